This is an optimization exercise on Yosys and OpenROAD, whose aim is small area, a short achievable clock period and few clock cycles per item, not a production implementation.
Where RTL was checked, it was by simulation tests only, not by an equivalence proof against the original.
The runs stand in the order in which they began. Some may have run side by side, so a run need not build on the results above it, and the first need not be the original design.
Not every run is shown, and edits may drop behaviour that the tests do not exercise.
Only the layout flow was run in runs 2 to 7 and 10 to 14; the RTL was not checked for function there.

===== flow/design.v =====
module FFT(
    clk,
    rst_n,
    in_valid,
    din_r,
    din_i,
    out_valid,
    dout_r,
    dout_i
);
parameter n_points = 32;
parameter n_levels = $clog2(n_points);
parameter S_IDLE = 0;
parameter S_START = 1;
parameter S_BUFFER = 2;
parameter S_DONE = 3;
input clk;
input rst_n;
input in_valid;
input signed [11:0] din_r;
input signed [11:0] din_i;
output out_valid;
output signed [15:0] dout_r;
output signed [15:0] dout_i;
reg [n_levels:0] counter_r, counter_w;
reg signed [11:0] din_r_r;
reg signed [11:0] din_i_r;
reg [1:0] state_r, state_w;
wire signed [15:0] commut_in_top_r [0:n_levels-1];
wire signed [15:0] commut_in_top_i [0:n_levels-1];
wire signed [15:0] commut_out_top_r [0:n_levels-1];
wire signed [15:0] commut_out_top_i [0:n_levels-1];
wire signed [15:0] commut_in_bottom_r [0:n_levels-1];
wire signed [15:0] commut_in_bottom_i [0:n_levels-1];
wire signed [15:0] commut_out_bottom_r [0:n_levels-1];
wire signed [15:0] commut_out_bottom_i [0:n_levels-1];
wire signed [15:0] butterfly_in_top_r [0:n_levels-1];
wire signed [15:0] butterfly_in_top_i [0:n_levels-1];
wire signed [15:0] butterfly_out_bottom_r [0:n_levels-1];
wire signed [15:0] butterfly_out_bottom_i [0:n_levels-1];
wire signed [15:0] twiddle_mult_out_r [0:n_levels-2];
wire signed [15:0] twiddle_mult_out_i [0:n_levels-2];
wire signed [15:0] buff_out1_r, buff_out1_i, buff_out2_r, buff_out2_i;
wire swap [0:n_levels-1];
wire buffer_valid;
assign out_valid = (state_r == S_DONE) ? 1 : 0;
assign buffer_valid = (state_r == S_BUFFER) ? 1 : 0;
commutator commutator_level4({{4{din_r_r[11]}},din_r_r}, {{4{din_i_r[11]}},din_i_r}, 16'b0, 16'b0, 
    commut_out_top_r[4], commut_out_top_i[4], commut_out_bottom_r[4], commut_out_bottom_i[4], swap[4]);
commutator commutator_level3(commut_in_top_r[3], commut_in_top_i[3], commut_in_bottom_r[3], commut_in_bottom_i[3], 
    commut_out_top_r[3], commut_out_top_i[3], commut_out_bottom_r[3], commut_out_bottom_i[3], swap[3]);
commutator commutator_level2(commut_in_top_r[2], commut_in_top_i[2], commut_in_bottom_r[2], commut_in_bottom_i[2], 
    commut_out_top_r[2], commut_out_top_i[2], commut_out_bottom_r[2], commut_out_bottom_i[2], swap[2]);
commutator commutator_level1(commut_in_top_r[1], commut_in_top_i[1], commut_in_bottom_r[1], commut_in_bottom_i[1], 
    commut_out_top_r[1], commut_out_top_i[1], commut_out_bottom_r[1], commut_out_bottom_i[1], swap[1]);
commutator commutator_level0(commut_in_top_r[0], commut_in_top_i[0], commut_in_bottom_r[0], commut_in_bottom_i[0], 
    commut_out_top_r[0], commut_out_top_i[0], commut_out_bottom_r[0], commut_out_bottom_i[0], swap[0]);
delay_line #(.delay_nums(16)) delay_top_level4(clk, rst_n, commut_out_top_r[4], commut_out_top_i[4], butterfly_in_top_r[4], butterfly_in_top_i[4]);
delay_line #(.delay_nums(8)) delay_top_level3(clk, rst_n, commut_out_top_r[3], commut_out_top_i[3], butterfly_in_top_r[3], butterfly_in_top_i[3]);
delay_line #(.delay_nums(4)) delay_top_level2(clk, rst_n, commut_out_top_r[2], commut_out_top_i[2], butterfly_in_top_r[2], butterfly_in_top_i[2]);
delay_line #(.delay_nums(2)) delay_top_level1(clk, rst_n, commut_out_top_r[1], commut_out_top_i[1], butterfly_in_top_r[1], butterfly_in_top_i[1]);
delay_line #(.delay_nums(1)) delay_top_level0(clk, rst_n, commut_out_top_r[0], commut_out_top_i[0], butterfly_in_top_r[0], butterfly_in_top_i[0]);
delay_line #(.delay_nums(8)) delay_bottom_level3(clk, rst_n, twiddle_mult_out_r[3], twiddle_mult_out_i[3], commut_in_bottom_r[3], commut_in_bottom_i[3]);
delay_line #(.delay_nums(4)) delay_bottom_level2(clk, rst_n, twiddle_mult_out_r[2], twiddle_mult_out_i[2], commut_in_bottom_r[2], commut_in_bottom_i[2]);
delay_line #(.delay_nums(2)) delay_bottom_level1(clk, rst_n, twiddle_mult_out_r[1], twiddle_mult_out_i[1], commut_in_bottom_r[1], commut_in_bottom_i[1]);
delay_line #(.delay_nums(1)) delay_bottom_level0(clk, rst_n, twiddle_mult_out_r[0], twiddle_mult_out_i[0], commut_in_bottom_r[0], commut_in_bottom_i[0]);
butterfly butterfly_level4(butterfly_in_top_r[4], butterfly_in_top_i[4], commut_out_bottom_r[4], commut_out_bottom_i[4],
    commut_in_top_r[3], commut_in_top_i[3], butterfly_out_bottom_r[4], butterfly_out_bottom_i[4]);
butterfly butterfly_level3(butterfly_in_top_r[3], butterfly_in_top_i[3], commut_out_bottom_r[3], commut_out_bottom_i[3],
    commut_in_top_r[2], commut_in_top_i[2], butterfly_out_bottom_r[3], butterfly_out_bottom_i[3]);
butterfly butterfly_level2(butterfly_in_top_r[2], butterfly_in_top_i[2], commut_out_bottom_r[2], commut_out_bottom_i[2],
    commut_in_top_r[1], commut_in_top_i[1], butterfly_out_bottom_r[2], butterfly_out_bottom_i[2]);
butterfly butterfly_level1(butterfly_in_top_r[1], butterfly_in_top_i[1], commut_out_bottom_r[1], commut_out_bottom_i[1],
    commut_in_top_r[0], commut_in_top_i[0], butterfly_out_bottom_r[1], butterfly_out_bottom_i[1]);
butterfly butterfly_level0(butterfly_in_top_r[0], butterfly_in_top_i[0], commut_out_bottom_r[0], commut_out_bottom_i[0],
    buff_out1_r, buff_out1_i, buff_out2_r,buff_out2_i);
output_buffer output_buffer_0(clk, rst_n, buff_out1_r, buff_out1_i, buff_out2_r, buff_out2_i, buffer_valid, dout_r, dout_i);
twidle_mult3 twidle_mult3_0(counter_r[3:0], butterfly_out_bottom_r[4], butterfly_out_bottom_i[4], twiddle_mult_out_r[3], twiddle_mult_out_i[3]);
twidle_mult2 twidle_mult2_0(counter_r[2:0], butterfly_out_bottom_r[3], butterfly_out_bottom_i[3], twiddle_mult_out_r[2], twiddle_mult_out_i[2]);
twidle_mult1 twidle_mult1_0(counter_r[1:0], butterfly_out_bottom_r[2], butterfly_out_bottom_i[2], twiddle_mult_out_r[1], twiddle_mult_out_i[1]);
twidle_mult0 twidle_mult0_0(counter_r[0], butterfly_out_bottom_r[1], butterfly_out_bottom_i[1], twiddle_mult_out_r[0], twiddle_mult_out_i[0]);
assign swap[4] = counter_r[4]; 
assign swap[3] = counter_r[3]; 
assign swap[2] = counter_r[2]; 
assign swap[1] = counter_r[1]; 
assign swap[0] = counter_r[0]; 
always@(*) begin
    state_w = state_r;
    counter_w = counter_r;
    if(state_r != S_IDLE)
        counter_w = counter_r + 1;
    if(in_valid == 1)
        state_w = S_START;
    if(counter_r == 29)
        state_w = S_BUFFER;
    if(counter_r == 40)
        state_w = S_DONE;
end
always@(posedge clk or negedge rst_n) begin
    if(!rst_n) begin
        counter_r <= 0;
        state_r <= S_IDLE;
    end
    else begin
        counter_r <= counter_w;
        din_r_r <= din_r;
        din_i_r <= din_i;
        state_r <= state_w;
    end
end
endmodule
module delay_line(
    clk,
    rst_n,
    in_r,
    in_i,
    out_r,
    out_i
);
parameter data_bits = 16;
parameter delay_nums = 4;
input clk, rst_n;
input signed [data_bits-1:0] in_r, in_i;
output signed [data_bits-1:0] out_r, out_i;
reg signed [data_bits-1:0] buffers_r [0:delay_nums-1], buffers_i [0:delay_nums-1];
integer i;
assign out_r = buffers_r[delay_nums-1];
assign out_i = buffers_i[delay_nums-1];
always@(posedge clk or negedge rst_n) begin
    if(!rst_n) begin
        for(i=0;i<delay_nums;i=i+1)
            buffers_r[i] <= 0;
        for(i=0;i<delay_nums;i=i+1)
            buffers_i[i] <= 0;
    end
    else begin
        buffers_r[0] <= in_r;
        buffers_i[0] <= in_i;
        for(i=1;i<delay_nums;i=i+1)
            buffers_r[i] <= buffers_r[i-1];
        for(i=1;i<delay_nums;i=i+1)
            buffers_i[i] <= buffers_i[i-1];
    end
end
endmodule
module commutator(
    in1_r,
    in1_i,
    in2_r,
    in2_i,
    out1_r,
    out1_i,
    out2_r,
    out2_i,
    swap
);
parameter data_bits = 16;
input swap;
input signed [data_bits-1:0] in1_r, in1_i, in2_r, in2_i;
output signed [data_bits-1:0] out1_r, out1_i, out2_r, out2_i;
assign out1_r = (swap == 1) ? in2_r : in1_r;
assign out1_i = (swap == 1) ? in2_i : in1_i;
assign out2_r = (swap == 1) ? in1_r : in2_r;
assign out2_i = (swap == 1) ? in1_i : in2_i;
endmodule
module butterfly(
    in1_r,
    in1_i,
    in2_r,
    in2_i,
    out1_r,
    out1_i,
    out2_r,
    out2_i
);
parameter data_bits = 16;
input signed [data_bits-1:0] in1_r, in1_i, in2_r, in2_i;
output signed [data_bits-1:0] out1_r, out1_i, out2_r, out2_i;
assign out1_r = in1_r + in2_r;
assign out1_i = in1_i + in2_i;
assign out2_r = in1_r - in2_r;
assign out2_i = in1_i - in2_i;
endmodule
module twidle_mult0(
    in_point,
    in_r,
    in_i,
    out_r,
    out_i
);
parameter data_bits = 16;
input in_point;
input signed [data_bits-1:0] in_r, in_i;
output reg signed [data_bits-1:0] out_r, out_i;
always@(*) begin
    case(in_point)
        0:  
        begin
            out_r = in_r;
            out_i = in_i;
        end
        1:  
        begin
            out_r = in_i;
            out_i = -in_r;
        end
    endcase
end
endmodule
module twidle_mult1(
    in_point,
    in_r,
    in_i,
    out_r,
    out_i
);
parameter data_bits = 16;
input [1:0] in_point;
input signed [data_bits-1:0] in_r, in_i;
output reg signed [data_bits-1:0] out_r, out_i;
always@(*) begin
    case(in_point)
        0:  
        begin   
            out_r = in_r;
            out_i = in_i;
        end
        1:  
        begin
            out_r =  in_r - (in_r >>> 2) - (in_r >>> 4) + (in_r >>> 6) + (in_r >>> 8)
                + in_i - (in_i >>> 2) - (in_i >>> 4) + (in_i >>> 6) + (in_i >>> 8) ;
            out_i = - in_r + (in_r >>> 2) + (in_r >>> 4) - (in_r >>> 6) - (in_r >>> 8) 
                + in_i - (in_i >>> 2) - (in_i >>> 4) + (in_i >>> 6) + (in_i >>> 8);
        end
        2:  
        begin
            out_r = in_i;
            out_i = -in_r;
        end
        3:  
        begin
            out_r = - in_r + (in_r >>> 2) + (in_r >>> 4) - (in_r >>> 6) - (in_r >>> 8) 
                + in_i - (in_i >>> 2) - (in_i >>> 4) + (in_i >>> 6) + (in_i >>> 8);
            out_i = - (in_r >>> 1) - (in_r >>> 2) + (in_r >>> 4) - (in_r >>> 6) - (in_r >>> 8)
                - in_i + (in_i >>> 2) + (in_i >>> 4) - (in_i >>> 6) - (in_i >>> 8);
        end
    endcase
end
endmodule
module twidle_mult2(
    in_point,
    in_r,
    in_i,
    out_r,
    out_i
);
parameter data_bits = 16;
input [2:0] in_point;
input signed [data_bits-1:0] in_r, in_i;
output reg signed [data_bits-1:0] out_r, out_i;
always@(*) begin
    case(in_point)
        0:  
        begin
            out_r = in_r;
            out_i = in_i;
        end
        1:  
        begin
            out_r = in_r - (in_r >>> 4) - (in_r >>> 6) + (in_i >>> 1) - (in_i >>> 3);
            out_i = - (in_r >>> 1) + (in_r >>> 3) + in_i - (in_i >>> 4) - (in_i >>> 6);
        end
        2:  
        begin
            out_r =  in_r - (in_r >>> 2) - (in_r >>> 4) + (in_r >>> 6) 
                + in_i - (in_i >>> 2) - (in_i >>> 4) + (in_i >>> 6) ;
            out_i = - in_r + (in_r >>> 2) + (in_r >>> 4) - (in_r >>> 6) 
                + in_i - (in_i >>> 2) - (in_i >>> 4) + (in_i >>> 6) ;
        end
        3:  
        begin
            out_r = (in_r >>> 1) - (in_r >>> 3) + in_i - (in_i >>> 4) - (in_i >>> 6);
            out_i = -in_r + (in_r >>> 4) + (in_r >>> 6) + (in_i >>> 1) - (in_i >>> 3);
        end
        4:  
        begin
            out_r = in_i;
            out_i = -in_r;
        end
        5:  
        begin
            out_r = -(in_r >>> 1) + (in_r >>> 3) + in_i - (in_i >>> 4) - (in_i >>> 6);
            out_i = -in_r + (in_r >>> 4) + (in_r >>> 6) - (in_i >>> 1) + (in_i >>> 3);
        end
        6:  
        begin
            out_r = - in_r + (in_r >>> 2) + (in_r >>> 4) - (in_r >>> 6) 
                + in_i - (in_i >>> 2) - (in_i >>> 4) + (in_i >>> 6) ;
            out_i = - (in_r >>> 1) - (in_r >>> 2) + (in_r >>> 4) - (in_r >>> 6) 
                - in_i + (in_i >>> 2) + (in_i >>> 4) - (in_i >>> 6) ;
        end
        7:  
        begin
            out_r = -in_r + (in_r >>> 4) + (in_r >>> 6) + (in_i >>> 1) - (in_i >>> 3);
            out_i = - (in_r >>> 1) + (in_r >>> 3) - in_i +  (in_i >>> 4) + (in_i >>> 6);
        end
    endcase
end
endmodule
module twidle_mult3(
    in_point,
    in_r,
    in_i,
    out_r,
    out_i
);
parameter data_bits = 16;
input [3:0] in_point;
input signed [data_bits-1:0] in_r, in_i;
output reg signed [data_bits-1:0] out_r, out_i;
always@(*) begin
    case(in_point)
        0:  
        begin
            out_r = in_r;
            out_i = in_i;
        end
        1:  
        begin
            out_r = in_r - (in_r >>> 6) + (in_i >>> 2) - (in_i >>> 4);
            out_i = - (in_r >>> 2) + (in_r >>> 4) + in_i - (in_i >>> 6);
        end
        2:  
        begin
            out_r = in_r - (in_r >>> 4) - (in_r >>> 6) + (in_i >>> 1) - (in_i >>> 3);
            out_i = - (in_r >>> 1) + (in_r >>> 3) + in_i - (in_i >>> 4) - (in_i >>> 6);
        end
        3:  
        begin
            out_r = in_r - (in_r >>> 2) + (in_r >>> 4) + (in_r >>> 6) + (in_i >>> 1) + (in_i >>> 4) - (in_i >>> 6);
            out_i = - (in_r >>> 1) - (in_r >>> 4) + (in_r >>> 6) + in_i - (in_i >>> 2) + (in_i >>> 4) + (in_i >>> 6);
        end
        4:  
        begin
            out_r =  in_r - (in_r >>> 2) - (in_r >>> 4) + (in_r >>> 6) 
                + in_i - (in_i >>> 2) - (in_i >>> 4) + (in_i >>> 6) ;
            out_i = - in_r + (in_r >>> 2) + (in_r >>> 4) - (in_r >>> 6) 
                + in_i - (in_i >>> 2) - (in_i >>> 4) + (in_i >>> 6) ;
        end
        5:  
        begin
            out_r = (in_r >>> 1) + (in_r >>> 4) - (in_r >>> 6) + in_i - (in_i >>> 2) + (in_i >>> 4) ;
            out_i = - in_r + (in_r >>> 2) - (in_r >>> 4) - (in_r >>> 6) + (in_i >>> 1) + (in_i >>> 4) ;
        end
        6:  
        begin
            out_r = (in_r >>> 1) - (in_r >>> 3) + in_i - (in_i >>> 4) - (in_i >>> 6);
            out_i = -in_r + (in_r >>> 4) + (in_r >>> 6) + (in_i >>> 1) - (in_i >>> 3);
        end
        7:  
        begin
            out_r =   (in_r >>> 2) - (in_r >>> 4) + in_i - (in_i >>> 5);
            out_i = - in_r + (in_r >>> 5) + (in_i >>> 2) - (in_i >>> 4);
        end
        8:  
        begin
            out_r = in_i;
            out_i = -in_r;
        end
        9:  
        begin
            out_r = - (in_r >>> 2) + (in_r >>> 4) + in_i - (in_i >>> 5);
            out_i = - in_r + (in_r >>> 5) - (in_i >>> 2) + (in_i >>> 4);
        end
        10:  
        begin
            out_r = -(in_r >>> 1) + (in_r >>> 3) + in_i - (in_i >>> 4) - (in_i >>> 6);
            out_i = -in_r + (in_r >>> 4) + (in_r >>> 6) - (in_i >>> 1) + (in_i >>> 3);
        end
        11:  
        begin
            out_r = - (in_r >>> 1) - (in_r >>> 4) + (in_r >>> 6) + in_i - (in_i >>> 2) + (in_i >>> 4) + (in_i >>> 6);
            out_i = - in_r + (in_r >>> 2) - (in_r >>> 4) - (in_r >>> 6) - (in_i >>> 1) - (in_i >>> 4) + (in_i >>> 6);
        end
        12:  
        begin
            out_r = - in_r + (in_r >>> 2) + (in_r >>> 4) - (in_r >>> 6) 
                + in_i - (in_i >>> 2) - (in_i >>> 4) + (in_i >>> 6) ;
            out_i = - (in_r >>> 1) - (in_r >>> 2) + (in_r >>> 4) - (in_r >>> 6) 
                - in_i + (in_i >>> 2) + (in_i >>> 4) - (in_i >>> 6) ;
        end
        13:  
        begin
            out_r = - in_r + (in_r >>> 2) - (in_r >>> 4) - (in_r >>> 6) + (in_i >>> 1) + (in_i >>> 4) - (in_i >>> 6);
            out_i = - (in_r >>> 1) - (in_r >>> 4) + (in_r >>> 6) - in_i + (in_i >>> 2) - (in_i >>> 4) - (in_i >>> 6);
        end
        14:  
        begin
            out_r = -in_r + (in_r >>> 4) + (in_r >>> 6) + (in_i >>> 1) - (in_i >>> 3);
            out_i = - (in_r >>> 1) + (in_r >>> 3) - in_i +  (in_i >>> 4) + (in_i >>> 6);
        end
        15:  
        begin
            out_r = - in_r + (in_r >>> 5) + (in_i >>> 2) - (in_i >>> 4);
            out_i = - (in_r >>> 2) + (in_r >>> 4) - in_i + (in_i >>> 5);
        end
    endcase
end
endmodule
module output_buffer(
    clk,
    rst_n,
    in1_r,
    in1_i, 
    in2_r, 
    in2_i, 
    i_valid, 
    out_r, 
    out_i
);
parameter data_bits = 16;
parameter n_points = 32;
input clk, rst_n, i_valid;
input signed [data_bits-1:0] in1_r, in1_i, in2_r, in2_i;
output signed [data_bits-1:0] out_r, out_i;
parameter S_IDLE = 0;
parameter S_START = 1;
parameter S_DONE = 2;
integer i;
reg [data_bits-1:0] buffer_r_r [0:n_points-1], buffer_r_w [0:n_points-1];
reg [data_bits-1:0] buffer_i_r [0:n_points-1], buffer_i_w [0:n_points-1];
reg [$clog2(n_points)-1:0] counter_r, counter_w;
reg [$clog2(n_points)-1:0] counter2_r, counter2_w;
reg [$clog2(n_points)-1:0] counter3_r, counter3_w;
reg [$clog2(n_points)-1:0] reverse_w, reverse2_w;
reg [1:0] state_r, state_w;
assign out_r = buffer_r_r[counter3_r];
assign out_i = buffer_i_r[counter3_r];
always@(*) begin
    state_w = state_r;
    counter_w = counter_r;
    counter2_w = counter2_r;
    counter3_w = counter3_r;
    reverse_w = {counter_r[0],counter_r[1],counter_r[2],counter_r[3],counter_r[4]};
    reverse2_w = {counter2_r[0],counter2_r[1],counter2_r[2],counter2_r[3],counter2_r[4]};
    for(i=0;i<n_points;i=i+1) begin
        buffer_r_w[i] = buffer_r_r[i];
        buffer_i_w[i] = buffer_i_r[i];
    end
    if(i_valid == 1)
        state_w = S_START;
    if(state_r == S_START) begin
        counter_w = counter_r + 2;
        counter2_w = counter2_r + 2;
    end
    if(counter2_r == 31)
        state_w = S_DONE;
    if(state_r ==  S_START) begin
        buffer_r_w[reverse_w] = in1_r;
        buffer_i_w[reverse_w] = in1_i;
        buffer_r_w[reverse2_w] = in2_r;
        buffer_i_w[reverse2_w] = in2_i;
    end
    if(state_r != S_IDLE)
        counter3_w = counter3_r + 1;
end
always@(posedge clk or negedge rst_n) begin
    if(!rst_n) begin
        state_r <= S_IDLE;
        counter_r <= 0;
        counter2_r <= 1;
        counter3_r <= 0-10;
    end
    else begin
        state_r <= state_w;
        counter_r <= counter_w;
        counter2_r <= counter2_w;
        counter3_r <= counter3_w;
        for(i=0;i<n_points;i=i+1) begin
            buffer_r_r[i] <= buffer_r_w[i];
            buffer_i_r[i] <= buffer_i_w[i];
        end
    end
end
endmodule

===== flow/constraint.sdc =====
create_clock -name core_clock -period 12.0 [get_ports {clk}]
set_input_delay 2.4000 -clock core_clock [delete_from_list [all_inputs] [get_ports {clk}]]
set_output_delay 2.4000 -clock core_clock [all_outputs]
set_load 0.01 [all_outputs]

===== flow/run.sh =====
#!/bin/bash
# synth_recipe.tcl (not shown) runs the flow's synth.tcl, then flattens the netlist and writes it again
# the make line also repeats each setting of config.mk as NAME=value (left out here)
make -C /OpenROAD-flow-scripts/flow DESIGN_CONFIG=/design/flow/config.mk WORK_HOME=/design/flow/orfs CLKGATE_MAP_FILE= SYNTH_SCRIPT=/design/flow/synth_recipe.tcl finish

===== flow/config.mk =====
export PLATFORM = sky130hd
export DESIGN_NAME = FFT
export DESIGN_NICKNAME = FFT
export VERILOG_FILES = /design/flow/design.v
export SDC_FILE = /design/flow/constraint.sdc
export NUM_CORES = 4
export LEC_CHECK = 0
export CAP_MARGIN = 20
export CORE_MARGIN = 2
export CORE_UTILIZATION = 40
export PLACE_DENSITY = 0.6
export SLEW_MARGIN = 20

==> results of run 1 <==
## area by class of cell
cell class,instances,share of cell area (%)
multi-input cells,9556,48.6
flip-flops and latches,2415,36.1
inverters,2101,4.34
clock buffers,341,4.02
well taps,5405,3.72
repair buffers,538,2.37
clock inverters,116,0.740
diodes,15,0.0206
## synthesized netlist by cell type (105+ instances only)
| library cell | count |
|---|---|
| nor2b_1 | 105 |
| o21ai_0 | 670 |
| o21bai_1 | 241 |
| mux2i_1 | 127 |
| dfrtp_1 | 1364 |
| nor2_1 | 713 |
| a21oi_1 | 878 |
| a22o_1 | 125 |
| nand2_1 | 969 |
| fa_1 | 1389 |
| a22oi_1 | 268 |
| nand3_1 | 183 |
| clkbuf_1 | 433 |
| mux2_2 | 142 |
| nor3_1 | 149 |
| xor2_1 | 267 |
| a221oi_1 | 221 |
| xnor2_1 | 738 |
| ha_1 | 1176 |
| a21o_1 | 191 |
| inv_1 | 2095 |
| edfxtp_1 | 1048 |
## routing by layer
metal | vias up | GRT usage, % | wire (um)
li1 | 50060 | - | -
met4 | 8 | 16.4 | 41200
met5 | - | 0 | 53
met2 | 6103 | 47.1 | 277000
met1 | 58641 | 35.4 | 219000
met3 | 1738 | 4.97 | 52100
## cell families after synthesis
| logic type | Yosys count | synth area share (%) |
|---|---|---|
| buf+inv | 2601 | 6.03 |
| xor+xnor | 1022 | 5.64 |
| fa+ha+maj | 2565 | 26.2 |
| simple gates | 2472 | 6.75 |
| mux | 273 | 1.82 |
| flops | 2415 | 40.4 |
| compound gates | 3224 | 13.1 |
## worst register-to-register path: cells and delay by family, from the launching register on
family | cells | cell delay [ns]
compound gates | 18 | 3.28
xor+xnor | 4 | 0.78
fa+ha+maj | 11 | 4.55
buf+inv | 6 | 0.60
flops | 1 | 0.44
mux | 1 | 0.30
simple gates | 9 | 0.99
## stage by stage
stage          cells  hold WS [ns]  area (um2)  worst slack (ns)  util (%)
2_1_floorplan  14572         0.331      162000            0.0910         -
3_3_place_gp   20009         0.331      173000             0.411      42.8
3_5_place_dp   20011         0.335      173000             0.366      42.9
4_1_cts        20468         0.298      182000             0.210      45.0
5_1_grt        20480         0.316      182000           -0.0523      45.1
6_report       20487         0.304      182000             0.830      45.1
## cell usage in the layout, fill, tap and decap left out, drive strengths merged, types with 343 or more instances in the layout
| cell | Yosys | routed |
|---|---|---|
| a21oi | 881 | 881 |
| buf | 66 | 478 |
| o21ai | 679 | 679 |
| edfxtp | 1048 | 1048 |
| nor2 | 713 | 713 |
| fa | 1389 | 1389 |
| ha | 1176 | 1176 |
| clkbuf | 434 | 343 |
| dfrtp | 1364 | 1364 |
| nand2 | 969 | 969 |
| inv | 2097 | 2120 |
| xnor2 | 745 | 745 |
## registers in the layout (all words and copies together), names as in the netlist, 128 cells and up
signal                         cells
delay_bottom_level3.buffers_i    128
delay_bottom_level3.buffers_r    128
delay_top_level3.buffers_i       128
delay_top_level3.buffers_r       128
delay_top_level4.buffers_i       192
delay_top_level4.buffers_r       192
output_buffer_0.buffer_i_r       512
output_buffer_0.buffer_r_r       512
## worst min-delay path by stage
stage	cells past startpoint	startpoint	endpoint	slack [ns]
after global placement	0	delay_top_level3.buffers_i[5][6]	delay_top_level3.buffers_i[6][6]	0.33
after global routing	0	delay_top_level3.buffers_i[2][3]	delay_top_level3.buffers_i[3][3]	0.32
after CTS	0	delay_bottom_level3.buffers_i[5][5]	delay_bottom_level3.buffers_i[6][5]	0.30
after detailed placement	0	delay_bottom_level1.buffers_i[0][5]	delay_bottom_level1.buffers_i[1][5]	0.33
final	0	delay_bottom_level3.buffers_i[5][5]	delay_bottom_level3.buffers_i[6][5]	0.30
after floorplan	0	delay_bottom_level1.buffers_i[0][0]	delay_bottom_level1.buffers_i[1][0]	0.33
## what timing repair did
| item | in CTS | in global routing |
|---|---|---|
| setup buffers | 0 | 1 |
| hold buffers | 0 | 0 |
| endpoints found under the setup margin | 0 | 9 |
| gates resized for setup | 0 | 34 |
==> results by group, run 1 <==
Clock tree
  – CTS Buffer Depth: 4
  – Num CTS Buffers: 266
  – Clock latency on the worst-skew pair: 0.90 ns
  – CTS tree: built
  – CTS sink count: 2415
  – Clk pin slew, worst setup/hold paths: around 0.06 ns
  – Clock root buffer: clkbuf_16
  – H-tree Lvls: 5

GRT
  – First-pass GRT wire length: 844000 um
  – Largest net degree at the start of global routing: 174
  – Grt ovf: 0
  – Vias in the first global route: roughly 120k
  – Tot GR Track Use: 28.6%
  – Initial antenna violation count: 18

Setup path
  – FF-to-FF setup slack: roughly 0.83 ns
  – Crit end category: flip-flop
  – Termination of the worst setup path: delay_bottom_level1.buffers_i[0][15]
  – CP Launch Type: flip-flop
  – Req. time, crit path: 12.67 ns
  – Worst path top cell family by delay: adder cells
  – CP max FO: 9
  – Crit path DAT: 11.84 ns
  – Reg2reg path depth: 49
  – Reg2reg start: counter_r[4]
  – R2r endpoint: delay_bottom_level1.buffers_i[0][15]
  – WP buf/inv: 6
  – Kind of critical path: reg2reg
  – Critical path's slowest cell: fa_1
  – Crit. Startpoint: counter_r[4]
  – WP depth: 49
  – CP max stage delay: between 0.5 and 0.6 ns

Detailed routing
  – Wire per inst: approximately 29 um
  – First-pass detailed-route iteration total: 9
  – DRT antenna net count: 0
  – Post-DR vias/cell: 5.69
  – WL final: 590000 um
  – Via count: 116550
  – DRC viols: 0
  – 1st-iter DRT viols: approximately 13000

Logic synthesis
  – Post-Syn Area per Cell: 11.1 um2
  – Synth Flop Type: dfrtp_1
  – Synth top area share: 21.0%
  – Post-synth EDFFs: 1048
  – Distinct cells, synth: 116
  – Ys async rst share: 56.6%
  – Yosys reg bits: 2415
  – Cells after Synth: 14572
  – Syn. warnings: 25
  – Largest cells by area after synthesis: dfrtp_1 21%, edfxtp_1 19%, fa_1 17%, ha_1 9.1%, inv_1 4.8%
  – Syn Nets: 17164
  – Mapped cell area: about 160000 um2
  – Dominant cell type by area after synthesis: dfrtp_1
  – Post-synthesis sequential area ratio: 40.4%

STA
  – Setup_tns: 0 ns
  – Hold Vio Cnt, Final: 0
  – RSZ-0062 raised after global routing: yes
  – Final setup violation count: 0
  – Slew Viols, Final: 0
  – Post-route minimum period: 11.17 ns
  – Relative slew slack: 19.7%
  – Tcrit/Tclk final: 93.1%
  – Max Freq: 89.5 MHz
  – Worst-Margin Slew: 1.20 ns
  – Max Clock Skew: 0.104 ns

Final layout
  – Share of cells above drive strength 1: between 8 and 9%
  – FILL cells: ~38000
  – # nets final: 17470
  – Reg area: ~66000 um2
  – Area of the multi-input gates: a little under 90000 um2
  – Layout area overhead: 11.9%

Floorplanning
  – Die area: 411000 um2
  – # IOs: 60
  – Core area: 403000 um2
  – Initial Util: 40.2%
  – Die Height: around 640 um
  – FP Rows: 233
  – Die X: 641 um

Status
  – Outcome: finished clean

Placement
  – IO Port Bufs: 59
  – Dpl hpwl: roughly 420000 um
  – RePlAce Congestion: between 1 and 1.5

Worst hold path
  – Hold WC Path Type: reg2reg

Job
  – Max-cap violations: 0
Testbench counts, summed over its fixed seeds: cycles 28,416, frames 384.
Power of run 1 is not shown: default switching activity piles up to over one toggle a cycle in this logic, so the estimate is an artifact.
==> run 2, diff against run 1 <==
==> flow/design.v (replaced) <==
module FFT(clk, rst_n, in_valid, din_r, din_i, out_valid, dout_r, dout_i);
input clk;
input rst_n;
input in_valid;
input signed [11:0] din_r;
input signed [11:0] din_i;
output out_valid;
output signed [15:0] dout_r;
output signed [15:0] dout_i;
integer k;
reg run;
reg [6:0] P;
reg ov;
assign out_valid = ov;
always @(posedge clk or negedge rst_n) begin
  if (!rst_n) begin
    run <= 1'b0; P <= 7'd0; ov <= 1'b0;
  end else begin
    if (in_valid) run <= 1'b1;
    if ((run || in_valid) && P != 7'd127) P <= P + 7'd1;
    if (P == 7'd37) ov <= 1'b1;
  end
end
function inr; input [6:0] p; input integer lo, hi; inr = (p >= lo) && (p <= hi); endfunction
wire [6:0] Pn = P + 7'd1;
reg f0_dl, f0_ld, f1_ld, f1_pre, f2_dl, f2_ld, f3_ld, f3_pre;
always @(posedge clk) begin
  f0_dl <= inr(Pn, 18, 25);
  f0_ld <= inr(Pn, 26, 33);
  f1_ld <= inr(Pn, 27, 34);
  f1_pre <= (Pn < 27);
  f2_dl <= inr(Pn, 19, 26);
  f2_ld <= inr(Pn, 27, 34);
  f3_ld <= inr(Pn, 28, 35);
  f3_pre <= (Pn < 28);
end
reg [3:0] idx4; reg [2:0] idx3t, idx3b;
always @(posedge clk) begin
  idx4 <= Pn - 7'd18;
  idx3t <= Pn - 7'd27;
  idx3b <= Pn - 7'd28;
end
reg signed [11:0] xr, xi;
always @(posedge clk) begin xr <= din_r; xi <= din_i; end
reg signed [13:0] r0r [0:7], r0i [0:7];
reg signed [15:0] r1r [0:7], r1i [0:7];
reg signed [15:0] r2r [0:7], r2i [0:7];
reg signed [15:0] r3r [0:7], r3i [0:7];
wire signed [11:0] a4r = r3r[7][11:0], a4i = r3i[7][11:0];
reg signed [12:0] S4r, S4i, D4r, D4i;
always @(posedge clk) begin
  S4r <= a4r + xr; S4i <= a4i + xi;
  D4r <= a4r - xr; D4i <= a4i - xi;
end
wire signed [14:0] t4r, t4i;
fft_tw4 u_tw4(.idx(idx4), .dr(D4r), .di(D4i), .yr(t4r), .yi(t4i));
reg signed [14:0] T4r, T4i;
always @(posedge clk) begin T4r <= t4r; T4i <= t4i; end
wire signed [13:0] s3t_r = r0r[7] + S4r, s3t_i = r0i[7] + S4i;
reg signed [13:0] D3tr, D3ti;
always @(posedge clk) begin D3tr <= r0r[7] - S4r; D3ti <= r0i[7] - S4i; end
wire signed [15:0] t3t_r, t3t_i;
fft_tw3 u_tw3t(.idx(idx3t), .dr({{2{D3tr[13]}},D3tr}), .di({{2{D3ti[13]}},D3ti}), .yr(t3t_r), .yi(t3t_i));
wire signed [15:0] b2r = r2r[7], b2i = r2i[7];
wire signed [15:0] s3b_r = b2r + T4r, s3b_i = b2i + T4i;
reg signed [15:0] D3br, D3bi;
always @(posedge clk) begin D3br <= b2r - T4r; D3bi <= b2i - T4i; end
wire signed [15:0] t3b_r, t3b_i;
fft_tw3 u_tw3b(.idx(idx3b), .dr(D3br), .di(D3bi), .yr(t3b_r), .yi(t3b_i));
always @(posedge clk) begin
  for (k = 1; k < 8; k = k + 1) begin
    r0r[k] <= r0r[k-1]; r0i[k] <= r0i[k-1];
    r1r[k] <= r1r[k-1]; r1i[k] <= r1i[k-1];
    r2r[k] <= r2r[k-1]; r2i[k] <= r2i[k-1];
    r3r[k] <= r3r[k-1]; r3i[k] <= r3i[k-1];
  end
  r0r[0] <= f0_ld ? s3t_r : f0_dl ? {S4r[12],S4r} : r0r[7];
  r0i[0] <= f0_ld ? s3t_i : f0_dl ? {S4i[12],S4i} : r0i[7];
  r1r[0] <= f1_ld ? t3t_r : f1_pre ? {{4{xr[11]}},xr} : r1r[7];
  r1i[0] <= f1_ld ? t3t_i : f1_pre ? {{4{xi[11]}},xi} : r1i[7];
  r2r[0] <= f2_ld ? s3b_r : f2_dl ? {T4r[14],T4r} : r2r[7];
  r2i[0] <= f2_ld ? s3b_i : f2_dl ? {T4i[14],T4i} : r2i[7];
  r3r[0] <= f3_ld ? t3b_r : f3_pre ? r1r[7] : r3r[7];
  r3i[0] <= f3_ld ? t3b_i : f3_pre ? r1i[7] : r3i[7];
end
reg [3:0] qsel; reg c2, c3, c4;   
wire [6:0] kn = Pn - 7'd34;
always @(posedge clk) begin
  case (kn[1:0]) 2'd0: qsel <= 4'b0001; 2'd1: qsel <= 4'b0100; 2'd2: qsel <= 4'b0010; default: qsel <= 4'b1000; endcase
  c2 <= kn[2]; c3 <= kn[3]; c4 <= kn[4];
end
wire signed [15:0] w0r = ({16{qsel[0]}} & {{2{r0r[3][13]}},r0r[3]}) | ({16{qsel[1]}} & r1r[4]) | ({16{qsel[2]}} & r2r[3]) | ({16{qsel[3]}} & r3r[4]);
wire signed [15:0] w0i = ({16{qsel[0]}} & {{2{r0i[3][13]}},r0i[3]}) | ({16{qsel[1]}} & r1i[4]) | ({16{qsel[2]}} & r2i[3]) | ({16{qsel[3]}} & r3i[4]);
wire signed [15:0] w1r = ({16{qsel[0]}} & {{2{r0r[2][13]}},r0r[2]}) | ({16{qsel[1]}} & r1r[3]) | ({16{qsel[2]}} & r2r[2]) | ({16{qsel[3]}} & r3r[3]);
wire signed [15:0] w1i = ({16{qsel[0]}} & {{2{r0i[2][13]}},r0i[2]}) | ({16{qsel[1]}} & r1i[3]) | ({16{qsel[2]}} & r2i[2]) | ({16{qsel[3]}} & r3i[3]);
wire signed [15:0] w2r = ({16{qsel[0]}} & {{2{r0r[1][13]}},r0r[1]}) | ({16{qsel[1]}} & r1r[2]) | ({16{qsel[2]}} & r2r[1]) | ({16{qsel[3]}} & r3r[2]);
wire signed [15:0] w2i = ({16{qsel[0]}} & {{2{r0i[1][13]}},r0i[1]}) | ({16{qsel[1]}} & r1i[2]) | ({16{qsel[2]}} & r2i[1]) | ({16{qsel[3]}} & r3i[2]);
wire signed [15:0] w3r = ({16{qsel[0]}} & {{2{r0r[0][13]}},r0r[0]}) | ({16{qsel[1]}} & r1r[1]) | ({16{qsel[2]}} & r2r[0]) | ({16{qsel[3]}} & r3r[1]);
wire signed [15:0] w3i = ({16{qsel[0]}} & {{2{r0i[0][13]}},r0i[0]}) | ({16{qsel[1]}} & r1i[1]) | ({16{qsel[2]}} & r2i[0]) | ({16{qsel[3]}} & r3i[1]);
wire signed [15:0] w4r = ({16{qsel[0]}} & {{2{r0r[7][13]}},r0r[7]}) | ({16{qsel[1]}} & r1r[0]) | ({16{qsel[2]}} & r2r[7]) | ({16{qsel[3]}} & r3r[0]);
wire signed [15:0] w4i = ({16{qsel[0]}} & {{2{r0i[7][13]}},r0i[7]}) | ({16{qsel[1]}} & r1i[0]) | ({16{qsel[2]}} & r2i[7]) | ({16{qsel[3]}} & r3i[0]);
wire signed [15:0] w5r = ({16{qsel[0]}} & {{2{r0r[6][13]}},r0r[6]}) | ({16{qsel[1]}} & r1r[7]) | ({16{qsel[2]}} & r2r[6]) | ({16{qsel[3]}} & r3r[7]);
wire signed [15:0] w5i = ({16{qsel[0]}} & {{2{r0i[6][13]}},r0i[6]}) | ({16{qsel[1]}} & r1i[7]) | ({16{qsel[2]}} & r2i[6]) | ({16{qsel[3]}} & r3i[7]);
wire signed [15:0] w6r = ({16{qsel[0]}} & {{2{r0r[5][13]}},r0r[5]}) | ({16{qsel[1]}} & r1r[6]) | ({16{qsel[2]}} & r2r[5]) | ({16{qsel[3]}} & r3r[6]);
wire signed [15:0] w6i = ({16{qsel[0]}} & {{2{r0i[5][13]}},r0i[5]}) | ({16{qsel[1]}} & r1i[6]) | ({16{qsel[2]}} & r2i[5]) | ({16{qsel[3]}} & r3i[6]);
wire signed [15:0] w7r = ({16{qsel[0]}} & {{2{r0r[4][13]}},r0r[4]}) | ({16{qsel[1]}} & r1r[5]) | ({16{qsel[2]}} & r2r[4]) | ({16{qsel[3]}} & r3r[5]);
wire signed [15:0] w7i = ({16{qsel[0]}} & {{2{r0i[4][13]}},r0i[4]}) | ({16{qsel[1]}} & r1i[5]) | ({16{qsel[2]}} & r2i[4]) | ({16{qsel[3]}} & r3i[5]);
function signed [15:0] addsub; input signed [15:0] a, b; input sub;
  addsub = a + (sub ? ~b : b) + {15'd0, sub};
endfunction
reg signed [15:0] U0r, U0i, U2r, U2i, E1r, E1i, E3r, E3i;
reg d2, d3, d4;
always @(posedge clk) begin
  U0r <= addsub(w0r, w4r, c2); U0i <= addsub(w0i, w4i, c2);
  U2r <= c2 ? w2i - w6i : w2r + w6r;
  U2i <= c2 ? w6r - w2r : w2i + w6i;
  E1r <= addsub(w1r, w5r, c2); E1i <= addsub(w1i, w5i, c2);
  E3r <= addsub(w3r, w7r, c2); E3i <= addsub(w3i, w7i, c2);
  d2 <= c2; d3 <= c3; d4 <= c4;
end
function signed [15:0] f2; input signed [15:0] x;
  f2 = x - (x >>> 2) - (x >>> 4) + (x >>> 6) + (x >>> 8);
endfunction
function signed [15:0] g2; input signed [15:0] x;
  g2 = - (x >>> 1) - (x >>> 2) + (x >>> 4) - (x >>> 6) - (x >>> 8);
endfunction
wire signed [15:0] f1r = f2(E1r), f1i = f2(E1i), f3r = f2(E3r), f3i = f2(E3i), g3r = g2(E3r);
reg signed [15:0] V0r, V0i, V2r, V2i, U1r, U1i, U3r, U3i;
reg e3, e4;
always @(posedge clk) begin
  V0r <= U0r; V0i <= U0i; V2r <= U2r; V2i <= U2i;
  U1r <= d2 ? f1r + f1i : E1r;
  U1i <= d2 ? f1i - f1r : E1i;
  U3r <= d2 ? f3i - f3r : E3r;
  U3i <= d2 ? g3r - f3i : E3i;
  e3 <= d3; e4 <= d4;
end
reg signed [15:0] Y0r, Y0i, Y1r, Y1i;
reg g4;
always @(posedge clk) begin
  Y0r <= addsub(V0r, V2r, e3); Y0i <= addsub(V0i, V2i, e3);
  Y1r <= e3 ? U1i - U3i : U1r + U3r;
  Y1i <= e3 ? U3r - U1r : U1i + U3i;
  g4 <= e4;
end
reg signed [15:0] Xr, Xi;
always @(posedge clk) begin
  Xr <= addsub(Y0r, Y1r, g4); Xi <= addsub(Y0i, Y1i, g4);
end
assign dout_r = Xr;
assign dout_i = Xi;
endmodule
module fft_tw4(input [3:0] idx, input signed [12:0] dr, input signed [12:0] di, output signed [14:0] yr, output signed [14:0] yi);
  wire signed [14:0] xr = dr; wire signed [14:0] xi = di;
  wire en_yr_i0 = (idx==4||idx==5||idx==6||idx==7||idx==8||idx==9||idx==10||idx==11||idx==12); wire ng_yr_i0 = 1'b0;
  wire signed [14:0] sh_yr_i0 = xi >>> 0;
  wire [14:0] t_yr_i0 = (sh_yr_i0 & {15{en_yr_i0}}) ^ {15{ng_yr_i0}};
  wire en_yr_i1 = (idx==2||idx==3||idx==13||idx==14); wire ng_yr_i1 = 1'b0;
  wire signed [14:0] sh_yr_i1 = xi >>> 1;
  wire [14:0] t_yr_i1 = (sh_yr_i1 & {15{en_yr_i1}}) ^ {15{ng_yr_i1}};
  wire en_yr_i2 = (idx==1||idx==4||idx==5||idx==11||idx==12||idx==15); wire ng_yr_i2 = (idx==4||idx==5||idx==11||idx==12);
  wire signed [14:0] sh_yr_i2 = xi >>> 2;
  wire [14:0] t_yr_i2 = (sh_yr_i2 & {15{en_yr_i2}}) ^ {15{ng_yr_i2}};
  wire en_yr_i3 = (idx==2||idx==14); wire ng_yr_i3 = (idx==2||idx==14);
  wire signed [14:0] sh_yr_i3 = xi >>> 3;
  wire [14:0] t_yr_i3 = (sh_yr_i3 & {15{en_yr_i3}}) ^ {15{ng_yr_i3}};
  wire en_yr_i4 = (idx==1||idx==3||idx==4||idx==5||idx==6||idx==10||idx==11||idx==12||idx==13||idx==15); wire ng_yr_i4 = (idx==1||idx==4||idx==6||idx==10||idx==12||idx==15);
  wire signed [14:0] sh_yr_i4 = xi >>> 4;
  wire [14:0] t_yr_i4 = (sh_yr_i4 & {15{en_yr_i4}}) ^ {15{ng_yr_i4}};
  wire en_yr_i5 = (idx==7||idx==9); wire ng_yr_i5 = (idx==7||idx==9);
  wire signed [14:0] sh_yr_i5 = xi >>> 5;
  wire [14:0] t_yr_i5 = (sh_yr_i5 & {15{en_yr_i5}}) ^ {15{ng_yr_i5}};
  wire en_yr_i6 = (idx==3||idx==4||idx==6||idx==10||idx==11||idx==12||idx==13); wire ng_yr_i6 = (idx==3||idx==6||idx==10||idx==13);
  wire signed [14:0] sh_yr_i6 = xi >>> 6;
  wire [14:0] t_yr_i6 = (sh_yr_i6 & {15{en_yr_i6}}) ^ {15{ng_yr_i6}};
  wire en_yr_r0 = (idx==0||idx==1||idx==2||idx==3||idx==4||idx==12||idx==13||idx==14||idx==15); wire ng_yr_r0 = (idx==12||idx==13||idx==14||idx==15);
  wire signed [14:0] sh_yr_r0 = xr >>> 0;
  wire [14:0] t_yr_r0 = (sh_yr_r0 & {15{en_yr_r0}}) ^ {15{ng_yr_r0}};
  wire en_yr_r1 = (idx==5||idx==6||idx==10||idx==11); wire ng_yr_r1 = (idx==10||idx==11);
  wire signed [14:0] sh_yr_r1 = xr >>> 1;
  wire [14:0] t_yr_r1 = (sh_yr_r1 & {15{en_yr_r1}}) ^ {15{ng_yr_r1}};
  wire en_yr_r2 = (idx==3||idx==4||idx==7||idx==9||idx==12||idx==13); wire ng_yr_r2 = (idx==3||idx==4||idx==9);
  wire signed [14:0] sh_yr_r2 = xr >>> 2;
  wire [14:0] t_yr_r2 = (sh_yr_r2 & {15{en_yr_r2}}) ^ {15{ng_yr_r2}};
  wire en_yr_r3 = (idx==6||idx==10); wire ng_yr_r3 = (idx==6);
  wire signed [14:0] sh_yr_r3 = xr >>> 3;
  wire [14:0] t_yr_r3 = (sh_yr_r3 & {15{en_yr_r3}}) ^ {15{ng_yr_r3}};
  wire en_yr_r4 = (idx==2||idx==3||idx==4||idx==5||idx==7||idx==9||idx==11||idx==12||idx==13||idx==14); wire ng_yr_r4 = (idx==2||idx==4||idx==7||idx==11||idx==13);
  wire signed [14:0] sh_yr_r4 = xr >>> 4;
  wire [14:0] t_yr_r4 = (sh_yr_r4 & {15{en_yr_r4}}) ^ {15{ng_yr_r4}};
  wire en_yr_r5 = (idx==15); wire ng_yr_r5 = 1'b0;
  wire signed [14:0] sh_yr_r5 = xr >>> 5;
  wire [14:0] t_yr_r5 = (sh_yr_r5 & {15{en_yr_r5}}) ^ {15{ng_yr_r5}};
  wire en_yr_r6 = (idx==1||idx==2||idx==3||idx==4||idx==5||idx==11||idx==12||idx==13||idx==14); wire ng_yr_r6 = (idx==1||idx==2||idx==5||idx==12||idx==13);
  wire signed [14:0] sh_yr_r6 = xr >>> 6;
  wire [14:0] t_yr_r6 = (sh_yr_r6 & {15{en_yr_r6}}) ^ {15{ng_yr_r6}};
  reg [2:0] k_yr;
  always @(*) case(idx)
    0: k_yr = 0;
    1: k_yr = 2;
    2: k_yr = 3;
    3: k_yr = 2;
    4: k_yr = 4;
    5: k_yr = 2;
    6: k_yr = 3;
    7: k_yr = 2;
    8: k_yr = 0;
    9: k_yr = 2;
    10: k_yr = 3;
    11: k_yr = 3;
    12: k_yr = 4;
    13: k_yr = 4;
    14: k_yr = 2;
    15: k_yr = 2;
    default: k_yr = 0;
  endcase
  assign yr = t_yr_i0 + t_yr_i1 + t_yr_i2 + t_yr_i3 + t_yr_i4 + t_yr_i5 + t_yr_i6 + t_yr_r0 + t_yr_r1 + t_yr_r2 + t_yr_r3 + t_yr_r4 + t_yr_r5 + t_yr_r6 + k_yr;
  wire en_yi_i0 = (idx==0||idx==1||idx==2||idx==3||idx==4||idx==12||idx==13||idx==14||idx==15); wire ng_yi_i0 = (idx==12||idx==13||idx==14||idx==15);
  wire signed [14:0] sh_yi_i0 = xi >>> 0;
  wire [14:0] t_yi_i0 = (sh_yi_i0 & {15{en_yi_i0}}) ^ {15{ng_yi_i0}};
  wire en_yi_i1 = (idx==5||idx==6||idx==10||idx==11); wire ng_yi_i1 = (idx==10||idx==11);
  wire signed [14:0] sh_yi_i1 = xi >>> 1;
  wire [14:0] t_yi_i1 = (sh_yi_i1 & {15{en_yi_i1}}) ^ {15{ng_yi_i1}};
  wire en_yi_i2 = (idx==3||idx==4||idx==7||idx==9||idx==12||idx==13); wire ng_yi_i2 = (idx==3||idx==4||idx==9);
  wire signed [14:0] sh_yi_i2 = xi >>> 2;
  wire [14:0] t_yi_i2 = (sh_yi_i2 & {15{en_yi_i2}}) ^ {15{ng_yi_i2}};
  wire en_yi_i3 = (idx==6||idx==10); wire ng_yi_i3 = (idx==6);
  wire signed [14:0] sh_yi_i3 = xi >>> 3;
  wire [14:0] t_yi_i3 = (sh_yi_i3 & {15{en_yi_i3}}) ^ {15{ng_yi_i3}};
  wire en_yi_i4 = (idx==2||idx==3||idx==4||idx==5||idx==7||idx==9||idx==11||idx==12||idx==13||idx==14); wire ng_yi_i4 = (idx==2||idx==4||idx==7||idx==11||idx==13);
  wire signed [14:0] sh_yi_i4 = xi >>> 4;
  wire [14:0] t_yi_i4 = (sh_yi_i4 & {15{en_yi_i4}}) ^ {15{ng_yi_i4}};
  wire en_yi_i5 = (idx==15); wire ng_yi_i5 = 1'b0;
  wire signed [14:0] sh_yi_i5 = xi >>> 5;
  wire [14:0] t_yi_i5 = (sh_yi_i5 & {15{en_yi_i5}}) ^ {15{ng_yi_i5}};
  wire en_yi_i6 = (idx==1||idx==2||idx==3||idx==4||idx==11||idx==12||idx==13||idx==14); wire ng_yi_i6 = (idx==1||idx==2||idx==12||idx==13);
  wire signed [14:0] sh_yi_i6 = xi >>> 6;
  wire [14:0] t_yi_i6 = (sh_yi_i6 & {15{en_yi_i6}}) ^ {15{ng_yi_i6}};
  wire en_yi_r0 = (idx==4||idx==5||idx==6||idx==7||idx==8||idx==9||idx==10||idx==11); wire ng_yi_r0 = (idx==4||idx==5||idx==6||idx==7||idx==8||idx==9||idx==10||idx==11);
  wire signed [14:0] sh_yi_r0 = xr >>> 0;
  wire [14:0] t_yi_r0 = (sh_yi_r0 & {15{en_yi_r0}}) ^ {15{ng_yi_r0}};
  wire en_yi_r1 = (idx==2||idx==3||idx==12||idx==13||idx==14); wire ng_yi_r1 = (idx==2||idx==3||idx==12||idx==13||idx==14);
  wire signed [14:0] sh_yi_r1 = xr >>> 1;
  wire [14:0] t_yi_r1 = (sh_yi_r1 & {15{en_yi_r1}}) ^ {15{ng_yi_r1}};
  wire en_yi_r2 = (idx==1||idx==4||idx==5||idx==11||idx==12||idx==15); wire ng_yi_r2 = (idx==1||idx==12||idx==15);
  wire signed [14:0] sh_yi_r2 = xr >>> 2;
  wire [14:0] t_yi_r2 = (sh_yi_r2 & {15{en_yi_r2}}) ^ {15{ng_yi_r2}};
  wire en_yi_r3 = (idx==2||idx==14); wire ng_yi_r3 = 1'b0;
  wire signed [14:0] sh_yi_r3 = xr >>> 3;
  wire [14:0] t_yi_r3 = (sh_yi_r3 & {15{en_yi_r3}}) ^ {15{ng_yi_r3}};
  wire en_yi_r4 = (idx==1||idx==3||idx==4||idx==5||idx==6||idx==10||idx==11||idx==12||idx==13||idx==15); wire ng_yi_r4 = (idx==3||idx==5||idx==11||idx==13);
  wire signed [14:0] sh_yi_r4 = xr >>> 4;
  wire [14:0] t_yi_r4 = (sh_yi_r4 & {15{en_yi_r4}}) ^ {15{ng_yi_r4}};
  wire en_yi_r5 = (idx==7||idx==9); wire ng_yi_r5 = 1'b0;
  wire signed [14:0] sh_yi_r5 = xr >>> 5;
  wire [14:0] t_yi_r5 = (sh_yi_r5 & {15{en_yi_r5}}) ^ {15{ng_yi_r5}};
  wire en_yi_r6 = (idx==3||idx==4||idx==5||idx==6||idx==10||idx==11||idx==12||idx==13); wire ng_yi_r6 = (idx==4||idx==5||idx==11||idx==12);
  wire signed [14:0] sh_yi_r6 = xr >>> 6;
  wire [14:0] t_yi_r6 = (sh_yi_r6 & {15{en_yi_r6}}) ^ {15{ng_yi_r6}};
  reg [2:0] k_yi;
  always @(*) case(idx)
    0: k_yi = 0;
    1: k_yi = 2;
    2: k_yi = 3;
    3: k_yi = 3;
    4: k_yi = 4;
    5: k_yi = 3;
    6: k_yi = 2;
    7: k_yi = 2;
    8: k_yi = 1;
    9: k_yi = 2;
    10: k_yi = 2;
    11: k_yi = 5;
    12: k_yi = 5;
    13: k_yi = 5;
    14: k_yi = 2;
    15: k_yi = 2;
    default: k_yi = 0;
  endcase
  assign yi = t_yi_i0 + t_yi_i1 + t_yi_i2 + t_yi_i3 + t_yi_i4 + t_yi_i5 + t_yi_i6 + t_yi_r0 + t_yi_r1 + t_yi_r2 + t_yi_r3 + t_yi_r4 + t_yi_r5 + t_yi_r6 + k_yi;
endmodule
module fft_tw3(input [2:0] idx, input signed [15:0] dr, input signed [15:0] di, output signed [15:0] yr, output signed [15:0] yi);
  wire signed [15:0] xr = dr; wire signed [15:0] xi = di;
  wire en_yr_i0 = (idx==2||idx==3||idx==4||idx==5||idx==6); wire ng_yr_i0 = 1'b0;
  wire signed [15:0] sh_yr_i0 = xi >>> 0;
  wire [15:0] t_yr_i0 = (sh_yr_i0 & {16{en_yr_i0}}) ^ {16{ng_yr_i0}};
  wire en_yr_i1 = (idx==1||idx==7); wire ng_yr_i1 = 1'b0;
  wire signed [15:0] sh_yr_i1 = xi >>> 1;
  wire [15:0] t_yr_i1 = (sh_yr_i1 & {16{en_yr_i1}}) ^ {16{ng_yr_i1}};
  wire en_yr_i2 = (idx==2||idx==6); wire ng_yr_i2 = (idx==2||idx==6);
  wire signed [15:0] sh_yr_i2 = xi >>> 2;
  wire [15:0] t_yr_i2 = (sh_yr_i2 & {16{en_yr_i2}}) ^ {16{ng_yr_i2}};
  wire en_yr_i3 = (idx==1||idx==7); wire ng_yr_i3 = (idx==1||idx==7);
  wire signed [15:0] sh_yr_i3 = xi >>> 3;
  wire [15:0] t_yr_i3 = (sh_yr_i3 & {16{en_yr_i3}}) ^ {16{ng_yr_i3}};
  wire en_yr_i4 = (idx==2||idx==3||idx==5||idx==6); wire ng_yr_i4 = (idx==2||idx==3||idx==5||idx==6);
  wire signed [15:0] sh_yr_i4 = xi >>> 4;
  wire [15:0] t_yr_i4 = (sh_yr_i4 & {16{en_yr_i4}}) ^ {16{ng_yr_i4}};
  wire en_yr_i6 = (idx==2||idx==3||idx==5||idx==6); wire ng_yr_i6 = (idx==3||idx==5);
  wire signed [15:0] sh_yr_i6 = xi >>> 6;
  wire [15:0] t_yr_i6 = (sh_yr_i6 & {16{en_yr_i6}}) ^ {16{ng_yr_i6}};
  wire en_yr_r0 = (idx==0||idx==1||idx==2||idx==6||idx==7); wire ng_yr_r0 = (idx==6||idx==7);
  wire signed [15:0] sh_yr_r0 = xr >>> 0;
  wire [15:0] t_yr_r0 = (sh_yr_r0 & {16{en_yr_r0}}) ^ {16{ng_yr_r0}};
  wire en_yr_r1 = (idx==3||idx==5); wire ng_yr_r1 = (idx==5);
  wire signed [15:0] sh_yr_r1 = xr >>> 1;
  wire [15:0] t_yr_r1 = (sh_yr_r1 & {16{en_yr_r1}}) ^ {16{ng_yr_r1}};
  wire en_yr_r2 = (idx==2||idx==6); wire ng_yr_r2 = (idx==2);
  wire signed [15:0] sh_yr_r2 = xr >>> 2;
  wire [15:0] t_yr_r2 = (sh_yr_r2 & {16{en_yr_r2}}) ^ {16{ng_yr_r2}};
  wire en_yr_r3 = (idx==3||idx==5); wire ng_yr_r3 = (idx==3);
  wire signed [15:0] sh_yr_r3 = xr >>> 3;
  wire [15:0] t_yr_r3 = (sh_yr_r3 & {16{en_yr_r3}}) ^ {16{ng_yr_r3}};
  wire en_yr_r4 = (idx==1||idx==2||idx==6||idx==7); wire ng_yr_r4 = (idx==1||idx==2);
  wire signed [15:0] sh_yr_r4 = xr >>> 4;
  wire [15:0] t_yr_r4 = (sh_yr_r4 & {16{en_yr_r4}}) ^ {16{ng_yr_r4}};
  wire en_yr_r6 = (idx==1||idx==2||idx==6||idx==7); wire ng_yr_r6 = (idx==1||idx==6);
  wire signed [15:0] sh_yr_r6 = xr >>> 6;
  wire [15:0] t_yr_r6 = (sh_yr_r6 & {16{en_yr_r6}}) ^ {16{ng_yr_r6}};
  reg [2:0] k_yr;
  always @(*) case(idx)
    0: k_yr = 0;
    1: k_yr = 3;
    2: k_yr = 4;
    3: k_yr = 3;
    4: k_yr = 0;
    5: k_yr = 3;
    6: k_yr = 4;
    7: k_yr = 2;
    default: k_yr = 0;
  endcase
  assign yr = t_yr_i0 + t_yr_i1 + t_yr_i2 + t_yr_i3 + t_yr_i4 + t_yr_i6 + t_yr_r0 + t_yr_r1 + t_yr_r2 + t_yr_r3 + t_yr_r4 + t_yr_r6 + k_yr;
  wire en_yi_i0 = (idx==0||idx==1||idx==2||idx==6||idx==7); wire ng_yi_i0 = (idx==6||idx==7);
  wire signed [15:0] sh_yi_i0 = xi >>> 0;
  wire [15:0] t_yi_i0 = (sh_yi_i0 & {16{en_yi_i0}}) ^ {16{ng_yi_i0}};
  wire en_yi_i1 = (idx==3||idx==5); wire ng_yi_i1 = (idx==5);
  wire signed [15:0] sh_yi_i1 = xi >>> 1;
  wire [15:0] t_yi_i1 = (sh_yi_i1 & {16{en_yi_i1}}) ^ {16{ng_yi_i1}};
  wire en_yi_i2 = (idx==2||idx==6); wire ng_yi_i2 = (idx==2);
  wire signed [15:0] sh_yi_i2 = xi >>> 2;
  wire [15:0] t_yi_i2 = (sh_yi_i2 & {16{en_yi_i2}}) ^ {16{ng_yi_i2}};
  wire en_yi_i3 = (idx==3||idx==5); wire ng_yi_i3 = (idx==3);
  wire signed [15:0] sh_yi_i3 = xi >>> 3;
  wire [15:0] t_yi_i3 = (sh_yi_i3 & {16{en_yi_i3}}) ^ {16{ng_yi_i3}};
  wire en_yi_i4 = (idx==1||idx==2||idx==6||idx==7); wire ng_yi_i4 = (idx==1||idx==2);
  wire signed [15:0] sh_yi_i4 = xi >>> 4;
  wire [15:0] t_yi_i4 = (sh_yi_i4 & {16{en_yi_i4}}) ^ {16{ng_yi_i4}};
  wire en_yi_i6 = (idx==1||idx==2||idx==6||idx==7); wire ng_yi_i6 = (idx==1||idx==6);
  wire signed [15:0] sh_yi_i6 = xi >>> 6;
  wire [15:0] t_yi_i6 = (sh_yi_i6 & {16{en_yi_i6}}) ^ {16{ng_yi_i6}};
  wire en_yi_r0 = (idx==2||idx==3||idx==4||idx==5); wire ng_yi_r0 = (idx==2||idx==3||idx==4||idx==5);
  wire signed [15:0] sh_yi_r0 = xr >>> 0;
  wire [15:0] t_yi_r0 = (sh_yi_r0 & {16{en_yi_r0}}) ^ {16{ng_yi_r0}};
  wire en_yi_r1 = (idx==1||idx==6||idx==7); wire ng_yi_r1 = (idx==1||idx==6||idx==7);
  wire signed [15:0] sh_yi_r1 = xr >>> 1;
  wire [15:0] t_yi_r1 = (sh_yi_r1 & {16{en_yi_r1}}) ^ {16{ng_yi_r1}};
  wire en_yi_r2 = (idx==2||idx==6); wire ng_yi_r2 = (idx==6);
  wire signed [15:0] sh_yi_r2 = xr >>> 2;
  wire [15:0] t_yi_r2 = (sh_yi_r2 & {16{en_yi_r2}}) ^ {16{ng_yi_r2}};
  wire en_yi_r3 = (idx==1||idx==7); wire ng_yi_r3 = 1'b0;
  wire signed [15:0] sh_yi_r3 = xr >>> 3;
  wire [15:0] t_yi_r3 = (sh_yi_r3 & {16{en_yi_r3}}) ^ {16{ng_yi_r3}};
  wire en_yi_r4 = (idx==2||idx==3||idx==5||idx==6); wire ng_yi_r4 = 1'b0;
  wire signed [15:0] sh_yi_r4 = xr >>> 4;
  wire [15:0] t_yi_r4 = (sh_yi_r4 & {16{en_yi_r4}}) ^ {16{ng_yi_r4}};
  wire en_yi_r6 = (idx==2||idx==3||idx==5||idx==6); wire ng_yi_r6 = (idx==2||idx==6);
  wire signed [15:0] sh_yi_r6 = xr >>> 6;
  wire [15:0] t_yi_r6 = (sh_yi_r6 & {16{en_yi_r6}}) ^ {16{ng_yi_r6}};
  reg [2:0] k_yi;
  always @(*) case(idx)
    0: k_yi = 0;
    1: k_yi = 3;
    2: k_yi = 4;
    3: k_yi = 2;
    4: k_yi = 1;
    5: k_yi = 2;
    6: k_yi = 5;
    7: k_yi = 2;
    default: k_yi = 0;
  endcase
  assign yi = t_yi_i0 + t_yi_i1 + t_yi_i2 + t_yi_i3 + t_yi_i4 + t_yi_i6 + t_yi_r0 + t_yi_r1 + t_yi_r2 + t_yi_r3 + t_yi_r4 + t_yi_r6 + k_yi;
endmodule
==> results by group, run 2 <==
GRT
  – Initial antenna violation count: 32 (+14)
  – Vias in the first global route: 76084 (-36%)
  – Grt ovf: 0 (unchanged)
  – First-pass GRT wire length: 472000 um (-44%)
  – Tot GR Track Use: 24.0% (-4.6 points)
  – Largest net degree at the start of global routing: 134 (-23%)

Clock tree
  – Num CTS Buffers: 168 (-37%)
  – Clock root buffer: clkbuf_16
  – Setup bufs post-CTS: 0 (unchanged)
  – CTS Buffer Depth: 3 (-1)
  – CTS resizes: 0 (unchanged)
  – CTS tree: built
  – Hold buffers post-CTS: 0 (unchanged)
  – Clock latency on the worst-skew pair: 0.87 ns (-0.03 ns)
  – Clk pin slew, worst setup/hold paths: 0.07 ns (about the same)
  – CTS sink count: 1554 (-36%)
  – H-tree Lvls: 4 (-1)

Detailed routing
  – Via count: 75102 (-36%)
  – 1st-iter DRT viols: 6561 (-49%)
  – Post-DR vias/cell: 5.33 (-6.3%)
  – DRC viols: 0 (unchanged)
  – DRT antenna net count: 0 (unchanged)
  – WL final: 312000 um (-47%)
  – Wire per inst: 22.2 um (-23%)
  – First-pass detailed-route iteration total: 6 (-3)

Floorplanning
  – # IOs: 60 (unchanged)
  – Die Height: 509 um (-21%)
  – Core area: 254000 um2 (-37%)
  – Die X: 509 um (-21%)
  – FP Rows: 185 (-21%)
  – Initial Util: 40.2% (-0.054 points)
  – Die area: 259000 um2 (-37%)

STA
  – RSZ-0062 raised after global routing: no
  – Max Clock Skew: 0.0931 ns (-0.0111 ns)
  – Setup_tns: 0 ns (unchanged)
  – Post-route minimum period: 8.85 ns (-2.32 ns)
  – Worst hold slack: 0.280 ns (-0.0235 ns)
  – Relative slew slack: 16.8% (-2.9 points)
  – Max Freq: 113 MHz (+26%)
  – Slew Viols, Final: 0 (unchanged)
  – Final setup violation count: 0 (unchanged)
  – Hold Vio Cnt, Final: 0 (unchanged)
  – Tcrit/Tclk final: 73.8% (-19 points)
  – Worst-Margin Slew: 1.24 ns (+0.0372 ns)

Setup path
  – Reg2reg start: c3
  – Termination of the worst setup path: T4i[14]
  – R2r endpoint: T4i[14]
  – FF-to-FF setup slack: 3.15 ns (+2.32 ns)
  – WP buf/inv: 2 (-4)
  – Kind of critical path: reg2reg
  – Cell mode on critical path: fa_1
  – CP Launch Type: flip-flop
  – CP max FO: 59 (+50)
  – CP max stage delay: 0.99 ns (+0.45 ns)
  – Crit path DAT: 9.59 ns (-2.25 ns)
  – Req. time, crit path: 12.74 ns (+0.07 ns)
  – WP depth: 26 (-47%)
  – Worst path top cell family by delay: adder cells
  – Crit. Startpoint: c3
  – Reg2reg path depth: 26 (-47%)
  – Critical path's slowest cell: dfxtp_2
  – Crit end category: flip-flop

Logic synthesis
  – Mapped cell area: 102000 um2 (-37%)
  – Post-Syn Area per Cell: 9.48 um2 (-15%)
  – Post-synthesis sequential area ratio: 30.6% (-9.9 points)
  – Largest cells by area after synthesis: dfxtp_1 30%, fa_1 21%, ha_1 8.3%, xnor2_1 5.1%, inv_1 4.8%
  – Post-synth EDFFs: 0 (-100%)
  – Syn. warnings: 11 (-56%)
  – Yosys reg bits: 1554 (-36%)
  – Top cells by count, synth: 1545 x dfxtp_1, 1317 x inv_1, 1076 x fa_1
  – Synth Flop Type: dfxtp_1
  – Synth top area share: 30.3% (+9.3 points)
  – Dominant cell type by area after synthesis: dfxtp_1
  – Cells after Synth: 10760 (-26%)
  – Syn Nets: 12539 (-27%)
  – Ys async rst share: 0.579% (-56 points)
  – Cell with the most instances after synthesis: dfxtp_1
  – Distinct cells, synth: 87 (-25%)

Final layout
  – Share of cells above drive strength 1: 4.97% (-3.8 points)
  – Layout Utilization: 44.0% (-1.1 points)
  – Commonest non-fill, non-tap cells in the layout: 1527 x dfxtp_1, 1316 x inv_1, 1076 x fa_1
  – Reg area: 31200 um2 (-53%)
  – Area of the multi-input gates: 64000 um2 (-28%)
  – # nets final: 12345 (-29%)
  – Commonest non-fill, non-tap cell in the layout: dfxtp_1
  – Design area: 112000 um2 (-39%)
  – FILL cells: 24282 (-35%)
  – Layout area overhead: 9.44%

Status
  – Outcome: finished clean

Job
  – Max-cap violations: 0 (unchanged)

Placement
  – Dpl hpwl: 247000 um (-41%)
  – RePlAce Congestion: 0.946 (-5.8%)
  – IO Port Bufs: 59 (unchanged)
  – Placed cell areas: 106000 um2 (-39%)

Worst hold path
  – Hold WC Path Type: reg2reg
  – Min-delay src: r2r[4][12]
## run 2: changes by cell type after synthesis, sizes merged, moves of 138 or more
cell    delta
o21bai   -138
a21oi    -279
xnor2    -155
dfrtp   -1355
dfxtp   +1545
a221oi   -141
inv      -780
fa       -313
edfxtp  -1048
ha       -500
## run 2: kinds of logic after synthesis
kind of cell / share of synthesized area [%]
AND/OR/NAND/NOR: 10.8
AO/OA/AOI/OAI: 13.6
buffers and inverters: 6.76
adder cells (fa/ha/maj): 29.4
flip-flops: 30.6
XOR/XNOR: 7.65
multiplexers: 1.23
## run 2: layout make-up
type | instances | area share [%]
Multi-Input combinational cell | 7384 | 57.3
Sequential cell | 1554 | 28.0
Inverter | 1318 | 4.43
Clock buffer | 224 | 4.28
Tap cell | 3366 | 3.77
Timing Repair Buffer | 140 | 1.12
Clock inverter | 84 | 1.05
Antenna cell | 25 | 0.0561
## run 2: metrics by stage
stage / setup WS (ns) / instances
finish: 3.15 / 14095
detailed placement: 2.96 / 13761
CTS: 2.92 / 14069
global placement: 3.22 / 13761
global route: 2.61 / 14087
floorplan: 4.85 / 10760
## run 2: worst register-to-register path, delay by kind of cell (launching register included)
kind	cells	cell delay [ns]
adder cells (fa/ha/maj)	7	3.26
AO/OA/AOI/OAI	10	2.44
AND/OR/NAND/NOR	5	1.46
flip-flops	1	0.99
XOR/XNOR	2	0.37
buffers and inverters	2	0.27
## run 2: worst min-delay path by stage
stage,to,slack (ns),cells after the start
floorplan,V0i[0],0.31,0
detailed placement,V0i[1],0.31,0
global route,r2r[5][12],0.29,0
CTS,r2r[5][12],0.28,0
global placement,V0r[3],0.31,0
finish,r2r[5][12],0.28,0
## run 2: routing by layer
metal  global-route usage [%]  share of wire [%]  vias to the layer above
met1                     32.4                 43                    37249
met4                     12.2                5.5                       14
li1                         -                  -                    34724
met5                        0              0.036                        -
met2                     38.1                 45                     2576
met3                     2.86                5.9                      539
Power of run 2 is left out for the same reason.
==> run 3, diff against run 2 <==
==> flow/design.v (replaced) <==
module FFT(clk, rst_n, in_valid, din_r, din_i, out_valid, dout_r, dout_i);
input clk;
input rst_n;
input in_valid;
input signed [11:0] din_r;
input signed [11:0] din_i;
output out_valid;
output signed [15:0] dout_r;
output signed [15:0] dout_i;
integer k;
reg run;
reg [6:0] P;
reg ov;
assign out_valid = ov;
always @(posedge clk or negedge rst_n) begin
  if (!rst_n) begin
    run <= 1'b0; P <= 7'd0; ov <= 1'b0;
  end else begin
    if (in_valid) run <= 1'b1;
    if ((run || in_valid) && P != 7'd127) P <= P + 7'd1;
    if (P == 7'd38) ov <= 1'b1;
  end
end
wire [6:0] Pn = P + 7'd1;
reg f0_dl, f0_ld, f1_ld, f1_pre, f2_dl, f2_ld, f3_ld, f3_pre;
always @(posedge clk) begin
  f0_dl <= (Pn >= 7'd18) && (Pn <= 7'd25);
  f0_ld <= (Pn >= 7'd26) && (Pn <= 7'd33);
  f1_ld <= (Pn >= 7'd28) && (Pn <= 7'd35);
  f1_pre <= (Pn < 7'd28);
  f2_dl <= (Pn >= 7'd20) && (Pn <= 7'd27);
  f2_ld <= (Pn >= 7'd28) && (Pn <= 7'd35);
  f3_ld <= (Pn >= 7'd30) && (Pn <= 7'd37);
  f3_pre <= (Pn < 7'd30);
end
wire [3:0] n4 = Pn - 7'd18;
wire [2:0] n3t = Pn - 7'd27;
wire [2:0] n3b = Pn - 7'd29;
reg [15:0] oh4; reg [7:0] oh3t, oh3b;
always @(posedge clk) begin
  oh4 <= 16'd1 << n4;
  oh3t <= 8'd1 << n3t;
  oh3b <= 8'd1 << n3b;
end
reg signed [11:0] xr, xi;
always @(posedge clk) begin xr <= din_r; xi <= din_i; end
reg signed [13:0] r0r [0:7], r0i [0:7];
reg signed [15:0] r1r [0:7], r1i [0:7];
reg signed [15:0] r2r [0:7], r2i [0:7];
reg signed [15:0] r3r [0:7], r3i [0:7];
wire signed [11:0] a4r = r3r[7][11:0], a4i = r3i[7][11:0];
reg signed [12:0] S4r, S4i, D4r, D4i;
always @(posedge clk) begin
  S4r <= a4r + xr; S4i <= a4i + xi;
  D4r <= a4r - xr; D4i <= a4i - xi;
end
wire [14:0] t4r_s, t4r_c, t4i_s, t4i_c;
fft_tw4 u_tw4(.oh(oh4), .dr(D4r), .di(D4i), .yr_s(t4r_s), .yr_c(t4r_c), .yi_s(t4i_s), .yi_c(t4i_c));
reg [14:0] C4rs, C4rc, C4is, C4ic;
reg signed [14:0] T4r, T4i;
always @(posedge clk) begin
  C4rs <= t4r_s; C4rc <= t4r_c; C4is <= t4i_s; C4ic <= t4i_c;
  T4r <= C4rs + C4rc; T4i <= C4is + C4ic;
end
wire signed [13:0] s3t_r = r0r[7] + S4r, s3t_i = r0i[7] + S4i;
reg signed [13:0] D3tr, D3ti;
always @(posedge clk) begin D3tr <= r0r[7] - S4r; D3ti <= r0i[7] - S4i; end
wire [15:0] t3tr_s, t3tr_c, t3ti_s, t3ti_c;
fft_tw3 u_tw3t(.oh(oh3t), .dr({{2{D3tr[13]}},D3tr}), .di({{2{D3ti[13]}},D3ti}), .yr_s(t3tr_s), .yr_c(t3tr_c), .yi_s(t3ti_s), .yi_c(t3ti_c));
reg [15:0] C3trs, C3trc, C3tis, C3tic;
always @(posedge clk) begin C3trs <= t3tr_s; C3trc <= t3tr_c; C3tis <= t3ti_s; C3tic <= t3ti_c; end
wire [15:0] t3t_r = C3trs + C3trc, t3t_i = C3tis + C3tic;
wire signed [15:0] b2r = r2r[7], b2i = r2i[7];
wire signed [15:0] s3b_r = b2r + T4r, s3b_i = b2i + T4i;
reg signed [15:0] D3br, D3bi;
always @(posedge clk) begin D3br <= b2r - T4r; D3bi <= b2i - T4i; end
wire [15:0] t3br_s, t3br_c, t3bi_s, t3bi_c;
fft_tw3 u_tw3b(.oh(oh3b), .dr(D3br), .di(D3bi), .yr_s(t3br_s), .yr_c(t3br_c), .yi_s(t3bi_s), .yi_c(t3bi_c));
reg [15:0] C3brs, C3brc, C3bis, C3bic;
always @(posedge clk) begin C3brs <= t3br_s; C3brc <= t3br_c; C3bis <= t3bi_s; C3bic <= t3bi_c; end
wire [15:0] t3b_r = C3brs + C3brc, t3b_i = C3bis + C3bic;
always @(posedge clk) begin
  for (k = 1; k < 8; k = k + 1) begin
    r0r[k] <= r0r[k-1]; r0i[k] <= r0i[k-1];
    r1r[k] <= r1r[k-1]; r1i[k] <= r1i[k-1];
    r2r[k] <= r2r[k-1]; r2i[k] <= r2i[k-1];
    r3r[k] <= r3r[k-1]; r3i[k] <= r3i[k-1];
  end
  r0r[0] <= f0_ld ? s3t_r : f0_dl ? {S4r[12],S4r} : r0r[7];
  r0i[0] <= f0_ld ? s3t_i : f0_dl ? {S4i[12],S4i} : r0i[7];
  r1r[0] <= f1_ld ? t3t_r : f1_pre ? {{4{xr[11]}},xr} : r1r[7];
  r1i[0] <= f1_ld ? t3t_i : f1_pre ? {{4{xi[11]}},xi} : r1i[7];
  r2r[0] <= f2_ld ? s3b_r : f2_dl ? {T4r[14],T4r} : r2r[7];
  r2i[0] <= f2_ld ? s3b_i : f2_dl ? {T4i[14],T4i} : r2i[7];
  r3r[0] <= f3_ld ? t3b_r : f3_pre ? r1r[7] : r3r[7];
  r3i[0] <= f3_ld ? t3b_i : f3_pre ? r1i[7] : r3i[7];
end
reg [3:0] qsel; reg c2, c3, c4;
wire [6:0] kn = Pn - 7'd35;
always @(posedge clk) begin
  case (kn[1:0]) 2'd0: qsel <= 4'b0001; 2'd1: qsel <= 4'b0100; 2'd2: qsel <= 4'b0010; default: qsel <= 4'b1000; endcase
  c2 <= kn[2]; c3 <= kn[3]; c4 <= kn[4];
end
wire signed [15:0] w0r = ({16{qsel[0]}} & {{2{r0r[4][13]}},r0r[4]}) | ({16{qsel[1]}} & r1r[4]) | ({16{qsel[2]}} & r2r[3]) | ({16{qsel[3]}} & r3r[3]);
wire signed [15:0] w0i = ({16{qsel[0]}} & {{2{r0i[4][13]}},r0i[4]}) | ({16{qsel[1]}} & r1i[4]) | ({16{qsel[2]}} & r2i[3]) | ({16{qsel[3]}} & r3i[3]);
wire signed [15:0] w1r = ({16{qsel[0]}} & {{2{r0r[3][13]}},r0r[3]}) | ({16{qsel[1]}} & r1r[3]) | ({16{qsel[2]}} & r2r[2]) | ({16{qsel[3]}} & r3r[2]);
wire signed [15:0] w1i = ({16{qsel[0]}} & {{2{r0i[3][13]}},r0i[3]}) | ({16{qsel[1]}} & r1i[3]) | ({16{qsel[2]}} & r2i[2]) | ({16{qsel[3]}} & r3i[2]);
wire signed [15:0] w2r = ({16{qsel[0]}} & {{2{r0r[2][13]}},r0r[2]}) | ({16{qsel[1]}} & r1r[2]) | ({16{qsel[2]}} & r2r[1]) | ({16{qsel[3]}} & r3r[1]);
wire signed [15:0] w2i = ({16{qsel[0]}} & {{2{r0i[2][13]}},r0i[2]}) | ({16{qsel[1]}} & r1i[2]) | ({16{qsel[2]}} & r2i[1]) | ({16{qsel[3]}} & r3i[1]);
wire signed [15:0] w3r = ({16{qsel[0]}} & {{2{r0r[1][13]}},r0r[1]}) | ({16{qsel[1]}} & r1r[1]) | ({16{qsel[2]}} & r2r[0]) | ({16{qsel[3]}} & r3r[0]);
wire signed [15:0] w3i = ({16{qsel[0]}} & {{2{r0i[1][13]}},r0i[1]}) | ({16{qsel[1]}} & r1i[1]) | ({16{qsel[2]}} & r2i[0]) | ({16{qsel[3]}} & r3i[0]);
wire signed [15:0] w4r = ({16{qsel[0]}} & {{2{r0r[0][13]}},r0r[0]}) | ({16{qsel[1]}} & r1r[0]) | ({16{qsel[2]}} & r2r[7]) | ({16{qsel[3]}} & r3r[7]);
wire signed [15:0] w4i = ({16{qsel[0]}} & {{2{r0i[0][13]}},r0i[0]}) | ({16{qsel[1]}} & r1i[0]) | ({16{qsel[2]}} & r2i[7]) | ({16{qsel[3]}} & r3i[7]);
wire signed [15:0] w5r = ({16{qsel[0]}} & {{2{r0r[7][13]}},r0r[7]}) | ({16{qsel[1]}} & r1r[7]) | ({16{qsel[2]}} & r2r[6]) | ({16{qsel[3]}} & r3r[6]);
wire signed [15:0] w5i = ({16{qsel[0]}} & {{2{r0i[7][13]}},r0i[7]}) | ({16{qsel[1]}} & r1i[7]) | ({16{qsel[2]}} & r2i[6]) | ({16{qsel[3]}} & r3i[6]);
wire signed [15:0] w6r = ({16{qsel[0]}} & {{2{r0r[6][13]}},r0r[6]}) | ({16{qsel[1]}} & r1r[6]) | ({16{qsel[2]}} & r2r[5]) | ({16{qsel[3]}} & r3r[5]);
wire signed [15:0] w6i = ({16{qsel[0]}} & {{2{r0i[6][13]}},r0i[6]}) | ({16{qsel[1]}} & r1i[6]) | ({16{qsel[2]}} & r2i[5]) | ({16{qsel[3]}} & r3i[5]);
wire signed [15:0] w7r = ({16{qsel[0]}} & {{2{r0r[5][13]}},r0r[5]}) | ({16{qsel[1]}} & r1r[5]) | ({16{qsel[2]}} & r2r[4]) | ({16{qsel[3]}} & r3r[4]);
wire signed [15:0] w7i = ({16{qsel[0]}} & {{2{r0i[5][13]}},r0i[5]}) | ({16{qsel[1]}} & r1i[5]) | ({16{qsel[2]}} & r2i[4]) | ({16{qsel[3]}} & r3i[4]);
function [15:0] addsub; input [15:0] a, b; input sub;
  addsub = a + (b ^ {16{sub}}) + {15'd0, sub};
endfunction
reg [15:0] U0r, U0i, U2r, U2i, E1r, E1i, E3r, E3i;
reg d2, d3, d4;
always @(posedge clk) begin
  U0r <= addsub(w0r, w4r, c2); U0i <= addsub(w0i, w4i, c2);
  U2r <= addsub(c2 ? w2i : w2r, c2 ? w6i : w6r, c2);
  U2i <= c2 ? w6r - w2r : w2i + w6i;
  E1r <= addsub(w1r, w5r, c2); E1i <= addsub(w1i, w5i, c2);
  E3r <= addsub(w3r, w7r, c2); E3i <= addsub(w3i, w7i, c2);
  d2 <= c2; d3 <= c3; d4 <= c4;
end
wire [15:0] sx_E1r_1 = $signed(E1r) >>> 1;
wire [15:0] sx_E1r_2 = $signed(E1r) >>> 2;
wire [15:0] sx_E1r_4 = $signed(E1r) >>> 4;
wire [15:0] sx_E1r_6 = $signed(E1r) >>> 6;
wire [15:0] sx_E1r_8 = $signed(E1r) >>> 8;
wire [15:0] sx_E1i_1 = $signed(E1i) >>> 1;
wire [15:0] sx_E1i_2 = $signed(E1i) >>> 2;
wire [15:0] sx_E1i_4 = $signed(E1i) >>> 4;
wire [15:0] sx_E1i_6 = $signed(E1i) >>> 6;
wire [15:0] sx_E1i_8 = $signed(E1i) >>> 8;
wire [15:0] sx_E3r_1 = $signed(E3r) >>> 1;
wire [15:0] sx_E3r_2 = $signed(E3r) >>> 2;
wire [15:0] sx_E3r_4 = $signed(E3r) >>> 4;
wire [15:0] sx_E3r_6 = $signed(E3r) >>> 6;
wire [15:0] sx_E3r_8 = $signed(E3r) >>> 8;
wire [15:0] sx_E3i_1 = $signed(E3i) >>> 1;
wire [15:0] sx_E3i_2 = $signed(E3i) >>> 2;
wire [15:0] sx_E3i_4 = $signed(E3i) >>> 4;
wire [15:0] sx_E3i_6 = $signed(E3i) >>> 6;
wire [15:0] sx_E3i_8 = $signed(E3i) >>> 8;
  wire [15:0] fas1 = E1r ^ (~sx_E1r_2 & {16{d2}}) ^ (~sx_E1r_4 & {16{d2}});
  wire [15:0] fac2 = {((E1r) & ((~sx_E1r_2 & {16{d2}})) | (E1r) & ((~sx_E1r_4 & {16{d2}})) | ((~sx_E1r_2 & {16{d2}})) & ((~sx_E1r_4 & {16{d2}}))), 1'b0} ;
  wire [15:0] fas3 = (sx_E1r_6 & {16{d2}}) ^ (sx_E1r_8 & {16{d2}}) ^ {1'b0, 1'b0, 1'b0, 1'b0, 1'b0, 1'b0, 1'b0, 1'b0, 1'b0, 1'b0, 1'b0, 1'b0, 1'b0, 1'b0, d2, 1'b0};
  wire [15:0] fac4 = {(((sx_E1r_6 & {16{d2}})) & ((sx_E1r_8 & {16{d2}})) | ((sx_E1r_6 & {16{d2}})) & ({1'b0, 1'b0, 1'b0, 1'b0, 1'b0, 1'b0, 1'b0, 1'b0, 1'b0, 1'b0, 1'b0, 1'b0, 1'b0, 1'b0, d2, 1'b0}) | ((sx_E1r_8 & {16{d2}})) & ({1'b0, 1'b0, 1'b0, 1'b0, 1'b0, 1'b0, 1'b0, 1'b0, 1'b0, 1'b0, 1'b0, 1'b0, 1'b0, 1'b0, d2, 1'b0})), 1'b0} ;
  wire [15:0] fas5 = fas1 ^ fac2 ^ fas3;
  wire [15:0] fac6 = {((fas1) & (fac2) | (fas1) & (fas3) | (fac2) & (fas3)), 1'b0} ;
  wire [15:0] fas7 = fas5 ^ fac6 ^ fac4;
  wire [15:0] fac8 = {((fas5) & (fac6) | (fas5) & (fac4) | (fac6) & (fac4)), 1'b0} ;
  wire [15:0] fbs9 = E1i ^ (~sx_E1i_2 & {16{d2}}) ^ (~sx_E1i_4 & {16{d2}});
  wire [15:0] fbc10 = {((E1i) & ((~sx_E1i_2 & {16{d2}})) | (E1i) & ((~sx_E1i_4 & {16{d2}})) | ((~sx_E1i_2 & {16{d2}})) & ((~sx_E1i_4 & {16{d2}}))), 1'b0} ;
  wire [15:0] fbs11 = (sx_E1i_6 & {16{d2}}) ^ (sx_E1i_8 & {16{d2}}) ^ {1'b0, 1'b0, 1'b0, 1'b0, 1'b0, 1'b0, 1'b0, 1'b0, 1'b0, 1'b0, 1'b0, 1'b0, 1'b0, 1'b0, d2, 1'b0};
  wire [15:0] fbc12 = {(((sx_E1i_6 & {16{d2}})) & ((sx_E1i_8 & {16{d2}})) | ((sx_E1i_6 & {16{d2}})) & ({1'b0, 1'b0, 1'b0, 1'b0, 1'b0, 1'b0, 1'b0, 1'b0, 1'b0, 1'b0, 1'b0, 1'b0, 1'b0, 1'b0, d2, 1'b0}) | ((sx_E1i_8 & {16{d2}})) & ({1'b0, 1'b0, 1'b0, 1'b0, 1'b0, 1'b0, 1'b0, 1'b0, 1'b0, 1'b0, 1'b0, 1'b0, 1'b0, 1'b0, d2, 1'b0})), 1'b0} ;
  wire [15:0] fbs13 = fbs9 ^ fbc10 ^ fbs11;
  wire [15:0] fbc14 = {((fbs9) & (fbc10) | (fbs9) & (fbs11) | (fbc10) & (fbs11)), 1'b0} ;
  wire [15:0] fbs15 = fbs13 ^ fbc14 ^ fbc12;
  wire [15:0] fbc16 = {((fbs13) & (fbc14) | (fbs13) & (fbc12) | (fbc14) & (fbc12)), 1'b0} ;
  wire [15:0] fcs17 = E3r ^ (~sx_E3r_2 & {16{d2}}) ^ (~sx_E3r_4 & {16{d2}});
  wire [15:0] fcc18 = {((E3r) & ((~sx_E3r_2 & {16{d2}})) | (E3r) & ((~sx_E3r_4 & {16{d2}})) | ((~sx_E3r_2 & {16{d2}})) & ((~sx_E3r_4 & {16{d2}}))), 1'b0} ;
  wire [15:0] fcs19 = (sx_E3r_6 & {16{d2}}) ^ (sx_E3r_8 & {16{d2}}) ^ {1'b0, 1'b0, 1'b0, 1'b0, 1'b0, 1'b0, 1'b0, 1'b0, 1'b0, 1'b0, 1'b0, 1'b0, 1'b0, 1'b0, d2, 1'b0};
  wire [15:0] fcc20 = {(((sx_E3r_6 & {16{d2}})) & ((sx_E3r_8 & {16{d2}})) | ((sx_E3r_6 & {16{d2}})) & ({1'b0, 1'b0, 1'b0, 1'b0, 1'b0, 1'b0, 1'b0, 1'b0, 1'b0, 1'b0, 1'b0, 1'b0, 1'b0, 1'b0, d2, 1'b0}) | ((sx_E3r_8 & {16{d2}})) & ({1'b0, 1'b0, 1'b0, 1'b0, 1'b0, 1'b0, 1'b0, 1'b0, 1'b0, 1'b0, 1'b0, 1'b0, 1'b0, 1'b0, d2, 1'b0})), 1'b0} ;
  wire [15:0] fcs21 = fcs17 ^ fcc18 ^ fcs19;
  wire [15:0] fcc22 = {((fcs17) & (fcc18) | (fcs17) & (fcs19) | (fcc18) & (fcs19)), 1'b0} ;
  wire [15:0] fcs23 = fcs21 ^ fcc22 ^ fcc20;
  wire [15:0] fcc24 = {((fcs21) & (fcc22) | (fcs21) & (fcc20) | (fcc22) & (fcc20)), 1'b0} ;
  wire [15:0] fds25 = E3i ^ (~sx_E3i_2 & {16{d2}}) ^ (~sx_E3i_4 & {16{d2}});
  wire [15:0] fdc26 = {((E3i) & ((~sx_E3i_2 & {16{d2}})) | (E3i) & ((~sx_E3i_4 & {16{d2}})) | ((~sx_E3i_2 & {16{d2}})) & ((~sx_E3i_4 & {16{d2}}))), 1'b0} ;
  wire [15:0] fds27 = (sx_E3i_6 & {16{d2}}) ^ (sx_E3i_8 & {16{d2}}) ^ {1'b0, 1'b0, 1'b0, 1'b0, 1'b0, 1'b0, 1'b0, 1'b0, 1'b0, 1'b0, 1'b0, 1'b0, 1'b0, 1'b0, d2, 1'b0};
  wire [15:0] fdc28 = {(((sx_E3i_6 & {16{d2}})) & ((sx_E3i_8 & {16{d2}})) | ((sx_E3i_6 & {16{d2}})) & ({1'b0, 1'b0, 1'b0, 1'b0, 1'b0, 1'b0, 1'b0, 1'b0, 1'b0, 1'b0, 1'b0, 1'b0, 1'b0, 1'b0, d2, 1'b0}) | ((sx_E3i_8 & {16{d2}})) & ({1'b0, 1'b0, 1'b0, 1'b0, 1'b0, 1'b0, 1'b0, 1'b0, 1'b0, 1'b0, 1'b0, 1'b0, 1'b0, 1'b0, d2, 1'b0})), 1'b0} ;
  wire [15:0] fds29 = fds25 ^ fdc26 ^ fds27;
  wire [15:0] fdc30 = {((fds25) & (fdc26) | (fds25) & (fds27) | (fdc26) & (fds27)), 1'b0} ;
  wire [15:0] fds31 = fds29 ^ fdc30 ^ fdc28;
  wire [15:0] fdc32 = {((fds29) & (fdc30) | (fds29) & (fdc28) | (fdc30) & (fdc28)), 1'b0} ;
  wire [15:0] fes33 = (~sx_E3r_1 & {16{d2}}) ^ (~sx_E3r_2 & {16{d2}}) ^ (sx_E3r_4 & {16{d2}});
  wire [15:0] fec34 = {(((~sx_E3r_1 & {16{d2}})) & ((~sx_E3r_2 & {16{d2}})) | ((~sx_E3r_1 & {16{d2}})) & ((sx_E3r_4 & {16{d2}})) | ((~sx_E3r_2 & {16{d2}})) & ((sx_E3r_4 & {16{d2}}))), 1'b0} ;
  wire [15:0] fes35 = (~sx_E3r_6 & {16{d2}}) ^ (~sx_E3r_8 & {16{d2}}) ^ {1'b0, 1'b0, 1'b0, 1'b0, 1'b0, 1'b0, 1'b0, 1'b0, 1'b0, 1'b0, 1'b0, 1'b0, 1'b0, d2, 1'b0, 1'b0};
  wire [15:0] fec36 = {(((~sx_E3r_6 & {16{d2}})) & ((~sx_E3r_8 & {16{d2}})) | ((~sx_E3r_6 & {16{d2}})) & ({1'b0, 1'b0, 1'b0, 1'b0, 1'b0, 1'b0, 1'b0, 1'b0, 1'b0, 1'b0, 1'b0, 1'b0, 1'b0, d2, 1'b0, 1'b0}) | ((~sx_E3r_8 & {16{d2}})) & ({1'b0, 1'b0, 1'b0, 1'b0, 1'b0, 1'b0, 1'b0, 1'b0, 1'b0, 1'b0, 1'b0, 1'b0, 1'b0, d2, 1'b0, 1'b0})), 1'b0} ;
  wire [15:0] fes37 = fes33 ^ fec34 ^ fes35;
  wire [15:0] fec38 = {((fes33) & (fec34) | (fes33) & (fes35) | (fec34) & (fes35)), 1'b0} ;
  wire [15:0] fes39 = fes37 ^ fec38 ^ fec36;
  wire [15:0] fec40 = {((fes37) & (fec38) | (fes37) & (fec36) | (fec38) & (fec36)), 1'b0} ;
  wire [15:0] uas41 = fas7 ^ fac8 ^ (fbs15 & {16{d2}});
  wire [15:0] uac42 = {((fas7) & (fac8) | (fas7) & ((fbs15 & {16{d2}})) | (fac8) & ((fbs15 & {16{d2}}))), 1'b0} ;
  wire [15:0] uas43 = uas41 ^ uac42 ^ (fbc16 & {16{d2}});
  wire [15:0] uac44 = {((uas41) & (uac42) | (uas41) & ((fbc16 & {16{d2}})) | (uac42) & ((fbc16 & {16{d2}}))), 1'b0} ;
  wire [15:0] ubs45 = fbs15 ^ fbc16 ^ ((fas7 ^ {16{d2}}) & {16{d2}});
  wire [15:0] ubc46 = {((fbs15) & (fbc16) | (fbs15) & (((fas7 ^ {16{d2}}) & {16{d2}})) | (fbc16) & (((fas7 ^ {16{d2}}) & {16{d2}}))), 1'b0} ;
  wire [15:0] ubs47 = ubs45 ^ ubc46 ^ ((fac8 ^ {16{d2}}) & {16{d2}});
  wire [15:0] ubc48 = {((ubs45) & (ubc46) | (ubs45) & (((fac8 ^ {16{d2}}) & {16{d2}})) | (ubc46) & (((fac8 ^ {16{d2}}) & {16{d2}}))), 1'b0} ;
  wire [15:0] ubs49 = ubs47 ^ ubc48 ^ {1'b0, 1'b0, 1'b0, 1'b0, 1'b0, 1'b0, 1'b0, 1'b0, 1'b0, 1'b0, 1'b0, 1'b0, 1'b0, 1'b0, d2, 1'b0};
  wire [15:0] ubc50 = {((ubs47) & (ubc48) | (ubs47) & ({1'b0, 1'b0, 1'b0, 1'b0, 1'b0, 1'b0, 1'b0, 1'b0, 1'b0, 1'b0, 1'b0, 1'b0, 1'b0, 1'b0, d2, 1'b0}) | (ubc48) & ({1'b0, 1'b0, 1'b0, 1'b0, 1'b0, 1'b0, 1'b0, 1'b0, 1'b0, 1'b0, 1'b0, 1'b0, 1'b0, 1'b0, d2, 1'b0})), 1'b0} ;
  wire [15:0] ucs51 = (fcs23 ^ {16{d2}}) ^ (fcc24 ^ {16{d2}}) ^ (fds31 & {16{d2}});
  wire [15:0] ucc52 = {(((fcs23 ^ {16{d2}})) & ((fcc24 ^ {16{d2}})) | ((fcs23 ^ {16{d2}})) & ((fds31 & {16{d2}})) | ((fcc24 ^ {16{d2}})) & ((fds31 & {16{d2}}))), 1'b0} ;
  wire [15:0] ucs53 = ucs51 ^ ucc52 ^ (fdc32 & {16{d2}});
  wire [15:0] ucc54 = {((ucs51) & (ucc52) | (ucs51) & ((fdc32 & {16{d2}})) | (ucc52) & ((fdc32 & {16{d2}}))), 1'b0} ;
  wire [15:0] ucs55 = ucs53 ^ ucc54 ^ {1'b0, 1'b0, 1'b0, 1'b0, 1'b0, 1'b0, 1'b0, 1'b0, 1'b0, 1'b0, 1'b0, 1'b0, 1'b0, 1'b0, d2, 1'b0};
  wire [15:0] ucc56 = {((ucs53) & (ucc54) | (ucs53) & ({1'b0, 1'b0, 1'b0, 1'b0, 1'b0, 1'b0, 1'b0, 1'b0, 1'b0, 1'b0, 1'b0, 1'b0, 1'b0, 1'b0, d2, 1'b0}) | (ucc54) & ({1'b0, 1'b0, 1'b0, 1'b0, 1'b0, 1'b0, 1'b0, 1'b0, 1'b0, 1'b0, 1'b0, 1'b0, 1'b0, 1'b0, d2, 1'b0})), 1'b0} ;
  wire [15:0] uds57 = (fds31 ^ {16{d2}}) ^ (fdc32 ^ {16{d2}}) ^ (fes39 & {16{d2}});
  wire [15:0] udc58 = {(((fds31 ^ {16{d2}})) & ((fdc32 ^ {16{d2}})) | ((fds31 ^ {16{d2}})) & ((fes39 & {16{d2}})) | ((fdc32 ^ {16{d2}})) & ((fes39 & {16{d2}}))), 1'b0} ;
  wire [15:0] uds59 = uds57 ^ udc58 ^ (fec40 & {16{d2}});
  wire [15:0] udc60 = {((uds57) & (udc58) | (uds57) & ((fec40 & {16{d2}})) | (udc58) & ((fec40 & {16{d2}}))), 1'b0} ;
  wire [15:0] uds61 = uds59 ^ udc60 ^ {1'b0, 1'b0, 1'b0, 1'b0, 1'b0, 1'b0, 1'b0, 1'b0, 1'b0, 1'b0, 1'b0, 1'b0, 1'b0, 1'b0, d2, 1'b0};
  wire [15:0] udc62 = {((uds59) & (udc60) | (uds59) & ({1'b0, 1'b0, 1'b0, 1'b0, 1'b0, 1'b0, 1'b0, 1'b0, 1'b0, 1'b0, 1'b0, 1'b0, 1'b0, 1'b0, d2, 1'b0}) | (udc60) & ({1'b0, 1'b0, 1'b0, 1'b0, 1'b0, 1'b0, 1'b0, 1'b0, 1'b0, 1'b0, 1'b0, 1'b0, 1'b0, 1'b0, d2, 1'b0})), 1'b0} ;
reg [15:0] V0r, V0i, V2r, V2i, U1rs, U1rc, U1is, U1ic, U3rs, U3rc, U3is, U3ic;
reg e3, e4;
always @(posedge clk) begin
  V0r <= U0r; V0i <= U0i; V2r <= U2r; V2i <= U2i;
  U1rs <= uas43; U1rc <= uac44; U1is <= ubs49; U1ic <= ubc50;
  U3rs <= ucs55; U3rc <= ucc56; U3is <= uds61; U3ic <= udc62;
  e3 <= d3; e4 <= d4;
end
wire [15:0] E3M = {16{e3}};
wire [15:0] y1r = (e3 ? U1is : U1rs) + (e3 ? U1ic : U1rc) + ((e3 ? U3is : U3rs) ^ E3M) + ((e3 ? U3ic : U3rc) ^ E3M) + {14'd0, e3, 1'b0};
wire [15:0] y1i = (e3 ? U3rs : U1is) + (e3 ? U3rc : U1ic) + (e3 ? U1rs ^ 16'hffff : U3is) + (e3 ? U1rc ^ 16'hffff : U3ic) + {14'd0, e3, 1'b0};
reg [15:0] Y0r, Y0i, Y1r, Y1i;
reg g4;
always @(posedge clk) begin
  Y0r <= addsub(V0r, V2r, e3); Y0i <= addsub(V0i, V2i, e3);
  Y1r <= y1r; Y1i <= y1i;
  g4 <= e4;
end
reg [15:0] Xr, Xi;
always @(posedge clk) begin
  Xr <= addsub(Y0r, Y1r, g4); Xi <= addsub(Y0i, Y1i, g4);
end
assign dout_r = Xr;
assign dout_i = Xi;
endmodule
module fft_tw4(input [15:0] oh, input signed [12:0] dr, input signed [12:0] di, output [14:0] yr_s, yr_c, yi_s, yi_c);
  wire signed [14:0] xr = dr; wire signed [14:0] xi = di;
  wire en_yr_i0 = (oh[4]|oh[5]|oh[6]|oh[7]|oh[8]|oh[9]|oh[10]|oh[11]|oh[12]); wire ng_yr_i0 = 1'b0;
  wire signed [14:0] sh_yr_i0 = xi >>> 0;
  wire [14:0] t_yr_i0 = (sh_yr_i0 & {15{en_yr_i0}}) ^ {15{ng_yr_i0}};
  wire en_yr_i1 = (oh[2]|oh[3]|oh[13]|oh[14]); wire ng_yr_i1 = 1'b0;
  wire signed [14:0] sh_yr_i1 = xi >>> 1;
  wire [14:0] t_yr_i1 = (sh_yr_i1 & {15{en_yr_i1}}) ^ {15{ng_yr_i1}};
  wire en_yr_i2 = (oh[1]|oh[4]|oh[5]|oh[11]|oh[12]|oh[15]); wire ng_yr_i2 = (oh[4]|oh[5]|oh[11]|oh[12]);
  wire signed [14:0] sh_yr_i2 = xi >>> 2;
  wire [14:0] t_yr_i2 = (sh_yr_i2 & {15{en_yr_i2}}) ^ {15{ng_yr_i2}};
  wire en_yr_i3 = (oh[2]|oh[14]); wire ng_yr_i3 = (oh[2]|oh[14]);
  wire signed [14:0] sh_yr_i3 = xi >>> 3;
  wire [14:0] t_yr_i3 = (sh_yr_i3 & {15{en_yr_i3}}) ^ {15{ng_yr_i3}};
  wire en_yr_i4 = (oh[1]|oh[3]|oh[4]|oh[5]|oh[6]|oh[10]|oh[11]|oh[12]|oh[13]|oh[15]); wire ng_yr_i4 = (oh[1]|oh[4]|oh[6]|oh[10]|oh[12]|oh[15]);
  wire signed [14:0] sh_yr_i4 = xi >>> 4;
  wire [14:0] t_yr_i4 = (sh_yr_i4 & {15{en_yr_i4}}) ^ {15{ng_yr_i4}};
  wire en_yr_i5 = (oh[7]|oh[9]); wire ng_yr_i5 = (oh[7]|oh[9]);
  wire signed [14:0] sh_yr_i5 = xi >>> 5;
  wire [14:0] t_yr_i5 = (sh_yr_i5 & {15{en_yr_i5}}) ^ {15{ng_yr_i5}};
  wire en_yr_i6 = (oh[3]|oh[4]|oh[6]|oh[10]|oh[11]|oh[12]|oh[13]); wire ng_yr_i6 = (oh[3]|oh[6]|oh[10]|oh[13]);
  wire signed [14:0] sh_yr_i6 = xi >>> 6;
  wire [14:0] t_yr_i6 = (sh_yr_i6 & {15{en_yr_i6}}) ^ {15{ng_yr_i6}};
  wire en_yr_r0 = (oh[0]|oh[1]|oh[2]|oh[3]|oh[4]|oh[12]|oh[13]|oh[14]|oh[15]); wire ng_yr_r0 = (oh[12]|oh[13]|oh[14]|oh[15]);
  wire signed [14:0] sh_yr_r0 = xr >>> 0;
  wire [14:0] t_yr_r0 = (sh_yr_r0 & {15{en_yr_r0}}) ^ {15{ng_yr_r0}};
  wire en_yr_r1 = (oh[5]|oh[6]|oh[10]|oh[11]); wire ng_yr_r1 = (oh[10]|oh[11]);
  wire signed [14:0] sh_yr_r1 = xr >>> 1;
  wire [14:0] t_yr_r1 = (sh_yr_r1 & {15{en_yr_r1}}) ^ {15{ng_yr_r1}};
  wire en_yr_r2 = (oh[3]|oh[4]|oh[7]|oh[9]|oh[12]|oh[13]); wire ng_yr_r2 = (oh[3]|oh[4]|oh[9]);
  wire signed [14:0] sh_yr_r2 = xr >>> 2;
  wire [14:0] t_yr_r2 = (sh_yr_r2 & {15{en_yr_r2}}) ^ {15{ng_yr_r2}};
  wire en_yr_r3 = (oh[6]|oh[10]); wire ng_yr_r3 = (oh[6]);
  wire signed [14:0] sh_yr_r3 = xr >>> 3;
  wire [14:0] t_yr_r3 = (sh_yr_r3 & {15{en_yr_r3}}) ^ {15{ng_yr_r3}};
  wire en_yr_r4 = (oh[2]|oh[3]|oh[4]|oh[5]|oh[7]|oh[9]|oh[11]|oh[12]|oh[13]|oh[14]); wire ng_yr_r4 = (oh[2]|oh[4]|oh[7]|oh[11]|oh[13]);
  wire signed [14:0] sh_yr_r4 = xr >>> 4;
  wire [14:0] t_yr_r4 = (sh_yr_r4 & {15{en_yr_r4}}) ^ {15{ng_yr_r4}};
  wire en_yr_r5 = (oh[15]); wire ng_yr_r5 = 1'b0;
  wire signed [14:0] sh_yr_r5 = xr >>> 5;
  wire [14:0] t_yr_r5 = (sh_yr_r5 & {15{en_yr_r5}}) ^ {15{ng_yr_r5}};
  wire en_yr_r6 = (oh[1]|oh[2]|oh[3]|oh[4]|oh[5]|oh[11]|oh[12]|oh[13]|oh[14]); wire ng_yr_r6 = (oh[1]|oh[2]|oh[5]|oh[12]|oh[13]);
  wire signed [14:0] sh_yr_r6 = xr >>> 6;
  wire [14:0] t_yr_r6 = (sh_yr_r6 & {15{en_yr_r6}}) ^ {15{ng_yr_r6}};
  wire [14:0] k_yr = {12'd0, (oh[4]|oh[12]|oh[13]), (oh[1]|oh[2]|oh[3]|oh[5]|oh[6]|oh[7]|oh[9]|oh[10]|oh[11]|oh[14]|oh[15]), (oh[2]|oh[6]|oh[10]|oh[11])};
  wire [14:0] yrs63 = t_yr_i0 ^ t_yr_i1 ^ t_yr_i2;
  wire [14:0] yrc64 = {((t_yr_i0) & (t_yr_i1) | (t_yr_i0) & (t_yr_i2) | (t_yr_i1) & (t_yr_i2)), 1'b0} ;
  wire [14:0] yrs65 = t_yr_i3 ^ t_yr_i4 ^ t_yr_i5;
  wire [14:0] yrc66 = {((t_yr_i3) & (t_yr_i4) | (t_yr_i3) & (t_yr_i5) | (t_yr_i4) & (t_yr_i5)), 1'b0} ;
  wire [14:0] yrs67 = t_yr_i6 ^ t_yr_r0 ^ t_yr_r1;
  wire [14:0] yrc68 = {((t_yr_i6) & (t_yr_r0) | (t_yr_i6) & (t_yr_r1) | (t_yr_r0) & (t_yr_r1)), 1'b0} ;
  wire [14:0] yrs69 = t_yr_r2 ^ t_yr_r3 ^ t_yr_r4;
  wire [14:0] yrc70 = {((t_yr_r2) & (t_yr_r3) | (t_yr_r2) & (t_yr_r4) | (t_yr_r3) & (t_yr_r4)), 1'b0} ;
  wire [14:0] yrs71 = t_yr_r5 ^ t_yr_r6 ^ k_yr;
  wire [14:0] yrc72 = {((t_yr_r5) & (t_yr_r6) | (t_yr_r5) & (k_yr) | (t_yr_r6) & (k_yr)), 1'b0} ;
  wire [14:0] yrs73 = yrs63 ^ yrc64 ^ yrs65;
  wire [14:0] yrc74 = {((yrs63) & (yrc64) | (yrs63) & (yrs65) | (yrc64) & (yrs65)), 1'b0} ;
  wire [14:0] yrs75 = yrc66 ^ yrs67 ^ yrc68;
  wire [14:0] yrc76 = {((yrc66) & (yrs67) | (yrc66) & (yrc68) | (yrs67) & (yrc68)), 1'b0} ;
  wire [14:0] yrs77 = yrs69 ^ yrc70 ^ yrs71;
  wire [14:0] yrc78 = {((yrs69) & (yrc70) | (yrs69) & (yrs71) | (yrc70) & (yrs71)), 1'b0} ;
  wire [14:0] yrs79 = yrs73 ^ yrc74 ^ yrs75;
  wire [14:0] yrc80 = {((yrs73) & (yrc74) | (yrs73) & (yrs75) | (yrc74) & (yrs75)), 1'b0} ;
  wire [14:0] yrs81 = yrc76 ^ yrs77 ^ yrc78;
  wire [14:0] yrc82 = {((yrc76) & (yrs77) | (yrc76) & (yrc78) | (yrs77) & (yrc78)), 1'b0} ;
  wire [14:0] yrs83 = yrs79 ^ yrc80 ^ yrs81;
  wire [14:0] yrc84 = {((yrs79) & (yrc80) | (yrs79) & (yrs81) | (yrc80) & (yrs81)), 1'b0} ;
  wire [14:0] yrs85 = yrs83 ^ yrc84 ^ yrc82;
  wire [14:0] yrc86 = {((yrs83) & (yrc84) | (yrs83) & (yrc82) | (yrc84) & (yrc82)), 1'b0} ;
  wire [14:0] yrs87 = yrs85 ^ yrc86 ^ yrc72;
  wire [14:0] yrc88 = {((yrs85) & (yrc86) | (yrs85) & (yrc72) | (yrc86) & (yrc72)), 1'b0} ;
  assign yr_s = yrs87; assign yr_c = yrc88;
  wire en_yi_i0 = (oh[0]|oh[1]|oh[2]|oh[3]|oh[4]|oh[12]|oh[13]|oh[14]|oh[15]); wire ng_yi_i0 = (oh[12]|oh[13]|oh[14]|oh[15]);
  wire signed [14:0] sh_yi_i0 = xi >>> 0;
  wire [14:0] t_yi_i0 = (sh_yi_i0 & {15{en_yi_i0}}) ^ {15{ng_yi_i0}};
  wire en_yi_i1 = (oh[5]|oh[6]|oh[10]|oh[11]); wire ng_yi_i1 = (oh[10]|oh[11]);
  wire signed [14:0] sh_yi_i1 = xi >>> 1;
  wire [14:0] t_yi_i1 = (sh_yi_i1 & {15{en_yi_i1}}) ^ {15{ng_yi_i1}};
  wire en_yi_i2 = (oh[3]|oh[4]|oh[7]|oh[9]|oh[12]|oh[13]); wire ng_yi_i2 = (oh[3]|oh[4]|oh[9]);
  wire signed [14:0] sh_yi_i2 = xi >>> 2;
  wire [14:0] t_yi_i2 = (sh_yi_i2 & {15{en_yi_i2}}) ^ {15{ng_yi_i2}};
  wire en_yi_i3 = (oh[6]|oh[10]); wire ng_yi_i3 = (oh[6]);
  wire signed [14:0] sh_yi_i3 = xi >>> 3;
  wire [14:0] t_yi_i3 = (sh_yi_i3 & {15{en_yi_i3}}) ^ {15{ng_yi_i3}};
  wire en_yi_i4 = (oh[2]|oh[3]|oh[4]|oh[5]|oh[7]|oh[9]|oh[11]|oh[12]|oh[13]|oh[14]); wire ng_yi_i4 = (oh[2]|oh[4]|oh[7]|oh[11]|oh[13]);
  wire signed [14:0] sh_yi_i4 = xi >>> 4;
  wire [14:0] t_yi_i4 = (sh_yi_i4 & {15{en_yi_i4}}) ^ {15{ng_yi_i4}};
  wire en_yi_i5 = (oh[15]); wire ng_yi_i5 = 1'b0;
  wire signed [14:0] sh_yi_i5 = xi >>> 5;
  wire [14:0] t_yi_i5 = (sh_yi_i5 & {15{en_yi_i5}}) ^ {15{ng_yi_i5}};
  wire en_yi_i6 = (oh[1]|oh[2]|oh[3]|oh[4]|oh[11]|oh[12]|oh[13]|oh[14]); wire ng_yi_i6 = (oh[1]|oh[2]|oh[12]|oh[13]);
  wire signed [14:0] sh_yi_i6 = xi >>> 6;
  wire [14:0] t_yi_i6 = (sh_yi_i6 & {15{en_yi_i6}}) ^ {15{ng_yi_i6}};
  wire en_yi_r0 = (oh[4]|oh[5]|oh[6]|oh[7]|oh[8]|oh[9]|oh[10]|oh[11]); wire ng_yi_r0 = (oh[4]|oh[5]|oh[6]|oh[7]|oh[8]|oh[9]|oh[10]|oh[11]);
  wire signed [14:0] sh_yi_r0 = xr >>> 0;
  wire [14:0] t_yi_r0 = (sh_yi_r0 & {15{en_yi_r0}}) ^ {15{ng_yi_r0}};
  wire en_yi_r1 = (oh[2]|oh[3]|oh[12]|oh[13]|oh[14]); wire ng_yi_r1 = (oh[2]|oh[3]|oh[12]|oh[13]|oh[14]);
  wire signed [14:0] sh_yi_r1 = xr >>> 1;
  wire [14:0] t_yi_r1 = (sh_yi_r1 & {15{en_yi_r1}}) ^ {15{ng_yi_r1}};
  wire en_yi_r2 = (oh[1]|oh[4]|oh[5]|oh[11]|oh[12]|oh[15]); wire ng_yi_r2 = (oh[1]|oh[12]|oh[15]);
  wire signed [14:0] sh_yi_r2 = xr >>> 2;
  wire [14:0] t_yi_r2 = (sh_yi_r2 & {15{en_yi_r2}}) ^ {15{ng_yi_r2}};
  wire en_yi_r3 = (oh[2]|oh[14]); wire ng_yi_r3 = 1'b0;
  wire signed [14:0] sh_yi_r3 = xr >>> 3;
  wire [14:0] t_yi_r3 = (sh_yi_r3 & {15{en_yi_r3}}) ^ {15{ng_yi_r3}};
  wire en_yi_r4 = (oh[1]|oh[3]|oh[4]|oh[5]|oh[6]|oh[10]|oh[11]|oh[12]|oh[13]|oh[15]); wire ng_yi_r4 = (oh[3]|oh[5]|oh[11]|oh[13]);
  wire signed [14:0] sh_yi_r4 = xr >>> 4;
  wire [14:0] t_yi_r4 = (sh_yi_r4 & {15{en_yi_r4}}) ^ {15{ng_yi_r4}};
  wire en_yi_r5 = (oh[7]|oh[9]); wire ng_yi_r5 = 1'b0;
  wire signed [14:0] sh_yi_r5 = xr >>> 5;
  wire [14:0] t_yi_r5 = (sh_yi_r5 & {15{en_yi_r5}}) ^ {15{ng_yi_r5}};
  wire en_yi_r6 = (oh[3]|oh[4]|oh[5]|oh[6]|oh[10]|oh[11]|oh[12]|oh[13]); wire ng_yi_r6 = (oh[4]|oh[5]|oh[11]|oh[12]);
  wire signed [14:0] sh_yi_r6 = xr >>> 6;
  wire [14:0] t_yi_r6 = (sh_yi_r6 & {15{en_yi_r6}}) ^ {15{ng_yi_r6}};
  wire [14:0] k_yi = {12'd0, (oh[4]|oh[11]|oh[12]|oh[13]), (oh[1]|oh[2]|oh[3]|oh[5]|oh[6]|oh[7]|oh[9]|oh[10]|oh[14]|oh[15]), (oh[2]|oh[3]|oh[5]|oh[8]|oh[11]|oh[12]|oh[13])};
  wire [14:0] yis89 = t_yi_i0 ^ t_yi_i1 ^ t_yi_i2;
  wire [14:0] yic90 = {((t_yi_i0) & (t_yi_i1) | (t_yi_i0) & (t_yi_i2) | (t_yi_i1) & (t_yi_i2)), 1'b0} ;
  wire [14:0] yis91 = t_yi_i3 ^ t_yi_i4 ^ t_yi_i5;
  wire [14:0] yic92 = {((t_yi_i3) & (t_yi_i4) | (t_yi_i3) & (t_yi_i5) | (t_yi_i4) & (t_yi_i5)), 1'b0} ;
  wire [14:0] yis93 = t_yi_i6 ^ t_yi_r0 ^ t_yi_r1;
  wire [14:0] yic94 = {((t_yi_i6) & (t_yi_r0) | (t_yi_i6) & (t_yi_r1) | (t_yi_r0) & (t_yi_r1)), 1'b0} ;
  wire [14:0] yis95 = t_yi_r2 ^ t_yi_r3 ^ t_yi_r4;
  wire [14:0] yic96 = {((t_yi_r2) & (t_yi_r3) | (t_yi_r2) & (t_yi_r4) | (t_yi_r3) & (t_yi_r4)), 1'b0} ;
  wire [14:0] yis97 = t_yi_r5 ^ t_yi_r6 ^ k_yi;
  wire [14:0] yic98 = {((t_yi_r5) & (t_yi_r6) | (t_yi_r5) & (k_yi) | (t_yi_r6) & (k_yi)), 1'b0} ;
  wire [14:0] yis99 = yis89 ^ yic90 ^ yis91;
  wire [14:0] yic100 = {((yis89) & (yic90) | (yis89) & (yis91) | (yic90) & (yis91)), 1'b0} ;
  wire [14:0] yis101 = yic92 ^ yis93 ^ yic94;
  wire [14:0] yic102 = {((yic92) & (yis93) | (yic92) & (yic94) | (yis93) & (yic94)), 1'b0} ;
  wire [14:0] yis103 = yis95 ^ yic96 ^ yis97;
  wire [14:0] yic104 = {((yis95) & (yic96) | (yis95) & (yis97) | (yic96) & (yis97)), 1'b0} ;
  wire [14:0] yis105 = yis99 ^ yic100 ^ yis101;
  wire [14:0] yic106 = {((yis99) & (yic100) | (yis99) & (yis101) | (yic100) & (yis101)), 1'b0} ;
  wire [14:0] yis107 = yic102 ^ yis103 ^ yic104;
  wire [14:0] yic108 = {((yic102) & (yis103) | (yic102) & (yic104) | (yis103) & (yic104)), 1'b0} ;
  wire [14:0] yis109 = yis105 ^ yic106 ^ yis107;
  wire [14:0] yic110 = {((yis105) & (yic106) | (yis105) & (yis107) | (yic106) & (yis107)), 1'b0} ;
  wire [14:0] yis111 = yis109 ^ yic110 ^ yic108;
  wire [14:0] yic112 = {((yis109) & (yic110) | (yis109) & (yic108) | (yic110) & (yic108)), 1'b0} ;
  wire [14:0] yis113 = yis111 ^ yic112 ^ yic98;
  wire [14:0] yic114 = {((yis111) & (yic112) | (yis111) & (yic98) | (yic112) & (yic98)), 1'b0} ;
  assign yi_s = yis113; assign yi_c = yic114;
endmodule
module fft_tw3(input [7:0] oh, input signed [15:0] dr, input signed [15:0] di, output [15:0] yr_s, yr_c, yi_s, yi_c);
  wire signed [15:0] xr = dr; wire signed [15:0] xi = di;
  wire en_yr_i0 = (oh[2]|oh[3]|oh[4]|oh[5]|oh[6]); wire ng_yr_i0 = 1'b0;
  wire signed [15:0] sh_yr_i0 = xi >>> 0;
  wire [15:0] t_yr_i0 = (sh_yr_i0 & {16{en_yr_i0}}) ^ {16{ng_yr_i0}};
  wire en_yr_i1 = (oh[1]|oh[7]); wire ng_yr_i1 = 1'b0;
  wire signed [15:0] sh_yr_i1 = xi >>> 1;
  wire [15:0] t_yr_i1 = (sh_yr_i1 & {16{en_yr_i1}}) ^ {16{ng_yr_i1}};
  wire en_yr_i2 = (oh[2]|oh[6]); wire ng_yr_i2 = (oh[2]|oh[6]);
  wire signed [15:0] sh_yr_i2 = xi >>> 2;
  wire [15:0] t_yr_i2 = (sh_yr_i2 & {16{en_yr_i2}}) ^ {16{ng_yr_i2}};
  wire en_yr_i3 = (oh[1]|oh[7]); wire ng_yr_i3 = (oh[1]|oh[7]);
  wire signed [15:0] sh_yr_i3 = xi >>> 3;
  wire [15:0] t_yr_i3 = (sh_yr_i3 & {16{en_yr_i3}}) ^ {16{ng_yr_i3}};
  wire en_yr_i4 = (oh[2]|oh[3]|oh[5]|oh[6]); wire ng_yr_i4 = (oh[2]|oh[3]|oh[5]|oh[6]);
  wire signed [15:0] sh_yr_i4 = xi >>> 4;
  wire [15:0] t_yr_i4 = (sh_yr_i4 & {16{en_yr_i4}}) ^ {16{ng_yr_i4}};
  wire en_yr_i6 = (oh[2]|oh[3]|oh[5]|oh[6]); wire ng_yr_i6 = (oh[3]|oh[5]);
  wire signed [15:0] sh_yr_i6 = xi >>> 6;
  wire [15:0] t_yr_i6 = (sh_yr_i6 & {16{en_yr_i6}}) ^ {16{ng_yr_i6}};
  wire en_yr_r0 = (oh[0]|oh[1]|oh[2]|oh[6]|oh[7]); wire ng_yr_r0 = (oh[6]|oh[7]);
  wire signed [15:0] sh_yr_r0 = xr >>> 0;
  wire [15:0] t_yr_r0 = (sh_yr_r0 & {16{en_yr_r0}}) ^ {16{ng_yr_r0}};
  wire en_yr_r1 = (oh[3]|oh[5]); wire ng_yr_r1 = (oh[5]);
  wire signed [15:0] sh_yr_r1 = xr >>> 1;
  wire [15:0] t_yr_r1 = (sh_yr_r1 & {16{en_yr_r1}}) ^ {16{ng_yr_r1}};
  wire en_yr_r2 = (oh[2]|oh[6]); wire ng_yr_r2 = (oh[2]);
  wire signed [15:0] sh_yr_r2 = xr >>> 2;
  wire [15:0] t_yr_r2 = (sh_yr_r2 & {16{en_yr_r2}}) ^ {16{ng_yr_r2}};
  wire en_yr_r3 = (oh[3]|oh[5]); wire ng_yr_r3 = (oh[3]);
  wire signed [15:0] sh_yr_r3 = xr >>> 3;
  wire [15:0] t_yr_r3 = (sh_yr_r3 & {16{en_yr_r3}}) ^ {16{ng_yr_r3}};
  wire en_yr_r4 = (oh[1]|oh[2]|oh[6]|oh[7]); wire ng_yr_r4 = (oh[1]|oh[2]);
  wire signed [15:0] sh_yr_r4 = xr >>> 4;
  wire [15:0] t_yr_r4 = (sh_yr_r4 & {16{en_yr_r4}}) ^ {16{ng_yr_r4}};
  wire en_yr_r6 = (oh[1]|oh[2]|oh[6]|oh[7]); wire ng_yr_r6 = (oh[1]|oh[6]);
  wire signed [15:0] sh_yr_r6 = xr >>> 6;
  wire [15:0] t_yr_r6 = (sh_yr_r6 & {16{en_yr_r6}}) ^ {16{ng_yr_r6}};
  wire [15:0] k_yr = {13'd0, (oh[2]|oh[6]), (oh[1]|oh[3]|oh[5]|oh[7]), (oh[1]|oh[3]|oh[5])};
  wire [15:0] yrs115 = t_yr_i0 ^ t_yr_i1 ^ t_yr_i2;
  wire [15:0] yrc116 = {((t_yr_i0) & (t_yr_i1) | (t_yr_i0) & (t_yr_i2) | (t_yr_i1) & (t_yr_i2)), 1'b0} ;
  wire [15:0] yrs117 = t_yr_i3 ^ t_yr_i4 ^ t_yr_i6;
  wire [15:0] yrc118 = {((t_yr_i3) & (t_yr_i4) | (t_yr_i3) & (t_yr_i6) | (t_yr_i4) & (t_yr_i6)), 1'b0} ;
  wire [15:0] yrs119 = t_yr_r0 ^ t_yr_r1 ^ t_yr_r2;
  wire [15:0] yrc120 = {((t_yr_r0) & (t_yr_r1) | (t_yr_r0) & (t_yr_r2) | (t_yr_r1) & (t_yr_r2)), 1'b0} ;
  wire [15:0] yrs121 = t_yr_r3 ^ t_yr_r4 ^ t_yr_r6;
  wire [15:0] yrc122 = {((t_yr_r3) & (t_yr_r4) | (t_yr_r3) & (t_yr_r6) | (t_yr_r4) & (t_yr_r6)), 1'b0} ;
  wire [15:0] yrs123 = yrs115 ^ yrc116 ^ yrs117;
  wire [15:0] yrc124 = {((yrs115) & (yrc116) | (yrs115) & (yrs117) | (yrc116) & (yrs117)), 1'b0} ;
  wire [15:0] yrs125 = yrc118 ^ yrs119 ^ yrc120;
  wire [15:0] yrc126 = {((yrc118) & (yrs119) | (yrc118) & (yrc120) | (yrs119) & (yrc120)), 1'b0} ;
  wire [15:0] yrs127 = yrs121 ^ yrc122 ^ k_yr;
  wire [15:0] yrc128 = {((yrs121) & (yrc122) | (yrs121) & (k_yr) | (yrc122) & (k_yr)), 1'b0} ;
  wire [15:0] yrs129 = yrs123 ^ yrc124 ^ yrs125;
  wire [15:0] yrc130 = {((yrs123) & (yrc124) | (yrs123) & (yrs125) | (yrc124) & (yrs125)), 1'b0} ;
  wire [15:0] yrs131 = yrc126 ^ yrs127 ^ yrc128;
  wire [15:0] yrc132 = {((yrc126) & (yrs127) | (yrc126) & (yrc128) | (yrs127) & (yrc128)), 1'b0} ;
  wire [15:0] yrs133 = yrs129 ^ yrc130 ^ yrs131;
  wire [15:0] yrc134 = {((yrs129) & (yrc130) | (yrs129) & (yrs131) | (yrc130) & (yrs131)), 1'b0} ;
  wire [15:0] yrs135 = yrs133 ^ yrc134 ^ yrc132;
  wire [15:0] yrc136 = {((yrs133) & (yrc134) | (yrs133) & (yrc132) | (yrc134) & (yrc132)), 1'b0} ;
  assign yr_s = yrs135; assign yr_c = yrc136;
  wire en_yi_i0 = (oh[0]|oh[1]|oh[2]|oh[6]|oh[7]); wire ng_yi_i0 = (oh[6]|oh[7]);
  wire signed [15:0] sh_yi_i0 = xi >>> 0;
  wire [15:0] t_yi_i0 = (sh_yi_i0 & {16{en_yi_i0}}) ^ {16{ng_yi_i0}};
  wire en_yi_i1 = (oh[3]|oh[5]); wire ng_yi_i1 = (oh[5]);
  wire signed [15:0] sh_yi_i1 = xi >>> 1;
  wire [15:0] t_yi_i1 = (sh_yi_i1 & {16{en_yi_i1}}) ^ {16{ng_yi_i1}};
  wire en_yi_i2 = (oh[2]|oh[6]); wire ng_yi_i2 = (oh[2]);
  wire signed [15:0] sh_yi_i2 = xi >>> 2;
  wire [15:0] t_yi_i2 = (sh_yi_i2 & {16{en_yi_i2}}) ^ {16{ng_yi_i2}};
  wire en_yi_i3 = (oh[3]|oh[5]); wire ng_yi_i3 = (oh[3]);
  wire signed [15:0] sh_yi_i3 = xi >>> 3;
  wire [15:0] t_yi_i3 = (sh_yi_i3 & {16{en_yi_i3}}) ^ {16{ng_yi_i3}};
  wire en_yi_i4 = (oh[1]|oh[2]|oh[6]|oh[7]); wire ng_yi_i4 = (oh[1]|oh[2]);
  wire signed [15:0] sh_yi_i4 = xi >>> 4;
  wire [15:0] t_yi_i4 = (sh_yi_i4 & {16{en_yi_i4}}) ^ {16{ng_yi_i4}};
  wire en_yi_i6 = (oh[1]|oh[2]|oh[6]|oh[7]); wire ng_yi_i6 = (oh[1]|oh[6]);
  wire signed [15:0] sh_yi_i6 = xi >>> 6;
  wire [15:0] t_yi_i6 = (sh_yi_i6 & {16{en_yi_i6}}) ^ {16{ng_yi_i6}};
  wire en_yi_r0 = (oh[2]|oh[3]|oh[4]|oh[5]); wire ng_yi_r0 = (oh[2]|oh[3]|oh[4]|oh[5]);
  wire signed [15:0] sh_yi_r0 = xr >>> 0;
  wire [15:0] t_yi_r0 = (sh_yi_r0 & {16{en_yi_r0}}) ^ {16{ng_yi_r0}};
  wire en_yi_r1 = (oh[1]|oh[6]|oh[7]); wire ng_yi_r1 = (oh[1]|oh[6]|oh[7]);
  wire signed [15:0] sh_yi_r1 = xr >>> 1;
  wire [15:0] t_yi_r1 = (sh_yi_r1 & {16{en_yi_r1}}) ^ {16{ng_yi_r1}};
  wire en_yi_r2 = (oh[2]|oh[6]); wire ng_yi_r2 = (oh[6]);
  wire signed [15:0] sh_yi_r2 = xr >>> 2;
  wire [15:0] t_yi_r2 = (sh_yi_r2 & {16{en_yi_r2}}) ^ {16{ng_yi_r2}};
  wire en_yi_r3 = (oh[1]|oh[7]); wire ng_yi_r3 = 1'b0;
  wire signed [15:0] sh_yi_r3 = xr >>> 3;
  wire [15:0] t_yi_r3 = (sh_yi_r3 & {16{en_yi_r3}}) ^ {16{ng_yi_r3}};
  wire en_yi_r4 = (oh[2]|oh[3]|oh[5]|oh[6]); wire ng_yi_r4 = 1'b0;
  wire signed [15:0] sh_yi_r4 = xr >>> 4;
  wire [15:0] t_yi_r4 = (sh_yi_r4 & {16{en_yi_r4}}) ^ {16{ng_yi_r4}};
  wire en_yi_r6 = (oh[2]|oh[3]|oh[5]|oh[6]); wire ng_yi_r6 = (oh[2]|oh[6]);
  wire signed [15:0] sh_yi_r6 = xr >>> 6;
  wire [15:0] t_yi_r6 = (sh_yi_r6 & {16{en_yi_r6}}) ^ {16{ng_yi_r6}};
  wire [15:0] k_yi = {13'd0, (oh[2]|oh[6]), (oh[1]|oh[3]|oh[5]|oh[7]), (oh[1]|oh[4]|oh[6])};
  wire [15:0] yis137 = t_yi_i0 ^ t_yi_i1 ^ t_yi_i2;
  wire [15:0] yic138 = {((t_yi_i0) & (t_yi_i1) | (t_yi_i0) & (t_yi_i2) | (t_yi_i1) & (t_yi_i2)), 1'b0} ;
  wire [15:0] yis139 = t_yi_i3 ^ t_yi_i4 ^ t_yi_i6;
  wire [15:0] yic140 = {((t_yi_i3) & (t_yi_i4) | (t_yi_i3) & (t_yi_i6) | (t_yi_i4) & (t_yi_i6)), 1'b0} ;
  wire [15:0] yis141 = t_yi_r0 ^ t_yi_r1 ^ t_yi_r2;
  wire [15:0] yic142 = {((t_yi_r0) & (t_yi_r1) | (t_yi_r0) & (t_yi_r2) | (t_yi_r1) & (t_yi_r2)), 1'b0} ;
  wire [15:0] yis143 = t_yi_r3 ^ t_yi_r4 ^ t_yi_r6;
  wire [15:0] yic144 = {((t_yi_r3) & (t_yi_r4) | (t_yi_r3) & (t_yi_r6) | (t_yi_r4) & (t_yi_r6)), 1'b0} ;
  wire [15:0] yis145 = yis137 ^ yic138 ^ yis139;
  wire [15:0] yic146 = {((yis137) & (yic138) | (yis137) & (yis139) | (yic138) & (yis139)), 1'b0} ;
  wire [15:0] yis147 = yic140 ^ yis141 ^ yic142;
  wire [15:0] yic148 = {((yic140) & (yis141) | (yic140) & (yic142) | (yis141) & (yic142)), 1'b0} ;
  wire [15:0] yis149 = yis143 ^ yic144 ^ k_yi;
  wire [15:0] yic150 = {((yis143) & (yic144) | (yis143) & (k_yi) | (yic144) & (k_yi)), 1'b0} ;
  wire [15:0] yis151 = yis145 ^ yic146 ^ yis147;
  wire [15:0] yic152 = {((yis145) & (yic146) | (yis145) & (yis147) | (yic146) & (yis147)), 1'b0} ;
  wire [15:0] yis153 = yic148 ^ yis149 ^ yic150;
  wire [15:0] yic154 = {((yic148) & (yis149) | (yic148) & (yic150) | (yis149) & (yic150)), 1'b0} ;
  wire [15:0] yis155 = yis151 ^ yic152 ^ yis153;
  wire [15:0] yic156 = {((yis151) & (yic152) | (yis151) & (yis153) | (yic152) & (yis153)), 1'b0} ;
  wire [15:0] yis157 = yis155 ^ yic156 ^ yic154;
  wire [15:0] yic158 = {((yis155) & (yic156) | (yis155) & (yic154) | (yic156) & (yic154)), 1'b0} ;
  assign yi_s = yis157; assign yi_c = yic158;
endmodule
==> results by group, run 3 <==
Placement
  – RePlAce Congestion: 0.926 (-2.1%)
  – Dpl hpwl: 249000 um (+0.77%)
  – IO Port Bufs: 59 (unchanged)

Logic synthesis
  – Yosys reg bits: 1801 (+16%)
  – Syn. warnings: 9 (-2)
  – Cell with the most instances after synthesis: dfxtp_1
  – Post-Syn Area per Cell: 10.1 um2 (+6.2%)
  – Largest cells by area after synthesis: dfxtp_1 33%, fa_1 22%, ha_1 8.4%, inv_1 5.5%, xnor2_1 4.9%
  – Syn Nets: 12825 (+2.3%)
  – Synth top area share: 32.8% (+2.5 points)
  – Cells after Synth: 10866 (+0.99%)
  – Post-synth EDFFs: 0 (unchanged)
  – Post-synthesis sequential area ratio: 33.0% (+2.5 points)
  – Ys async rst share: 0.500% (-0.079 points)
  – Synth Flop Type: dfxtp_1
  – Dominant cell type by area after synthesis: dfxtp_1
  – Distinct cells, synth: 86 (-1.1%)
  – Top cells by count, synth: 1792 x dfxtp_1, 1588 x inv_1, 1196 x fa_1
  – Mapped cell area: 109000 um2 (+7.2%)

Floorplanning
  – FP Rows: 191 (+3.2%)
  – # IOs: 60 (unchanged)
  – Die Height: 527 um (+3.5%)
  – Die X: 527 um (+3.5%)
  – Core area: 271000 um2 (+6.9%)
  – Die area: 277000 um2 (+7.1%)
  – Initial Util: 40.3% (+0.11 points)

Clock tree
  – Setup bufs post-CTS: 0 (unchanged)
  – Clock root buffer: clkbuf_16
  – CTS sink count: 1801 (+16%)
  – CTS tree: built
  – Hold buffers post-CTS: 0 (unchanged)
  – Clock latency on the worst-skew pair: 0.88 ns (about the same)
  – CTS Buffer Depth: 3 (unchanged)
  – H-tree Lvls: 4 (unchanged)
  – Clk pin slew, worst setup/hold paths: 0.06 ns (about the same)
  – Num CTS Buffers: 188 (+12%)
  – CTS resizes: 0 (unchanged)

Detailed routing
  – Via count: 74399 (-0.94%)
  – WL final: 311000 um (-0.28%)
  – 1st-iter DRT viols: 5008 (-24%)
  – Wire per inst: 21.5 um (-3.0%)
  – First-pass detailed-route iteration total: 6 (unchanged)
  – DRT antenna net count: 0 (unchanged)
  – Post-DR vias/cell: 5.14 (-3.6%)
  – DRC viols: 0 (unchanged)

STA
  – RSZ-0062 raised after global routing: no
  – Relative slew slack: 24.3% (+7.6 points)
  – Tcrit/Tclk final: 57.4% (-16 points)
  – Setup_tns: 0 ns (unchanged)
  – Post-route minimum period: 6.89 ns (-1.96 ns)
  – Max Clock Skew: 0.0981 ns (+0.00506 ns)
  – Max Freq: 145 MHz (+28%)
  – Final setup violation count: 0 (unchanged)
  – Hold Vio Cnt, Final: 0 (unchanged)
  – Worst-Margin Slew: 1.14 ns (-0.105 ns)
  – Slew Viols, Final: 0 (unchanged)

GRT
  – Largest net degree at the start of global routing: 97 (-28%)
  – Tot GR Track Use: 22.3% (-1.7 points)
  – Grt ovf: 0 (unchanged)
  – First-pass GRT wire length: 472000 um (about the same)
  – Met2 global-route usage: 37.2% (-0.92 points)
  – Vias in the first global route: 77755 (+2.2%)
  – GRT Max-Usage Layer: met2
  – GR Layer Usage met1: 29.3% (-3.1 points)
  – M3 GR Usage: 3.57% (+0.71 points)
  – Initial antenna violation count: 32 (unchanged)

Setup path
  – Req. time, crit path: 12.71 ns (-0.03 ns)
  – Kind of critical path: reg2reg
  – FF-to-FF setup slack: 5.11 ns (+1.96 ns)
  – CP max FO: 13 (-78%)
  – Crit end category: flip-flop
  – Crit path DAT: 7.60 ns (-1.99 ns)
  – CP Launch Type: flip-flop

Final layout
  – FILL cells: 25521 (+5.1%)
  – Area of the multi-input gates: 65500 um2 (+2.4%)
  – Share of cells above drive strength 1: 6.20% (+1.2 points)
  – Commonest non-fill, non-tap cells in the layout: 1777 x dfxtp_1, 1587 x inv_1, 1196 x fa_1
  – Commonest non-fill, non-tap cell in the layout: dfxtp_1
  – Reg area: 36100 um2 (+16%)
  – # nets final: 12691 (+2.8%)
  – Layout area overhead: 10.0%

Job
  – Max-cap violations: 0 (unchanged)

Worst hold path
  – Hold WC Path Type: reg2reg

Status
  – Outcome: finished clean
[run 3: layout make-up]
| type | instances | share of cell area (%) |
|---|---|---|
| Inverter | 1590 | 4.96 |
| Timing Repair Buffer | 154 | 1.10 |
| Clock inverter | 114 | 1.36 |
| Clock buffer | 237 | 4.31 |
| Multi-Input combinational cell | 6997 | 54.5 |
| Sequential cell | 1801 | 30.0 |
| Tap cell | 3570 | 3.71 |
| Antenna cell | 21 | 0.0437 |
[run 3: critical path: stages (launching register included)]
cell     delay [ns]
dfxtp_1        0.37
or2_2          0.43
or3_1          0.60
nor2_1         0.68
nand3_1        0.59
buf_4          0.38
nand2_1        0.09
xnor2_1        0.13
fa_1           0.55
inv_1          0.07
fa_1           0.49
inv_1          0.11
fa_1           0.53
inv_1          0.06
fa_1           0.54
inv_1          0.05
fa_1           0.37
xnor2_1        0.14
xnor2_1        0.19
xnor2_1        0.15
xnor2_1        0.15
xnor2_1        0.09
[run 3: logic make-up (layout without fill, tap and decap cells)]
| kind of cell | Yosys count | after routing | share of synthesized area (%) |
|---|---|---|---|
| simple gates | 2129 | 2129 | 8.87 |
| buf+inv | 2068 | 2095 | 7.13 |
| fa+ha+maj | 1932 | 1932 | 30.3 |
| flops | 1801 | 1801 | 33.0 |
| compound gates | 1688 | 1688 | 10.2 |
| xor+xnor | 907 | 907 | 7.27 |
| mux | 341 | 341 | 3.21 |
| other cells | 0 | 21 | 0 |
[run 3: worst paths after layout]
kind                            from   endpoint  cells after the start
setup / recovery              oh4[2]   C4rs[14]                     21
min in group asynchronous      rst_n        run                      1
hold / removal             r1i[3][1]  r1i[4][1]                      0
setup reg to reg              oh4[2]   C4rs[14]                     21
max in group asynchronous      rst_n       P[5]                      1
hold reg to reg            r1i[3][1]  r1i[4][1]                      0
[run 3: through the flow]
| stage | instances | area (um2) | hold slack [ns] | utilization [%] | setup slack [ns] |
|---|---|---|---|---|---|
| final | 14484 | 120000 | 0.261 | 44.4 | 5.11 |
| after global routing | 14471 | 120000 | 0.262 | 44.3 | 4.71 |
| after CTS | 14462 | 120000 | 0.257 | 44.3 | 5.19 |
| after detailed placement | 14111 | 113000 | 0.312 | 41.8 | 5.23 |
| after global placement | 14107 | 113000 | 0.311 | 41.8 | 5.24 |
| after floorplan | 10866 | 109000 | 0.310 | - | 6.50 |
[run 3: layer usage]
| layer | vias up | wire [um] |
|---|---|---|
| met5 | - | 75 |
| met4 | 10 | 11300 |
| met3 | 493 | 16800 |
| met2 | 1950 | 146000 |
| met1 | 37287 | 137000 |
| li1 | 34659 | - |
Power of run 3 is left out for the same reason.
==> run 4, diff against run 3 <==
--- a/flow/config.mk
+++ b/flow/config.mk
@@ -11,2 +11,3 @@
 export PLACE_DENSITY = 0.6
+export SETUP_SLACK_MARGIN = 5
 export SLEW_MARGIN = 20
==> results by group, run 4 <==
Status
  – Outcome: finished clean

Clock tree
  – Setup bufs post-CTS: 0 (unchanged)
  – Num CTS Buffers: 188 (unchanged)
  – CTS Buffer Depth: 3 (unchanged)
  – CTS tree: built
  – CTS sink count: 1801 (unchanged)
  – Clock root buffer: clkbuf_16
  – Clock latency on the worst-skew pair: 0.88 ns (about the same)
  – Clk pin slew, worst setup/hold paths: 0.06 ns (about the same)
  – H-tree Lvls: 4 (unchanged)

Detailed routing
  – DRC viols: 0 (unchanged)
  – 1st-iter DRT viols: 5004 (-0.080%)
  – Via count: 74376 (-0.031%)
  – Routed met3 length: 17200 um (+2.9%)
  – First-pass detailed-route iteration total: 6 (unchanged)
  – Metal2 WL: 146000 um (+0.13%)
  – Wire per inst: 21.5 um (about the same)
  – DRT antenna net count: 0 (unchanged)
  – Top layer reached by signal wires: met5
  – WL met1: 137000 um (-0.38%)
  – WL final: 311000 um (about the same)
  – Post-DR vias/cell: 5.13 (about the same)

GRT
  – Vias in the first global route: 77755 (unchanged)
  – Largest net degree at the start of global routing: 97 (unchanged)
  – Tot GR Track Use: 22.3% (unchanged)
  – Initial antenna violation count: 32 (unchanged)
  – Grt ovf: 0 (unchanged)
  – First-pass GRT wire length: 472000 um (unchanged)

Setup path
  – Crit end category: flip-flop
  – Cell mode on critical path: xnor2_1
  – Critical path's slowest cell: or3_1
  – Req. time, crit path: 12.71 ns (about the same)
  – CP Launch Type: flip-flop
  – Cells along the critical path: or2_2 -> or3_1 -> nor2_2 -> nand3_1 -> buf_4 -> nand2_1 -> xnor2_1 -> fa_1 -> inv_1 -> fa_1 -> inv_1 -> fa_1 -> inv_1 -> fa_1 -> inv_1 -> fa_1 -> xnor2_1 -> xnor2_1 -> xnor2_1 -> xnor2_1 -> xnor2_1
  – FF-to-FF setup slack: 5.40 ns (+0.29 ns)
  – Reg2reg start: oh4[14]
  – Crit path DAT: 7.31 ns (-0.29 ns)
  – Worst path top cell family by delay: adder cells
  – R2r endpoint: C4rs[14]
  – WP buf/inv: 5 (unchanged)
  – Kind of critical path: reg2reg
  – WP depth: 21 (unchanged)
  – Reg2reg path depth: 21 (unchanged)
  – CP max FO: 13 (unchanged)
  – CP max stage delay: 0.60 ns (-0.08 ns)

Placement
  – Dpl hpwl: 249000 um (unchanged)
  – RePlAce Congestion: 0.926 (unchanged)
  – Place WS: 5.23 ns (unchanged)
  – IO Port Bufs: 59 (unchanged)
  – Placed insts: 14111 (unchanged)

Logic synthesis
  – Synth top area share: 32.8% (unchanged)
  – Syn Nets: 12825 (unchanged)
  – Cells after Synth: 10866 (unchanged)
  – Syn. warnings: 9 (unchanged)
  – Post-Syn Area per Cell: 10.1 um2 (unchanged)
  – Post-synthesis sequential area ratio: 33.0% (unchanged)
  – Cell with the most instances after synthesis: dfxtp_1
  – Top cells by count, synth: 1792 x dfxtp_1, 1588 x inv_1, 1196 x fa_1
  – Mapped cell area: 109000 um2 (unchanged)
  – Ys async rst share: 0.500% (unchanged)
  – Distinct cells, synth: 86 (unchanged)
  – Dominant cell type by area after synthesis: dfxtp_1
  – Yosys reg bits: 1801 (unchanged)
  – Synth Flop Type: dfxtp_1
  – Largest cells by area after synthesis: dfxtp_1 33%, fa_1 22%, ha_1 8.4%, inv_1 5.5%, xnor2_1 4.9%
  – Post-synth EDFFs: 0 (unchanged)

Floorplanning
  – FP Rows: 191 (unchanged)
  – Core area: 271000 um2 (unchanged)
  – Die Height: 527 um (unchanged)
  – # IOs: 60 (unchanged)
  – Die X: 527 um (unchanged)
  – Die area: 277000 um2 (unchanged)
  – Initial Util: 40.3% (unchanged)

Final layout
  – Finished Layout Cells: 14485 (+0.0069%)
  – FILL cells: 25519 (-0.0078%)
  – Reg area: 36100 um2 (unchanged)
  – Commonest non-fill, non-tap cell in the layout: dfxtp_1
  – # nets final: 12691 (unchanged)
  – Commonest non-fill, non-tap cells in the layout: 1777 x dfxtp_1, 1587 x inv_1, 1196 x fa_1
  – Area of the multi-input gates: 65500 um2 (about the same)
  – Share of cells above drive strength 1: 6.21% (+0.0092 points)
  – Layout area overhead: 10.0% (about the same)

STA
  – Setup ws final: 5.40 ns (+0.287 ns)
  – Relative slew slack: 24.6% (+0.32 points)
  – Max Freq: 151 MHz (+4.3%)
  – Tcrit/Tclk final: 55.0% (-2.4 points)
  – Worst-Margin Slew: 1.13 ns (-0.00474 ns)
  – Post-route minimum period: 6.60 ns (-0.287 ns)
  – Worst hold slack: 0.261 ns (-0.000253 ns)
  – Max Clock Skew: 0.0984 ns (+0.000209 ns)
  – RSZ-0062 raised after global routing: no
  – Final setup violation count: 0 (unchanged)
  – Hold Vio Cnt, Final: 0 (unchanged)
  – Slew Viols, Final: 0 (unchanged)
  – Setup_tns: 0 ns (unchanged)

Worst hold path
  – WHS Path Cells: 0 (unchanged)
  – Worst hold endpoint: r1i[4][1]
  – Hold WC Path Type: reg2reg
  – Min-delay src: r1i[3][1]

Job
  – Max-cap violations: 0 (unchanged)
run 4: changes by cell type in the layout (fill, tap and decap cells not counted), sizes merged:
cell	change
diode	+1
run 4: through the flow:
stage	utilization (%)	cell area (um2)
CTS	44.3	120000
finish	44.4	120000
global route	44.3	120000
detailed placement	41.8	113000
floorplan	-	109000
global placement	41.8	113000
run 4: routing by layer:
| metal | global-route usage, % | vias up |
|---|---|---|
| li1 | - | 34662 |
| met3 | 3.57 | 499 |
| met5 | 0 | - |
| met2 | 37.2 | 1965 |
| met1 | 29.3 | 37240 |
| met4 | 7.75 | 10 |
run 4: layout make-up:
| type | count | share of cell area, % |
|---|---|---|
| diodes | 22 | 0.0458 |
| clock buffers | 237 | 4.31 |
| clock inverters | 114 | 1.36 |
| inverters | 1590 | 4.96 |
| multi-input cells | 6997 | 54.5 |
| flip-flops and latches | 1801 | 30.0 |
| well taps | 3570 | 3.71 |
| repair buffers | 154 | 1.10 |
run 4: worst max-delay path by stage:
| stage | from | end | slack (ns) |
|---|---|---|---|
| 2_1_floorplan | oh4[12] | C4rs[14] | 6.50 |
| 3_3_place_gp | oh4[2] | C4rs[14] | 5.24 |
| 3_5_place_dp | oh4[2] | C4rs[14] | 5.23 |
| 4_1_cts | oh4[2] | C4rs[14] | 5.19 |
| 5_1_grt | oh4[2] | C4rs[14] | 5.02 |
| 6_report | oh4[14] | C4rs[14] | 5.40 |
run 4: kinds of logic (layout without fill, tap and decap cells):
group / after synthesis / in the layout / share of synthesized area (%)
AOI/OAI and AO/OA: 1688 / 1688 / 10.2
xor gates and xnor gates: 907 / 907 / 7.27
adders and majority gates: 1932 / 1932 / 30.3
buffers and inverters: 2068 / 2095 / 7.13
DFF: 1801 / 1801 / 33.0
muxes: 341 / 341 / 3.21
other: 0 / 22 / 0
and+or+nand+nor: 2129 / 2129 / 8.87
run 4: worst reg2reg max path, cell delays in order, from the launching register on:
cell,delay (ns)
dfxtp_1,0.36
or2_2,0.45
or3_1,0.61
nor2_2,0.49
nand3_1,0.51
buf_4,0.37
nand2_1,0.10
xnor2_1,0.13
fa_1,0.55
inv_1,0.07
fa_1,0.49
inv_1,0.11
fa_1,0.54
inv_1,0.06
fa_1,0.54
inv_1,0.05
fa_1,0.37
xnor2_1,0.14
xnor2_1,0.19
xnor2_1,0.15
xnor2_1,0.15
xnor2_1,0.09
run 4: repair_timing:
action	in CTS	in global routing
gates resized for setup	0	1
hold buffers	0	0
endpoints found under the setup margin	0	7
Power of run 4 is left out for the same reason.
## Run 5: large edit since run 4, in outline
flow/design.v: 505 -> 744 lines; modules unchanged: 0
  FFT: edited, 239 -> 744 lines, shown in part
  removed: fft_tw4, fft_tw3
==> module FFT, changes in run 5, first 36 of 853 lines <==
@@ -20,3 +20,3 @@
     if ((run || in_valid) && P != 7'd127) P <= P + 7'd1;
-    if (P == 7'd38) ov <= 1'b1;
+    if (P == 7'd37) ov <= 1'b1;
   end
@@ -30,16 +30,250 @@
   f1_pre <= (Pn < 7'd28);
-  f2_dl <= (Pn >= 7'd20) && (Pn <= 7'd27);
-  f2_ld <= (Pn >= 7'd28) && (Pn <= 7'd35);
-  f3_ld <= (Pn >= 7'd30) && (Pn <= 7'd37);
-  f3_pre <= (Pn < 7'd30);
-end
-wire [3:0] n4 = Pn - 7'd18;
-wire [2:0] n3t = Pn - 7'd27;
-wire [2:0] n3b = Pn - 7'd29;
-reg [15:0] oh4; reg [7:0] oh3t, oh3b;
-always @(posedge clk) begin
-  oh4 <= 16'd1 << n4;
-  oh3t <= 8'd1 << n3t;
-  oh3b <= 8'd1 << n3b;
-end
+  f2_dl <= (Pn >= 7'd19) && (Pn <= 7'd26);
+  f2_ld <= (Pn >= 7'd27) && (Pn <= 7'd34);
+  f3_ld <= (Pn >= 7'd29) && (Pn <= 7'd36);
+  f3_pre <= (Pn < 7'd29);
+end
+wire [3:0] tw4_n = Pn - 7'd18;
+reg tw4_r_i0_en, tw4_r_i0_ng;
+always @(posedge clk) begin tw4_r_i0_en <= (tw4_n == 4'd4 || tw4_n == 4'd5 || tw4_n == 4'd6 || tw4_n == 4'd7 || tw4_n == 4'd8 || tw4_n == 4'd9 || tw4_n == 4'd10 || tw4_n == 4'd11 || tw4_n == 4'd12); tw4_r_i0_ng <= 1'b0; end
+reg tw4_r_i1_en, tw4_r_i1_ng;
+always @(posedge clk) begin tw4_r_i1_en <= (tw4_n == 4'd2 || tw4_n == 4'd3 || tw4_n == 4'd13 || tw4_n == 4'd14); tw4_r_i1_ng <= 1'b0; end
+reg tw4_r_i2_en, tw4_r_i2_ng;
+always @(posedge clk) begin tw4_r_i2_en <= (tw4_n == 4'd1 || tw4_n == 4'd4 || tw4_n == 4'd5 || tw4_n == 4'd11 || tw4_n == 4'd12 || tw4_n == 4'd15); tw4_r_i2_ng <= (tw4_n == 4'd4 || tw4_n == 4'd5 || tw4_n == 4'd11 || tw4_n == 4'd12); end
+reg tw4_r_i3_en, tw4_r_i3_ng;
+always @(posedge clk) begin tw4_r_i3_en <= (tw4_n == 4'd2 || tw4_n == 4'd14); tw4_r_i3_ng <= (tw4_n == 4'd2 || tw4_n == 4'd14); end
+reg tw4_r_i4_en, tw4_r_i4_ng;
==> results by group, run 5 <==
Setup path
  – Kind of critical path: reg2reg
  – WP buf/inv: 4 (-1)
  – Reg2reg path depth: 11 (-48%)
  – Crit end category: flip-flop
  – Reg2reg start: tw3t_r_k[2]
  – Crit path DAT: 6.49 ns (-0.82 ns)
  – Cell mode on critical path: fa_1
  – Req. time, crit path: 12.70 ns (about the same)
  – CP max FO: 97 (+84)
  – R2r endpoint: C3tis[14]
  – Worst path top cell family by delay: adder cells
  – CP max stage delay: 0.82 ns (+0.22 ns)
  – CP Launch Type: flip-flop
  – Critical path's slowest cell: dfxtp_4
  – Cells along the critical path: buf_4 -> buf_12 -> nand2_1 -> xnor2_1 -> fa_1 -> inv_1 -> fa_1 -> fa_1 -> inv_1 -> fa_1 -> fa_1
  – FF-to-FF setup slack: 6.21 ns (+0.82 ns)

Placement
  – IO Port Bufs: 59 (unchanged)
  – RePlAce Congestion: 0.928 (+0.24%)
  – Dpl hpwl: 263000 um (+5.7%)

Detailed routing
  – Via count: 75706 (+1.8%)
  – DRC viols: 0 (unchanged)
  – Wire per inst: 22.3 um (+3.8%)
  – Post-DR vias/cell: 5.12 (-0.30%)
  – WL final: 330000 um (+6.0%)
  – DRT antenna net count: 0 (unchanged)
  – First-pass detailed-route iteration total: 6 (unchanged)
  – 1st-iter DRT viols: 5421 (+8.3%)

Logic synthesis
  – Post-synthesis adder-cell area fraction: 31.2% (+0.85 points)
  – Cells after Synth: 10981 (+1.1%)
  – Synth Flop Type: dfxtp_1
  – Ys async rst share: 0.504% (+0.0048 points)
  – Distinct cells, synth: 82 (-4.7%)
  – Top cells by count, synth: 1775 x dfxtp_1, 1674 x inv_1, 1250 x fa_1
  – Dominant cell type by area after synthesis: dfxtp_1
  – Post-Syn Area per Cell: 10.1 um2 (+0.80%)
  – Syn. warnings: 9 (unchanged)
  – Cell with the most instances after synthesis: dfxtp_1
  – Multiplexer share of the synthesized area: 1.89% (-1.3 points)
  – Yosys reg bits: 1784 (-0.94%)
  – Mapped cell area: 111000 um2 (+1.9%)
  – Synth top area share: 31.9% (-0.91 points)
  – Largest family of logic cells by synthesized area: adder cells
  – Post-synthesis sequential area ratio: 32.1% (-0.91 points)
  – Syn Nets: 13030 (+1.6%)
  – Largest cells by area after synthesis: dfxtp_1 32%, fa_1 22%, ha_1 8.7%, inv_1 5.6%, xnor2_1 5.6%
  – Post-synth EDFFs: 0 (unchanged)
  – Compound-Gate Fraction of Synth Area: 9.69% (-0.49 points)
  – Post-synthesis xor/xnor area fraction: 9.35% (+2.1 points)
  – Simple-Gate Fraction of Synth Area: 8.64% (-0.22 points)

Final layout
  – FILL cells: 26283 (+3.0%)
  – # nets final: 12961 (+2.1%)
  – Share of cells above drive strength 1: 5.01% (-1.2 points)
  – Commonest non-fill, non-tap cell in the layout: dfxtp_1
  – Layout area overhead: 10.1% (about the same)
  – Commonest non-fill, non-tap cells in the layout: 1754 x dfxtp_1, 1673 x inv_1, 1250 x fa_1

Worst hold path
  – Hold WC Path Type: reg2reg
  – Min-delay src: r3r[0][1]
  – WHS Path Cells: 0 (unchanged)
  – Worst hold endpoint: r3r[1][1]

GRT
  – Grt ovf: 0 (unchanged)
  – Initial antenna violation count: 30 (-6.3%)
  – First-pass GRT wire length: 498000 um (+5.6%)
  – Vias in the first global route: 78774 (+1.3%)
  – Largest net degree at the start of global routing: 142 (+46%)
  – Tot GR Track Use: 23.2% (+0.92 points)

Clock tree
  – CTS Buffer Depth: 4 (+1)
  – CTS resizes: 0 (unchanged)
  – Clock root buffer: clkbuf_16
  – Hold buffers post-CTS: 0 (unchanged)
  – Setup bufs post-CTS: 0 (unchanged)
  – Clk pin slew, worst setup/hold paths: 0.06 ns (about the same)
  – CTS sink count: 1784 (-0.94%)
  – Clock latency on the worst-skew pair: 0.88 ns (about the same)
  – CTS tree: built
  – Num CTS Buffers: 199 (+5.9%)
  – H-tree Lvls: 4 (unchanged)

Floorplanning
  – Die X: 532 um (+0.92%)
  – Die area: 283000 um2 (+1.9%)
  – Initial Util: 40.2% (-0.063 points)
  – Die Height: 532 um (+0.92%)
  – Core area: 277000 um2 (+2.0%)
  – FP Rows: 193 (+1.0%)
  – # IOs: 60 (unchanged)

STA
  – Worst-Margin Slew: 1.20 ns (+0.0722 ns)
  – Hold Vio Cnt, Final: 0 (unchanged)
  – Relative slew slack: 19.8% (-4.8 points)
  – Final setup violation count: 0 (unchanged)
  – RSZ-0062 raised after global routing: no
  – Post-route minimum period: 5.79 ns (-0.816 ns)
  – Slew Viols, Final: 0 (unchanged)
  – Max Freq: 173 MHz (+14%)
  – Tcrit/Tclk final: 48.2% (-6.8 points)
  – Max Clock Skew: 0.110 ns (+0.0118 ns)
  – Worst hold slack: 0.249 ns (-0.0126 ns)
  – Setup_tns: 0 ns (unchanged)

Job
  – Max-cap violations: 0 (unchanged)

Status
  – Outcome: finished clean
==> run 5: area by class of cell <==
| type | count | area [um2] | area share (%) |
|---|---|---|---|
| multi-input combinational | 7086 | 67700 | 55.2 |
| tap | 3705 | 4640 | 3.78 |
| timing repair buffer | 160 | 1390 | 1.14 |
| clock buffer | 267 | 5690 | 4.64 |
| clock inverter | 85 | 1060 | 0.868 |
| antenna | 20 | 50.0 | 0.0408 |
| inverter | 1681 | 6310 | 5.15 |
| sequential | 1784 | 35800 | 29.2 |
==> run 5: cells by family after synthesis <==
kind of cell	after synthesis
buffers and inverters	2111
adder cells (fa/ha/maj)	2025
multiplexers	155
flip-flops	1784
AND/OR/NAND/NOR	2109
AO/OA/AOI/OAI	1608
XOR/XNOR	1189
==> run 5: worst reg2reg max path, cell delays in order, from the launching register on <==
cell and delay [ns]:
dfxtp_4 0.82, buf_4 0.65, buf_12 0.52, nand2_1 0.41
xnor2_1 0.53, fa_1 0.56, inv_1 0.11, fa_1 0.47
fa_1 0.56, inv_1 0.05, fa_1 0.52, fa_1 0.42
==> run 5: per-layer routing <==
metal	vias to the layer above	track usage [%]	wire (um)
met5	-	0	92
met2	2117	37.8	153000
met4	14	9.44	15000
met3	493	3.09	18100
li1	34829	-	-
met1	38253	31.2	144000
==> run 5: worst max-delay path by stage <==
stage / cells after the start / slack (ns) / end / start
CTS: 11 / 6.32 / C3tis[14] / tw3t_r_k[2]
global placement: 11 / 6.45 / C3tis[14] / tw3t_r_k[2]
global route: 16 / 5.92 / E1r[14] / tw3t_r_k[2]
finish: 11 / 6.21 / C3tis[14] / tw3t_r_k[2]
floorplan: 16 / 7.12 / C3tis[10] / tw3t_r_k[2]
detailed placement: 11 / 6.39 / C3tis[14] / tw3t_r_k[2]
==> run 5: per-stage QoR <==
stage               setup slack (ns)  instances  area (um2)  utilization, %
floorplan                       7.12      10981      111000               -
global placement                6.45      14415      116000            41.8
detailed placement              6.39      14415      116000            41.8
CTS                             6.32      14767      123000            44.3
global route                    5.92      14779      123000            44.3
finish                          6.21      14788      123000            44.3
Power of run 5 is left out for the same reason.
==> run 6, diff against run 5 <==
==> flow/design.v (replaced) <==
module FFT(clk, rst_n, in_valid, din_r, din_i, out_valid, dout_r, dout_i);
input clk;
input rst_n;
input in_valid;
input signed [11:0] din_r;
input signed [11:0] din_i;
output out_valid;
output signed [15:0] dout_r;
output signed [15:0] dout_i;
integer k;
reg run;
reg [6:0] P;
reg ov;
assign out_valid = ov;
always @(posedge clk or negedge rst_n) begin
  if (!rst_n) begin
    run <= 1'b0; P <= 7'd0; ov <= 1'b0;
  end else begin
    if (in_valid) run <= 1'b1;
    if ((run || in_valid) && P != 7'd127) P <= P + 7'd1;
    if (P == 7'd37) ov <= 1'b1;
  end
end
wire [6:0] Pn = P + 7'd1;
reg f0_dl, f0_ld, f1_ld, f1_pre, f2_dl, f2_ld, f3_ld, f3_pre;
always @(posedge clk) begin
  f0_dl <= (Pn >= 7'd18) && (Pn <= 7'd25);
  f0_ld <= (Pn >= 7'd26) && (Pn <= 7'd33);
  f1_ld <= (Pn >= 7'd28) && (Pn <= 7'd35);
  f1_pre <= (Pn < 7'd28);
  f2_dl <= (Pn >= 7'd19) && (Pn <= 7'd26);
  f2_ld <= (Pn >= 7'd27) && (Pn <= 7'd34);
  f3_ld <= (Pn >= 7'd29) && (Pn <= 7'd36);
  f3_pre <= (Pn < 7'd29);
end
wire [3:0] tw4_n = Pn - 7'd18;
reg tw4_r0_s0; always @(posedge clk) tw4_r0_s0 <= tw4_n == 4'd0 || tw4_n == 4'd1 || tw4_n == 4'd2 || tw4_n == 4'd3 || tw4_n == 4'd4 || tw4_n == 4'd12 || tw4_n == 4'd13 || tw4_n == 4'd14 || tw4_n == 4'd15;
reg tw4_r0_s1; always @(posedge clk) tw4_r0_s1 <= tw4_n == 4'd5 || tw4_n == 4'd6 || tw4_n == 4'd10 || tw4_n == 4'd11;
reg tw4_r0_s2; always @(posedge clk) tw4_r0_s2 <= tw4_n == 4'd7 || tw4_n == 4'd9;
reg tw4_r0_ng; always @(posedge clk) tw4_r0_ng <= tw4_n == 4'd9 || tw4_n == 4'd10 || tw4_n == 4'd11 || tw4_n == 4'd12 || tw4_n == 4'd13 || tw4_n == 4'd14 || tw4_n == 4'd15;
reg tw4_r1_s2; always @(posedge clk) tw4_r1_s2 <= tw4_n == 4'd3 || tw4_n == 4'd4 || tw4_n == 4'd12 || tw4_n == 4'd13;
reg tw4_r1_s3; always @(posedge clk) tw4_r1_s3 <= tw4_n == 4'd6 || tw4_n == 4'd10;
reg tw4_r1_s4; always @(posedge clk) tw4_r1_s4 <= tw4_n == 4'd2 || tw4_n == 4'd5 || tw4_n == 4'd7 || tw4_n == 4'd9 || tw4_n == 4'd11 || tw4_n == 4'd14;
reg tw4_r1_s5; always @(posedge clk) tw4_r1_s5 <= tw4_n == 4'd15;
reg tw4_r1_s6; always @(posedge clk) tw4_r1_s6 <= tw4_n == 4'd1;
reg tw4_r1_ng; always @(posedge clk) tw4_r1_ng <= tw4_n == 4'd1 || tw4_n == 4'd2 || tw4_n == 4'd3 || tw4_n == 4'd4 || tw4_n == 4'd6 || tw4_n == 4'd7 || tw4_n == 4'd11;
reg tw4_r2_s4; always @(posedge clk) tw4_r2_s4 <= tw4_n == 4'd3 || tw4_n == 4'd4 || tw4_n == 4'd12 || tw4_n == 4'd13;
reg tw4_r2_s6; always @(posedge clk) tw4_r2_s6 <= tw4_n == 4'd2 || tw4_n == 4'd5 || tw4_n == 4'd11 || tw4_n == 4'd14;
reg tw4_r2_ng; always @(posedge clk) tw4_r2_ng <= tw4_n == 4'd2 || tw4_n == 4'd4 || tw4_n == 4'd5 || tw4_n == 4'd13;
reg tw4_r3_s6; always @(posedge clk) tw4_r3_s6 <= tw4_n == 4'd3 || tw4_n == 4'd4 || tw4_n == 4'd12 || tw4_n == 4'd13;
reg tw4_r3_ng; always @(posedge clk) tw4_r3_ng <= tw4_n == 4'd12 || tw4_n == 4'd13;
reg tw4_r4_s0; always @(posedge clk) tw4_r4_s0 <= tw4_n == 4'd4 || tw4_n == 4'd5 || tw4_n == 4'd6 || tw4_n == 4'd7 || tw4_n == 4'd8 || tw4_n == 4'd9 || tw4_n == 4'd10 || tw4_n == 4'd11 || tw4_n == 4'd12;
reg tw4_r4_s1; always @(posedge clk) tw4_r4_s1 <= tw4_n == 4'd2 || tw4_n == 4'd3 || tw4_n == 4'd13 || tw4_n == 4'd14;
reg tw4_r4_s2; always @(posedge clk) tw4_r4_s2 <= tw4_n == 4'd1 || tw4_n == 4'd15;
reg tw4_r5_s2; always @(posedge clk) tw4_r5_s2 <= tw4_n == 4'd4 || tw4_n == 4'd5 || tw4_n == 4'd11 || tw4_n == 4'd12;
reg tw4_r5_s3; always @(posedge clk) tw4_r5_s3 <= tw4_n == 4'd2 || tw4_n == 4'd14;
reg tw4_r5_s4; always @(posedge clk) tw4_r5_s4 <= tw4_n == 4'd1 || tw4_n == 4'd3 || tw4_n == 4'd6 || tw4_n == 4'd10 || tw4_n == 4'd13 || tw4_n == 4'd15;
reg tw4_r5_s5; always @(posedge clk) tw4_r5_s5 <= tw4_n == 4'd7 || tw4_n == 4'd9;
reg tw4_r5_ng; always @(posedge clk) tw4_r5_ng <= tw4_n == 4'd1 || tw4_n == 4'd2 || tw4_n == 4'd4 || tw4_n == 4'd5 || tw4_n == 4'd6 || tw4_n == 4'd7 || tw4_n == 4'd9 || tw4_n == 4'd10 || tw4_n == 4'd11 || tw4_n == 4'd12 || tw4_n == 4'd14 || tw4_n == 4'd15;
reg tw4_r6_s4; always @(posedge clk) tw4_r6_s4 <= tw4_n == 4'd4 || tw4_n == 4'd5 || tw4_n == 4'd11 || tw4_n == 4'd12;
reg tw4_r6_s6; always @(posedge clk) tw4_r6_s6 <= tw4_n == 4'd3 || tw4_n == 4'd6 || tw4_n == 4'd10 || tw4_n == 4'd13;
reg tw4_r6_ng; always @(posedge clk) tw4_r6_ng <= tw4_n == 4'd3 || tw4_n == 4'd4 || tw4_n == 4'd6 || tw4_n == 4'd10 || tw4_n == 4'd12 || tw4_n == 4'd13;
reg tw4_r7_s6; always @(posedge clk) tw4_r7_s6 <= tw4_n == 4'd4 || tw4_n == 4'd11 || tw4_n == 4'd12;
reg [2:0] tw4_r_k;
always @(posedge clk) case (tw4_n)
  4'd0: tw4_r_k <= 3'd0;
  4'd1: tw4_r_k <= 3'd2;
  4'd2: tw4_r_k <= 3'd3;
  4'd3: tw4_r_k <= 3'd2;
  4'd4: tw4_r_k <= 3'd4;
  4'd5: tw4_r_k <= 3'd2;
  4'd6: tw4_r_k <= 3'd3;
  4'd7: tw4_r_k <= 3'd2;
  4'd8: tw4_r_k <= 3'd0;
  4'd9: tw4_r_k <= 3'd2;
  4'd10: tw4_r_k <= 3'd3;
  4'd11: tw4_r_k <= 3'd3;
  4'd12: tw4_r_k <= 3'd4;
  4'd13: tw4_r_k <= 3'd4;
  4'd14: tw4_r_k <= 3'd2;
  4'd15: tw4_r_k <= 3'd2;
  default: tw4_r_k <= 3'd0;
endcase
reg tw4_i0_s0; always @(posedge clk) tw4_i0_s0 <= tw4_n == 4'd4 || tw4_n == 4'd5 || tw4_n == 4'd6 || tw4_n == 4'd7 || tw4_n == 4'd8 || tw4_n == 4'd9 || tw4_n == 4'd10 || tw4_n == 4'd11;
reg tw4_i0_s1; always @(posedge clk) tw4_i0_s1 <= tw4_n == 4'd2 || tw4_n == 4'd3 || tw4_n == 4'd12 || tw4_n == 4'd13 || tw4_n == 4'd14;
reg tw4_i0_s2; always @(posedge clk) tw4_i0_s2 <= tw4_n == 4'd1 || tw4_n == 4'd15;
reg tw4_i0_ng; always @(posedge clk) tw4_i0_ng <= tw4_n == 4'd1 || tw4_n == 4'd2 || tw4_n == 4'd3 || tw4_n == 4'd4 || tw4_n == 4'd5 || tw4_n == 4'd6 || tw4_n == 4'd7 || tw4_n == 4'd8 || tw4_n == 4'd9 || tw4_n == 4'd10 || tw4_n == 4'd11 || tw4_n == 4'd12 || tw4_n == 4'd13 || tw4_n == 4'd14 || tw4_n == 4'd15;
reg tw4_i1_s2; always @(posedge clk) tw4_i1_s2 <= tw4_n == 4'd4 || tw4_n == 4'd5 || tw4_n == 4'd11 || tw4_n == 4'd12;
reg tw4_i1_s3; always @(posedge clk) tw4_i1_s3 <= tw4_n == 4'd2 || tw4_n == 4'd14;
reg tw4_i1_s4; always @(posedge clk) tw4_i1_s4 <= tw4_n == 4'd1 || tw4_n == 4'd3 || tw4_n == 4'd6 || tw4_n == 4'd10 || tw4_n == 4'd13 || tw4_n == 4'd15;
reg tw4_i1_s5; always @(posedge clk) tw4_i1_s5 <= tw4_n == 4'd7 || tw4_n == 4'd9;
reg tw4_i1_ng; always @(posedge clk) tw4_i1_ng <= tw4_n == 4'd3 || tw4_n == 4'd12 || tw4_n == 4'd13;
reg tw4_i2_s4; always @(posedge clk) tw4_i2_s4 <= tw4_n == 4'd4 || tw4_n == 4'd5 || tw4_n == 4'd11 || tw4_n == 4'd12;
reg tw4_i2_s6; always @(posedge clk) tw4_i2_s6 <= tw4_n == 4'd3 || tw4_n == 4'd6 || tw4_n == 4'd10 || tw4_n == 4'd13;
reg tw4_i2_ng; always @(posedge clk) tw4_i2_ng <= tw4_n == 4'd5 || tw4_n == 4'd11;
reg tw4_i3_s6; always @(posedge clk) tw4_i3_s6 <= tw4_n == 4'd4 || tw4_n == 4'd5 || tw4_n == 4'd11 || tw4_n == 4'd12;
reg tw4_i3_ng; always @(posedge clk) tw4_i3_ng <= tw4_n == 4'd4 || tw4_n == 4'd5 || tw4_n == 4'd11 || tw4_n == 4'd12;
reg tw4_i4_s0; always @(posedge clk) tw4_i4_s0 <= tw4_n == 4'd0 || tw4_n == 4'd1 || tw4_n == 4'd2 || tw4_n == 4'd3 || tw4_n == 4'd4 || tw4_n == 4'd12 || tw4_n == 4'd13 || tw4_n == 4'd14 || tw4_n == 4'd15;
reg tw4_i4_s1; always @(posedge clk) tw4_i4_s1 <= tw4_n == 4'd5 || tw4_n == 4'd6 || tw4_n == 4'd10 || tw4_n == 4'd11;
reg tw4_i4_s2; always @(posedge clk) tw4_i4_s2 <= tw4_n == 4'd7 || tw4_n == 4'd9;
reg tw4_i4_ng; always @(posedge clk) tw4_i4_ng <= tw4_n == 4'd9 || tw4_n == 4'd10 || tw4_n == 4'd11 || tw4_n == 4'd12 || tw4_n == 4'd13 || tw4_n == 4'd14 || tw4_n == 4'd15;
reg tw4_i5_s2; always @(posedge clk) tw4_i5_s2 <= tw4_n == 4'd3 || tw4_n == 4'd4 || tw4_n == 4'd12 || tw4_n == 4'd13;
reg tw4_i5_s3; always @(posedge clk) tw4_i5_s3 <= tw4_n == 4'd6 || tw4_n == 4'd10;
reg tw4_i5_s4; always @(posedge clk) tw4_i5_s4 <= tw4_n == 4'd2 || tw4_n == 4'd5 || tw4_n == 4'd7 || tw4_n == 4'd9 || tw4_n == 4'd11 || tw4_n == 4'd14;
reg tw4_i5_s5; always @(posedge clk) tw4_i5_s5 <= tw4_n == 4'd15;
reg tw4_i5_s6; always @(posedge clk) tw4_i5_s6 <= tw4_n == 4'd1;
reg tw4_i5_ng; always @(posedge clk) tw4_i5_ng <= tw4_n == 4'd1 || tw4_n == 4'd2 || tw4_n == 4'd3 || tw4_n == 4'd4 || tw4_n == 4'd6 || tw4_n == 4'd7 || tw4_n == 4'd11;
reg tw4_i6_s4; always @(posedge clk) tw4_i6_s4 <= tw4_n == 4'd3 || tw4_n == 4'd4 || tw4_n == 4'd12 || tw4_n == 4'd13;
reg tw4_i6_s6; always @(posedge clk) tw4_i6_s6 <= tw4_n == 4'd2 || tw4_n == 4'd11 || tw4_n == 4'd14;
reg tw4_i6_ng; always @(posedge clk) tw4_i6_ng <= tw4_n == 4'd2 || tw4_n == 4'd4 || tw4_n == 4'd13;
reg tw4_i7_s6; always @(posedge clk) tw4_i7_s6 <= tw4_n == 4'd3 || tw4_n == 4'd4 || tw4_n == 4'd12 || tw4_n == 4'd13;
reg tw4_i7_ng; always @(posedge clk) tw4_i7_ng <= tw4_n == 4'd12 || tw4_n == 4'd13;
reg [2:0] tw4_i_k;
always @(posedge clk) case (tw4_n)
  4'd0: tw4_i_k <= 3'd0;
  4'd1: tw4_i_k <= 3'd2;
  4'd2: tw4_i_k <= 3'd3;
  4'd3: tw4_i_k <= 3'd3;
  4'd4: tw4_i_k <= 3'd4;
  4'd5: tw4_i_k <= 3'd3;
  4'd6: tw4_i_k <= 3'd2;
  4'd7: tw4_i_k <= 3'd2;
  4'd8: tw4_i_k <= 3'd1;
  4'd9: tw4_i_k <= 3'd2;
  4'd10: tw4_i_k <= 3'd2;
  4'd11: tw4_i_k <= 3'd5;
  4'd12: tw4_i_k <= 3'd5;
  4'd13: tw4_i_k <= 3'd5;
  4'd14: tw4_i_k <= 3'd2;
  4'd15: tw4_i_k <= 3'd2;
  default: tw4_i_k <= 3'd0;
endcase
wire [2:0] tw3t_n = Pn - 7'd27;
reg tw3t_r0_s0; always @(posedge clk) tw3t_r0_s0 <= tw3t_n == 3'd0 || tw3t_n == 3'd1 || tw3t_n == 3'd2 || tw3t_n == 3'd6 || tw3t_n == 3'd7;
reg tw3t_r0_s1; always @(posedge clk) tw3t_r0_s1 <= tw3t_n == 3'd3 || tw3t_n == 3'd5;
reg tw3t_r0_ng; always @(posedge clk) tw3t_r0_ng <= tw3t_n == 3'd5 || tw3t_n == 3'd6 || tw3t_n == 3'd7;
reg tw3t_r1_s2; always @(posedge clk) tw3t_r1_s2 <= tw3t_n == 3'd2 || tw3t_n == 3'd6;
reg tw3t_r1_s3; always @(posedge clk) tw3t_r1_s3 <= tw3t_n == 3'd3 || tw3t_n == 3'd5;
reg tw3t_r1_s4; always @(posedge clk) tw3t_r1_s4 <= tw3t_n == 3'd1 || tw3t_n == 3'd7;
reg tw3t_r1_ng; always @(posedge clk) tw3t_r1_ng <= tw3t_n == 3'd1 || tw3t_n == 3'd2 || tw3t_n == 3'd3;
reg tw3t_r2_s4; always @(posedge clk) tw3t_r2_s4 <= tw3t_n == 3'd2 || tw3t_n == 3'd6;
reg tw3t_r2_s6; always @(posedge clk) tw3t_r2_s6 <= tw3t_n == 3'd1 || tw3t_n == 3'd7;
reg tw3t_r2_ng; always @(posedge clk) tw3t_r2_ng <= tw3t_n == 3'd1 || tw3t_n == 3'd2;
reg tw3t_r3_s6; always @(posedge clk) tw3t_r3_s6 <= tw3t_n == 3'd2 || tw3t_n == 3'd6;
reg tw3t_r3_ng; always @(posedge clk) tw3t_r3_ng <= tw3t_n == 3'd6;
reg tw3t_r4_s0; always @(posedge clk) tw3t_r4_s0 <= tw3t_n == 3'd2 || tw3t_n == 3'd3 || tw3t_n == 3'd4 || tw3t_n == 3'd5 || tw3t_n == 3'd6;
reg tw3t_r4_s1; always @(posedge clk) tw3t_r4_s1 <= tw3t_n == 3'd1 || tw3t_n == 3'd7;
reg tw3t_r5_s2; always @(posedge clk) tw3t_r5_s2 <= tw3t_n == 3'd2 || tw3t_n == 3'd6;
reg tw3t_r5_s3; always @(posedge clk) tw3t_r5_s3 <= tw3t_n == 3'd1 || tw3t_n == 3'd7;
reg tw3t_r5_s4; always @(posedge clk) tw3t_r5_s4 <= tw3t_n == 3'd3 || tw3t_n == 3'd5;
reg tw3t_r5_ng; always @(posedge clk) tw3t_r5_ng <= tw3t_n == 3'd1 || tw3t_n == 3'd2 || tw3t_n == 3'd3 || tw3t_n == 3'd5 || tw3t_n == 3'd6 || tw3t_n == 3'd7;
reg tw3t_r6_s4; always @(posedge clk) tw3t_r6_s4 <= tw3t_n == 3'd2 || tw3t_n == 3'd6;
reg tw3t_r6_s6; always @(posedge clk) tw3t_r6_s6 <= tw3t_n == 3'd3 || tw3t_n == 3'd5;
reg tw3t_r6_ng; always @(posedge clk) tw3t_r6_ng <= tw3t_n == 3'd2 || tw3t_n == 3'd3 || tw3t_n == 3'd5 || tw3t_n == 3'd6;
reg tw3t_r7_s6; always @(posedge clk) tw3t_r7_s6 <= tw3t_n == 3'd2 || tw3t_n == 3'd6;
reg [2:0] tw3t_r_k;
always @(posedge clk) case (tw3t_n)
  3'd0: tw3t_r_k <= 3'd0;
  3'd1: tw3t_r_k <= 3'd3;
  3'd2: tw3t_r_k <= 3'd4;
  3'd3: tw3t_r_k <= 3'd3;
  3'd4: tw3t_r_k <= 3'd0;
  3'd5: tw3t_r_k <= 3'd3;
  3'd6: tw3t_r_k <= 3'd4;
  3'd7: tw3t_r_k <= 3'd2;
  default: tw3t_r_k <= 3'd0;
endcase
reg tw3t_i0_s0; always @(posedge clk) tw3t_i0_s0 <= tw3t_n == 3'd2 || tw3t_n == 3'd3 || tw3t_n == 3'd4 || tw3t_n == 3'd5;
reg tw3t_i0_s1; always @(posedge clk) tw3t_i0_s1 <= tw3t_n == 3'd1 || tw3t_n == 3'd6 || tw3t_n == 3'd7;
reg tw3t_i0_ng; always @(posedge clk) tw3t_i0_ng <= tw3t_n == 3'd1 || tw3t_n == 3'd2 || tw3t_n == 3'd3 || tw3t_n == 3'd4 || tw3t_n == 3'd5 || tw3t_n == 3'd6 || tw3t_n == 3'd7;
reg tw3t_i1_s2; always @(posedge clk) tw3t_i1_s2 <= tw3t_n == 3'd2 || tw3t_n == 3'd6;
reg tw3t_i1_s3; always @(posedge clk) tw3t_i1_s3 <= tw3t_n == 3'd1 || tw3t_n == 3'd7;
reg tw3t_i1_s4; always @(posedge clk) tw3t_i1_s4 <= tw3t_n == 3'd3 || tw3t_n == 3'd5;
reg tw3t_i1_ng; always @(posedge clk) tw3t_i1_ng <= tw3t_n == 3'd6;
reg tw3t_i2_s4; always @(posedge clk) tw3t_i2_s4 <= tw3t_n == 3'd2 || tw3t_n == 3'd6;
reg tw3t_i2_s6; always @(posedge clk) tw3t_i2_s6 <= tw3t_n == 3'd3 || tw3t_n == 3'd5;
reg tw3t_i3_s6; always @(posedge clk) tw3t_i3_s6 <= tw3t_n == 3'd2 || tw3t_n == 3'd6;
reg tw3t_i3_ng; always @(posedge clk) tw3t_i3_ng <= tw3t_n == 3'd2 || tw3t_n == 3'd6;
reg tw3t_i4_s0; always @(posedge clk) tw3t_i4_s0 <= tw3t_n == 3'd0 || tw3t_n == 3'd1 || tw3t_n == 3'd2 || tw3t_n == 3'd6 || tw3t_n == 3'd7;
reg tw3t_i4_s1; always @(posedge clk) tw3t_i4_s1 <= tw3t_n == 3'd3 || tw3t_n == 3'd5;
reg tw3t_i4_ng; always @(posedge clk) tw3t_i4_ng <= tw3t_n == 3'd5 || tw3t_n == 3'd6 || tw3t_n == 3'd7;
reg tw3t_i5_s2; always @(posedge clk) tw3t_i5_s2 <= tw3t_n == 3'd2 || tw3t_n == 3'd6;
reg tw3t_i5_s3; always @(posedge clk) tw3t_i5_s3 <= tw3t_n == 3'd3 || tw3t_n == 3'd5;
reg tw3t_i5_s4; always @(posedge clk) tw3t_i5_s4 <= tw3t_n == 3'd1 || tw3t_n == 3'd7;
reg tw3t_i5_ng; always @(posedge clk) tw3t_i5_ng <= tw3t_n == 3'd1 || tw3t_n == 3'd2 || tw3t_n == 3'd3;
reg tw3t_i6_s4; always @(posedge clk) tw3t_i6_s4 <= tw3t_n == 3'd2 || tw3t_n == 3'd6;
reg tw3t_i6_s6; always @(posedge clk) tw3t_i6_s6 <= tw3t_n == 3'd1 || tw3t_n == 3'd7;
reg tw3t_i6_ng; always @(posedge clk) tw3t_i6_ng <= tw3t_n == 3'd1 || tw3t_n == 3'd2;
reg tw3t_i7_s6; always @(posedge clk) tw3t_i7_s6 <= tw3t_n == 3'd2 || tw3t_n == 3'd6;
reg tw3t_i7_ng; always @(posedge clk) tw3t_i7_ng <= tw3t_n == 3'd6;
reg [2:0] tw3t_i_k;
always @(posedge clk) case (tw3t_n)
  3'd0: tw3t_i_k <= 3'd0;
  3'd1: tw3t_i_k <= 3'd3;
  3'd2: tw3t_i_k <= 3'd4;
  3'd3: tw3t_i_k <= 3'd2;
  3'd4: tw3t_i_k <= 3'd1;
  3'd5: tw3t_i_k <= 3'd2;
  3'd6: tw3t_i_k <= 3'd5;
  3'd7: tw3t_i_k <= 3'd2;
  default: tw3t_i_k <= 3'd0;
endcase
wire [2:0] tw3b_n = Pn - 7'd28;
reg tw3b_r0_s0; always @(posedge clk) tw3b_r0_s0 <= tw3b_n == 3'd0 || tw3b_n == 3'd1 || tw3b_n == 3'd2 || tw3b_n == 3'd6 || tw3b_n == 3'd7;
reg tw3b_r0_s1; always @(posedge clk) tw3b_r0_s1 <= tw3b_n == 3'd3 || tw3b_n == 3'd5;
reg tw3b_r0_ng; always @(posedge clk) tw3b_r0_ng <= tw3b_n == 3'd5 || tw3b_n == 3'd6 || tw3b_n == 3'd7;
reg tw3b_r1_s2; always @(posedge clk) tw3b_r1_s2 <= tw3b_n == 3'd2 || tw3b_n == 3'd6;
reg tw3b_r1_s3; always @(posedge clk) tw3b_r1_s3 <= tw3b_n == 3'd3 || tw3b_n == 3'd5;
reg tw3b_r1_s4; always @(posedge clk) tw3b_r1_s4 <= tw3b_n == 3'd1 || tw3b_n == 3'd7;
reg tw3b_r1_ng; always @(posedge clk) tw3b_r1_ng <= tw3b_n == 3'd1 || tw3b_n == 3'd2 || tw3b_n == 3'd3;
reg tw3b_r2_s4; always @(posedge clk) tw3b_r2_s4 <= tw3b_n == 3'd2 || tw3b_n == 3'd6;
reg tw3b_r2_s6; always @(posedge clk) tw3b_r2_s6 <= tw3b_n == 3'd1 || tw3b_n == 3'd7;
reg tw3b_r2_ng; always @(posedge clk) tw3b_r2_ng <= tw3b_n == 3'd1 || tw3b_n == 3'd2;
reg tw3b_r3_s6; always @(posedge clk) tw3b_r3_s6 <= tw3b_n == 3'd2 || tw3b_n == 3'd6;
reg tw3b_r3_ng; always @(posedge clk) tw3b_r3_ng <= tw3b_n == 3'd6;
reg tw3b_r4_s0; always @(posedge clk) tw3b_r4_s0 <= tw3b_n == 3'd2 || tw3b_n == 3'd3 || tw3b_n == 3'd4 || tw3b_n == 3'd5 || tw3b_n == 3'd6;
reg tw3b_r4_s1; always @(posedge clk) tw3b_r4_s1 <= tw3b_n == 3'd1 || tw3b_n == 3'd7;
reg tw3b_r5_s2; always @(posedge clk) tw3b_r5_s2 <= tw3b_n == 3'd2 || tw3b_n == 3'd6;
reg tw3b_r5_s3; always @(posedge clk) tw3b_r5_s3 <= tw3b_n == 3'd1 || tw3b_n == 3'd7;
reg tw3b_r5_s4; always @(posedge clk) tw3b_r5_s4 <= tw3b_n == 3'd3 || tw3b_n == 3'd5;
reg tw3b_r5_ng; always @(posedge clk) tw3b_r5_ng <= tw3b_n == 3'd1 || tw3b_n == 3'd2 || tw3b_n == 3'd3 || tw3b_n == 3'd5 || tw3b_n == 3'd6 || tw3b_n == 3'd7;
reg tw3b_r6_s4; always @(posedge clk) tw3b_r6_s4 <= tw3b_n == 3'd2 || tw3b_n == 3'd6;
reg tw3b_r6_s6; always @(posedge clk) tw3b_r6_s6 <= tw3b_n == 3'd3 || tw3b_n == 3'd5;
reg tw3b_r6_ng; always @(posedge clk) tw3b_r6_ng <= tw3b_n == 3'd2 || tw3b_n == 3'd3 || tw3b_n == 3'd5 || tw3b_n == 3'd6;
reg tw3b_r7_s6; always @(posedge clk) tw3b_r7_s6 <= tw3b_n == 3'd2 || tw3b_n == 3'd6;
reg [2:0] tw3b_r_k;
always @(posedge clk) case (tw3b_n)
  3'd0: tw3b_r_k <= 3'd0;
  3'd1: tw3b_r_k <= 3'd3;
  3'd2: tw3b_r_k <= 3'd4;
  3'd3: tw3b_r_k <= 3'd3;
  3'd4: tw3b_r_k <= 3'd0;
  3'd5: tw3b_r_k <= 3'd3;
  3'd6: tw3b_r_k <= 3'd4;
  3'd7: tw3b_r_k <= 3'd2;
  default: tw3b_r_k <= 3'd0;
endcase
reg tw3b_i0_s0; always @(posedge clk) tw3b_i0_s0 <= tw3b_n == 3'd2 || tw3b_n == 3'd3 || tw3b_n == 3'd4 || tw3b_n == 3'd5;
reg tw3b_i0_s1; always @(posedge clk) tw3b_i0_s1 <= tw3b_n == 3'd1 || tw3b_n == 3'd6 || tw3b_n == 3'd7;
reg tw3b_i0_ng; always @(posedge clk) tw3b_i0_ng <= tw3b_n == 3'd1 || tw3b_n == 3'd2 || tw3b_n == 3'd3 || tw3b_n == 3'd4 || tw3b_n == 3'd5 || tw3b_n == 3'd6 || tw3b_n == 3'd7;
reg tw3b_i1_s2; always @(posedge clk) tw3b_i1_s2 <= tw3b_n == 3'd2 || tw3b_n == 3'd6;
reg tw3b_i1_s3; always @(posedge clk) tw3b_i1_s3 <= tw3b_n == 3'd1 || tw3b_n == 3'd7;
reg tw3b_i1_s4; always @(posedge clk) tw3b_i1_s4 <= tw3b_n == 3'd3 || tw3b_n == 3'd5;
reg tw3b_i1_ng; always @(posedge clk) tw3b_i1_ng <= tw3b_n == 3'd6;
reg tw3b_i2_s4; always @(posedge clk) tw3b_i2_s4 <= tw3b_n == 3'd2 || tw3b_n == 3'd6;
reg tw3b_i2_s6; always @(posedge clk) tw3b_i2_s6 <= tw3b_n == 3'd3 || tw3b_n == 3'd5;
reg tw3b_i3_s6; always @(posedge clk) tw3b_i3_s6 <= tw3b_n == 3'd2 || tw3b_n == 3'd6;
reg tw3b_i3_ng; always @(posedge clk) tw3b_i3_ng <= tw3b_n == 3'd2 || tw3b_n == 3'd6;
reg tw3b_i4_s0; always @(posedge clk) tw3b_i4_s0 <= tw3b_n == 3'd0 || tw3b_n == 3'd1 || tw3b_n == 3'd2 || tw3b_n == 3'd6 || tw3b_n == 3'd7;
reg tw3b_i4_s1; always @(posedge clk) tw3b_i4_s1 <= tw3b_n == 3'd3 || tw3b_n == 3'd5;
reg tw3b_i4_ng; always @(posedge clk) tw3b_i4_ng <= tw3b_n == 3'd5 || tw3b_n == 3'd6 || tw3b_n == 3'd7;
reg tw3b_i5_s2; always @(posedge clk) tw3b_i5_s2 <= tw3b_n == 3'd2 || tw3b_n == 3'd6;
reg tw3b_i5_s3; always @(posedge clk) tw3b_i5_s3 <= tw3b_n == 3'd3 || tw3b_n == 3'd5;
reg tw3b_i5_s4; always @(posedge clk) tw3b_i5_s4 <= tw3b_n == 3'd1 || tw3b_n == 3'd7;
reg tw3b_i5_ng; always @(posedge clk) tw3b_i5_ng <= tw3b_n == 3'd1 || tw3b_n == 3'd2 || tw3b_n == 3'd3;
reg tw3b_i6_s4; always @(posedge clk) tw3b_i6_s4 <= tw3b_n == 3'd2 || tw3b_n == 3'd6;
reg tw3b_i6_s6; always @(posedge clk) tw3b_i6_s6 <= tw3b_n == 3'd1 || tw3b_n == 3'd7;
reg tw3b_i6_ng; always @(posedge clk) tw3b_i6_ng <= tw3b_n == 3'd1 || tw3b_n == 3'd2;
reg tw3b_i7_s6; always @(posedge clk) tw3b_i7_s6 <= tw3b_n == 3'd2 || tw3b_n == 3'd6;
reg tw3b_i7_ng; always @(posedge clk) tw3b_i7_ng <= tw3b_n == 3'd6;
reg [2:0] tw3b_i_k;
always @(posedge clk) case (tw3b_n)
  3'd0: tw3b_i_k <= 3'd0;
  3'd1: tw3b_i_k <= 3'd3;
  3'd2: tw3b_i_k <= 3'd4;
  3'd3: tw3b_i_k <= 3'd2;
  3'd4: tw3b_i_k <= 3'd1;
  3'd5: tw3b_i_k <= 3'd2;
  3'd6: tw3b_i_k <= 3'd5;
  3'd7: tw3b_i_k <= 3'd2;
  default: tw3b_i_k <= 3'd0;
endcase
reg signed [11:0] xr, xi;
always @(posedge clk) begin xr <= din_r; xi <= din_i; end
reg signed [13:0] r0r [0:7], r0i [0:7];
reg signed [15:0] r1r [0:7], r1i [0:7];
reg signed [15:0] r2r [0:7], r2i [0:7];
reg signed [15:0] r3r [0:7], r3i [0:7];
wire signed [11:0] a4r = r3r[7][11:0], a4i = r3i[7][11:0];
reg signed [12:0] S4r, S4i, D4r, D4i;
always @(posedge clk) begin
  S4r <= a4r + xr; S4i <= a4i + xi;
  D4r <= a4r - xr; D4i <= a4i - xi;
end
wire signed [15:0] tw4_xr = $signed(D4r), tw4_xi = $signed(D4i);
wire signed [15:0] tw4_xr_sh0 = tw4_xr >>> 0;
wire signed [15:0] tw4_xr_sh1 = tw4_xr >>> 1;
wire signed [15:0] tw4_xr_sh2 = tw4_xr >>> 2;
wire [15:0] tw4_t1 = ((tw4_xr_sh0 & {16{tw4_r0_s0}}) | (tw4_xr_sh1 & {16{tw4_r0_s1}}) | (tw4_xr_sh2 & {16{tw4_r0_s2}})) ^ {16{tw4_r0_ng}};
wire signed [15:0] tw4_xr_sh3 = tw4_xr >>> 3;
wire signed [15:0] tw4_xr_sh4 = tw4_xr >>> 4;
wire signed [15:0] tw4_xr_sh5 = tw4_xr >>> 5;
wire signed [15:0] tw4_xr_sh6 = tw4_xr >>> 6;
wire [15:0] tw4_t2 = ((tw4_xr_sh2 & {16{tw4_r1_s2}}) | (tw4_xr_sh3 & {16{tw4_r1_s3}}) | (tw4_xr_sh4 & {16{tw4_r1_s4}}) | (tw4_xr_sh5 & {16{tw4_r1_s5}}) | (tw4_xr_sh6 & {16{tw4_r1_s6}})) ^ {16{tw4_r1_ng}};
wire [15:0] tw4_t3 = ((tw4_xr_sh4 & {16{tw4_r2_s4}}) | (tw4_xr_sh6 & {16{tw4_r2_s6}})) ^ {16{tw4_r2_ng}};
wire [15:0] tw4_t4 = ((tw4_xr_sh6 & {16{tw4_r3_s6}})) ^ {16{tw4_r3_ng}};
wire signed [15:0] tw4_xi_sh0 = tw4_xi >>> 0;
wire signed [15:0] tw4_xi_sh1 = tw4_xi >>> 1;
wire signed [15:0] tw4_xi_sh2 = tw4_xi >>> 2;
wire [15:0] tw4_t5 = (tw4_xi_sh0 & {16{tw4_r4_s0}}) | (tw4_xi_sh1 & {16{tw4_r4_s1}}) | (tw4_xi_sh2 & {16{tw4_r4_s2}});
wire signed [15:0] tw4_xi_sh3 = tw4_xi >>> 3;
wire signed [15:0] tw4_xi_sh4 = tw4_xi >>> 4;
wire signed [15:0] tw4_xi_sh5 = tw4_xi >>> 5;
wire [15:0] tw4_t6 = ((tw4_xi_sh2 & {16{tw4_r5_s2}}) | (tw4_xi_sh3 & {16{tw4_r5_s3}}) | (tw4_xi_sh4 & {16{tw4_r5_s4}}) | (tw4_xi_sh5 & {16{tw4_r5_s5}})) ^ {16{tw4_r5_ng}};
wire signed [15:0] tw4_xi_sh6 = tw4_xi >>> 6;
wire [15:0] tw4_t7 = ((tw4_xi_sh4 & {16{tw4_r6_s4}}) | (tw4_xi_sh6 & {16{tw4_r6_s6}})) ^ {16{tw4_r6_ng}};
wire [15:0] tw4_t8 = (tw4_xi_sh6 & {16{tw4_r7_s6}});
wire [15:0] tw4rs9 = tw4_t1 ^ tw4_t2 ^ tw4_t3;
wire [15:0] tw4rc10 = {((tw4_t1) & (tw4_t2) | (tw4_t1) & (tw4_t3) | (tw4_t2) & (tw4_t3)), 1'b0};
wire [15:0] tw4rs11 = tw4_t4 ^ tw4_t5 ^ tw4_t6;
wire [15:0] tw4rc12 = {((tw4_t4) & (tw4_t5) | (tw4_t4) & (tw4_t6) | (tw4_t5) & (tw4_t6)), 1'b0};
wire [15:0] tw4rs13 = tw4_t7 ^ tw4_t8 ^ {13'd0, tw4_r_k};
wire [15:0] tw4rc14 = {((tw4_t7) & (tw4_t8) | (tw4_t7) & ({13'd0, tw4_r_k}) | (tw4_t8) & ({13'd0, tw4_r_k})), 1'b0};
wire [15:0] tw4rs15 = tw4rs9 ^ tw4rc10 ^ tw4rs11;
wire [15:0] tw4rc16 = {((tw4rs9) & (tw4rc10) | (tw4rs9) & (tw4rs11) | (tw4rc10) & (tw4rs11)), 1'b0};
wire [15:0] tw4rs17 = tw4rc12 ^ tw4rs13 ^ tw4rc14;
wire [15:0] tw4rc18 = {((tw4rc12) & (tw4rs13) | (tw4rc12) & (tw4rc14) | (tw4rs13) & (tw4rc14)), 1'b0};
wire [15:0] tw4rs19 = tw4rs15 ^ tw4rc16 ^ tw4rs17;
wire [15:0] tw4rc20 = {((tw4rs15) & (tw4rc16) | (tw4rs15) & (tw4rs17) | (tw4rc16) & (tw4rs17)), 1'b0};
wire [15:0] tw4rs21 = tw4rs19 ^ tw4rc20 ^ tw4rc18;
wire [15:0] tw4rc22 = {((tw4rs19) & (tw4rc20) | (tw4rs19) & (tw4rc18) | (tw4rc20) & (tw4rc18)), 1'b0};
wire [15:0] tw4_t23 = ((tw4_xr_sh0 & {16{tw4_i0_s0}}) | (tw4_xr_sh1 & {16{tw4_i0_s1}}) | (tw4_xr_sh2 & {16{tw4_i0_s2}})) ^ {16{tw4_i0_ng}};
wire [15:0] tw4_t24 = ((tw4_xr_sh2 & {16{tw4_i1_s2}}) | (tw4_xr_sh3 & {16{tw4_i1_s3}}) | (tw4_xr_sh4 & {16{tw4_i1_s4}}) | (tw4_xr_sh5 & {16{tw4_i1_s5}})) ^ {16{tw4_i1_ng}};
wire [15:0] tw4_t25 = ((tw4_xr_sh4 & {16{tw4_i2_s4}}) | (tw4_xr_sh6 & {16{tw4_i2_s6}})) ^ {16{tw4_i2_ng}};
wire [15:0] tw4_t26 = ((tw4_xr_sh6 & {16{tw4_i3_s6}})) ^ {16{tw4_i3_ng}};
wire [15:0] tw4_t27 = ((tw4_xi_sh0 & {16{tw4_i4_s0}}) | (tw4_xi_sh1 & {16{tw4_i4_s1}}) | (tw4_xi_sh2 & {16{tw4_i4_s2}})) ^ {16{tw4_i4_ng}};
wire [15:0] tw4_t28 = ((tw4_xi_sh2 & {16{tw4_i5_s2}}) | (tw4_xi_sh3 & {16{tw4_i5_s3}}) | (tw4_xi_sh4 & {16{tw4_i5_s4}}) | (tw4_xi_sh5 & {16{tw4_i5_s5}}) | (tw4_xi_sh6 & {16{tw4_i5_s6}})) ^ {16{tw4_i5_ng}};
wire [15:0] tw4_t29 = ((tw4_xi_sh4 & {16{tw4_i6_s4}}) | (tw4_xi_sh6 & {16{tw4_i6_s6}})) ^ {16{tw4_i6_ng}};
wire [15:0] tw4_t30 = ((tw4_xi_sh6 & {16{tw4_i7_s6}})) ^ {16{tw4_i7_ng}};
wire [15:0] tw4is31 = tw4_t23 ^ tw4_t24 ^ tw4_t25;
wire [15:0] tw4ic32 = {((tw4_t23) & (tw4_t24) | (tw4_t23) & (tw4_t25) | (tw4_t24) & (tw4_t25)), 1'b0};
wire [15:0] tw4is33 = tw4_t26 ^ tw4_t27 ^ tw4_t28;
wire [15:0] tw4ic34 = {((tw4_t26) & (tw4_t27) | (tw4_t26) & (tw4_t28) | (tw4_t27) & (tw4_t28)), 1'b0};
wire [15:0] tw4is35 = tw4_t29 ^ tw4_t30 ^ {13'd0, tw4_i_k};
wire [15:0] tw4ic36 = {((tw4_t29) & (tw4_t30) | (tw4_t29) & ({13'd0, tw4_i_k}) | (tw4_t30) & ({13'd0, tw4_i_k})), 1'b0};
wire [15:0] tw4is37 = tw4is31 ^ tw4ic32 ^ tw4is33;
wire [15:0] tw4ic38 = {((tw4is31) & (tw4ic32) | (tw4is31) & (tw4is33) | (tw4ic32) & (tw4is33)), 1'b0};
wire [15:0] tw4is39 = tw4ic34 ^ tw4is35 ^ tw4ic36;
wire [15:0] tw4ic40 = {((tw4ic34) & (tw4is35) | (tw4ic34) & (tw4ic36) | (tw4is35) & (tw4ic36)), 1'b0};
wire [15:0] tw4is41 = tw4is37 ^ tw4ic38 ^ tw4is39;
wire [15:0] tw4ic42 = {((tw4is37) & (tw4ic38) | (tw4is37) & (tw4is39) | (tw4ic38) & (tw4is39)), 1'b0};
wire [15:0] tw4is43 = tw4is41 ^ tw4ic42 ^ tw4ic40;
wire [15:0] tw4ic44 = {((tw4is41) & (tw4ic42) | (tw4is41) & (tw4ic40) | (tw4ic42) & (tw4ic40)), 1'b0};
reg [15:0] C4rs, C4rc, C4is, C4ic;
always @(posedge clk) begin C4rs <= tw4rs21; C4rc <= tw4rc22; C4is <= tw4is43; C4ic <= tw4ic44; end
wire [15:0] t4r = C4rs + C4rc, t4i = C4is + C4ic;
wire signed [13:0] s3t_r = r0r[7] + S4r, s3t_i = r0i[7] + S4i;
reg signed [13:0] D3tr, D3ti;
always @(posedge clk) begin D3tr <= r0r[7] - S4r; D3ti <= r0i[7] - S4i; end
wire signed [15:0] tw3t_xr = $signed(D3tr), tw3t_xi = $signed(D3ti);
wire signed [15:0] tw3t_xr_sh0 = tw3t_xr >>> 0;
wire signed [15:0] tw3t_xr_sh1 = tw3t_xr >>> 1;
wire [15:0] tw3t_t45 = ((tw3t_xr_sh0 & {16{tw3t_r0_s0}}) | (tw3t_xr_sh1 & {16{tw3t_r0_s1}})) ^ {16{tw3t_r0_ng}};
wire signed [15:0] tw3t_xr_sh2 = tw3t_xr >>> 2;
wire signed [15:0] tw3t_xr_sh3 = tw3t_xr >>> 3;
wire signed [15:0] tw3t_xr_sh4 = tw3t_xr >>> 4;
wire [15:0] tw3t_t46 = ((tw3t_xr_sh2 & {16{tw3t_r1_s2}}) | (tw3t_xr_sh3 & {16{tw3t_r1_s3}}) | (tw3t_xr_sh4 & {16{tw3t_r1_s4}})) ^ {16{tw3t_r1_ng}};
wire signed [15:0] tw3t_xr_sh6 = tw3t_xr >>> 6;
wire [15:0] tw3t_t47 = ((tw3t_xr_sh4 & {16{tw3t_r2_s4}}) | (tw3t_xr_sh6 & {16{tw3t_r2_s6}})) ^ {16{tw3t_r2_ng}};
wire [15:0] tw3t_t48 = ((tw3t_xr_sh6 & {16{tw3t_r3_s6}})) ^ {16{tw3t_r3_ng}};
wire signed [15:0] tw3t_xi_sh0 = tw3t_xi >>> 0;
wire signed [15:0] tw3t_xi_sh1 = tw3t_xi >>> 1;
wire [15:0] tw3t_t49 = (tw3t_xi_sh0 & {16{tw3t_r4_s0}}) | (tw3t_xi_sh1 & {16{tw3t_r4_s1}});
wire signed [15:0] tw3t_xi_sh2 = tw3t_xi >>> 2;
wire signed [15:0] tw3t_xi_sh3 = tw3t_xi >>> 3;
wire signed [15:0] tw3t_xi_sh4 = tw3t_xi >>> 4;
wire [15:0] tw3t_t50 = ((tw3t_xi_sh2 & {16{tw3t_r5_s2}}) | (tw3t_xi_sh3 & {16{tw3t_r5_s3}}) | (tw3t_xi_sh4 & {16{tw3t_r5_s4}})) ^ {16{tw3t_r5_ng}};
wire signed [15:0] tw3t_xi_sh6 = tw3t_xi >>> 6;
wire [15:0] tw3t_t51 = ((tw3t_xi_sh4 & {16{tw3t_r6_s4}}) | (tw3t_xi_sh6 & {16{tw3t_r6_s6}})) ^ {16{tw3t_r6_ng}};
wire [15:0] tw3t_t52 = (tw3t_xi_sh6 & {16{tw3t_r7_s6}});
wire [15:0] tw3trs53 = tw3t_t45 ^ tw3t_t46 ^ tw3t_t47;
wire [15:0] tw3trc54 = {((tw3t_t45) & (tw3t_t46) | (tw3t_t45) & (tw3t_t47) | (tw3t_t46) & (tw3t_t47)), 1'b0};
wire [15:0] tw3trs55 = tw3t_t48 ^ tw3t_t49 ^ tw3t_t50;
wire [15:0] tw3trc56 = {((tw3t_t48) & (tw3t_t49) | (tw3t_t48) & (tw3t_t50) | (tw3t_t49) & (tw3t_t50)), 1'b0};
wire [15:0] tw3trs57 = tw3t_t51 ^ tw3t_t52 ^ {13'd0, tw3t_r_k};
wire [15:0] tw3trc58 = {((tw3t_t51) & (tw3t_t52) | (tw3t_t51) & ({13'd0, tw3t_r_k}) | (tw3t_t52) & ({13'd0, tw3t_r_k})), 1'b0};
wire [15:0] tw3trs59 = tw3trs53 ^ tw3trc54 ^ tw3trs55;
wire [15:0] tw3trc60 = {((tw3trs53) & (tw3trc54) | (tw3trs53) & (tw3trs55) | (tw3trc54) & (tw3trs55)), 1'b0};
wire [15:0] tw3trs61 = tw3trc56 ^ tw3trs57 ^ tw3trc58;
wire [15:0] tw3trc62 = {((tw3trc56) & (tw3trs57) | (tw3trc56) & (tw3trc58) | (tw3trs57) & (tw3trc58)), 1'b0};
wire [15:0] tw3trs63 = tw3trs59 ^ tw3trc60 ^ tw3trs61;
wire [15:0] tw3trc64 = {((tw3trs59) & (tw3trc60) | (tw3trs59) & (tw3trs61) | (tw3trc60) & (tw3trs61)), 1'b0};
wire [15:0] tw3trs65 = tw3trs63 ^ tw3trc64 ^ tw3trc62;
wire [15:0] tw3trc66 = {((tw3trs63) & (tw3trc64) | (tw3trs63) & (tw3trc62) | (tw3trc64) & (tw3trc62)), 1'b0};
wire [15:0] tw3t_t67 = ((tw3t_xr_sh0 & {16{tw3t_i0_s0}}) | (tw3t_xr_sh1 & {16{tw3t_i0_s1}})) ^ {16{tw3t_i0_ng}};
wire [15:0] tw3t_t68 = ((tw3t_xr_sh2 & {16{tw3t_i1_s2}}) | (tw3t_xr_sh3 & {16{tw3t_i1_s3}}) | (tw3t_xr_sh4 & {16{tw3t_i1_s4}})) ^ {16{tw3t_i1_ng}};
wire [15:0] tw3t_t69 = (tw3t_xr_sh4 & {16{tw3t_i2_s4}}) | (tw3t_xr_sh6 & {16{tw3t_i2_s6}});
wire [15:0] tw3t_t70 = ((tw3t_xr_sh6 & {16{tw3t_i3_s6}})) ^ {16{tw3t_i3_ng}};
wire [15:0] tw3t_t71 = ((tw3t_xi_sh0 & {16{tw3t_i4_s0}}) | (tw3t_xi_sh1 & {16{tw3t_i4_s1}})) ^ {16{tw3t_i4_ng}};
wire [15:0] tw3t_t72 = ((tw3t_xi_sh2 & {16{tw3t_i5_s2}}) | (tw3t_xi_sh3 & {16{tw3t_i5_s3}}) | (tw3t_xi_sh4 & {16{tw3t_i5_s4}})) ^ {16{tw3t_i5_ng}};
wire [15:0] tw3t_t73 = ((tw3t_xi_sh4 & {16{tw3t_i6_s4}}) | (tw3t_xi_sh6 & {16{tw3t_i6_s6}})) ^ {16{tw3t_i6_ng}};
wire [15:0] tw3t_t74 = ((tw3t_xi_sh6 & {16{tw3t_i7_s6}})) ^ {16{tw3t_i7_ng}};
wire [15:0] tw3tis75 = tw3t_t67 ^ tw3t_t68 ^ tw3t_t69;
wire [15:0] tw3tic76 = {((tw3t_t67) & (tw3t_t68) | (tw3t_t67) & (tw3t_t69) | (tw3t_t68) & (tw3t_t69)), 1'b0};
wire [15:0] tw3tis77 = tw3t_t70 ^ tw3t_t71 ^ tw3t_t72;
wire [15:0] tw3tic78 = {((tw3t_t70) & (tw3t_t71) | (tw3t_t70) & (tw3t_t72) | (tw3t_t71) & (tw3t_t72)), 1'b0};
wire [15:0] tw3tis79 = tw3t_t73 ^ tw3t_t74 ^ {13'd0, tw3t_i_k};
wire [15:0] tw3tic80 = {((tw3t_t73) & (tw3t_t74) | (tw3t_t73) & ({13'd0, tw3t_i_k}) | (tw3t_t74) & ({13'd0, tw3t_i_k})), 1'b0};
wire [15:0] tw3tis81 = tw3tis75 ^ tw3tic76 ^ tw3tis77;
wire [15:0] tw3tic82 = {((tw3tis75) & (tw3tic76) | (tw3tis75) & (tw3tis77) | (tw3tic76) & (tw3tis77)), 1'b0};
wire [15:0] tw3tis83 = tw3tic78 ^ tw3tis79 ^ tw3tic80;
wire [15:0] tw3tic84 = {((tw3tic78) & (tw3tis79) | (tw3tic78) & (tw3tic80) | (tw3tis79) & (tw3tic80)), 1'b0};
wire [15:0] tw3tis85 = tw3tis81 ^ tw3tic82 ^ tw3tis83;
wire [15:0] tw3tic86 = {((tw3tis81) & (tw3tic82) | (tw3tis81) & (tw3tis83) | (tw3tic82) & (tw3tis83)), 1'b0};
wire [15:0] tw3tis87 = tw3tis85 ^ tw3tic86 ^ tw3tic84;
wire [15:0] tw3tic88 = {((tw3tis85) & (tw3tic86) | (tw3tis85) & (tw3tic84) | (tw3tic86) & (tw3tic84)), 1'b0};
reg [15:0] C3trs, C3trc, C3tis, C3tic;
always @(posedge clk) begin C3trs <= tw3trs65; C3trc <= tw3trc66; C3tis <= tw3tis87; C3tic <= tw3tic88; end
wire [15:0] t3t_r = C3trs + C3trc, t3t_i = C3tis + C3tic;
wire [15:0] b2r = r2r[7], b2i = r2i[7];
wire [15:0] s3b_r = b2r + C4rs + C4rc, s3b_i = b2i + C4is + C4ic;
reg [15:0] D3br, D3bi;
always @(posedge clk) begin D3br <= b2r + ~C4rs + ~C4rc + 16'd2; D3bi <= b2i + ~C4is + ~C4ic + 16'd2; end
wire signed [15:0] tw3b_xr = $signed(D3br), tw3b_xi = $signed(D3bi);
wire signed [15:0] tw3b_xr_sh0 = tw3b_xr >>> 0;
wire signed [15:0] tw3b_xr_sh1 = tw3b_xr >>> 1;
wire [15:0] tw3b_t89 = ((tw3b_xr_sh0 & {16{tw3b_r0_s0}}) | (tw3b_xr_sh1 & {16{tw3b_r0_s1}})) ^ {16{tw3b_r0_ng}};
wire signed [15:0] tw3b_xr_sh2 = tw3b_xr >>> 2;
wire signed [15:0] tw3b_xr_sh3 = tw3b_xr >>> 3;
wire signed [15:0] tw3b_xr_sh4 = tw3b_xr >>> 4;
wire [15:0] tw3b_t90 = ((tw3b_xr_sh2 & {16{tw3b_r1_s2}}) | (tw3b_xr_sh3 & {16{tw3b_r1_s3}}) | (tw3b_xr_sh4 & {16{tw3b_r1_s4}})) ^ {16{tw3b_r1_ng}};
wire signed [15:0] tw3b_xr_sh6 = tw3b_xr >>> 6;
wire [15:0] tw3b_t91 = ((tw3b_xr_sh4 & {16{tw3b_r2_s4}}) | (tw3b_xr_sh6 & {16{tw3b_r2_s6}})) ^ {16{tw3b_r2_ng}};
wire [15:0] tw3b_t92 = ((tw3b_xr_sh6 & {16{tw3b_r3_s6}})) ^ {16{tw3b_r3_ng}};
wire signed [15:0] tw3b_xi_sh0 = tw3b_xi >>> 0;
wire signed [15:0] tw3b_xi_sh1 = tw3b_xi >>> 1;
wire [15:0] tw3b_t93 = (tw3b_xi_sh0 & {16{tw3b_r4_s0}}) | (tw3b_xi_sh1 & {16{tw3b_r4_s1}});
wire signed [15:0] tw3b_xi_sh2 = tw3b_xi >>> 2;
wire signed [15:0] tw3b_xi_sh3 = tw3b_xi >>> 3;
wire signed [15:0] tw3b_xi_sh4 = tw3b_xi >>> 4;
wire [15:0] tw3b_t94 = ((tw3b_xi_sh2 & {16{tw3b_r5_s2}}) | (tw3b_xi_sh3 & {16{tw3b_r5_s3}}) | (tw3b_xi_sh4 & {16{tw3b_r5_s4}})) ^ {16{tw3b_r5_ng}};
wire signed [15:0] tw3b_xi_sh6 = tw3b_xi >>> 6;
wire [15:0] tw3b_t95 = ((tw3b_xi_sh4 & {16{tw3b_r6_s4}}) | (tw3b_xi_sh6 & {16{tw3b_r6_s6}})) ^ {16{tw3b_r6_ng}};
wire [15:0] tw3b_t96 = (tw3b_xi_sh6 & {16{tw3b_r7_s6}});
wire [15:0] tw3brs97 = tw3b_t89 ^ tw3b_t90 ^ tw3b_t91;
wire [15:0] tw3brc98 = {((tw3b_t89) & (tw3b_t90) | (tw3b_t89) & (tw3b_t91) | (tw3b_t90) & (tw3b_t91)), 1'b0};
wire [15:0] tw3brs99 = tw3b_t92 ^ tw3b_t93 ^ tw3b_t94;
wire [15:0] tw3brc100 = {((tw3b_t92) & (tw3b_t93) | (tw3b_t92) & (tw3b_t94) | (tw3b_t93) & (tw3b_t94)), 1'b0};
wire [15:0] tw3brs101 = tw3b_t95 ^ tw3b_t96 ^ {13'd0, tw3b_r_k};
wire [15:0] tw3brc102 = {((tw3b_t95) & (tw3b_t96) | (tw3b_t95) & ({13'd0, tw3b_r_k}) | (tw3b_t96) & ({13'd0, tw3b_r_k})), 1'b0};
wire [15:0] tw3brs103 = tw3brs97 ^ tw3brc98 ^ tw3brs99;
wire [15:0] tw3brc104 = {((tw3brs97) & (tw3brc98) | (tw3brs97) & (tw3brs99) | (tw3brc98) & (tw3brs99)), 1'b0};
wire [15:0] tw3brs105 = tw3brc100 ^ tw3brs101 ^ tw3brc102;
wire [15:0] tw3brc106 = {((tw3brc100) & (tw3brs101) | (tw3brc100) & (tw3brc102) | (tw3brs101) & (tw3brc102)), 1'b0};
wire [15:0] tw3brs107 = tw3brs103 ^ tw3brc104 ^ tw3brs105;
wire [15:0] tw3brc108 = {((tw3brs103) & (tw3brc104) | (tw3brs103) & (tw3brs105) | (tw3brc104) & (tw3brs105)), 1'b0};
wire [15:0] tw3brs109 = tw3brs107 ^ tw3brc108 ^ tw3brc106;
wire [15:0] tw3brc110 = {((tw3brs107) & (tw3brc108) | (tw3brs107) & (tw3brc106) | (tw3brc108) & (tw3brc106)), 1'b0};
wire [15:0] tw3b_t111 = ((tw3b_xr_sh0 & {16{tw3b_i0_s0}}) | (tw3b_xr_sh1 & {16{tw3b_i0_s1}})) ^ {16{tw3b_i0_ng}};
wire [15:0] tw3b_t112 = ((tw3b_xr_sh2 & {16{tw3b_i1_s2}}) | (tw3b_xr_sh3 & {16{tw3b_i1_s3}}) | (tw3b_xr_sh4 & {16{tw3b_i1_s4}})) ^ {16{tw3b_i1_ng}};
wire [15:0] tw3b_t113 = (tw3b_xr_sh4 & {16{tw3b_i2_s4}}) | (tw3b_xr_sh6 & {16{tw3b_i2_s6}});
wire [15:0] tw3b_t114 = ((tw3b_xr_sh6 & {16{tw3b_i3_s6}})) ^ {16{tw3b_i3_ng}};
wire [15:0] tw3b_t115 = ((tw3b_xi_sh0 & {16{tw3b_i4_s0}}) | (tw3b_xi_sh1 & {16{tw3b_i4_s1}})) ^ {16{tw3b_i4_ng}};
wire [15:0] tw3b_t116 = ((tw3b_xi_sh2 & {16{tw3b_i5_s2}}) | (tw3b_xi_sh3 & {16{tw3b_i5_s3}}) | (tw3b_xi_sh4 & {16{tw3b_i5_s4}})) ^ {16{tw3b_i5_ng}};
wire [15:0] tw3b_t117 = ((tw3b_xi_sh4 & {16{tw3b_i6_s4}}) | (tw3b_xi_sh6 & {16{tw3b_i6_s6}})) ^ {16{tw3b_i6_ng}};
wire [15:0] tw3b_t118 = ((tw3b_xi_sh6 & {16{tw3b_i7_s6}})) ^ {16{tw3b_i7_ng}};
wire [15:0] tw3bis119 = tw3b_t111 ^ tw3b_t112 ^ tw3b_t113;
wire [15:0] tw3bic120 = {((tw3b_t111) & (tw3b_t112) | (tw3b_t111) & (tw3b_t113) | (tw3b_t112) & (tw3b_t113)), 1'b0};
wire [15:0] tw3bis121 = tw3b_t114 ^ tw3b_t115 ^ tw3b_t116;
wire [15:0] tw3bic122 = {((tw3b_t114) & (tw3b_t115) | (tw3b_t114) & (tw3b_t116) | (tw3b_t115) & (tw3b_t116)), 1'b0};
wire [15:0] tw3bis123 = tw3b_t117 ^ tw3b_t118 ^ {13'd0, tw3b_i_k};
wire [15:0] tw3bic124 = {((tw3b_t117) & (tw3b_t118) | (tw3b_t117) & ({13'd0, tw3b_i_k}) | (tw3b_t118) & ({13'd0, tw3b_i_k})), 1'b0};
wire [15:0] tw3bis125 = tw3bis119 ^ tw3bic120 ^ tw3bis121;
wire [15:0] tw3bic126 = {((tw3bis119) & (tw3bic120) | (tw3bis119) & (tw3bis121) | (tw3bic120) & (tw3bis121)), 1'b0};
wire [15:0] tw3bis127 = tw3bic122 ^ tw3bis123 ^ tw3bic124;
wire [15:0] tw3bic128 = {((tw3bic122) & (tw3bis123) | (tw3bic122) & (tw3bic124) | (tw3bis123) & (tw3bic124)), 1'b0};
wire [15:0] tw3bis129 = tw3bis125 ^ tw3bic126 ^ tw3bis127;
wire [15:0] tw3bic130 = {((tw3bis125) & (tw3bic126) | (tw3bis125) & (tw3bis127) | (tw3bic126) & (tw3bis127)), 1'b0};
wire [15:0] tw3bis131 = tw3bis129 ^ tw3bic130 ^ tw3bic128;
wire [15:0] tw3bic132 = {((tw3bis129) & (tw3bic130) | (tw3bis129) & (tw3bic128) | (tw3bic130) & (tw3bic128)), 1'b0};
reg [15:0] C3brs, C3brc, C3bis, C3bic;
always @(posedge clk) begin C3brs <= tw3brs109; C3brc <= tw3brc110; C3bis <= tw3bis131; C3bic <= tw3bic132; end
wire [15:0] t3b_r = C3brs + C3brc, t3b_i = C3bis + C3bic;
always @(posedge clk) begin
  for (k = 1; k < 8; k = k + 1) begin
    r0r[k] <= r0r[k-1]; r0i[k] <= r0i[k-1];
    r1r[k] <= r1r[k-1]; r1i[k] <= r1i[k-1];
    r2r[k] <= r2r[k-1]; r2i[k] <= r2i[k-1];
    r3r[k] <= r3r[k-1]; r3i[k] <= r3i[k-1];
  end
  r0r[0] <= f0_ld ? s3t_r : f0_dl ? {S4r[12],S4r} : r0r[7];
  r0i[0] <= f0_ld ? s3t_i : f0_dl ? {S4i[12],S4i} : r0i[7];
  r1r[0] <= f1_ld ? t3t_r : f1_pre ? {{4{xr[11]}},xr} : r1r[7];
  r1i[0] <= f1_ld ? t3t_i : f1_pre ? {{4{xi[11]}},xi} : r1i[7];
  r2r[0] <= f2_ld ? s3b_r : f2_dl ? t4r : r2r[7];
  r2i[0] <= f2_ld ? s3b_i : f2_dl ? t4i : r2i[7];
  r3r[0] <= f3_ld ? t3b_r : f3_pre ? r1r[7] : r3r[7];
  r3i[0] <= f3_ld ? t3b_i : f3_pre ? r1i[7] : r3i[7];
end
wire [6:0] kn0 = Pn + 7'd94;
reg [3:0] qsel0; reg c2_0;
always @(posedge clk) begin
  case (kn0[1:0]) 2'd0: qsel0 <= 4'b0001; 2'd1: qsel0 <= 4'b0100; 2'd2: qsel0 <= 4'b0010; default: qsel0 <= 4'b1000; endcase
  c2_0 <= kn0[2];
end
wire [6:0] kn1 = Pn + 7'd102;
reg [3:0] qsel1; reg c2_1;
always @(posedge clk) begin
  case (kn1[1:0]) 2'd0: qsel1 <= 4'b0001; 2'd1: qsel1 <= 4'b0100; 2'd2: qsel1 <= 4'b0010; default: qsel1 <= 4'b1000; endcase
  c2_1 <= kn1[2];
end
wire [6:0] kn2 = Pn + 7'd110;
reg [3:0] qsel2; reg c2_2;
always @(posedge clk) begin
  case (kn2[1:0]) 2'd0: qsel2 <= 4'b0001; 2'd1: qsel2 <= 4'b0100; 2'd2: qsel2 <= 4'b0010; default: qsel2 <= 4'b1000; endcase
  c2_2 <= kn2[2];
end
wire [6:0] kn3 = Pn + 7'd118;
reg [3:0] qsel3; reg c2_3;
always @(posedge clk) begin
  case (kn3[1:0]) 2'd0: qsel3 <= 4'b0001; 2'd1: qsel3 <= 4'b0100; 2'd2: qsel3 <= 4'b0010; default: qsel3 <= 4'b1000; endcase
  c2_3 <= kn3[2];
end
reg c3, c4;
always @(posedge clk) begin c3 <= kn0[3]; c4 <= kn0[4]; end
wire [15:0] w0r = ({16{qsel0[0]}} & {{2{r0r[3][13]}},r0r[3]}) | ({16{qsel0[1]}} & r1r[3]) | ({16{qsel0[2]}} & r2r[3]) | ({16{qsel0[3]}} & r3r[3]);
wire [15:0] w0i = ({16{qsel0[0]}} & {{2{r0i[3][13]}},r0i[3]}) | ({16{qsel0[1]}} & r1i[3]) | ({16{qsel0[2]}} & r2i[3]) | ({16{qsel0[3]}} & r3i[3]);
wire [15:0] w1r = ({16{qsel1[0]}} & {{2{r0r[2][13]}},r0r[2]}) | ({16{qsel1[1]}} & r1r[2]) | ({16{qsel1[2]}} & r2r[2]) | ({16{qsel1[3]}} & r3r[2]);
wire [15:0] w1i = ({16{qsel1[0]}} & {{2{r0i[2][13]}},r0i[2]}) | ({16{qsel1[1]}} & r1i[2]) | ({16{qsel1[2]}} & r2i[2]) | ({16{qsel1[3]}} & r3i[2]);
wire [15:0] w2r = ({16{qsel2[0]}} & {{2{r0r[1][13]}},r0r[1]}) | ({16{qsel2[1]}} & r1r[1]) | ({16{qsel2[2]}} & r2r[1]) | ({16{qsel2[3]}} & r3r[1]);
wire [15:0] w2i = ({16{qsel2[0]}} & {{2{r0i[1][13]}},r0i[1]}) | ({16{qsel2[1]}} & r1i[1]) | ({16{qsel2[2]}} & r2i[1]) | ({16{qsel2[3]}} & r3i[1]);
wire [15:0] w3r = ({16{qsel3[0]}} & {{2{r0r[0][13]}},r0r[0]}) | ({16{qsel3[1]}} & r1r[0]) | ({16{qsel3[2]}} & r2r[0]) | ({16{qsel3[3]}} & r3r[0]);
wire [15:0] w3i = ({16{qsel3[0]}} & {{2{r0i[0][13]}},r0i[0]}) | ({16{qsel3[1]}} & r1i[0]) | ({16{qsel3[2]}} & r2i[0]) | ({16{qsel3[3]}} & r3i[0]);
wire [15:0] w4r = ({16{qsel0[0]}} & {{2{r0r[7][13]}},r0r[7]}) | ({16{qsel0[1]}} & r1r[7]) | ({16{qsel0[2]}} & r2r[7]) | ({16{qsel0[3]}} & r3r[7]);
wire [15:0] w4i = ({16{qsel0[0]}} & {{2{r0i[7][13]}},r0i[7]}) | ({16{qsel0[1]}} & r1i[7]) | ({16{qsel0[2]}} & r2i[7]) | ({16{qsel0[3]}} & r3i[7]);
wire [15:0] w5r = ({16{qsel1[0]}} & {{2{r0r[6][13]}},r0r[6]}) | ({16{qsel1[1]}} & r1r[6]) | ({16{qsel1[2]}} & r2r[6]) | ({16{qsel1[3]}} & r3r[6]);
wire [15:0] w5i = ({16{qsel1[0]}} & {{2{r0i[6][13]}},r0i[6]}) | ({16{qsel1[1]}} & r1i[6]) | ({16{qsel1[2]}} & r2i[6]) | ({16{qsel1[3]}} & r3i[6]);
wire [15:0] w6r = ({16{qsel2[0]}} & {{2{r0r[5][13]}},r0r[5]}) | ({16{qsel2[1]}} & r1r[5]) | ({16{qsel2[2]}} & r2r[5]) | ({16{qsel2[3]}} & r3r[5]);
wire [15:0] w6i = ({16{qsel2[0]}} & {{2{r0i[5][13]}},r0i[5]}) | ({16{qsel2[1]}} & r1i[5]) | ({16{qsel2[2]}} & r2i[5]) | ({16{qsel2[3]}} & r3i[5]);
wire [15:0] w7r = ({16{qsel3[0]}} & {{2{r0r[4][13]}},r0r[4]}) | ({16{qsel3[1]}} & r1r[4]) | ({16{qsel3[2]}} & r2r[4]) | ({16{qsel3[3]}} & r3r[4]);
wire [15:0] w7i = ({16{qsel3[0]}} & {{2{r0i[4][13]}},r0i[4]}) | ({16{qsel3[1]}} & r1i[4]) | ({16{qsel3[2]}} & r2i[4]) | ({16{qsel3[3]}} & r3i[4]);
function [15:0] addsub; input [15:0] a, b; input sub;
  addsub = a + (b ^ {16{sub}}) + {15'd0, sub};
endfunction
reg [15:0] U0r, U0i, U2r, U2i, E1r, E1i, E3r, E3i;
reg d2, d3, d3b, d4;
always @(posedge clk) begin
  U0r <= addsub(w0r, w4r, c2_0); U0i <= addsub(w0i, w4i, c2_0);
  U2r <= addsub(c2_2 ? w2i : w2r, c2_2 ? w6i : w6r, c2_2);
  U2i <= c2_2 ? w6r - w2r : w2i + w6i;
  E1r <= addsub(w1r, w5r, c2_1); E1i <= addsub(w1i, w5i, c2_1);
  E3r <= addsub(w3r, w7r, c2_3); E3i <= addsub(w3i, w7i, c2_3);
  d2 <= c2_0; d3 <= c3; d3b <= c3; d4 <= c4;
end
wire signed [15:0] E1r_sh2 = $signed(E1r) >>> 2;
wire signed [15:0] E1r_sh4 = $signed(E1r) >>> 4;
wire signed [15:0] E1r_sh6 = $signed(E1r) >>> 6;
wire signed [15:0] E1r_sh8 = $signed(E1r) >>> 8;
wire [15:0] fas133 = E1r ^ ~(E1r_sh2) ^ ~(E1r_sh4);
wire [15:0] fac134 = {((E1r) & (~(E1r_sh2)) | (E1r) & (~(E1r_sh4)) | (~(E1r_sh2)) & (~(E1r_sh4))), 1'b0};
wire [15:0] fas135 = (E1r_sh6) ^ (E1r_sh8) ^ 16'd2;
wire [15:0] fac136 = {(((E1r_sh6)) & ((E1r_sh8)) | ((E1r_sh6)) & (16'd2) | ((E1r_sh8)) & (16'd2)), 1'b0};
wire [15:0] fas137 = fas133 ^ fac134 ^ fas135;
wire [15:0] fac138 = {((fas133) & (fac134) | (fas133) & (fas135) | (fac134) & (fas135)), 1'b0};
wire [15:0] fas139 = fas137 ^ fac138 ^ fac136;
wire [15:0] fac140 = {((fas137) & (fac138) | (fas137) & (fac136) | (fac138) & (fac136)), 1'b0};
wire signed [15:0] E1i_sh2 = $signed(E1i) >>> 2;
wire signed [15:0] E1i_sh4 = $signed(E1i) >>> 4;
wire signed [15:0] E1i_sh6 = $signed(E1i) >>> 6;
wire signed [15:0] E1i_sh8 = $signed(E1i) >>> 8;
wire [15:0] fbs141 = E1i ^ ~(E1i_sh2) ^ ~(E1i_sh4);
wire [15:0] fbc142 = {((E1i) & (~(E1i_sh2)) | (E1i) & (~(E1i_sh4)) | (~(E1i_sh2)) & (~(E1i_sh4))), 1'b0};
wire [15:0] fbs143 = (E1i_sh6) ^ (E1i_sh8) ^ 16'd2;
wire [15:0] fbc144 = {(((E1i_sh6)) & ((E1i_sh8)) | ((E1i_sh6)) & (16'd2) | ((E1i_sh8)) & (16'd2)), 1'b0};
wire [15:0] fbs145 = fbs141 ^ fbc142 ^ fbs143;
wire [15:0] fbc146 = {((fbs141) & (fbc142) | (fbs141) & (fbs143) | (fbc142) & (fbs143)), 1'b0};
wire [15:0] fbs147 = fbs145 ^ fbc146 ^ fbc144;
wire [15:0] fbc148 = {((fbs145) & (fbc146) | (fbs145) & (fbc144) | (fbc146) & (fbc144)), 1'b0};
wire signed [15:0] E3r_sh2 = $signed(E3r) >>> 2;
wire signed [15:0] E3r_sh4 = $signed(E3r) >>> 4;
wire signed [15:0] E3r_sh6 = $signed(E3r) >>> 6;
wire signed [15:0] E3r_sh8 = $signed(E3r) >>> 8;
wire [15:0] fcs149 = E3r ^ ~(E3r_sh2) ^ ~(E3r_sh4);
wire [15:0] fcc150 = {((E3r) & (~(E3r_sh2)) | (E3r) & (~(E3r_sh4)) | (~(E3r_sh2)) & (~(E3r_sh4))), 1'b0};
wire [15:0] fcs151 = (E3r_sh6) ^ (E3r_sh8) ^ 16'd2;
wire [15:0] fcc152 = {(((E3r_sh6)) & ((E3r_sh8)) | ((E3r_sh6)) & (16'd2) | ((E3r_sh8)) & (16'd2)), 1'b0};
wire [15:0] fcs153 = fcs149 ^ fcc150 ^ fcs151;
wire [15:0] fcc154 = {((fcs149) & (fcc150) | (fcs149) & (fcs151) | (fcc150) & (fcs151)), 1'b0};
wire [15:0] fcs155 = fcs153 ^ fcc154 ^ fcc152;
wire [15:0] fcc156 = {((fcs153) & (fcc154) | (fcs153) & (fcc152) | (fcc154) & (fcc152)), 1'b0};
wire signed [15:0] E3i_sh2 = $signed(E3i) >>> 2;
wire signed [15:0] E3i_sh4 = $signed(E3i) >>> 4;
wire signed [15:0] E3i_sh6 = $signed(E3i) >>> 6;
wire signed [15:0] E3i_sh8 = $signed(E3i) >>> 8;
wire [15:0] fds157 = E3i ^ ~(E3i_sh2) ^ ~(E3i_sh4);
wire [15:0] fdc158 = {((E3i) & (~(E3i_sh2)) | (E3i) & (~(E3i_sh4)) | (~(E3i_sh2)) & (~(E3i_sh4))), 1'b0};
wire [15:0] fds159 = (E3i_sh6) ^ (E3i_sh8) ^ 16'd2;
wire [15:0] fdc160 = {(((E3i_sh6)) & ((E3i_sh8)) | ((E3i_sh6)) & (16'd2) | ((E3i_sh8)) & (16'd2)), 1'b0};
wire [15:0] fds161 = fds157 ^ fdc158 ^ fds159;
wire [15:0] fdc162 = {((fds157) & (fdc158) | (fds157) & (fds159) | (fdc158) & (fds159)), 1'b0};
wire [15:0] fds163 = fds161 ^ fdc162 ^ fdc160;
wire [15:0] fdc164 = {((fds161) & (fdc162) | (fds161) & (fdc160) | (fdc162) & (fdc160)), 1'b0};
wire signed [15:0] E3r_sh1 = $signed(E3r) >>> 1;
wire [15:0] fes165 = ~(E3r_sh1) ^ ~(E3r_sh2) ^ (E3r_sh4);
wire [15:0] fec166 = {((~(E3r_sh1)) & (~(E3r_sh2)) | (~(E3r_sh1)) & ((E3r_sh4)) | (~(E3r_sh2)) & ((E3r_sh4))), 1'b0};
wire [15:0] fes167 = ~(E3r_sh6) ^ ~(E3r_sh8) ^ 16'd4;
wire [15:0] fec168 = {((~(E3r_sh6)) & (~(E3r_sh8)) | (~(E3r_sh6)) & (16'd4) | (~(E3r_sh8)) & (16'd4)), 1'b0};
wire [15:0] fes169 = fes165 ^ fec166 ^ fes167;
wire [15:0] fec170 = {((fes165) & (fec166) | (fes165) & (fes167) | (fec166) & (fes167)), 1'b0};
wire [15:0] fes171 = fes169 ^ fec170 ^ fec168;
wire [15:0] fec172 = {((fes169) & (fec170) | (fes169) & (fec168) | (fec170) & (fec168)), 1'b0};
wire [15:0] uas173 = fas139 ^ fac140 ^ fbs147;
wire [15:0] uac174 = {((fas139) & (fac140) | (fas139) & (fbs147) | (fac140) & (fbs147)), 1'b0};
wire [15:0] uas175 = uas173 ^ uac174 ^ fbc148;
wire [15:0] uac176 = {((uas173) & (uac174) | (uas173) & (fbc148) | (uac174) & (fbc148)), 1'b0};
wire [15:0] ubs177 = fbs147 ^ fbc148 ^ ~fas139;
wire [15:0] ubc178 = {((fbs147) & (fbc148) | (fbs147) & (~fas139) | (fbc148) & (~fas139)), 1'b0};
wire [15:0] ubs179 = ubs177 ^ ubc178 ^ ~fac140;
wire [15:0] ubc180 = {((ubs177) & (ubc178) | (ubs177) & (~fac140) | (ubc178) & (~fac140)), 1'b0};
wire [15:0] ubs181 = ubs179 ^ ubc180 ^ 16'd2;
wire [15:0] ubc182 = {((ubs179) & (ubc180) | (ubs179) & (16'd2) | (ubc180) & (16'd2)), 1'b0};
wire [15:0] ucs183 = fds163 ^ fdc164 ^ ~fcs155;
wire [15:0] ucc184 = {((fds163) & (fdc164) | (fds163) & (~fcs155) | (fdc164) & (~fcs155)), 1'b0};
wire [15:0] ucs185 = ucs183 ^ ucc184 ^ ~fcc156;
wire [15:0] ucc186 = {((ucs183) & (ucc184) | (ucs183) & (~fcc156) | (ucc184) & (~fcc156)), 1'b0};
wire [15:0] ucs187 = ucs185 ^ ucc186 ^ 16'd2;
wire [15:0] ucc188 = {((ucs185) & (ucc186) | (ucs185) & (16'd2) | (ucc186) & (16'd2)), 1'b0};
wire [15:0] uds189 = fes171 ^ fec172 ^ ~fds163;
wire [15:0] udc190 = {((fes171) & (fec172) | (fes171) & (~fds163) | (fec172) & (~fds163)), 1'b0};
wire [15:0] uds191 = uds189 ^ udc190 ^ ~fdc164;
wire [15:0] udc192 = {((uds189) & (udc190) | (uds189) & (~fdc164) | (udc190) & (~fdc164)), 1'b0};
wire [15:0] uds193 = uds191 ^ udc192 ^ 16'd2;
wire [15:0] udc194 = {((uds191) & (udc192) | (uds191) & (16'd2) | (udc192) & (16'd2)), 1'b0};
wire [15:0] U1rs = d2 ? uas175 : E1r; wire [15:0] U1rc = d2 ? uac176 : 16'd0;
wire [15:0] U1is = d2 ? ubs181 : E1i; wire [15:0] U1ic = d2 ? ubc182 : 16'd0;
wire [15:0] U3rs = d2 ? ucs187 : E3r; wire [15:0] U3rc = d2 ? ucc188 : 16'd0;
wire [15:0] U3is = d2 ? uds193 : E3i; wire [15:0] U3ic = d2 ? udc194 : 16'd0;
reg [15:0] Ars, Arc, Brs, Brc, Ais, Aic, Bis, Bic;
reg [15:0] Y0r, Y0i;
reg e3, e4;
always @(posedge clk) begin
  Ars <= d3 ? U1is : U1rs; Arc <= d3 ? U1ic : U1rc;
  Brs <= d3 ? ~U3is : U3rs; Brc <= d3 ? ~U3ic : U3rc;
  Ais <= d3b ? U3rs : U1is; Aic <= d3b ? U3rc : U1ic;
  Bis <= d3b ? ~U1rs : U3is; Bic <= d3b ? ~U1rc : U3ic;
  Y0r <= addsub(U0r, U2r, d3); Y0i <= addsub(U0i, U2i, d3b);
  e3 <= d3; e4 <= d4;
end
wire [15:0] y1r = Ars + Arc + Brs + Brc + {14'd0, e3, 1'b0};
wire [15:0] y1i = Ais + Aic + Bis + Bic + {14'd0, e3, 1'b0};
reg [15:0] Y0dr, Y0di, Y1r, Y1i;
reg g4;
always @(posedge clk) begin
  Y0dr <= Y0r; Y0di <= Y0i;
  Y1r <= y1r ^ {16{e4}}; Y1i <= y1i ^ {16{e4}};
  g4 <= e4;
end
reg [15:0] Xr, Xi;
always @(posedge clk) begin
  Xr <= Y0dr + Y1r + {15'd0, g4}; Xi <= Y0di + Y1i + {15'd0, g4};
end
assign dout_r = Xr;
assign dout_i = Xi;
endmodule
==> results by group, run 6 <==
Logic synthesis
  – Dominant cell type by area after synthesis: dfxtp_1
  – Syn Nets: 11759 (-9.8%)
  – Cell with the most instances after synthesis: dfxtp_1
  – Post-synth EDFFs: 0 (unchanged)
  – Top cells by count, synth: 1771 x dfxtp_1, 1392 x inv_1, 933 x fa_1
  – Distinct cells, synth: 86 (+4.9%)
  – Largest cells by area after synthesis: dfxtp_1 35%, fa_1 18%, ha_1 8.8%, xnor2_1 6.0%, inv_1 5.1%
  – Synth Flop Type: dfxtp_1
  – Yosys reg bits: 1780 (-0.22%)
  – Synth top area share: 34.6% (+2.7 points)
  – Post-synthesis sequential area ratio: 34.8% (+2.7 points)
  – Mapped cell area: 102000 um2 (-8.0%)
  – Post-Syn Area per Cell: 10.2 um2 (+0.26%)
  – Ys async rst share: 0.506% (+0.0011 points)
  – Syn. warnings: 9 (unchanged)
  – Cells after Synth: 10077 (-8.2%)

Detailed routing
  – 1st-iter DRT viols: 6555 (+21%)
  – Wire per inst: 23.2 um (+3.8%)
  – Post-DR vias/cell: 5.32 (+3.9%)
  – First-pass detailed-route iteration total: 9 (+3)
  – Via count: 71733 (-5.2%)
  – DRT antenna net count: 0 (unchanged)
  – WL final: 312000 um (-5.4%)
  – DRC viols: 0 (unchanged)

Setup path
  – Reg2reg start: tw3b_r_k[2]
  – Req. time, crit path: 12.73 ns (+0.03 ns)
  – FF-to-FF setup slack: 6.67 ns (+0.46 ns)
  – Kind of critical path: reg2reg
  – Reg2reg path depth: 15 (+4)
  – CP Launch Type: flip-flop
  – Crit path DAT: 6.06 ns (-0.43 ns)
  – Crit end category: flip-flop
  – CP max FO: 63 (-35%)
  – R2r endpoint: E3i[14]

Floorplanning
  – # IOs: 60 (unchanged)
  – Die X: 510 um (-4.0%)
  – FP Rows: 185 (-4.1%)
  – Initial Util: 40.3% (about the same)
  – Core area: 254000 um2 (-8.1%)
  – Die Height: 510 um (-4.0%)
  – Die area: 260000 um2 (-7.9%)

STA
  – Max Freq: 188 MHz (+8.6%)
  – Max Clock Skew: 0.0512 ns (-0.0589 ns)
  – Final setup violation count: 0 (unchanged)
  – Post-route minimum period: 5.33 ns (-0.458 ns)
  – Worst-Margin Slew: 1.18 ns (-0.0205 ns)
  – Setup_tns: 0 ns (unchanged)
  – Tcrit/Tclk final: 44.4% (-3.8 points)
  – Hold Vio Cnt, Final: 0 (unchanged)
  – Slew Viols, Final: 0 (unchanged)
  – Relative slew slack: 20.6% (+0.80 points)
  – RSZ-0062 raised after global routing: no
  – Worst hold slack: 0.318 ns (+0.0692 ns)

Clock tree
  – Clock root buffer: clkbuf_16
  – CTS resizes: 0 (unchanged)
  – CTS Buffer Depth: 3 (-1)
  – Hold buffers post-CTS: 0 (unchanged)
  – H-tree Lvls: 4 (unchanged)
  – Clock latency on the worst-skew pair: 0.84 ns (-0.04 ns)
  – CTS tree: built
  – Setup bufs post-CTS: 0 (unchanged)
  – Clk pin slew, worst setup/hold paths: 0.06 ns (about the same)
  – CTS sink count: 1780 (-0.22%)
  – Num CTS Buffers: 187 (-6.0%)

Final layout
  – # nets final: 11625 (-10%)
  – Commonest non-fill, non-tap cells in the layout: 1747 x dfxtp_1, 1391 x inv_1, 933 x fa_1
  – FILL cells: 23872 (-9.2%)
  – Commonest non-fill, non-tap cell in the layout: dfxtp_1
  – Layout area overhead: 10.1% (about the same)
  – Reg area: 35700 um2 (-0.21%)
  – Area of the multi-input gates: 59800 um2 (-12%)
  – Share of cells above drive strength 1: 4.98% (-0.025 points)

GRT
  – Grt ovf: 0 (unchanged)
  – Vias in the first global route: 73685 (-6.5%)
  – Initial antenna violation count: 29 (-3.3%)
  – Tot GR Track Use: 23.9% (+0.68 points)
  – First-pass GRT wire length: 467000 um (-6.3%)
  – Largest net degree at the start of global routing: 155 (+9.2%)

Worst hold path
  – WHS Path Cells: 0 (unchanged)
  – Min-delay src: r2i[1][11]
  – Hold WC Path Type: reg2reg
  – Worst hold endpoint: r2i[2][11]

Job
  – Max-cap violations: 0 (unchanged)

Status
  – Outcome: finished clean

Placement
  – RePlAce Congestion: 0.950 (+2.3%)
  – IO Port Bufs: 59 (unchanged)
  – Dpl hpwl: 248000 um (-5.8%)
[run 6: cell types whose count changed after synthesis, sizes merged, moves of 50 or more]
cell	change
xor2	-141
fa	-317
and2	-68
nor2b	-67
a222oi	+73
nand2	-261
nand2b	-68
clkbuf	+51
a22oi	+191
ha	-50
inv	-283
[run 6: cell type report]
class	instances	area share, %
Multi-Input combinational cell	6442	53.0
Sequential cell	1780	31.7
Clock buffer	255	4.64
Inverter	1395	4.64
Tap cell	3366	3.73
Clock inverter	86	1.21
Timing Repair Buffer	137	1.10
Antenna cell	20	0.0444
[run 6: critical path: stages (launching register included)]
cell and delay (ns):
dfxtp_4 0.70, buf_4 0.68, buf_4 0.72, a221oi_1 0.25, xnor2_1 0.18, ha_1 0.38, a21o_1 0.19, a21oi_1 0.23
o21bai_1 0.11, a21oi_1 0.24, o21bai_1 0.09, a21oi_1 0.28, o21ai_0 0.17, or4_1 0.44, a2111o_1 0.38, o311ai_0 0.10
[run 6: layer usage]
metal	up-vias	wire, um	track usage, %
met5	-	66	0
met4	10	14400	10.1
met3	472	20100	3.55
met2	2502	142000	38.2
met1	35816	136000	32.3
li1	32933	-	-
[run 6: kinds of logic after synthesis]
| family | Yosys count | synth area share (%) |
|---|---|---|
| AO/OA/AOI/OAI | 1919 | 12.9 |
| XOR/XNOR | 1038 | 8.88 |
| adder cells (fa/ha/maj) | 1656 | 27.1 |
| buffers and inverters | 1855 | 6.85 |
| flip-flops | 1780 | 34.8 |
| multiplexers | 164 | 2.15 |
| AND/OR/NAND/NOR | 1665 | 7.34 |
[run 6: metrics by stage]
stage | worst slack (ns) | util, % | cell area [um2] | cells
floorplan | 7.47 | - | 102000 | 10077
global placement | 6.73 | 41.7 | 106000 | 13119
detailed placement | 6.71 | 41.7 | 106000 | 13120
CTS | 6.73 | 44.3 | 113000 | 13461
global route | 6.44 | 44.3 | 113000 | 13474
finish | 6.67 | 44.4 | 113000 | 13481
[run 6: how the worst max path moves through the flow]
stage | cells past startpoint | to | from
after floorplan | 12 | Ais[8] | E3r[15]
after global placement | 15 | E3i[14] | tw3b_r_k[2]
after detailed placement | 15 | E3i[14] | tw3b_r_k[2]
after CTS | 15 | E3i[14] | tw3b_r_k[2]
after global routing | 15 | E3i[14] | tw3b_r_k[2]
final | 15 | E3i[14] | tw3b_r_k[2]
Power of run 6 is left out for the same reason.
==> run 7, diff against run 6 <==
==> flow/flow/run.sh (new file) <==
#!/bin/bash
set -euo pipefail
export SETUP_SLACK_MARGIN=8
bash standard.sh finish > flow_make.log 2>&1
==> flow/standard.sh (new file) <==
#!/bin/bash
# synth_recipe.tcl (not shown) runs the flow's synth.tcl, then flattens the netlist and writes it again
# the make line also repeats each setting of config.mk as NAME=value (left out here)
make -C /OpenROAD-flow-scripts/flow DESIGN_CONFIG=/design/flow/config.mk WORK_HOME=/design/flow/orfs CLKGATE_MAP_FILE= SYNTH_SCRIPT=/design/flow/synth_recipe.tcl "${@:-finish}"
--- a/flow/config.mk
+++ b/flow/config.mk
@@ -11,3 +11,2 @@
 export PLACE_DENSITY = 0.6
-export SETUP_SLACK_MARGIN = 5
 export SLEW_MARGIN = 20
removed: flow/run.sh
==> results by group, run 7 <==
Detailed routing
  – First-pass detailed-route iteration total: 12 (+3)
  – Wire per inst: 23.9 um (+3.1%)
  – DRT antenna net count: 0 (unchanged)
  – WL final: 327000 um (+4.7%)
  – 1st-iter DRT viols: 6594 (+0.59%)
  – Post-DR vias/cell: 5.32 (about the same)
  – Via count: 72832 (+1.5%)
  – DRC viols: 0 (unchanged)

Logic synthesis
  – Post-synthesis sequential area ratio: 34.8% (unchanged)
  – Yosys reg bits: 1780 (unchanged)
  – Cell with the most instances after synthesis: dfxtp_1
  – Distinct cells, synth: 86 (unchanged)
  – Syn. warnings: 9 (unchanged)
  – Syn Nets: 11759 (unchanged)
  – Ys async rst share: 0.506% (unchanged)
  – Top cells by count, synth: 1771 x dfxtp_1, 1392 x inv_1, 933 x fa_1
  – Mapped cell area: 102000 um2 (unchanged)
  – Synth Flop Type: dfxtp_1
  – Dominant cell type by area after synthesis: dfxtp_1
  – Largest cells by area after synthesis: dfxtp_1 35%, fa_1 18%, ha_1 8.8%, xnor2_1 6.0%, inv_1 5.1%
  – Post-synth EDFFs: 0 (unchanged)
  – Cells after Synth: 10077 (unchanged)
  – Synth top area share: 34.6% (unchanged)
  – Post-Syn Area per Cell: 10.2 um2 (unchanged)

STA
  – Worst-Margin Slew: 1.25 ns (+0.0667 ns)
  – Tcrit/Tclk final: 35.5% (-8.9 points)
  – Max Clock Skew: 0.0890 ns (+0.0378 ns)
  – Relative slew slack: 16.1% (-4.5 points)
  – Slew Viols, Final: 0 (unchanged)
  – RSZ-0062 raised after global routing: yes
  – Max Freq: 235 MHz (+25%)
  – Post-route minimum period: 4.26 ns (-1.07 ns)
  – Worst hold slack: 0.275 ns (-0.0428 ns)
  – Final setup violation count: 0 (unchanged)
  – Hold Vio Cnt, Final: 0 (unchanged)
  – Setup_tns: 0 ns (unchanged)

Clock tree
  – Clock latency on the worst-skew pair: 0.90 ns (+0.06 ns)
  – Clock root buffer: clkbuf_16
  – CTS tree: built
  – CTS sink count: 1780 (unchanged)
  – Hold buffers post-CTS: 0 (unchanged)
  – Num CTS Buffers: 193 (+3.2%)
  – CTS Buffer Depth: 3 (unchanged)
  – H-tree Lvls: 4 (unchanged)
  – Clk pin slew, worst setup/hold paths: 0.06 ns (about the same)

Worst hold path
  – Hold WC Path Type: reg2reg

Floorplanning
  – Die X: 510 um (unchanged)
  – Die Height: 510 um (unchanged)
  – Initial Util: 40.3% (unchanged)
  – FP Rows: 185 (unchanged)
  – Core area: 254000 um2 (unchanged)
  – # IOs: 60 (unchanged)
  – Die area: 260000 um2 (unchanged)

GRT
  – Grt ovf: 0 (unchanged)
  – First-pass GRT wire length: 479000 um (+2.7%)
  – Largest net degree at the start of global routing: 80 (-48%)
  – Initial antenna violation count: 35 (+21%)
  – Vias in the first global route: 73856 (+0.23%)
  – Tot GR Track Use: 24.8% (+0.87 points)

Placement
  – IO Port Bufs: 59 (unchanged)
  – Dpl hpwl: 251000 um (+1.5%)
  – RePlAce Congestion: 0.947 (-0.37%)

Setup path
  – Critical path's slowest cell: fa_2
  – CP Launch Type: flip-flop
  – Crit end category: flip-flop
  – Cell mode on critical path: fa_1
  – Kind of critical path: reg2reg
  – CP max FO: 4 (-94%)
  – Req. time, crit path: 12.71 ns (-0.02 ns)
  – WP buf/inv: 3 (+1)
  – Cells along the critical path: clkinvlp_4 -> buf_6 -> fa_1 -> fa_2 -> fa_1 -> buf_6 -> fa_2 -> fa_1 -> ha_1 -> mux4_2
  – CP max stage delay: 0.57 ns (-0.15 ns)
  – Crit path DAT: 4.97 ns (-1.09 ns)
  – Worst path top cell family by delay: adder cells

Job
  – Max-cap violations: 0 (unchanged)

Final layout
  – Commonest non-fill, non-tap cell in the layout: dfxtp_1
  – Share of cells above drive strength 1: 10.6% (+5.6 points)
  – FILL cells: 23720 (-0.64%)
  – Commonest non-fill, non-tap cells in the layout: 1675 x dfxtp_1, 1302 x inv_1, 881 x fa_1
  – Reg area: 35900 um2 (+0.60%)
  – Area of the multi-input gates: 61100 um2 (+2.3%)
  – Layout area overhead: 14.2%
  – # nets final: 11817 (+1.7%)

Status
  – Outcome: finished clean
run 7: cell counts after synthesis:
Identical to the previous run, type by type.
run 7: path summary, 6_finish.rpt:
kind / startpoint / endpoint / slack, ns / cells past startpoint
setup / recovery: E3i[7] / Bis[7] / 7.74 / 10
hold / removal: r2i[6][14] / r2i[7][14] / 0.28 / 0
setup reg to reg: E3i[7] / Bis[7] / 7.74 / 10
hold reg to reg: r2i[6][14] / r2i[7][14] / 0.28 / 0
max in group asynchronous: rst_n / P[5] / 9.89 / 1
min in group asynchronous: rst_n / P[3] / 1.82 / 1
run 7: cells by family (layout without fill, tap and decap cells):
family | count (synthesis) | in the layout | share of synthesized area (%)
multiplexers | 164 | 164 | 2.15
AO/OA/AOI/OAI | 1919 | 1919 | 12.9
flip-flops | 1780 | 1780 | 34.8
adder cells (fa/ha/maj) | 1656 | 1656 | 27.1
buffers and inverters | 1855 | 2080 | 6.85
XOR/XNOR | 1038 | 1038 | 8.88
AND/OR/NAND/NOR | 1665 | 1665 | 7.34
other | 0 | 13 | 0
run 7: timing repair:
item                                    CTS  global route
setup buffers                           112            55
cloned                                   10             5
endpoints found under the setup margin  346           137
resized for setup                       317           238
pin swaps                                76           139
run 7: area by class of cell:
class,count,area share [%]
diodes,13,0.0278
clock buffers,253,4.66
repair buffers,323,2.91
inverters,1395,4.56
flip-flops and latches,1780,30.7
multi-input cells,6442,52.2
well taps,3366,3.60
clock inverters,109,1.29
run 7: metal layers:
metal	up-vias	global-route usage, %	part of all wire [%]
met2	2433	40.0	46
met1	36469	33.3	43
li1	33374	-	-
met3	540	3.65	6.0
met5	-	0	0.035
met4	16	9.97	4.5
run 7: stage by stage:
stage,area [um2],utilization (%),cells,worst slack (ns)
after global placement,106000,41.8,13123,6.58
after CTS,116000,45.4,13608,7.78
after detailed placement,106000,41.8,13124,6.89
final,117000,46.0,13681,7.74
after floorplan,103000,-,10077,7.82
after global routing,117000,46.0,13677,7.70
Power of run 7 is left out for the same reason.
==> run 8, diff against run 7 <==
--- a/flow/design.v
+++ b/flow/design.v
@@ -20,3 +20,3 @@
     if ((run || in_valid) && P != 7'd127) P <= P + 7'd1;
-    if (P == 7'd37) ov <= 1'b1;
+    if (P == 7'd36) ov <= 1'b1;
   end
@@ -284,3 +284,3 @@
 end
-wire signed [15:0] tw4_xr = $signed(D4r), tw4_xi = $signed(D4i);
+wire signed [15:0] tw4_xr = D4r, tw4_xi = D4i;
 wire signed [15:0] tw4_xr_sh0 = tw4_xr >>> 0;
@@ -349,3 +349,3 @@
 always @(posedge clk) begin D3tr <= r0r[7] - S4r; D3ti <= r0i[7] - S4i; end
-wire signed [15:0] tw3t_xr = $signed(D3tr), tw3t_xi = $signed(D3ti);
+wire signed [15:0] tw3t_xr = D3tr, tw3t_xi = D3ti;
 wire signed [15:0] tw3t_xr_sh0 = tw3t_xr >>> 0;
@@ -413,3 +413,3 @@
 always @(posedge clk) begin D3br <= b2r + ~C4rs + ~C4rc + 16'd2; D3bi <= b2i + ~C4is + ~C4ic + 16'd2; end
-wire signed [15:0] tw3b_xr = $signed(D3br), tw3b_xi = $signed(D3bi);
+wire signed [15:0] tw3b_xr = D3br, tw3b_xi = D3bi;
 wire signed [15:0] tw3b_xr_sh0 = tw3b_xr >>> 0;
@@ -534,8 +534,7 @@
 endfunction
-reg [15:0] U0r, U0i, U2r, U2i, E1r, E1i, E3r, E3i;
+reg [15:0] U0r, U0i, U2r, U2i, E1r, E1i, E3r, E3i, Z0r, Z0i;
 reg d2, d3, d3b, d4;
 always @(posedge clk) begin
-  U0r <= addsub(w0r, w4r, c2_0); U0i <= addsub(w0i, w4i, c2_0);
-  U2r <= addsub(c2_2 ? w2i : w2r, c2_2 ? w6i : w6r, c2_2);
-  U2i <= c2_2 ? w6r - w2r : w2i + w6i;
+  Z0r <= w0r + (w4r ^ {16{c2_0}}) + ((c2_2 ? w2i : w2r) ^ {16{c3}}) + ((c2_2 ? ~w6i : w6r) ^ {16{c3}}) + {14'd0, (c2_0 | c3), 1'b0};
+  Z0i <= w0i + (w4i ^ {16{c2_0}}) + ((c2_2 ? w6r : w2i) ^ {16{c3}}) + ((c2_2 ? ~w2r : w6i) ^ {16{c3}}) + {14'd0, (c2_0 | c3), 1'b0};
   E1r <= addsub(w1r, w5r, c2_1); E1i <= addsub(w1i, w5i, c2_1);
@@ -544,6 +543,7 @@
 end
-wire signed [15:0] E1r_sh2 = $signed(E1r) >>> 2;
-wire signed [15:0] E1r_sh4 = $signed(E1r) >>> 4;
-wire signed [15:0] E1r_sh6 = $signed(E1r) >>> 6;
-wire signed [15:0] E1r_sh8 = $signed(E1r) >>> 8;
+wire signed [15:0] E1r_sg = E1r;
+wire signed [15:0] E1r_sh2 = E1r_sg >>> 2;
+wire signed [15:0] E1r_sh4 = E1r_sg >>> 4;
+wire signed [15:0] E1r_sh6 = E1r_sg >>> 6;
+wire signed [15:0] E1r_sh8 = E1r_sg >>> 8;
 wire [15:0] fas133 = E1r ^ ~(E1r_sh2) ^ ~(E1r_sh4);
@@ -556,6 +556,7 @@
 wire [15:0] fac140 = {((fas137) & (fac138) | (fas137) & (fac136) | (fac138) & (fac136)), 1'b0};
-wire signed [15:0] E1i_sh2 = $signed(E1i) >>> 2;
-wire signed [15:0] E1i_sh4 = $signed(E1i) >>> 4;
-wire signed [15:0] E1i_sh6 = $signed(E1i) >>> 6;
-wire signed [15:0] E1i_sh8 = $signed(E1i) >>> 8;
+wire signed [15:0] E1i_sg = E1i;
+wire signed [15:0] E1i_sh2 = E1i_sg >>> 2;
+wire signed [15:0] E1i_sh4 = E1i_sg >>> 4;
+wire signed [15:0] E1i_sh6 = E1i_sg >>> 6;
+wire signed [15:0] E1i_sh8 = E1i_sg >>> 8;
 wire [15:0] fbs141 = E1i ^ ~(E1i_sh2) ^ ~(E1i_sh4);
@@ -568,6 +569,7 @@
 wire [15:0] fbc148 = {((fbs145) & (fbc146) | (fbs145) & (fbc144) | (fbc146) & (fbc144)), 1'b0};
-wire signed [15:0] E3r_sh2 = $signed(E3r) >>> 2;
-wire signed [15:0] E3r_sh4 = $signed(E3r) >>> 4;
-wire signed [15:0] E3r_sh6 = $signed(E3r) >>> 6;
-wire signed [15:0] E3r_sh8 = $signed(E3r) >>> 8;
+wire signed [15:0] E3r_sg = E3r;
+wire signed [15:0] E3r_sh2 = E3r_sg >>> 2;
+wire signed [15:0] E3r_sh4 = E3r_sg >>> 4;
+wire signed [15:0] E3r_sh6 = E3r_sg >>> 6;
+wire signed [15:0] E3r_sh8 = E3r_sg >>> 8;
 wire [15:0] fcs149 = E3r ^ ~(E3r_sh2) ^ ~(E3r_sh4);
@@ -580,6 +582,7 @@
 wire [15:0] fcc156 = {((fcs153) & (fcc154) | (fcs153) & (fcc152) | (fcc154) & (fcc152)), 1'b0};
-wire signed [15:0] E3i_sh2 = $signed(E3i) >>> 2;
-wire signed [15:0] E3i_sh4 = $signed(E3i) >>> 4;
-wire signed [15:0] E3i_sh6 = $signed(E3i) >>> 6;
-wire signed [15:0] E3i_sh8 = $signed(E3i) >>> 8;
+wire signed [15:0] E3i_sg = E3i;
+wire signed [15:0] E3i_sh2 = E3i_sg >>> 2;
+wire signed [15:0] E3i_sh4 = E3i_sg >>> 4;
+wire signed [15:0] E3i_sh6 = E3i_sg >>> 6;
+wire signed [15:0] E3i_sh8 = E3i_sg >>> 8;
 wire [15:0] fds157 = E3i ^ ~(E3i_sh2) ^ ~(E3i_sh4);
@@ -592,3 +595,3 @@
 wire [15:0] fdc164 = {((fds161) & (fdc162) | (fds161) & (fdc160) | (fdc162) & (fdc160)), 1'b0};
-wire signed [15:0] E3r_sh1 = $signed(E3r) >>> 1;
+wire signed [15:0] E3r_sh1 = E3r_sg >>> 1;
 wire [15:0] fes165 = ~(E3r_sh1) ^ ~(E3r_sh2) ^ (E3r_sh4);
@@ -629,19 +632,11 @@
 reg [15:0] Y0r, Y0i;
-reg e3, e4;
+reg [2:0] KX;
+wire [15:0] M4 = {16{d4}};
 always @(posedge clk) begin
-  Ars <= d3 ? U1is : U1rs; Arc <= d3 ? U1ic : U1rc;
-  Brs <= d3 ? ~U3is : U3rs; Brc <= d3 ? ~U3ic : U3rc;
-  Ais <= d3b ? U3rs : U1is; Aic <= d3b ? U3rc : U1ic;
-  Bis <= d3b ? ~U1rs : U3is; Bic <= d3b ? ~U1rc : U3ic;
-  Y0r <= addsub(U0r, U2r, d3); Y0i <= addsub(U0i, U2i, d3b);
-  e3 <= d3; e4 <= d4;
-end
-wire [15:0] y1r = Ars + Arc + Brs + Brc + {14'd0, e3, 1'b0};
-wire [15:0] y1i = Ais + Aic + Bis + Bic + {14'd0, e3, 1'b0};
-reg [15:0] Y0dr, Y0di, Y1r, Y1i;
-reg g4;
-always @(posedge clk) begin
-  Y0dr <= Y0r; Y0di <= Y0i;
-  Y1r <= y1r ^ {16{e4}}; Y1i <= y1i ^ {16{e4}};
-  g4 <= e4;
+  Ars <= (d3 ? U1is : U1rs) ^ M4; Arc <= (d3 ? U1ic : U1rc) ^ M4;
+  Brs <= (d3 ? ~U3is : U3rs) ^ M4; Brc <= (d3 ? ~U3ic : U3rc) ^ M4;
+  Ais <= (d3b ? U3rs : U1is) ^ M4; Aic <= (d3b ? U3rc : U1ic) ^ M4;
+  Bis <= (d3b ? ~U1rs : U3is) ^ M4; Bic <= (d3b ? ~U1rc : U3ic) ^ M4;
+  Y0r <= Z0r; Y0i <= Z0i;
+  KX <= d4 ? (d3 ? 3'd2 : 3'd4) : (d3 ? 3'd2 : 3'd0);
 end
@@ -649,3 +644,4 @@
 always @(posedge clk) begin
-  Xr <= Y0dr + Y1r + {15'd0, g4}; Xi <= Y0di + Y1i + {15'd0, g4};
+  Xr <= Y0r + Ars + Arc + Brs + Brc + {13'd0, KX};
+  Xi <= Y0i + Ais + Aic + Bis + Bic + {13'd0, KX};
 end
==> results by group, run 8 <==
Status
  – Outcome: finished clean

Floorplanning
  – Die X: 505 um (-1.0%)
  – # IOs: 60 (unchanged)
  – Core area: 249000 um2 (-2.1%)
  – Die area: 255000 um2 (-2.0%)
  – Initial Util: 40.3% (about the same)
  – FP Rows: 183 (-1.1%)
  – Die Height: 505 um (-1.0%)

Clock tree
  – Clk pin slew, worst setup/hold paths: 0.06 ns (about the same)
  – H-tree Lvls: 4 (unchanged)
  – CTS sink count: 1685 (-5.3%)
  – Num CTS Buffers: 180 (-6.7%)
  – Hold buffers post-CTS: 0 (unchanged)
  – Clock root buffer: clkbuf_16
  – CTS Buffer Depth: 3 (unchanged)
  – CTS tree: built
  – Clock latency on the worst-skew pair: 0.87 ns (-0.03 ns)

Logic synthesis
  – Syn Nets: 11708 (-0.43%)
  – Dominant cell type by area after synthesis: dfxtp_1
  – Post-synthesis sequential area ratio: 33.6% (-1.2 points)
  – Mapped cell area: 100000 um2 (-2.0%)
  – Post-Syn Area per Cell: 10.0 um2 (-1.3%)
  – Syn. warnings: 9 (unchanged)
  – Synth Flop Type: dfxtp_1
  – Compound-Gate Fraction of Synth Area: 12.4% (-0.52 points)
  – Top cells by count, synth: 1676 x dfxtp_1, 1662 x inv_1, 1018 x fa_1
  – Post-synthesis xor/xnor area fraction: 9.40% (+0.52 points)
  – Largest family of logic cells by synthesized area: adder cells
  – Ys async rst share: 0.534% (+0.029 points)
  – Multiplexer share of the synthesized area: 1.48% (-0.67 points)
  – Post-synth EDFFs: 0 (unchanged)
  – Post-synthesis adder-cell area fraction: 28.4% (+1.4 points)
  – Yosys reg bits: 1685 (-5.3%)
  – Cells after Synth: 10009 (-0.67%)
  – Cell with the most instances after synthesis: dfxtp_1
  – Largest cells by area after synthesis: dfxtp_1 33%, fa_1 20%, ha_1 8.2%, xnor2_1 6.4%, inv_1 6.2%
  – Synth top area share: 33.4% (-1.2 points)
  – Distinct cells, synth: 82 (-4.7%)
  – Simple-Gate Fraction of Synth Area: 6.58% (-0.76 points)

Placement
  – Dpl hpwl: 255000 um (+1.6%)
  – RePlAce Congestion: 0.957 (+1.1%)
  – IO Port Bufs: 59 (unchanged)

Detailed routing
  – DRC viols: 0 (unchanged)
  – DRT antenna net count: 0 (unchanged)
  – 1st-iter DRT viols: 6969 (+5.7%)
  – First-pass detailed-route iteration total: 8 (-4)
  – WL final: 344000 um (+5.1%)
  – Via count: 72912 (+0.11%)
  – Wire per inst: 25.2 um (+5.3%)
  – Post-DR vias/cell: 5.34 (+0.32%)

Final layout
  – Commonest non-fill, non-tap cell in the layout: dfxtp_1
  – FILL cells: 22944 (-3.3%)
  – Commonest non-fill, non-tap cells in the layout: 1575 x dfxtp_1, 1508 x inv_1, 937 x fa_1
  – Layout area overhead: 17.4%
  – Share of cells above drive strength 1: 14.7% (+4.2 points)
  – # nets final: 11841 (+0.20%)

Job
  – Max-cap violations: 0 (unchanged)

STA
  – Max Clock Skew: 0.0736 ns (-0.0154 ns)
  – Slew Viols, Final: 0 (unchanged)
  – Setup_tns: 0 ns (unchanged)
  – Worst-Margin Slew: 1.23 ns (-0.0159 ns)
  – Max Freq: 222 MHz (-5.4%)
  – Post-route minimum period: 4.50 ns (+0.244 ns)
  – Relative slew slack: 17.8% (+1.7 points)
  – Tcrit/Tclk final: 37.5% (+2.0 points)
  – RSZ-0062 raised after global routing: yes
  – Worst hold slack: 0.297 ns (+0.0220 ns)
  – Hold Vio Cnt, Final: 0 (unchanged)
  – Final setup violation count: 0 (unchanged)

Worst hold path
  – Min-delay src: r3r[1][10]
  – WHS Path Cells: 0 (unchanged)
  – Worst hold endpoint: r3r[2][10]
  – Hold WC Path Type: reg2reg

GRT
  – GRT Max-Usage Layer: met2
  – Grt ovf: 0 (unchanged)
  – Initial antenna violation count: 32 (-8.6%)
  – Met2 global-route usage: 41.8% (+1.7 points)
  – Vias in the first global route: 74689 (+1.1%)
  – Tot GR Track Use: 26.2% (+1.4 points)
  – GR Layer Usage met1: 33.8% (+0.44 points)
  – M3 GR Usage: 4.09% (+0.45 points)
  – First-pass GRT wire length: 495000 um (+3.3%)
  – Largest net degree at the start of global routing: 93 (+16%)

Setup path
  – Crit path DAT: 5.27 ns (+0.30 ns)
  – Kind of critical path: reg2reg
  – Req. time, crit path: 12.77 ns (+0.06 ns)
  – CP Launch Type: flip-flop
  – Reg2reg path depth: 21 (+11)
  – Reg2reg start: tw3b_r_k[2]
  – CP max FO: 6 (+2)
  – R2r endpoint: Z0i[13]
  – FF-to-FF setup slack: 7.50 ns (-0.24 ns)
  – Crit end category: flip-flop
## run 8: cell count changes after synthesis, moves of 43 or more
cell,change
o21ai_0,+47
dfxtp_1,-95
nor2_1,-68
fa_1,+85
inv_1,+270
ha_1,-68
a21oi_1,-85
a21o_1,-43
## run 8: metrics by stage
stage	cells	area, um2	util [%]	setup slack [ns]
floorplan	10009	101000	-	7.31
global placement	12979	104000	41.8	5.83
detailed placement	12979	104000	41.8	5.72
CTS	13535	115000	46.2	7.60
global route	13643	118000	47.3	7.37
finish	13653	118000	47.3	7.50
## run 8: logic make-up (layout without fill, tap and decap cells)
family,count (synthesis),count (layout)
compound gates,1806,1806
xor+xnor,1078,1078
fa+ha+maj,1672,1672
buf+inv,2148,2432
flops,1685,1685
mux,132,132
other cells,0,30
simple gates,1488,1488
## run 8: critical path, stage by stage (launching register included)
cell and delay [ns]:
dfxtp_4 0.40, buf_16 0.17, buf_16 0.16, a22o_1 0.21
a221oi_2 0.23, nand2_1 0.09, o21ai_1 0.10, xnor2_1 0.11
fa_1 0.51, inv_1 0.05, fa_1 0.49, inv_2 0.05
ha_4 0.25, inv_1 0.05, o21ai_2 0.17, a21oi_4 0.09
o21ai_4 0.18, a41oi_2 0.17, a211o_1 0.36, o21ba_2 0.23
o21bai_1 0.18, xor2_1 0.16
## run 8: layer usage
layer	wire length [um]	part of all wire, %	vias to the layer above
li1	-	-	32663
met2	158000	46	2975
met3	24500	7.1	662
met1	140000	41	36608
met5	27	0.0079	-
met4	21700	6.3	4
## run 8: layout make-up
type / instances / area, um2 / area share [%]
multi-input combinational: 6176 / 62000 / 52.6
antenna: 30 / 75.1 / 0.0637
clock inverter: 96 / 1330 / 1.13
tap: 3330 / 4170 / 3.54
timing repair buffer: 434 / 4750 / 4.03
clock buffer: 237 / 5040 / 4.28
sequential: 1685 / 34100 / 28.9
inverter: 1665 / 6400 / 5.43
## run 8: worst max path at each step
| stage | from | endpoint | depth (start not counted) |
|---|---|---|---|
| 2_1_floorplan | tw3b_r_k[2] | Z0r[14] | 26 |
| 3_3_place_gp | tw3t_r_k[2] | Z0r[14] | 20 |
| 3_5_place_dp | tw3t_r_k[2] | Z0r[14] | 20 |
| 4_1_cts | tw3b_r_k[2] | Z0i[13] | 21 |
| 5_1_grt | tw3b_r_k[2] | Z0r[14] | 21 |
| 6_report | tw3b_r_k[2] | Z0i[13] | 21 |
## run 8: repair_timing
action,CTS,global route
setup buffers,199,81
setup endpoints to repair,364,202
resized for setup,610,463
cloned,24,6
pin swaps,201,272
Testbench counts for the RTL of run 8, summed over its fixed seeds: cycles 26,496, frames 384.
Power of run 8 is left out for the same reason.
==> run 9, diff against run 8 <==
--- a/flow/config.mk
+++ b/flow/config.mk
@@ -9,4 +9,4 @@
 export CORE_MARGIN = 2
-export CORE_UTILIZATION = 40
-export PLACE_DENSITY = 0.6
+export CORE_UTILIZATION = 60
+export PLACE_DENSITY = 0.7
 export SLEW_MARGIN = 20
==> results by group, run 9 <==
Placement
  – IO Port Bufs: 59 (unchanged)
  – Placed cell areas: 103000 um2 (-1.3%)
  – RePlAce Congestion: 0.970 (+1.4%)
  – Dpl hpwl: 251000 um (-1.8%)
  – Placed insts: 11858 (-8.6%)

Setup path
  – Worst path top cell family by delay: compound AO/OA/AOI/OAI gates
  – Crit. Startpoint: qsel0[2]
  – Req. time, crit path: 12.74 ns (-0.03 ns)
  – Reg2reg start: qsel0[2]
  – Crit path DAT: 5.38 ns (+0.11 ns)
  – CP max FO: 9 (+3)
  – WP buf/inv: 5 (unchanged)
  – Kind of critical path: reg2reg
  – Critical path's slowest cell: fa_1
  – Cells along the critical path: buf_16 -> buf_16 -> a22o_1 -> a221oi_4 -> xnor2_2 -> fa_1 -> inv_1 -> fa_1 -> inv_1 -> ha_4 -> nor2b_2 -> o21ai_2 -> a21boi_2 -> o21ai_2 -> a21boi_2 -> o21ai_2 -> a21oi_2 -> o41ai_4 -> buf_4 -> or4b_1 -> o211ai_1
  – CP Launch Type: flip-flop
  – Crit end category: flip-flop
  – CP max stage delay: 0.51 ns (about the same)
  – Cell mode on critical path: o21ai_2

GRT
  – Largest net degree at the start of global routing: 79 (-15%)
  – Initial antenna violation count: 27 (-16%)
  – Grt ovf: 0 (unchanged)
  – Vias in the first global route: 74207 (-0.65%)
  – Tot GR Track Use: 39.1% (+13 points)
  – First-pass GRT wire length: 486000 um (-1.9%)

STA
  – Worst-Margin Slew: 1.23 ns (-0.00229 ns)
  – Setup_tns: 0 ns (unchanged)
  – Hold Vio Cnt, Final: 0 (unchanged)
  – RSZ-0062 raised after global routing: yes
  – Max Freq: 215 MHz (-3.1%)
  – Relative slew slack: 17.8% (-0.046 points)
  – Slew Viols, Final: 0 (unchanged)
  – Post-route minimum period: 4.64 ns (+0.142 ns)
  – Max Clock Skew: 0.0841 ns (+0.0105 ns)
  – Worst hold slack: 0.318 ns (+0.0208 ns)
  – Final setup violation count: 0 (unchanged)
  – Tcrit/Tclk final: 38.7% (+1.2 points)

Logic synthesis
  – Cell with the most instances after synthesis: dfxtp_1
  – Post-Syn Area per Cell: 10.0 um2 (unchanged)
  – Dominant cell type by area after synthesis: dfxtp_1
  – Mapped cell area: 100000 um2 (unchanged)
  – Post-synthesis adder-cell area fraction: 28.4% (unchanged)
  – Top cells by count, synth: 1676 x dfxtp_1, 1662 x inv_1, 1018 x fa_1
  – Synth Flop Type: dfxtp_1
  – Yosys reg bits: 1685 (unchanged)
  – Cells after Synth: 10009 (unchanged)
  – Ys async rst share: 0.534% (unchanged)
  – Simple-Gate Fraction of Synth Area: 6.58% (unchanged)
  – Distinct cells, synth: 82 (unchanged)
  – Post-synthesis sequential area ratio: 33.6% (unchanged)
  – Largest family of logic cells by synthesized area: adder cells
  – Multiplexer share of the synthesized area: 1.48% (unchanged)
  – Syn. warnings: 9 (unchanged)
  – Synth top area share: 33.4% (unchanged)
  – Largest cells by area after synthesis: dfxtp_1 33%, fa_1 20%, ha_1 8.2%, xnor2_1 6.4%, inv_1 6.2%
  – Post-synthesis xor/xnor area fraction: 9.40% (unchanged)
  – Compound-Gate Fraction of Synth Area: 12.4% (unchanged)
  – Syn Nets: 11708 (unchanged)
  – Post-synth EDFFs: 0 (unchanged)

Clock tree
  – Clock latency on the worst-skew pair: 0.87 ns (about the same)
  – Clk pin slew, worst setup/hold paths: 0.06 ns (about the same)
  – CTS tree: built
  – H-tree Lvls: 4 (unchanged)
  – Num CTS Buffers: 173 (-3.9%)
  – CTS Buffer Depth: 3 (unchanged)
  – CTS sink count: 1685 (unchanged)
  – Clock root buffer: clkbuf_16

Detailed routing
  – 1st-iter DRT viols: 7878 (+13%)
  – Wire per inst: 27.0 um (+7.5%)
  – Post-DR vias/cell: 5.91 (+11%)
  – DRC viols: 0 (unchanged)
  – DRT antenna net count: 0 (unchanged)
  – WL final: 337000 um (-2.0%)
  – Via count: 73560 (+0.89%)
  – First-pass detailed-route iteration total: 9 (+1)

Job
  – Max-cap violations: 0 (unchanged)

Final layout
  – Finished Layout Cells: 12449 (-8.8%)
  – Share of cells above drive strength 1: 13.4% (-1.3 points)
  – # nets final: 11796 (-0.38%)
  – Design area: 115000 um2 (-2.3%)
  – Layout area overhead: 14.7%
  – Commonest non-fill, non-tap cells in the layout: 1575 x dfxtp_1, 1515 x inv_1, 951 x fa_1
  – Commonest non-fill, non-tap cell in the layout: dfxtp_1
  – FILL cells: 12751 (-44%)

Worst hold path
  – Hold WC Path Type: reg2reg
  – Min-delay src: r3r[1][5]

Floorplanning
  – Core area: 167000 um2 (-33%)
  – # IOs: 60 (unchanged)
  – Die Height: 413 um (-18%)
  – FP Rows: 150 (-18%)
  – Die X: 413 um (-18%)
  – Die area: 171000 um2 (-33%)
  – Initial Util: 60.2% (+20 points)

Status
  – Outcome: finished clean
run 9: cell types whose count changed in the layout (fill, tap and decap cells not counted), sizes merged:
cell,before,now
buf,356,311
diode,30,3
clkinv,53,39
clkbuf,243,255
dlygate4sd2,32,27
clkinvlp,29,25
inv,1661,1665
bufbuf,14,16
bufinv,18,17
run 9: cell type report:
cell class	count	area, um2	area share [%]
diodes	3	7.51	0.00652
clock buffers	239	4890	4.25
clock inverters	81	1240	1.07
inverters	1665	6400	5.56
multi-input cells	6176	61400	53.3
flip-flops and latches	1685	34000	29.6
well taps	2204	2760	2.39
repair buffers	396	4420	3.84
run 9: cell families (layout without fill, tap and decap cells):
logic type | after synthesis | in the layout
xor+xnor | 1078 | 1078
simple gates | 1488 | 1488
fa+ha+maj | 1672 | 1672
compound gates | 1806 | 1806
mux | 132 | 132
other cells | 0 | 3
buf+inv | 2148 | 2381
flops | 1685 | 1685
run 9: per-stage QoR:
| stage | util [%] | worst slack (ns) |
|---|---|---|
| 3_3_place_gp | 61.7 | 5.49 |
| 2_1_floorplan | - | 7.31 |
| 3_5_place_dp | 61.7 | 5.47 |
| 6_report | 69.1 | 7.36 |
| 4_1_cts | 67.8 | 7.34 |
| 5_1_grt | 69.1 | 7.21 |
run 9: worst paths after layout:
path,end,slack (ns),cells after the start
max reg2reg,Z0r[14],7.36,21
min reg2reg,r3r[2][5],0.32,0
min,r3r[2][5],0.32,0
min in group asynchronous,P[3],1.87,1
max,Z0r[14],7.36,21
max in group asynchronous,P[0],9.82,1
run 9: layer usage:
metal	part of all wire [%]	wire, um	GRT usage (%)	vias to the layer above
li1	-	-	-	32541
met3	8.9	29900	8.54	910
met1	38	127000	48.5	36592
met4	7.4	24800	23.3	22
met5	0.041	138	0	-
met2	46	155000	62.7	3495
run 9: what timing repair did:
action,in CTS,in global routing
endpoints found under the setup margin,350,208
resized for setup,590,353
setup buffers,170,67
hold buffers,0,0
pin swaps,220,270
gates cloned,22,9
run 9: worst reg2reg max path, cell delays in order, from the launching register on:
cell	delay [ns]
dfxtp_4	0.36
buf_16	0.16
buf_16	0.16
a22o_1	0.21
a221oi_4	0.29
xnor2_2	0.12
fa_1	0.51
inv_1	0.05
fa_1	0.47
inv_1	0.06
ha_4	0.23
nor2b_2	0.15
o21ai_2	0.18
a21boi_2	0.10
o21ai_2	0.16
a21boi_2	0.09
o21ai_2	0.18
a21oi_2	0.12
o41ai_4	0.20
buf_4	0.20
or4b_1	0.44
o211ai_1	0.10
Power of run 9 is left out for the same reason.
==> run 10, diff against run 9 <==
--- a/flow/design.v
+++ b/flow/design.v
@@ -26,12 +26,12 @@
 always @(posedge clk) begin
-  f0_dl <= (Pn >= 7'd18) && (Pn <= 7'd25);
-  f0_ld <= (Pn >= 7'd26) && (Pn <= 7'd33);
-  f1_ld <= (Pn >= 7'd28) && (Pn <= 7'd35);
-  f1_pre <= (Pn < 7'd28);
-  f2_dl <= (Pn >= 7'd19) && (Pn <= 7'd26);
-  f2_ld <= (Pn >= 7'd27) && (Pn <= 7'd34);
-  f3_ld <= (Pn >= 7'd29) && (Pn <= 7'd36);
-  f3_pre <= (Pn < 7'd29);
+  f0_dl <= (Pn >= 7'd17) && (Pn <= 7'd24);
+  f0_ld <= (Pn >= 7'd25) && (Pn <= 7'd32);
+  f1_ld <= (Pn >= 7'd27) && (Pn <= 7'd34);
+  f1_pre <= (Pn < 7'd27);
+  f2_dl <= (Pn >= 7'd18) && (Pn <= 7'd25);
+  f2_ld <= (Pn >= 7'd26) && (Pn <= 7'd33);
+  f3_ld <= (Pn >= 7'd28) && (Pn <= 7'd35);
+  f3_pre <= (Pn < 7'd28);
 end
-wire [3:0] tw4_n = Pn - 7'd18;
+wire [3:0] tw4_n = Pn - 7'd17;
 reg tw4_r0_s0; always @(posedge clk) tw4_r0_s0 <= tw4_n == 4'd0 || tw4_n == 4'd1 || tw4_n == 4'd2 || tw4_n == 4'd3 || tw4_n == 4'd4 || tw4_n == 4'd12 || tw4_n == 4'd13 || tw4_n == 4'd14 || tw4_n == 4'd15;
@@ -132,3 +132,3 @@
 endcase
-wire [2:0] tw3t_n = Pn - 7'd27;
+wire [2:0] tw3t_n = Pn - 7'd26;
 reg tw3t_r0_s0; always @(posedge clk) tw3t_r0_s0 <= tw3t_n == 3'd0 || tw3t_n == 3'd1 || tw3t_n == 3'd2 || tw3t_n == 3'd6 || tw3t_n == 3'd7;
@@ -202,3 +202,3 @@
 endcase
-wire [2:0] tw3b_n = Pn - 7'd28;
+wire [2:0] tw3b_n = Pn - 7'd27;
 reg tw3b_r0_s0; always @(posedge clk) tw3b_r0_s0 <= tw3b_n == 3'd0 || tw3b_n == 3'd1 || tw3b_n == 3'd2 || tw3b_n == 3'd6 || tw3b_n == 3'd7;
@@ -272,4 +272,3 @@
 endcase
-reg signed [11:0] xr, xi;
-always @(posedge clk) begin xr <= din_r; xi <= din_i; end
+wire signed [11:0] xr = din_r, xi = din_i;   
 reg signed [13:0] r0r [0:7], r0i [0:7];
@@ -489,3 +488,3 @@
 end
-wire [6:0] kn0 = Pn + 7'd94;
+wire [6:0] kn0 = Pn + 7'd95;
 reg [3:0] qsel0; reg c2_0;
@@ -495,3 +494,3 @@
 end
-wire [6:0] kn1 = Pn + 7'd102;
+wire [6:0] kn1 = Pn + 7'd103;
 reg [3:0] qsel1; reg c2_1;
@@ -501,3 +500,3 @@
 end
-wire [6:0] kn2 = Pn + 7'd110;
+wire [6:0] kn2 = Pn + 7'd111;
 reg [3:0] qsel2; reg c2_2;
@@ -507,3 +506,3 @@
 end
-wire [6:0] kn3 = Pn + 7'd118;
+wire [6:0] kn3 = Pn + 7'd119;
 reg [3:0] qsel3; reg c2_3;
@@ -537,4 +536,5 @@
 always @(posedge clk) begin
-  Z0r <= w0r + (w4r ^ {16{c2_0}}) + ((c2_2 ? w2i : w2r) ^ {16{c3}}) + ((c2_2 ? ~w6i : w6r) ^ {16{c3}}) + {14'd0, (c2_0 | c3), 1'b0};
-  Z0i <= w0i + (w4i ^ {16{c2_0}}) + ((c2_2 ? w6r : w2i) ^ {16{c3}}) + ((c2_2 ? ~w2r : w6i) ^ {16{c3}}) + {14'd0, (c2_0 | c3), 1'b0};
+  U0r <= addsub(w0r, w4r, c2_0); U0i <= addsub(w0i, w4i, c2_0);
+  U2r <= addsub(c2_2 ? w2i : w2r, c2_2 ? w6i : w6r, c2_2);
+  U2i <= c2_2 ? w6r - w2r : w2i + w6i;
   E1r <= addsub(w1r, w5r, c2_1); E1i <= addsub(w1i, w5i, c2_1);
@@ -630,21 +630,28 @@
 wire [15:0] U3is = d2 ? uds193 : E3i; wire [15:0] U3ic = d2 ? udc194 : 16'd0;
-reg [15:0] Ars, Arc, Brs, Brc, Ais, Aic, Bis, Bic;
-reg [15:0] Y0r, Y0i;
-reg [2:0] KX;
-wire [15:0] M4 = {16{d4}};
-always @(posedge clk) begin
-  Ars <= (d3 ? U1is : U1rs) ^ M4; Arc <= (d3 ? U1ic : U1rc) ^ M4;
-  Brs <= (d3 ? ~U3is : U3rs) ^ M4; Brc <= (d3 ? ~U3ic : U3rc) ^ M4;
-  Ais <= (d3b ? U3rs : U1is) ^ M4; Aic <= (d3b ? U3rc : U1ic) ^ M4;
-  Bis <= (d3b ? ~U1rs : U3is) ^ M4; Bic <= (d3b ? ~U1rc : U3ic) ^ M4;
-  Y0r <= Z0r; Y0i <= Z0i;
-  KX <= d4 ? (d3 ? 3'd2 : 3'd4) : (d3 ? 3'd2 : 3'd0);
-end
-reg [15:0] Xr, Xi;
-always @(posedge clk) begin
-  Xr <= Y0r + Ars + Arc + Brs + Brc + {13'd0, KX};
-  Xi <= Y0i + Ais + Aic + Bis + Bic + {13'd0, KX};
-end
-assign dout_r = Xr;
-assign dout_i = Xi;
-endmodule
+    reg [15:0] Ars, Arc, Brs, Brc, Ais, Aic, Bis, Bic;
+    reg [15:0] Y0r, Y0i;
+    reg e3, e4;
+    always @(posedge clk) begin
+      Ars <= d3 ? U1is : U1rs; Arc <= d3 ? U1ic : U1rc;
+      Brs <= d3 ? ~U3is : U3rs; Brc <= d3 ? ~U3ic : U3rc;
+      Ais <= d3b ? U3rs : U1is; Aic <= d3b ? U3rc : U1ic;
+      Bis <= d3b ? ~U1rs : U3is; Bic <= d3b ? ~U1rc : U3ic;
+      Y0r <= addsub(U0r, U2r, d3); Y0i <= addsub(U0i, U2i, d3b);
+      e3 <= d3; e4 <= d4;
+    end
+    wire [15:0] y1r = Ars + Arc + Brs + Brc + {14'd0, e3, 1'b0};
+    wire [15:0] y1i = Ais + Aic + Bis + Bic + {14'd0, e3, 1'b0};
+    reg [15:0] Y0dr, Y0di, Y1r, Y1i;
+    reg g4;
+    always @(posedge clk) begin
+      Y0dr <= Y0r; Y0di <= Y0i;
+      Y1r <= y1r ^ {16{e4}}; Y1i <= y1i ^ {16{e4}};
+      g4 <= e4;
+    end
+    reg [15:0] Xr, Xi;
+    always @(posedge clk) begin
+      Xr <= Y0dr + Y1r + {15'd0, g4}; Xi <= Y0di + Y1i + {15'd0, g4};
+    end
+    assign dout_r = Xr;
+    assign dout_i = Xi;
+    endmodule
--- a/flow/config.mk
+++ b/flow/config.mk
@@ -9,4 +9,4 @@
 export CORE_MARGIN = 2
-export CORE_UTILIZATION = 60
-export PLACE_DENSITY = 0.7
+export CORE_UTILIZATION = 40
+export PLACE_DENSITY = 0.6
 export SLEW_MARGIN = 20
==> results by group, run 10 <==
Detailed routing
  – DRT antenna net count: 0 (unchanged)
  – WL met1: 137000 um (+7.9%)
  – DRC viols: 0 (unchanged)
  – Via count: 73784 (+0.30%)
  – Post-DR vias/cell: 5.34 (-9.7%)
  – First-pass detailed-route iteration total: 12 (+3)
  – Wire per inst: 23.8 um (-12%)
  – Top layer reached by signal wires: met5
  – WL final: 329000 um (-2.4%)
  – Routed met3 length: 21600 um (-28%)
  – 1st-iter DRT viols: 6790 (-14%)
  – Metal2 WL: 153000 um (-1.1%)

Setup path
  – Cells along the critical path: clkinvlp_4 -> buf_12 -> fa_1 -> inv_1 -> fa_1 -> inv_2 -> fa_1 -> buf_6 -> xor2_1 -> xnor2_1 -> fa_1 -> inv_1 -> ha_1 -> and2_4 -> o31a_1
  – CP max FO: 4 (-5)
  – CP max stage delay: 0.53 ns (+0.02 ns)
  – FF-to-FF setup slack: 7.88 ns (+0.52 ns)
  – Cell mode on critical path: fa_1
  – Crit end category: flip-flop
  – Reg2reg start: E3i[8]
  – Crit path DAT: 4.83 ns (-0.55 ns)
  – Req. time, crit path: 12.71 ns (-0.03 ns)
  – Critical path's slowest cell: fa_1
  – Reg2reg path depth: 15 (-29%)
  – R2r endpoint: Ais[6]
  – Kind of critical path: reg2reg
  – CP Launch Type: flip-flop

Logic synthesis
  – Dominant cell type by area after synthesis: dfxtp_1
  – Yosys reg bits: 1756 (+4.2%)
  – Syn. warnings: 9 (unchanged)
  – Post-synthesis sequential area ratio: 34.5% (+0.87 points)
  – Post-Syn Area per Cell: 9.94 um2 (-0.94%)
  – Post-synthesis xor/xnor area fraction: 9.30% (-0.10 points)
  – Synth Flop Type: dfxtp_1
  – Post-synth EDFFs: 0 (unchanged)
  – Top cells by count, synth: 1747 x dfxtp_1, 1537 x inv_1, 914 x fa_1
  – Ys async rst share: 0.513% (-0.022 points)
  – Cell with the most instances after synthesis: dfxtp_1
  – Largest cells by area after synthesis: dfxtp_1 34%, fa_1 18%, ha_1 9.1%, xnor2_1 6.1%, inv_1 5.7%
  – Post-synthesis adder-cell area fraction: 27.1% (-1.4 points)
  – Cells after Synth: 10262 (+2.5%)
  – Mapped cell area: 102000 um2 (+1.6%)
  – Multiplexer share of the synthesized area: 1.32% (-0.16 points)
  – Distinct cells, synth: 77 (-6.1%)
  – Compound-Gate Fraction of Synth Area: 13.2% (+0.85 points)
  – Largest family of logic cells by synthesized area: adder cells
  – Simple-Gate Fraction of Synth Area: 7.15% (+0.57 points)
  – Synth top area share: 34.3% (+0.88 points)
  – Syn Nets: 11947 (+2.0%)

Floorplanning
  – Core area: 254000 um2 (+52%)
  – Initial Util: 40.2% (-20 points)
  – FP Rows: 185 (+23%)
  – # IOs: 60 (unchanged)
  – Die X: 509 um (+23%)
  – Die Height: 509 um (+23%)
  – Die area: 259000 um2 (+52%)

GRT
  – Largest net degree at the start of global routing: 101 (+28%)
  – First-pass GRT wire length: 479000 um (-1.4%)
  – Vias in the first global route: 74134 (-0.098%)
  – Initial antenna violation count: 41 (+52%)
  – Tot GR Track Use: 24.8% (-14 points)
  – Grt ovf: 0 (unchanged)

STA
  – Post-route minimum period: 4.12 ns (-0.521 ns)
  – Slew Viols, Final: 0 (unchanged)
  – Relative slew slack: 21.8% (+4.0 points)
  – Setup_tns: 0 ns (unchanged)
  – Max Clock Skew: 0.0512 ns (-0.0329 ns)
  – Worst hold slack: 0.323 ns (+0.00536 ns)
  – Max Freq: 243 MHz (+13%)
  – RSZ-0062 raised after global routing: yes
  – Worst-Margin Slew: 1.17 ns (-0.0592 ns)
  – Tcrit/Tclk final: 34.4% (-4.3 points)
  – Hold Vio Cnt, Final: 0 (unchanged)
  – Final setup violation count: 0 (unchanged)

Worst hold path
  – Worst hold endpoint: r1i[4][13]
  – Min-delay src: r1i[3][13]
  – WHS Path Cells: 0 (unchanged)
  – Hold WC Path Type: reg2reg

Placement
  – RePlAce Congestion: 0.943 (-2.8%)
  – IO Port Bufs: 59 (unchanged)
  – Dpl hpwl: 254000 um (+1.1%)
  – Placed cell areas: 106000 um2 (+3.0%)

Clock tree
  – CTS tree: built
  – CTS sink count: 1756 (+4.2%)
  – Clock latency on the worst-skew pair: 0.85 ns (-0.02 ns)
  – Num CTS Buffers: 180 (+4.0%)
  – CTS Buffer Depth: 3 (unchanged)
  – H-tree Lvls: 4 (unchanged)
  – Clk pin slew, worst setup/hold paths: 0.06 ns (about the same)
  – Clock root buffer: clkbuf_16

Final layout
  – Commonest non-fill, non-tap cell in the layout: dfxtp_1
  – Layout area overhead: 13.5%
  – # nets final: 11984 (+1.6%)
  – Share of cells above drive strength 1: 9.47% (-3.9 points)
  – Design area: 116000 um2 (+0.47%)
  – FILL cells: 23675 (+86%)
  – Commonest non-fill, non-tap cells in the layout: 1654 x dfxtp_1, 1476 x inv_1, 871 x fa_1

Status
  – Outcome: finished clean

Job
  – Max-cap violations: 0 (unchanged)
==> run 10: cell count changes after synthesis, moves of 60 or more <==
cell     change
o21ai_0     -60
ha_1        +90
inv_1      -125
a21oi_1    +129
nor2_1     +186
fa_1       -104
dfxtp_1     +71
==> run 10: repair_timing <==
action                                 4_1_cts  5_1_grt
resized for setup                          325      214
setup endpoints to repair                  326      166
cloned                                       7        7
hold buffers                                 0        0
pin swaps                                   83      111
setup buffers                              105       53
endpoints found under the hold margin        0        0
==> run 10: kinds of logic after synthesis <==
family / count (synthesis)
AOI/OAI and AO/OA: 1962
adders and majority gates: 1658
buffers and inverters: 2002
muxes: 134
and+or+nand+nor: 1667
DFF: 1756
xor gates and xnor gates: 1083
==> run 10: layout make-up <==
| cell class | count | area [um2] | area share (%) |
|---|---|---|---|
| Tap cell | 3366 | 4210 | 3.64 |
| Clock inverter | 78 | 1150 | 0.993 |
| Clock buffer | 254 | 5230 | 4.52 |
| Inverter | 1542 | 5890 | 5.09 |
| Timing Repair Buffer | 315 | 3210 | 2.77 |
| Sequential cell | 1756 | 35400 | 30.6 |
| Antenna cell | 11 | 27.5 | 0.0238 |
| Multi-Input combinational cell | 6504 | 60600 | 52.3 |
==> run 10: worst max path at each step <==
| stage | to | slack, ns | depth (start not counted) | from |
|---|---|---|---|---|
| 4_1_cts | Ais[6] | 7.88 | 15 | E3i[8] |
| 3_5_place_dp | U2r[15] | 6.51 | 15 | tw3b_r_k[2] |
| 2_1_floorplan | D4i[12] | 7.79 | 12 | din_i[0] |
| 3_3_place_gp | U0r[14] | 6.60 | 16 | tw3b_r_k[2] |
| 5_1_grt | Ais[6] | 7.75 | 15 | E3i[8] |
| 6_report | Ais[6] | 7.88 | 15 | E3i[8] |
==> run 10: critical path, delay by kind of cell (launching register included) <==
| family | cells | cell delay, ns |
|---|---|---|
| fa+ha+maj | 5 | 2.25 |
| buf+inv | 6 | 0.60 |
| flops | 1 | 0.35 |
| xor+xnor | 2 | 0.31 |
| compound gates | 1 | 0.29 |
| simple gates | 1 | 0.18 |
==> run 10: layer usage <==
| layer | up-vias | GRT usage [%] |
|---|---|---|
| li1 | 33637 | - |
| met1 | 36836 | 32.2 |
| met2 | 2647 | 40.9 |
| met3 | 648 | 3.79 |
| met4 | 16 | 10.6 |
| met5 | - | 0 |
==> run 10: metrics by stage <==
step	std cells	worst slack [ns]	utilization, %
after floorplan	10262	7.79	-
after global placement	13311	6.60	41.7
after detailed placement	13311	6.51	41.7
after CTS	13755	7.88	45.0
after global routing	13816	7.75	45.6
final	13826	7.88	45.6
Power of run 10 is left out for the same reason.
==> run 11, diff against run 10 <==
--- a/flow/design.v
+++ b/flow/design.v
@@ -20,3 +20,3 @@
     if ((run || in_valid) && P != 7'd127) P <= P + 7'd1;
-    if (P == 7'd36) ov <= 1'b1;
+    if (P == 7'd35) ov <= 1'b1;
   end
@@ -536,5 +536,4 @@
 always @(posedge clk) begin
-  U0r <= addsub(w0r, w4r, c2_0); U0i <= addsub(w0i, w4i, c2_0);
-  U2r <= addsub(c2_2 ? w2i : w2r, c2_2 ? w6i : w6r, c2_2);
-  U2i <= c2_2 ? w6r - w2r : w2i + w6i;
+  Z0r <= w0r + (w4r ^ {16{c2_0}}) + ((c2_2 ? w2i : w2r) ^ {16{c3}}) + ((c2_2 ? ~w6i : w6r) ^ {16{c3}}) + {14'd0, (c2_0 | c3), 1'b0};
+  Z0i <= w0i + (w4i ^ {16{c2_0}}) + ((c2_2 ? w6r : w2i) ^ {16{c3}}) + ((c2_2 ? ~w2r : w6i) ^ {16{c3}}) + {14'd0, (c2_0 | c3), 1'b0};
   E1r <= addsub(w1r, w5r, c2_1); E1i <= addsub(w1i, w5i, c2_1);
@@ -630,28 +629,21 @@
 wire [15:0] U3is = d2 ? uds193 : E3i; wire [15:0] U3ic = d2 ? udc194 : 16'd0;
-    reg [15:0] Ars, Arc, Brs, Brc, Ais, Aic, Bis, Bic;
-    reg [15:0] Y0r, Y0i;
-    reg e3, e4;
-    always @(posedge clk) begin
-      Ars <= d3 ? U1is : U1rs; Arc <= d3 ? U1ic : U1rc;
-      Brs <= d3 ? ~U3is : U3rs; Brc <= d3 ? ~U3ic : U3rc;
-      Ais <= d3b ? U3rs : U1is; Aic <= d3b ? U3rc : U1ic;
-      Bis <= d3b ? ~U1rs : U3is; Bic <= d3b ? ~U1rc : U3ic;
-      Y0r <= addsub(U0r, U2r, d3); Y0i <= addsub(U0i, U2i, d3b);
-      e3 <= d3; e4 <= d4;
-    end
-    wire [15:0] y1r = Ars + Arc + Brs + Brc + {14'd0, e3, 1'b0};
-    wire [15:0] y1i = Ais + Aic + Bis + Bic + {14'd0, e3, 1'b0};
-    reg [15:0] Y0dr, Y0di, Y1r, Y1i;
-    reg g4;
-    always @(posedge clk) begin
-      Y0dr <= Y0r; Y0di <= Y0i;
-      Y1r <= y1r ^ {16{e4}}; Y1i <= y1i ^ {16{e4}};
-      g4 <= e4;
-    end
-    reg [15:0] Xr, Xi;
-    always @(posedge clk) begin
-      Xr <= Y0dr + Y1r + {15'd0, g4}; Xi <= Y0di + Y1i + {15'd0, g4};
-    end
-    assign dout_r = Xr;
-    assign dout_i = Xi;
-    endmodule
+reg [15:0] Ars, Arc, Brs, Brc, Ais, Aic, Bis, Bic;
+reg [15:0] Y0r, Y0i;
+reg [2:0] KX;
+wire [15:0] M4 = {16{d4}};
+always @(posedge clk) begin
+  Ars <= (d3 ? U1is : U1rs) ^ M4; Arc <= (d3 ? U1ic : U1rc) ^ M4;
+  Brs <= (d3 ? ~U3is : U3rs) ^ M4; Brc <= (d3 ? ~U3ic : U3rc) ^ M4;
+  Ais <= (d3b ? U3rs : U1is) ^ M4; Aic <= (d3b ? U3rc : U1ic) ^ M4;
+  Bis <= (d3b ? ~U1rs : U3is) ^ M4; Bic <= (d3b ? ~U1rc : U3ic) ^ M4;
+  Y0r <= Z0r; Y0i <= Z0i;
+  KX <= d4 ? (d3 ? 3'd2 : 3'd4) : (d3 ? 3'd2 : 3'd0);
+end
+reg [15:0] Xr, Xi;
+always @(posedge clk) begin
+  Xr <= Y0r + Ars + Arc + Brs + Brc + {13'd0, KX};
+  Xi <= Y0i + Ais + Aic + Bis + Bic + {13'd0, KX};
+end
+assign dout_r = Xr;
+assign dout_i = Xi;
+endmodule
==> results by group, run 11 <==
GRT
  – Largest net degree at the start of global routing: 75 (-26%)
  – Grt ovf: 0 (unchanged)
  – First-pass GRT wire length: 487000 um (+1.6%)
  – M3 GR Usage: 4.35% (+0.57 points)
  – Vias in the first global route: 75000 (+1.2%)
  – Met2 global-route usage: 40.0% (-0.96 points)
  – Tot GR Track Use: 25.5% (+0.66 points)
  – GR Layer Usage met1: 33.9% (+1.7 points)
  – GRT Max-Usage Layer: met2
  – Initial antenna violation count: 34 (-17%)

STA
  – Hold Vio Cnt, Final: 0 (unchanged)
  – Worst hold slack: 0.326 ns (+0.00280 ns)
  – Worst-Margin Slew: 1.31 ns (+0.138 ns)
  – RSZ-0062 raised after global routing: yes
  – Max Clock Skew: 0.0393 ns (-0.0119 ns)
  – Post-route minimum period: 4.59 ns (+0.471 ns)
  – Tcrit/Tclk final: 38.3% (+3.9 points)
  – Max Freq: 218 MHz (-10%)
  – Relative slew slack: 12.6% (-9.2 points)
  – Final setup violation count: 0 (unchanged)
  – Slew Viols, Final: 0 (unchanged)
  – Setup_tns: 0 ns (unchanged)

Final layout
  – Layout Utilization: 47.7% (+2.1 points)
  – Commonest non-fill, non-tap cells in the layout: 1561 x dfxtp_1, 1426 x inv_1, 900 x fa_1
  – Share of cells above drive strength 1: 16.2% (+6.7 points)
  – Layout area overhead: 18.3%
  – FILL cells: 22730 (-4.0%)
  – # nets final: 11909 (-0.63%)
  – Commonest non-fill, non-tap cell in the layout: dfxtp_1

Floorplanning
  – Die area: 255000 um2 (-1.5%)
  – Initial Util: 40.3% (+0.14 points)
  – Core area: 249000 um2 (-1.9%)
  – FP Rows: 183 (-1.1%)
  – Die X: 505 um (-0.78%)
  – Die Height: 505 um (-0.78%)
  – # IOs: 60 (unchanged)

Logic synthesis
  – Largest cells by area after synthesis: dfxtp_1 33%, fa_1 20%, ha_1 8.3%, xnor2_1 6.6%, inv_1 6.0%
  – Post-Syn Area per Cell: 10.0 um2 (+0.70%)
  – Cells after Synth: 10032 (-2.2%)
  – Top cells by count, synth: 1652 x dfxtp_1, 1606 x inv_1, 1018 x fa_1
  – Synth top area share: 32.9% (-1.4 points)
  – Syn Nets: 11740 (-1.7%)
  – Yosys reg bits: 1661 (-5.4%)
  – Ys async rst share: 0.542% (+0.029 points)
  – Mapped cell area: 100000 um2 (-1.6%)
  – Dominant cell type by area after synthesis: dfxtp_1
  – Synth Flop Type: dfxtp_1
  – Syn. warnings: 9 (unchanged)
  – Distinct cells, synth: 77 (unchanged)
  – Post-synthesis sequential area ratio: 33.2% (-1.3 points)
  – Cell with the most instances after synthesis: dfxtp_1
  – Post-synth EDFFs: 0 (unchanged)

Worst hold path
  – WHS Path Cells: 0 (unchanged)
  – Hold WC Path Type: reg2reg

Setup path
  – Crit end category: flip-flop
  – Kind of critical path: reg2reg
  – Reg2reg path depth: 20 (+5)
  – Req. time, crit path: 12.72 ns (about the same)
  – CP Launch Type: flip-flop
  – CP max FO: 6 (+2)
  – FF-to-FF setup slack: 7.41 ns (-0.47 ns)
  – Crit path DAT: 5.31 ns (+0.48 ns)

Clock tree
  – H-tree Lvls: 4 (unchanged)
  – Clock latency on the worst-skew pair: 0.85 ns (about the same)
  – Clk pin slew, worst setup/hold paths: 0.07 ns (about the same)
  – Num CTS Buffers: 176 (-2.2%)
  – Clock root buffer: clkbuf_16
  – CTS tree: built
  – CTS sink count: 1661 (-5.4%)
  – CTS Buffer Depth: 3 (unchanged)
  – Hold buffers post-CTS: 0 (unchanged)

Detailed routing
  – DRC viols: 0 (unchanged)
  – DRT antenna net count: 0 (unchanged)
  – 1st-iter DRT viols: 7197 (+6.0%)
  – WL final: 334000 um (+1.6%)
  – First-pass detailed-route iteration total: 13 (+1)
  – Via count: 73384 (-0.54%)
  – Wire per inst: 24.4 um (+2.6%)
  – Post-DR vias/cell: 5.36 (+0.45%)

Placement
  – RePlAce Congestion: 0.989 (+4.8%)
  – IO Port Bufs: 59 (unchanged)
  – Dpl hpwl: 250000 um (-1.4%)

Job
  – Max-cap violations: 0 (unchanged)

Status
  – Outcome: finished clean
==> run 11: cell count changes after synthesis, moves of 69 or more <==
| cell | before | now |
|---|---|---|
| a21oi_1 | 427 | 316 |
| dfxtp_1 | 1747 | 1652 |
| fa_1 | 914 | 1018 |
| ha_1 | 744 | 663 |
| inv_1 | 1537 | 1606 |
| nor2_1 | 430 | 260 |
==> run 11: logic make-up (layout without fill, tap and decap cells) <==
group | Yosys count | count (layout) | synth area share [%]
flip-flops | 1661 | 1661 | 33.2
AO/OA/AOI/OAI | 1763 | 1763 | 12.2
other | 0 | 12 | 0
multiplexers | 146 | 146 | 1.62
adder cells (fa/ha/maj) | 1681 | 1681 | 28.6
XOR/XNOR | 1105 | 1105 | 9.64
buffers and inverters | 2097 | 2413 | 7.86
AND/OR/NAND/NOR | 1579 | 1579 | 6.99
==> run 11: cell type report <==
class	count	area (um2)	share of cell area (%)
diodes	12	30.0	0.0253
well taps	3330	4170	3.51
clock inverters	99	1470	1.24
clock buffers	226	4920	4.14
repair buffers	480	5020	4.22
multi-input cells	6274	63400	53.4
flip-flops and latches	1661	33600	28.3
inverters	1608	6190	5.21
==> run 11: worst max-delay path, cell delays in order (launching register included) <==
cell	delay, ns
dfxtp_4	0.41
buf_12	0.15
buf_12	0.14
buf_8	0.14
a22oi_2	0.16
nand2_2	0.10
o21ai_2	0.16
xnor2_1	0.16
fa_1	0.47
fa_1	0.55
inv_1	0.09
fa_2	0.40
nor2b_2	0.13
o21ai_2	0.09
a21boi_2	0.19
o21ai_2	0.13
a211oi_4	0.32
nor3_2	0.09
o41ai_2	0.34
a21oi_1	0.13
xnor2_1	0.14
==> run 11: path summary, 6_finish.rpt <==
path                                from       to
worst max-delay path            qsel0[0]  Z0r[14]
worst min-delay path              Z0r[0]   Y0r[0]
worst max register to register  qsel0[0]  Z0r[14]
worst min register to register    Z0r[0]   Y0r[0]
max in group asynchronous          rst_n     P[0]
min in group asynchronous          rst_n      run
==> run 11: stage by stage <==
step | worst slack, ns | cell area [um2] | cells
3_3_place_gp | 5.88 | 104000 | 13009
5_1_grt | 7.32 | 119000 | 13683
2_1_floorplan | 7.61 | 101000 | 10032
4_1_cts | 7.42 | 115000 | 13554
6_report | 7.41 | 119000 | 13690
3_5_place_dp | 5.90 | 104000 | 13010
==> run 11: what timing repair did <==
action / 4_1_cts / 5_1_grt
endpoints found under the setup margin: 372 / 240
gates resized for setup: 645 / 589
buffers inserted: 204 / 118
pin swaps: 185 / 326
cloned: 15 / 6
==> run 11: routing by layer <==
metal | up-vias | wire length [um]
met5 | - | 88
met3 | 720 | 26300
met4 | 14 | 19600
li1 | 32903 | -
met1 | 36669 | 138000
met2 | 3078 | 149000
Power of run 11 is left out for the same reason.
==> run 12, diff against run 11 <==
--- a/flow/design.v
+++ b/flow/design.v
@@ -20,3 +20,3 @@
     if ((run || in_valid) && P != 7'd127) P <= P + 7'd1;
-    if (P == 7'd35) ov <= 1'b1;
+    if (P == 7'd36) ov <= 1'b1;
   end
@@ -536,4 +536,5 @@
 always @(posedge clk) begin
-  Z0r <= w0r + (w4r ^ {16{c2_0}}) + ((c2_2 ? w2i : w2r) ^ {16{c3}}) + ((c2_2 ? ~w6i : w6r) ^ {16{c3}}) + {14'd0, (c2_0 | c3), 1'b0};
-  Z0i <= w0i + (w4i ^ {16{c2_0}}) + ((c2_2 ? w6r : w2i) ^ {16{c3}}) + ((c2_2 ? ~w2r : w6i) ^ {16{c3}}) + {14'd0, (c2_0 | c3), 1'b0};
+  U0r <= addsub(w0r, w4r, c2_0); U0i <= addsub(w0i, w4i, c2_0);
+  U2r <= addsub(c2_2 ? w2i : w2r, c2_2 ? w6i : w6r, c2_2);
+  U2i <= c2_2 ? w6r - w2r : w2i + w6i;
   E1r <= addsub(w1r, w5r, c2_1); E1i <= addsub(w1i, w5i, c2_1);
@@ -611,39 +612,42 @@
 wire [15:0] ubc180 = {((ubs177) & (ubc178) | (ubs177) & (~fac140) | (ubc178) & (~fac140)), 1'b0};
-wire [15:0] ubs181 = ubs179 ^ ubc180 ^ 16'd2;
-wire [15:0] ubc182 = {((ubs179) & (ubc180) | (ubs179) & (16'd2) | (ubc180) & (16'd2)), 1'b0};
-wire [15:0] ucs183 = fds163 ^ fdc164 ^ ~fcs155;
-wire [15:0] ucc184 = {((fds163) & (fdc164) | (fds163) & (~fcs155) | (fdc164) & (~fcs155)), 1'b0};
-wire [15:0] ucs185 = ucs183 ^ ucc184 ^ ~fcc156;
-wire [15:0] ucc186 = {((ucs183) & (ucc184) | (ucs183) & (~fcc156) | (ucc184) & (~fcc156)), 1'b0};
-wire [15:0] ucs187 = ucs185 ^ ucc186 ^ 16'd2;
-wire [15:0] ucc188 = {((ucs185) & (ucc186) | (ucs185) & (16'd2) | (ucc186) & (16'd2)), 1'b0};
-wire [15:0] uds189 = fes171 ^ fec172 ^ ~fds163;
-wire [15:0] udc190 = {((fes171) & (fec172) | (fes171) & (~fds163) | (fec172) & (~fds163)), 1'b0};
-wire [15:0] uds191 = uds189 ^ udc190 ^ ~fdc164;
-wire [15:0] udc192 = {((uds189) & (udc190) | (uds189) & (~fdc164) | (udc190) & (~fdc164)), 1'b0};
-wire [15:0] uds193 = uds191 ^ udc192 ^ 16'd2;
-wire [15:0] udc194 = {((uds191) & (udc192) | (uds191) & (16'd2) | (udc192) & (16'd2)), 1'b0};
+wire [15:0] ucs181 = fds163 ^ fdc164 ^ ~fcs155;
+wire [15:0] ucc182 = {((fds163) & (fdc164) | (fds163) & (~fcs155) | (fdc164) & (~fcs155)), 1'b0};
+wire [15:0] ucs183 = ucs181 ^ ucc182 ^ ~fcc156;
+wire [15:0] ucc184 = {((ucs181) & (ucc182) | (ucs181) & (~fcc156) | (ucc182) & (~fcc156)), 1'b0};
+wire [15:0] uds185 = fes171 ^ fec172 ^ ~fds163;
+wire [15:0] udc186 = {((fes171) & (fec172) | (fes171) & (~fds163) | (fec172) & (~fds163)), 1'b0};
+wire [15:0] uds187 = uds185 ^ udc186 ^ ~fdc164;
+wire [15:0] udc188 = {((uds185) & (udc186) | (uds185) & (~fdc164) | (udc186) & (~fdc164)), 1'b0};
 wire [15:0] U1rs = d2 ? uas175 : E1r; wire [15:0] U1rc = d2 ? uac176 : 16'd0;
-wire [15:0] U1is = d2 ? ubs181 : E1i; wire [15:0] U1ic = d2 ? ubc182 : 16'd0;
-wire [15:0] U3rs = d2 ? ucs187 : E3r; wire [15:0] U3rc = d2 ? ucc188 : 16'd0;
-wire [15:0] U3is = d2 ? uds193 : E3i; wire [15:0] U3ic = d2 ? udc194 : 16'd0;
-reg [15:0] Ars, Arc, Brs, Brc, Ais, Aic, Bis, Bic;
-reg [15:0] Y0r, Y0i;
-reg [2:0] KX;
-wire [15:0] M4 = {16{d4}};
-always @(posedge clk) begin
-  Ars <= (d3 ? U1is : U1rs) ^ M4; Arc <= (d3 ? U1ic : U1rc) ^ M4;
-  Brs <= (d3 ? ~U3is : U3rs) ^ M4; Brc <= (d3 ? ~U3ic : U3rc) ^ M4;
-  Ais <= (d3b ? U3rs : U1is) ^ M4; Aic <= (d3b ? U3rc : U1ic) ^ M4;
-  Bis <= (d3b ? ~U1rs : U3is) ^ M4; Bic <= (d3b ? ~U1rc : U3ic) ^ M4;
-  Y0r <= Z0r; Y0i <= Z0i;
-  KX <= d4 ? (d3 ? 3'd2 : 3'd4) : (d3 ? 3'd2 : 3'd0);
-end
-reg [15:0] Xr, Xi;
-always @(posedge clk) begin
-  Xr <= Y0r + Ars + Arc + Brs + Brc + {13'd0, KX};
-  Xi <= Y0i + Ais + Aic + Bis + Bic + {13'd0, KX};
-end
-assign dout_r = Xr;
-assign dout_i = Xi;
-endmodule
+wire [15:0] U1is = d2 ? ubs179 : E1i; wire [15:0] U1ic = d2 ? ubc180 : 16'd0;
+wire [15:0] U3rs = d2 ? ucs183 : E3r; wire [15:0] U3rc = d2 ? ucc184 : 16'd0;
+wire [15:0] U3is = d2 ? uds187 : E3i; wire [15:0] U3ic = d2 ? udc188 : 16'd0;
+    reg [15:0] Ars, Arc, Brs, Brc, Ais, Aic, Bis, Bic;
+    reg [15:0] Y0r, Y0i;
+    reg e3, e4;
+    reg [2:0] KYr, KYi;
+    always @(posedge clk) begin
+      Ars <= d3 ? U1is : U1rs; Arc <= d3 ? U1ic : U1rc;
+      Brs <= d3 ? ~U3is : U3rs; Brc <= d3 ? ~U3ic : U3rc;
+      Ais <= d3b ? U3rs : U1is; Aic <= d3b ? U3rc : U1ic;
+      Bis <= d3b ? ~U1rs : U3is; Bic <= d3b ? ~U1rc : U3ic;
+      Y0r <= addsub(U0r, U2r, d3); Y0i <= addsub(U0i, U2i, d3b);
+      e3 <= d3; e4 <= d4;
+      KYr <= d3 ? 3'd2 : (d2 ? 3'd2 : 3'd0); KYi <= d3b ? (d2 ? 3'd4 : 3'd2) : (d2 ? 3'd4 : 3'd0);
+    end
+    wire [15:0] y1r = Ars + Arc + Brs + Brc + {13'd0, KYr};
+    wire [15:0] y1i = Ais + Aic + Bis + Bic + {13'd0, KYi};
+    reg [15:0] Y0dr, Y0di, Y1r, Y1i;
+    reg g4;
+    always @(posedge clk) begin
+      Y0dr <= Y0r; Y0di <= Y0i;
+      Y1r <= y1r ^ {16{e4}}; Y1i <= y1i ^ {16{e4}};
+      g4 <= e4;
+    end
+    reg [15:0] Xr, Xi;
+    always @(posedge clk) begin
+      Xr <= Y0dr + Y1r + {15'd0, g4}; Xi <= Y0di + Y1i + {15'd0, g4};
+    end
+    assign dout_r = Xr;
+    assign dout_i = Xi;
+    endmodule
==> results by group, run 12 <==
Job
  – Max-cap violations: 0 (unchanged)

Setup path
  – Worst path top cell family by delay: adder cells
  – Kind of critical path: reg2reg
  – Req. time, crit path: 12.76 ns (+0.04 ns)
  – FF-to-FF setup slack: 7.88 ns (+0.47 ns)
  – Crit path DAT: 4.88 ns (-0.43 ns)
  – Crit end category: flip-flop
  – WP buf/inv: 5 (+1)
  – Reg2reg start: Bis[2]
  – Cell mode on critical path: a21o_1
  – CP max FO: 2 (-4)
  – Cells along the critical path: inv_2 -> fa_1 -> inv_1 -> fa_1 -> inv_1 -> fa_2 -> inv_2 -> ha_4 -> inv_2 -> fa_2 -> nor2b_2 -> o21ai_1 -> nand2b_1 -> a21o_1 -> a21o_1 -> a21o_1 -> a21o_1 -> a31oi_4 -> a21oi_2 -> xnor2_2
  – Reg2reg path depth: 20 (unchanged)
  – CP max stage delay: 0.54 ns (about the same)
  – R2r endpoint: Y1i[14]
  – CP Launch Type: flip-flop
  – Critical path's slowest cell: fa_1

Final layout
  – FILL cells: 23635 (+4.0%)
  – Layout area overhead: 12.5%
  – # nets final: 11814 (-0.80%)
  – Share of cells above drive strength 1: 8.13% (-8.1 points)
  – Commonest non-fill, non-tap cell in the layout: dfxtp_1
  – Commonest non-fill, non-tap cells in the layout: 1682 x dfxtp_1, 1444 x inv_1, 918 x fa_1

Clock tree
  – CTS Buffer Depth: 3 (unchanged)
  – Hold buffers post-CTS: 0 (unchanged)
  – Clk pin slew, worst setup/hold paths: 0.06 ns (about the same)
  – Clock root buffer: clkbuf_16
  – H-tree Lvls: 4 (unchanged)
  – Clock latency on the worst-skew pair: 0.86 ns (about the same)
  – CTS sink count: 1763 (+6.1%)
  – CTS tree: built
  – Num CTS Buffers: 179 (+1.7%)

Logic synthesis
  – Post-synthesis sequential area ratio: 34.8% (+1.6 points)
  – Synth top area share: 34.6% (+1.6 points)
  – Dominant cell type by area after synthesis: dfxtp_1
  – Ys async rst share: 0.510% (-0.031 points)
  – Syn Nets: 11839 (+0.84%)
  – Top cells by count, synth: 1754 x dfxtp_1, 1474 x inv_1, 935 x fa_1
  – Largest cells by area after synthesis: dfxtp_1 35%, fa_1 18%, ha_1 8.7%, xnor2_1 5.8%, inv_1 5.5%
  – Cell with the most instances after synthesis: dfxtp_1
  – Mapped cell area: 102000 um2 (+1.1%)
  – Synth Flop Type: dfxtp_1
  – Yosys reg bits: 1763 (+6.1%)
  – Post-Syn Area per Cell: 9.98 um2 (-0.25%)
  – Syn. warnings: 9 (unchanged)
  – Post-synth EDFFs: 0 (unchanged)
  – Distinct cells, synth: 77 (unchanged)
  – Cells after Synth: 10170 (+1.4%)

Worst hold path
  – Hold WC Path Type: reg2reg
  – Worst hold endpoint: r0r[3][1]
  – WHS Path Cells: 0 (unchanged)
  – Min-delay src: r0r[2][1]

Detailed routing
  – First-pass detailed-route iteration total: 8 (-5)
  – DRC viols: 0 (unchanged)
  – Via count: 72724 (-0.90%)
  – WL final: 321000 um (-3.8%)
  – Wire per inst: 23.5 um (-3.5%)
  – 1st-iter DRT viols: 7494 (+4.1%)
  – DRT antenna net count: 0 (unchanged)
  – Post-DR vias/cell: 5.33 (-0.59%)

STA
  – Tcrit/Tclk final: 34.3% (-4.0 points)
  – Max Freq: 243 MHz (+12%)
  – Max Clock Skew: 0.0680 ns (+0.0287 ns)
  – Slew Viols, Final: 0 (unchanged)
  – Final setup violation count: 0 (unchanged)
  – Post-route minimum period: 4.12 ns (-0.475 ns)
  – Worst-Margin Slew: 1.16 ns (-0.149 ns)
  – RSZ-0062 raised after global routing: yes
  – Setup_tns: 0 ns (unchanged)
  – Hold Vio Cnt, Final: 0 (unchanged)
  – Relative slew slack: 22.5% (+10 points)

Placement
  – Dpl hpwl: 248000 um (-1.0%)
  – IO Port Bufs: 59 (unchanged)
  – RePlAce Congestion: 0.938 (-5.1%)

Floorplanning
  – # IOs: 60 (unchanged)
  – Initial Util: 40.3% (about the same)
  – FP Rows: 184 (+0.55%)
  – Die Height: 508 um (+0.55%)
  – Die X: 508 um (+0.55%)
  – Core area: 252000 um2 (+1.1%)
  – Die area: 258000 um2 (+1.1%)

GRT
  – Tot GR Track Use: 24.5% (-1.0 points)
  – Largest net degree at the start of global routing: 94 (+25%)
  – Vias in the first global route: 73887 (-1.5%)
  – Grt ovf: 0 (unchanged)
  – First-pass GRT wire length: 473000 um (-2.8%)
  – Initial antenna violation count: 50 (+47%)

Status
  – Outcome: finished clean
run 12: cell count changes in the layout (fill, tap and decap cells not counted), moves of 54 or more:
cell and delta:
buf_4 -137, inv_2 -127, a21oi_1 +122, dfxtp_1 +121
ha_1 +116, nor2_1 +103, fa_2 -101, o21ai_0 +77
ha_4 -66, nand2_1 +63, xor2_1 +54
run 12: kinds of logic (layout without fill, tap and decap cells):
kind of cell	after synthesis	count (layout)	synth area share, %
AOI/OAI and AO/OA	1984	1984	13.4
buffers and inverters	1947	2069	7.24
DFF	1763	1763	34.8
and+or+nand+nor	1677	1677	7.29
adders and majority gates	1642	1642	27.2
xor gates and xnor gates	1059	1059	9.14
muxes	98	98	0.972
other	0	8	0
run 12: cell type report:
class                           instances  area, um2  share of cell area, %
Multi-Input combinational cell       6460      59800                   52.4
Sequential cell                      1763      35500                   31.1
Inverter                             1478       5630                   4.93
Clock buffer                          252       5170                   4.53
Tap cell                             3348       4190                   3.67
Timing Repair Buffer                  263       2820                   2.47
Clock inverter                         76       1030                  0.903
Antenna cell                            8       20.0                 0.0175
run 12: worst register-to-register path, stage by stage (launching register included):
cell,delay (ns)
dfxtp_2,0.32
inv_2,0.03
fa_1,0.54
inv_1,0.05
fa_1,0.48
inv_1,0.05
fa_2,0.52
inv_2,0.04
ha_4,0.15
inv_2,0.06
fa_2,0.22
nor2b_2,0.05
o21ai_1,0.13
nand2b_1,0.13
a21o_1,0.19
a21o_1,0.19
a21o_1,0.16
a21o_1,0.21
a31oi_4,0.17
a21oi_2,0.10
xnor2_2,0.22
run 12: per-stage QoR:
stage / area [um2] / hold slack (ns) / cells / setup slack [ns] / util (%)
floorplan: 102000 / 0.310 / 10170 / 7.79 / -
global placement: 105000 / 0.313 / 13187 / 6.42 / 41.8
detailed placement: 105000 / 0.312 / 13189 / 6.40 / 41.8
CTS: 113000 / 0.289 / 13575 / 7.84 / 44.8
global route: 114000 / 0.299 / 13641 / 7.77 / 45.3
finish: 114000 / 0.292 / 13648 / 7.88 / 45.3
run 12: worst max-delay path by stage:
stage	start	end	slack [ns]	cells past startpoint
2_1_floorplan	din_r[0]	D4r[12]	7.79	12
3_3_place_gp	qsel0[2]	U2r[15]	6.42	14
3_5_place_dp	qsel0[2]	U2r[14]	6.40	15
4_1_cts	Bis[2]	Y1i[14]	7.84	20
5_1_grt	Bis[2]	Y1i[14]	7.77	20
6_report	Bis[2]	Y1i[14]	7.88	20
run 12: metal layers:
metal	GRT usage (%)	vias to the layer above	part of all wire (%)
met3	4.61	566	7.7
met2	38.5	2597	45
li1	-	33286	-
met1	33.2	36243	43
met5	0	-	0.059
met4	9.39	32	4.4
run 12: repair_timing:
| item | in CTS | in global routing |
|---|---|---|
| endpoints found under the hold margin | 0 | 0 |
| pin swaps | 33 | 51 |
| setup endpoints to repair | 298 | 125 |
| setup buffers | 47 | 57 |
| cloned | 11 | 7 |
| resized for setup | 202 | 191 |
Power of run 12 is left out for the same reason.
==> run 13, diff against run 12 <==
==> flow/design.v: back to that of run 10 <==
==> flow/flow/run.sh (replaced) <==
#!/bin/bash
set -euo pipefail
export SETUP_SLACK_MARGIN=9
bash standard.sh finish > flow_make.log 2>&1
==> results by group, run 13 <==
Logic synthesis
  – Yosys reg bits: 1756 (-0.40%)
  – Syn Nets: 11947 (+0.91%)
  – Mapped cell area: 102000 um2 (+0.46%)
  – Synth top area share: 34.3% (-0.29 points)
  – Syn. warnings: 9 (unchanged)
  – Post-synth EDFFs: 0 (unchanged)
  – Dominant cell type by area after synthesis: dfxtp_1
  – Post-synthesis sequential area ratio: 34.5% (-0.30 points)
  – Ys async rst share: 0.513% (+0.0020 points)
  – Post-Syn Area per Cell: 9.94 um2 (-0.44%)
  – Synth Flop Type: dfxtp_1
  – Cell with the most instances after synthesis: dfxtp_1
  – Top cells by count, synth: 1747 x dfxtp_1, 1537 x inv_1, 914 x fa_1
  – Distinct cells, synth: 77 (unchanged)
  – Cells after Synth: 10262 (+0.90%)
  – Largest cells by area after synthesis: dfxtp_1 34%, fa_1 18%, ha_1 9.1%, xnor2_1 6.1%, inv_1 5.7%

Clock tree
  – Clk pin slew, worst setup/hold paths: 0.06 ns (about the same)
  – Num CTS Buffers: 185 (+3.4%)
  – CTS Buffer Depth: 3 (unchanged)
  – Hold buffers post-CTS: 0 (unchanged)
  – CTS sink count: 1756 (-0.40%)
  – CTS tree: built
  – Clock root buffer: clkbuf_16
  – H-tree Lvls: 4 (unchanged)
  – Clock latency on the worst-skew pair: 0.87 ns (about the same)

Final layout
  – Finished Layout Cells: 14406 (+5.6%)
  – FILL cells: 21751 (-8.0%)
  – Layout area overhead: 28.4%
  – Commonest non-fill, non-tap cells in the layout: 1549 x dfxtp_1, 1251 x inv_1, 631 x fa_1
  – Share of cells above drive strength 1: 28.7% (+21 points)
  – # nets final: 12557 (+6.3%)
  – Commonest non-fill, non-tap cell in the layout: dfxtp_1

Job
  – Max-cap violations: 0 (unchanged)

Placement
  – RePlAce Congestion: 0.930 (-0.87%)
  – Dpl hpwl: 247000 um (-0.31%)
  – Placed insts: 13299 (+0.83%)
  – IO Port Bufs: 59 (unchanged)

Setup path
  – Worst path top cell family by delay: adder cells
  – CP max stage delay: 0.56 ns (+0.02 ns)
  – Crit path DAT: 4.72 ns (-0.16 ns)
  – CP Launch Type: flip-flop
  – Kind of critical path: reg2reg
  – WP depth: 14 (-30%)
  – Termination of the worst setup path: Ais[5]
  – Crit. Startpoint: E3i[5]
  – Critical path's slowest cell: fa_1
  – R2r endpoint: Ais[5]
  – Req. time, crit path: 12.74 ns (-0.02 ns)
  – Crit end category: flip-flop
  – CP max FO: 3 (+1)
  – Reg2reg start: E3i[5]
  – Cell mode on critical path: fa_1
  – Cells along the critical path: buf_12 -> fa_1 -> inv_1 -> fa_1 -> inv_1 -> fa_1 -> buf_6 -> xor2_2 -> xnor2_2 -> fa_1 -> inv_2 -> ha_4 -> and2_4 -> o31a_1
  – WP buf/inv: 5 (unchanged)
  – Reg2reg path depth: 14 (-30%)
  – FF-to-FF setup slack: 8.01 ns (+0.13 ns)

STA
  – Post-route minimum period: 3.99 ns (-0.133 ns)
  – Final setup violation count: 0 (unchanged)
  – Max Clock Skew: 0.0672 ns (-0.000888 ns)
  – RSZ-0062 raised after global routing: yes
  – Worst-Margin Slew: 1.28 ns (+0.120 ns)
  – Max Freq: 251 MHz (+3.3%)
  – Hold Vio Cnt, Final: 0 (unchanged)
  – Worst hold slack: 0.321 ns (+0.0292 ns)
  – Tcrit/Tclk final: 33.2% (-1.1 points)
  – Setup_tns: 0 ns (unchanged)
  – Slew Viols, Final: 0 (unchanged)
  – Relative slew slack: 14.6% (-7.9 points)

Floorplanning
  – Core area: 254000 um2 (+0.82%)
  – Initial Util: 40.2% (-0.14 points)
  – FP Rows: 185 (+0.54%)
  – Die Height: 509 um (+0.23%)
  – # IOs: 60 (unchanged)
  – Die X: 509 um (+0.23%)
  – Die area: 259000 um2 (+0.45%)

GRT
  – Tot GR Track Use: 25.6% (+1.2 points)
  – Initial antenna violation count: 21 (-58%)
  – Vias in the first global route: 77638 (+5.1%)
  – First-pass GRT wire length: 497000 um (+5.1%)
  – Largest net degree at the start of global routing: 90 (-4.3%)
  – Grt ovf: 0 (unchanged)

Detailed routing
  – Post-DR vias/cell: 5.34 (+0.21%)
  – WL final: 342000 um (+6.6%)
  – First-pass detailed-route iteration total: 9 (+1)
  – Wire per inst: 23.8 um (+1.0%)
  – Via count: 76927 (+5.8%)
  – 1st-iter DRT viols: 6976 (-6.9%)
  – DRC viols: 0 (unchanged)
  – DRT antenna net count: 0 (unchanged)

Worst hold path
  – Hold WC Path Type: reg2reg

Status
  – Outcome: finished clean
-- run 13: cell count changes in the layout (fill, tap and decap cells not counted), moves of 116 or more --
cell     previous run  this run
fa_2               17       283
buf_6              11       214
nand2_1           758       596
o21ai_0           321       188
inv_2              13       240
a21oi_1           369       220
inv_1            1444      1251
dfxtp_1          1682      1549
fa_1              918       631
a21oi_2            41       180
buf_4             155       488
ha_4                9       125
-- run 13: worst reg2reg max path, delay by kind of cell (launching register included) --
kind	cells	cell delay, ns
adders and majority gates	5	2.26
AOI/OAI and AO/OA	1	0.27
xor gates and xnor gates	2	0.34
DFF	1	0.39
and+or+nand+nor	1	0.17
buffers and inverters	5	0.45
-- run 13: worst min-delay path by stage --
stage | start | to | slack [ns] | depth (start not counted)
final | r3i[1][3] | r3i[2][3] | 0.32 | 0
after global routing | r3i[3][13] | r3i[4][13] | 0.32 | 0
after CTS | r1i[3][13] | r1i[4][13] | 0.32 | 0
after detailed placement | c4 | d4 | 0.31 | 0
after global placement | Y0r[9] | Y0dr[9] | 0.31 | 0
after floorplan | Y0i[0] | Y0di[0] | 0.31 | 0
-- run 13: cell type report --
class	instances	area, um2	share of cell area [%]
multi-input combinational	6504	68800	52.5
sequential	1756	35700	27.2
timing repair buffer	883	9650	7.37
inverter	1542	6030	4.60
clock buffer	258	5400	4.12
tap	3366	4210	3.22
clock inverter	88	1250	0.951
antenna	9	22.5	0.0172
-- run 13: through the flow --
| step | utilization (%) | cell area, um2 | worst slack, ns |
|---|---|---|---|
| finish | 51.6 | 131000 | 8.01 |
| detailed placement | 42.8 | 109000 | 6.83 |
| CTS | 49.6 | 126000 | 8.04 |
| floorplan | - | 106000 | 7.79 |
| global route | 51.6 | 131000 | 7.94 |
| global placement | 42.8 | 109000 | 6.82 |
-- run 13: cells by family (layout without fill, tap and decap cells) --
kind of cell	Yosys count	after routing	share of synthesized area, %
buf+inv	2002	2771	7.39
mux	134	134	1.32
flops	1756	1756	34.5
fa+ha+maj	1658	1658	27.1
xor+xnor	1083	1083	9.30
other cells	0	9	0
simple gates	1667	1667	7.15
compound gates	1962	1962	13.2
-- run 13: timing repair --
| action | 4_1_cts | 5_1_grt |
|---|---|---|
| hold endpoints to repair | 0 | 0 |
| pin swaps | 734 | 582 |
| gates resized for setup | 1499 | 722 |
| buffers inserted | 492 | 209 |
| endpoints found under the setup margin | 604 | 545 |
| gates cloned | 44 | 7 |
-- run 13: metal layers --
layer / vias to the layer above / global-route usage [%] / wire length (um)
met5: - / 0 / 67
met4: 10 / 11.5 / 18400
met3: 655 / 4.49 / 26200
met2: 2944 / 40.5 / 154000
met1: 38541 / 34.2 / 144000
li1: 34777 / - / -
Power of run 13 is left out for the same reason.
==> run 14, diff against run 13 <==
--- a/flow/design.v
+++ b/flow/design.v
@@ -20,3 +20,3 @@
     if ((run || in_valid) && P != 7'd127) P <= P + 7'd1;
-    if (P == 7'd36) ov <= 1'b1;
+    if (P == 7'd35) ov <= 1'b1;
   end
@@ -411,3 +411,7 @@
 reg [15:0] D3br, D3bi;
-always @(posedge clk) begin D3br <= b2r + ~C4rs + ~C4rc + 16'd2; D3bi <= b2i + ~C4is + ~C4ic + 16'd2; end
+wire [15:0] d3rs89 = b2r ^ ~C4rs ^ ~C4rc;
+wire [15:0] d3rc90 = {((b2r) & (~C4rs) | (b2r) & (~C4rc) | (~C4rs) & (~C4rc)), 1'b1};
+wire [15:0] d3is91 = b2i ^ ~C4is ^ ~C4ic;
+wire [15:0] d3ic92 = {((b2i) & (~C4is) | (b2i) & (~C4ic) | (~C4is) & (~C4ic)), 1'b1};
+always @(posedge clk) begin D3br <= d3rs89 + d3rc90 + 16'd1; D3bi <= d3is91 + d3ic92 + 16'd1; end
 wire signed [15:0] tw3b_xr = D3br, tw3b_xi = D3bi;
@@ -415,3 +419,3 @@
 wire signed [15:0] tw3b_xr_sh1 = tw3b_xr >>> 1;
-wire [15:0] tw3b_t89 = ((tw3b_xr_sh0 & {16{tw3b_r0_s0}}) | (tw3b_xr_sh1 & {16{tw3b_r0_s1}})) ^ {16{tw3b_r0_ng}};
+wire [15:0] tw3b_t93 = ((tw3b_xr_sh0 & {16{tw3b_r0_s0}}) | (tw3b_xr_sh1 & {16{tw3b_r0_s1}})) ^ {16{tw3b_r0_ng}};
 wire signed [15:0] tw3b_xr_sh2 = tw3b_xr >>> 2;
@@ -419,9 +423,9 @@
 wire signed [15:0] tw3b_xr_sh4 = tw3b_xr >>> 4;
-wire [15:0] tw3b_t90 = ((tw3b_xr_sh2 & {16{tw3b_r1_s2}}) | (tw3b_xr_sh3 & {16{tw3b_r1_s3}}) | (tw3b_xr_sh4 & {16{tw3b_r1_s4}})) ^ {16{tw3b_r1_ng}};
+wire [15:0] tw3b_t94 = ((tw3b_xr_sh2 & {16{tw3b_r1_s2}}) | (tw3b_xr_sh3 & {16{tw3b_r1_s3}}) | (tw3b_xr_sh4 & {16{tw3b_r1_s4}})) ^ {16{tw3b_r1_ng}};
 wire signed [15:0] tw3b_xr_sh6 = tw3b_xr >>> 6;
-wire [15:0] tw3b_t91 = ((tw3b_xr_sh4 & {16{tw3b_r2_s4}}) | (tw3b_xr_sh6 & {16{tw3b_r2_s6}})) ^ {16{tw3b_r2_ng}};
-wire [15:0] tw3b_t92 = ((tw3b_xr_sh6 & {16{tw3b_r3_s6}})) ^ {16{tw3b_r3_ng}};
+wire [15:0] tw3b_t95 = ((tw3b_xr_sh4 & {16{tw3b_r2_s4}}) | (tw3b_xr_sh6 & {16{tw3b_r2_s6}})) ^ {16{tw3b_r2_ng}};
+wire [15:0] tw3b_t96 = ((tw3b_xr_sh6 & {16{tw3b_r3_s6}})) ^ {16{tw3b_r3_ng}};
 wire signed [15:0] tw3b_xi_sh0 = tw3b_xi >>> 0;
 wire signed [15:0] tw3b_xi_sh1 = tw3b_xi >>> 1;
-wire [15:0] tw3b_t93 = (tw3b_xi_sh0 & {16{tw3b_r4_s0}}) | (tw3b_xi_sh1 & {16{tw3b_r4_s1}});
+wire [15:0] tw3b_t97 = (tw3b_xi_sh0 & {16{tw3b_r4_s0}}) | (tw3b_xi_sh1 & {16{tw3b_r4_s1}});
 wire signed [15:0] tw3b_xi_sh2 = tw3b_xi >>> 2;
@@ -429,44 +433,44 @@
 wire signed [15:0] tw3b_xi_sh4 = tw3b_xi >>> 4;
-wire [15:0] tw3b_t94 = ((tw3b_xi_sh2 & {16{tw3b_r5_s2}}) | (tw3b_xi_sh3 & {16{tw3b_r5_s3}}) | (tw3b_xi_sh4 & {16{tw3b_r5_s4}})) ^ {16{tw3b_r5_ng}};
+wire [15:0] tw3b_t98 = ((tw3b_xi_sh2 & {16{tw3b_r5_s2}}) | (tw3b_xi_sh3 & {16{tw3b_r5_s3}}) | (tw3b_xi_sh4 & {16{tw3b_r5_s4}})) ^ {16{tw3b_r5_ng}};
 wire signed [15:0] tw3b_xi_sh6 = tw3b_xi >>> 6;
-wire [15:0] tw3b_t95 = ((tw3b_xi_sh4 & {16{tw3b_r6_s4}}) | (tw3b_xi_sh6 & {16{tw3b_r6_s6}})) ^ {16{tw3b_r6_ng}};
-wire [15:0] tw3b_t96 = (tw3b_xi_sh6 & {16{tw3b_r7_s6}});
-wire [15:0] tw3brs97 = tw3b_t89 ^ tw3b_t90 ^ tw3b_t91;
-wire [15:0] tw3brc98 = {((tw3b_t89) & (tw3b_t90) | (tw3b_t89) & (tw3b_t91) | (tw3b_t90) & (tw3b_t91)), 1'b0};
-wire [15:0] tw3brs99 = tw3b_t92 ^ tw3b_t93 ^ tw3b_t94;
-wire [15:0] tw3brc100 = {((tw3b_t92) & (tw3b_t93) | (tw3b_t92) & (tw3b_t94) | (tw3b_t93) & (tw3b_t94)), 1'b0};
-wire [15:0] tw3brs101 = tw3b_t95 ^ tw3b_t96 ^ {13'd0, tw3b_r_k};
-wire [15:0] tw3brc102 = {((tw3b_t95) & (tw3b_t96) | (tw3b_t95) & ({13'd0, tw3b_r_k}) | (tw3b_t96) & ({13'd0, tw3b_r_k})), 1'b0};
-wire [15:0] tw3brs103 = tw3brs97 ^ tw3brc98 ^ tw3brs99;
-wire [15:0] tw3brc104 = {((tw3brs97) & (tw3brc98) | (tw3brs97) & (tw3brs99) | (tw3brc98) & (tw3brs99)), 1'b0};
-wire [15:0] tw3brs105 = tw3brc100 ^ tw3brs101 ^ tw3brc102;
-wire [15:0] tw3brc106 = {((tw3brc100) & (tw3brs101) | (tw3brc100) & (tw3brc102) | (tw3brs101) & (tw3brc102)), 1'b0};
-wire [15:0] tw3brs107 = tw3brs103 ^ tw3brc104 ^ tw3brs105;
-wire [15:0] tw3brc108 = {((tw3brs103) & (tw3brc104) | (tw3brs103) & (tw3brs105) | (tw3brc104) & (tw3brs105)), 1'b0};
-wire [15:0] tw3brs109 = tw3brs107 ^ tw3brc108 ^ tw3brc106;
-wire [15:0] tw3brc110 = {((tw3brs107) & (tw3brc108) | (tw3brs107) & (tw3brc106) | (tw3brc108) & (tw3brc106)), 1'b0};
-wire [15:0] tw3b_t111 = ((tw3b_xr_sh0 & {16{tw3b_i0_s0}}) | (tw3b_xr_sh1 & {16{tw3b_i0_s1}})) ^ {16{tw3b_i0_ng}};
-wire [15:0] tw3b_t112 = ((tw3b_xr_sh2 & {16{tw3b_i1_s2}}) | (tw3b_xr_sh3 & {16{tw3b_i1_s3}}) | (tw3b_xr_sh4 & {16{tw3b_i1_s4}})) ^ {16{tw3b_i1_ng}};
-wire [15:0] tw3b_t113 = (tw3b_xr_sh4 & {16{tw3b_i2_s4}}) | (tw3b_xr_sh6 & {16{tw3b_i2_s6}});
-wire [15:0] tw3b_t114 = ((tw3b_xr_sh6 & {16{tw3b_i3_s6}})) ^ {16{tw3b_i3_ng}};
-wire [15:0] tw3b_t115 = ((tw3b_xi_sh0 & {16{tw3b_i4_s0}}) | (tw3b_xi_sh1 & {16{tw3b_i4_s1}})) ^ {16{tw3b_i4_ng}};
-wire [15:0] tw3b_t116 = ((tw3b_xi_sh2 & {16{tw3b_i5_s2}}) | (tw3b_xi_sh3 & {16{tw3b_i5_s3}}) | (tw3b_xi_sh4 & {16{tw3b_i5_s4}})) ^ {16{tw3b_i5_ng}};
-wire [15:0] tw3b_t117 = ((tw3b_xi_sh4 & {16{tw3b_i6_s4}}) | (tw3b_xi_sh6 & {16{tw3b_i6_s6}})) ^ {16{tw3b_i6_ng}};
-wire [15:0] tw3b_t118 = ((tw3b_xi_sh6 & {16{tw3b_i7_s6}})) ^ {16{tw3b_i7_ng}};
-wire [15:0] tw3bis119 = tw3b_t111 ^ tw3b_t112 ^ tw3b_t113;
-wire [15:0] tw3bic120 = {((tw3b_t111) & (tw3b_t112) | (tw3b_t111) & (tw3b_t113) | (tw3b_t112) & (tw3b_t113)), 1'b0};
-wire [15:0] tw3bis121 = tw3b_t114 ^ tw3b_t115 ^ tw3b_t116;
-wire [15:0] tw3bic122 = {((tw3b_t114) & (tw3b_t115) | (tw3b_t114) & (tw3b_t116) | (tw3b_t115) & (tw3b_t116)), 1'b0};
-wire [15:0] tw3bis123 = tw3b_t117 ^ tw3b_t118 ^ {13'd0, tw3b_i_k};
-wire [15:0] tw3bic124 = {((tw3b_t117) & (tw3b_t118) | (tw3b_t117) & ({13'd0, tw3b_i_k}) | (tw3b_t118) & ({13'd0, tw3b_i_k})), 1'b0};
-wire [15:0] tw3bis125 = tw3bis119 ^ tw3bic120 ^ tw3bis121;
-wire [15:0] tw3bic126 = {((tw3bis119) & (tw3bic120) | (tw3bis119) & (tw3bis121) | (tw3bic120) & (tw3bis121)), 1'b0};
-wire [15:0] tw3bis127 = tw3bic122 ^ tw3bis123 ^ tw3bic124;
-wire [15:0] tw3bic128 = {((tw3bic122) & (tw3bis123) | (tw3bic122) & (tw3bic124) | (tw3bis123) & (tw3bic124)), 1'b0};
-wire [15:0] tw3bis129 = tw3bis125 ^ tw3bic126 ^ tw3bis127;
-wire [15:0] tw3bic130 = {((tw3bis125) & (tw3bic126) | (tw3bis125) & (tw3bis127) | (tw3bic126) & (tw3bis127)), 1'b0};
-wire [15:0] tw3bis131 = tw3bis129 ^ tw3bic130 ^ tw3bic128;
-wire [15:0] tw3bic132 = {((tw3bis129) & (tw3bic130) | (tw3bis129) & (tw3bic128) | (tw3bic130) & (tw3bic128)), 1'b0};
+wire [15:0] tw3b_t99 = ((tw3b_xi_sh4 & {16{tw3b_r6_s4}}) | (tw3b_xi_sh6 & {16{tw3b_r6_s6}})) ^ {16{tw3b_r6_ng}};
+wire [15:0] tw3b_t100 = (tw3b_xi_sh6 & {16{tw3b_r7_s6}});
+wire [15:0] tw3brs101 = tw3b_t93 ^ tw3b_t94 ^ tw3b_t95;
+wire [15:0] tw3brc102 = {((tw3b_t93) & (tw3b_t94) | (tw3b_t93) & (tw3b_t95) | (tw3b_t94) & (tw3b_t95)), 1'b0};
+wire [15:0] tw3brs103 = tw3b_t96 ^ tw3b_t97 ^ tw3b_t98;
+wire [15:0] tw3brc104 = {((tw3b_t96) & (tw3b_t97) | (tw3b_t96) & (tw3b_t98) | (tw3b_t97) & (tw3b_t98)), 1'b0};
+wire [15:0] tw3brs105 = tw3b_t99 ^ tw3b_t100 ^ {13'd0, tw3b_r_k};
+wire [15:0] tw3brc106 = {((tw3b_t99) & (tw3b_t100) | (tw3b_t99) & ({13'd0, tw3b_r_k}) | (tw3b_t100) & ({13'd0, tw3b_r_k})), 1'b0};
+wire [15:0] tw3brs107 = tw3brs101 ^ tw3brc102 ^ tw3brs103;
+wire [15:0] tw3brc108 = {((tw3brs101) & (tw3brc102) | (tw3brs101) & (tw3brs103) | (tw3brc102) & (tw3brs103)), 1'b0};
+wire [15:0] tw3brs109 = tw3brc104 ^ tw3brs105 ^ tw3brc106;
+wire [15:0] tw3brc110 = {((tw3brc104) & (tw3brs105) | (tw3brc104) & (tw3brc106) | (tw3brs105) & (tw3brc106)), 1'b0};
+wire [15:0] tw3brs111 = tw3brs107 ^ tw3brc108 ^ tw3brs109;
+wire [15:0] tw3brc112 = {((tw3brs107) & (tw3brc108) | (tw3brs107) & (tw3brs109) | (tw3brc108) & (tw3brs109)), 1'b0};
+wire [15:0] tw3brs113 = tw3brs111 ^ tw3brc112 ^ tw3brc110;
+wire [15:0] tw3brc114 = {((tw3brs111) & (tw3brc112) | (tw3brs111) & (tw3brc110) | (tw3brc112) & (tw3brc110)), 1'b0};
+wire [15:0] tw3b_t115 = ((tw3b_xr_sh0 & {16{tw3b_i0_s0}}) | (tw3b_xr_sh1 & {16{tw3b_i0_s1}})) ^ {16{tw3b_i0_ng}};
+wire [15:0] tw3b_t116 = ((tw3b_xr_sh2 & {16{tw3b_i1_s2}}) | (tw3b_xr_sh3 & {16{tw3b_i1_s3}}) | (tw3b_xr_sh4 & {16{tw3b_i1_s4}})) ^ {16{tw3b_i1_ng}};
+wire [15:0] tw3b_t117 = (tw3b_xr_sh4 & {16{tw3b_i2_s4}}) | (tw3b_xr_sh6 & {16{tw3b_i2_s6}});
+wire [15:0] tw3b_t118 = ((tw3b_xr_sh6 & {16{tw3b_i3_s6}})) ^ {16{tw3b_i3_ng}};
+wire [15:0] tw3b_t119 = ((tw3b_xi_sh0 & {16{tw3b_i4_s0}}) | (tw3b_xi_sh1 & {16{tw3b_i4_s1}})) ^ {16{tw3b_i4_ng}};
+wire [15:0] tw3b_t120 = ((tw3b_xi_sh2 & {16{tw3b_i5_s2}}) | (tw3b_xi_sh3 & {16{tw3b_i5_s3}}) | (tw3b_xi_sh4 & {16{tw3b_i5_s4}})) ^ {16{tw3b_i5_ng}};
+wire [15:0] tw3b_t121 = ((tw3b_xi_sh4 & {16{tw3b_i6_s4}}) | (tw3b_xi_sh6 & {16{tw3b_i6_s6}})) ^ {16{tw3b_i6_ng}};
+wire [15:0] tw3b_t122 = ((tw3b_xi_sh6 & {16{tw3b_i7_s6}})) ^ {16{tw3b_i7_ng}};
+wire [15:0] tw3bis123 = tw3b_t115 ^ tw3b_t116 ^ tw3b_t117;
+wire [15:0] tw3bic124 = {((tw3b_t115) & (tw3b_t116) | (tw3b_t115) & (tw3b_t117) | (tw3b_t116) & (tw3b_t117)), 1'b0};
+wire [15:0] tw3bis125 = tw3b_t118 ^ tw3b_t119 ^ tw3b_t120;
+wire [15:0] tw3bic126 = {((tw3b_t118) & (tw3b_t119) | (tw3b_t118) & (tw3b_t120) | (tw3b_t119) & (tw3b_t120)), 1'b0};
+wire [15:0] tw3bis127 = tw3b_t121 ^ tw3b_t122 ^ {13'd0, tw3b_i_k};
+wire [15:0] tw3bic128 = {((tw3b_t121) & (tw3b_t122) | (tw3b_t121) & ({13'd0, tw3b_i_k}) | (tw3b_t122) & ({13'd0, tw3b_i_k})), 1'b0};
+wire [15:0] tw3bis129 = tw3bis123 ^ tw3bic124 ^ tw3bis125;
+wire [15:0] tw3bic130 = {((tw3bis123) & (tw3bic124) | (tw3bis123) & (tw3bis125) | (tw3bic124) & (tw3bis125)), 1'b0};
+wire [15:0] tw3bis131 = tw3bic126 ^ tw3bis127 ^ tw3bic128;
+wire [15:0] tw3bic132 = {((tw3bic126) & (tw3bis127) | (tw3bic126) & (tw3bic128) | (tw3bis127) & (tw3bic128)), 1'b0};
+wire [15:0] tw3bis133 = tw3bis129 ^ tw3bic130 ^ tw3bis131;
+wire [15:0] tw3bic134 = {((tw3bis129) & (tw3bic130) | (tw3bis129) & (tw3bis131) | (tw3bic130) & (tw3bis131)), 1'b0};
+wire [15:0] tw3bis135 = tw3bis133 ^ tw3bic134 ^ tw3bic132;
+wire [15:0] tw3bic136 = {((tw3bis133) & (tw3bic134) | (tw3bis133) & (tw3bic132) | (tw3bic134) & (tw3bic132)), 1'b0};
 reg [15:0] C3brs, C3brc, C3bis, C3bic;
-always @(posedge clk) begin C3brs <= tw3brs109; C3brc <= tw3brc110; C3bis <= tw3bis131; C3bic <= tw3bic132; end
+always @(posedge clk) begin C3brs <= tw3brs113; C3brc <= tw3brc114; C3bis <= tw3bis135; C3bic <= tw3bic136; end
 wire [15:0] t3b_r = C3brs + C3brc, t3b_i = C3bis + C3bic;
@@ -548,10 +552,10 @@
 wire signed [15:0] E1r_sh8 = E1r_sg >>> 8;
-wire [15:0] fas133 = E1r ^ ~(E1r_sh2) ^ ~(E1r_sh4);
-wire [15:0] fac134 = {((E1r) & (~(E1r_sh2)) | (E1r) & (~(E1r_sh4)) | (~(E1r_sh2)) & (~(E1r_sh4))), 1'b0};
-wire [15:0] fas135 = (E1r_sh6) ^ (E1r_sh8) ^ 16'd2;
-wire [15:0] fac136 = {(((E1r_sh6)) & ((E1r_sh8)) | ((E1r_sh6)) & (16'd2) | ((E1r_sh8)) & (16'd2)), 1'b0};
-wire [15:0] fas137 = fas133 ^ fac134 ^ fas135;
-wire [15:0] fac138 = {((fas133) & (fac134) | (fas133) & (fas135) | (fac134) & (fas135)), 1'b0};
-wire [15:0] fas139 = fas137 ^ fac138 ^ fac136;
-wire [15:0] fac140 = {((fas137) & (fac138) | (fas137) & (fac136) | (fac138) & (fac136)), 1'b0};
+wire [15:0] fas137 = E1r ^ ~(E1r_sh2) ^ ~(E1r_sh4);
+wire [15:0] fac138 = {((E1r) & (~(E1r_sh2)) | (E1r) & (~(E1r_sh4)) | (~(E1r_sh2)) & (~(E1r_sh4))), 1'b0};
+wire [15:0] fas139 = (E1r_sh6) ^ (E1r_sh8) ^ 16'd2;
+wire [15:0] fac140 = {(((E1r_sh6)) & ((E1r_sh8)) | ((E1r_sh6)) & (16'd2) | ((E1r_sh8)) & (16'd2)), 1'b0};
+wire [15:0] fas141 = fas137 ^ fac138 ^ fas139;
+wire [15:0] fac142 = {((fas137) & (fac138) | (fas137) & (fas139) | (fac138) & (fas139)), 1'b0};
+wire [15:0] fas143 = fas141 ^ fac142 ^ fac140;
+wire [15:0] fac144 = {((fas141) & (fac142) | (fas141) & (fac140) | (fac142) & (fac140)), 1'b0};
 wire signed [15:0] E1i_sg = E1i;
@@ -561,10 +565,10 @@
 wire signed [15:0] E1i_sh8 = E1i_sg >>> 8;
-wire [15:0] fbs141 = E1i ^ ~(E1i_sh2) ^ ~(E1i_sh4);
-wire [15:0] fbc142 = {((E1i) & (~(E1i_sh2)) | (E1i) & (~(E1i_sh4)) | (~(E1i_sh2)) & (~(E1i_sh4))), 1'b0};
-wire [15:0] fbs143 = (E1i_sh6) ^ (E1i_sh8) ^ 16'd2;
-wire [15:0] fbc144 = {(((E1i_sh6)) & ((E1i_sh8)) | ((E1i_sh6)) & (16'd2) | ((E1i_sh8)) & (16'd2)), 1'b0};
-wire [15:0] fbs145 = fbs141 ^ fbc142 ^ fbs143;
-wire [15:0] fbc146 = {((fbs141) & (fbc142) | (fbs141) & (fbs143) | (fbc142) & (fbs143)), 1'b0};
-wire [15:0] fbs147 = fbs145 ^ fbc146 ^ fbc144;
-wire [15:0] fbc148 = {((fbs145) & (fbc146) | (fbs145) & (fbc144) | (fbc146) & (fbc144)), 1'b0};
+wire [15:0] fbs145 = E1i ^ ~(E1i_sh2) ^ ~(E1i_sh4);
+wire [15:0] fbc146 = {((E1i) & (~(E1i_sh2)) | (E1i) & (~(E1i_sh4)) | (~(E1i_sh2)) & (~(E1i_sh4))), 1'b0};
+wire [15:0] fbs147 = (E1i_sh6) ^ (E1i_sh8) ^ 16'd2;
+wire [15:0] fbc148 = {(((E1i_sh6)) & ((E1i_sh8)) | ((E1i_sh6)) & (16'd2) | ((E1i_sh8)) & (16'd2)), 1'b0};
+wire [15:0] fbs149 = fbs145 ^ fbc146 ^ fbs147;
+wire [15:0] fbc150 = {((fbs145) & (fbc146) | (fbs145) & (fbs147) | (fbc146) & (fbs147)), 1'b0};
+wire [15:0] fbs151 = fbs149 ^ fbc150 ^ fbc148;
+wire [15:0] fbc152 = {((fbs149) & (fbc150) | (fbs149) & (fbc148) | (fbc150) & (fbc148)), 1'b0};
 wire signed [15:0] E3r_sg = E3r;
@@ -574,10 +578,10 @@
 wire signed [15:0] E3r_sh8 = E3r_sg >>> 8;
-wire [15:0] fcs149 = E3r ^ ~(E3r_sh2) ^ ~(E3r_sh4);
-wire [15:0] fcc150 = {((E3r) & (~(E3r_sh2)) | (E3r) & (~(E3r_sh4)) | (~(E3r_sh2)) & (~(E3r_sh4))), 1'b0};
-wire [15:0] fcs151 = (E3r_sh6) ^ (E3r_sh8) ^ 16'd2;
-wire [15:0] fcc152 = {(((E3r_sh6)) & ((E3r_sh8)) | ((E3r_sh6)) & (16'd2) | ((E3r_sh8)) & (16'd2)), 1'b0};
-wire [15:0] fcs153 = fcs149 ^ fcc150 ^ fcs151;
-wire [15:0] fcc154 = {((fcs149) & (fcc150) | (fcs149) & (fcs151) | (fcc150) & (fcs151)), 1'b0};
-wire [15:0] fcs155 = fcs153 ^ fcc154 ^ fcc152;
-wire [15:0] fcc156 = {((fcs153) & (fcc154) | (fcs153) & (fcc152) | (fcc154) & (fcc152)), 1'b0};
+wire [15:0] fcs153 = E3r ^ ~(E3r_sh2) ^ ~(E3r_sh4);
+wire [15:0] fcc154 = {((E3r) & (~(E3r_sh2)) | (E3r) & (~(E3r_sh4)) | (~(E3r_sh2)) & (~(E3r_sh4))), 1'b0};
+wire [15:0] fcs155 = (E3r_sh6) ^ (E3r_sh8) ^ 16'd2;
+wire [15:0] fcc156 = {(((E3r_sh6)) & ((E3r_sh8)) | ((E3r_sh6)) & (16'd2) | ((E3r_sh8)) & (16'd2)), 1'b0};
+wire [15:0] fcs157 = fcs153 ^ fcc154 ^ fcs155;
+wire [15:0] fcc158 = {((fcs153) & (fcc154) | (fcs153) & (fcs155) | (fcc154) & (fcs155)), 1'b0};
+wire [15:0] fcs159 = fcs157 ^ fcc158 ^ fcc156;
+wire [15:0] fcc160 = {((fcs157) & (fcc158) | (fcs157) & (fcc156) | (fcc158) & (fcc156)), 1'b0};
 wire signed [15:0] E3i_sg = E3i;
@@ -587,71 +591,71 @@
 wire signed [15:0] E3i_sh8 = E3i_sg >>> 8;
-wire [15:0] fds157 = E3i ^ ~(E3i_sh2) ^ ~(E3i_sh4);
-wire [15:0] fdc158 = {((E3i) & (~(E3i_sh2)) | (E3i) & (~(E3i_sh4)) | (~(E3i_sh2)) & (~(E3i_sh4))), 1'b0};
-wire [15:0] fds159 = (E3i_sh6) ^ (E3i_sh8) ^ 16'd2;
-wire [15:0] fdc160 = {(((E3i_sh6)) & ((E3i_sh8)) | ((E3i_sh6)) & (16'd2) | ((E3i_sh8)) & (16'd2)), 1'b0};
-wire [15:0] fds161 = fds157 ^ fdc158 ^ fds159;
-wire [15:0] fdc162 = {((fds157) & (fdc158) | (fds157) & (fds159) | (fdc158) & (fds159)), 1'b0};
-wire [15:0] fds163 = fds161 ^ fdc162 ^ fdc160;
-wire [15:0] fdc164 = {((fds161) & (fdc162) | (fds161) & (fdc160) | (fdc162) & (fdc160)), 1'b0};
+wire [15:0] fds161 = E3i ^ ~(E3i_sh2) ^ ~(E3i_sh4);
+wire [15:0] fdc162 = {((E3i) & (~(E3i_sh2)) | (E3i) & (~(E3i_sh4)) | (~(E3i_sh2)) & (~(E3i_sh4))), 1'b0};
+wire [15:0] fds163 = (E3i_sh6) ^ (E3i_sh8) ^ 16'd2;
+wire [15:0] fdc164 = {(((E3i_sh6)) & ((E3i_sh8)) | ((E3i_sh6)) & (16'd2) | ((E3i_sh8)) & (16'd2)), 1'b0};
+wire [15:0] fds165 = fds161 ^ fdc162 ^ fds163;
+wire [15:0] fdc166 = {((fds161) & (fdc162) | (fds161) & (fds163) | (fdc162) & (fds163)), 1'b0};
+wire [15:0] fds167 = fds165 ^ fdc166 ^ fdc164;
+wire [15:0] fdc168 = {((fds165) & (fdc166) | (fds165) & (fdc164) | (fdc166) & (fdc164)), 1'b0};
 wire signed [15:0] E3r_sh1 = E3r_sg >>> 1;
-wire [15:0] fes165 = ~(E3r_sh1) ^ ~(E3r_sh2) ^ (E3r_sh4);
-wire [15:0] fec166 = {((~(E3r_sh1)) & (~(E3r_sh2)) | (~(E3r_sh1)) & ((E3r_sh4)) | (~(E3r_sh2)) & ((E3r_sh4))), 1'b0};
-wire [15:0] fes167 = ~(E3r_sh6) ^ ~(E3r_sh8) ^ 16'd4;
-wire [15:0] fec168 = {((~(E3r_sh6)) & (~(E3r_sh8)) | (~(E3r_sh6)) & (16'd4) | (~(E3r_sh8)) & (16'd4)), 1'b0};
-wire [15:0] fes169 = fes165 ^ fec166 ^ fes167;
-wire [15:0] fec170 = {((fes165) & (fec166) | (fes165) & (fes167) | (fec166) & (fes167)), 1'b0};
-wire [15:0] fes171 = fes169 ^ fec170 ^ fec168;
-wire [15:0] fec172 = {((fes169) & (fec170) | (fes169) & (fec168) | (fec170) & (fec168)), 1'b0};
-wire [15:0] uas173 = fas139 ^ fac140 ^ fbs147;
-wire [15:0] uac174 = {((fas139) & (fac140) | (fas139) & (fbs147) | (fac140) & (fbs147)), 1'b0};
-wire [15:0] uas175 = uas173 ^ uac174 ^ fbc148;
-wire [15:0] uac176 = {((uas173) & (uac174) | (uas173) & (fbc148) | (uac174) & (fbc148)), 1'b0};
-wire [15:0] ubs177 = fbs147 ^ fbc148 ^ ~fas139;
-wire [15:0] ubc178 = {((fbs147) & (fbc148) | (fbs147) & (~fas139) | (fbc148) & (~fas139)), 1'b0};
-wire [15:0] ubs179 = ubs177 ^ ubc178 ^ ~fac140;
-wire [15:0] ubc180 = {((ubs177) & (ubc178) | (ubs177) & (~fac140) | (ubc178) & (~fac140)), 1'b0};
-wire [15:0] ubs181 = ubs179 ^ ubc180 ^ 16'd2;
-wire [15:0] ubc182 = {((ubs179) & (ubc180) | (ubs179) & (16'd2) | (ubc180) & (16'd2)), 1'b0};
-wire [15:0] ucs183 = fds163 ^ fdc164 ^ ~fcs155;
-wire [15:0] ucc184 = {((fds163) & (fdc164) | (fds163) & (~fcs155) | (fdc164) & (~fcs155)), 1'b0};
-wire [15:0] ucs185 = ucs183 ^ ucc184 ^ ~fcc156;
-wire [15:0] ucc186 = {((ucs183) & (ucc184) | (ucs183) & (~fcc156) | (ucc184) & (~fcc156)), 1'b0};
-wire [15:0] ucs187 = ucs185 ^ ucc186 ^ 16'd2;
-wire [15:0] ucc188 = {((ucs185) & (ucc186) | (ucs185) & (16'd2) | (ucc186) & (16'd2)), 1'b0};
-wire [15:0] uds189 = fes171 ^ fec172 ^ ~fds163;
-wire [15:0] udc190 = {((fes171) & (fec172) | (fes171) & (~fds163) | (fec172) & (~fds163)), 1'b0};
-wire [15:0] uds191 = uds189 ^ udc190 ^ ~fdc164;
-wire [15:0] udc192 = {((uds189) & (udc190) | (uds189) & (~fdc164) | (udc190) & (~fdc164)), 1'b0};
-wire [15:0] uds193 = uds191 ^ udc192 ^ 16'd2;
-wire [15:0] udc194 = {((uds191) & (udc192) | (uds191) & (16'd2) | (udc192) & (16'd2)), 1'b0};
-wire [15:0] U1rs = d2 ? uas175 : E1r; wire [15:0] U1rc = d2 ? uac176 : 16'd0;
-wire [15:0] U1is = d2 ? ubs181 : E1i; wire [15:0] U1ic = d2 ? ubc182 : 16'd0;
+wire [15:0] fes169 = ~(E3r_sh1) ^ ~(E3r_sh2) ^ (E3r_sh4);
+wire [15:0] fec170 = {((~(E3r_sh1)) & (~(E3r_sh2)) | (~(E3r_sh1)) & ((E3r_sh4)) | (~(E3r_sh2)) & ((E3r_sh4))), 1'b0};
+wire [15:0] fes171 = ~(E3r_sh6) ^ ~(E3r_sh8) ^ 16'd4;
+wire [15:0] fec172 = {((~(E3r_sh6)) & (~(E3r_sh8)) | (~(E3r_sh6)) & (16'd4) | (~(E3r_sh8)) & (16'd4)), 1'b0};
+wire [15:0] fes173 = fes169 ^ fec170 ^ fes171;
+wire [15:0] fec174 = {((fes169) & (fec170) | (fes169) & (fes171) | (fec170) & (fes171)), 1'b0};
+wire [15:0] fes175 = fes173 ^ fec174 ^ fec172;
+wire [15:0] fec176 = {((fes173) & (fec174) | (fes173) & (fec172) | (fec174) & (fec172)), 1'b0};
+wire [15:0] uas177 = fas143 ^ fac144 ^ fbs151;
+wire [15:0] uac178 = {((fas143) & (fac144) | (fas143) & (fbs151) | (fac144) & (fbs151)), 1'b0};
+wire [15:0] uas179 = uas177 ^ uac178 ^ fbc152;
+wire [15:0] uac180 = {((uas177) & (uac178) | (uas177) & (fbc152) | (uac178) & (fbc152)), 1'b0};
+wire [15:0] ubs181 = fbs151 ^ fbc152 ^ ~fas143;
+wire [15:0] ubc182 = {((fbs151) & (fbc152) | (fbs151) & (~fas143) | (fbc152) & (~fas143)), 1'b0};
+wire [15:0] ubs183 = ubs181 ^ ubc182 ^ ~fac144;
+wire [15:0] ubc184 = {((ubs181) & (ubc182) | (ubs181) & (~fac144) | (ubc182) & (~fac144)), 1'b0};
+wire [15:0] ucs185 = fds167 ^ fdc168 ^ ~fcs159;
+wire [15:0] ucc186 = {((fds167) & (fdc168) | (fds167) & (~fcs159) | (fdc168) & (~fcs159)), 1'b0};
+wire [15:0] ucs187 = ucs185 ^ ucc186 ^ ~fcc160;
+wire [15:0] ucc188 = {((ucs185) & (ucc186) | (ucs185) & (~fcc160) | (ucc186) & (~fcc160)), 1'b0};
+wire [15:0] uds189 = fes175 ^ fec176 ^ ~fds167;
+wire [15:0] udc190 = {((fes175) & (fec176) | (fes175) & (~fds167) | (fec176) & (~fds167)), 1'b0};
+wire [15:0] uds191 = uds189 ^ udc190 ^ ~fdc168;
+wire [15:0] udc192 = {((uds189) & (udc190) | (uds189) & (~fdc168) | (udc190) & (~fdc168)), 1'b0};
+wire [15:0] U1rs = d2 ? uas179 : E1r; wire [15:0] U1rc = d2 ? uac180 : 16'd0;
+wire [15:0] U1is = d2 ? ubs183 : E1i; wire [15:0] U1ic = d2 ? ubc184 : 16'd0;
 wire [15:0] U3rs = d2 ? ucs187 : E3r; wire [15:0] U3rc = d2 ? ucc188 : 16'd0;
-wire [15:0] U3is = d2 ? uds193 : E3i; wire [15:0] U3ic = d2 ? udc194 : 16'd0;
-    reg [15:0] Ars, Arc, Brs, Brc, Ais, Aic, Bis, Bic;
-    reg [15:0] Y0r, Y0i;
-    reg e3, e4;
-    always @(posedge clk) begin
-      Ars <= d3 ? U1is : U1rs; Arc <= d3 ? U1ic : U1rc;
-      Brs <= d3 ? ~U3is : U3rs; Brc <= d3 ? ~U3ic : U3rc;
-      Ais <= d3b ? U3rs : U1is; Aic <= d3b ? U3rc : U1ic;
-      Bis <= d3b ? ~U1rs : U3is; Bic <= d3b ? ~U1rc : U3ic;
-      Y0r <= addsub(U0r, U2r, d3); Y0i <= addsub(U0i, U2i, d3b);
-      e3 <= d3; e4 <= d4;
-    end
-    wire [15:0] y1r = Ars + Arc + Brs + Brc + {14'd0, e3, 1'b0};
-    wire [15:0] y1i = Ais + Aic + Bis + Bic + {14'd0, e3, 1'b0};
-    reg [15:0] Y0dr, Y0di, Y1r, Y1i;
-    reg g4;
-    always @(posedge clk) begin
-      Y0dr <= Y0r; Y0di <= Y0i;
-      Y1r <= y1r ^ {16{e4}}; Y1i <= y1i ^ {16{e4}};
-      g4 <= e4;
-    end
-    reg [15:0] Xr, Xi;
-    always @(posedge clk) begin
-      Xr <= Y0dr + Y1r + {15'd0, g4}; Xi <= Y0di + Y1i + {15'd0, g4};
-    end
-    assign dout_r = Xr;
-    assign dout_i = Xi;
-    endmodule
+wire [15:0] U3is = d2 ? uds191 : E3i; wire [15:0] U3ic = d2 ? udc192 : 16'd0;
+reg [15:0] Ars, Arc, Brs, Brc, Ais, Aic, Bis, Bic;
+reg [15:0] Y0r, Y0i;
+reg [4:0] KXr, KXi;
+wire [15:0] M4 = {16{d4}};
+always @(posedge clk) begin
+  Ars <= (d3 ? U1is : U1rs) ^ M4; Arc <= (d3 ? U1ic : U1rc) ^ M4;
+  Brs <= (d3 ? ~U3is : U3rs) ^ M4; Brc <= (d3 ? ~U3ic : U3rc) ^ M4;
+  Ais <= (d3b ? U3rs : U1is) ^ M4; Aic <= (d3b ? U3rc : U1ic) ^ M4;
+  Bis <= (d3b ? ~U1rs : U3is) ^ M4; Bic <= (d3b ? ~U1rc : U3ic) ^ M4;
+  Y0r <= addsub(U0r, U2r, d3); Y0i <= addsub(U0i, U2i, d3b);
+  KXr <= ~(5'h1f << (d4 ? 3'd5 - {(d3 | d2), 1'b0} : {(d3 | d2), 1'b0})); KXi <= ~(5'h1f << (d4 ? 3'd5 - {(d3b | d2), 1'b0} - {d2, 1'b0} : {(d3b | d2), 1'b0} + {d2, 1'b0}));
+end
+wire [15:0] xrs193 = Y0r ^ Ars ^ {Arc[15:1], KXr[0]};
+wire [15:0] xrc194 = {((Y0r) & (Ars) | (Y0r) & ({Arc[15:1], KXr[0]}) | (Ars) & ({Arc[15:1], KXr[0]})), KXr[1]};
+wire [15:0] xrs195 = xrs193 ^ xrc194 ^ Brs;
+wire [15:0] xrc196 = {((xrs193) & (xrc194) | (xrs193) & (Brs) | (xrc194) & (Brs)), KXr[2]};
+wire [15:0] xrs197 = xrs195 ^ xrc196 ^ Brc;
+wire [15:0] xrc198 = {((xrs195) & (xrc196) | (xrs195) & (Brc) | (xrc196) & (Brc)), KXr[3]};
+wire [15:0] xis199 = Y0i ^ Ais ^ {Aic[15:1], KXi[0]};
+wire [15:0] xic200 = {((Y0i) & (Ais) | (Y0i) & ({Aic[15:1], KXi[0]}) | (Ais) & ({Aic[15:1], KXi[0]})), KXi[1]};
+wire [15:0] xis201 = xis199 ^ xic200 ^ Bis;
+wire [15:0] xic202 = {((xis199) & (xic200) | (xis199) & (Bis) | (xic200) & (Bis)), KXi[2]};
+wire [15:0] xis203 = xis201 ^ xic202 ^ Bic;
+wire [15:0] xic204 = {((xis201) & (xic202) | (xis201) & (Bic) | (xic202) & (Bic)), KXi[3]};
+wire [15:0] xsum_r = xrs197 + xrc198 + {15'd0, KXr[4]};
+wire [15:0] xsum_i = xis203 + xic204 + {15'd0, KXi[4]};
+reg [15:0] Xr, Xi;
+always @(posedge clk) begin
+  Xr <= xsum_r; Xi <= xsum_i;
+end
+assign dout_r = Xr;
+assign dout_i = Xi;
+endmodule
==> flow/flow/run.sh (replaced) <==
#!/bin/bash
set -euo pipefail
export SETUP_SLACK_MARGIN=8
bash standard.sh finish > flow_make.log 2>&1
==> results by group, run 14 <==
Clock tree
  – H-tree Lvls: 4 (unchanged)
  – Clk pin slew, worst setup/hold paths: 0.06 ns (about the same)
  – Clock latency on the worst-skew pair: 0.85 ns (-0.02 ns)
  – CTS sink count: 1702 (-3.1%)
  – Num CTS Buffers: 184 (-0.54%)
  – CTS Buffer Depth: 3 (unchanged)
  – CTS tree: built
  – Clock root buffer: clkbuf_16

STA
  – Max Freq: 231 MHz (-8.1%)
  – Slew Viols, Final: 0 (unchanged)
  – Worst-Margin Slew: 1.18 ns (-0.105 ns)
  – Final setup violation count: 0 (unchanged)
  – Hold Vio Cnt, Final: 0 (unchanged)
  – Tcrit/Tclk final: 36.1% (+2.9 points)
  – Relative slew slack: 21.5% (+6.9 points)
  – Setup_tns: 0 ns (unchanged)
  – Post-route minimum period: 4.34 ns (+0.352 ns)
  – Max Clock Skew: 0.0546 ns (-0.0125 ns)
  – RSZ-0062 raised after global routing: yes

Logic synthesis
  – Yosys reg bits: 1702 (-3.1%)
  – Cell with the most instances after synthesis: dfxtp_1
  – Post-Syn Area per Cell: 9.99 um2 (+0.49%)
  – Ys async rst share: 0.529% (+0.016 points)
  – Cells after Synth: 10120 (-1.4%)
  – Distinct cells, synth: 82 (+6.5%)
  – Syn. warnings: 9 (unchanged)
  – Synth Flop Type: dfxtp_1
  – Largest cells by area after synthesis: dfxtp_1 34%, fa_1 19%, ha_1 8.3%, xnor2_1 6.3%, inv_1 5.6%
  – Syn Nets: 11768 (-1.5%)
  – Mapped cell area: 101000 um2 (-0.90%)
  – Top cells by count, synth: 1693 x dfxtp_1, 1502 x inv_1, 953 x fa_1
  – Dominant cell type by area after synthesis: dfxtp_1
  – Synth top area share: 33.5% (-0.76 points)
  – Post-synthesis sequential area ratio: 33.8% (-0.76 points)
  – Post-synth EDFFs: 0 (unchanged)

Detailed routing
  – Via count: 72818 (-5.3%)
  – WL final: 323000 um (-5.6%)
  – DRC viols: 0 (unchanged)
  – First-pass detailed-route iteration total: 10 (+1)
  – DRT antenna net count: 0 (unchanged)
  – Wire per inst: 23.6 um (-0.85%)
  – Post-DR vias/cell: 5.31 (-0.57%)
  – 1st-iter DRT viols: 6675 (-4.3%)

Setup path
  – Reg2reg path depth: 16 (+2)
  – Crit end category: flip-flop
  – Crit. Startpoint: Y0r[0]
  – Reg2reg start: Y0r[0]
  – Kind of critical path: reg2reg
  – Req. time, crit path: 12.71 ns (-0.03 ns)
  – WP buf/inv: 2 (-3)
  – Cell mode on critical path: fa_1
  – Critical path's slowest cell: fa_1
  – WP depth: 16 (+2)
  – CP max FO: 2 (-1)
  – Termination of the worst setup path: Xr[15]
  – FF-to-FF setup slack: 7.66 ns (-0.35 ns)
  – CP Launch Type: flip-flop
  – Cells along the critical path: fa_1 -> inv_1 -> fa_1 -> fa_1 -> inv_2 -> ha_4 -> o21a_1 -> o21ai_2 -> a21boi_2 -> o211ai_1 -> nand3_1 -> a31oi_4 -> o21bai_2 -> a2111o_1 -> a2111o_1 -> o211ai_1
  – Crit path DAT: 5.04 ns (+0.32 ns)
  – Worst path top cell family by delay: compound AO/OA/AOI/OAI gates
  – R2r endpoint: Xr[15]
  – CP max stage delay: 0.55 ns (about the same)

Floorplanning
  – FP Rows: 184 (-0.54%)
  – Die Height: 507 um (-0.45%)
  – Initial Util: 40.2% (about the same)
  – Die area: 257000 um2 (-0.89%)
  – # IOs: 60 (unchanged)
  – Die X: 507 um (-0.45%)
  – Core area: 251000 um2 (-0.99%)

Status
  – Outcome: finished clean

GRT
  – Largest net degree at the start of global routing: 93 (+3.3%)
  – Tot GR Track Use: 24.6% (-1.0 points)
  – Initial antenna violation count: 29 (+38%)
  – Vias in the first global route: 73609 (-5.2%)
  – First-pass GRT wire length: 474000 um (-4.8%)
  – Grt ovf: 0 (unchanged)

Placement
  – IO Port Bufs: 59 (unchanged)
  – RePlAce Congestion: 0.951 (+2.3%)
  – Dpl hpwl: 247000 um (+0.17%)

Final layout
  – Share of cells above drive strength 1: 11.1% (-18 points)
  – # nets final: 11837 (-5.7%)
  – FILL cells: 23452 (+7.8%)
  – Layout area overhead: 14.5%
  – Commonest non-fill, non-tap cell in the layout: dfxtp_1
  – Commonest non-fill, non-tap cells in the layout: 1604 x dfxtp_1, 1439 x inv_1, 902 x fa_1

Job
  – Max-cap violations: 0 (unchanged)

Worst hold path
  – Hold WC Path Type: reg2reg
  – Min-delay src: r1r[4][14]
run 14: changes by cell type after synthesis, moves of 24 or more:
cell	previous run	this run
a21oi_1	427	380
nor2_1	430	371
inv_1	1537	1502
a21o_1	76	52
xor2_1	372	407
dfxtp_1	1747	1693
ha_1	744	668
fa_1	914	953
run 14: worst min-delay path by stage:
stage | endpoint | cells past startpoint | slack (ns)
4_1_cts | r3i[7][0] | 0 | 0.32
5_1_grt | r2r[6][11] | 0 | 0.33
6_report | r1r[5][14] | 0 | 0.32
2_1_floorplan | d3b | 0 | 0.31
3_3_place_gp | r0i[3][12] | 0 | 0.33
3_5_place_dp | r0r[4][13] | 0 | 0.34
run 14: worst reg2reg max path: stages (launching register included):
cell	delay, ns
dfxtp_2	0.32
fa_1	0.54
inv_1	0.05
fa_1	0.46
fa_1	0.55
inv_2	0.06
ha_4	0.17
o21a_1	0.17
o21ai_2	0.17
a21boi_2	0.09
o211ai_1	0.23
nand3_1	0.19
a31oi_4	0.24
o21bai_2	0.09
a2111o_1	0.39
a2111o_1	0.39
o211ai_1	0.12
run 14: metal layers:
metal  track usage, %  up-vias  routed length, um
li1                 -    33225                  -
met1             32.8    36498             138000
met2             39.5     2511             149000
met3             3.60      576              20100
met4             11.4        8              16600
met5                0        -                 50
run 14: kinds of logic after synthesis:
| logic type | synth area share [%] |
|---|---|
| compound gates | 12.8 |
| mux | 1.71 |
| buf+inv | 7.36 |
| fa+ha+maj | 27.2 |
| xor+xnor | 9.84 |
| simple gates | 7.26 |
| flops | 33.8 |
run 14: layout make-up:
cell class	instances	area [um2]	share of cell area, %
well taps	3348	4190	3.62
flip-flops and latches	1702	34300	29.7
repair buffers	353	3600	3.11
diodes	23	57.6	0.0497
clock inverters	92	1190	1.03
clock buffers	249	5290	4.57
multi-input cells	6442	61300	53.0
inverters	1506	5780	4.99
run 14: repair_timing:
action | CTS | global route
endpoints found under the setup margin | 332 | 163
pin swaps | 83 | 154
gates cloned | 9 | 5
resized for setup | 348 | 269
buffers inserted | 121 | 85
hold buffers | 0 | 0
run 14: per-stage QoR:
stage	instance area (um2)	hold WS (ns)	setup WS [ns]	utilization, %	std cells
finish	116000	0.324	7.66	46.0	13715
global route	116000	0.331	7.42	46.0	13706
CTS	114000	0.320	7.60	45.3	13602
detailed placement	105000	0.336	6.66	41.8	13131
global placement	105000	0.332	6.68	41.7	13131
floorplan	101000	0.310	7.79	-	10120
Power of run 14 is left out for the same reason.
==> run 15, diff against run 14 <==
--- a/flow/design.v
+++ b/flow/design.v
@@ -20,3 +20,3 @@
     if ((run || in_valid) && P != 7'd127) P <= P + 7'd1;
-    if (P == 7'd35) ov <= 1'b1;
+    if (P == 7'd36) ov <= 1'b1;
   end
@@ -628,34 +628,38 @@
 wire [15:0] U3is = d2 ? uds191 : E3i; wire [15:0] U3ic = d2 ? udc192 : 16'd0;
-reg [15:0] Ars, Arc, Brs, Brc, Ais, Aic, Bis, Bic;
-reg [15:0] Y0r, Y0i;
-reg [4:0] KXr, KXi;
-wire [15:0] M4 = {16{d4}};
-always @(posedge clk) begin
-  Ars <= (d3 ? U1is : U1rs) ^ M4; Arc <= (d3 ? U1ic : U1rc) ^ M4;
-  Brs <= (d3 ? ~U3is : U3rs) ^ M4; Brc <= (d3 ? ~U3ic : U3rc) ^ M4;
-  Ais <= (d3b ? U3rs : U1is) ^ M4; Aic <= (d3b ? U3rc : U1ic) ^ M4;
-  Bis <= (d3b ? ~U1rs : U3is) ^ M4; Bic <= (d3b ? ~U1rc : U3ic) ^ M4;
-  Y0r <= addsub(U0r, U2r, d3); Y0i <= addsub(U0i, U2i, d3b);
-  KXr <= ~(5'h1f << (d4 ? 3'd5 - {(d3 | d2), 1'b0} : {(d3 | d2), 1'b0})); KXi <= ~(5'h1f << (d4 ? 3'd5 - {(d3b | d2), 1'b0} - {d2, 1'b0} : {(d3b | d2), 1'b0} + {d2, 1'b0}));
-end
-wire [15:0] xrs193 = Y0r ^ Ars ^ {Arc[15:1], KXr[0]};
-wire [15:0] xrc194 = {((Y0r) & (Ars) | (Y0r) & ({Arc[15:1], KXr[0]}) | (Ars) & ({Arc[15:1], KXr[0]})), KXr[1]};
-wire [15:0] xrs195 = xrs193 ^ xrc194 ^ Brs;
-wire [15:0] xrc196 = {((xrs193) & (xrc194) | (xrs193) & (Brs) | (xrc194) & (Brs)), KXr[2]};
-wire [15:0] xrs197 = xrs195 ^ xrc196 ^ Brc;
-wire [15:0] xrc198 = {((xrs195) & (xrc196) | (xrs195) & (Brc) | (xrc196) & (Brc)), KXr[3]};
-wire [15:0] xis199 = Y0i ^ Ais ^ {Aic[15:1], KXi[0]};
-wire [15:0] xic200 = {((Y0i) & (Ais) | (Y0i) & ({Aic[15:1], KXi[0]}) | (Ais) & ({Aic[15:1], KXi[0]})), KXi[1]};
-wire [15:0] xis201 = xis199 ^ xic200 ^ Bis;
-wire [15:0] xic202 = {((xis199) & (xic200) | (xis199) & (Bis) | (xic200) & (Bis)), KXi[2]};
-wire [15:0] xis203 = xis201 ^ xic202 ^ Bic;
-wire [15:0] xic204 = {((xis201) & (xic202) | (xis201) & (Bic) | (xic202) & (Bic)), KXi[3]};
-wire [15:0] xsum_r = xrs197 + xrc198 + {15'd0, KXr[4]};
-wire [15:0] xsum_i = xis203 + xic204 + {15'd0, KXi[4]};
-reg [15:0] Xr, Xi;
-always @(posedge clk) begin
-  Xr <= xsum_r; Xi <= xsum_i;
-end
-assign dout_r = Xr;
-assign dout_i = Xi;
-endmodule
+    reg [15:0] Ars, Arc, Brs, Brc, Ais, Aic, Bis, Bic;
+    reg [15:0] Y0r, Y0i;
+    reg e3, e4;
+    reg [3:0] KYr, KYi;
+    always @(posedge clk) begin
+      Ars <= d3 ? U1is : U1rs; Arc <= d3 ? U1ic : U1rc;
+      Brs <= d3 ? ~U3is : U3rs; Brc <= d3 ? ~U3ic : U3rc;
+      Ais <= d3b ? U3rs : U1is; Aic <= d3b ? U3rc : U1ic;
+      Bis <= d3b ? ~U1rs : U3is; Bic <= d3b ? ~U1rc : U3ic;
+      Y0r <= addsub(U0r, U2r, d3); Y0i <= addsub(U0i, U2i, d3b);
+      e3 <= d3; e4 <= d4;
+      KYr <= {2{d3 | d2}}; KYi <= {d2, d2, d3b | d2, d3b | d2};
+    end
+    wire [15:0] y1rs193 = Ars ^ {Arc[15:1], KYr[0]} ^ Brs;
+wire [15:0] y1rc194 = {((Ars) & ({Arc[15:1], KYr[0]}) | (Ars) & (Brs) | ({Arc[15:1], KYr[0]}) & (Brs)), KYr[1]};
+wire [15:0] y1rs195 = y1rs193 ^ y1rc194 ^ Brc;
+wire [15:0] y1rc196 = {((y1rs193) & (y1rc194) | (y1rs193) & (Brc) | (y1rc194) & (Brc)), 1'b0};
+wire [15:0] y1is197 = Ais ^ {Aic[15:1], KYi[0]} ^ Bis;
+wire [15:0] y1ic198 = {((Ais) & ({Aic[15:1], KYi[0]}) | (Ais) & (Bis) | ({Aic[15:1], KYi[0]}) & (Bis)), KYi[1]};
+wire [15:0] y1is199 = y1is197 ^ y1ic198 ^ Bic;
+wire [15:0] y1ic200 = {((y1is197) & (y1ic198) | (y1is197) & (Bic) | (y1ic198) & (Bic)), KYi[2]};
+wire [15:0] y1r = y1rs195 + y1rc196;
+wire [15:0] y1i = y1is199 + y1ic200 + {15'd0, KYi[3]};
+    reg [15:0] Y0dr, Y0di, Y1r, Y1i;
+    reg g4;
+    always @(posedge clk) begin
+      Y0dr <= Y0r; Y0di <= Y0i;
+      Y1r <= y1r ^ {16{e4}}; Y1i <= y1i ^ {16{e4}};
+      g4 <= e4;
+    end
+    reg [15:0] Xr, Xi;
+    always @(posedge clk) begin
+      Xr <= Y0dr + Y1r + {15'd0, g4}; Xi <= Y0di + Y1i + {15'd0, g4};
+    end
+    assign dout_r = Xr;
+    assign dout_i = Xi;
+    endmodule
==> results by group, run 15 <==
Status
  – Outcome: finished clean

STA
  – Max Freq: 249 MHz (+8.2%)
  – Worst-Margin Slew: 1.20 ns (+0.0212 ns)
  – RSZ-0062 raised after global routing: yes
  – Post-route minimum period: 4.01 ns (-0.327 ns)
  – Setup_tns: 0 ns (unchanged)
  – Final setup violation count: 0 (unchanged)
  – Tcrit/Tclk final: 33.4% (-2.7 points)
  – Slew Viols, Final: 0 (unchanged)
  – Hold Vio Cnt, Final: 0 (unchanged)
  – Relative slew slack: 19.6% (-1.9 points)
  – Max Clock Skew: 0.0573 ns (+0.00270 ns)

GRT
  – Initial antenna violation count: 26 (-10%)
  – First-pass GRT wire length: 474000 um (about the same)
  – Tot GR Track Use: 24.6% (about the same)
  – Grt ovf: 0 (unchanged)
  – Largest net degree at the start of global routing: 91 (-2.2%)
  – Vias in the first global route: 73555 (-0.073%)

Setup path
  – Crit. Startpoint: tw3t_r_k[2]
  – CP Launch Type: flip-flop
  – Reg2reg start: tw3t_r_k[2]
  – CP max stage delay: 0.39 ns (-0.16 ns)
  – FF-to-FF setup slack: 7.99 ns (+0.33 ns)
  – Kind of critical path: reg2reg
  – R2r endpoint: E1r[15]
  – Worst path top cell family by delay: compound AO/OA/AOI/OAI gates
  – WP buf/inv: 3 (+1)
  – Reg2reg path depth: 16 (unchanged)
  – Req. time, crit path: 12.67 ns (-0.04 ns)
  – Critical path's slowest cell: dfxtp_4
  – Crit end category: flip-flop
  – Cells along the critical path: buf_12 -> bufbuf_16 -> bufbuf_16 -> a22oi_2 -> nand2_2 -> ha_4 -> and3_1 -> a32o_2 -> a311oi_4 -> a21oi_2 -> and2_4 -> a311oi_4 -> a21oi_2 -> a41o_1 -> o41a_1 -> xnor2_1
  – CP max FO: 12 (+10)
  – Crit path DAT: 4.68 ns (-0.36 ns)

Logic synthesis
  – Post-synthesis sequential area ratio: 34.8% (+1.0 points)
  – Distinct cells, synth: 80 (-2.4%)
  – Syn Nets: 11835 (+0.57%)
  – Cells after Synth: 10176 (+0.55%)
  – Post-Syn Area per Cell: 9.97 um2 (-0.15%)
  – Mapped cell area: 101000 um2 (+0.40%)
  – Synth top area share: 34.6% (+1.0 points)
  – Syn. warnings: 9 (unchanged)
  – Synth Flop Type: dfxtp_1
  – Yosys reg bits: 1762 (+3.5%)
  – Cell with the most instances after synthesis: dfxtp_1
  – Post-synth EDFFs: 0 (unchanged)
  – Ys async rst share: 0.511% (-0.018 points)
  – Largest cells by area after synthesis: dfxtp_1 35%, fa_1 18%, ha_1 8.6%, xnor2_1 5.9%, inv_1 5.5%
  – Top cells by count, synth: 1753 x dfxtp_1, 1481 x inv_1, 936 x fa_1
  – Dominant cell type by area after synthesis: dfxtp_1

Placement
  – IO Port Bufs: 59 (unchanged)
  – Dpl hpwl: 250000 um (+1.2%)
  – RePlAce Congestion: 0.929 (-2.3%)

Final layout
  – Commonest non-fill, non-tap cells in the layout: 1675 x dfxtp_1, 1449 x inv_1, 927 x fa_1
  – # nets final: 11854 (+0.14%)
  – FILL cells: 23666 (+0.91%)
  – Layout area overhead: 12.9%
  – Share of cells above drive strength 1: 8.66% (-2.5 points)
  – Commonest non-fill, non-tap cell in the layout: dfxtp_1

Detailed routing
  – WL final: 322000 um (-0.37%)
  – First-pass detailed-route iteration total: 9 (-1)
  – DRT antenna net count: 0 (unchanged)
  – DRC viols: 0 (unchanged)
  – Post-DR vias/cell: 5.28 (-0.61%)
  – Via count: 72405 (-0.57%)
  – Wire per inst: 23.5 um (-0.41%)
  – 1st-iter DRT viols: 6259 (-6.2%)

Floorplanning
  – # IOs: 60 (unchanged)
  – Core area: 252000 um2 (+0.18%)
  – FP Rows: 184 (unchanged)
  – Die Height: 508 um (+0.20%)
  – Die X: 508 um (+0.20%)
  – Initial Util: 40.3% (+0.087 points)
  – Die area: 258000 um2 (+0.40%)

Worst hold path
  – Min-delay src: d4
  – WHS Path Cells: 0 (unchanged)
  – Hold WC Path Type: reg2reg
  – Worst hold endpoint: e4

Clock tree
  – Clock root buffer: clkbuf_16
  – Clock latency on the worst-skew pair: 0.86 ns (about the same)
  – Clk pin slew, worst setup/hold paths: 0.06 ns (about the same)
  – CTS Buffer Depth: 3 (unchanged)
  – CTS tree: built
  – CTS sink count: 1762 (+3.5%)
  – Hold buffers post-CTS: 0 (unchanged)
  – Num CTS Buffers: 184 (unchanged)
  – H-tree Lvls: 4 (unchanged)

Job
  – Max-cap violations: 0 (unchanged)
-- run 15: cell types whose count changed in the layout (fill, tap and decap cells not counted), sizes merged, moves of 19 or more --
cell / before / now
buf: 279 / 224
ha: 668 / 696
xor2: 407 / 366
a21oi: 382 / 402
nor2: 371 / 394
mux4: 21 / 0
clkbuf: 257 / 238
xnor2: 728 / 683
dfxtp: 1693 / 1753
o21ai: 338 / 384
-- run 15: worst register-to-register path: stages (launching register included) --
cell	delay [ns]
dfxtp_4	0.39
buf_12	0.16
bufbuf_16	0.29
bufbuf_16	0.29
a22oi_2	0.17
nand2_2	0.11
ha_4	0.23
and3_1	0.19
a32o_2	0.26
a311oi_4	0.29
a21oi_2	0.12
and2_4	0.19
a311oi_4	0.32
a21oi_2	0.11
a41o_1	0.22
o41a_1	0.38
xnor2_1	0.13
-- run 15: area by class of cell --
type                       instances  area, um2  share of cell area, %
multi-input combinational       6465      59900                   52.3
sequential                      1762      35500                   31.0
inverter                        1484       5660                   4.94
clock buffer                     235       5060                   4.41
tap                             3348       4190                   3.66
timing repair buffer             298       3010                   2.63
clock inverter                    93       1150                   1.01
antenna                           36       90.1                 0.0786
-- run 15: layer usage --
metal  wire length, um  share of wire [%]  global-route usage (%)  vias to the layer above
li1                  -                  -                       -                    33321
met1            135000                 42                    31.7                    36097
met2            151000                 47                    40.7                     2382
met3             18100                5.6                    3.46                      597
met4             17700                5.5                    11.8                        8
met5                53              0.016                       0                        -
-- run 15: cell families after synthesis --
family / Yosys count / share of synthesized area (%)
xor+xnor: 1049 / 9.05
flops: 1762 / 34.8
mux: 109 / 1.08
fa+ha+maj: 1632 / 27.0
compound gates: 1983 / 13.4
simple gates: 1692 / 7.37
buf+inv: 1949 / 7.23
-- run 15: timing repair --
action | in CTS | in global routing
resized for setup | 200 | 204
setup buffers | 61 | 76
endpoints found under the setup margin | 261 | 132
pin swaps | 21 | 71
cloned | 13 | 0
-- run 15: how the worst max path moves through the flow --
stage / to / slack (ns) / cells after the start
2_1_floorplan: D4r[12] / 7.79 / 12
3_3_place_gp: D4i[10] / 6.86 / 13
3_5_place_dp: D4i[10] / 6.89 / 13
4_1_cts: E1r[14] / 7.88 / 16
5_1_grt: E1r[15] / 7.92 / 16
6_report: E1r[15] / 7.99 / 16
-- run 15: through the flow --
| stage | setup slack [ns] | hold WS [ns] | cells | cell area [um2] | util, % |
|---|---|---|---|---|---|
| floorplan | 7.79 | 0.310 | 10176 | 102000 | - |
| global placement | 6.86 | 0.313 | 13207 | 105000 | 41.8 |
| finish | 7.99 | 0.327 | 13721 | 115000 | 45.5 |
| detailed placement | 6.89 | 0.313 | 13207 | 105000 | 41.9 |
| global route | 7.92 | 0.333 | 13707 | 115000 | 45.5 |
| CTS | 7.88 | 0.327 | 13609 | 113000 | 44.9 |
Testbench counts for the RTL of run 15, summed over its fixed seeds: cycles 26,496, frames 384.
Power of run 15 is left out for the same reason.
==> run 16, diff against run 15 <==
--- a/flow/design.v
+++ b/flow/design.v
@@ -287,3 +287,3 @@
 wire signed [15:0] tw4_xr_sh2 = tw4_xr >>> 2;
-wire [15:0] tw4_t1 = ((tw4_xr_sh0 & {16{tw4_r0_s0}}) | (tw4_xr_sh1 & {16{tw4_r0_s1}}) | (tw4_xr_sh2 & {16{tw4_r0_s2}})) ^ {16{tw4_r0_ng}};
+wire [15:0] tw4_t1 = {3'd0, ~((tw4_xr[12] & (tw4_r0_s0 | tw4_r0_s1 | tw4_r0_s2)) ^ tw4_r0_ng), ((tw4_xr_sh0[11:0] & {12{tw4_r0_s0}}) | (tw4_xr_sh1[11:0] & {12{tw4_r0_s1}}) | (tw4_xr_sh2[11:0] & {12{tw4_r0_s2}})) ^ {12{tw4_r0_ng}}};
 wire signed [15:0] tw4_xr_sh3 = tw4_xr >>> 3;
@@ -292,5 +292,5 @@
 wire signed [15:0] tw4_xr_sh6 = tw4_xr >>> 6;
-wire [15:0] tw4_t2 = ((tw4_xr_sh2 & {16{tw4_r1_s2}}) | (tw4_xr_sh3 & {16{tw4_r1_s3}}) | (tw4_xr_sh4 & {16{tw4_r1_s4}}) | (tw4_xr_sh5 & {16{tw4_r1_s5}}) | (tw4_xr_sh6 & {16{tw4_r1_s6}})) ^ {16{tw4_r1_ng}};
-wire [15:0] tw4_t3 = ((tw4_xr_sh4 & {16{tw4_r2_s4}}) | (tw4_xr_sh6 & {16{tw4_r2_s6}})) ^ {16{tw4_r2_ng}};
-wire [15:0] tw4_t4 = ((tw4_xr_sh6 & {16{tw4_r3_s6}})) ^ {16{tw4_r3_ng}};
+wire [15:0] tw4_t2 = {5'd0, ~((tw4_xr[12] & (tw4_r1_s2 | tw4_r1_s3 | tw4_r1_s4 | tw4_r1_s5 | tw4_r1_s6)) ^ tw4_r1_ng), ((tw4_xr_sh2[9:0] & {10{tw4_r1_s2}}) | (tw4_xr_sh3[9:0] & {10{tw4_r1_s3}}) | (tw4_xr_sh4[9:0] & {10{tw4_r1_s4}}) | (tw4_xr_sh5[9:0] & {10{tw4_r1_s5}}) | (tw4_xr_sh6[9:0] & {10{tw4_r1_s6}})) ^ {10{tw4_r1_ng}}};
+wire [15:0] tw4_t3 = {7'd0, ~((tw4_xr[12] & (tw4_r2_s4 | tw4_r2_s6)) ^ tw4_r2_ng), ((tw4_xr_sh4[7:0] & {8{tw4_r2_s4}}) | (tw4_xr_sh6[7:0] & {8{tw4_r2_s6}})) ^ {8{tw4_r2_ng}}};
+wire [15:0] tw4_t4 = {9'd0, ~((tw4_xr[12] & (tw4_r3_s6)) ^ tw4_r3_ng), ((tw4_xr_sh6[5:0] & {6{tw4_r3_s6}})) ^ {6{tw4_r3_ng}}};
 wire signed [15:0] tw4_xi_sh0 = tw4_xi >>> 0;
@@ -298,3 +298,3 @@
 wire signed [15:0] tw4_xi_sh2 = tw4_xi >>> 2;
-wire [15:0] tw4_t5 = (tw4_xi_sh0 & {16{tw4_r4_s0}}) | (tw4_xi_sh1 & {16{tw4_r4_s1}}) | (tw4_xi_sh2 & {16{tw4_r4_s2}});
+wire [15:0] tw4_t5 = {3'd0, ~(tw4_xi[12] & (tw4_r4_s0 | tw4_r4_s1 | tw4_r4_s2)), (tw4_xi_sh0[11:0] & {12{tw4_r4_s0}}) | (tw4_xi_sh1[11:0] & {12{tw4_r4_s1}}) | (tw4_xi_sh2[11:0] & {12{tw4_r4_s2}})};
 wire signed [15:0] tw4_xi_sh3 = tw4_xi >>> 3;
@@ -302,6 +302,26 @@
 wire signed [15:0] tw4_xi_sh5 = tw4_xi >>> 5;
-wire [15:0] tw4_t6 = ((tw4_xi_sh2 & {16{tw4_r5_s2}}) | (tw4_xi_sh3 & {16{tw4_r5_s3}}) | (tw4_xi_sh4 & {16{tw4_r5_s4}}) | (tw4_xi_sh5 & {16{tw4_r5_s5}})) ^ {16{tw4_r5_ng}};
+wire [15:0] tw4_t6 = {5'd0, ~((tw4_xi[12] & (tw4_r5_s2 | tw4_r5_s3 | tw4_r5_s4 | tw4_r5_s5)) ^ tw4_r5_ng), ((tw4_xi_sh2[9:0] & {10{tw4_r5_s2}}) | (tw4_xi_sh3[9:0] & {10{tw4_r5_s3}}) | (tw4_xi_sh4[9:0] & {10{tw4_r5_s4}}) | (tw4_xi_sh5[9:0] & {10{tw4_r5_s5}})) ^ {10{tw4_r5_ng}}};
 wire signed [15:0] tw4_xi_sh6 = tw4_xi >>> 6;
-wire [15:0] tw4_t7 = ((tw4_xi_sh4 & {16{tw4_r6_s4}}) | (tw4_xi_sh6 & {16{tw4_r6_s6}})) ^ {16{tw4_r6_ng}};
-wire [15:0] tw4_t8 = (tw4_xi_sh6 & {16{tw4_r7_s6}});
+wire [15:0] tw4_t7 = {7'd0, ~((tw4_xi[12] & (tw4_r6_s4 | tw4_r6_s6)) ^ tw4_r6_ng), ((tw4_xi_sh4[7:0] & {8{tw4_r6_s4}}) | (tw4_xi_sh6[7:0] & {8{tw4_r6_s6}})) ^ {8{tw4_r6_ng}}};
+wire [15:0] tw4_t8 = {9'd0, ~(tw4_xi[12] & (tw4_r7_s6)), (tw4_xi_sh6[5:0] & {6{tw4_r7_s6}})};
+reg [15:0] tw4_r_kc;
+always @(posedge clk) case (tw4_n)
+  4'd0: tw4_r_kc <= 16'd54656;
+  4'd1: tw4_r_kc <= 16'd54658;
+  4'd2: tw4_r_kc <= 16'd54659;
+  4'd3: tw4_r_kc <= 16'd54658;
+  4'd4: tw4_r_kc <= 16'd54660;
+  4'd5: tw4_r_kc <= 16'd54658;
+  4'd6: tw4_r_kc <= 16'd54659;
+  4'd7: tw4_r_kc <= 16'd54658;
+  4'd8: tw4_r_kc <= 16'd54656;
+  4'd9: tw4_r_kc <= 16'd54658;
+  4'd10: tw4_r_kc <= 16'd54659;
+  4'd11: tw4_r_kc <= 16'd54659;
+  4'd12: tw4_r_kc <= 16'd54660;
+  4'd13: tw4_r_kc <= 16'd54660;
+  4'd14: tw4_r_kc <= 16'd54658;
+  4'd15: tw4_r_kc <= 16'd54658;
+  default: tw4_r_kc <= 16'd0;
+endcase
 wire [15:0] tw4rs9 = tw4_t1 ^ tw4_t2 ^ tw4_t3;
@@ -310,4 +330,4 @@
 wire [15:0] tw4rc12 = {((tw4_t4) & (tw4_t5) | (tw4_t4) & (tw4_t6) | (tw4_t5) & (tw4_t6)), 1'b0};
-wire [15:0] tw4rs13 = tw4_t7 ^ tw4_t8 ^ {13'd0, tw4_r_k};
-wire [15:0] tw4rc14 = {((tw4_t7) & (tw4_t8) | (tw4_t7) & ({13'd0, tw4_r_k}) | (tw4_t8) & ({13'd0, tw4_r_k})), 1'b0};
+wire [15:0] tw4rs13 = tw4_t7 ^ tw4_t8 ^ tw4_r_kc;
+wire [15:0] tw4rc14 = {((tw4_t7) & (tw4_t8) | (tw4_t7) & (tw4_r_kc) | (tw4_t8) & (tw4_r_kc)), 1'b0};
 wire [15:0] tw4rs15 = tw4rs9 ^ tw4rc10 ^ tw4rs11;
@@ -320,10 +340,30 @@
 wire [15:0] tw4rc22 = {((tw4rs19) & (tw4rc20) | (tw4rs19) & (tw4rc18) | (tw4rc20) & (tw4rc18)), 1'b0};
-wire [15:0] tw4_t23 = ((tw4_xr_sh0 & {16{tw4_i0_s0}}) | (tw4_xr_sh1 & {16{tw4_i0_s1}}) | (tw4_xr_sh2 & {16{tw4_i0_s2}})) ^ {16{tw4_i0_ng}};
-wire [15:0] tw4_t24 = ((tw4_xr_sh2 & {16{tw4_i1_s2}}) | (tw4_xr_sh3 & {16{tw4_i1_s3}}) | (tw4_xr_sh4 & {16{tw4_i1_s4}}) | (tw4_xr_sh5 & {16{tw4_i1_s5}})) ^ {16{tw4_i1_ng}};
-wire [15:0] tw4_t25 = ((tw4_xr_sh4 & {16{tw4_i2_s4}}) | (tw4_xr_sh6 & {16{tw4_i2_s6}})) ^ {16{tw4_i2_ng}};
-wire [15:0] tw4_t26 = ((tw4_xr_sh6 & {16{tw4_i3_s6}})) ^ {16{tw4_i3_ng}};
-wire [15:0] tw4_t27 = ((tw4_xi_sh0 & {16{tw4_i4_s0}}) | (tw4_xi_sh1 & {16{tw4_i4_s1}}) | (tw4_xi_sh2 & {16{tw4_i4_s2}})) ^ {16{tw4_i4_ng}};
-wire [15:0] tw4_t28 = ((tw4_xi_sh2 & {16{tw4_i5_s2}}) | (tw4_xi_sh3 & {16{tw4_i5_s3}}) | (tw4_xi_sh4 & {16{tw4_i5_s4}}) | (tw4_xi_sh5 & {16{tw4_i5_s5}}) | (tw4_xi_sh6 & {16{tw4_i5_s6}})) ^ {16{tw4_i5_ng}};
-wire [15:0] tw4_t29 = ((tw4_xi_sh4 & {16{tw4_i6_s4}}) | (tw4_xi_sh6 & {16{tw4_i6_s6}})) ^ {16{tw4_i6_ng}};
-wire [15:0] tw4_t30 = ((tw4_xi_sh6 & {16{tw4_i7_s6}})) ^ {16{tw4_i7_ng}};
+wire [15:0] tw4_t23 = {3'd0, ~((tw4_xr[12] & (tw4_i0_s0 | tw4_i0_s1 | tw4_i0_s2)) ^ tw4_i0_ng), ((tw4_xr_sh0[11:0] & {12{tw4_i0_s0}}) | (tw4_xr_sh1[11:0] & {12{tw4_i0_s1}}) | (tw4_xr_sh2[11:0] & {12{tw4_i0_s2}})) ^ {12{tw4_i0_ng}}};
+wire [15:0] tw4_t24 = {5'd0, ~((tw4_xr[12] & (tw4_i1_s2 | tw4_i1_s3 | tw4_i1_s4 | tw4_i1_s5)) ^ tw4_i1_ng), ((tw4_xr_sh2[9:0] & {10{tw4_i1_s2}}) | (tw4_xr_sh3[9:0] & {10{tw4_i1_s3}}) | (tw4_xr_sh4[9:0] & {10{tw4_i1_s4}}) | (tw4_xr_sh5[9:0] & {10{tw4_i1_s5}})) ^ {10{tw4_i1_ng}}};
+wire [15:0] tw4_t25 = {7'd0, ~((tw4_xr[12] & (tw4_i2_s4 | tw4_i2_s6)) ^ tw4_i2_ng), ((tw4_xr_sh4[7:0] & {8{tw4_i2_s4}}) | (tw4_xr_sh6[7:0] & {8{tw4_i2_s6}})) ^ {8{tw4_i2_ng}}};
+wire [15:0] tw4_t26 = {9'd0, ~((tw4_xr[12] & (tw4_i3_s6)) ^ tw4_i3_ng), ((tw4_xr_sh6[5:0] & {6{tw4_i3_s6}})) ^ {6{tw4_i3_ng}}};
+wire [15:0] tw4_t27 = {3'd0, ~((tw4_xi[12] & (tw4_i4_s0 | tw4_i4_s1 | tw4_i4_s2)) ^ tw4_i4_ng), ((tw4_xi_sh0[11:0] & {12{tw4_i4_s0}}) | (tw4_xi_sh1[11:0] & {12{tw4_i4_s1}}) | (tw4_xi_sh2[11:0] & {12{tw4_i4_s2}})) ^ {12{tw4_i4_ng}}};
+wire [15:0] tw4_t28 = {5'd0, ~((tw4_xi[12] & (tw4_i5_s2 | tw4_i5_s3 | tw4_i5_s4 | tw4_i5_s5 | tw4_i5_s6)) ^ tw4_i5_ng), ((tw4_xi_sh2[9:0] & {10{tw4_i5_s2}}) | (tw4_xi_sh3[9:0] & {10{tw4_i5_s3}}) | (tw4_xi_sh4[9:0] & {10{tw4_i5_s4}}) | (tw4_xi_sh5[9:0] & {10{tw4_i5_s5}}) | (tw4_xi_sh6[9:0] & {10{tw4_i5_s6}})) ^ {10{tw4_i5_ng}}};
+wire [15:0] tw4_t29 = {7'd0, ~((tw4_xi[12] & (tw4_i6_s4 | tw4_i6_s6)) ^ tw4_i6_ng), ((tw4_xi_sh4[7:0] & {8{tw4_i6_s4}}) | (tw4_xi_sh6[7:0] & {8{tw4_i6_s6}})) ^ {8{tw4_i6_ng}}};
+wire [15:0] tw4_t30 = {9'd0, ~((tw4_xi[12] & (tw4_i7_s6)) ^ tw4_i7_ng), ((tw4_xi_sh6[5:0] & {6{tw4_i7_s6}})) ^ {6{tw4_i7_ng}}};
+reg [15:0] tw4_i_kc;
+always @(posedge clk) case (tw4_n)
+  4'd0: tw4_i_kc <= 16'd54656;
+  4'd1: tw4_i_kc <= 16'd54658;
+  4'd2: tw4_i_kc <= 16'd54659;
+  4'd3: tw4_i_kc <= 16'd54659;
+  4'd4: tw4_i_kc <= 16'd54660;
+  4'd5: tw4_i_kc <= 16'd54659;
+  4'd6: tw4_i_kc <= 16'd54658;
+  4'd7: tw4_i_kc <= 16'd54658;
+  4'd8: tw4_i_kc <= 16'd54657;
+  4'd9: tw4_i_kc <= 16'd54658;
+  4'd10: tw4_i_kc <= 16'd54658;
+  4'd11: tw4_i_kc <= 16'd54661;
+  4'd12: tw4_i_kc <= 16'd54661;
+  4'd13: tw4_i_kc <= 16'd54661;
+  4'd14: tw4_i_kc <= 16'd54658;
+  4'd15: tw4_i_kc <= 16'd54658;
+  default: tw4_i_kc <= 16'd0;
+endcase
 wire [15:0] tw4is31 = tw4_t23 ^ tw4_t24 ^ tw4_t25;
@@ -332,4 +372,4 @@
 wire [15:0] tw4ic34 = {((tw4_t26) & (tw4_t27) | (tw4_t26) & (tw4_t28) | (tw4_t27) & (tw4_t28)), 1'b0};
-wire [15:0] tw4is35 = tw4_t29 ^ tw4_t30 ^ {13'd0, tw4_i_k};
-wire [15:0] tw4ic36 = {((tw4_t29) & (tw4_t30) | (tw4_t29) & ({13'd0, tw4_i_k}) | (tw4_t30) & ({13'd0, tw4_i_k})), 1'b0};
+wire [15:0] tw4is35 = tw4_t29 ^ tw4_t30 ^ tw4_i_kc;
+wire [15:0] tw4ic36 = {((tw4_t29) & (tw4_t30) | (tw4_t29) & (tw4_i_kc) | (tw4_t30) & (tw4_i_kc)), 1'b0};
 wire [15:0] tw4is37 = tw4is31 ^ tw4ic32 ^ tw4is33;
@@ -351,3 +391,3 @@
 wire signed [15:0] tw3t_xr_sh1 = tw3t_xr >>> 1;
-wire [15:0] tw3t_t45 = ((tw3t_xr_sh0 & {16{tw3t_r0_s0}}) | (tw3t_xr_sh1 & {16{tw3t_r0_s1}})) ^ {16{tw3t_r0_ng}};
+wire [15:0] tw3t_t45 = {2'd0, ~((tw3t_xr[13] & (tw3t_r0_s0 | tw3t_r0_s1)) ^ tw3t_r0_ng), ((tw3t_xr_sh0[12:0] & {13{tw3t_r0_s0}}) | (tw3t_xr_sh1[12:0] & {13{tw3t_r0_s1}})) ^ {13{tw3t_r0_ng}}};
 wire signed [15:0] tw3t_xr_sh2 = tw3t_xr >>> 2;
@@ -355,9 +395,9 @@
 wire signed [15:0] tw3t_xr_sh4 = tw3t_xr >>> 4;
-wire [15:0] tw3t_t46 = ((tw3t_xr_sh2 & {16{tw3t_r1_s2}}) | (tw3t_xr_sh3 & {16{tw3t_r1_s3}}) | (tw3t_xr_sh4 & {16{tw3t_r1_s4}})) ^ {16{tw3t_r1_ng}};
+wire [15:0] tw3t_t46 = {4'd0, ~((tw3t_xr[13] & (tw3t_r1_s2 | tw3t_r1_s3 | tw3t_r1_s4)) ^ tw3t_r1_ng), ((tw3t_xr_sh2[10:0] & {11{tw3t_r1_s2}}) | (tw3t_xr_sh3[10:0] & {11{tw3t_r1_s3}}) | (tw3t_xr_sh4[10:0] & {11{tw3t_r1_s4}})) ^ {11{tw3t_r1_ng}}};
 wire signed [15:0] tw3t_xr_sh6 = tw3t_xr >>> 6;
-wire [15:0] tw3t_t47 = ((tw3t_xr_sh4 & {16{tw3t_r2_s4}}) | (tw3t_xr_sh6 & {16{tw3t_r2_s6}})) ^ {16{tw3t_r2_ng}};
-wire [15:0] tw3t_t48 = ((tw3t_xr_sh6 & {16{tw3t_r3_s6}})) ^ {16{tw3t_r3_ng}};
+wire [15:0] tw3t_t47 = {6'd0, ~((tw3t_xr[13] & (tw3t_r2_s4 | tw3t_r2_s6)) ^ tw3t_r2_ng), ((tw3t_xr_sh4[8:0] & {9{tw3t_r2_s4}}) | (tw3t_xr_sh6[8:0] & {9{tw3t_r2_s6}})) ^ {9{tw3t_r2_ng}}};
+wire [15:0] tw3t_t48 = {8'd0, ~((tw3t_xr[13] & (tw3t_r3_s6)) ^ tw3t_r3_ng), ((tw3t_xr_sh6[6:0] & {7{tw3t_r3_s6}})) ^ {7{tw3t_r3_ng}}};
 wire signed [15:0] tw3t_xi_sh0 = tw3t_xi >>> 0;
 wire signed [15:0] tw3t_xi_sh1 = tw3t_xi >>> 1;
-wire [15:0] tw3t_t49 = (tw3t_xi_sh0 & {16{tw3t_r4_s0}}) | (tw3t_xi_sh1 & {16{tw3t_r4_s1}});
+wire [15:0] tw3t_t49 = {2'd0, ~(tw3t_xi[13] & (tw3t_r4_s0 | tw3t_r4_s1)), (tw3t_xi_sh0[12:0] & {13{tw3t_r4_s0}}) | (tw3t_xi_sh1[12:0] & {13{tw3t_r4_s1}})};
 wire signed [15:0] tw3t_xi_sh2 = tw3t_xi >>> 2;
@@ -365,6 +405,18 @@
 wire signed [15:0] tw3t_xi_sh4 = tw3t_xi >>> 4;
-wire [15:0] tw3t_t50 = ((tw3t_xi_sh2 & {16{tw3t_r5_s2}}) | (tw3t_xi_sh3 & {16{tw3t_r5_s3}}) | (tw3t_xi_sh4 & {16{tw3t_r5_s4}})) ^ {16{tw3t_r5_ng}};
+wire [15:0] tw3t_t50 = {4'd0, ~((tw3t_xi[13] & (tw3t_r5_s2 | tw3t_r5_s3 | tw3t_r5_s4)) ^ tw3t_r5_ng), ((tw3t_xi_sh2[10:0] & {11{tw3t_r5_s2}}) | (tw3t_xi_sh3[10:0] & {11{tw3t_r5_s3}}) | (tw3t_xi_sh4[10:0] & {11{tw3t_r5_s4}})) ^ {11{tw3t_r5_ng}}};
 wire signed [15:0] tw3t_xi_sh6 = tw3t_xi >>> 6;
-wire [15:0] tw3t_t51 = ((tw3t_xi_sh4 & {16{tw3t_r6_s4}}) | (tw3t_xi_sh6 & {16{tw3t_r6_s6}})) ^ {16{tw3t_r6_ng}};
-wire [15:0] tw3t_t52 = (tw3t_xi_sh6 & {16{tw3t_r7_s6}});
+wire [15:0] tw3t_t51 = {6'd0, ~((tw3t_xi[13] & (tw3t_r6_s4 | tw3t_r6_s6)) ^ tw3t_r6_ng), ((tw3t_xi_sh4[8:0] & {9{tw3t_r6_s4}}) | (tw3t_xi_sh6[8:0] & {9{tw3t_r6_s6}})) ^ {9{tw3t_r6_ng}}};
+wire [15:0] tw3t_t52 = {8'd0, ~(tw3t_xi[13] & (tw3t_r7_s6)), (tw3t_xi_sh6[6:0] & {7{tw3t_r7_s6}})};
+reg [15:0] tw3t_r_kc;
+always @(posedge clk) case (tw3t_n)
+  3'd0: tw3t_r_kc <= 16'd43776;
+  3'd1: tw3t_r_kc <= 16'd43779;
+  3'd2: tw3t_r_kc <= 16'd43780;
+  3'd3: tw3t_r_kc <= 16'd43779;
+  3'd4: tw3t_r_kc <= 16'd43776;
+  3'd5: tw3t_r_kc <= 16'd43779;
+  3'd6: tw3t_r_kc <= 16'd43780;
+  3'd7: tw3t_r_kc <= 16'd43778;
+  default: tw3t_r_kc <= 16'd0;
+endcase
 wire [15:0] tw3trs53 = tw3t_t45 ^ tw3t_t46 ^ tw3t_t47;
@@ -373,4 +425,4 @@
 wire [15:0] tw3trc56 = {((tw3t_t48) & (tw3t_t49) | (tw3t_t48) & (tw3t_t50) | (tw3t_t49) & (tw3t_t50)), 1'b0};
-wire [15:0] tw3trs57 = tw3t_t51 ^ tw3t_t52 ^ {13'd0, tw3t_r_k};
-wire [15:0] tw3trc58 = {((tw3t_t51) & (tw3t_t52) | (tw3t_t51) & ({13'd0, tw3t_r_k}) | (tw3t_t52) & ({13'd0, tw3t_r_k})), 1'b0};
+wire [15:0] tw3trs57 = tw3t_t51 ^ tw3t_t52 ^ tw3t_r_kc;
+wire [15:0] tw3trc58 = {((tw3t_t51) & (tw3t_t52) | (tw3t_t51) & (tw3t_r_kc) | (tw3t_t52) & (tw3t_r_kc)), 1'b0};
 wire [15:0] tw3trs59 = tw3trs53 ^ tw3trc54 ^ tw3trs55;
@@ -383,10 +435,22 @@
 wire [15:0] tw3trc66 = {((tw3trs63) & (tw3trc64) | (tw3trs63) & (tw3trc62) | (tw3trc64) & (tw3trc62)), 1'b0};
-wire [15:0] tw3t_t67 = ((tw3t_xr_sh0 & {16{tw3t_i0_s0}}) | (tw3t_xr_sh1 & {16{tw3t_i0_s1}})) ^ {16{tw3t_i0_ng}};
-wire [15:0] tw3t_t68 = ((tw3t_xr_sh2 & {16{tw3t_i1_s2}}) | (tw3t_xr_sh3 & {16{tw3t_i1_s3}}) | (tw3t_xr_sh4 & {16{tw3t_i1_s4}})) ^ {16{tw3t_i1_ng}};
-wire [15:0] tw3t_t69 = (tw3t_xr_sh4 & {16{tw3t_i2_s4}}) | (tw3t_xr_sh6 & {16{tw3t_i2_s6}});
-wire [15:0] tw3t_t70 = ((tw3t_xr_sh6 & {16{tw3t_i3_s6}})) ^ {16{tw3t_i3_ng}};
-wire [15:0] tw3t_t71 = ((tw3t_xi_sh0 & {16{tw3t_i4_s0}}) | (tw3t_xi_sh1 & {16{tw3t_i4_s1}})) ^ {16{tw3t_i4_ng}};
-wire [15:0] tw3t_t72 = ((tw3t_xi_sh2 & {16{tw3t_i5_s2}}) | (tw3t_xi_sh3 & {16{tw3t_i5_s3}}) | (tw3t_xi_sh4 & {16{tw3t_i5_s4}})) ^ {16{tw3t_i5_ng}};
-wire [15:0] tw3t_t73 = ((tw3t_xi_sh4 & {16{tw3t_i6_s4}}) | (tw3t_xi_sh6 & {16{tw3t_i6_s6}})) ^ {16{tw3t_i6_ng}};
-wire [15:0] tw3t_t74 = ((tw3t_xi_sh6 & {16{tw3t_i7_s6}})) ^ {16{tw3t_i7_ng}};
+wire [15:0] tw3t_t67 = {2'd0, ~((tw3t_xr[13] & (tw3t_i0_s0 | tw3t_i0_s1)) ^ tw3t_i0_ng), ((tw3t_xr_sh0[12:0] & {13{tw3t_i0_s0}}) | (tw3t_xr_sh1[12:0] & {13{tw3t_i0_s1}})) ^ {13{tw3t_i0_ng}}};
+wire [15:0] tw3t_t68 = {4'd0, ~((tw3t_xr[13] & (tw3t_i1_s2 | tw3t_i1_s3 | tw3t_i1_s4)) ^ tw3t_i1_ng), ((tw3t_xr_sh2[10:0] & {11{tw3t_i1_s2}}) | (tw3t_xr_sh3[10:0] & {11{tw3t_i1_s3}}) | (tw3t_xr_sh4[10:0] & {11{tw3t_i1_s4}})) ^ {11{tw3t_i1_ng}}};
+wire [15:0] tw3t_t69 = {6'd0, ~(tw3t_xr[13] & (tw3t_i2_s4 | tw3t_i2_s6)), (tw3t_xr_sh4[8:0] & {9{tw3t_i2_s4}}) | (tw3t_xr_sh6[8:0] & {9{tw3t_i2_s6}})};
+wire [15:0] tw3t_t70 = {8'd0, ~((tw3t_xr[13] & (tw3t_i3_s6)) ^ tw3t_i3_ng), ((tw3t_xr_sh6[6:0] & {7{tw3t_i3_s6}})) ^ {7{tw3t_i3_ng}}};
+wire [15:0] tw3t_t71 = {2'd0, ~((tw3t_xi[13] & (tw3t_i4_s0 | tw3t_i4_s1)) ^ tw3t_i4_ng), ((tw3t_xi_sh0[12:0] & {13{tw3t_i4_s0}}) | (tw3t_xi_sh1[12:0] & {13{tw3t_i4_s1}})) ^ {13{tw3t_i4_ng}}};
+wire [15:0] tw3t_t72 = {4'd0, ~((tw3t_xi[13] & (tw3t_i5_s2 | tw3t_i5_s3 | tw3t_i5_s4)) ^ tw3t_i5_ng), ((tw3t_xi_sh2[10:0] & {11{tw3t_i5_s2}}) | (tw3t_xi_sh3[10:0] & {11{tw3t_i5_s3}}) | (tw3t_xi_sh4[10:0] & {11{tw3t_i5_s4}})) ^ {11{tw3t_i5_ng}}};
+wire [15:0] tw3t_t73 = {6'd0, ~((tw3t_xi[13] & (tw3t_i6_s4 | tw3t_i6_s6)) ^ tw3t_i6_ng), ((tw3t_xi_sh4[8:0] & {9{tw3t_i6_s4}}) | (tw3t_xi_sh6[8:0] & {9{tw3t_i6_s6}})) ^ {9{tw3t_i6_ng}}};
+wire [15:0] tw3t_t74 = {8'd0, ~((tw3t_xi[13] & (tw3t_i7_s6)) ^ tw3t_i7_ng), ((tw3t_xi_sh6[6:0] & {7{tw3t_i7_s6}})) ^ {7{tw3t_i7_ng}}};
+reg [15:0] tw3t_i_kc;
+always @(posedge clk) case (tw3t_n)
+  3'd0: tw3t_i_kc <= 16'd43776;
+  3'd1: tw3t_i_kc <= 16'd43779;
+  3'd2: tw3t_i_kc <= 16'd43780;
+  3'd3: tw3t_i_kc <= 16'd43778;
+  3'd4: tw3t_i_kc <= 16'd43777;
+  3'd5: tw3t_i_kc <= 16'd43778;
+  3'd6: tw3t_i_kc <= 16'd43781;
+  3'd7: tw3t_i_kc <= 16'd43778;
+  default: tw3t_i_kc <= 16'd0;
+endcase
 wire [15:0] tw3tis75 = tw3t_t67 ^ tw3t_t68 ^ tw3t_t69;
@@ -395,4 +459,4 @@
 wire [15:0] tw3tic78 = {((tw3t_t70) & (tw3t_t71) | (tw3t_t70) & (tw3t_t72) | (tw3t_t71) & (tw3t_t72)), 1'b0};
-wire [15:0] tw3tis79 = tw3t_t73 ^ tw3t_t74 ^ {13'd0, tw3t_i_k};
-wire [15:0] tw3tic80 = {((tw3t_t73) & (tw3t_t74) | (tw3t_t73) & ({13'd0, tw3t_i_k}) | (tw3t_t74) & ({13'd0, tw3t_i_k})), 1'b0};
+wire [15:0] tw3tis79 = tw3t_t73 ^ tw3t_t74 ^ tw3t_i_kc;
+wire [15:0] tw3tic80 = {((tw3t_t73) & (tw3t_t74) | (tw3t_t73) & (tw3t_i_kc) | (tw3t_t74) & (tw3t_i_kc)), 1'b0};
 wire [15:0] tw3tis81 = tw3tis75 ^ tw3tic76 ^ tw3tis77;
@@ -419,3 +483,3 @@
 wire signed [15:0] tw3b_xr_sh1 = tw3b_xr >>> 1;
-wire [15:0] tw3b_t93 = ((tw3b_xr_sh0 & {16{tw3b_r0_s0}}) | (tw3b_xr_sh1 & {16{tw3b_r0_s1}})) ^ {16{tw3b_r0_ng}};
+wire [15:0] tw3b_t93 = {~((tw3b_xr[15] & (tw3b_r0_s0 | tw3b_r0_s1)) ^ tw3b_r0_ng), ((tw3b_xr_sh0[14:0] & {15{tw3b_r0_s0}}) | (tw3b_xr_sh1[14:0] & {15{tw3b_r0_s1}})) ^ {15{tw3b_r0_ng}}};
 wire signed [15:0] tw3b_xr_sh2 = tw3b_xr >>> 2;
@@ -423,9 +487,9 @@
 wire signed [15:0] tw3b_xr_sh4 = tw3b_xr >>> 4;
-wire [15:0] tw3b_t94 = ((tw3b_xr_sh2 & {16{tw3b_r1_s2}}) | (tw3b_xr_sh3 & {16{tw3b_r1_s3}}) | (tw3b_xr_sh4 & {16{tw3b_r1_s4}})) ^ {16{tw3b_r1_ng}};
+wire [15:0] tw3b_t94 = {2'd0, ~((tw3b_xr[15] & (tw3b_r1_s2 | tw3b_r1_s3 | tw3b_r1_s4)) ^ tw3b_r1_ng), ((tw3b_xr_sh2[12:0] & {13{tw3b_r1_s2}}) | (tw3b_xr_sh3[12:0] & {13{tw3b_r1_s3}}) | (tw3b_xr_sh4[12:0] & {13{tw3b_r1_s4}})) ^ {13{tw3b_r1_ng}}};
 wire signed [15:0] tw3b_xr_sh6 = tw3b_xr >>> 6;
-wire [15:0] tw3b_t95 = ((tw3b_xr_sh4 & {16{tw3b_r2_s4}}) | (tw3b_xr_sh6 & {16{tw3b_r2_s6}})) ^ {16{tw3b_r2_ng}};
-wire [15:0] tw3b_t96 = ((tw3b_xr_sh6 & {16{tw3b_r3_s6}})) ^ {16{tw3b_r3_ng}};
+wire [15:0] tw3b_t95 = {4'd0, ~((tw3b_xr[15] & (tw3b_r2_s4 | tw3b_r2_s6)) ^ tw3b_r2_ng), ((tw3b_xr_sh4[10:0] & {11{tw3b_r2_s4}}) | (tw3b_xr_sh6[10:0] & {11{tw3b_r2_s6}})) ^ {11{tw3b_r2_ng}}};
+wire [15:0] tw3b_t96 = {6'd0, ~((tw3b_xr[15] & (tw3b_r3_s6)) ^ tw3b_r3_ng), ((tw3b_xr_sh6[8:0] & {9{tw3b_r3_s6}})) ^ {9{tw3b_r3_ng}}};
 wire signed [15:0] tw3b_xi_sh0 = tw3b_xi >>> 0;
 wire signed [15:0] tw3b_xi_sh1 = tw3b_xi >>> 1;
-wire [15:0] tw3b_t97 = (tw3b_xi_sh0 & {16{tw3b_r4_s0}}) | (tw3b_xi_sh1 & {16{tw3b_r4_s1}});
+wire [15:0] tw3b_t97 = {~(tw3b_xi[15] & (tw3b_r4_s0 | tw3b_r4_s1)), (tw3b_xi_sh0[14:0] & {15{tw3b_r4_s0}}) | (tw3b_xi_sh1[14:0] & {15{tw3b_r4_s1}})};
 wire signed [15:0] tw3b_xi_sh2 = tw3b_xi >>> 2;
@@ -433,6 +497,18 @@
 wire signed [15:0] tw3b_xi_sh4 = tw3b_xi >>> 4;
-wire [15:0] tw3b_t98 = ((tw3b_xi_sh2 & {16{tw3b_r5_s2}}) | (tw3b_xi_sh3 & {16{tw3b_r5_s3}}) | (tw3b_xi_sh4 & {16{tw3b_r5_s4}})) ^ {16{tw3b_r5_ng}};
+wire [15:0] tw3b_t98 = {2'd0, ~((tw3b_xi[15] & (tw3b_r5_s2 | tw3b_r5_s3 | tw3b_r5_s4)) ^ tw3b_r5_ng), ((tw3b_xi_sh2[12:0] & {13{tw3b_r5_s2}}) | (tw3b_xi_sh3[12:0] & {13{tw3b_r5_s3}}) | (tw3b_xi_sh4[12:0] & {13{tw3b_r5_s4}})) ^ {13{tw3b_r5_ng}}};
 wire signed [15:0] tw3b_xi_sh6 = tw3b_xi >>> 6;
-wire [15:0] tw3b_t99 = ((tw3b_xi_sh4 & {16{tw3b_r6_s4}}) | (tw3b_xi_sh6 & {16{tw3b_r6_s6}})) ^ {16{tw3b_r6_ng}};
-wire [15:0] tw3b_t100 = (tw3b_xi_sh6 & {16{tw3b_r7_s6}});
+wire [15:0] tw3b_t99 = {4'd0, ~((tw3b_xi[15] & (tw3b_r6_s4 | tw3b_r6_s6)) ^ tw3b_r6_ng), ((tw3b_xi_sh4[10:0] & {11{tw3b_r6_s4}}) | (tw3b_xi_sh6[10:0] & {11{tw3b_r6_s6}})) ^ {11{tw3b_r6_ng}}};
+wire [15:0] tw3b_t100 = {6'd0, ~(tw3b_xi[15] & (tw3b_r7_s6)), (tw3b_xi_sh6[8:0] & {9{tw3b_r7_s6}})};
+reg [15:0] tw3b_r_kc;
+always @(posedge clk) case (tw3b_n)
+  3'd0: tw3b_r_kc <= 16'd44032;
+  3'd1: tw3b_r_kc <= 16'd44035;
+  3'd2: tw3b_r_kc <= 16'd44036;
+  3'd3: tw3b_r_kc <= 16'd44035;
+  3'd4: tw3b_r_kc <= 16'd44032;
+  3'd5: tw3b_r_kc <= 16'd44035;
+  3'd6: tw3b_r_kc <= 16'd44036;
+  3'd7: tw3b_r_kc <= 16'd44034;
+  default: tw3b_r_kc <= 16'd0;
+endcase
 wire [15:0] tw3brs101 = tw3b_t93 ^ tw3b_t94 ^ tw3b_t95;
@@ -441,4 +517,4 @@
 wire [15:0] tw3brc104 = {((tw3b_t96) & (tw3b_t97) | (tw3b_t96) & (tw3b_t98) | (tw3b_t97) & (tw3b_t98)), 1'b0};
-wire [15:0] tw3brs105 = tw3b_t99 ^ tw3b_t100 ^ {13'd0, tw3b_r_k};
-wire [15:0] tw3brc106 = {((tw3b_t99) & (tw3b_t100) | (tw3b_t99) & ({13'd0, tw3b_r_k}) | (tw3b_t100) & ({13'd0, tw3b_r_k})), 1'b0};
+wire [15:0] tw3brs105 = tw3b_t99 ^ tw3b_t100 ^ tw3b_r_kc;
+wire [15:0] tw3brc106 = {((tw3b_t99) & (tw3b_t100) | (tw3b_t99) & (tw3b_r_kc) | (tw3b_t100) & (tw3b_r_kc)), 1'b0};
 wire [15:0] tw3brs107 = tw3brs101 ^ tw3brc102 ^ tw3brs103;
@@ -451,10 +527,22 @@
 wire [15:0] tw3brc114 = {((tw3brs111) & (tw3brc112) | (tw3brs111) & (tw3brc110) | (tw3brc112) & (tw3brc110)), 1'b0};
-wire [15:0] tw3b_t115 = ((tw3b_xr_sh0 & {16{tw3b_i0_s0}}) | (tw3b_xr_sh1 & {16{tw3b_i0_s1}})) ^ {16{tw3b_i0_ng}};
-wire [15:0] tw3b_t116 = ((tw3b_xr_sh2 & {16{tw3b_i1_s2}}) | (tw3b_xr_sh3 & {16{tw3b_i1_s3}}) | (tw3b_xr_sh4 & {16{tw3b_i1_s4}})) ^ {16{tw3b_i1_ng}};
-wire [15:0] tw3b_t117 = (tw3b_xr_sh4 & {16{tw3b_i2_s4}}) | (tw3b_xr_sh6 & {16{tw3b_i2_s6}});
-wire [15:0] tw3b_t118 = ((tw3b_xr_sh6 & {16{tw3b_i3_s6}})) ^ {16{tw3b_i3_ng}};
-wire [15:0] tw3b_t119 = ((tw3b_xi_sh0 & {16{tw3b_i4_s0}}) | (tw3b_xi_sh1 & {16{tw3b_i4_s1}})) ^ {16{tw3b_i4_ng}};
-wire [15:0] tw3b_t120 = ((tw3b_xi_sh2 & {16{tw3b_i5_s2}}) | (tw3b_xi_sh3 & {16{tw3b_i5_s3}}) | (tw3b_xi_sh4 & {16{tw3b_i5_s4}})) ^ {16{tw3b_i5_ng}};
-wire [15:0] tw3b_t121 = ((tw3b_xi_sh4 & {16{tw3b_i6_s4}}) | (tw3b_xi_sh6 & {16{tw3b_i6_s6}})) ^ {16{tw3b_i6_ng}};
-wire [15:0] tw3b_t122 = ((tw3b_xi_sh6 & {16{tw3b_i7_s6}})) ^ {16{tw3b_i7_ng}};
+wire [15:0] tw3b_t115 = {~((tw3b_xr[15] & (tw3b_i0_s0 | tw3b_i0_s1)) ^ tw3b_i0_ng), ((tw3b_xr_sh0[14:0] & {15{tw3b_i0_s0}}) | (tw3b_xr_sh1[14:0] & {15{tw3b_i0_s1}})) ^ {15{tw3b_i0_ng}}};
+wire [15:0] tw3b_t116 = {2'd0, ~((tw3b_xr[15] & (tw3b_i1_s2 | tw3b_i1_s3 | tw3b_i1_s4)) ^ tw3b_i1_ng), ((tw3b_xr_sh2[12:0] & {13{tw3b_i1_s2}}) | (tw3b_xr_sh3[12:0] & {13{tw3b_i1_s3}}) | (tw3b_xr_sh4[12:0] & {13{tw3b_i1_s4}})) ^ {13{tw3b_i1_ng}}};
+wire [15:0] tw3b_t117 = {4'd0, ~(tw3b_xr[15] & (tw3b_i2_s4 | tw3b_i2_s6)), (tw3b_xr_sh4[10:0] & {11{tw3b_i2_s4}}) | (tw3b_xr_sh6[10:0] & {11{tw3b_i2_s6}})};
+wire [15:0] tw3b_t118 = {6'd0, ~((tw3b_xr[15] & (tw3b_i3_s6)) ^ tw3b_i3_ng), ((tw3b_xr_sh6[8:0] & {9{tw3b_i3_s6}})) ^ {9{tw3b_i3_ng}}};
+wire [15:0] tw3b_t119 = {~((tw3b_xi[15] & (tw3b_i4_s0 | tw3b_i4_s1)) ^ tw3b_i4_ng), ((tw3b_xi_sh0[14:0] & {15{tw3b_i4_s0}}) | (tw3b_xi_sh1[14:0] & {15{tw3b_i4_s1}})) ^ {15{tw3b_i4_ng}}};
+wire [15:0] tw3b_t120 = {2'd0, ~((tw3b_xi[15] & (tw3b_i5_s2 | tw3b_i5_s3 | tw3b_i5_s4)) ^ tw3b_i5_ng), ((tw3b_xi_sh2[12:0] & {13{tw3b_i5_s2}}) | (tw3b_xi_sh3[12:0] & {13{tw3b_i5_s3}}) | (tw3b_xi_sh4[12:0] & {13{tw3b_i5_s4}})) ^ {13{tw3b_i5_ng}}};
+wire [15:0] tw3b_t121 = {4'd0, ~((tw3b_xi[15] & (tw3b_i6_s4 | tw3b_i6_s6)) ^ tw3b_i6_ng), ((tw3b_xi_sh4[10:0] & {11{tw3b_i6_s4}}) | (tw3b_xi_sh6[10:0] & {11{tw3b_i6_s6}})) ^ {11{tw3b_i6_ng}}};
+wire [15:0] tw3b_t122 = {6'd0, ~((tw3b_xi[15] & (tw3b_i7_s6)) ^ tw3b_i7_ng), ((tw3b_xi_sh6[8:0] & {9{tw3b_i7_s6}})) ^ {9{tw3b_i7_ng}}};
+reg [15:0] tw3b_i_kc;
+always @(posedge clk) case (tw3b_n)
+  3'd0: tw3b_i_kc <= 16'd44032;
+  3'd1: tw3b_i_kc <= 16'd44035;
+  3'd2: tw3b_i_kc <= 16'd44036;
+  3'd3: tw3b_i_kc <= 16'd44034;
+  3'd4: tw3b_i_kc <= 16'd44033;
+  3'd5: tw3b_i_kc <= 16'd44034;
+  3'd6: tw3b_i_kc <= 16'd44037;
+  3'd7: tw3b_i_kc <= 16'd44034;
+  default: tw3b_i_kc <= 16'd0;
+endcase
 wire [15:0] tw3bis123 = tw3b_t115 ^ tw3b_t116 ^ tw3b_t117;
@@ -463,4 +551,4 @@
 wire [15:0] tw3bic126 = {((tw3b_t118) & (tw3b_t119) | (tw3b_t118) & (tw3b_t120) | (tw3b_t119) & (tw3b_t120)), 1'b0};
-wire [15:0] tw3bis127 = tw3b_t121 ^ tw3b_t122 ^ {13'd0, tw3b_i_k};
-wire [15:0] tw3bic128 = {((tw3b_t121) & (tw3b_t122) | (tw3b_t121) & ({13'd0, tw3b_i_k}) | (tw3b_t122) & ({13'd0, tw3b_i_k})), 1'b0};
+wire [15:0] tw3bis127 = tw3b_t121 ^ tw3b_t122 ^ tw3b_i_kc;
+wire [15:0] tw3bic128 = {((tw3b_t121) & (tw3b_t122) | (tw3b_t121) & (tw3b_i_kc) | (tw3b_t122) & (tw3b_i_kc)), 1'b0};
 wire [15:0] tw3bis129 = tw3bis123 ^ tw3bic124 ^ tw3bis125;
--- a/flow/config.mk
+++ b/flow/config.mk
@@ -7,3 +7,3 @@
 export LEC_CHECK = 0
-export CAP_MARGIN = 20
+export CAP_MARGIN = 0
 export CORE_MARGIN = 2
@@ -11,2 +11,2 @@
 export PLACE_DENSITY = 0.6
-export SLEW_MARGIN = 20
+export SLEW_MARGIN = 0
==> results by group, run 16 <==
Clock tree
  – CTS tree: built
  – CTS sink count: 1754 (-0.45%)
  – Clock latency on the worst-skew pair: 0.84 ns (-0.02 ns)
  – CTS Buffer Depth: 3 (unchanged)
  – Num CTS Buffers: 182 (-1.1%)
  – Clock root buffer: clkbuf_16
  – H-tree Lvls: 4 (unchanged)
  – Clk pin slew, worst setup/hold paths: 0.07 ns (about the same)

Detailed routing
  – Post-DR vias/cell: 5.37 (+1.8%)
  – DRC viols: 0 (unchanged)
  – Top layer reached by signal wires: met5
  – Routed met3 length: 23400 um (+29%)
  – 1st-iter DRT viols: 6592 (+5.3%)
  – Metal2 WL: 140000 um (-7.5%)
  – Wire per inst: 23.7 um (+0.92%)
  – Via count: 70565 (-2.5%)
  – WL final: 311000 um (-3.4%)
  – WL met1: 136000 um (+0.30%)
  – DRT antenna net count: 0 (unchanged)
  – First-pass detailed-route iteration total: 9 (unchanged)

STA
  – Post-route minimum period: 4.00 ns (-0.0114 ns)
  – Worst-Margin Slew: 1.35 ns (+0.154 ns)
  – Final setup violation count: 0 (unchanged)
  – Max Clock Skew: 0.0435 ns (-0.0139 ns)
  – Max Freq: 250 MHz (+0.29%)
  – RSZ-0062 raised after global routing: yes
  – Setup ws final: 8.00 ns (+0.0114 ns)
  – Hold Vio Cnt, Final: 0 (unchanged)
  – Relative slew slack: 9.83% (-9.8 points)
  – Tcrit/Tclk final: 33.3% (-0.095 points)
  – Slew Viols, Final: 0 (unchanged)
  – Setup_tns: 0 ns (unchanged)

Final layout
  – Commonest non-fill, non-tap cells in the layout: 1684 x dfxtp_1, 1220 x inv_1, 811 x fa_1
  – Layout area overhead: 12.6%
  – FILL cells: 22690 (-4.1%)
  – Share of cells above drive strength 1: 7.95% (-0.71 points)
  – Commonest non-fill, non-tap cell in the layout: dfxtp_1
  – # nets final: 11355 (-4.2%)

Logic synthesis
  – Yosys reg bits: 1754 (-0.45%)
  – Post-synth EDFFs: 0 (unchanged)
  – Syn Nets: 11375 (-3.9%)
  – Top cells by count, synth: 1745 x dfxtp_1, 1251 x inv_1, 823 x fa_1
  – Dominant cell type by area after synthesis: dfxtp_1
  – Distinct cells, synth: 76 (-5.0%)
  – Mapped cell area: 98300 um2 (-3.1%)
  – Synth top area share: 35.5% (+0.96 points)
  – Synth Flop Type: dfxtp_1
  – Post-synthesis sequential area ratio: 35.8% (+0.97 points)
  – Ys async rst share: 0.513% (+0.0023 points)
  – Cells after Synth: 9797 (-3.7%)
  – Cell with the most instances after synthesis: dfxtp_1
  – Largest cells by area after synthesis: dfxtp_1 36%, fa_1 17%, ha_1 9.3%, xnor2_1 5.8%, inv_1 4.8%
  – Syn. warnings: 9 (unchanged)
  – Post-Syn Area per Cell: 10.0 um2 (+0.61%)

Worst hold path
  – Min-delay src: Y0r[4]
  – WHS Path Cells: 0 (unchanged)
  – Worst hold endpoint: Y0dr[4]
  – Hold WC Path Type: reg2reg

Setup path
  – Req. time, crit path: 12.69 ns (+0.02 ns)
  – CP Launch Type: flip-flop
  – R2r endpoint: E3r[15]
  – CP max stage delay: 0.71 ns (+0.32 ns)
  – Crit path DAT: 4.69 ns (about the same)
  – Crit end category: flip-flop
  – CP max FO: 32 (+20)
  – Cells along the critical path: buf_4 -> buf_12 -> bufbuf_16 -> a22o_1 -> a221oi_1 -> xnor2_1 -> ha_1 -> inv_1 -> o21ai_0 -> a41o_1 -> o41ai_4 -> o21bai_2 -> a21oi_2 -> xnor2_2
  – Reg2reg start: qsel0[2]
  – FF-to-FF setup slack: 8.00 ns (about the same)
  – Critical path's slowest cell: a221oi_1
  – Kind of critical path: reg2reg
  – Reg2reg path depth: 14 (-2)

Placement
  – RePlAce Congestion: 0.941 (+1.3%)
  – Place WS: 6.56 ns (-0.330 ns)
  – IO Port Bufs: 59 (unchanged)
  – Dpl hpwl: 239000 um (-4.3%)

Floorplanning
  – # IOs: 60 (unchanged)
  – Core area: 244000 um2 (-3.2%)
  – Die X: 500 um (-1.6%)
  – Die area: 250000 um2 (-3.1%)
  – Initial Util: 40.3% (+0.046 points)
  – Die Height: 500 um (-1.6%)
  – FP Rows: 181 (-1.6%)

GRT
  – Largest net degree at the start of global routing: 178 (+96%)
  – Vias in the first global route: 71273 (-3.1%)
  – Initial antenna violation count: 28 (+7.7%)
  – Grt ovf: 0 (unchanged)
  – Tot GR Track Use: 24.4% (-0.20 points)
  – First-pass GRT wire length: 458000 um (-3.4%)

Status
  – Outcome: finished clean

Job
  – Max-cap violations: 0 (unchanged)
-- run 16: repair_timing --
item                       in CTS  in global routing
pin swaps                       5                 43
hold buffers                    0                  0
buffers inserted               57                 52
cloned                         10                  2
setup endpoints to repair     272                106
gates resized for setup       170                144
-- run 16: cell families after synthesis --
group | share of synthesized area [%]
simple gates | 7.34
buf+inv | 6.58
fa+ha+maj | 26.0
compound gates | 14.0
mux | 1.14
xor+xnor | 9.12
flops | 35.8
-- run 16: worst max-delay path: cells and delay by family, from the launching register on --
family                   cells  cell delay, ns
flip-flops                   1            0.37
buffers and inverters        4            0.76
XOR/XNOR                     2            0.42
AO/OA/AOI/OAI                7            1.89
adder cells (fa/ha/maj)      1            0.39
-- run 16: final cells by class --
cell class | count | area (um2) | area share, %
Multi-Input combinational cell | 6326 | 57400 | 51.9
Sequential cell | 1754 | 35300 | 31.9
Clock buffer | 253 | 5240 | 4.73
Inverter | 1256 | 4800 | 4.34
Tap cell | 3202 | 4010 | 3.62
Timing Repair Buffer | 257 | 2770 | 2.50
Clock inverter | 81 | 1150 | 1.04
Antenna cell | 5 | 12.5 | 0.0113
-- run 16: metal layers --
metal  vias up  global-route usage (%)
li1      32328                       -
met1     35024                    33.3
met2      2658                    38.8
met3       543                    4.19
met4        12                    9.04
met5         -                       0
-- run 16: per-stage QoR --
stage	cell area (um2)	hold slack (ns)	instances	util, %
3_5_place_dp	102000	0.312	12674	41.8
3_3_place_gp	102000	0.310	12674	41.8
2_1_floorplan	98400	0.310	9797	-
5_1_grt	111000	0.338	13130	45.4
4_1_cts	110000	0.326	13075	45.0
6_report	111000	0.325	13134	45.4
-- run 16: worst max-delay path by stage --
stage            startpoint      end  slack (ns)
2_1_floorplan      din_i[0]  D4i[12]        7.79
3_3_place_gp       qsel0[2]  E1i[14]        6.56
3_5_place_dp       qsel0[2]  E1i[14]        6.56
4_1_cts            qsel0[1]  E3i[14]        7.88
5_1_grt        tw3t_r_kc[2]  E3i[14]        7.86
6_report           qsel0[2]  E3r[15]        8.00
Testbench counts for the RTL of run 16, summed over its fixed seeds: cycles 26,496, frames 384.
Power of run 16 is left out for the same reason.
==> run 17, diff against run 16 <==
--- a/flow/config.mk
+++ b/flow/config.mk
@@ -7,3 +7,3 @@
 export LEC_CHECK = 0
-export CAP_MARGIN = 0
+export CAP_MARGIN = 20
 export CORE_MARGIN = 2
@@ -11,2 +11,2 @@
 export PLACE_DENSITY = 0.6
-export SLEW_MARGIN = 0
+export SLEW_MARGIN = 20
==> results by group, run 17 <==
STA
  – RSZ-0062 raised after global routing: yes
  – Slew Viols, Final: 0 (unchanged)
  – Worst-Margin Slew: 1.22 ns (-0.127 ns)
  – Setup_tns: 0 ns (unchanged)
  – Hold Vio Cnt, Final: 0 (unchanged)
  – Max Freq: 250 MHz (-0.22%)
  – Final setup violation count: 0 (unchanged)
  – Worst hold slack: 0.324 ns (-0.00134 ns)
  – Tcrit/Tclk final: 33.4% (+0.074 points)
  – Max Clock Skew: 0.0433 ns (-0.000183 ns)
  – Relative slew slack: 18.4% (+8.6 points)
  – Post-route minimum period: 4.01 ns (+0.00889 ns)

Worst hold path
  – Worst hold endpoint: r2r[7][14]
  – Hold WC Path Type: reg2reg
  – WHS Path Cells: 0 (unchanged)
  – Min-delay src: r2r[6][14]

Final layout
  – Share of cells above drive strength 1: 8.18% (+0.23 points)
  – FILL cells: 22570 (-0.53%)
  – Design area: 111000 um2 (+0.27%)
  – Commonest non-fill, non-tap cells in the layout: 1684 x dfxtp_1, 1221 x inv_1, 812 x fa_1
  – Layout area overhead: 12.9%
  – # nets final: 11366 (+0.097%)
  – Finished Layout Cells: 13148 (+0.11%)
  – Commonest non-fill, non-tap cell in the layout: dfxtp_1

Setup path
  – Reg2reg path depth: 12 (-2)
  – Critical path's slowest cell: fa_1
  – Cells along the critical path: buf_6 -> buf_4 -> buf_8 -> a22oi_1 -> nand2_1 -> xor2_1 -> fa_1 -> inv_1 -> fa_1 -> fa_1 -> inv_1 -> fa_1
  – CP max FO: 15 (-53%)
  – FF-to-FF setup slack: 7.99 ns (about the same)
  – Crit path DAT: 4.71 ns (+0.02 ns)
  – Reg2reg start: tw3b_r_kc[2]
  – Crit end category: flip-flop
  – Cell mode on critical path: fa_1
  – WP depth: 12 (-2)
  – WP buf/inv: 5 (+1)
  – R2r endpoint: C3brs[3]
  – CP max stage delay: 0.59 ns (-0.12 ns)
  – Worst path top cell family by delay: adder cells
  – Req. time, crit path: 12.71 ns (+0.02 ns)
  – Kind of critical path: reg2reg
  – CP Launch Type: flip-flop

Logic synthesis
  – Ys async rst share: 0.513% (unchanged)
  – Syn. warnings: 9 (unchanged)
  – Dominant cell type by area after synthesis: dfxtp_1
  – Syn Nets: 11375 (unchanged)
  – Synth top area share: 35.5% (unchanged)
  – Cells after Synth: 9797 (unchanged)
  – Post-synth EDFFs: 0 (unchanged)
  – Synth Flop Type: dfxtp_1
  – Distinct cells, synth: 76 (unchanged)
  – Yosys reg bits: 1754 (unchanged)
  – Mapped cell area: 98300 um2 (unchanged)
  – Largest cells by area after synthesis: dfxtp_1 36%, fa_1 17%, ha_1 9.3%, xnor2_1 5.8%, inv_1 4.8%
  – Post-Syn Area per Cell: 10.0 um2 (unchanged)
  – Top cells by count, synth: 1745 x dfxtp_1, 1251 x inv_1, 823 x fa_1
  – Post-synthesis sequential area ratio: 35.8% (unchanged)
  – Cell with the most instances after synthesis: dfxtp_1

Detailed routing
  – DRC viols: 0 (unchanged)
  – Post-DR vias/cell: 5.38 (+0.15%)
  – DRT antenna net count: 0 (unchanged)
  – 1st-iter DRT viols: 6812 (+3.3%)
  – WL final: 313000 um (+0.59%)
  – First-pass detailed-route iteration total: 11 (+2)
  – Wire per inst: 23.8 um (+0.48%)
  – Via count: 70745 (+0.26%)

Clock tree
  – CTS sink count: 1754 (unchanged)
  – Clock latency on the worst-skew pair: 0.85 ns (about the same)
  – CTS Buffer Depth: 3 (unchanged)
  – Clock root buffer: clkbuf_16
  – CTS tree: built
  – Clk pin slew, worst setup/hold paths: 0.06 ns (about the same)
  – Hold buffers post-CTS: 0 (unchanged)
  – H-tree Lvls: 4 (unchanged)
  – Num CTS Buffers: 184 (+1.1%)

Floorplanning
  – Die area: 250000 um2 (unchanged)
  – Die Height: 500 um (unchanged)
  – Core area: 244000 um2 (unchanged)
  – Initial Util: 40.3% (unchanged)
  – FP Rows: 181 (unchanged)
  – # IOs: 60 (unchanged)
  – Die X: 500 um (unchanged)

Placement
  – Placed insts: 12676 (+0.016%)
  – Dpl hpwl: 239000 um (about the same)
  – RePlAce Congestion: 0.941 (unchanged)
  – IO Port Bufs: 59 (unchanged)
  – Placed cell areas: 102000 um2 (about the same)

GRT
  – Tot GR Track Use: 24.3% (-0.080 points)
  – First-pass GRT wire length: 457000 um (-0.21%)
  – Initial antenna violation count: 32 (+14%)
  – Grt ovf: 0 (unchanged)
  – Vias in the first global route: 71089 (-0.26%)
  – Largest net degree at the start of global routing: 178 (unchanged)

Status
  – Outcome: finished clean

Job
  – Max-cap violations: 0 (unchanged)
## run 17: cells by family after synthesis
family	share of synthesized area, %
muxes	1.14
and+or+nand+nor	7.34
AOI/OAI and AO/OA	14.0
xor gates and xnor gates	9.12
adders and majority gates	26.0
buffers and inverters	6.58
DFF	35.8
## run 17: layout make-up
class | count | area, um2 | share of cell area [%]
inverter | 1256 | 4790 | 4.32
clock buffer | 235 | 5130 | 4.62
tap | 3202 | 4010 | 3.61
sequential | 1754 | 35300 | 31.8
antenna | 7 | 17.5 | 0.0158
multi-input combinational | 6326 | 57400 | 51.7
timing repair buffer | 266 | 2880 | 2.59
clock inverter | 102 | 1490 | 1.34
## run 17: worst register-to-register path, stage by stage, from the launching register on
cell     delay (ns)
dfxtp_4        0.41
buf_6          0.21
buf_4          0.21
buf_8          0.18
a22oi_1        0.41
nand2_1        0.13
xor2_1         0.18
fa_1           0.59
inv_1          0.06
fa_1           0.51
fa_1           0.49
inv_1          0.05
fa_1           0.46
## run 17: worst max-delay path by stage
stage | startpoint | endpoint | slack [ns]
CTS | tw3b_r_kc[2] | U0r[14] | 7.84
global placement | qsel0[2] | E1i[14] | 6.56
floorplan | din_i[0] | D4i[12] | 7.79
finish | tw3b_r_kc[2] | C3brs[3] | 7.99
detailed placement | qsel0[2] | E3i[14] | 6.56
global route | tw3b_r_kc[2] | U0r[14] | 7.86
## run 17: what timing repair did
| item | 4_1_cts | 5_1_grt |
|---|---|---|
| pin swaps | 7 | 44 |
| cloned | 7 | 10 |
| setup endpoints to repair | 270 | 112 |
| resized for setup | 160 | 151 |
| setup buffers | 51 | 60 |
## run 17: routing by layer
layer | global-route usage, % | vias up | wire length (um)
met4 | 8.74 | 8 | 12300
met3 | 3.91 | 527 | 23600
met5 | 0 | - | 55
met2 | 38.7 | 2738 | 141000
li1 | - | 32331 | -
met1 | 33.5 | 35141 | 136000
## run 17: stage by stage
| step | util, % | setup slack, ns |
|---|---|---|
| finish | 45.5 | 7.99 |
| CTS | 45.0 | 7.84 |
| detailed placement | 41.8 | 6.56 |
| floorplan | - | 7.79 |
| global placement | 41.8 | 6.56 |
| global route | 45.5 | 7.86 |
Power of run 17 is left out for the same reason.
==> run 18, diff against run 17 <==
==> flow/flow/run.sh (replaced) <==
#!/bin/bash
# The standard layout (standard.sh), with repair_timing aiming for extra setup slack.
# The clock, the SDC and every other constraint are unchanged; only the optimisation target moves.
set -euo pipefail
export SETUP_SLACK_MARGIN=8
bash standard.sh synth > synth.log 2>&1
bash standard.sh finish > layout.log 2>&1
--- a/flow/config.mk
+++ b/flow/config.mk
@@ -9,4 +9,4 @@
 export CORE_MARGIN = 2
-export CORE_UTILIZATION = 40
-export PLACE_DENSITY = 0.6
+export CORE_UTILIZATION = 50
+export PLACE_DENSITY = 0.65
 export SLEW_MARGIN = 20
==> results by group, run 18 <==
Status
  – Outcome: finished clean

GRT
  – First-pass GRT wire length: 452000 um (-0.92%)
  – Grt ovf: 0 (unchanged)
  – Vias in the first global route: 71046 (-0.060%)
  – Tot GR Track Use: 30.5% (+6.2 points)
  – Initial antenna violation count: 31 (-3.1%)
  – Largest net degree at the start of global routing: 87 (-51%)

Logic synthesis
  – Post-Syn Area per Cell: 10.0 um2 (unchanged)
  – Post-synth EDFFs: 0 (unchanged)
  – Post-synthesis sequential area ratio: 35.8% (unchanged)
  – Distinct cells, synth: 76 (unchanged)
  – Synth top area share: 35.5% (unchanged)
  – Cells after Synth: 9797 (unchanged)
  – Ys async rst share: 0.513% (unchanged)
  – Synth Flop Type: dfxtp_1
  – Mapped cell area: 98300 um2 (unchanged)
  – Yosys reg bits: 1754 (unchanged)
  – Syn Nets: 11375 (unchanged)
  – Syn. warnings: 9 (unchanged)
  – Cell with the most instances after synthesis: dfxtp_1
  – Top cells by count, synth: 1745 x dfxtp_1, 1251 x inv_1, 823 x fa_1
  – Largest cells by area after synthesis: dfxtp_1 36%, fa_1 17%, ha_1 9.3%, xnor2_1 5.8%, inv_1 4.8%
  – Dominant cell type by area after synthesis: dfxtp_1

STA
  – Tcrit/Tclk final: 33.9% (+0.45 points)
  – Post-route minimum period: 4.06 ns (+0.0542 ns)
  – Max Clock Skew: 0.0752 ns (+0.0319 ns)
  – Slew Viols, Final: 0 (unchanged)
  – Relative slew slack: 20.5% (+2.1 points)
  – Worst-Margin Slew: 1.19 ns (-0.0315 ns)
  – RSZ-0062 raised after global routing: yes
  – Setup_tns: 0 ns (unchanged)
  – Hold Vio Cnt, Final: 0 (unchanged)
  – Max Freq: 246 MHz (-1.3%)
  – Final setup violation count: 0 (unchanged)

Final layout
  – FILL cells: 16942 (-25%)
  – Commonest non-fill, non-tap cell in the layout: dfxtp_1
  – Commonest non-fill, non-tap cells in the layout: 1678 x dfxtp_1, 1222 x inv_1, 809 x fa_1
  – # nets final: 11327 (-0.34%)
  – Share of cells above drive strength 1: 7.56% (-0.62 points)
  – Layout area overhead: 11.3%

Floorplanning
  – Initial Util: 50.4% (+10 points)
  – Core area: 195000 um2 (-20%)
  – # IOs: 60 (unchanged)
  – FP Rows: 162 (-10%)
  – Die area: 200000 um2 (-20%)
  – Die Height: 447 um (-10%)
  – Die X: 447 um (-10%)

Setup path
  – CP max stage delay: 0.42 ns (-0.17 ns)
  – CP max FO: 30 (+15)
  – Kind of critical path: reg2reg
  – Cells along the critical path: buf_16 -> buf_16 -> a22o_1 -> or3_1 -> and2_1 -> fa_2 -> a21o_1 -> a21oi_2 -> o21bai_1 -> a21oi_2 -> o21bai_1 -> a21bo_2 -> a21o_1 -> a2111oi_4 -> nor3_1 -> xor2_1
  – Crit path DAT: 4.79 ns (+0.08 ns)
  – CP Launch Type: flip-flop
  – Crit end category: flip-flop
  – Critical path's slowest cell: fa_2
  – Req. time, crit path: 12.73 ns (+0.02 ns)

Clock tree
  – Num CTS Buffers: 178 (-3.3%)
  – CTS sink count: 1754 (unchanged)
  – Clock latency on the worst-skew pair: 0.86 ns (about the same)
  – H-tree Lvls: 4 (unchanged)
  – Clock root buffer: clkbuf_16
  – CTS tree: built
  – Clk pin slew, worst setup/hold paths: 0.06 ns (about the same)
  – CTS Buffer Depth: 3 (unchanged)
  – Hold buffers post-CTS: 0 (unchanged)

Detailed routing
  – Wire per inst: 24.7 um (+3.9%)
  – Post-DR vias/cell: 5.67 (+5.4%)
  – 1st-iter DRT viols: 7342 (+7.8%)
  – Via count: 71017 (+0.38%)
  – First-pass detailed-route iteration total: 10 (-1)
  – WL final: 310000 um (-1.1%)
  – DRC viols: 0 (unchanged)
  – DRT antenna net count: 0 (unchanged)

Placement
  – RePlAce Congestion: 0.971 (+3.2%)
  – Dpl hpwl: 237000 um (-1.2%)
  – IO Port Bufs: 59 (unchanged)

Job
  – Max-cap violations: 0 (unchanged)

Worst hold path
  – Hold WC Path Type: reg2reg
## run 18: final timing paths
kind,from,end,slack (ns),depth (start not counted)
min reg2reg,r2i[0][4],r2i[1][4],0.31,0
max,qsel0[2],E1i[14],7.94,16
min,r2i[0][4],r2i[1][4],0.31,0
min in group asynchronous,rst_n,ov,1.85,1
max in group asynchronous,rst_n,P[0],9.84,1
max reg2reg,qsel0[2],E1i[14],7.94,16
## run 18: critical path, delay by kind of cell (launching register included)
kind                     cells  cell delay (ns)
AO/OA/AOI/OAI                9             1.82
XOR/XNOR                     1             0.15
adder cells (fa/ha/maj)      1             0.42
buffers and inverters        2             0.39
flip-flops                   1             0.39
AND/OR/NAND/NOR              3             0.68
## run 18: layer usage
metal / global-route usage, % / share of wire [%]
met1: 40.1 / 41
met2: 49.7 / 46
met3: 4.69 / 7.3
met4: 13.7 / 5.4
met5: 0 / 0.039
## run 18: final cells by class
cell class,instances,area (um2),area share (%)
antenna,6,15.0,0.0137
clock buffer,245,5090,4.65
clock inverter,75,1080,0.987
inverter,1256,4780,4.37
multi-input combinational,6326,57300,52.4
sequential,1754,35300,32.3
tap,2624,3280,3.00
timing repair buffer,233,2520,2.31
## run 18: cells by family after synthesis
group                      Yosys count  share of synthesized area [%]
AOI/OAI and AO/OA                 2003                           14.0
and+or+nand+nor                   1639                           7.34
buffers and inverters             1717                           6.58
DFF                               1754                           35.8
muxes                              111                           1.14
xor gates and xnor gates          1022                           9.12
adders and majority gates         1551                           26.0
## run 18: stage by stage
stage | util [%] | instances | worst slack (ns) | cell area (um2) | hold WS [ns]
floorplan | - | 9797 | 7.79 | 98400 | 0.310
global placement | 51.9 | 12103 | 6.66 | 101000 | 0.312
detailed placement | 51.9 | 12103 | 6.61 | 101000 | 0.313
CTS | 55.7 | 12487 | 7.82 | 109000 | 0.309
global route | 56.0 | 12515 | 7.77 | 109000 | 0.317
finish | 56.0 | 12519 | 7.94 | 109000 | 0.309
## run 18: timing repair
item / CTS / global route
setup buffers: 53 / 23
gates resized for setup: 152 / 135
endpoints found under the setup margin: 279 / 101
cloned: 11 / 3
pin swaps: 9 / 30
Power of run 18 is left out for the same reason.
==> run 19, diff against run 18 <==
--- a/flow/flow/run.sh
+++ b/flow/flow/run.sh
@@ -4,3 +4,3 @@
 set -euo pipefail
-export SETUP_SLACK_MARGIN=8
+export SETUP_SLACK_MARGIN=7.9
 bash standard.sh synth > synth.log 2>&1
--- a/flow/config.mk
+++ b/flow/config.mk
@@ -9,4 +9,4 @@
 export CORE_MARGIN = 2
-export CORE_UTILIZATION = 50
-export PLACE_DENSITY = 0.65
+export CORE_UTILIZATION = 40
+export PLACE_DENSITY = 0.6
 export SLEW_MARGIN = 20
==> results by group, run 19 <==
Detailed routing
  – WL final: 306000 um (-1.3%)
  – DRC viols: 0 (unchanged)
  – Post-DR vias/cell: 5.35 (-5.6%)
  – DRT antenna net count: 0 (unchanged)
  – Wire per inst: 23.3 um (-5.6%)
  – 1st-iter DRT viols: 6736 (-8.3%)
  – First-pass detailed-route iteration total: 9 (-1)
  – Via count: 70114 (-1.3%)

Final layout
  – # nets final: 11312 (-0.13%)
  – Commonest non-fill, non-tap cells in the layout: 1689 x dfxtp_1, 1230 x inv_1, 815 x fa_1
  – Commonest non-fill, non-tap cell in the layout: dfxtp_1
  – Layout area overhead: 11.9%
  – Finished Layout Cells: 13097 (+4.6%)
  – Share of cells above drive strength 1: 7.02% (-0.54 points)
  – Design area: 110000 um2 (+0.60%)

Clock tree
  – Num CTS Buffers: 182 (+2.2%)
  – Clk pin slew, worst setup/hold paths: 0.06 ns (about the same)
  – Clock root buffer: clkbuf_16
  – CTS Buffer Depth: 3 (unchanged)
  – CTS tree: built
  – CTS sink count: 1754 (unchanged)
  – H-tree Lvls: 4 (unchanged)
  – Clock latency on the worst-skew pair: 0.84 ns (-0.02 ns)

Logic synthesis
  – Top cells by count, synth: 1745 x dfxtp_1, 1251 x inv_1, 823 x fa_1
  – Post-synth EDFFs: 0 (unchanged)
  – Post-Syn Area per Cell: 10.0 um2 (unchanged)
  – Dominant cell type by area after synthesis: dfxtp_1
  – Mapped cell area: 98300 um2 (unchanged)
  – Syn Nets: 11375 (unchanged)
  – Post-synthesis sequential area ratio: 35.8% (unchanged)
  – Syn. warnings: 9 (unchanged)
  – Synth top area share: 35.5% (unchanged)
  – Yosys reg bits: 1754 (unchanged)
  – Largest cells by area after synthesis: dfxtp_1 36%, fa_1 17%, ha_1 9.3%, xnor2_1 5.8%, inv_1 4.8%
  – Synth Flop Type: dfxtp_1
  – Cells after Synth: 9797 (unchanged)
  – Ys async rst share: 0.513% (unchanged)
  – Distinct cells, synth: 76 (unchanged)
  – Cell with the most instances after synthesis: dfxtp_1

Setup path
  – R2r endpoint: r2i[0][15]
  – Reg2reg path depth: 15 (-1)
  – FF-to-FF setup slack: 7.93 ns (about the same)
  – Req. time, crit path: 12.75 ns (+0.02 ns)
  – Crit path DAT: 4.82 ns (+0.03 ns)
  – CP Launch Type: flip-flop
  – Kind of critical path: reg2reg
  – Reg2reg start: r2i[7][1]
  – Crit end category: flip-flop
  – CP max FO: 4 (-87%)

Floorplanning
  – Core area: 244000 um2 (+25%)
  – Die area: 250000 um2 (+25%)
  – Die X: 500 um (+12%)
  – # IOs: 60 (unchanged)
  – Initial Util: 40.3% (-10 points)
  – FP Rows: 181 (+12%)
  – Die Height: 500 um (+12%)

Placement
  – IO Port Bufs: 59 (unchanged)
  – RePlAce Congestion: 0.926 (-4.6%)
  – Dpl hpwl: 236000 um (-0.14%)
  – Placed insts: 12673 (+4.7%)
  – Placed cell areas: 102000 um2 (+0.56%)

STA
  – Setup_tns: 0 ns (unchanged)
  – Slew Viols, Final: 0 (unchanged)
  – Max Clock Skew: 0.0546 ns (-0.0207 ns)
  – Max Freq: 246 MHz (-0.24%)
  – Final setup violation count: 0 (unchanged)
  – RSZ-0062 raised after global routing: yes
  – Worst hold slack: 0.317 ns (+0.00839 ns)
  – Post-route minimum period: 4.07 ns (+0.00974 ns)
  – Relative slew slack: 16.8% (-3.7 points)
  – Worst-Margin Slew: 1.25 ns (+0.0535 ns)
  – Hold Vio Cnt, Final: 0 (unchanged)
  – Tcrit/Tclk final: 33.9% (+0.081 points)

Status
  – Outcome: finished clean

Worst hold path
  – Hold WC Path Type: reg2reg
  – WHS Path Cells: 0 (unchanged)
  – Worst hold endpoint: Y0dr[3]
  – Min-delay src: Y0r[3]

GRT
  – Vias in the first global route: 70819 (-0.32%)
  – Initial antenna violation count: 24 (-23%)
  – Grt ovf: 0 (unchanged)
  – Tot GR Track Use: 23.8% (-6.7 points)
  – Largest net degree at the start of global routing: 174 (+100%)
  – First-pass GRT wire length: 449000 um (-0.83%)

Job
  – Max-cap violations: 0 (unchanged)
[run 19: layout make-up]
class | instances | area (um2)
fillers | 22867 | 134000
well taps | 3202 | 4010
clock inverters | 90 | 1520
multi-input cells | 6326 | 57100
clock buffers | 245 | 5120
diodes | 10 | 25.0
flip-flops and latches | 1754 | 35300
inverters | 1256 | 4780
repair buffers | 214 | 2250
[run 19: repair_timing]
action,in CTS,in global routing
gates resized for setup,117,122
gates cloned,4,5
endpoints found under the hold margin,0,0
pin swaps,6,20
endpoints found under the setup margin,200,91
hold buffers,0,0
buffers inserted,45,25
[run 19: worst max path at each step]
stage,startpoint,to,depth (start not counted)
CTS,qsel0[2],E3i[14],16
floorplan,din_i[0],D4i[12],12
finish,r2i[7][1],r2i[0][15],15
global placement,qsel0[2],E3i[14],16
global route,qsel0[2],E3i[14],16
detailed placement,qsel0[2],E3i[14],16
[run 19: through the flow]
| stage | setup slack [ns] | utilization [%] |
|---|---|---|
| after detailed placement | 6.44 | 41.8 |
| after global routing | 7.77 | 45.1 |
| after global placement | 6.50 | 41.8 |
| after floorplan | 7.79 | - |
| final | 7.93 | 45.1 |
| after CTS | 7.88 | 44.8 |
[run 19: cells by family after synthesis]
kind of cell,count (synthesis),synth area share [%]
xor gates and xnor gates,1022,9.12
and+or+nand+nor,1639,7.34
muxes,111,1.14
buffers and inverters,1717,6.58
AOI/OAI and AO/OA,2003,14.0
DFF,1754,35.8
adders and majority gates,1551,26.0
[run 19: routing by layer]
metal | wire [um] | GRT usage [%]
met1 | 132000 | 32.1
met4 | 12200 | 8.77
met2 | 140000 | 38.4
met3 | 21400 | 3.94
met5 | 70 | 0
[run 19: critical path: stages, from the launching register on]
cell and delay (ns):
dfxtp_1 0.53, inv_1 0.09, ha_1 0.31, inv_1 0.05, ha_1 0.21, fa_1 0.47
a21oi_1 0.20, o21bai_1 0.14, a21oi_1 0.24, o21ai_0 0.28, a211oi_1 0.58, o31ai_1 0.16
a21oi_1 0.21, xor2_1 0.10, a211o_1 0.29, a21oi_1 0.16
Power of run 19 is left out for the same reason.
==> run 20, diff against run 19 <==
--- a/flow/design.v
+++ b/flow/design.v
@@ -473,3 +473,3 @@
 wire [15:0] b2r = r2r[7], b2i = r2i[7];
-wire [15:0] s3b_r = b2r + C4rs + C4rc, s3b_i = b2i + C4is + C4ic;
+wire [15:0] s3b_r = (b2r & {16{f2_ld}}) + C4rs + C4rc, s3b_i = (b2i & {16{f2_ld}}) + C4is + C4ic;
 reg [15:0] D3br, D3bi;
@@ -575,4 +575,4 @@
   r1i[0] <= f1_ld ? t3t_i : f1_pre ? {{4{xi[11]}},xi} : r1i[7];
-  r2r[0] <= f2_ld ? s3b_r : f2_dl ? t4r : r2r[7];
-  r2i[0] <= f2_ld ? s3b_i : f2_dl ? t4i : r2i[7];
+  r2r[0] <= (f2_ld | f2_dl) ? s3b_r : r2r[7];
+  r2i[0] <= (f2_ld | f2_dl) ? s3b_i : r2i[7];
   r3r[0] <= f3_ld ? t3b_r : f3_pre ? r1r[7] : r3r[7];
--- a/flow/flow/run.sh
+++ b/flow/flow/run.sh
@@ -4,3 +4,3 @@
 set -euo pipefail
-export SETUP_SLACK_MARGIN=7.9
+export SETUP_SLACK_MARGIN=8
 bash standard.sh synth > synth.log 2>&1
--- a/flow/config.mk
+++ b/flow/config.mk
@@ -7,3 +7,3 @@
 export LEC_CHECK = 0
-export CAP_MARGIN = 20
+export CAP_MARGIN = 0
 export CORE_MARGIN = 2
@@ -11,2 +11,2 @@
 export PLACE_DENSITY = 0.6
-export SLEW_MARGIN = 20
+export SLEW_MARGIN = 0
==> results by group, run 20 <==
Status
  – Outcome: finished clean

Logic synthesis
  – Synth top area share: 35.7% (+0.20 points)
  – Dominant cell type by area after synthesis: dfxtp_1
  – Distinct cells, synth: 80 (+5.3%)
  – Syn. warnings: 9 (unchanged)
  – Cell with the most instances after synthesis: dfxtp_1
  – Cells after Synth: 9829 (+0.33%)
  – Post-synthesis sequential area ratio: 36.0% (+0.20 points)
  – Post-Syn Area per Cell: 9.94 um2 (-0.88%)
  – Ys async rst share: 0.513% (unchanged)
  – Largest cells by area after synthesis: dfxtp_1 36%, fa_1 17%, ha_1 8.9%, xnor2_1 5.5%, inv_1 5.4%
  – Post-synth EDFFs: 0 (unchanged)
  – Syn Nets: 11370 (-0.044%)
  – Mapped cell area: 97700 um2 (-0.55%)
  – Yosys reg bits: 1754 (unchanged)
  – Top cells by count, synth: 1745 x dfxtp_1, 1413 x inv_1, 821 x fa_1
  – Synth Flop Type: dfxtp_1

Floorplanning
  – Die X: 498 um (-0.27%)
  – # IOs: 60 (unchanged)
  – FP Rows: 181 (unchanged)
  – Core area: 243000 um2 (-0.28%)
  – Initial Util: 40.2% (-0.11 points)
  – Die area: 248000 um2 (-0.55%)
  – Die Height: 498 um (-0.27%)

STA
  – Relative slew slack: 20.3% (+3.4 points)
  – Max Freq: 252 MHz (+2.5%)
  – Worst-Margin Slew: 1.19 ns (-0.0540 ns)
  – Hold Vio Cnt, Final: 0 (unchanged)
  – Final setup violation count: 0 (unchanged)
  – RSZ-0062 raised after global routing: yes
  – Setup_tns: 0 ns (unchanged)
  – Slew Viols, Final: 0 (unchanged)
  – Post-route minimum period: 3.97 ns (-0.0986 ns)
  – Max Clock Skew: 0.0517 ns (-0.00285 ns)
  – Tcrit/Tclk final: 33.1% (-0.82 points)
  – Setup ws final: 8.03 ns (+0.0986 ns)

Placement
  – Place WS: 6.85 ns (+0.409 ns)
  – Dpl hpwl: 241000 um (+1.9%)
  – Placed cell areas: 101000 um2 (-0.42%)
  – IO Port Bufs: 59 (unchanged)
  – RePlAce Congestion: 0.959 (+3.5%)

Setup path
  – WP buf/inv: 3 (+1)
  – Critical path's slowest cell: fa_1
  – Crit path DAT: 4.73 ns (-0.09 ns)
  – CP max FO: 25 (+21)
  – Crit end category: flip-flop
  – Cell mode on critical path: a21oi_1
  – Kind of critical path: reg2reg
  – CP max stage delay: 0.45 ns (-0.13 ns)
  – Cells along the critical path: buf_4 -> buf_8 -> buf_12 -> a22oi_1 -> nand3_1 -> and2_1 -> fa_1 -> a21o_1 -> a21oi_1 -> o21bai_1 -> a21oi_1 -> o21bai_1 -> a21boi_1 -> o31ai_1 -> a21o_1 -> a21oi_1 -> xnor2_1
  – CP Launch Type: flip-flop
  – Req. time, crit path: 12.75 ns (about the same)
  – Worst path top cell family by delay: compound AO/OA/AOI/OAI gates

Clock tree
  – Clock latency on the worst-skew pair: 0.86 ns (+0.02 ns)
  – H-tree Lvls: 4 (unchanged)
  – Num CTS Buffers: 182 (unchanged)
  – Clock root buffer: clkbuf_16
  – Hold buffers post-CTS: 0 (unchanged)
  – CTS Buffer Depth: 3 (unchanged)
  – CTS tree: built
  – Clk pin slew, worst setup/hold paths: 0.07 ns (about the same)
  – CTS sink count: 1754 (unchanged)

Detailed routing
  – Via count: 70154 (+0.057%)
  – Post-DR vias/cell: 5.32 (-0.54%)
  – 1st-iter DRT viols: 6565 (-2.5%)
  – First-pass detailed-route iteration total: 12 (+3)
  – Wire per inst: 23.7 um (+1.6%)
  – DRC viols: 0 (unchanged)
  – WL final: 312000 um (+2.2%)
  – DRT antenna net count: 0 (unchanged)

GRT
  – First-pass GRT wire length: 455000 um (+1.5%)
  – Initial antenna violation count: 35 (+46%)
  – Grt ovf: 0 (unchanged)
  – Vias in the first global route: 70909 (+0.13%)
  – Tot GR Track Use: 24.6% (+0.72 points)
  – Largest net degree at the start of global routing: 85 (-51%)

Worst hold path
  – Hold WC Path Type: reg2reg

Job
  – Max-cap violations: 0 (unchanged)

Final layout
  – # nets final: 11347 (+0.31%)
  – Layout area overhead: 12.7%
  – Design area: 110000 um2 (+0.11%)
  – Commonest non-fill, non-tap cells in the layout: 1665 x dfxtp_1, 1383 x inv_1, 815 x fa_1
  – FILL cells: 22845 (-0.096%)
  – Share of cells above drive strength 1: 8.07% (+1.1 points)
  – Commonest non-fill, non-tap cell in the layout: dfxtp_1
==> run 20: path summary, 6_finish.rpt <==
path,cells after the start,slack [ns],end,from
hold / removal,0,0.33,Y0dr[13],Y0r[13]
setup reg to reg,17,8.03,E3i[14],qsel0[2]
max in group asynchronous,1,9.78,P[1],rst_n
min in group asynchronous,1,1.90,P[2],rst_n
hold reg to reg,0,0.33,Y0dr[13],Y0r[13]
setup / recovery,17,8.03,E3i[14],qsel0[2]
==> run 20: final cells by class <==
class	count	area, um2	area share [%]
clock inverters	85	1230	1.12
clock buffers	253	5340	4.84
inverters	1415	5380	4.88
repair buffers	257	2670	2.43
multi-input cells	6196	56200	51.0
diodes	14	35.0	0.0318
flip-flops and latches	1754	35300	32.1
well taps	3202	4010	3.64
==> run 20: layer usage <==
layer	vias up	share of wire, %	routed length [um]	GRT usage, %
li1	32237	-	-	-
met1	34763	43	133000	32.6
met2	2610	46	143000	39.5
met3	532	7.3	22700	4.27
met4	12	4.4	13900	9.97
met5	-	0.026	81	0
==> run 20: cell families (layout without fill, tap and decap cells) <==
logic type	after synthesis	in the layout	share of synthesized area, %
AO/OA/AOI/OAI	1948	1948	13.7
XOR/XNOR	1000	1000	8.96
adder cells (fa/ha/maj)	1514	1514	25.7
buffers and inverters	1879	2010	7.27
flip-flops	1754	1754	36.0
multiplexers	94	94	0.979
other	0	14	0
AND/OR/NAND/NOR	1640	1640	7.42
==> run 20: metrics by stage <==
stage,cells,util [%],hold WS (ns)
floorplan,9829,-,0.310
global placement,12707,41.7,0.314
detailed placement,12707,41.7,0.312
CTS,13097,44.9,0.322
global route,13165,45.3,0.325
finish,13176,45.3,0.325
==> run 20: repair_timing <==
item,4_1_cts,5_1_grt
cloned,6,5
pin swaps,7,35
buffers inserted,46,60
endpoints found under the setup margin,313,137
resized for setup,158,174
Testbench counts for the RTL of run 20, summed over its fixed seeds: cycles 26,496, frames 384.
Power of run 20 is left out for the same reason.
==> run 21, diff against run 20 <==
--- a/flow/config.mk
+++ b/flow/config.mk
@@ -10,2 +10,3 @@
 export CORE_UTILIZATION = 40
+export CTS_BUF_LIST = sky130_fd_sc_hd__clkbuf_4 sky130_fd_sc_hd__clkbuf_8
 export PLACE_DENSITY = 0.6
==> results by group, run 21 <==
STA
  – RSZ-0062 raised after global routing: yes
  – Slew Viols, Final: 0 (unchanged)
  – Max Freq: 252 MHz (+0.21%)
  – Worst-Margin Slew: 1.28 ns (+0.0920 ns)
  – Relative slew slack: 14.1% (-6.2 points)
  – Max Clock Skew: 0.0980 ns (+0.0463 ns)
  – Hold Vio Cnt, Final: 0 (unchanged)
  – Worst hold slack: 0.309 ns (-0.0161 ns)
  – Tcrit/Tclk final: 33.0% (-0.068 points)
  – Post-route minimum period: 3.97 ns (-0.00816 ns)
  – Setup_tns: 0 ns (unchanged)
  – Final setup violation count: 0 (unchanged)

Final layout
  – # nets final: 11445 (+0.86%)
  – Layout area overhead: 12.0%
  – Commonest non-fill, non-tap cells in the layout: 1669 x dfxtp_1, 1388 x inv_1, 815 x fa_1
  – Commonest non-fill, non-tap cell in the layout: dfxtp_1
  – Layout Utilization: 45.1% (-0.27 points)
  – Design area: 109000 um2 (-0.59%)
  – FILL cells: 22990 (+0.63%)
  – Share of cells above drive strength 1: 9.84% (+1.8 points)

Detailed routing
  – WL final: 314000 um (+0.51%)
  – DRC viols: 0 (unchanged)
  – DRT antenna net count: 0 (unchanged)
  – Post-DR vias/cell: 5.31 (-0.31%)
  – 1st-iter DRT viols: 6347 (-3.3%)
  – First-pass detailed-route iteration total: 14 (+2)
  – Via count: 70741 (+0.84%)
  – Wire per inst: 23.6 um (-0.63%)

Logic synthesis
  – Yosys reg bits: 1754 (unchanged)
  – Mapped cell area: 97700 um2 (unchanged)
  – Largest cells by area after synthesis: dfxtp_1 36%, fa_1 17%, ha_1 8.9%, xnor2_1 5.5%, inv_1 5.4%
  – Cell with the most instances after synthesis: dfxtp_1
  – Synth top area share: 35.7% (unchanged)
  – Syn Nets: 11370 (unchanged)
  – Post-synth EDFFs: 0 (unchanged)
  – Distinct cells, synth: 80 (unchanged)
  – Top cells by count, synth: 1745 x dfxtp_1, 1413 x inv_1, 821 x fa_1
  – Dominant cell type by area after synthesis: dfxtp_1
  – Ys async rst share: 0.513% (unchanged)
  – Syn. warnings: 9 (unchanged)
  – Cells after Synth: 9829 (unchanged)
  – Post-synthesis sequential area ratio: 36.0% (unchanged)
  – Post-Syn Area per Cell: 9.94 um2 (unchanged)
  – Synth Flop Type: dfxtp_1

Floorplanning
  – # IOs: 60 (unchanged)
  – Die X: 498 um (unchanged)
  – Die area: 248000 um2 (unchanged)
  – Die Height: 498 um (unchanged)
  – FP Rows: 181 (unchanged)
  – Initial Util: 40.2% (unchanged)
  – Core area: 243000 um2 (unchanged)

Setup path
  – Crit end category: flip-flop
  – WP depth: 15 (-2)
  – Cell mode on critical path: xnor2_1
  – Req. time, crit path: 12.89 ns (+0.14 ns)
  – Worst path top cell family by delay: compound AO/OA/AOI/OAI gates
  – WP buf/inv: 1 (-2)
  – Critical path's slowest cell: dfxtp_4
  – Crit path DAT: 4.85 ns (+0.12 ns)
  – CP Launch Type: flip-flop
  – CP max stage delay: 0.40 ns (-0.05 ns)
  – Cells along the critical path: buf_8 -> a22o_1 -> a221oi_1 -> xnor2_1 -> ha_1 -> and3_1 -> a32o_1 -> a311oi_2 -> a211oi_1 -> nor4_1 -> a21oi_1 -> a211oi_2 -> o21bai_1 -> a21oi_2 -> xnor2_1
  – Reg2reg path depth: 15 (-2)
  – Kind of critical path: reg2reg
  – CP max FO: 52 (+110%)

GRT
  – Tot GR Track Use: 24.7% (+0.13 points)
  – First-pass GRT wire length: 458000 um (+0.66%)
  – Grt ovf: 0 (unchanged)
  – Vias in the first global route: 71846 (+1.3%)
  – Initial antenna violation count: 40 (+14%)
  – Largest net degree at the start of global routing: 85 (unchanged)

Clock tree
  – CTS Buffer Depth: 4 (+1)
  – Clk pin slew, worst setup/hold paths: 0.07 ns (about the same)
  – CTS tree: built
  – CTS sink count: 1754 (unchanged)
  – Clock root buffer: clkbuf_8
  – H-tree Lvls: 5 (+1)
  – Clock latency on the worst-skew pair: 1.07 ns (+0.21 ns)
  – Num CTS Buffers: 306 (+68%)

Worst hold path
  – Hold WC Path Type: reg2reg
  – WHS Path Cells: 0 (unchanged)

Placement
  – Dpl hpwl: 241000 um (unchanged)
  – IO Port Bufs: 59 (unchanged)
  – RePlAce Congestion: 0.959 (unchanged)
  – Placed cell areas: 101000 um2 (unchanged)

Job
  – Max-cap violations: 0 (unchanged)

Status
  – Outcome: finished clean
==> run 21: through the flow <==
step           worst slack (ns)  cells
6_report                   8.03  13327
5_1_grt                    7.84  13316
4_1_cts                    7.86  13266
3_5_place_dp               6.85  12707
3_3_place_gp               6.84  12707
2_1_floorplan              7.92   9829
==> run 21: path summary, 6_finish.rpt <==
path / startpoint / endpoint / slack [ns]
worst max register to register: tw3t_r_kc[2] / U0r[15] / 8.03
worst min register to register: r2r[3][10] / r2r[4][10] / 0.31
worst max-delay path: tw3t_r_kc[2] / U0r[15] / 8.03
min in group asynchronous: rst_n / ov / 1.72
worst min-delay path: r2r[3][10] / r2r[4][10] / 0.31
max in group asynchronous: rst_n / P[1] / 9.95
==> run 21: cell type report <==
class	count	area [um2]	share of cell area, %
well taps	3202	4010	3.66
diodes	16	40.0	0.0366
flip-flops and latches	1754	35300	32.2
multi-input cells	6196	56100	51.2
inverters	1415	5370	4.91
clock inverters	62	662	0.604
repair buffers	231	2290	2.09
clock buffers	451	5710	5.21
==> run 21: cells by family after synthesis <==
| group | after synthesis | synth area share (%) |
|---|---|---|
| and+or+nand+nor | 1640 | 7.42 |
| DFF | 1754 | 36.0 |
| buffers and inverters | 1879 | 7.27 |
| AOI/OAI and AO/OA | 1948 | 13.7 |
| adders and majority gates | 1514 | 25.7 |
| xor gates and xnor gates | 1000 | 8.96 |
| muxes | 94 | 0.979 |
==> run 21: timing repair <==
item                                    CTS  global route
resized for setup                       244           152
buffers inserted                         41            42
endpoints found under the hold margin     0             0
hold buffers                              0             0
pin swaps                                 7            29
endpoints found under the setup margin  297           126
gates cloned                              5             3
==> run 21: per-layer routing <==
layer | global-route usage [%] | part of all wire, %
met1 | 32.4 | 42
met2 | 39.6 | 46
met3 | 4.73 | 7.6
met4 | 10.6 | 4.5
met5 | 0 | 0.042
Power of run 21 is left out for the same reason.
==> run 22, diff against run 21 <==
--- a/flow/config.mk
+++ b/flow/config.mk
@@ -10,3 +10,3 @@
 export CORE_UTILIZATION = 40
-export CTS_BUF_LIST = sky130_fd_sc_hd__clkbuf_4 sky130_fd_sc_hd__clkbuf_8
+export CTS_BUF_LIST = sky130_fd_sc_hd__clkbuf_2 sky130_fd_sc_hd__clkbuf_4
 export PLACE_DENSITY = 0.6
==> results by group, run 22 <==
Status
  – Outcome: finished clean

Clock tree
  – CTS tree: built
  – Num CTS Buffers: 454 (+48%)
  – H-tree Lvls: 5 (unchanged)
  – Clock root buffer: clkbuf_4
  – CTS sink count: 1754 (unchanged)
  – Clock latency on the worst-skew pair: 1.46 ns (+0.39 ns)
  – Hold buffers post-CTS: 0 (unchanged)
  – CTS Buffer Depth: 4 (unchanged)
  – Clk pin slew, worst setup/hold paths: 0.07 ns (about the same)

STA
  – Max Freq: 234 MHz (-7.2%)
  – Setup ws final: 7.73 ns (-0.306 ns)
  – Max Clock Skew: 0.169 ns (+0.0705 ns)
  – Relative slew slack: 13.7% (-0.41 points)
  – Tcrit/Tclk final: 35.6% (+2.5 points)
  – Setup_tns: 0 ns (unchanged)
  – Slew Viols, Final: 0 (unchanged)
  – Post-route minimum period: 4.27 ns (+0.306 ns)
  – RSZ-0062 raised after global routing: yes
  – Worst-Margin Slew: 1.29 ns (+0.00164 ns)
  – Final setup violation count: 0 (unchanged)
  – Hold Vio Cnt, Final: 0 (unchanged)

Setup path
  – FF-to-FF setup slack: 7.90 ns (-0.13 ns)
  – Critical path's slowest cell: dfrtp_1
  – CP max stage delay: 0.38 ns (-0.02 ns)
  – WP buf/inv: 1 (unchanged)
  – Kind of critical path: reg2out
  – Reg2reg path depth: 15 (unchanged)
  – R2r endpoint: U2i[15]
  – Reg2reg start: tw3b_r_kc[2]
  – Crit path DAT: 1.87 ns (-2.98 ns)
  – CP Launch Type: flip-flop
  – CP max FO: 2 (-96%)
  – Crit end category: output port
  – Worst path top cell family by delay: flip-flops
  – Req. time, crit path: 9.60 ns (-3.29 ns)
  – Cells along the critical path: buf_2

Logic synthesis
  – Post-Syn Area per Cell: 9.94 um2 (unchanged)
  – Ys async rst share: 0.513% (unchanged)
  – Largest cells by area after synthesis: dfxtp_1 36%, fa_1 17%, ha_1 8.9%, xnor2_1 5.5%, inv_1 5.4%
  – Yosys reg bits: 1754 (unchanged)
  – Synth Flop Type: dfxtp_1
  – Post-synth EDFFs: 0 (unchanged)
  – Dominant cell type by area after synthesis: dfxtp_1
  – Mapped cell area: 97700 um2 (unchanged)
  – Cell with the most instances after synthesis: dfxtp_1
  – Top cells by count, synth: 1745 x dfxtp_1, 1413 x inv_1, 821 x fa_1
  – Synth top area share: 35.7% (unchanged)
  – Post-synthesis sequential area ratio: 36.0% (unchanged)
  – Distinct cells, synth: 80 (unchanged)
  – Syn. warnings: 9 (unchanged)
  – Cells after Synth: 9829 (unchanged)
  – Syn Nets: 11370 (unchanged)

Placement
  – IO Port Bufs: 59 (unchanged)
  – Place WS: 6.85 ns (unchanged)
  – Dpl hpwl: 241000 um (unchanged)
  – RePlAce Congestion: 0.959 (unchanged)

Floorplanning
  – Core area: 243000 um2 (unchanged)
  – Die area: 248000 um2 (unchanged)
  – Initial Util: 40.2% (unchanged)
  – # IOs: 60 (unchanged)
  – Die X: 498 um (unchanged)
  – FP Rows: 181 (unchanged)
  – Die Height: 498 um (unchanged)

GRT
  – Largest net degree at the start of global routing: 85 (unchanged)
  – Grt ovf: 0 (unchanged)
  – Initial antenna violation count: 33 (-18%)
  – Tot GR Track Use: 24.8% (+0.077 points)
  – First-pass GRT wire length: 461000 um (+0.47%)
  – Vias in the first global route: 73193 (+1.9%)

Detailed routing
  – Metal2 WL: 144000 um (+0.44%)
  – DRC viols: 0 (unchanged)
  – Post-DR vias/cell: 5.27 (-0.64%)
  – Routed met3 length: 22800 um (-4.8%)
  – DRT antenna net count: 0 (unchanged)
  – WL final: 315000 um (+0.19%)
  – Top layer reached by signal wires: met5
  – WL met1: 133000 um (+0.33%)
  – 1st-iter DRT viols: 6623 (+4.3%)
  – First-pass detailed-route iteration total: 13 (-1)
  – Wire per inst: 23.1 um (-1.9%)
  – Via count: 71773 (+1.5%)

Final layout
  – # nets final: 11603 (+1.4%)
  – Layout area overhead: 11.3%
  – Commonest non-fill, non-tap cell in the layout: dfxtp_1
  – Commonest non-fill, non-tap cells in the layout: 1667 x dfxtp_1, 1389 x inv_1, 816 x fa_1
  – Share of cells above drive strength 1: 11.2% (+1.4 points)
  – FILL cells: 23259 (+1.2%)

Worst hold path
  – Hold WC Path Type: reg2reg
  – Worst hold endpoint: r1i[1][8]
  – WHS Path Cells: 0 (unchanged)
  – Min-delay src: r1i[0][8]

Job
  – Max-cap violations: 0 (unchanged)
-- run 22: cell counts after synthesis --
No cell type changed its count.
-- run 22: layout make-up --
cell class	instances	area, um2	area share, %
inverters	1415	5370	4.94
well taps	3202	4010	3.68
repair buffers	241	2460	2.26
clock buffers	632	4740	4.36
diodes	23	57.6	0.0529
clock inverters	145	702	0.645
multi-input cells	6196	56200	51.6
flip-flops and latches	1754	35300	32.4
-- run 22: logic make-up after synthesis --
family,count (synthesis),share of synthesized area [%]
DFF,1754,36.0
adders and majority gates,1514,25.7
xor gates and xnor gates,1000,8.96
muxes,94,0.979
AOI/OAI and AO/OA,1948,13.7
buffers and inverters,1879,7.27
and+or+nand+nor,1640,7.42
-- run 22: how the worst max path moves through the flow --
| stage | depth (start not counted) | to | startpoint | slack (ns) |
|---|---|---|---|---|
| final | 1 | out_valid | ov | 7.73 |
| after global routing | 1 | dout_r[0] | Xr[0] | 7.60 |
| after CTS | 1 | dout_i[13] | Xi[13] | 7.59 |
| after detailed placement | 15 | U2i[15] | qsel0[1] | 6.85 |
| after global placement | 15 | U2i[15] | qsel0[1] | 6.84 |
| after floorplan | 12 | S4i[11] | din_i[1] | 7.92 |
-- run 22: layer usage --
metal  vias to the layer above  global-route usage [%]
li1                      33030                       -
met1                     35312                    32.3
met2                      2801                    39.8
met3                       618                    4.76
met4                        12                    11.2
met5                         -                       0
-- run 22: stage by stage --
stage | instance area (um2) | utilization (%) | cells | hold WS [ns]
global placement | 101000 | 41.7 | 12707 | 0.314
CTS | 108000 | 44.3 | 13529 | 0.260
floorplan | 97900 | - | 9829 | 0.310
finish | 109000 | 44.8 | 13608 | 0.260
detailed placement | 101000 | 41.7 | 12707 | 0.312
global route | 109000 | 44.8 | 13594 | 0.260
-- run 22: worst register-to-register path: stages, from the launching register on --
cell      delay [ns]
dfxtp_4         0.44
buf_16          0.22
a22o_1          0.31
a221oi_4        0.35
inv_1           0.09
ha_1            0.28
a21o_1          0.19
a21oi_2         0.25
o21ai_0         0.16
a21o_1          0.21
a221oi_1        0.45
o21ai_0         0.25
o21ba_2         0.25
nor2_1          0.11
xnor2_1         0.08
a211o_1         0.30
-- run 22: timing repair --
action                                  CTS  global route
resized for setup                       240           167
endpoints found under the setup margin  298           139
cloned                                    6             3
buffers inserted                         39            53
pin swaps                                 7            36
Power of run 22 is left out for the same reason.

[re-timing with driven ports]
The results above use ideal ports. As a check the final layouts listed here were re-extracted and re-timed, cells and wires unchanged. Step 1, drivers: a clkbuf_16 drives clk and a buf_2 each remaining input, both assumed. Step 2 moves the port delays by t, midway between the first and last clock arrival at a register: inputs arrive t later, outputs are due t later. That takes back most of the time a late clock gives input paths. Three values: no drivers, after step 1, after step 2; two values: the first two.
run | t, ns | slack for setup (ns) | worst register clock-pin slew, ns | worst data-port slew with drivers (ns)
run 1 | 0.931 | 0.830 / 0.830 / 0.830 | 0.07 / 0.07 | 0.08
run 2 | 0.906 | 3.150 / 3.150 / 3.150 | 0.07 / 0.07 | 0.14
run 3 | 0.922 | 5.113 / 5.113 / 5.113 | 0.07 / 0.07 | 0.07
run 4 | 0.922 | 5.399 / 5.399 / 5.399 | 0.07 / 0.07 | 0.07
run 5 | 0.909 | 6.215 / 6.215 / 6.215 | 0.08 / 0.08 | 0.07
run 6 | 0.918 | 6.673 / 6.673 / 6.673 | 0.07 / 0.07 | 0.05
run 7 | 0.950 | 7.743 / 7.743 / 7.743 | 0.07 / 0.07 | 0.04
run 8 | 0.934 | 7.498 / 7.498 / 7.498 | 0.08 / 0.08 | 0.14
run 9 | 0.921 | 7.357 / 7.357 / 7.357 | 0.08 / 0.08 | 0.08
run 10 | 0.919 | 7.877 / 7.877 / 7.259 | 0.07 / 0.07 | 0.18
run 11 | 0.928 | 7.407 / 7.407 / 7.078 | 0.07 / 0.07 | 0.24
run 12 | 0.921 | 7.881 / 7.881 / 7.215 | 0.07 / 0.07 | 0.09
run 13 | 0.931 | 8.014 / 8.014 / 7.345 | 0.07 / 0.07 | 0.18
run 14 | 0.924 | 7.662 / 7.662 / 7.122 | 0.07 / 0.07 | 0.21
run 15 | 0.922 | 7.990 / 7.990 / 7.185 | 0.07 / 0.07 | 0.18
run 16 | 0.910 | 8.001 / 7.995 / 7.182 | 0.07 / 0.07 | 0.08
run 17 | 0.915 | 7.992 / 7.992 / 7.320 | 0.07 / 0.07 | 0.08
run 18 | 0.914 | 7.938 / 7.938 / 7.279 | 0.07 / 0.07 | 0.09
run 19 | 0.899 | 7.928 / 7.875 / 7.098 | 0.07 / 0.07 | 0.18
run 20 | 0.912 | 8.027 / 8.017 / 7.105 | 0.07 / 0.07 | 0.16
run 21 | 1.086 | 8.035 / 7.980 / 6.998 | 0.08 / 0.08 | 0.17
run 22 | 1.459 | 7.729 / 7.647 / 6.746 | 0.08 / 0.08 | 0.17
After both steps every run listed still meets setup and hold. For run 21, which loses most, drivers alone change the setup slack by -0.055 ns; drivers and shift together by -1.037 ns.
